This design comes from an exercise in tuning for small area on the open sky130 flow, not from production work. At most, simulation tests tie the RTL to the original design; equivalence was not proved. Runs are listed by start time; runs that overlapped did not see each other's results, and the first one shown may already differ from the original design. Not every run is shown, and edits may drop behaviour that the tests do not exercise. For runs 2 to 6, only the layout was checked, not whether the RTL still works. Power and IR drop assume default switching activity.

[flow/run.sh]
#!/bin/bash
# synth_recipe.tcl (not shown) runs the flow's synth.tcl, then flattens the netlist and writes it again
# the make line also repeats each setting of config.mk as NAME=value (left out here)
make -C /OpenROAD-flow-scripts/flow DESIGN_CONFIG=/design/flow/config.mk WORK_HOME=/design/flow/orfs CLKGATE_MAP_FILE= SYNTH_SCRIPT=/design/flow/synth_recipe.tcl finish
[flow/config.mk]
export PLATFORM = sky130hd
export DESIGN_NAME = lininterp
export DESIGN_NICKNAME = lininterp
export VERILOG_FILES = /design/flow/design.v
export SDC_FILE = /design/flow/constraint.sdc
export NUM_CORES = 4
export LEC_CHECK = 0
export CAP_MARGIN = 20
export CORE_MARGIN = 2
export CORE_UTILIZATION = 40
export SLEW_MARGIN = 20
[flow/constraint.sdc]
create_clock -name core_clock -period 10.0 [get_ports {i_clk}]
set_input_delay 2.0000 -clock core_clock [delete_from_list [all_inputs] [get_ports {i_clk}]]
set_output_delay 2.0000 -clock core_clock [all_outputs]
set_load 0.01 [all_outputs]
[flow/design.v]
`default_nettype none
module	lininterp #(
		parameter	INW   = 28,	 
				OWID  = 28,	 
				MPREC = 28,	 
				CTRBITS = 32	 
	) (
		input	wire			i_clk,
		input	wire			i_reset,
		input	wire			i_ce,
		input	wire	[(CTRBITS-1):0]	i_step,
		input	wire	[(INW-1):0]	i_data,
		output	wire			o_ce,
		output	wire	[(OWID-1):0]	o_data
	);
	localparam	FWID = MPREC+INW;
	reg				pre_ce;
	reg				r_ce, r_ovfl;
	reg	signed	[(INW-1):0]	r_next, r_last;
	reg	signed	[(INW):0]	r_slope;
	reg		[(CTRBITS-1):0]	r_counter;
	reg	signed	[(MPREC):0]	r_offset;
	wire	signed [(MPREC):0]	pre_offset;
	reg				x_ce;
	reg	[(INW-1):0]		x_base;
	reg	signed [(MPREC+INW+1):0] x_offset;
	reg	[(MPREC+INW-1):0]		pre_rounding;
	reg	[(FWID-1):0]	rounded_result;
	always @(posedge i_clk)
	if (i_reset)
	begin
		pre_ce <= 1'b0;
	end else
		pre_ce <= i_ce;
	always @(posedge i_clk)
	if (i_reset)
	begin
		r_next <= 0;
		r_last <= 0;
		r_slope <= 0;
	end else
	if (i_ce)
	begin
		r_next <= i_data;
		r_last <= r_next;
		r_slope <= { i_data[(INW-1)], i_data }
			- { r_next[(INW-1)], r_next };
	end
	always @(posedge i_clk)
	if (i_reset)
	begin
		r_ovfl <= 1'b1;
		r_counter <= 0;
	end else
	if (i_ce)
		{ r_ovfl, r_counter } <= r_counter + i_step;
	else if (!r_ovfl)
		{ r_ovfl, r_counter } <= r_counter + i_step;
	always @(posedge i_clk)
	if (i_reset)
	begin
		r_ce <= 1'b0;
	end else
		r_ce <= ((pre_ce)||(!r_ovfl));
	assign	pre_offset = { 1'b0, r_counter[(CTRBITS-1):(CTRBITS-MPREC)] };
	always @(posedge i_clk)
	if (i_reset)
	begin
		r_offset <= 0;
	end else
	if (r_ce)
		r_offset <= pre_offset;
	always @(posedge i_clk)
	if (i_reset)
	begin
		x_base <= 0;
		x_offset <= 0;
	end else
	if (r_ce)
	begin
		x_base   <= r_last;
		x_offset <= r_slope * r_offset;
	end
	always @(posedge i_clk)
	if (i_reset)
	begin
		x_ce <= 1'b0;
	end else
		x_ce <= r_ce;
	always @(posedge i_clk)
	if (i_reset)
	begin
		pre_rounding <= 0;
	end else
	if (x_ce)
		pre_rounding <= { x_base, {(MPREC){1'b0}} }
				+ x_offset[(MPREC+INW-1):0];
	always @(posedge i_clk)
	if (i_reset)
	begin
		rounded_result <= 0;
	end else
	if (x_ce)
		rounded_result <= pre_rounding
			+ { {(OWID){1'b0}},
				pre_rounding[(FWID-OWID)],
			{(FWID-OWID-1){!pre_rounding[(FWID-OWID)]}} };
	assign	o_ce = x_ce;
	assign	o_data = rounded_result[(FWID-1):(FWID-OWID)];
	/*verilator lint_off UNUSED*/
	wire	unused;
	assign	unused = &{ 1'b0, x_offset[(MPREC+INW+1):(MPREC+INW)],
			rounded_result[(FWID-OWID-1):0] };
	/*verilator lint_on UNUSED*/
endmodule
==> results by group, run 1 <==
Run status
  – Status: finished clean

Clocking
  – H-tree depth: 2
  – TritonCTS clock tree: built
  – Hold buffers post-CTS: 0
  – CTS clk-pin slew, worst paths: 0.07 ns
  – CTS root buf: clkbuf_16
  – Worst-Skew Late Latency: 0.55 ns
  – Post-cts sizing count: 0
  – CTS Buffer Depth: 3
  – CTS Sinks: 317
  – CTS Buf Count: 34
  – Post-CTS setup buffers: 0

Floorplanning
  – IO Pins: 92
  – Core area: 0.114 mm²
  – Die X: 342 µm
  – Die area: 0.117 mm²
  – Starting Density: 0.401
  – Die Y-Extent: 342 µm
  – Standard-cell row count: 124

Run
  – Max_cap viols: 0

Min path
  – Worst min-delay path class: register to register

Yosys
  – Top cells by area, synth: fa_1, dfxtp_1, ha_1, inv_1, and2_1
  – Syn_area_per_cell: 9.15 µm²
  – Synth Flop Type: dfxtp_1
  – FF+latch count, synth: 317
  – Syn Inst Count: 4993
  – Mapped cell area: 0.0457 mm²
  – Most frequent cell after synthesis: inv_1
  – Synth async-reset ratio: 0
  – Yosys top cell area share: 0.375
  – Post-synth EDFFs: 0
  – Ys Warns: 1
  – Synth area leader: fa_1
  – Post-synthesis sequential area ratio: 0.139
  – Most instantiated cells after synthesis: inv_1, fa_1, and2_1
  – Cell variety after synth: 75

Critical path
  – Crit Path Category: register to register
  – Crit path top cell by count: fa_1
  – CP required: 10.41 ns
  – Worst Setup Start Kind: register
  – Largest delay share family, worst path: adder cells
  – Crit path arrival time: 9.47 ns
  – Crit. End Element: register
  – CP Cell Sequence: nand2_1 -> fa_1 -> fa_1 -> fa_1 -> fa_1 -> inv_1 -> fa_1 -> fa_1 -> fa_1 -> inv_1 -> fa_1 -> inv_1 -> ha_1 -> and3_1 -> a221oi_1 -> a21oi_1 -> a211oi_1 -> o211ai_1 -> a41oi_1 -> o21ai_1 -> a221oi_2 -> mux2i_1 -> a211oi_1
  – CP Buf/Inv Count: 3
  – Slowest stage cell, crit path: dfxtp_1
  – R2R Setup Slk: 0.93 ns
  – CP max stage delay: 0.94 ns
  – Max FO, Critical Path: 30

STA
  – Final max-slew violation count: 0
  – RSZ-0062 raised after global routing: false
  – Clock Skew: 0.0299 ns
  – Actual slew at the worst max-slew pin: 1.12 ns
  – Final hold vios: 0
  – Final setup viols: 0
  – Final Critical Period: 9.07 ns
  – Slew headroom: 0.250
  – Tcrit/Tclk final: 0.907
  – Max Freq: 110 MHz
  – Setup_tns: 0 ns

Power and ir drop
  – PD cells: 99.3 mW/mm²
  – Lkg Pwr: 0.0243 µW
  – Total chip power: 4900 µW
  – Max VDD drop: 0.000108 V

Detailed routing
  – Average routed wire per standard cell: 18.8 µm
  – Avg Vias per Cell: 5.08
  – DRC viols: 0
  – Initial DRC Count: 1963
  – DR pass1 iterations: 5
  – Via count of the routed design: 32907
  – Post-route ant nets: 0
  – Routed wire length: 122 mm

Layout
  – Fin nets: 6143
  – Area Overhead vs Synth: 7.93%
  – Layout cell share with drive strength beyond 1: 0.0361

Global route
  – Initial antenna violation count: 2
  – Total grt overflow: 0
  – Vias in the first global route: 34565
  – Pin count of the biggest net entering global routing: 91
  – First-pass GRT wire length: 197 mm
  – Gr usage total: 0.215

Place
  – Final RePlAce weighted congestion: 0.911
  – Port bufs: 91
  – Post-DP HPWL: 98.1 mm
==> area by class of cell <==
cell class,instances,area (µm²)
Tap cell,1512,1890
Sequential cell,317,6360
Multi-Input combinational cell,3473,34800
Clock inverter,13,209
Antenna cell,1,2.50
Inverter,942,3540
Timing Repair Buffer,173,1530
Clock buffer,46,956
Fill cell,11225,64600
==> state kept, by name (all words and copies together), names as in the netlist <==
register / flops
pre_rounding: 56
x_offset: 56
r_counter: 32
r_slope: 29
r_last: 28
r_next: 28
r_offset: 28
rounded_result: 28
x_base: 28
pre_ce: 1
r_ce: 1
r_ovfl: 1
x_ce: 1
==> layout by cell type, fill, tap and decap left out, types with 47 or more instances in the layout <==
cell type,Yosys,layout
xor2_1,49,49
nand2_1,414,414
mux2i_1,211,211
xnor2_1,107,107
buf_4,1,83
a21oi_1,135,135
dfxtp_1,317,307
o21ai_0,78,78
ha_1,283,283
and2_1,523,523
a21o_1,73,73
a211oi_1,47,47
fa_1,856,856
nor2_1,320,320
clkdlybuf4s50_1,0,89
inv_1,942,942
==> stage by stage <==
stage	setup WS (ns)	util	cells	cell area, µm²	hold slack (ns)
5_1_grt	0.399	0.433	6476	49300	0.458
4_1_cts	0.881	0.433	6476	49300	0.429
3_5_place_dp	0.927	0.423	6417	48200	0.442
2_1_floorplan	2.01	-	4993	45700	0.415
3_3_place_gp	1.13	0.423	6417	48200	0.437
6_report	0.932	0.433	6477	49300	0.445
==> power by group <==
part | switching (µW) | internal, µW
clock network | 576 | 784
logic | 1170 | 782
registers | 222 | 1370
total | 1970 | 2930
==> logic make-up after synthesis <==
kind of cell / after synthesis / synth area share
flip-flops: 317 / 0.139
AND/OR/NAND/NOR: 1462 / 0.159
multiplexers: 211 / 0.0462
XOR/XNOR: 156 / 0.0299
buffers and inverters: 1203 / 0.0989
AO/OA/AOI/OAI: 505 / 0.0745
adder cells (fa/ha/maj): 1139 / 0.452
==> path summary, 6_finish.rpt <==
check             cells past startpoint   startpoint      endpoint
setup / recovery                     23  r_offset[2]  x_offset[55]
hold / removal                        1       r_ovfl          r_ce
hold reg to reg                       1       r_ovfl          r_ce
setup reg to reg                     23  r_offset[2]  x_offset[55]
==> routing by layer <==
| metal | vias to the layer above | share of wire | GRT usage |
|---|---|---|---|
| met5 | - | 0 | 0 |
| met4 | 0 | 0.028 | 0.0503 |
| met2 | 675 | 0.49 | 0.369 |
| li1 | 15223 | - | - |
| met3 | 153 | 0.045 | 0.0268 |
| met1 | 16856 | 0.43 | 0.287 |
==> worst register-to-register path, delay by kind of cell (launching register included) <==
kind	cells	cell delay, ns
flip-flops	1	0.94
adder cells (fa/ha/maj)	9	5.03
AO/OA/AOI/OAI	8	1.76
multiplexers	1	0.21
AND/OR/NAND/NOR	2	0.54
buffers and inverters	3	0.44
==> run 2: too many edits to list; what changed since run 1 <==
flow/design.v: 115 -> 3745 lines; modules unchanged: 0
  lininterp: edited, 114 -> 3736 lines, shown in part
  lininterp_fa: new, 4 lines
  lininterp_ha: new, 4 lines
==> module lininterp, changes in run 2, first 103 of 3808 lines <==
@@ -1,8 +1,8 @@
 module	lininterp #(
-		parameter	INW   = 28,	 
-				OWID  = 28,	 
-				MPREC = 28,	 
-				CTRBITS = 32	 
+		parameter	INW   = 28,
+				OWID  = 28,
+				MPREC = 28,
+				CTRBITS = 32
 	) (
 		input	wire			i_clk,
 		input	wire			i_reset,
@@ -12,103 +12,3725 @@
 		output	wire			o_ce,
 		output	wire	[(OWID-1):0]	o_data
 	);
-	localparam	FWID = MPREC+INW;
-	reg				pre_ce;
-	reg				r_ce, r_ovfl;
-	reg	signed	[(INW-1):0]	r_next, r_last;
-	reg	signed	[(INW):0]	r_slope;
-	reg		[(CTRBITS-1):0]	r_counter;
-	reg	signed	[(MPREC):0]	r_offset;
-	wire	signed [(MPREC):0]	pre_offset;
-	reg				x_ce;
-	reg	[(INW-1):0]		x_base;
-	reg	signed [(MPREC+INW+1):0] x_offset;
-	reg	[(MPREC+INW-1):0]		pre_rounding;
-	reg	[(FWID-1):0]	rounded_result;
+	reg			pre_ce, r_ce, r_ovfl, x_ce, p_valid;
+	reg	[27:0]		r_next;
+	reg	[28:0]		r_slope;
+	reg	[31:0]		r_counter;
+	reg	[27:0]		r_offset;
+	reg	[27:0]		x_res, p_res, o_res;
+	wire	one1;
+	wire	two2;
+	wire	neg3;
+	wire	pp4;
+	wire	pp5;
+	wire	pp6;
+	wire	pp7;
+	wire	pp8;
+	wire	pp9;
+	wire	pp10;
+	wire	pp11;
+	wire	pp12;
+	wire	pp13;
+	wire	pp14;
+	wire	pp15;
+	wire	pp16;
+	wire	pp17;
+	wire	pp18;
+	wire	pp19;
+	wire	pp20;
+	wire	pp21;
+	wire	pp22;
+	wire	pp23;
+	wire	pp24;
+	wire	pp25;
+	wire	pp26;
+	wire	pp27;
+	wire	pp28;
+	wire	pp29;
+	wire	pp30;
+	wire	pp31;
+	wire	pp32;
+	wire	pp33;
+	wire	one34;
+	wire	two35;
+	wire	neg36;
+	wire	pp37;
+	wire	pp38;
+	wire	pp39;
+	wire	pp40;
+	wire	pp41;
+	wire	pp42;
+	wire	pp43;
+	wire	pp44;
+	wire	pp45;
+	wire	pp46;
+	wire	pp47;
+	wire	pp48;
+	wire	pp49;
+	wire	pp50;
+	wire	pp51;
+	wire	pp52;
+	wire	pp53;
+	wire	pp54;
+	wire	pp55;
+	wire	pp56;
+	wire	pp57;
+	wire	pp58;
+	wire	pp59;
+	wire	pp60;
+	wire	pp61;
+	wire	pp62;
+	wire	pp63;
+	wire	pp64;
+	wire	pp65;
+	wire	pp66;
+	wire	one67;
==> module lininterp_fa as of run 2 <==
module lininterp_fa(input wire a, input wire b, input wire c, output wire s, output wire co);
	assign s = a ^ b ^ c;
	assign co = (a & b) | (c & (a ^ b));
endmodule
==> module lininterp_ha as of run 2 <==
module lininterp_ha(input wire a, input wire b, output wire s, output wire co);
	assign s = a ^ b;
	assign co = a & b;
endmodule
--- a/flow/config.mk
+++ b/flow/config.mk
@@ -5,7 +5,10 @@
 export SDC_FILE = /design/flow/constraint.sdc
 export NUM_CORES = 4
 export LEC_CHECK = 0
+export ABC_AREA = 1
 export CAP_MARGIN = 20
 export CORE_MARGIN = 2
 export CORE_UTILIZATION = 40
 export SLEW_MARGIN = 20
+export SYNTH_HIERARCHICAL = 1
+export SYNTH_MINIMUM_KEEP_SIZE = 0
==> run 2 against run 1 <==
Effect of this change: still clean; register-to-register slack gained 1.0 ns; count of clock-buffer cells in the layout shrank 16; first-iteration DRC count grew 7.8%; sequential share of layout area grew 3.7 points; cell count shrank 43%; core utilization grew 0.50 points; sequential cell count shrank 111.
==> results by group, run 2 <==
Min path
  – Worst min-delay path class: register to register

Floorplanning
  – Die X: 267 µm (-22%)
  – IO Pins: 92 (unchanged)
  – Starting Density: 0.404 (+0.00314)
  – Standard-cell row count: 96 (-23%)
  – Die Y-Extent: 267 µm (-22%)
  – Die area: 0.0715 mm² (-39%)
  – Core area: 0.0686 mm² (-40%)

Yosys
  – Synth area leader: fa_1
  – Post-synthesis sequential area ratio: 0.179 (+0.0405)
  – Syn Inst Count: 2809 (-44%)
  – Yosys top cell area share: 0.325 (-0.0502)
  – Synth Flop Type: dfxtp_1
  – Top cells by area, synth: fa_1, xor2_1, edfxtp_1, o22ai_1, dfxtp_1
  – Syn_area_per_cell: 9.88 µm² (+7.9%)
  – Most instantiated cells after synthesis: fa_1, xor2_1, o22ai_1
  – Mapped cell area: 0.0277 mm² (-39%)
  – Cell variety after synth: 47 (-37%)
  – Synth async-reset ratio: 0 (unchanged)
  – FF+latch count, synth: 206 (-35%)
  – Most frequent cell after synthesis: fa_1
  – Ys Warns: 7 (+6)
  – Post-synth EDFFs: 85 (+85)

Layout
  – Commonest non-fill, non-tap cells in the layout: fa_1, xor2_1, o22ai_1, nand2_1, ha_1
  – Largest regs: r_counter: 32 flops, r_slope: 29 flops
  – Fin nets: 3424 (-44%)
  – Layout cell share with drive strength beyond 1: 0.0770 (+0.0410)
  – Most common cell after layout, fill and taps aside: fa_1
  – Area Overhead vs Synth: 8.32%
  – Max reg flops: 32
  – Sequential cell area: 0.00499 mm² (-22%)
  – Most flops, register: r_counter
  – Fill cells: 6454 (-43%)
  – Multi-input logic area: 0.0211 mm² (-40%)
  – Number of inserted diodes: 0 (-1)

Clocking
  – Worst-Skew Late Latency: 0.57 ns (+0.02 ns)
  – CTS Buffer Depth: 3 (unchanged)
  – Post-CTS setup buffers: 0 (unchanged)
  – CTS root buf: clkbuf_16
  – CTS clk-pin slew, worst paths: 0.07 ns (about the same)
  – TritonCTS clock tree: built
  – Hold buffers post-CTS: 0 (unchanged)
  – H-tree depth: 1 (-1)
  – CTS Buf Count: 25 (-26%)
  – Post-cts sizing count: 0 (unchanged)
  – CTS Sinks: 206 (-35%)

Critical path
  – Crit path arrival time: 8.34 ns (-1.13 ns)
  – Worst setup path end: x_res[27]
  – Worst r2r dst: x_res[27]
  – Crit path launch: r_offset[11]
  – Crit. End Element: register
  – CP required: 10.32 ns (-0.09 ns)
  – Worst Setup Start Kind: register
  – Reg2Reg Depth: 24 (+4.3%)
  – Max FO, Critical Path: 35 (+17%)
  – Crit Path Category: register to register
  – R2R Setup Slk: 1.98 ns (+1.04 ns)
  – Reg2reg start: r_offset[11]

Run status
  – Status: finished clean

Detailed routing
  – Via count of the routed design: 21591 (-34%)
  – Average routed wire per standard cell: 23.2 µm (+23%)
  – Avg Vias per Cell: 5.82 (+15%)
  – DRC viols: 0 (unchanged)
  – Routed wire length: 86.0 mm (-29%)
  – DR pass1 iterations: 6 (+1)
  – Initial DRC Count: 2117 (+7.8%)
  – Post-route ant nets: 0 (unchanged)

STA
  – Final Critical Period: 8.02 ns (-1.04 ns)
  – Final hold vios: 0 (unchanged)
  – Tcrit/Tclk final: 0.802 (-0.104)
  – Final setup viols: 0 (unchanged)
  – RSZ-0062 raised after global routing: false
  – Final max-slew violation count: 0 (unchanged)
  – Setup_tns: 0 ns (unchanged)
  – Slew headroom: 0.254 (+0.00361)
  – Actual slew at the worst max-slew pin: 1.12 ns (-0.00388 ns)
  – Max Freq: 125 MHz (+13%)
  – Clock Skew: 0.0332 ns (+0.00336 ns)

Global route
  – Total grt overflow: 0 (unchanged)
  – First-pass GRT wire length: 134 mm (-32%)
  – Gr usage total: 0.242 (+0.0278)
  – Initial antenna violation count: 0 (-2)
  – Pin count of the biggest net entering global routing: 82 (-9.9%)
  – Vias in the first global route: 22733 (-34%)

Run
  – Max_cap viols: 0 (unchanged)

Place
  – Post-DP HPWL: 61.1 mm (-38%)
  – Port bufs: 91 (unchanged)
  – Final RePlAce weighted congestion: 0.933 (+2.4%)
run 2: Yosys stat by module (local to each module, per instance):
module / area, µm² / cells / times used / flip-flops and latches
lininterp_fa: 20.0 / 1 / 393 / 0
lininterp_ha: 12.5 / 1 / 40 / 0
lininterp: 19400 / 2376 / 1 / 206
run 2: per-layer routing:
layer / routed length [µm] / vias up / global-route usage
met5: 0 / - / 0
met4: 2820 / 0 / 0.0802
met3: 7200 / 183 / 0.0442
met2: 39400 / 1133 / 0.385
met1: 36500 / 10890 / 0.334
li1: - / 9385 / -
run 2: kinds of logic (layout without fill, tap and decap cells):
| group | after synthesis | after routing | share of synthesized area |
|---|---|---|---|
| compound gates | 687 | 687 | 0.151 |
| fa+ha+maj | 602 | 602 | 0.393 |
| xor+xnor | 457 | 457 | 0.144 |
| simple gates | 434 | 434 | 0.0668 |
| buf+inv | 422 | 376 | 0.0648 |
| flops | 206 | 206 | 0.179 |
| other cells | 1 | 16 | 0.000135 |
run 2: worst min path at each step:
stage,start,endpoint,slack (ns),cells after the start
finish,x_res[18],p_res[18],0.42,0
global route,x_res[18],p_res[18],0.43,0
CTS,x_res[25],p_res[25],0.42,0
detailed placement,x_res[25],p_res[25],0.41,0
global placement,x_res[13],p_res[13],0.41,0
floorplan,x_res[0],p_res[0],0.40,0
run 2: critical path, cell delays in order (launching register included):
cell and delay, ns:
dfxtp_2 1.07, inv_1 0.28, o21ai_4 0.85, o22ai_1 0.17, xor2_1 0.21, fa_1 0.58, fa_1 0.45, fa_1 0.53
fa_1 0.52, fa_1 0.53, fa_1 0.54, ha_1 0.36, a21o_1 0.20, nor2_1 0.12, nand2_1 0.08, a21oi_2 0.16
nand2_4 0.12, nand2_2 0.08, nand2_2 0.11, nand2_2 0.09, nand2_2 0.07, nand2_2 0.07, nand2_2 0.05, fa_1 0.38
xnor2_1 0.13
run 2: area by class of cell:
class,instances,share of cell area
clock buffer,30,0.0218
clock inverter,16,0.00770
inverter,199,0.0249
multi-input combinational,2196,0.701
sequential,206,0.166
tap,931,0.0388
timing repair buffer,131,0.0401
run 2: stage by stage:
stage	setup WS [ns]	area (µm²)	utilization	hold slack (ns)	std cells
2_1_floorplan	3.72	27800	-	0.400	2824
3_3_place_gp	1.85	29100	0.425	0.408	3663
3_5_place_dp	2.11	29200	0.425	0.407	3663
4_1_cts	2.09	30000	0.438	0.423	3709
5_1_grt	1.71	30100	0.438	0.426	3709
6_report	1.98	30100	0.438	0.423	3709
Power of run 2 is left out: the tool's default activity adds up to more than one toggle a clock period on the data nets, which glitch-free logic cannot reach.
==> inputs of run 3 (changes only) <==
--- a/flow/design.v
+++ b/flow/design.v
@@ -3712,7 +3712,6 @@
 	else if (r_ce)
 		r_offset <= r_counter[31:4];
 	always @(posedge i_clk)
-	if (r_ce)
 		x_res <= rres;
 	always @(posedge i_clk)
 	if (i_reset)
--- a/flow/config.mk
+++ b/flow/config.mk
@@ -9,6 +9,8 @@
 export CAP_MARGIN = 20
 export CORE_MARGIN = 2
 export CORE_UTILIZATION = 40
+export CTS_BUF_LIST = sky130_fd_sc_hd__clkbuf_4
+export CTS_CLUSTER_SIZE = 20
 export SLEW_MARGIN = 20
 export SYNTH_HIERARCHICAL = 1
 export SYNTH_MINIMUM_KEEP_SIZE = 0
==> run 3 against run 2 <==
Effect of this change: wire length increased by 0.99%; count of clock-buffer cells in the layout up 56; largest cell class unchanged; critical path depth rose by 2; critical path type unchanged; critical endpoint is now x_res[27]; die area fell by 1.3%; highest routed layer unchanged; setup slack better by 0.088 ns; cell area is 1.3% lower; worst hold slack got worse by 0.032 ns; register-to-register slack better by 0.09 ns; core utilization increased by 0.19 points.
==> results by group, run 3 <==
Yosys
  – Most instantiated cells after synthesis: fa_1, xor2_1, o22ai_1
  – Post-synth EDFFs: 57 (-33%)
  – Synth area leader: fa_1
  – Syn_area_per_cell: 9.73 µm² (-1.5%)
  – FF+latch count, synth: 206 (unchanged)
  – Synth async-reset ratio: 0 (unchanged)
  – Most frequent cell after synthesis: fa_1
  – Cell variety after synth: 44 (-6.4%)
  – Yosys top cell area share: 0.329 (+0.00450)
  – Ys Warns: 7 (unchanged)
  – Post-synthesis sequential area ratio: 0.172 (-0.00776)
  – Mapped cell area: 0.0274 mm² (-1.4%)
  – Synth Flop Type: dfxtp_1
  – Syn Inst Count: 2813 (+0.14%)
  – Top cells by area, synth: fa_1, xor2_1, dfxtp_1, o22ai_1, ha_1

Global route
  – Pin count of the biggest net entering global routing: 76 (-7.3%)
  – GR Layer Usage met3: 0.0543 (+0.0101)
  – First-pass GRT wire length: 133 mm (-0.28%)
  – Vias in the first global route: 22565 (-0.74%)
  – Total grt overflow: 0 (unchanged)
  – Met2 Track Usage GR: 0.385 (about the same)
  – Gr usage total: 0.246 (+0.00375)
  – Most Used Layer, Global Route: met2
  – Met1 Use GR: 0.332 (-0.00247)
  – Initial antenna violation count: 2 (+2)

Detailed routing
  – Average routed wire per standard cell: 23.3 µm (+0.50%)
  – Routed wire length: 86.8 mm (+0.99%)
  – DRC viols: 0 (unchanged)
  – DR pass1 iterations: 5 (-1)
  – Via count of the routed design: 21875 (+1.3%)
  – Avg Vias per Cell: 5.87 (+0.83%)
  – Post-route ant nets: 0 (unchanged)
  – Initial DRC Count: 2156 (+1.8%)

Critical path
  – CP required: 10.72 ns (+0.40 ns)
  – CP max stage delay: 0.65 ns (-0.42 ns)
  – Slowest stage cell, crit path: nand2_1
  – Crit. End Element: register
  – Crit path arrival time: 8.65 ns (+0.31 ns)
  – Crit path top cell by count: fa_1
  – Crit Path Category: register to register
  – Max FO, Critical Path: 36 (+2.9%)
  – Worst Setup Start Kind: register

STA
  – Final max-slew violation count: 0 (unchanged)
  – Setup_tns: 0 ns (unchanged)
  – Final setup viols: 0 (unchanged)
  – RSZ-0062 raised after global routing: false
  – Max Freq: 126 MHz (+1.1%)
  – Final Critical Period: 7.94 ns (-0.0882 ns)
  – Final hold vios: 0 (unchanged)
  – Slew headroom: 0.220 (-0.0337)
  – Clock Skew: 0.101 ns (+0.0673 ns)
  – Actual slew at the worst max-slew pin: 1.17 ns (+0.0477 ns)
  – Tcrit/Tclk final: 0.794 (-0.00882)

Place
  – Final RePlAce weighted congestion: 0.928 (-0.54%)
  – Cell area after placement: 0.0288 mm² (-1.4%)
  – Placed insts: 3611 (-1.4%)
  – Port bufs: 91 (unchanged)
  – Post-DP HPWL: 60.8 mm (-0.54%)

Layout
  – Max reg flops: 32 (unchanged)
  – Fill cells: 6298 (-2.4%)
  – Design area: 0.0297 mm² (-1.3%)
  – Largest regs: r_counter: 32 flops, r_slope: 29 flops
  – Most flops, register: r_counter
  – Layout cell share with drive strength beyond 1: 0.0940 (+0.0169)
  – Most common cell after layout, fill and taps aside: fa_1
  – Non-Filler Instances: 3727 (+0.49%)
  – Fin nets: 3467 (+1.3%)
  – Commonest non-fill, non-tap cells in the layout: fa_1, xor2_1, o22ai_1, nand2_1
  – Multi-input logic area: 0.0210 mm² (-0.33%)
  – Finished Core Util: 0.440 (+0.00187)
  – Sequential cell area: 0.00471 mm² (-5.6%)
  – Area Overhead vs Synth: 8.38% (about the same)

Floorplanning
  – Die X: 266 µm (-0.68%)
  – Core area: 0.0674 mm² (-1.7%)
  – Die area: 0.0705 mm² (-1.3%)
  – Starting Density: 0.406 (+0.00152)
  – Standard-cell row count: 95 (-1.0%)
  – Die Y-Extent: 266 µm (-0.68%)
  – IO Pins: 92 (unchanged)

Min path
  – Worst min-delay path class: register to register

Clocking
  – Worst-Skew Late Latency: 0.84 ns (+0.27 ns)
  – CTS Buf Count: 59 (+140%)
  – CTS clk-pin slew, worst paths: 0.07 ns (about the same)
  – CTS Sinks: 206 (unchanged)
  – CTS root buf: clkbuf_4
  – CTS Buffer Depth: 3 (unchanged)
  – TritonCTS clock tree: built
  – Hold buffers post-CTS: 0 (unchanged)
  – Post-CTS setup buffers: 0 (unchanged)
  – Post-cts sizing count: 0 (unchanged)
  – H-tree depth: 2 (+1)

Run
  – Max_cap viols: 0 (unchanged)

Run status
  – Status: finished clean
==> run 3: cell types whose count changed after synthesis, sizes merged, moves of 8 or more <==
cell	before	now
dfxtp	121	149
clkbuf	60	71
buf	163	152
edfxtp	85	57
o21ai	98	108
nand2	222	230
==> run 3: path summary, 6_finish.rpt <==
| check | endpoint | slack (ns) | from | cells after the start |
|---|---|---|---|---|
| setup / recovery | x_res[27] | 2.06 | r_offset[17] | 26 |
| hold / removal | p_res[7] | 0.39 | x_res[7] | 0 |
| setup reg to reg | x_res[27] | 2.06 | r_offset[17] | 26 |
| hold reg to reg | p_res[7] | 0.39 | x_res[7] | 0 |
==> run 3: cell families (layout without fill, tap and decap cells) <==
family / Yosys count / count (layout) / share of synthesized area
DFF: 206 / 206 / 0.172
xor gates and xnor gates: 452 / 452 / 0.145
AOI/OAI and AO/OA: 695 / 695 / 0.154
buffers and inverters: 426 / 450 / 0.0650
adders and majority gates: 602 / 602 / 0.399
and+or+nand+nor: 431 / 431 / 0.0662
other: 1 / 18 / 0.000137
==> run 3: critical path: cells and delay by family (launching register included) <==
family	cells	cell delay [ns]
flops	1	0.34
buf+inv	2	0.71
compound gates	3	0.86
simple gates	11	1.67
fa+ha+maj	8	3.79
xor+xnor	2	0.36
==> run 3: routing by layer <==
metal / up-vias / share of wire
li1: 9516 / -
met1: 10950 / 0.41
met2: 1194 / 0.45
met3: 215 / 0.093
met4: 0 / 0.042
met5: - / 0
==> run 3: per-stage QoR <==
step	hold WS (ns)	setup slack, ns
2_1_floorplan	0.386	3.85
3_3_place_gp	0.390	2.15
3_5_place_dp	0.389	2.10
4_1_cts	0.395	2.04
5_1_grt	0.402	1.86
6_report	0.391	2.06
==> run 3: layout make-up <==
| class | instances | share of cell area |
|---|---|---|
| Clock buffer | 86 | 0.0218 |
| Timing Repair Buffer | 136 | 0.0435 |
| Tap cell | 873 | 0.0368 |
| Clock inverter | 25 | 0.00553 |
| Sequential cell | 206 | 0.159 |
| Inverter | 203 | 0.0257 |
| Antenna cell | 2 | 0.000169 |
| Multi-Input combinational cell | 2196 | 0.708 |
==> run 3: per-module statistics from Yosys, one instance, submodules excluded <==
module	area, µm²	flops+latches
lininterp_fa	20.0	0
lininterp	19000	206
lininterp_ha	12.5	0
Power of run 3 is left out for the same reason.
==> inputs of run 4 (changes only) <==
--- a/flow/config.mk
+++ b/flow/config.mk
@@ -9,8 +9,8 @@
 export CAP_MARGIN = 20
 export CORE_MARGIN = 2
 export CORE_UTILIZATION = 40
-export CTS_BUF_LIST = sky130_fd_sc_hd__clkbuf_4
-export CTS_CLUSTER_SIZE = 20
+export CTS_BUF_LIST = sky130_fd_sc_hd__clkbuf_8
+export CTS_CLUSTER_SIZE = 30
 export SLEW_MARGIN = 20
 export SYNTH_HIERARCHICAL = 1
 export SYNTH_MINIMUM_KEEP_SIZE = 0
==> run 4 against run 3 <==
Effect of this change: first-iteration DRC count rose by 4.6%; global-route usage fell by 0.13 points; clock skew fell by 0.053 ns; non-clock buffer count did not move; area after synthesis did not move; cell area fell by 0.17%; core utilization fell by 0.076 points; highest routed layer unchanged; synthesized cell count did not move; still clean on timing, DRC and antenna; via count fell by 1.4%.
==> results by group, run 4 <==
Clocking
  – CTS root buf: clkbuf_8
  – Post-CTS setup buffers: 0 (unchanged)
  – Post-cts sizing count: 0 (unchanged)
  – H-tree depth: 2 (unchanged)
  – Worst-Skew Late Latency: 0.61 ns (-0.23 ns)
  – TritonCTS clock tree: built
  – Hold buffers post-CTS: 0 (unchanged)
  – CTS Buffer Depth: 3 (unchanged)
  – CTS Buf Count: 38 (-36%)
  – CTS clk-pin slew, worst paths: 0.06 ns (about the same)
  – CTS Sinks: 206 (unchanged)

Layout
  – Non-Filler Instances: 3681 (-1.2%)
  – Area Overhead vs Synth: 8.19%
  – Layout cell share with drive strength beyond 1: 0.0798 (-0.0142)
  – Fin nets: 3446 (-0.61%)
  – Commonest non-fill, non-tap cells in the layout: fa_1, xor2_1, o22ai_1, nand2_1, inv_1
  – Number of inserted diodes: 0 (-2)
  – Most flops, register: r_counter
  – Max reg flops: 32 (unchanged)
  – Largest regs: r_counter: 32 flops, r_slope: 29 flops
  – Most common cell after layout, fill and taps aside: fa_1

Yosys
  – Ys Warns: 7 (unchanged)
  – FF+latch count, synth: 206 (unchanged)
  – Most frequent cell after synthesis: fa_1
  – Synth Flop Type: dfxtp_1
  – Post-synthesis sequential area ratio: 0.172 (unchanged)
  – Synth async-reset ratio: 0 (unchanged)
  – Yosys top cell area share: 0.329 (unchanged)
  – Top cells by area, synth: fa_1, xor2_1, dfxtp_1, o22ai_1, ha_1
  – Synth area leader: fa_1
  – Syn_area_per_cell: 9.73 µm² (unchanged)
  – Most instantiated cells after synthesis: fa_1, xor2_1, o22ai_1
  – Post-synth EDFFs: 57 (unchanged)
  – Syn Inst Count: 2813 (unchanged)
  – Mapped cell area: 0.0274 mm² (unchanged)
  – Cell variety after synth: 44 (unchanged)

Global route
  – Vias in the first global route: 22372 (-0.86%)
  – Total grt overflow: 0 (unchanged)
  – GR Layer Usage met3: 0.0526 (-0.00176)
  – Initial antenna violation count: 0 (-2)
  – First-pass GRT wire length: 133 mm (-0.57%)
  – Met1 Use GR: 0.332 (about the same)
  – Met2 Track Usage GR: 0.383 (-0.00241)
  – Gr usage total: 0.245 (-0.00134)
  – Pin count of the biggest net entering global routing: 76 (unchanged)
  – Most Used Layer, Global Route: met2

Critical path
  – Slowest stage cell, crit path: nand2_1
  – Reg2Reg Depth: 26 (unchanged)
  – Worst Setup Start Kind: register
  – Crit path top cell by count: fa_1
  – Max FO, Critical Path: 36 (unchanged)
  – CP required: 10.50 ns (-0.22 ns)
  – CP max stage delay: 0.65 ns (about the same)
  – Crit path arrival time: 8.35 ns (-0.30 ns)
  – R2R Setup Slk: 2.15 ns (+0.08 ns)
  – Reg2reg start: r_offset[17]
  – Crit. End Element: register
  – Worst r2r dst: x_res[27]
  – Crit Path Category: register to register

Place
  – Placed insts: 3611 (unchanged)
  – Port bufs: 91 (unchanged)
  – Final RePlAce weighted congestion: 0.928 (unchanged)
  – Post-place setup slack: 2.10 ns (unchanged)
  – Post-DP HPWL: 60.8 mm (unchanged)

Detailed routing
  – DRC viols: 0 (unchanged)
  – DR pass1 iterations: 5 (unchanged)
  – Average routed wire per standard cell: 23.5 µm (+0.89%)
  – Via count of the routed design: 21560 (-1.4%)
  – Post-route ant nets: 0 (unchanged)
  – Avg Vias per Cell: 5.86 (-0.21%)
  – Initial DRC Count: 2255 (+4.6%)
  – Routed wire length: 86.5 mm (-0.35%)

Floorplanning
  – Core area: 0.0674 mm² (unchanged)
  – Die Y-Extent: 266 µm (unchanged)
  – IO Pins: 92 (unchanged)
  – Standard-cell row count: 95 (unchanged)
  – Starting Density: 0.406 (unchanged)
  – Die area: 0.0705 mm² (unchanged)
  – Die X: 266 µm (unchanged)

STA
  – Tcrit/Tclk final: 0.785 (-0.00841)
  – Max Freq: 127 MHz (+1.1%)
  – Final worst slack: 2.15 ns (+0.0841 ns)
  – RSZ-0062 raised after global routing: false
  – Final hold vios: 0 (unchanged)
  – Actual slew at the worst max-slew pin: 1.16 ns (-0.00495 ns)
  – Slew headroom: 0.224 (+0.00331)
  – Final max-slew violation count: 0 (unchanged)
  – Clock Skew: 0.0476 ns (-0.0529 ns)
  – Final Critical Period: 7.85 ns (-0.0841 ns)
  – Final setup viols: 0 (unchanged)
  – Setup_tns: 0 ns (unchanged)

Min path
  – HP Start: x_res[10]
  – Worst-case hold path end point: p_res[10]
  – Worst min-delay path class: register to register
  – Hold Path Depth: 0 (unchanged)

Run status
  – Status: finished clean

Run
  – Max_cap viols: 0 (unchanged)
run 4: Yosys stat by module (local to each module, per instance):
module        times used  cells
lininterp_ha          40      1
lininterp_fa         393      1
lininterp              1   2380
run 4: worst max path at each step:
stage                             from         to  slack (ns)  cells after the start
final                     r_offset[17]  x_res[27]        2.15                     26
after global routing       r_offset[9]  x_res[10]        1.87                     23
after CTS                  r_offset[9]  x_res[27]        2.08                     24
after detailed placement   r_offset[9]  x_res[27]        2.10                     24
after global placement     r_offset[9]  x_res[27]        2.15                     25
after floorplan           r_offset[15]  x_res[19]        3.85                     26
run 4: critical path: cells and delay by family, from the launching register on:
kind,cells,cell delay [ns]
AOI/OAI and AO/OA,3,0.85
xor gates and xnor gates,2,0.36
adders and majority gates,8,3.78
buffers and inverters,2,0.70
DFF,1,0.33
and+or+nand+nor,11,1.65
run 4: cell families after synthesis:
logic type | synth area share
compound gates | 0.154
xor+xnor | 0.145
fa+ha+maj | 0.399
buf+inv | 0.0650
flops | 0.172
other cells | 0.000137
simple gates | 0.0662
run 4: layout make-up:
class                           count  area (µm²)
Fill cell                        6281       37800
Multi-Input combinational cell   2196       21000
Sequential cell                   206        4710
Timing Repair Buffer              136        1290
Tap cell                          873        1090
Inverter                          203         762
Clock buffer                       42         578
Clock inverter                     25         185
run 4: per-stage QoR:
stage / hold slack (ns) / area [µm²] / utilization
floorplan: 0.386 / 27400 / -
global placement: 0.390 / 28800 / 0.427
detailed placement: 0.389 / 28800 / 0.427
CTS: 0.399 / 29500 / 0.438
global route: 0.405 / 29600 / 0.439
finish: 0.401 / 29600 / 0.439
run 4: metal layers:
layer / wire, µm / up-vias
met5: 0 / -
met1: 35800 / 10775
met3: 8230 / 200
met2: 39000 / 1156
met4: 3440 / 0
li1: - / 9429
Power of run 4 is left out for the same reason.
==> inputs of run 5 (changes only) <==
--- a/flow/config.mk
+++ b/flow/config.mk
@@ -8,9 +8,8 @@
 export ABC_AREA = 1
 export CAP_MARGIN = 20
 export CORE_MARGIN = 2
-export CORE_UTILIZATION = 40
-export CTS_BUF_LIST = sky130_fd_sc_hd__clkbuf_8
-export CTS_CLUSTER_SIZE = 30
+export CORE_UTILIZATION = 70
+export PLACE_DENSITY = 0.8
 export SLEW_MARGIN = 20
 export SYNTH_HIERARCHICAL = 1
 export SYNTH_MINIMUM_KEEP_SIZE = 0
==> run 5 against run 4 <==
Effect of this change: still clean on timing, DRC and antenna; sequential cell count is the same; worst hold slack gained 0.00095 ns; cell area shrank 1.6%; count of clock-buffer cells in the layout shrank 8; global-route usage grew 19 points; non-clock buffer count grew 7; cell count shrank 10%; register-to-register slack lost 0.28 ns; via count grew 4.8%; highest routed layer is now met5.
==> results by group, run 5 <==
Yosys
  – Syn_area_per_cell: 9.73 µm² (unchanged)
  – Mapped cell area: 0.0274 mm² (unchanged)
  – Syn Inst Count: 2813 (unchanged)
  – Top cells by area, synth: fa_1, xor2_1, dfxtp_1, o22ai_1, ha_1
  – FF+latch count, synth: 206 (unchanged)
  – Yosys top cell area share: 0.329 (unchanged)
  – Ys Warns: 7 (unchanged)
  – Most frequent cell after synthesis: fa_1
  – Cell variety after synth: 44 (unchanged)
  – Most instantiated cells after synthesis: fa_1, xor2_1, o22ai_1
  – Post-synth EDFFs: 57 (unchanged)
  – Synth area leader: fa_1
  – Synth Flop Type: dfxtp_1
  – Post-synthesis sequential area ratio: 0.172 (unchanged)
  – Synth async-reset ratio: 0 (unchanged)

Critical path
  – Crit path top cell by count: fa_1
  – Crit Path Category: register to register
  – Largest delay share family, worst path: adder cells
  – Max FO, Critical Path: 28 (-22%)
  – Crit path arrival time: 8.54 ns (+0.19 ns)
  – Crit. End Element: register
  – CP max stage delay: 0.79 ns (+0.14 ns)
  – CP required: 10.41 ns (-0.09 ns)
  – Slowest stage cell, crit path: o21ai_2
  – Worst Setup Start Kind: register
  – CP Buf/Inv Count: 3 (+1)

Floorplanning
  – Starting Density: 0.708 (+0.302)
  – Core area: 0.0386 mm² (-43%)
  – Standard-cell row count: 72 (-24%)
  – Die area: 0.0407 mm² (-42%)
  – IO Pins: 92 (unchanged)
  – Die X: 202 µm (-24%)
  – Die Y-Extent: 202 µm (-24%)

Place
  – Port bufs: 91 (unchanged)
  – Post-DP HPWL: 60.5 mm (-0.43%)
  – Final RePlAce weighted congestion: 0.997 (+7.5%)

Detailed routing
  – Via count of the routed design: 22585 (+4.8%)
  – DRC viols: 0 (unchanged)
  – Initial DRC Count: 2723 (+21%)
  – Avg Vias per Cell: 6.83 (+17%)
  – Routed wire length: 85.8 mm (-0.75%)
  – Average routed wire per standard cell: 26.0 µm (+10%)
  – Post-route ant nets: 0 (unchanged)
  – DR pass1 iterations: 5 (unchanged)

Clocking
  – CTS Sinks: 206 (unchanged)
  – Worst-Skew Late Latency: 0.56 ns (-0.05 ns)
  – TritonCTS clock tree: built
  – H-tree depth: 1 (-1)
  – Hold buffers post-CTS: 0 (unchanged)
  – CTS Buffer Depth: 3 (unchanged)
  – Post-cts sizing count: 0 (unchanged)
  – CTS Buf Count: 23 (-39%)
  – CTS clk-pin slew, worst paths: 0.06 ns (about the same)
  – CTS root buf: clkbuf_16
  – Post-CTS setup buffers: 0 (unchanged)

STA
  – Worst hold slack: 0.402 ns (+0.000949 ns)
  – Final Critical Period: 8.13 ns (+0.281 ns)
  – Final setup viols: 0 (unchanged)
  – Max Freq: 123 MHz (-3.5%)
  – Setup_tns: 0 ns (unchanged)
  – Clock Skew: 0.0201 ns (-0.0275 ns)
  – Final hold vios: 0 (unchanged)
  – Final max-slew violation count: 0 (unchanged)
  – Actual slew at the worst max-slew pin: 1.14 ns (-0.0241 ns)
  – Slew headroom: 0.237 (+0.0132)
  – RSZ-0062 raised after global routing: false
  – Tcrit/Tclk final: 0.813 (+0.0281)

Run
  – Max_cap viols: 0 (unchanged)

Run status
  – Status: finished clean

Layout
  – Max reg flops: 32 (unchanged)
  – Largest regs: r_counter: 32 flops, r_slope: 29 flops
  – Most common cell after layout, fill and taps aside: fa_1
  – Commonest non-fill, non-tap cells in the layout: fa_1, xor2_1, o22ai_1, nand2_1
  – Number of inserted diodes: 0 (unchanged)
  – Most flops, register: r_counter
  – Layout cell share with drive strength beyond 1: 0.0753 (-0.00448)
  – Area Overhead vs Synth: 6.44%
  – Fin nets: 3438 (-0.23%)

Global route
  – Vias in the first global route: 23789 (+6.3%)
  – Gr usage total: 0.430 (+0.185)
  – First-pass GRT wire length: 134 mm (+0.86%)
  – Initial antenna violation count: 1 (+1)
  – Pin count of the biggest net entering global routing: 74 (-2.6%)
  – Total grt overflow: 0 (unchanged)

Min path
  – Worst min-delay path class: register to register
-- run 5: cell counts after synthesis --
No cell type changed its count.
-- run 5: worst paths after layout --
path	from	to	slack (ns)	cells past startpoint
setup / recovery	r_offset[3]	x_res[26]	1.87	26
hold / removal	x_res[16]	p_res[16]	0.40	0
setup reg to reg	r_offset[3]	x_res[26]	1.87	26
hold reg to reg	x_res[16]	p_res[16]	0.40	0
-- run 5: cell families (layout without fill, tap and decap cells) --
group | after synthesis | in the layout | share of synthesized area
compound gates | 695 | 695 | 0.154
other cells | 1 | 16 | 0.000137
fa+ha+maj | 602 | 602 | 0.399
flops | 206 | 206 | 0.172
simple gates | 431 | 431 | 0.0662
buf+inv | 426 | 387 | 0.0650
xor+xnor | 452 | 452 | 0.145
-- run 5: area by class of cell --
cell class	instances	area (µm²)
multi-input combinational	2196	21000
fill	2651	9520
sequential	206	4710
timing repair buffer	143	1300
inverter	203	762
clock buffer	34	658
tap	518	648
clock inverter	7	78.8
-- run 5: Yosys stat by module, one instance, submodules excluded --
module / flip-flops and latches / area (µm²)
lininterp: 206 / 19000
lininterp_fa: 0 / 20.0
lininterp_ha: 0 / 12.5
-- run 5: per-layer routing --
metal | global-route usage | wire length [µm]
met5 | 0 | 9
met4 | 0.204 | 5010
met3 | 0.151 | 12000
met2 | 0.653 | 37400
met1 | 0.554 | 31400
-- run 5: metrics by stage --
step / worst slack [ns] / utilization / instances / area (µm²)
6_report: 1.87 / 0.754 / 3307 / 29100
5_1_grt: 1.70 / 0.754 / 3307 / 29100
4_1_cts: 2.04 / 0.753 / 3306 / 29100
3_5_place_dp: 2.06 / 0.734 / 3265 / 28400
3_3_place_gp: 2.21 / 0.734 / 3265 / 28400
2_1_floorplan: 3.85 / - / 2828 / 27400
Power of run 5 is left out for the same reason.
## Run 6: large edit since run 5, in outline
flow/design.v: 3744 -> 3335 lines; modules unchanged: 2
  lininterp: edited, 3735 -> 3326 lines, shown in part
==> module lininterp as of run 6, first 130 of 3326 lines <==
module	lininterp #(
		parameter	INW   = 28,
				OWID  = 28,
				MPREC = 28,
				CTRBITS = 32
	) (
		input	wire			i_clk,
		input	wire			i_reset,
		input	wire			i_ce,
		input	wire	[(CTRBITS-1):0]	i_step,
		input	wire	[(INW-1):0]	i_data,
		output	wire			o_ce,
		output	wire	[(OWID-1):0]	o_data
	);
	reg			pre_ce, r_ce, r_ovfl, x_ce, p_valid;
	reg	[27:0]		r_next;
	reg	[28:0]		r_slope;
	reg	[31:0]		r_counter;
	reg	[27:0]		r_offset;
	reg	[27:0]		x_res, p_res, o_res;
	wire	one1;
	wire	two2;
	wire	neg3;
	wire	pp4;
	wire	pp5;
	wire	pp6;
	wire	pp7;
	wire	pp8;
	wire	pp9;
	wire	pp10;
	wire	pp11;
	wire	pp12;
	wire	pp13;
	wire	pp14;
	wire	pp15;
	wire	pp16;
	wire	pp17;
	wire	pp18;
	wire	pp19;
	wire	pp20;
	wire	pp21;
	wire	pp22;
	wire	pp23;
	wire	pp24;
	wire	pp25;
	wire	pp26;
	wire	pp27;
	wire	pp28;
	wire	pp29;
	wire	pp30;
	wire	pp31;
	wire	pp32;
	wire	pp33;
	wire	one34;
	wire	two35;
	wire	neg36;
	wire	pp37;
	wire	pp38;
	wire	pp39;
	wire	pp40;
	wire	pp41;
	wire	pp42;
	wire	pp43;
	wire	pp44;
	wire	pp45;
	wire	pp46;
	wire	pp47;
	wire	pp48;
	wire	pp49;
	wire	pp50;
	wire	pp51;
	wire	pp52;
	wire	pp53;
	wire	pp54;
	wire	pp55;
	wire	pp56;
	wire	pp57;
	wire	pp58;
	wire	pp59;
	wire	pp60;
	wire	pp61;
	wire	pp62;
	wire	pp63;
	wire	pp64;
	wire	pp65;
	wire	pp66;
	wire	one67;
	wire	two68;
	wire	neg69;
	wire	pp70;
	wire	pp71;
	wire	pp72;
	wire	pp73;
	wire	pp74;
	wire	pp75;
	wire	pp76;
	wire	pp77;
	wire	pp78;
	wire	pp79;
	wire	pp80;
	wire	pp81;
	wire	pp82;
	wire	pp83;
	wire	pp84;
	wire	pp85;
	wire	pp86;
	wire	pp87;
	wire	pp88;
	wire	pp89;
	wire	pp90;
	wire	pp91;
	wire	pp92;
	wire	pp93;
	wire	pp94;
	wire	pp95;
	wire	pp96;
	wire	pp97;
	wire	pp98;
	wire	pp99;
	wire	one100;
	wire	two101;
	wire	neg102;
	wire	pp103;
	wire	pp104;
	wire	pp105;
	wire	pp106;
	wire	pp107;
	wire	pp108;
	wire	pp109;
	wire	pp110;
--- a/flow/config.mk
+++ b/flow/config.mk
@@ -9,6 +9,9 @@
 export CAP_MARGIN = 20
 export CORE_MARGIN = 2
 export CORE_UTILIZATION = 70
+export CTS_BUF_LIST = sky130_fd_sc_hd__clkbuf_8
+export CTS_CLUSTER_DIAMETER = 100
+export CTS_CLUSTER_SIZE = 15
 export PLACE_DENSITY = 0.8
 export SLEW_MARGIN = 20
 export SYNTH_HIERARCHICAL = 1
==> run 6 against run 5 <==
Effect of this change: worst hold slack better by 0.0055 ns; area after synthesis shrank 3.5%; register-to-register slack lost 0.49 ns; cell count shrank 3.4%; highest routed layer unchanged.
==> results by group, run 6 <==
Run status
  – Status: finished clean

Detailed routing
  – DRC viols: 0 (unchanged)
  – Routed wire length: 78.8 mm (-8.2%)
  – Post-route ant nets: 0 (unchanged)
  – Average routed wire per standard cell: 24.7 µm (-4.9%)
  – Via count of the routed design: 21357 (-5.4%)
  – DR pass1 iterations: 10 (+5)
  – Initial DRC Count: 2666 (-2.1%)
  – Avg Vias per Cell: 6.69 (-2.1%)

Layout
  – Layout cell share with drive strength beyond 1: 0.0652 (-0.0101)
  – Largest regs: r_counter: 32 flops, r_slope: 29 flops
  – Area Overhead vs Synth: 6.43% (about the same)
  – Fin nets: 3305 (-3.9%)
  – Most flops, register: r_counter
  – Commonest non-fill, non-tap cells in the layout: fa_1, xor2_1, o22ai_1, inv_1, nand2_1
  – Most common cell after layout, fill and taps aside: fa_1
  – Number of inserted diodes: 0 (unchanged)
  – Fill cells: 2621 (-1.1%)
  – Max reg flops: 32 (unchanged)

Clocking
  – Worst-Skew Late Latency: 0.61 ns (+0.05 ns)
  – Hold buffers post-CTS: 0 (unchanged)
  – CTS Sinks: 206 (unchanged)
  – CTS clk-pin slew, worst paths: 0.10 ns (+0.04 ns)
  – TritonCTS clock tree: built
  – CTS Buffer Depth: 3 (unchanged)
  – CTS Buf Count: 18 (-22%)
  – Post-CTS setup buffers: 0 (unchanged)
  – CTS root buf: clkbuf_8
  – Post-cts sizing count: 0 (unchanged)
  – H-tree depth: 1 (unchanged)

Critical path
  – Slowest stage cell, crit path: dfxtp_2
  – Crit path top cell by count: fa_1
  – CP max stage delay: 0.99 ns (+0.20 ns)
  – R2R Setup Slk: 1.37 ns (-0.49 ns)
  – Reg2reg start: r_offset[3]
  – Crit Path Category: register to register
  – Reg2Reg Depth: 31 (+19%)
  – CP Buf/Inv Count: 3 (unchanged)
  – Worst r2r dst: x_res[23]
  – Crit. End Element: register
  – Largest delay share family, worst path: adder cells
  – Max FO, Critical Path: 35 (+25%)
  – Crit path arrival time: 9.16 ns (+0.62 ns)
  – CP required: 10.53 ns (+0.12 ns)
  – Worst Setup Start Kind: register

Yosys
  – Post-synthesis sequential area ratio: 0.178 (+0.00614)
  – FF+latch count, synth: 206 (unchanged)
  – Mapped cell area: 0.0264 mm² (-3.5%)
  – Cell variety after synth: 40 (-9.1%)
  – Syn Inst Count: 2707 (-3.8%)
  – Ys Warns: 7 (unchanged)
  – Post-synth EDFFs: 57 (unchanged)
  – Most frequent cell after synthesis: fa_1
  – Synth async-reset ratio: 0 (unchanged)
  – Top cells by area, synth: fa_1, xor2_1, dfxtp_1, o22ai_1, edfxtp_1
  – Syn_area_per_cell: 9.76 µm² (+0.32%)
  – Synth area leader: fa_1
  – Synth Flop Type: dfxtp_1
  – Most instantiated cells after synthesis: fa_1, xor2_1, o22ai_1
  – Yosys top cell area share: 0.363 (+0.0338)

Floorplanning
  – Core area: 0.0374 mm² (-3.2%)
  – IO Pins: 92 (unchanged)
  – Die area: 0.0393 mm² (-3.4%)
  – Die Y-Extent: 198 µm (-1.7%)
  – Die X: 198 µm (-1.7%)
  – Starting Density: 0.706 (-0.00168)
  – Standard-cell row count: 71 (-1.4%)

STA
  – Slew headroom: 0.198 (-0.0388)
  – Setup_tns: 0 ns (unchanged)
  – Actual slew at the worst max-slew pin: 1.20 ns (+0.0624 ns)
  – Final Critical Period: 8.63 ns (+0.494 ns)
  – Tcrit/Tclk final: 0.863 (+0.0494)
  – RSZ-0062 raised after global routing: false
  – Final max-slew violation count: 0 (unchanged)
  – Final setup viols: 0 (unchanged)
  – Max Freq: 116 MHz (-5.7%)
  – Final hold vios: 0 (unchanged)
  – Clock Skew: 0.0696 ns (+0.0495 ns)

Place
  – Final RePlAce weighted congestion: 1.03 (+3.1%)
  – Port bufs: 91 (unchanged)
  – Post-DP HPWL: 57.9 mm (-4.3%)

Min path
  – Worst min-delay path class: register to register
  – HP Start: x_res[3]
  – Worst-case hold path end point: p_res[3]
  – Hold Path Depth: 0 (unchanged)

Global route
  – Gr usage total: 0.413 (-0.0170)
  – Vias in the first global route: 21803 (-8.3%)
  – First-pass GRT wire length: 122 mm (-9.1%)
  – Pin count of the biggest net entering global routing: 88 (+19%)
  – Initial antenna violation count: 1 (unchanged)
  – Total grt overflow: 0 (unchanged)

Run
  – Max_cap viols: 0 (unchanged)
## run 6: per-layer routing
metal | wire length, µm | track usage | vias to the layer above
met1 | 27600 | 0.519 | 10329
met5 | 15 | 0 | -
met3 | 11500 | 0.154 | 422
li1 | - | - | 8928
met2 | 34300 | 0.619 | 1676
met4 | 5430 | 0.230 | 2
## run 6: logic make-up after synthesis
logic type      count (synthesis)  share of synthesized area
buf+inv                       431                     0.0623
xor+xnor                      422                      0.140
other cells                     1                   0.000142
fa+ha+maj                     569                      0.406
compound gates                651                      0.144
flops                         206                      0.178
simple gates                  427                     0.0701
## run 6: final cells by class
type                    instances  area, µm²  area share
clock buffers                  18        248     0.00881
clock inverters                12       75.1     0.00267
inverters                     205        772      0.0275
multi-input cells            2070      20100       0.716
flip-flops and latches        206       4710       0.168
well taps                     511        639      0.0227
repair buffers                172       1540      0.0547
## run 6: Yosys stat by module, one instance, submodules excluded
module | cells | times used | cell area, µm²
lininterp_fa | 1 | 479 | 20.0
lininterp | 2173 | 1 | 16100
lininterp_ha | 1 | 55 | 12.5
## run 6: worst max path at each step
stage / startpoint / to / slack, ns / cells past startpoint
2_1_floorplan: r_offset[11] / x_res[23] / 2.46 / 31
3_3_place_gp: r_offset[3] / x_res[23] / 1.64 / 31
3_5_place_dp: r_offset[3] / x_res[23] / 1.42 / 31
4_1_cts: r_offset[3] / x_res[23] / 1.45 / 31
5_1_grt: r_offset[3] / x_res[23] / 1.00 / 31
6_report: r_offset[3] / x_res[23] / 1.37 / 31
## run 6: metrics by stage
step | cells | setup WS [ns] | hold WS [ns] | instance area [µm²] | utilization
after floorplan | 2707 | 2.46 | 0.386 | 26400 | -
after CTS | 3193 | 1.45 | 0.407 | 28100 | 0.751
after global placement | 3163 | 1.64 | 0.386 | 27800 | 0.742
after detailed placement | 3163 | 1.42 | 0.389 | 27800 | 0.742
after global routing | 3194 | 1.00 | 0.422 | 28100 | 0.752
final | 3194 | 1.37 | 0.407 | 28100 | 0.752
Power of run 6 is left out for the same reason.
==> inputs of run 7 (changes only) <==
--- a/flow/design.v
+++ b/flow/design.v
@@ -13,7 +13,7 @@
 		output	wire			o_ce,
 		output	wire	[(OWID-1):0]	o_data
 	);
-	reg			pre_ce, r_ce, r_ovfl, x_ce, p_valid;
+	reg			pre_ce, r_ce, r_ovfl, x_ce, p_valid, r_first;
 	reg	[27:0]		r_next;
 	reg	[28:0]		r_slope;
 	reg	[31:0]		r_counter;
@@ -3123,35 +3123,35 @@
 	assign sum1716 = s1712 ^ e1715;
 	assign ao1717 = s1710 & s1712;
 	assign bc1718 = c1713 | (bc1709 & ao1717);
-	assign nn1719 = ~r_next[0];
-	assign nn1720 = ~r_next[1];
-	assign nn1721 = ~r_next[2];
-	assign nn1722 = ~r_next[3];
-	assign nn1723 = ~r_next[4];
-	assign nn1724 = ~r_next[5];
-	assign nn1725 = ~r_next[6];
-	assign nn1726 = ~r_next[7];
-	assign nn1727 = ~r_next[8];
-	assign nn1728 = ~r_next[9];
-	assign nn1729 = ~r_next[10];
-	assign nn1730 = ~r_next[11];
-	assign nn1731 = ~r_next[12];
-	assign nn1732 = ~r_next[13];
-	assign nn1733 = ~r_next[14];
-	assign nn1734 = ~r_next[15];
-	assign nn1735 = ~r_next[16];
-	assign nn1736 = ~r_next[17];
-	assign nn1737 = ~r_next[18];
-	assign nn1738 = ~r_next[19];
-	assign nn1739 = ~r_next[20];
-	assign nn1740 = ~r_next[21];
-	assign nn1741 = ~r_next[22];
-	assign nn1742 = ~r_next[23];
-	assign nn1743 = ~r_next[24];
-	assign nn1744 = ~r_next[25];
-	assign nn1745 = ~r_next[26];
-	assign nn1746 = ~r_next[27];
-	assign nn1747 = ~r_next[27];
+	assign nn1719 = ~(r_next[0] & !r_first);
+	assign nn1720 = ~(r_next[1] & !r_first);
+	assign nn1721 = ~(r_next[2] & !r_first);
+	assign nn1722 = ~(r_next[3] & !r_first);
+	assign nn1723 = ~(r_next[4] & !r_first);
+	assign nn1724 = ~(r_next[5] & !r_first);
+	assign nn1725 = ~(r_next[6] & !r_first);
+	assign nn1726 = ~(r_next[7] & !r_first);
+	assign nn1727 = ~(r_next[8] & !r_first);
+	assign nn1728 = ~(r_next[9] & !r_first);
+	assign nn1729 = ~(r_next[10] & !r_first);
+	assign nn1730 = ~(r_next[11] & !r_first);
+	assign nn1731 = ~(r_next[12] & !r_first);
+	assign nn1732 = ~(r_next[13] & !r_first);
+	assign nn1733 = ~(r_next[14] & !r_first);
+	assign nn1734 = ~(r_next[15] & !r_first);
+	assign nn1735 = ~(r_next[16] & !r_first);
+	assign nn1736 = ~(r_next[17] & !r_first);
+	assign nn1737 = ~(r_next[18] & !r_first);
+	assign nn1738 = ~(r_next[19] & !r_first);
+	assign nn1739 = ~(r_next[20] & !r_first);
+	assign nn1740 = ~(r_next[21] & !r_first);
+	assign nn1741 = ~(r_next[22] & !r_first);
+	assign nn1742 = ~(r_next[23] & !r_first);
+	assign nn1743 = ~(r_next[24] & !r_first);
+	assign nn1744 = ~(r_next[25] & !r_first);
+	assign nn1745 = ~(r_next[26] & !r_first);
+	assign nn1746 = ~(r_next[27] & !r_first);
+	assign nn1747 = ~(r_next[27] & !r_first);
 	lininterp_ha u_s1748 (i_data[0], nn1719, s1748, c1749);
 	lininterp_fa u_s1750 (i_data[1], nn1720, c1749, s1750, c1751);
 	lininterp_fa u_s1752 (i_data[2], nn1721, c1751, s1752, c1753);
@@ -3278,10 +3278,13 @@
 	else
 		pre_ce <= i_ce;
 	always @(posedge i_clk)
+	if (i_ce)
+		r_next <= i_data;
+	always @(posedge i_clk)
 	if (i_reset)
-		r_next <= 0;
+		r_first <= 1'b1;
 	else if (i_ce)
-		r_next <= i_data;
+		r_first <= 1'b0;
 	always @(posedge i_clk)
 	if (i_ce)
 		r_slope <= slope_d;
--- a/flow/config.mk
+++ b/flow/config.mk
@@ -8,11 +8,11 @@
 export ABC_AREA = 1
 export CAP_MARGIN = 20
 export CORE_MARGIN = 2
-export CORE_UTILIZATION = 70
+export CORE_UTILIZATION = 65
 export CTS_BUF_LIST = sky130_fd_sc_hd__clkbuf_8
 export CTS_CLUSTER_DIAMETER = 100
-export CTS_CLUSTER_SIZE = 15
-export PLACE_DENSITY = 0.8
+export CTS_CLUSTER_SIZE = 12
+export PLACE_DENSITY = 0.75
 export SLEW_MARGIN = 20
 export SYNTH_HIERARCHICAL = 1
 export SYNTH_MINIMUM_KEEP_SIZE = 0
==> run 7 against run 6 <==
Effect of this change: wire length fell by 2.1%; die area rose by 7.3%; synthesized cell count fell by 1.8%; setup slack got worse by 0.062 ns; register-to-register slack got worse by 0.06 ns; global-route usage fell by 3.5 points; area after synthesis fell by 0.23%; count of clock-buffer cells in the layout rose by 5; critical path type unchanged; critical endpoint unchanged; highest routed layer is now met4.
==> results by group, run 7 <==
Global route
  – First-pass GRT wire length: 121 mm (-0.79%)
  – Met2 Track Usage GR: 0.589 (-0.0299)
  – Vias in the first global route: 21608 (-0.89%)
  – Most Used Layer, Global Route: met2
  – Met1 Use GR: 0.491 (-0.0277)
  – Initial antenna violation count: 1 (unchanged)
  – Total grt overflow: 0 (unchanged)
  – GR Layer Usage met3: 0.108 (-0.0466)
  – Pin count of the biggest net entering global routing: 61 (-31%)
  – Gr usage total: 0.378 (-0.0345)

Detailed routing
  – Via count of the routed design: 20864 (-2.3%)
  – Post-route ant nets: 0 (unchanged)
  – DRC viols: 0 (unchanged)
  – Routed wire length: 77.2 mm (-2.1%)
  – DR pass1 iterations: 6 (-4)
  – Avg Vias per Cell: 6.57 (-1.7%)
  – Average routed wire per standard cell: 24.3 µm (-1.5%)
  – Initial DRC Count: 2633 (-1.2%)

Yosys
  – Synth Flop Type: dfxtp_1
  – Yosys top cell area share: 0.364 (+0.000827)
  – Post-synth EDFFs: 85 (+49%)
  – Syn Inst Count: 2657 (-1.8%)
  – Synth area leader: fa_1
  – Top cells by area, synth: fa_1, xor2_1, edfxtp_1, dfxtp_1, o22ai_1
  – Most frequent cell after synthesis: fa_1
  – Cell variety after synth: 42 (+5.0%)
  – Ys Warns: 7 (unchanged)
  – FF+latch count, synth: 207 (+0.49%)
  – Mapped cell area: 0.0264 mm² (-0.23%)
  – Most instantiated cells after synthesis: fa_1, xor2_1, o22ai_1
  – Post-synthesis sequential area ratio: 0.190 (+0.0118)
  – Synth async-reset ratio: 0 (unchanged)
  – Syn_area_per_cell: 9.92 µm² (+1.7%)

Critical path
  – Crit Path Category: register to register
  – Worst Setup Start Kind: register
  – R2R Setup Slk: 1.31 ns (-0.06 ns)
  – CP required: 10.51 ns (-0.02 ns)
  – Slowest stage cell, crit path: dfxtp_2
  – CP max stage delay: 1.00 ns (about the same)
  – Max FO, Critical Path: 35 (unchanged)
  – Crit path top cell by count: nand2_2
  – Crit. End Element: register
  – Crit path arrival time: 9.20 ns (+0.04 ns)

STA
  – Final setup viols: 0 (unchanged)
  – Tcrit/Tclk final: 0.869 (+0.00623)
  – RSZ-0062 raised after global routing: false
  – Final Critical Period: 8.69 ns (+0.0623 ns)
  – Final max-slew violation count: 0 (unchanged)
  – Actual slew at the worst max-slew pin: 1.11 ns (-0.0936 ns)
  – Slew headroom: 0.261 (+0.0626)
  – Max Freq: 115 MHz (-0.72%)
  – Final hold vios: 0 (unchanged)
  – Setup_tns: 0 ns (unchanged)
  – Clock Skew: 0.0317 ns (-0.0379 ns)

Layout
  – Commonest non-fill, non-tap cells in the layout: fa_1, xor2_1, o22ai_1, nand2_1, nor2_1
  – Most flops, register: r_counter
  – Largest regs: r_counter: 32 flops, r_slope: 29 flops
  – Most common cell after layout, fill and taps aside: fa_1
  – Fin nets: 3268 (-1.1%)
  – Max reg flops: 32 (unchanged)
  – Area Overhead vs Synth: 7.03%
  – Layout cell share with drive strength beyond 1: 0.0683 (+0.00310)

Floorplanning
  – IO Pins: 92 (unchanged)
  – Standard-cell row count: 73 (+2.8%)
  – Die area: 0.0422 mm² (+7.3%)
  – Starting Density: 0.660 (-0.0460)
  – Die Y-Extent: 205 µm (+3.6%)
  – Die X: 205 µm (+3.6%)
  – Core area: 0.0399 mm² (+6.7%)

Clocking
  – CTS Buffer Depth: 3 (unchanged)
  – H-tree depth: 1 (unchanged)
  – CTS clk-pin slew, worst paths: 0.09 ns (about the same)
  – Post-cts sizing count: 0 (unchanged)
  – TritonCTS clock tree: built
  – Worst-Skew Late Latency: 0.59 ns (-0.02 ns)
  – CTS Sinks: 207 (+0.49%)
  – Post-CTS setup buffers: 0 (unchanged)
  – CTS root buf: clkbuf_8
  – Hold buffers post-CTS: 0 (unchanged)
  – CTS Buf Count: 22 (+4)

Place
  – Final RePlAce weighted congestion: 1.00 (-2.3%)
  – Post-DP HPWL: 57.5 mm (-0.63%)
  – Port bufs: 91 (unchanged)

Run
  – Max_cap viols: 0 (unchanged)

Run status
  – Status: finished clean

Min path
  – Worst min-delay path class: register to register
[run 7: cell count changes after synthesis, moves of 5 or more]
| cell | change |
|---|---|
| edfxtp_1 | +28 |
| buf_2 | -18 |
| o21ai_0 | -28 |
| a21oi_1 | -26 |
| dfxtp_1 | -27 |
| inv_1 | -17 |
| clkbuf_1 | +11 |
| xnor2_1 | -5 |
| nand2_1 | +31 |
[run 7: cells by family (layout without fill, tap and decap cells)]
family | after synthesis | in the layout | synth area share
simple gates | 456 | 456 | 0.0727
flops | 207 | 207 | 0.190
buf+inv | 408 | 400 | 0.0585
fa+ha+maj | 569 | 569 | 0.407
other cells | 1 | 2 | 0.000142
compound gates | 600 | 600 | 0.134
xor+xnor | 416 | 416 | 0.138
[run 7: per-module statistics from Yosys, one instance, submodules excluded]
module        cell area (µm²)  flops+latches  cells inside  times used
lininterp               16100            207          2123           1
lininterp_fa             20.0              0             1         479
lininterp_ha             12.5              0             1          55
[run 7: path summary, 6_finish.rpt]
check	startpoint	to	depth (start not counted)
worst max-delay path	r_offset[3]	x_res[23]	33
worst min-delay path	x_res[1]	p_res[1]	0
worst max register to register	r_offset[3]	x_res[23]	33
worst min register to register	x_res[1]	p_res[1]	0
[run 7: worst max-delay path, delay by kind of cell, from the launching register on]
family          cells  cell delay (ns)
compound gates      2             0.68
xor+xnor            2             0.31
fa+ha+maj          11             4.56
buf+inv             2             0.55
flops               1             1.00
simple gates       16             1.49
[run 7: cell type report]
cell class	instances	area (µm²)
multi-input combinational	2042	19900
fill	2987	11700
antenna	1	2.50
inverter	187	702
clock buffer	23	317
clock inverter	14	77.6
sequential	207	5010
tap	525	657
timing repair buffer	176	1560
[run 7: through the flow]
step                      std cells  instance area [µm²]  worst slack (ns)  hold slack (ns)  utilization
after CTS                      3173                28200              1.43            0.402        0.706
after floorplan                2657                26400              2.38            0.386            -
after detailed placement       3136                27800              1.45            0.389        0.696
final                          3175                28200              1.31            0.403        0.707
after global placement         3136                27800              1.56            0.386        0.696
after global routing           3174                28200             0.865            0.403        0.707
[run 7: layer usage]
metal	wire (µm)	part of all wire
met3	9290	0.12
met2	34600	0.45
met5	0	0
met4	4450	0.058
met1	28800	0.37
Power of run 7 is left out for the same reason.
==> inputs of run 8 (changes only) <==
==> flow/flow/run.sh (new file) <==
#!/bin/bash
# Layout flow: the standard flow (standard.sh, unchanged synthesis and
# steps), except that the input and output port buffers are made from the
# smallest buffer cell, sky130_fd_sc_hd__buf_1, instead of the cell that
# buffer_ports picks by default. Every port still gets its own buffer.
set -euo pipefail
export BUFFER_PORTS_ARGS="-buffer_cell sky130_fd_sc_hd__buf_1"
bash standard.sh finish > standard_flow.log 2>&1
==> flow/standard.sh (new file) <==
#!/bin/bash
# synth_recipe.tcl (not shown) runs the flow's synth.tcl, then flattens the netlist and writes it again
# the make line also repeats each setting of config.mk as NAME=value (left out here)
make -C /OpenROAD-flow-scripts/flow DESIGN_CONFIG=/design/flow/config.mk WORK_HOME=/design/flow/orfs CLKGATE_MAP_FILE= SYNTH_SCRIPT=/design/flow/synth_recipe.tcl "${@:-finish}"
removed: flow/run.sh
==> run 8 against run 7 <==
Effect of this change: cell count about the same; sequential share of layout area increased by 0.34 points; worst hold slack better by 0.0032 ns; count of clock-buffer cells in the layout unchanged; area after synthesis unchanged; die area unchanged; fmax shrank 1.0%; sequential cell count is the same; register-to-register slack got worse by 0.09 ns; wire length rose by 3.2%; first-iteration DRC count rose by 1.6%.
==> results by group, run 8 <==
Run status
  – Status: finished clean

STA
  – Setup_tns: 0 ns (unchanged)
  – Worst hold slack: 0.406 ns (+0.00317 ns)
  – Final Critical Period: 8.78 ns (+0.0913 ns)
  – Final setup viols: 0 (unchanged)
  – Slew headroom: 0.221 (-0.0392)
  – RSZ-0062 raised after global routing: false
  – Final hold vios: 0 (unchanged)
  – Tcrit/Tclk final: 0.878 (+0.00913)
  – Max Freq: 114 MHz (-1.0%)
  – Clock Skew: 0.0216 ns (-0.0101 ns)
  – Actual slew at the worst max-slew pin: 1.17 ns (+0.0615 ns)
  – Final max-slew violation count: 0 (unchanged)

Floorplanning
  – Core area: 0.0399 mm² (unchanged)
  – Die area: 0.0422 mm² (unchanged)
  – Die Y-Extent: 205 µm (unchanged)
  – Die X: 205 µm (unchanged)
  – IO Pins: 92 (unchanged)
  – Starting Density: 0.660 (unchanged)
  – Standard-cell row count: 73 (unchanged)

Critical path
  – Crit path arrival time: 9.30 ns (+0.10 ns)
  – Crit path top cell by count: nand2_2
  – Slowest stage cell, crit path: dfxtp_2
  – CP required: 10.52 ns (about the same)
  – CP Buf/Inv Count: 2 (unchanged)
  – CP max stage delay: 1.00 ns (about the same)
  – Worst Setup Start Kind: register
  – Max FO, Critical Path: 35 (unchanged)
  – Largest delay share family, worst path: adder cells
  – Crit. End Element: register
  – Crit Path Category: register to register

Global route
  – Total grt overflow: 0 (unchanged)
  – Pin count of the biggest net entering global routing: 61 (unchanged)
  – First-pass GRT wire length: 123 mm (+2.0%)
  – Gr usage total: 0.388 (+0.00975)
  – Vias in the first global route: 21856 (+1.1%)
  – Initial antenna violation count: 1 (unchanged)

Yosys
  – Syn Inst Count: 2657 (unchanged)
  – Synth async-reset ratio: 0 (unchanged)
  – Xor/xnor share of the synthesized area: 0.138 (unchanged)
  – Main combinational cell family by area after synthesis: adder cells
  – Post-synthesis adder-cell area fraction: 0.407 (unchanged)
  – Synth area leader: fa_1
  – Syn_area_per_cell: 9.92 µm² (unchanged)
  – Cell variety after synth: 42 (unchanged)
  – Mapped cell area: 0.0264 mm² (unchanged)
  – Post-synth EDFFs: 85 (unchanged)
  – Compound-Gate Fraction of Synth Area: 0.134 (unchanged)
  – Most instantiated cells after synthesis: fa_1, xor2_1, o22ai_1
  – FF+latch count, synth: 207 (unchanged)
  – Post-synthesis sequential area ratio: 0.190 (unchanged)
  – Synth Area in Simple Gates: 0.0727 (unchanged)
  – Top cells by area, synth: fa_1, xor2_1, edfxtp_1, dfxtp_1, o22ai_1
  – Most frequent cell after synthesis: fa_1
  – Yosys top cell area share: 0.364 (unchanged)
  – Ys Warns: 7 (unchanged)
  – Mux cell area share after synthesis: 0 (unchanged)
  – Synth Flop Type: dfxtp_1

Clocking
  – H-tree depth: 1 (unchanged)
  – CTS Buffer Depth: 3 (unchanged)
  – CTS Buf Count: 22 (unchanged)
  – CTS root buf: clkbuf_8
  – TritonCTS clock tree: built
  – Post-CTS setup buffers: 0 (unchanged)
  – Hold buffers post-CTS: 0 (unchanged)
  – Worst-Skew Late Latency: 0.60 ns (about the same)
  – Post-cts sizing count: 0 (unchanged)
  – CTS clk-pin slew, worst paths: 0.10 ns (about the same)
  – CTS Sinks: 207 (unchanged)

Detailed routing
  – Via count of the routed design: 20954 (+0.43%)
  – Avg Vias per Cell: 6.59 (+0.34%)
  – Initial DRC Count: 2676 (+1.6%)
  – Post-route ant nets: 0 (unchanged)
  – Average routed wire per standard cell: 25.1 µm (+3.1%)
  – DR pass1 iterations: 7 (+1)
  – DRC viols: 0 (unchanged)
  – Routed wire length: 79.6 mm (+3.2%)

Layout
  – Most common cell after layout, fill and taps aside: fa_1
  – Most flops, register: r_counter
  – Max reg flops: 32 (unchanged)
  – Largest regs: r_counter: 32 flops, r_slope: 29 flops
  – Layout cell share with drive strength beyond 1: 0.0698 (+0.00143)
  – Fin nets: 3271 (+0.092%)
  – Area Overhead vs Synth: 5.01%
  – Commonest non-fill, non-tap cells in the layout: fa_1, xor2_1, o22ai_1, nand2_1, nor2_1

Min path
  – Worst min-delay path class: register to register

Place
  – Final RePlAce weighted congestion: 1.03 (+2.5%)
  – Port bufs: 91 (unchanged)
  – Post-DP HPWL: 58.0 mm (+0.74%)

Run
  – Max_cap viols: 0 (unchanged)
## run 8: cell counts after synthesis
No cell type changed its count.
## run 8: per-module statistics from Yosys (local to each module, per instance)
| module | cells inside | area (µm²) |
|---|---|---|
| lininterp | 2123 | 16100 |
| lininterp_fa | 1 | 20.0 |
| lininterp_ha | 1 | 12.5 |
## run 8: layer usage
metal | global-route usage | part of all wire | up-vias
met5 | 0.00595 | 0.00016 | -
met1 | 0.503 | 0.37 | 10374
li1 | - | - | 8825
met2 | 0.595 | 0.45 | 1463
met3 | 0.125 | 0.13 | 290
met4 | 0.185 | 0.052 | 2
## run 8: final timing paths
check	startpoint	end	slack (ns)	cells after the start
worst min register to register	x_res[17]	p_res[17]	0.41	0
worst max-delay path	r_offset[3]	x_res[23]	1.22	33
worst min-delay path	x_res[17]	p_res[17]	0.41	0
worst max register to register	r_offset[3]	x_res[23]	1.22	33
## run 8: cells by family after synthesis
group | Yosys count
compound gates | 600
xor+xnor | 416
flops | 207
other cells | 1
simple gates | 456
buf+inv | 408
fa+ha+maj | 569
## run 8: area by class of cell
type	instances	area, µm²
Antenna cell	1	2.50
Clock buffer	23	317
Clock inverter	14	78.8
Fill cell	3031	12200
Inverter	187	702
Multi-Input combinational cell	2042	19900
Sequential cell	207	5010
Tap cell	525	657
Timing Repair Buffer	179	1020
## run 8: worst reg2reg max path, delay by kind of cell, from the launching register on
family	cells	cell delay, ns
flops	1	1.00
fa+ha+maj	11	4.59
buf+inv	2	0.53
compound gates	2	0.68
xor+xnor	2	0.33
simple gates	16	1.61
## run 8: per-stage QoR
| stage | instance area (µm²) | std cells | setup WS (ns) | util |
|---|---|---|---|---|
| finish | 27700 | 3178 | 1.22 | 0.693 |
| global route | 27700 | 3177 | 0.790 | 0.693 |
| CTS | 27600 | 3176 | 1.33 | 0.692 |
| detailed placement | 27200 | 3139 | 1.34 | 0.683 |
| global placement | 27200 | 3139 | 1.57 | 0.683 |
| floorplan | 26400 | 2657 | 2.38 | - |
Power of run 8 is left out for the same reason.
==> inputs of run 9 (changes only) <==
==> flow/flow/run.sh (replaced) <==
#!/bin/bash
# Layout flow: the standard flow (standard.sh: the standard synthesis and
# ORFS steps, unchanged), run with these settings:
#  - the input and output port buffers use the smallest buffer cell,
#    sky130_fd_sc_hd__buf_1 (every port still gets its own buffer);
#  - synthesis buffers are removed at floorplan, and placement is not
#    timing driven, so no buffers are kept from virtual repair runs;
#  - clock tree: clkbuf_8 buffers, sink clusters of up to 12, and no
#    dummy loads.
set -euo pipefail
export BUFFER_PORTS_ARGS="-buffer_cell sky130_fd_sc_hd__buf_1"
export REMOVE_ABC_BUFFERS=1
export CTS_ARGS="-sink_clustering_enable -repair_clock_nets -sink_clustering_size 12 -sink_clustering_max_diameter 100 -buf_list sky130_fd_sc_hd__clkbuf_8 -dont_use_dummy_load"
bash standard.sh finish > standard_flow.log 2>&1
--- a/flow/config.mk
+++ b/flow/config.mk
@@ -9,9 +9,7 @@
 export CAP_MARGIN = 20
 export CORE_MARGIN = 2
 export CORE_UTILIZATION = 65
-export CTS_BUF_LIST = sky130_fd_sc_hd__clkbuf_8
-export CTS_CLUSTER_DIAMETER = 100
-export CTS_CLUSTER_SIZE = 12
+export GPL_TIMING_DRIVEN = 0
 export PLACE_DENSITY = 0.75
 export SLEW_MARGIN = 20
 export SYNTH_HIERARCHICAL = 1
==> run 9 against run 8 <==
Effect of this change: still clean; cell area is 0.44% higher; via count up 2.8%; worst hold slack worse by 0.038 ns.
==> results by group, run 9 <==
Global route
  – Initial antenna violation count: 1 (unchanged)
  – Met2 Track Usage GR: 0.622 (+0.0279)
  – Gr usage total: 0.395 (+0.00671)
  – Vias in the first global route: 22905 (+4.8%)
  – Total grt overflow: 0 (unchanged)
  – First-pass GRT wire length: 126 mm (+2.6%)
  – Most Used Layer, Global Route: met2
  – GR Layer Usage met3: 0.111 (-0.0138)
  – Met1 Use GR: 0.482 (-0.0209)
  – Pin count of the biggest net entering global routing: 61 (unchanged)

Layout
  – Commonest non-fill, non-tap cells in the layout: fa_1, xor2_1, o22ai_1, nand2_1, nor2_1
  – Area Overhead vs Synth: 5.47%
  – Design area: 0.0278 mm² (+0.44%)
  – Non-Filler Instances: 3107 (-2.2%)
  – Largest regs: r_counter: 32 flops, r_slope: 29 flops
  – Max reg flops: 32 (unchanged)
  – Finished Core Util: 0.696 (+0.00304)
  – Most common cell after layout, fill and taps aside: fa_1
  – Layout cell share with drive strength beyond 1: 0.0573 (-0.0124)
  – Fill cells: 2951 (-2.6%)
  – Fin nets: 3215 (-1.7%)
  – Most flops, register: r_counter

STA
  – Slew headroom: 0.234 (+0.0121)
  – Final max-slew violation count: 0 (unchanged)
  – Final setup viols: 0 (unchanged)
  – Worst hold slack: 0.368 ns (-0.0384 ns)
  – RSZ-0062 raised after global routing: false
  – Actual slew at the worst max-slew pin: 1.14 ns (-0.0253 ns)
  – Final Critical Period: 8.84 ns (+0.0587 ns)
  – Final hold vios: 0 (unchanged)
  – Clock Skew: 0.0530 ns (+0.0314 ns)
  – Tcrit/Tclk final: 0.884 (+0.00587)
  – Max Freq: 113 MHz (-0.66%)

Critical path
  – Crit Path Category: register to register
  – Slowest stage cell, crit path: dfxtp_2
  – CP required: 10.53 ns (about the same)
  – Worst Setup Start Kind: register
  – Max FO, Critical Path: 29 (-17%)
  – Crit path top cell by count: fa_1
  – Crit path arrival time: 9.37 ns (+0.07 ns)
  – Crit. End Element: register
  – CP max stage delay: 0.80 ns (-0.20 ns)

Clocking
  – TritonCTS clock tree: built
  – CTS Buf Count: 21 (-4.5%)
  – Post-cts sizing count: 0 (unchanged)
  – H-tree depth: 1 (unchanged)
  – CTS root buf: clkbuf_8
  – CTS Buffer Depth: 3 (unchanged)
  – Worst-Skew Late Latency: 0.60 ns (about the same)
  – CTS clk-pin slew, worst paths: 0.08 ns (-0.02 ns)
  – Hold buffers post-CTS: 0 (unchanged)
  – Post-CTS setup buffers: 0 (unchanged)
  – CTS Sinks: 207 (unchanged)

Detailed routing
  – Average routed wire per standard cell: 26.1 µm (+4.1%)
  – Post-route ant nets: 0 (unchanged)
  – Via count of the routed design: 21544 (+2.8%)
  – Avg Vias per Cell: 6.93 (+5.2%)
  – DRC viols: 0 (unchanged)
  – Routed wire length: 81.0 mm (+1.7%)
  – Initial DRC Count: 2765 (+3.3%)
  – DR pass1 iterations: 10 (+3)

Run status
  – Status: finished clean

Yosys
  – Syn Inst Count: 2657 (unchanged)
  – Synth async-reset ratio: 0 (unchanged)
  – Synth Flop Type: dfxtp_1
  – Top cells by area, synth: fa_1, xor2_1, edfxtp_1, dfxtp_1, o22ai_1
  – Syn_area_per_cell: 9.92 µm² (unchanged)
  – Cell variety after synth: 42 (unchanged)
  – Ys Warns: 7 (unchanged)
  – Most frequent cell after synthesis: fa_1
  – Mapped cell area: 0.0264 mm² (unchanged)
  – Most instantiated cells after synthesis: fa_1, xor2_1, o22ai_1
  – Yosys top cell area share: 0.364 (unchanged)
  – Synth area leader: fa_1
  – Post-synth EDFFs: 85 (unchanged)
  – FF+latch count, synth: 207 (unchanged)
  – Post-synthesis sequential area ratio: 0.190 (unchanged)

Floorplanning
  – Die area: 0.0422 mm² (unchanged)
  – Starting Density: 0.660 (unchanged)
  – IO Pins: 92 (unchanged)
  – Core area: 0.0399 mm² (unchanged)
  – Standard-cell row count: 73 (unchanged)
  – Die X: 205 µm (unchanged)
  – Die Y-Extent: 205 µm (unchanged)

Place
  – Post-DP HPWL: 56.0 mm (-3.5%)
  – Port bufs: 91 (unchanged)
  – Final RePlAce weighted congestion: 0.914 (-11%)
  – Placed insts: 3082 (-1.8%)
  – Cell area after placement: 0.0274 mm² (+0.66%)

Min path
  – Worst min-delay path class: register to register

Run
  – Max_cap viols: 0 (unchanged)
==> run 9: changes by cell type in the layout (fill, tap and decap cells not counted), moves of 12 or more <==
| cell | change |
|---|---|
| buf_4 | -87 |
| buf_16 | +19 |
| inv_1 | -14 |
| nand2_1 | -12 |
| nand2_2 | +12 |
==> run 9: critical path: cells and delay by family (launching register included) <==
kind | cells | cell delay, ns
adders and majority gates | 12 | 5.18
and+or+nand+nor | 12 | 1.65
DFF | 1 | 0.80
AOI/OAI and AO/OA | 1 | 0.42
buffers and inverters | 2 | 0.36
xor gates and xnor gates | 2 | 0.35
==> run 9: final timing paths <==
check / startpoint / end / slack [ns] / cells past startpoint
min reg2reg: x_res[1] / p_res[1] / 0.37 / 0
max: r_offset[9] / x_res[23] / 1.16 / 29
min: x_res[1] / p_res[1] / 0.37 / 0
max reg2reg: r_offset[9] / x_res[23] / 1.16 / 29
==> run 9: metal layers <==
| layer | share of wire | vias to the layer above |
|---|---|---|
| met2 | 0.46 | 1774 |
| li1 | - | 8707 |
| met4 | 0.072 | 0 |
| met5 | 0 | - |
| met3 | 0.13 | 527 |
| met1 | 0.34 | 10536 |
==> run 9: through the flow <==
stage | setup slack, ns | TNS (ns)
finish | 1.16 | 0
global route | 0.891 | 0
CTS | 0.923 | 0
detailed placement | 0.968 | 0
global placement | -1.60 | -31.78
floorplan | 1.09 | 0
==> run 9: kinds of logic after synthesis <==
family	synth area share
flops	0.190
xor+xnor	0.138
other cells	0.000142
buf+inv	0.0585
compound gates	0.134
fa+ha+maj	0.407
simple gates	0.0727
==> run 9: per-module statistics from Yosys, one instance, submodules excluded <==
| module | times used | flip-flops and latches | area, µm² |
|---|---|---|---|
| lininterp_fa | 479 | 0 | 20.0 |
| lininterp_ha | 55 | 0 | 12.5 |
| lininterp | 1 | 207 | 16100 |
==> run 9: area by class of cell <==
type,count,area (µm²),share of cell area
well taps,525,657,0.0236
inverters,187,702,0.0253
flip-flops and latches,207,5030,0.181
multi-input cells,2042,20000,0.719
clock buffers,21,289,0.0104
repair buffers,124,1120,0.0404
diodes,1,2.50,0.0000900
Power of run 9 is left out for the same reason.
==> inputs of run 10 (changes only) <==
--- a/flow/flow/run.sh
+++ b/flow/flow/run.sh
@@ -9,6 +9,6 @@
 #    dummy loads.
 set -euo pipefail
 export BUFFER_PORTS_ARGS="-buffer_cell sky130_fd_sc_hd__buf_1"
-export REMOVE_ABC_BUFFERS=1
+
 export CTS_ARGS="-sink_clustering_enable -repair_clock_nets -sink_clustering_size 12 -sink_clustering_max_diameter 100 -buf_list sky130_fd_sc_hd__clkbuf_8 -dont_use_dummy_load"
 bash standard.sh finish > standard_flow.log 2>&1
--- a/flow/config.mk
+++ b/flow/config.mk
@@ -9,7 +9,6 @@
 export CAP_MARGIN = 20
 export CORE_MARGIN = 2
 export CORE_UTILIZATION = 65
-export GPL_TIMING_DRIVEN = 0
 export PLACE_DENSITY = 0.75
 export SLEW_MARGIN = 20
 export SYNTH_HIERARCHICAL = 1
==> run 10 against run 9 <==
Effect of this change: critical path depth decreased by 2; cell count increased by 1.8%; area after synthesis unchanged; still clean; non-clock buffer count increased by 55; via count decreased by 3.2%; sequential share of layout area increased by 0.086 points; highest routed layer is now met5; synthesized cell count unchanged; critical path type unchanged; register-to-register slack improved by 0.08 ns; global-route usage decreased by 0.72 points; first-iteration DRC count decreased by 12%; fmax increased by 0.93%; wire length decreased by 2.0%.
==> results by group, run 10 <==
Critical path
  – Crit Path Category: register to register
  – Crit path top cell by count: fa_1
  – Slowest stage cell, crit path: dfxtp_2
  – CP max stage delay: 1.01 ns (+0.21 ns)
  – CP required: 10.52 ns (about the same)
  – Largest delay share family, worst path: adder cells
  – CP Buf/Inv Count: 0 (-2)
  – Crit path arrival time: 9.28 ns (-0.09 ns)
  – Worst Setup Start Kind: register
  – Max FO, Critical Path: 35 (+21%)
  – Crit. End Element: register

Yosys
  – Most instantiated cells after synthesis: fa_1, xor2_1, o22ai_1
  – Post-synthesis adder-cell area fraction: 0.407 (unchanged)
  – Mapped cell area: 0.0264 mm² (unchanged)
  – Synth Area in Simple Gates: 0.0727 (unchanged)
  – Post-synth EDFFs: 85 (unchanged)
  – Main combinational cell family by area after synthesis: adder cells
  – Post-synthesis sequential area ratio: 0.190 (unchanged)
  – Xor/xnor share of the synthesized area: 0.138 (unchanged)
  – Synth area leader: fa_1
  – Synth async-reset ratio: 0 (unchanged)
  – Top cells by area, synth: fa_1, xor2_1, edfxtp_1, dfxtp_1, o22ai_1
  – Cell variety after synth: 42 (unchanged)
  – Syn Inst Count: 2657 (unchanged)
  – Compound-Gate Fraction of Synth Area: 0.134 (unchanged)
  – Yosys top cell area share: 0.364 (unchanged)
  – Syn_area_per_cell: 9.92 µm² (unchanged)
  – Mux cell area share after synthesis: 0 (unchanged)
  – FF+latch count, synth: 207 (unchanged)
  – Ys Warns: 7 (unchanged)
  – Most frequent cell after synthesis: fa_1
  – Synth Flop Type: dfxtp_1

Clocking
  – CTS Sinks: 207 (unchanged)
  – Post-cts sizing count: 0 (unchanged)
  – Worst-Skew Late Latency: 0.60 ns (about the same)
  – CTS Buffer Depth: 3 (unchanged)
  – TritonCTS clock tree: built
  – CTS clk-pin slew, worst paths: 0.08 ns (about the same)
  – CTS root buf: clkbuf_8
  – H-tree depth: 1 (unchanged)
  – Post-CTS setup buffers: 0 (unchanged)
  – Hold buffers post-CTS: 0 (unchanged)
  – CTS Buf Count: 22 (+4.8%)

STA
  – Final hold vios: 0 (unchanged)
  – Final max-slew violation count: 0 (unchanged)
  – Clock Skew: 0.0660 ns (+0.0131 ns)
  – Final setup viols: 0 (unchanged)
  – Max Freq: 114 MHz (+0.93%)
  – Final Critical Period: 8.76 ns (-0.0814 ns)
  – RSZ-0062 raised after global routing: false
  – Worst hold slack: 0.387 ns (+0.0197 ns)
  – Actual slew at the worst max-slew pin: 1.15 ns (+0.00554 ns)
  – Slew headroom: 0.235 (+0.00102)
  – Setup_tns: 0 ns (unchanged)
  – Tcrit/Tclk final: 0.876 (-0.00814)

Run
  – Max_cap viols: 0 (unchanged)

Layout
  – Commonest non-fill, non-tap cells in the layout: fa_1, xor2_1, o22ai_1, nand2_1, nor2_1
  – Multi-input logic area: 0.0199 mm² (-0.56%)
  – Fin nets: 3271 (+1.7%)
  – Most flops, register: r_counter
  – Finished Core Util: 0.691 (-0.00536)
  – Non-Filler Instances: 3163 (+1.8%)
  – Largest regs: r_counter: 32 flops, r_slope: 29 flops
  – Layout cell share with drive strength beyond 1: 0.0683 (+0.0109)
  – Fill cells: 3040 (+3.0%)
  – Sequential cell area: 0.00501 mm² (-0.30%)
  – Most common cell after layout, fill and taps aside: fa_1
  – Area Overhead vs Synth: 4.66%
  – Max reg flops: 32 (unchanged)

Detailed routing
  – DR pass1 iterations: 9 (-1)
  – DRC viols: 0 (unchanged)
  – Routed wire length: 79.4 mm (-2.0%)
  – Avg Vias per Cell: 6.59 (-4.9%)
  – Post-route ant nets: 0 (unchanged)
  – Via count of the routed design: 20857 (-3.2%)
  – Average routed wire per standard cell: 25.1 µm (-3.7%)
  – Initial DRC Count: 2431 (-12%)

Global route
  – Gr usage total: 0.388 (-0.00717)
  – First-pass GRT wire length: 123 mm (-2.6%)
  – Pin count of the biggest net entering global routing: 61 (unchanged)
  – Initial antenna violation count: 1 (unchanged)
  – Vias in the first global route: 21857 (-4.6%)
  – Total grt overflow: 0 (unchanged)

Min path
  – Worst min-delay path class: register to register

Run status
  – Status: finished clean

Floorplanning
  – Die Y-Extent: 205 µm (unchanged)
  – Die area: 0.0422 mm² (unchanged)
  – Starting Density: 0.660 (unchanged)
  – Standard-cell row count: 73 (unchanged)
  – Core area: 0.0399 mm² (unchanged)
  – Die X: 205 µm (unchanged)
  – IO Pins: 92 (unchanged)

Place
  – Port bufs: 91 (unchanged)
  – Post-DP HPWL: 58.0 mm (+3.6%)
  – Final RePlAce weighted congestion: 1.03 (+13%)
  – Placed insts: 3139 (+1.8%)
## run 10: cell count changes in the layout (fill, tap and decap cells not counted), moves of 2 or more
cell,change
buf_8,-6
clkinv_1,+6
nand2_1,+12
buf_12,-7
dfxtp_1,+2
inv_1,+4
dfxtp_4,-5
buf_4,+87
dfxtp_2,+3
o21ai_2,+11
o21ai_4,-11
nand2_2,-12
inv_2,-10
buf_16,-19
## run 10: kinds of logic (layout without fill, tap and decap cells)
logic type,Yosys count,after routing
adders and majority gates,569,569
buffers and inverters,408,388
AOI/OAI and AO/OA,600,600
xor gates and xnor gates,416,416
and+or+nand+nor,456,456
DFF,207,207
other,1,2
## run 10: worst reg2reg max path: cells and delay by family (launching register included)
kind	cells	cell delay, ns
flip-flops	1	1.01
XOR/XNOR	2	0.33
adder cells (fa/ha/maj)	12	5.17
AO/OA/AOI/OAI	2	0.88
AND/OR/NAND/NOR	11	1.32
## run 10: per-stage QoR
| stage | worst slack [ns] | instance area (µm²) |
|---|---|---|
| floorplan | 2.38 | 26400 |
| global placement | 1.57 | 27200 |
| detailed placement | 1.34 | 27200 |
| CTS | 1.35 | 27500 |
| global route | 0.814 | 27600 |
| finish | 1.24 | 27600 |
## run 10: cell type report
cell class / instances / area share
repair buffers: 179 / 0.0371
multi-input cells: 2042 / 0.721
clock buffers: 22 / 0.0110
flip-flops and latches: 207 / 0.182
inverters: 187 / 0.0254
well taps: 525 / 0.0238
diodes: 1 / 0.0000907
## run 10: path summary, 6_finish.rpt
path | end | startpoint | slack, ns | depth (start not counted)
max | x_res[23] | r_offset[3] | 1.24 | 27
min | p_res[2] | x_res[2] | 0.39 | 0
max reg2reg | x_res[23] | r_offset[3] | 1.24 | 27
min reg2reg | p_res[2] | x_res[2] | 0.39 | 0
## run 10: per-module statistics from Yosys, one instance, submodules excluded
| module | area [µm²] | copies in the design |
|---|---|---|
| lininterp_fa | 20.0 | 479 |
| lininterp | 16100 | 1 |
| lininterp_ha | 12.5 | 55 |
## run 10: per-layer routing
metal | part of all wire | GRT usage | vias up | wire length, µm
met1 | 0.38 | 0.502 | 10305 | 29900
met2 | 0.44 | 0.593 | 1461 | 35300
met4 | 0.053 | 0.186 | 2 | 4190
li1 | - | - | 8801 | -
met3 | 0.13 | 0.126 | 288 | 10000
met5 | 0.00016 | 0.00595 | - | 13
Power of run 10 is left out for the same reason.
==> inputs of run 11 (changes only) <==
--- a/flow/config.mk
+++ b/flow/config.mk
@@ -6,10 +6,10 @@
 export NUM_CORES = 4
 export LEC_CHECK = 0
 export ABC_AREA = 1
-export CAP_MARGIN = 20
+export CAP_MARGIN = 5
 export CORE_MARGIN = 2
 export CORE_UTILIZATION = 65
 export PLACE_DENSITY = 0.75
-export SLEW_MARGIN = 20
+export SLEW_MARGIN = 5
 export SYNTH_HIERARCHICAL = 1
 export SYNTH_MINIMUM_KEEP_SIZE = 0
==> run 11 against run 10 <==
Effect of this change: global-route usage stayed put; sequential cell count stayed put; wire length hardly changed; register-to-register slack hardly changed; non-clock buffer count is 1 lower; worst hold slack hardly changed; first-iteration DRC count is 1.2% lower; die area stayed put; sequential share of layout area hardly changed; setup slack better by 0.0095 ns; via count hardly changed; cell count hardly changed; critical endpoint unchanged; highest routed layer unchanged.
==> results by group, run 11 <==
Yosys
  – Cell variety after synth: 42 (unchanged)
  – Ys Warns: 7 (unchanged)
  – Top cells by area, synth: fa_1, xor2_1, edfxtp_1, dfxtp_1, o22ai_1
  – Post-synthesis sequential area ratio: 0.190 (unchanged)
  – Synth Flop Type: dfxtp_1
  – Mapped cell area: 0.0264 mm² (unchanged)
  – Synth async-reset ratio: 0 (unchanged)
  – FF+latch count, synth: 207 (unchanged)
  – Syn_area_per_cell: 9.92 µm² (unchanged)
  – Most instantiated cells after synthesis: fa_1, xor2_1, o22ai_1
  – Yosys top cell area share: 0.364 (unchanged)
  – Synth area leader: fa_1
  – Syn Inst Count: 2657 (unchanged)
  – Post-synth EDFFs: 85 (unchanged)
  – Most frequent cell after synthesis: fa_1

Clocking
  – CTS Buf Count: 22 (unchanged)
  – H-tree depth: 1 (unchanged)
  – CTS Sinks: 207 (unchanged)
  – CTS Buffer Depth: 3 (unchanged)
  – TritonCTS clock tree: built
  – CTS clk-pin slew, worst paths: 0.08 ns (about the same)
  – CTS root buf: clkbuf_8
  – Post-cts sizing count: 0 (unchanged)
  – Post-CTS setup buffers: 0 (unchanged)
  – Worst-Skew Late Latency: 0.60 ns (about the same)
  – Hold buffers post-CTS: 0 (unchanged)

Min path
  – Worst min-delay path class: register to register
  – HP Start: x_res[2]

STA
  – Setup_tns: 0 ns (unchanged)
  – Final Critical Period: 8.75 ns (-0.00952 ns)
  – Clock Skew: 0.0665 ns (+0.000482 ns)
  – Tcrit/Tclk final: 0.875 (-0.000952)
  – Final max-slew violation count: 0 (unchanged)
  – Actual slew at the worst max-slew pin: 1.38 ns (+0.234 ns)
  – Slew headroom: 0.0789 (-0.156)
  – Final setup viols: 0 (unchanged)
  – Max Freq: 114 MHz (+0.11%)
  – Final hold vios: 0 (unchanged)
  – RSZ-0062 raised after global routing: false

Detailed routing
  – Via count of the routed design: 20870 (+0.062%)
  – DR pass1 iterations: 8 (-1)
  – Average routed wire per standard cell: 25.1 µm (about the same)
  – Routed wire length: 79.3 mm (about the same)
  – Avg Vias per Cell: 6.60 (about the same)
  – Initial DRC Count: 2403 (-1.2%)
  – Post-route ant nets: 0 (unchanged)
  – DRC viols: 0 (unchanged)

Critical path
  – Crit path launch: r_offset[3]
  – Crit. End Element: register
  – Crit path arrival time: 9.27 ns (about the same)
  – Max FO, Critical Path: 35 (unchanged)
  – CP max stage delay: 0.98 ns (-0.03 ns)
  – Reg2reg start: r_offset[3]
  – Worst Setup Start Kind: register
  – Crit path top cell by count: nand2_2
  – Crit Path Category: register to register
  – Slowest stage cell, crit path: dfxtp_2
  – CP required: 10.52 ns (about the same)

Global route
  – Initial antenna violation count: 1 (unchanged)
  – Gr usage total: 0.388 (unchanged)
  – Total grt overflow: 0 (unchanged)
  – First-pass GRT wire length: 123 mm (unchanged)
  – Pin count of the biggest net entering global routing: 61 (unchanged)
  – Vias in the first global route: 21857 (unchanged)

Place
  – Port bufs: 91 (unchanged)
  – Final RePlAce weighted congestion: 1.03 (unchanged)
  – Post-DP HPWL: 58.0 mm (unchanged)

Layout
  – Fin nets: 3270 (-0.031%)
  – Commonest non-fill, non-tap cells in the layout: fa_1, xor2_1, o22ai_1, nand2_1, nor2_1
  – Area Overhead vs Synth: 4.52%
  – Most flops, register: r_counter
  – Most common cell after layout, fill and taps aside: fa_1
  – Layout cell share with drive strength beyond 1: 0.0679 (-0.000353)
  – Max reg flops: 32 (unchanged)
  – Largest regs: r_counter: 32 flops, r_slope: 29 flops

Run
  – Max_cap viols: 0 (unchanged)

Floorplanning
  – Standard-cell row count: 73 (unchanged)
  – Core area: 0.0399 mm² (unchanged)
  – IO Pins: 92 (unchanged)
  – Starting Density: 0.660 (unchanged)
  – Die X: 205 µm (unchanged)
  – Die Y-Extent: 205 µm (unchanged)
  – Die area: 0.0422 mm² (unchanged)

Run status
  – Status: finished clean
-- run 11: per-module statistics from Yosys, one instance, submodules excluded --
module / flip-flops and latches / copies in the design / area (µm²)
lininterp_fa: 0 / 479 / 20.0
lininterp: 207 / 1 / 16100
lininterp_ha: 0 / 55 / 12.5
-- run 11: path summary, 6_finish.rpt --
check / depth (start not counted) / slack, ns / endpoint
setup reg to reg: 33 / 1.25 / x_res[23]
hold reg to reg: 0 / 0.39 / p_res[2]
hold / removal: 0 / 0.39 / p_res[2]
setup / recovery: 33 / 1.25 / x_res[23]
-- run 11: critical path: cells and delay by family (launching register included) --
family / cells / cell delay, ns
fa+ha+maj: 11 / 4.57
simple gates: 16 / 1.61
flops: 1 / 0.98
compound gates: 2 / 0.67
buf+inv: 2 / 0.53
xor+xnor: 2 / 0.32
-- run 11: metrics by stage --
stage / setup WS [ns] / instances / hold slack, ns / area (µm²) / utilization
after floorplan: 2.38 / 2657 / 0.386 / 26400 / -
after global placement: 1.57 / 3139 / 0.385 / 27200 / 0.683
after detailed placement: 1.34 / 3139 / 0.390 / 27200 / 0.683
after CTS: 1.35 / 3161 / 0.390 / 27500 / 0.690
after global routing: 0.814 / 3161 / 0.397 / 27500 / 0.690
final: 1.25 / 3162 / 0.387 / 27500 / 0.690
-- run 11: final cells by class --
cell class | instances | area, µm²
clock buffers | 22 | 303
diodes | 1 | 2.50
inverters | 187 | 702
flip-flops and latches | 207 | 5010
well taps | 525 | 657
repair buffers | 178 | 996
fillers | 3042 | 12400
multi-input cells | 2042 | 19900
-- run 11: metal layers --
| metal | vias up | routed length [µm] | global-route usage |
|---|---|---|---|
| met5 | - | 13 | 0.00595 |
| li1 | 8804 | - | - |
| met2 | 1425 | 35100 | 0.593 |
| met4 | 2 | 4340 | 0.186 |
| met1 | 10339 | 30100 | 0.502 |
| met3 | 300 | 9770 | 0.126 |
-- run 11: cells by family after synthesis --
| family | after synthesis | synth area share |
|---|---|---|
| other | 1 | 0.000142 |
| DFF | 207 | 0.190 |
| and+or+nand+nor | 456 | 0.0727 |
| buffers and inverters | 408 | 0.0585 |
| AOI/OAI and AO/OA | 600 | 0.134 |
| xor gates and xnor gates | 416 | 0.138 |
| adders and majority gates | 569 | 0.407 |
Power of run 11 is left out for the same reason.
==> inputs of run 12 (changes only) <==
--- a/flow/design.v
+++ b/flow/design.v
@@ -18,6 +18,7 @@
 	reg	[28:0]		r_slope;
 	reg	[31:0]		r_counter;
 	reg	[27:0]		r_offset;
+	wire			cnt_en = i_ce || !r_ovfl;
 	reg	[27:0]		x_res, p_res, o_res;
 	wire	one1;
 	wire	two2;
@@ -1161,109 +1162,109 @@
 	wire	s1140;
 	wire	c1141;
 	wire	s1142;
-	wire	c1143;
-	wire	s1144;
-	wire	c1145;
-	wire	s1146;
-	wire	c1147;
-	wire	s1148;
-	wire	c1149;
-	wire	s1150;
-	wire	c1151;
-	wire	s1152;
-	wire	c1153;
-	wire	s1154;
-	wire	c1155;
-	wire	s1156;
-	wire	c1157;
-	wire	s1158;
-	wire	c1159;
-	wire	s1160;
-	wire	c1161;
-	wire	s1162;
-	wire	c1163;
-	wire	s1164;
-	wire	c1165;
-	wire	s1166;
-	wire	c1167;
-	wire	s1168;
-	wire	c1169;
-	wire	s1170;
-	wire	c1171;
-	wire	s1172;
-	wire	c1173;
-	wire	s1174;
-	wire	c1175;
-	wire	s1176;
-	wire	c1177;
-	wire	s1178;
-	wire	c1179;
-	wire	s1180;
-	wire	c1181;
-	wire	s1182;
-	wire	c1183;
-	wire	s1184;
-	wire	c1185;
-	wire	s1186;
-	wire	c1187;
-	wire	s1188;
-	wire	c1189;
-	wire	s1190;
-	wire	c1191;
-	wire	s1192;
-	wire	c1193;
-	wire	s1194;
-	wire	c1195;
-	wire	s1196;
-	wire	c1197;
-	wire	s1198;
-	wire	c1199;
-	wire	s1200;
-	wire	c1201;
-	wire	s1202;
-	wire	c1203;
-	wire	s1204;
-	wire	c1205;
-	wire	s1206;
-	wire	c1207;
-	wire	s1208;
-	wire	c1209;
-	wire	s1210;
-	wire	c1211;
-	wire	s1212;
-	wire	c1213;
-	wire	s1214;
-	wire	c1215;
-	wire	s1216;
-	wire	c1217;
-	wire	s1218;
-	wire	c1219;
-	wire	s1220;
-	wire	c1221;
-	wire	s1222;
-	wire	c1223;
-	wire	s1224;
-	wire	c1225;
-	wire	s1226;
-	wire	c1227;
-	wire	s1228;
-	wire	c1229;
-	wire	s1230;
-	wire	c1231;
-	wire	s1232;
-	wire	c1233;
-	wire	s1234;
-	wire	c1235;
-	wire	s1236;
-	wire	c1237;
-	wire	s1238;
-	wire	c1239;
-	wire	s1240;
-	wire	c1241;
-	wire	s1242;
-	wire	c1243;
-	wire	s1244;
-	wire	c1245;
+	wire	s1143;
+	wire	c1144;
+	wire	s1145;
+	wire	c1146;
+	wire	s1147;
+	wire	c1148;
+	wire	s1149;
+	wire	c1150;
+	wire	s1151;
+	wire	c1152;
+	wire	s1153;
+	wire	c1154;
+	wire	s1155;
+	wire	c1156;
+	wire	s1157;
+	wire	c1158;
+	wire	s1159;
+	wire	c1160;
+	wire	s1161;
+	wire	c1162;
+	wire	s1163;
+	wire	c1164;
+	wire	s1165;
+	wire	c1166;
+	wire	s1167;
+	wire	c1168;
+	wire	s1169;
+	wire	c1170;
+	wire	s1171;
+	wire	c1172;
+	wire	s1173;
+	wire	c1174;
+	wire	s1175;
+	wire	c1176;
+	wire	s1177;
+	wire	c1178;
+	wire	s1179;
+	wire	c1180;
+	wire	s1181;
+	wire	c1182;
+	wire	s1183;
+	wire	c1184;
+	wire	s1185;
+	wire	c1186;
+	wire	s1187;
+	wire	c1188;
+	wire	s1189;
+	wire	c1190;
+	wire	s1191;
+	wire	c1192;
+	wire	s1193;
+	wire	c1194;
+	wire	s1195;
+	wire	c1196;
+	wire	s1197;
+	wire	c1198;
+	wire	s1199;
+	wire	c1200;
+	wire	s1201;
+	wire	c1202;
+	wire	s1203;
+	wire	c1204;
+	wire	s1205;
+	wire	c1206;
+	wire	s1207;
+	wire	c1208;
+	wire	s1209;
+	wire	c1210;
+	wire	s1211;
+	wire	c1212;
+	wire	s1213;
+	wire	c1214;
+	wire	s1215;
+	wire	c1216;
+	wire	s1217;
+	wire	c1218;
+	wire	s1219;
+	wire	c1220;
+	wire	s1221;
+	wire	c1222;
+	wire	s1223;
+	wire	c1224;
+	wire	s1225;
+	wire	c1226;
+	wire	s1227;
+	wire	c1228;
+	wire	s1229;
+	wire	c1230;
+	wire	s1231;
+	wire	c1232;
+	wire	s1233;
+	wire	c1234;
+	wire	s1235;
+	wire	c1236;
+	wire	s1237;
+	wire	c1238;
+	wire	s1239;
+	wire	c1240;
+	wire	s1241;
+	wire	c1242;
+	wire	s1243;
+	wire	c1244;
+	wire	s1245;
 	wire	s1246;
 	wire	c1247;
 	wire	s1248;
@@ -1371,31 +1372,31 @@
 	wire	s1350;
 	wire	c1351;
 	wire	s1352;
-	wire	c1353;
-	wire	s1354;
-	wire	c1355;
-	wire	s1356;
-	wire	c1357;
-	wire	s1358;
-	wire	c1359;
-	wire	s1360;
-	wire	c1361;
-	wire	s1362;
-	wire	c1363;
-	wire	s1364;
-	wire	c1365;
-	wire	s1366;
-	wire	c1367;
-	wire	s1368;
-	wire	c1369;
-	wire	s1370;
-	wire	c1371;
-	wire	s1372;
-	wire	c1373;
-	wire	s1374;
-	wire	c1375;
-	wire	s1376;
-	wire	c1377;
+	wire	s1353;
+	wire	c1354;
+	wire	s1355;
+	wire	c1356;
+	wire	s1357;
+	wire	c1358;
+	wire	s1359;
+	wire	c1360;
+	wire	s1361;
+	wire	c1362;
+	wire	s1363;
+	wire	c1364;
+	wire	s1365;
+	wire	c1366;
+	wire	s1367;
+	wire	c1368;
+	wire	s1369;
+	wire	c1370;
+	wire	s1371;
+	wire	c1372;
+	wire	s1373;
+	wire	c1374;
+	wire	s1375;
+	wire	c1376;
+	wire	or1377;
 	wire	s1378;
 	wire	c1379;
 	wire	s1380;
@@ -1408,163 +1409,163 @@
 	wire	c1387;
 	wire	s1388;
 	wire	c1389;
-	wire	s1390;
-	wire	c1391;
-	wire	sum1392;
-	wire	e1393;
-	wire	sum1394;
-	wire	ao1395;
-	wire	e1396;
-	wire	sum1397;
-	wire	ao1398;
-	wire	e1399;
-	wire	sum1400;
-	wire	ao1401;
-	wire	e1402;
-	wire	sum1403;
-	wire	ao1404;
-	wire	e1405;
-	wire	sum1406;
-	wire	ao1407;
-	wire	bc1408;
-	wire	s1409;
-	wire	c1410;
-	wire	s1411;
-	wire	c1412;
-	wire	s1413;
-	wire	c1414;
-	wire	s1415;
-	wire	c1416;
-	wire	s1417;
-	wire	c1418;
-	wire	sum1419;
-	wire	e1420;
-	wire	sum1421;
-	wire	ao1422;
-	wire	e1423;
-	wire	sum1424;
-	wire	ao1425;
-	wire	e1426;
-	wire	sum1427;
-	wire	ao1428;
-	wire	e1429;
+	wire	or1390;
+	wire	al1391;
+	wire	nzb1392;
+	wire	bc1393;
+	wire	s1394;
+	wire	c1395;
+	wire	s1396;
+	wire	c1397;
+	wire	s1398;
+	wire	c1399;
+	wire	s1400;
+	wire	c1401;
+	wire	s1402;
+	wire	c1403;
+	wire	or1404;
+	wire	al1405;
+	wire	nzb1406;
+	wire	bc1407;
+	wire	s1408;
+	wire	c1409;
+	wire	s1410;
+	wire	c1411;
+	wire	s1412;
+	wire	c1413;
+	wire	s1414;
+	wire	c1415;
+	wire	or1416;
+	wire	al1417;
+	wire	nzb1418;
+	wire	bc1419;
+	wire	s1420;
+	wire	c1421;
+	wire	s1422;
+	wire	c1423;
+	wire	s1424;
+	wire	c1425;
+	wire	s1426;
+	wire	c1427;
+	wire	s1428;
+	wire	c1429;
 	wire	sum1430;
-	wire	ao1431;
-	wire	bc1432;
-	wire	s1433;
-	wire	c1434;
-	wire	s1435;
-	wire	c1436;
-	wire	s1437;
-	wire	c1438;
-	wire	s1439;
-	wire	c1440;
-	wire	s1441;
-	wire	c1442;
-	wire	sum1443;
-	wire	e1444;
-	wire	sum1445;
-	wire	ao1446;
-	wire	e1447;
-	wire	sum1448;
-	wire	ao1449;
-	wire	e1450;
-	wire	sum1451;
-	wire	ao1452;
-	wire	e1453;
+	wire	e1431;
+	wire	sum1432;
+	wire	ao1433;
+	wire	e1434;
+	wire	sum1435;
+	wire	ao1436;
+	wire	e1437;
+	wire	sum1438;
+	wire	ao1439;
+	wire	e1440;
+	wire	sum1441;
+	wire	ao1442;
+	wire	bc1443;
+	wire	s1444;
+	wire	c1445;
+	wire	s1446;
+	wire	c1447;
+	wire	s1448;
+	wire	c1449;
+	wire	s1450;
+	wire	c1451;
+	wire	s1452;
+	wire	c1453;
 	wire	sum1454;
-	wire	ao1455;
-	wire	bc1456;
-	wire	s1457;
-	wire	c1458;
-	wire	s1459;
-	wire	c1460;
-	wire	s1461;
-	wire	c1462;
-	wire	s1463;
-	wire	c1464;
-	wire	s1465;
-	wire	c1466;
-	wire	sum1467;
-	wire	e1468;
-	wire	sum1469;
-	wire	ao1470;
-	wire	e1471;
-	wire	sum1472;
-	wire	ao1473;
-	wire	e1474;
-	wire	sum1475;
-	wire	ao1476;
-	wire	e1477;
-	wire	sum1478;
-	wire	ao1479;
-	wire	bc1480;
-	wire	s1481;
-	wire	c1482;
-	wire	s1483;
-	wire	c1484;
-	wire	s1485;
-	wire	c1486;
-	wire	s1487;
-	wire	c1488;
-	wire	s1489;
-	wire	c1490;
+	wire	e1455;
+	wire	sum1456;
+	wire	ao1457;
+	wire	e1458;
+	wire	sum1459;
+	wire	ao1460;
+	wire	e1461;
+	wire	sum1462;
+	wire	ao1463;
+	wire	e1464;
+	wire	sum1465;
+	wire	ao1466;
+	wire	bc1467;
+	wire	s1468;
+	wire	c1469;
+	wire	s1470;
+	wire	c1471;
+	wire	s1472;
+	wire	c1473;
+	wire	s1474;
+	wire	c1475;
+	wire	s1476;
+	wire	c1477;
+	wire	s1478;
+	wire	c1479;
+	wire	sum1480;
+	wire	e1481;
+	wire	sum1482;
+	wire	ao1483;
+	wire	e1484;
+	wire	sum1485;
+	wire	ao1486;
+	wire	e1487;
+	wire	sum1488;
+	wire	ao1489;
+	wire	e1490;
 	wire	sum1491;
-	wire	e1492;
-	wire	sum1493;
-	wire	ao1494;
-	wire	e1495;
-	wire	sum1496;
-	wire	ao1497;
-	wire	e1498;
-	wire	sum1499;
-	wire	ao1500;
-	wire	e1501;
-	wire	sum1502;
-	wire	ao1503;
-	wire	bc1504;
+	wire	ao1492;
+	wire	e1493;
+	wire	sum1494;
+	wire	ao1495;
+	wire	bc1496;
+	wire	s1497;
+	wire	c1498;
+	wire	s1499;
+	wire	c1500;
+	wire	s1501;
+	wire	c1502;
+	wire	s1503;
+	wire	c1504;
 	wire	s1505;
 	wire	c1506;
 	wire	s1507;
 	wire	c1508;
-	wire	s1509;
-	wire	c1510;
-	wire	s1511;
-	wire	c1512;
-	wire	s1513;
-	wire	c1514;
-	wire	s1515;
-	wire	c1516;
+	wire	sum1509;
+	wire	e1510;
+	wire	sum1511;
+	wire	ao1512;
+	wire	e1513;
+	wire	sum1514;
+	wire	ao1515;
+	wire	e1516;
 	wire	sum1517;
-	wire	e1518;
-	wire	sum1519;
-	wire	ao1520;
-	wire	e1521;
-	wire	sum1522;
-	wire	ao1523;
-	wire	e1524;
-	wire	sum1525;
-	wire	ao1526;
-	wire	e1527;
-	wire	sum1528;
-	wire	ao1529;
-	wire	e1530;
-	wire	sum1531;
-	wire	ao1532;
-	wire	bc1533;
+	wire	ao1518;
+	wire	e1519;
+	wire	sum1520;
+	wire	ao1521;
+	wire	e1522;
+	wire	sum1523;
+	wire	ao1524;
+	wire	bc1525;
+	wire	s1526;
+	wire	c1527;
+	wire	s1528;
+	wire	c1529;
+	wire	s1530;
+	wire	c1531;
+	wire	s1532;
+	wire	c1533;
 	wire	s1534;
 	wire	c1535;
 	wire	s1536;
 	wire	c1537;
 	wire	s1538;
 	wire	c1539;
-	wire	s1540;
-	wire	c1541;
-	wire	s1542;
-	wire	c1543;
-	wire	s1544;
-	wire	c1545;
-	wire	sum1546;
+	wire	sum1540;
+	wire	e1541;
+	wire	sum1542;
+	wire	ao1543;
+	wire	e1544;
+	wire	sum1545;
+	wire	ao1546;
 	wire	e1547;
 	wire	sum1548;
 	wire	ao1549;
@@ -1577,39 +1578,39 @@
 	wire	e1556;
 	wire	sum1557;
 	wire	ao1558;
-	wire	e1559;
-	wire	sum1560;
-	wire	ao1561;
-	wire	bc1562;
-	wire	s1563;
-	wire	c1564;
-	wire	s1565;
-	wire	c1566;
-	wire	s1567;
-	wire	c1568;
-	wire	s1569;
-	wire	c1570;
-	wire	s1571;
-	wire	c1572;
-	wire	s1573;
-	wire	c1574;
-	wire	sum1575;
-	wire	e1576;
-	wire	sum1577;
-	wire	ao1578;
-	wire	e1579;
-	wire	sum1580;
-	wire	ao1581;
-	wire	e1582;
-	wire	sum1583;
-	wire	ao1584;
-	wire	e1585;
-	wire	sum1586;
-	wire	ao1587;
-	wire	e1588;
-	wire	sum1589;
-	wire	ao1590;
-	wire	bc1591;
+	wire	bc1559;
+	wire	st1560;
+	wire	st1561;
+	wire	st1562;
+	wire	st1563;
+	wire	st1564;
+	wire	st1565;
+	wire	st1566;
+	wire	st1567;
+	wire	st1568;
+	wire	st1569;
+	wire	st1570;
+	wire	st1571;
+	wire	st1572;
+	wire	st1573;
+	wire	st1574;
+	wire	st1575;
+	wire	st1576;
+	wire	st1577;
+	wire	st1578;
+	wire	st1579;
+	wire	st1580;
+	wire	st1581;
+	wire	st1582;
+	wire	st1583;
+	wire	st1584;
+	wire	st1585;
+	wire	st1586;
+	wire	st1587;
+	wire	st1588;
+	wire	st1589;
+	wire	st1590;
+	wire	st1591;
 	wire	s1592;
 	wire	c1593;
 	wire	s1594;
@@ -1908,8 +1909,9 @@
 	wire	ao1887;
 	wire	bc1888;
 	wire	[55:0]	mA, mB;
-	assign mA = {s1354, s1352, s1350, s1348, s1346, s1344, s1342, s1340, s1338, s1336, s1334, s1332, s1330, s1328, s1326, s1324, s1322, s1320, s1318, s1316, s1314, s1312, s1310, s1308, s1306, s1304, s1302, s1300, s1298, s1296, s1294, s1292, s1290, s1288, s1286, s1284, s1282, s1280, s1278, s1276, s1274, s1272, s1270, s1268, s1266, s1264, s1262, s1260, s1258, s1256, s1254, s1252, s1250, s1248, pp5, pp4};
-	assign mB = {c1353, c1351, c1349, c1347, c1345, c1343, c1341, c1339, c1337, c1335, c1333, c1331, c1329, c1327, c1325, c1323, c1321, c1319, c1317, c1315, c1313, c1311, c1309, c1307, c1305, c1303, c1301, c1299, c1297, c1295, c1293, c1291, c1289, c1287, c1285, c1283, c1281, c1279, c1277, c1275, c1273, c1271, c1269, c1267, c1265, c1263, c1261, c1259, c1257, c1255, c1253, c1251, c1249, neg36, 1'b0, neg3};
+	wire	lo_nz;
+	assign mA = {s1352, s1350, s1348, s1346, s1344, s1342, s1340, s1338, s1336, s1334, s1332, s1330, s1328, s1326, s1324, s1322, s1320, s1318, s1316, s1314, s1312, s1310, s1308, s1306, s1304, s1302, s1300, s1298, s1296, s1294, s1292, s1290, s1288, s1286, s1284, s1282, s1280, s1278, s1276, s1274, s1272, s1270, s1268, s1266, s1264, s1262, s1260, s1258, s1256, s1254, s1252, s1250, s1248, s1246, pp5, pp4};
+	assign mB = {c1351, c1349, c1347, c1345, c1343, c1341, c1339, c1337, c1335, c1333, c1331, c1329, c1327, c1325, c1323, c1321, c1319, c1317, c1315, c1313, c1311, c1309, c1307, c1305, c1303, c1301, c1299, c1297, c1295, c1293, c1291, c1289, c1287, c1285, c1283, c1281, c1279, c1277, c1275, c1273, c1271, c1269, c1267, c1265, c1263, c1261, c1259, c1257, c1255, c1253, c1251, c1249, c1247, neg36, 1'b0, neg3};
 	assign one1 = r_offset[0] ^ 1'b0;
 	assign two2 = (r_offset[1] & ~r_offset[0] & ~1'b0) | (~r_offset[1] & r_offset[0] & 1'b0);
 	assign neg3 = r_offset[1];
@@ -2739,315 +2741,318 @@
 	assign s1137 = ~r_next[24];
 	lininterp_fa u_s1138 (pp429, pp460, pp488, s1138, c1139);
 	lininterp_ha u_s1140 (pp461, pp489, s1140, c1141);
-	lininterp_ha u_s1142 (pp462, pp490, s1142, c1143);
-	lininterp_ha u_s1144 (pp8, pp39, s1144, c1145);
-	lininterp_ha u_s1146 (pp9, pp40, s1146, c1147);
-	lininterp_fa u_s1148 (s955, pp72, pp103, s1148, c1149);
-	lininterp_fa u_s1150 (s957, pp73, pp104, s1150, c1151);
-	lininterp_fa u_s1152 (s959, s961, neg135, s1152, c1153);
-	lininterp_fa u_s1154 (s963, s965, c960, s1154, c1155);
-	lininterp_fa u_s1156 (s967, s969, c964, s1156, c1157);
-	lininterp_fa u_s1158 (s971, s973, c968, s1158, c1159);
-	lininterp_fa u_s1160 (s975, s977, c972, s1160, c1161);
-	lininterp_fa u_s1162 (s979, s981, c976, s1162, c1163);
-	lininterp_fa u_s1164 (s983, s985, c980, s1164, c1165);
-	lininterp_fa u_s1166 (s987, s989, c984, s1166, c1167);
-	lininterp_fa u_s1168 (s991, s993, c988, s1168, c1169);
-	lininterp_fa u_s1170 (s995, s997, c992, s1170, c1171);
-	lininterp_fa u_s1172 (s999, s1001, c996, s1172, c1173);
-	lininterp_fa u_s1174 (s1003, s1005, c1000, s1174, c1175);
-	lininterp_fa u_s1176 (s1007, s1009, c1004, s1176, c1177);
-	lininterp_fa u_s1178 (s1011, s1013, c1008, s1178, c1179);
-	lininterp_fa u_s1180 (s1015, s1017, c1012, s1180, c1181);
-	lininterp_fa u_s1182 (s1019, s1021, c1016, s1182, c1183);
-	lininterp_fa u_s1184 (s1023, s1025, c1020, s1184, c1185);
-	lininterp_fa u_s1186 (s1027, s1029, c1024, s1186, c1187);
-	lininterp_fa u_s1188 (s1031, s1033, c1028, s1188, c1189);
-	lininterp_fa u_s1190 (s1035, s1037, c1032, s1190, c1191);
-	lininterp_fa u_s1192 (s1039, s1041, c1036, s1192, c1193);
-	lininterp_fa u_s1194 (s1043, s1045, c1040, s1194, c1195);
-	lininterp_fa u_s1196 (s1047, s1049, c1044, s1196, c1197);
-	lininterp_fa u_s1198 (s1051, s1053, c1048, s1198, c1199);
-	lininterp_fa u_s1200 (s1055, s1057, c1052, s1200, c1201);
-	lininterp_fa u_s1202 (s1059, s1061, c1056, s1202, c1203);
-	lininterp_fa u_s1204 (s1063, s1065, c1060, s1204, c1205);
-	lininterp_fa u_s1206 (s1067, s1069, c1064, s1206, c1207);
-	lininterp_fa u_s1208 (s1071, s1073, c1068, s1208, c1209);
-	lininterp_fa u_s1210 (s1075, s1077, c1072, s1210, c1211);
-	lininterp_fa u_s1212 (s1079, s1081, c1076, s1212, c1213);
-	lininterp_fa u_s1214 (s1083, s1085, c1080, s1214, c1215);
-	lininterp_fa u_s1216 (s1087, s1089, c1084, s1216, c1217);
-	lininterp_fa u_s1218 (s1091, s1093, c1088, s1218, c1219);
-	lininterp_fa u_s1220 (s1095, s1097, c1092, s1220, c1221);
-	lininterp_fa u_s1222 (s1099, s1101, c1096, s1222, c1223);
-	lininterp_fa u_s1224 (s1103, s1105, c1100, s1224, c1225);
-	lininterp_fa u_s1226 (s1107, s1109, c1104, s1226, c1227);
-	lininterp_fa u_s1228 (s1111, s1113, c1108, s1228, c1229);
-	lininterp_fa u_s1230 (s1115, s1117, c1112, s1230, c1231);
-	lininterp_fa u_s1232 (s1119, s1121, c1116, s1232, c1233);
-	lininterp_fa u_s1234 (s1123, s1125, c1120, s1234, c1235);
-	lininterp_fa u_s1236 (s1127, s1129, c1124, s1236, c1237);
-	lininterp_fa u_s1238 (s1131, s1133, c1128, s1238, c1239);
-	lininterp_fa u_s1240 (s1135, s1137, c1132, s1240, c1241);
-	lininterp_fa u_s1242 (s1138, r_next[25], c1136, s1242, c1243);
-	assign s1244 = ~(s1140 ^ r_next[26]);
-	assign c1245 = s1140 | r_next[26];
-	assign s1246 = ~(s1142 ^ r_next[27]);
-	assign c1247 = s1142 | r_next[27];
-	lininterp_ha u_s1248 (pp6, pp37, s1248, c1249);
-	lininterp_ha u_s1250 (pp7, pp38, s1250, c1251);
-	lininterp_fa u_s1252 (s1144, pp70, neg69, s1252, c1253);
-	lininterp_fa u_s1254 (s1146, pp71, c1145, s1254, c1255);
-	lininterp_fa u_s1256 (s1148, neg102, c1147, s1256, c1257);
-	lininterp_fa u_s1258 (s1150, c956, c1149, s1258, c1259);
-	lininterp_fa u_s1260 (s1152, c958, c1151, s1260, c1261);
-	lininterp_fa u_s1262 (s1154, c962, c1153, s1262, c1263);
-	lininterp_fa u_s1264 (s1156, c966, c1155, s1264, c1265);
-	lininterp_fa u_s1266 (s1158, c970, c1157, s1266, c1267);
-	lininterp_fa u_s1268 (s1160, c974, c1159, s1268, c1269);
-	lininterp_fa u_s1270 (s1162, c978, c1161, s1270, c1271);
-	lininterp_fa u_s1272 (s1164, c982, c1163, s1272, c1273);
-	lininterp_fa u_s1274 (s1166, c986, c1165, s1274, c1275);
-	lininterp_fa u_s1276 (s1168, c990, c1167, s1276, c1277);
-	lininterp_fa u_s1278 (s1170, c994, c1169, s1278, c1279);
-	lininterp_fa u_s1280 (s1172, c998, c1171, s1280, c1281);
-	lininterp_fa u_s1282 (s1174, c1002, c1173, s1282, c1283);
-	lininterp_fa u_s1284 (s1176, c1006, c1175, s1284, c1285);
-	lininterp_fa u_s1286 (s1178, c1010, c1177, s1286, c1287);
-	lininterp_fa u_s1288 (s1180, c1014, c1179, s1288, c1289);
-	lininterp_fa u_s1290 (s1182, c1018, c1181, s1290, c1291);
-	lininterp_fa u_s1292 (s1184, c1022, c1183, s1292, c1293);
-	lininterp_fa u_s1294 (s1186, c1026, c1185, s1294, c1295);
-	lininterp_fa u_s1296 (s1188, c1030, c1187, s1296, c1297);
-	lininterp_fa u_s1298 (s1190, c1034, c1189, s1298, c1299);
-	lininterp_fa u_s1300 (s1192, c1038, c1191, s1300, c1301);
-	lininterp_fa u_s1302 (s1194, c1042, c1193, s1302, c1303);
-	lininterp_fa u_s1304 (s1196, c1046, c1195, s1304, c1305);
-	lininterp_fa u_s1306 (s1198, c1050, c1197, s1306, c1307);
-	lininterp_fa u_s1308 (s1200, c1054, c1199, s1308, c1309);
-	lininterp_fa u_s1310 (s1202, c1058, c1201, s1310, c1311);
-	lininterp_fa u_s1312 (s1204, c1062, c1203, s1312, c1313);
-	lininterp_fa u_s1314 (s1206, c1066, c1205, s1314, c1315);
-	lininterp_fa u_s1316 (s1208, c1070, c1207, s1316, c1317);
-	lininterp_fa u_s1318 (s1210, c1074, c1209, s1318, c1319);
-	lininterp_fa u_s1320 (s1212, c1078, c1211, s1320, c1321);
-	lininterp_fa u_s1322 (s1214, c1082, c1213, s1322, c1323);
-	lininterp_fa u_s1324 (s1216, c1086, c1215, s1324, c1325);
-	lininterp_fa u_s1326 (s1218, c1090, c1217, s1326, c1327);
-	lininterp_fa u_s1328 (s1220, c1094, c1219, s1328, c1329);
-	lininterp_fa u_s1330 (s1222, c1098, c1221, s1330, c1331);
-	lininterp_fa u_s1332 (s1224, c1102, c1223, s1332, c1333);
-	lininterp_fa u_s1334 (s1226, c1106, c1225, s1334, c1335);
-	lininterp_fa u_s1336 (s1228, c1110, c1227, s1336, c1337);
-	lininterp_fa u_s1338 (s1230, c1114, c1229, s1338, c1339);
-	lininterp_fa u_s1340 (s1232, c1118, c1231, s1340, c1341);
-	lininterp_fa u_s1342 (s1234, c1122, c1233, s1342, c1343);
-	lininterp_fa u_s1344 (s1236, c1126, c1235, s1344, c1345);
-	lininterp_fa u_s1346 (s1238, c1130, c1237, s1346, c1347);
-	lininterp_fa u_s1348 (s1240, c1134, c1239, s1348, c1349);
-	lininterp_fa u_s1350 (s1242, r_next[24], c1241, s1350, c1351);
-	lininterp_fa u_s1352 (s1244, c1139, c1243, s1352, c1353);
-	lininterp_fa u_s1354 (s1246, c1141, c1245, s1354, c1355);
-	lininterp_ha u_s1356 (pp4, neg3, s1356, c1357);
-	lininterp_fa u_s1358 (pp5, 1'b0, c1357, s1358, c1359);
-	lininterp_fa u_s1360 (s1248, neg36, c1359, s1360, c1361);
-	lininterp_fa u_s1362 (s1250, c1249, c1361, s1362, c1363);
-	lininterp_fa u_s1364 (s1252, c1251, c1363, s1364, c1365);
-	lininterp_fa u_s1366 (s1254, c1253, c1365, s1366, c1367);
-	lininterp_fa u_s1368 (s1256, c1255, c1367, s1368, c1369);
-	lininterp_fa u_s1370 (s1258, c1257, c1369, s1370, c1371);
-	lininterp_fa u_s1372 (s1260, c1259, c1371, s1372, c1373);
-	lininterp_fa u_s1374 (s1262, c1261, c1373, s1374, c1375);
-	lininterp_fa u_s1376 (s1264, c1263, c1375, s1376, c1377);
-	lininterp_fa u_s1378 (s1266, c1265, c1377, s1378, c1379);
-	lininterp_ha u_s1380 (s1268, c1267, s1380, c1381);
+	assign s1142 = pp462 ^ pp490;
+	lininterp_ha u_s1143 (pp8, pp39, s1143, c1144);
+	lininterp_ha u_s1145 (pp9, pp40, s1145, c1146);
+	lininterp_fa u_s1147 (s955, pp72, pp103, s1147, c1148);
+	lininterp_fa u_s1149 (s957, pp73, pp104, s1149, c1150);
+	lininterp_fa u_s1151 (s959, s961, neg135, s1151, c1152);
+	lininterp_fa u_s1153 (s963, s965, c960, s1153, c1154);
+	lininterp_fa u_s1155 (s967, s969, c964, s1155, c1156);
+	lininterp_fa u_s1157 (s971, s973, c968, s1157, c1158);
+	lininterp_fa u_s1159 (s975, s977, c972, s1159, c1160);
+	lininterp_fa u_s1161 (s979, s981, c976, s1161, c1162);
+	lininterp_fa u_s1163 (s983, s985, c980, s1163, c1164);
+	lininterp_fa u_s1165 (s987, s989, c984, s1165, c1166);
+	lininterp_fa u_s1167 (s991, s993, c988, s1167, c1168);
+	lininterp_fa u_s1169 (s995, s997, c992, s1169, c1170);
+	lininterp_fa u_s1171 (s999, s1001, c996, s1171, c1172);
+	lininterp_fa u_s1173 (s1003, s1005, c1000, s1173, c1174);
+	lininterp_fa u_s1175 (s1007, s1009, c1004, s1175, c1176);
+	lininterp_fa u_s1177 (s1011, s1013, c1008, s1177, c1178);
+	lininterp_fa u_s1179 (s1015, s1017, c1012, s1179, c1180);
+	lininterp_fa u_s1181 (s1019, s1021, c1016, s1181, c1182);
+	lininterp_fa u_s1183 (s1023, s1025, c1020, s1183, c1184);
+	lininterp_fa u_s1185 (s1027, s1029, c1024, s1185, c1186);
+	lininterp_fa u_s1187 (s1031, s1033, c1028, s1187, c1188);
+	lininterp_fa u_s1189 (s1035, s1037, c1032, s1189, c1190);
+	lininterp_fa u_s1191 (s1039, s1041, c1036, s1191, c1192);
+	lininterp_fa u_s1193 (s1043, s1045, c1040, s1193, c1194);
+	lininterp_fa u_s1195 (s1047, s1049, c1044, s1195, c1196);
+	lininterp_fa u_s1197 (s1051, s1053, c1048, s1197, c1198);
+	lininterp_fa u_s1199 (s1055, s1057, c1052, s1199, c1200);
+	lininterp_fa u_s1201 (s1059, s1061, c1056, s1201, c1202);
+	lininterp_fa u_s1203 (s1063, s1065, c1060, s1203, c1204);
+	lininterp_fa u_s1205 (s1067, s1069, c1064, s1205, c1206);
+	lininterp_fa u_s1207 (s1071, s1073, c1068, s1207, c1208);
+	lininterp_fa u_s1209 (s1075, s1077, c1072, s1209, c1210);
+	lininterp_fa u_s1211 (s1079, s1081, c1076, s1211, c1212);
+	lininterp_fa u_s1213 (s1083, s1085, c1080, s1213, c1214);
+	lininterp_fa u_s1215 (s1087, s1089, c1084, s1215, c1216);
+	lininterp_fa u_s1217 (s1091, s1093, c1088, s1217, c1218);
+	lininterp_fa u_s1219 (s1095, s1097, c1092, s1219, c1220);
+	lininterp_fa u_s1221 (s1099, s1101, c1096, s1221, c1222);
+	lininterp_fa u_s1223 (s1103, s1105, c1100, s1223, c1224);
+	lininterp_fa u_s1225 (s1107, s1109, c1104, s1225, c1226);
+	lininterp_fa u_s1227 (s1111, s1113, c1108, s1227, c1228);
+	lininterp_fa u_s1229 (s1115, s1117, c1112, s1229, c1230);
+	lininterp_fa u_s1231 (s1119, s1121, c1116, s1231, c1232);
+	lininterp_fa u_s1233 (s1123, s1125, c1120, s1233, c1234);
+	lininterp_fa u_s1235 (s1127, s1129, c1124, s1235, c1236);
+	lininterp_fa u_s1237 (s1131, s1133, c1128, s1237, c1238);
+	lininterp_fa u_s1239 (s1135, s1137, c1132, s1239, c1240);
+	lininterp_fa u_s1241 (s1138, r_next[25], c1136, s1241, c1242);
+	assign s1243 = ~(s1140 ^ r_next[26]);
+	assign c1244 = s1140 | r_next[26];
+	assign s1245 = s1142 ^ r_next[27] ^ 1'b1;
+	lininterp_ha u_s1246 (pp6, pp37, s1246, c1247);
+	lininterp_ha u_s1248 (pp7, pp38, s1248, c1249);
+	lininterp_fa u_s1250 (s1143, pp70, neg69, s1250, c1251);
+	lininterp_fa u_s1252 (s1145, pp71, c1144, s1252, c1253);
+	lininterp_fa u_s1254 (s1147, neg102, c1146, s1254, c1255);
+	lininterp_fa u_s1256 (s1149, c956, c1148, s1256, c1257);
+	lininterp_fa u_s1258 (s1151, c958, c1150, s1258, c1259);
+	lininterp_fa u_s1260 (s1153, c962, c1152, s1260, c1261);
+	lininterp_fa u_s1262 (s1155, c966, c1154, s1262, c1263);
+	lininterp_fa u_s1264 (s1157, c970, c1156, s1264, c1265);
+	lininterp_fa u_s1266 (s1159, c974, c1158, s1266, c1267);
+	lininterp_fa u_s1268 (s1161, c978, c1160, s1268, c1269);
+	lininterp_fa u_s1270 (s1163, c982, c1162, s1270, c1271);
+	lininterp_fa u_s1272 (s1165, c986, c1164, s1272, c1273);
+	lininterp_fa u_s1274 (s1167, c990, c1166, s1274, c1275);
+	lininterp_fa u_s1276 (s1169, c994, c1168, s1276, c1277);
+	lininterp_fa u_s1278 (s1171, c998, c1170, s1278, c1279);
+	lininterp_fa u_s1280 (s1173, c1002, c1172, s1280, c1281);
+	lininterp_fa u_s1282 (s1175, c1006, c1174, s1282, c1283);
+	lininterp_fa u_s1284 (s1177, c1010, c1176, s1284, c1285);
+	lininterp_fa u_s1286 (s1179, c1014, c1178, s1286, c1287);
+	lininterp_fa u_s1288 (s1181, c1018, c1180, s1288, c1289);
+	lininterp_fa u_s1290 (s1183, c1022, c1182, s1290, c1291);
+	lininterp_fa u_s1292 (s1185, c1026, c1184, s1292, c1293);
+	lininterp_fa u_s1294 (s1187, c1030, c1186, s1294, c1295);
+	lininterp_fa u_s1296 (s1189, c1034, c1188, s1296, c1297);
+	lininterp_fa u_s1298 (s1191, c1038, c1190, s1298, c1299);
+	lininterp_fa u_s1300 (s1193, c1042, c1192, s1300, c1301);
+	lininterp_fa u_s1302 (s1195, c1046, c1194, s1302, c1303);
+	lininterp_fa u_s1304 (s1197, c1050, c1196, s1304, c1305);
+	lininterp_fa u_s1306 (s1199, c1054, c1198, s1306, c1307);
+	lininterp_fa u_s1308 (s1201, c1058, c1200, s1308, c1309);
+	lininterp_fa u_s1310 (s1203, c1062, c1202, s1310, c1311);
+	lininterp_fa u_s1312 (s1205, c1066, c1204, s1312, c1313);
+	lininterp_fa u_s1314 (s1207, c1070, c1206, s1314, c1315);
+	lininterp_fa u_s1316 (s1209, c1074, c1208, s1316, c1317);
+	lininterp_fa u_s1318 (s1211, c1078, c1210, s1318, c1319);
+	lininterp_fa u_s1320 (s1213, c1082, c1212, s1320, c1321);
+	lininterp_fa u_s1322 (s1215, c1086, c1214, s1322, c1323);
+	lininterp_fa u_s1324 (s1217, c1090, c1216, s1324, c1325);
+	lininterp_fa u_s1326 (s1219, c1094, c1218, s1326, c1327);
+	lininterp_fa u_s1328 (s1221, c1098, c1220, s1328, c1329);
+	lininterp_fa u_s1330 (s1223, c1102, c1222, s1330, c1331);
+	lininterp_fa u_s1332 (s1225, c1106, c1224, s1332, c1333);
+	lininterp_fa u_s1334 (s1227, c1110, c1226, s1334, c1335);
+	lininterp_fa u_s1336 (s1229, c1114, c1228, s1336, c1337);
+	lininterp_fa u_s1338 (s1231, c1118, c1230, s1338, c1339);
+	lininterp_fa u_s1340 (s1233, c1122, c1232, s1340, c1341);
+	lininterp_fa u_s1342 (s1235, c1126, c1234, s1342, c1343);
+	lininterp_fa u_s1344 (s1237, c1130, c1236, s1344, c1345);
+	lininterp_fa u_s1346 (s1239, c1134, c1238, s1346, c1347);
+	lininterp_fa u_s1348 (s1241, r_next[24], c1240, s1348, c1349);
+	lininterp_fa u_s1350 (s1243, c1139, c1242, s1350, c1351);
+	assign s1352 = s1245 ^ c1141 ^ c1244;
+	lininterp_ha u_s1353 (pp4, neg3, s1353, c1354);
+	lininterp_fa u_s1355 (pp5, 1'b0, c1354, s1355, c1356);
+	lininterp_fa u_s1357 (s1246, neg36, c1356, s1357, c1358);
+	lininterp_fa u_s1359 (s1248, c1247, c1358, s1359, c1360);
+	lininterp_fa u_s1361 (s1250, c1249, c1360, s1361, c1362);
+	lininterp_fa u_s1363 (s1252, c1251, c1362, s1363, c1364);
+	lininterp_fa u_s1365 (s1254, c1253, c1364, s1365, c1366);
+	lininterp_fa u_s1367 (s1256, c1255, c1366, s1367, c1368);
+	lininterp_fa u_s1369 (s1258, c1257, c1368, s1369, c1370);
+	lininterp_fa u_s1371 (s1260, c1259, c1370, s1371, c1372);
+	lininterp_fa u_s1373 (s1262, c1261, c1372, s1373, c1374);
+	lininterp_fa u_s1375 (s1264, c1263, c1374, s1375, c1376);
+	assign or1377 = s1353 | s1355 | s1357 | s1359 | s1361 | s1363 | s1365 | s1367 | s1369 | s1371 | s1373 | s1375;
+	lininterp_ha u_s1378 (s1266, c1265, s1378, c1379);
+	lininterp_fa u_s1380 (s1268, c1267, c1379, s1380, c1381);
 	lininterp_fa u_s1382 (s1270, c1269, c1381, s1382, c1383);
 	lininterp_fa u_s1384 (s1272, c1271, c1383, s1384, c1385);
 	lininterp_fa u_s1386 (s1274, c1273, c1385, s1386, c1387);
 	lininterp_fa u_s1388 (s1276, c1275, c1387, s1388, c1389);
-	lininterp_fa u_s1390 (s1278, c1277, c1389, s1390, c1391);
-	assign sum1392 = s1380 ^ c1379;
-	assign e1393 = c1379 & s1380;
-	assign sum1394 = s1382 ^ e1393;
-	assign ao1395 = s1380 & s1382;
-	assign e1396 = c1379 & ao1395;
-	assign sum1397 = s1384 ^ e1396;
-	assign ao1398 = ao1395 & s1384;
-	assign e1399 = c1379 & ao1398;
-	assign sum1400 = s1386 ^ e1399;
-	assign ao1401 = ao1398 & s1386;
-	assign e1402 = c1379 & ao1401;
-	assign sum1403 = s1388 ^ e1402;
-	assign ao1404 = ao1401 & s1388;
-	assign e1405 = c1379 & ao1404;
-	assign sum1406 = s1390 ^ e1405;
-	assign ao1407 = ao1404 & s1390;
-	assign bc1408 = c1391 | (c1379 & ao1407);
-	lininterp_ha u_s1409 (s1280, c1279, s1409, c1410);
-	lininterp_fa u_s1411 (s1282, c1281, c1410, s1411, c1412);
-	lininterp_fa u_s1413 (s1284, c1283, c1412, s1413, c1414);
-	lininterp_fa u_s1415 (s1286, c1285, c1414, s1415, c1416);
-	lininterp_fa u_s1417 (s1288, c1287, c1416, s1417, c1418);
-	assign sum1419 = s1409 ^ bc1408;
-	assign e1420 = bc1408 & s1409;
-	assign sum1421 = s1411 ^ e1420;
-	assign ao1422 = s1409 & s1411;
-	assign e1423 = bc1408 & ao1422;
-	assign sum1424 = s1413 ^ e1423;
-	assign ao1425 = ao1422 & s1413;
-	assign e1426 = bc1408 & ao1425;
-	assign sum1427 = s1415 ^ e1426;
-	assign ao1428 = ao1425 & s1415;
-	assign e1429 = bc1408 & ao1428;
-	assign sum1430 = s1417 ^ e1429;
-	assign ao1431 = ao1428 & s1417;
-	assign bc1432 = c1418 | (bc1408 & ao1431);
-	lininterp_ha u_s1433 (s1290, c1289, s1433, c1434);
-	lininterp_fa u_s1435 (s1292, c1291, c1434, s1435, c1436);
-	lininterp_fa u_s1437 (s1294, c1293, c1436, s1437, c1438);
-	lininterp_fa u_s1439 (s1296, c1295, c1438, s1439, c1440);
-	lininterp_fa u_s1441 (s1298, c1297, c1440, s1441, c1442);
-	assign sum1443 = s1433 ^ bc1432;
-	assign e1444 = bc1432 & s1433;
-	assign sum1445 = s1435 ^ e1444;
-	assign ao1446 = s1433 & s1435;
-	assign e1447 = bc1432 & ao1446;
-	assign sum1448 = s1437 ^ e1447;
-	assign ao1449 = ao1446 & s1437;
-	assign e1450 = bc1432 & ao1449;
-	assign sum1451 = s1439 ^ e1450;
-	assign ao1452 = ao1449 & s1439;
-	assign e1453 = bc1432 & ao1452;
-	assign sum1454 = s1441 ^ e1453;
-	assign ao1455 = ao1452 & s1441;
-	assign bc1456 = c1442 | (bc1432 & ao1455);
-	lininterp_ha u_s1457 (s1300, c1299, s1457, c1458);
-	lininterp_fa u_s1459 (s1302, c1301, c1458, s1459, c1460);
-	lininterp_fa u_s1461 (s1304, c1303, c1460, s1461, c1462);
-	lininterp_fa u_s1463 (s1306, c1305, c1462, s1463, c1464);
-	lininterp_fa u_s1465 (s1308, c1307, c1464, s1465, c1466);
-	assign sum1467 = s1457 ^ bc1456;
-	assign e1468 = bc1456 & s1457;
-	assign sum1469 = s1459 ^ e1468;
-	assign ao1470 = s1457 & s1459;
-	assign e1471 = bc1456 & ao1470;
-	assign sum1472 = s1461 ^ e1471;
-	assign ao1473 = ao1470 & s1461;
-	assign e1474 = bc1456 & ao1473;
-	assign sum1475 = s1463 ^ e1474;
-	assign ao1476 = ao1473 & s1463;
-	assign e1477 = bc1456 & ao1476;
-	assign sum1478 = s1465 ^ e1477;
-	assign ao1479 = ao1476 & s1465;
-	assign bc1480 = c1466 | (bc1456 & ao1479);
-	lininterp_ha u_s1481 (s1310, c1309, s1481, c1482);
-	lininterp_fa u_s1483 (s1312, c1311, c1482, s1483, c1484);
-	lininterp_fa u_s1485 (s1314, c1313, c1484, s1485, c1486);
-	lininterp_fa u_s1487 (s1316, c1315, c1486, s1487, c1488);
-	lininterp_fa u_s1489 (s1318, c1317, c1488, s1489, c1490);
-	assign sum1491 = s1481 ^ bc1480;
-	assign e1492 = bc1480 & s1481;
-	assign sum1493 = s1483 ^ e1492;
-	assign ao1494 = s1481 & s1483;
-	assign e1495 = bc1480 & ao1494;
-	assign sum1496 = s1485 ^ e1495;
-	assign ao1497 = ao1494 & s1485;
-	assign e1498 = bc1480 & ao1497;
-	assign sum1499 = s1487 ^ e1498;
-	assign ao1500 = ao1497 & s1487;
-	assign e1501 = bc1480 & ao1500;
-	assign sum1502 = s1489 ^ e1501;
-	assign ao1503 = ao1500 & s1489;
-	assign bc1504 = c1490 | (bc1480 & ao1503);
-	lininterp_ha u_s1505 (s1320, c1319, s1505, c1506);
-	lininterp_fa u_s1507 (s1322, c1321, c1506, s1507, c1508);
-	lininterp_fa u_s1509 (s1324, c1323, c1508, s1509, c1510);
-	lininterp_fa u_s1511 (s1326, c1325, c1510, s1511, c1512);
-	lininterp_fa u_s1513 (s1328, c1327, c1512, s1513, c1514);
-	lininterp_fa u_s1515 (s1330, c1329, c1514, s1515, c1516);
-	assign sum1517 = s1505 ^ bc1504;
-	assign e1518 = bc1504 & s1505;
-	assign sum1519 = s1507 ^ e1518;
-	assign ao1520 = s1505 & s1507;
-	assign e1521 = bc1504 & ao1520;
-	assign sum1522 = s1509 ^ e1521;
-	assign ao1523 = ao1520 & s1509;
-	assign e1524 = bc1504 & ao1523;
-	assign sum1525 = s1511 ^ e1524;
-	assign ao1526 = ao1523 & s1511;
-	assign e1527 = bc1504 & ao1526;
-	assign sum1528 = s1513 ^ e1527;
-	assign ao1529 = ao1526 & s1513;
-	assign e1530 = bc1504 & ao1529;
-	assign sum1531 = s1515 ^ e1530;
-	assign ao1532 = ao1529 & s1515;
-	assign bc1533 = c1516 | (bc1504 & ao1532);
-	lininterp_ha u_s1534 (s1332, c1331, s1534, c1535);
-	lininterp_fa u_s1536 (s1334, c1333, c1535, s1536, c1537);
-	lininterp_fa u_s1538 (s1336, c1335, c1537, s1538, c1539);
-	lininterp_fa u_s1540 (s1338, c1337, c1539, s1540, c1541);
-	lininterp_fa u_s1542 (s1340, c1339, c1541, s1542, c1543);
-	lininterp_fa u_s1544 (s1342, c1341, c1543, s1544, c1545);
-	assign sum1546 = s1534 ^ bc1533;
-	assign e1547 = bc1533 & s1534;
-	assign sum1548 = s1536 ^ e1547;
-	assign ao1549 = s1534 & s1536;
-	assign e1550 = bc1533 & ao1549;
-	assign sum1551 = s1538 ^ e1550;
-	assign ao1552 = ao1549 & s1538;
-	assign e1553 = bc1533 & ao1552;
-	assign sum1554 = s1540 ^ e1553;
-	assign ao1555 = ao1552 & s1540;
-	assign e1556 = bc1533 & ao1555;
-	assign sum1557 = s1542 ^ e1556;
-	assign ao1558 = ao1555 & s1542;
-	assign e1559 = bc1533 & ao1558;
-	assign sum1560 = s1544 ^ e1559;
-	assign ao1561 = ao1558 & s1544;
-	assign bc1562 = c1545 | (bc1533 & ao1561);
-	lininterp_ha u_s1563 (s1344, c1343, s1563, c1564);
-	lininterp_fa u_s1565 (s1346, c1345, c1564, s1565, c1566);
-	lininterp_fa u_s1567 (s1348, c1347, c1566, s1567, c1568);
-	lininterp_fa u_s1569 (s1350, c1349, c1568, s1569, c1570);
-	lininterp_fa u_s1571 (s1352, c1351, c1570, s1571, c1572);
-	lininterp_fa u_s1573 (s1354, c1353, c1572, s1573, c1574);
-	assign sum1575 = s1563 ^ bc1562;
-	assign e1576 = bc1562 & s1563;
-	assign sum1577 = s1565 ^ e1576;
-	assign ao1578 = s1563 & s1565;
-	assign e1579 = bc1562 & ao1578;
-	assign sum1580 = s1567 ^ e1579;
-	assign ao1581 = ao1578 & s1567;
-	assign e1582 = bc1562 & ao1581;
-	assign sum1583 = s1569 ^ e1582;
-	assign ao1584 = ao1581 & s1569;
-	assign e1585 = bc1562 & ao1584;
-	assign sum1586 = s1571 ^ e1585;
-	assign ao1587 = ao1584 & s1571;
-	assign e1588 = bc1562 & ao1587;
-	assign sum1589 = s1573 ^ e1588;
-	assign ao1590 = ao1587 & s1573;
-	assign bc1591 = c1574 | (bc1562 & ao1590);
-	lininterp_ha u_s1592 (r_counter[0], i_step[0], s1592, c1593);
-	lininterp_fa u_s1594 (r_counter[1], i_step[1], c1593, s1594, c1595);
-	lininterp_fa u_s1596 (r_counter[2], i_step[2], c1595, s1596, c1597);
-	lininterp_fa u_s1598 (r_counter[3], i_step[3], c1597, s1598, c1599);
-	lininterp_fa u_s1600 (r_counter[4], i_step[4], c1599, s1600, c1601);
-	lininterp_fa u_s1602 (r_counter[5], i_step[5], c1601, s1602, c1603);
-	lininterp_fa u_s1604 (r_counter[6], i_step[6], c1603, s1604, c1605);
-	lininterp_fa u_s1606 (r_counter[7], i_step[7], c1605, s1606, c1607);
-	lininterp_fa u_s1608 (r_counter[8], i_step[8], c1607, s1608, c1609);
-	lininterp_fa u_s1610 (r_counter[9], i_step[9], c1609, s1610, c1611);
-	lininterp_ha u_s1612 (r_counter[10], i_step[10], s1612, c1613);
-	lininterp_fa u_s1614 (r_counter[11], i_step[11], c1613, s1614, c1615);
-	lininterp_fa u_s1616 (r_counter[12], i_step[12], c1615, s1616, c1617);
-	lininterp_fa u_s1618 (r_counter[13], i_step[13], c1617, s1618, c1619);
-	lininterp_fa u_s1620 (r_counter[14], i_step[14], c1619, s1620, c1621);
-	lininterp_fa u_s1622 (r_counter[15], i_step[15], c1621, s1622, c1623);
-	lininterp_fa u_s1624 (r_counter[16], i_step[16], c1623, s1624, c1625);
-	lininterp_fa u_s1626 (r_counter[17], i_step[17], c1625, s1626, c1627);
-	lininterp_fa u_s1628 (r_counter[18], i_step[18], c1627, s1628, c1629);
-	lininterp_fa u_s1630 (r_counter[19], i_step[19], c1629, s1630, c1631);
+	assign or1390 = s1378 | s1380 | s1382 | s1384 | s1386 | s1388;
+	assign al1391 = s1378 & s1380 & s1382 & s1384 & s1386 & s1388;
+	assign nzb1392 = c1376 ? ~al1391 : or1390;
+	assign bc1393 = c1389 | (c1376 & al1391);
+	lininterp_ha u_s1394 (s1278, c1277, s1394, c1395);
+	lininterp_fa u_s1396 (s1280, c1279, c1395, s1396, c1397);
+	lininterp_fa u_s1398 (s1282, c1281, c1397, s1398, c1399);
+	lininterp_fa u_s1400 (s1284, c1283, c1399, s1400, c1401);
+	lininterp_fa u_s1402 (s1286, c1285, c1401, s1402, c1403);
+	assign or1404 = s1394 | s1396 | s1398 | s1400 | s1402;
+	assign al1405 = s1394 & s1396 & s1398 & s1400 & s1402;
+	assign nzb1406 = bc1393 ? ~al1405 : or1404;
+	assign bc1407 = c1403 | (bc1393 & al1405);
+	lininterp_ha u_s1408 (s1288, c1287, s1408, c1409);
+	lininterp_fa u_s1410 (s1290, c1289, c1409, s1410, c1411);
+	lininterp_fa u_s1412 (s1292, c1291, c1411, s1412, c1413);
+	lininterp_fa u_s1414 (s1294, c1293, c1413, s1414, c1415);
+	assign or1416 = s1408 | s1410 | s1412 | s1414;
+	assign al1417 = s1408 & s1410 & s1412 & s1414;
+	assign nzb1418 = bc1407 ? ~al1417 : or1416;
+	assign bc1419 = c1415 | (bc1407 & al1417);
+	assign lo_nz = or1377 | nzb1392 | nzb1406 | nzb1418;
+	lininterp_ha u_s1420 (s1296, c1295, s1420, c1421);
+	lininterp_fa u_s1422 (s1298, c1297, c1421, s1422, c1423);
+	lininterp_fa u_s1424 (s1300, c1299, c1423, s1424, c1425);
+	lininterp_fa u_s1426 (s1302, c1301, c1425, s1426, c1427);
+	lininterp_fa u_s1428 (s1304, c1303, c1427, s1428, c1429);
+	assign sum1430 = s1420 ^ bc1419;
+	assign e1431 = bc1419 & s1420;
+	assign sum1432 = s1422 ^ e1431;
+	assign ao1433 = s1420 & s1422;
+	assign e1434 = bc1419 & ao1433;
+	assign sum1435 = s1424 ^ e1434;
+	assign ao1436 = ao1433 & s1424;
+	assign e1437 = bc1419 & ao1436;
+	assign sum1438 = s1426 ^ e1437;
+	assign ao1439 = ao1436 & s1426;
+	assign e1440 = bc1419 & ao1439;
+	assign sum1441 = s1428 ^ e1440;
+	assign ao1442 = ao1439 & s1428;
+	assign bc1443 = c1429 | (bc1419 & ao1442);
+	lininterp_ha u_s1444 (s1306, c1305, s1444, c1445);
+	lininterp_fa u_s1446 (s1308, c1307, c1445, s1446, c1447);
+	lininterp_fa u_s1448 (s1310, c1309, c1447, s1448, c1449);
+	lininterp_fa u_s1450 (s1312, c1311, c1449, s1450, c1451);
+	lininterp_fa u_s1452 (s1314, c1313, c1451, s1452, c1453);
+	assign sum1454 = s1444 ^ bc1443;
+	assign e1455 = bc1443 & s1444;
+	assign sum1456 = s1446 ^ e1455;
+	assign ao1457 = s1444 & s1446;
+	assign e1458 = bc1443 & ao1457;
+	assign sum1459 = s1448 ^ e1458;
+	assign ao1460 = ao1457 & s1448;
+	assign e1461 = bc1443 & ao1460;
+	assign sum1462 = s1450 ^ e1461;
+	assign ao1463 = ao1460 & s1450;
+	assign e1464 = bc1443 & ao1463;
+	assign sum1465 = s1452 ^ e1464;
+	assign ao1466 = ao1463 & s1452;
+	assign bc1467 = c1453 | (bc1443 & ao1466);
+	lininterp_ha u_s1468 (s1316, c1315, s1468, c1469);
+	lininterp_fa u_s1470 (s1318, c1317, c1469, s1470, c1471);
+	lininterp_fa u_s1472 (s1320, c1319, c1471, s1472, c1473);
+	lininterp_fa u_s1474 (s1322, c1321, c1473, s1474, c1475);
+	lininterp_fa u_s1476 (s1324, c1323, c1475, s1476, c1477);
+	lininterp_fa u_s1478 (s1326, c1325, c1477, s1478, c1479);
+	assign sum1480 = s1468 ^ bc1467;
+	assign e1481 = bc1467 & s1468;
+	assign sum1482 = s1470 ^ e1481;
+	assign ao1483 = s1468 & s1470;
+	assign e1484 = bc1467 & ao1483;
+	assign sum1485 = s1472 ^ e1484;
+	assign ao1486 = ao1483 & s1472;
+	assign e1487 = bc1467 & ao1486;
+	assign sum1488 = s1474 ^ e1487;
+	assign ao1489 = ao1486 & s1474;
+	assign e1490 = bc1467 & ao1489;
+	assign sum1491 = s1476 ^ e1490;
+	assign ao1492 = ao1489 & s1476;
+	assign e1493 = bc1467 & ao1492;
+	assign sum1494 = s1478 ^ e1493;
+	assign ao1495 = ao1492 & s1478;
+	assign bc1496 = c1479 | (bc1467 & ao1495);
+	lininterp_ha u_s1497 (s1328, c1327, s1497, c1498);
+	lininterp_fa u_s1499 (s1330, c1329, c1498, s1499, c1500);
+	lininterp_fa u_s1501 (s1332, c1331, c1500, s1501, c1502);
+	lininterp_fa u_s1503 (s1334, c1333, c1502, s1503, c1504);
+	lininterp_fa u_s1505 (s1336, c1335, c1504, s1505, c1506);
+	lininterp_fa u_s1507 (s1338, c1337, c1506, s1507, c1508);
+	assign sum1509 = s1497 ^ bc1496;
+	assign e1510 = bc1496 & s1497;
+	assign sum1511 = s1499 ^ e1510;
+	assign ao1512 = s1497 & s1499;
+	assign e1513 = bc1496 & ao1512;
+	assign sum1514 = s1501 ^ e1513;
+	assign ao1515 = ao1512 & s1501;
+	assign e1516 = bc1496 & ao1515;
+	assign sum1517 = s1503 ^ e1516;
+	assign ao1518 = ao1515 & s1503;
+	assign e1519 = bc1496 & ao1518;
+	assign sum1520 = s1505 ^ e1519;
+	assign ao1521 = ao1518 & s1505;
+	assign e1522 = bc1496 & ao1521;
+	assign sum1523 = s1507 ^ e1522;
+	assign ao1524 = ao1521 & s1507;
+	assign bc1525 = c1508 | (bc1496 & ao1524);
+	lininterp_ha u_s1526 (s1340, c1339, s1526, c1527);
+	lininterp_fa u_s1528 (s1342, c1341, c1527, s1528, c1529);
+	lininterp_fa u_s1530 (s1344, c1343, c1529, s1530, c1531);
+	lininterp_fa u_s1532 (s1346, c1345, c1531, s1532, c1533);
+	lininterp_fa u_s1534 (s1348, c1347, c1533, s1534, c1535);
+	lininterp_fa u_s1536 (s1350, c1349, c1535, s1536, c1537);
+	lininterp_fa u_s1538 (s1352, c1351, c1537, s1538, c1539);
+	assign sum1540 = s1526 ^ bc1525;
+	assign e1541 = bc1525 & s1526;
+	assign sum1542 = s1528 ^ e1541;
+	assign ao1543 = s1526 & s1528;
+	assign e1544 = bc1525 & ao1543;
+	assign sum1545 = s1530 ^ e1544;
+	assign ao1546 = ao1543 & s1530;
+	assign e1547 = bc1525 & ao1546;
+	assign sum1548 = s1532 ^ e1547;
+	assign ao1549 = ao1546 & s1532;
+	assign e1550 = bc1525 & ao1549;
+	assign sum1551 = s1534 ^ e1550;
+	assign ao1552 = ao1549 & s1534;
+	assign e1553 = bc1525 & ao1552;
+	assign sum1554 = s1536 ^ e1553;
+	assign ao1555 = ao1552 & s1536;
+	assign e1556 = bc1525 & ao1555;
+	assign sum1557 = s1538 ^ e1556;
+	assign ao1558 = ao1555 & s1538;
+	assign bc1559 = c1539 | (bc1525 & ao1558);
+	assign st1560 = i_step[0] & cnt_en;
+	assign st1561 = i_step[1] & cnt_en;
+	assign st1562 = i_step[2] & cnt_en;
+	assign st1563 = i_step[3] & cnt_en;
+	assign st1564 = i_step[4] & cnt_en;
+	assign st1565 = i_step[5] & cnt_en;
+	assign st1566 = i_step[6] & cnt_en;
+	assign st1567 = i_step[7] & cnt_en;
+	assign st1568 = i_step[8] & cnt_en;
+	assign st1569 = i_step[9] & cnt_en;
+	assign st1570 = i_step[10] & cnt_en;
+	assign st1571 = i_step[11] & cnt_en;
+	assign st1572 = i_step[12] & cnt_en;
+	assign st1573 = i_step[13] & cnt_en;
+	assign st1574 = i_step[14] & cnt_en;
+	assign st1575 = i_step[15] & cnt_en;
+	assign st1576 = i_step[16] & cnt_en;
+	assign st1577 = i_step[17] & cnt_en;
+	assign st1578 = i_step[18] & cnt_en;
+	assign st1579 = i_step[19] & cnt_en;
+	assign st1580 = i_step[20] & cnt_en;
+	assign st1581 = i_step[21] & cnt_en;
+	assign st1582 = i_step[22] & cnt_en;
+	assign st1583 = i_step[23] & cnt_en;
+	assign st1584 = i_step[24] & cnt_en;
+	assign st1585 = i_step[25] & cnt_en;
+	assign st1586 = i_step[26] & cnt_en;
+	assign st1587 = i_step[27] & cnt_en;
+	assign st1588 = i_step[28] & cnt_en;
+	assign st1589 = i_step[29] & cnt_en;
+	assign st1590 = i_step[30] & cnt_en;
+	assign st1591 = i_step[31] & cnt_en;
+	lininterp_ha u_s1592 (r_counter[0], st1560, s1592, c1593);
+	lininterp_fa u_s1594 (r_counter[1], st1561, c1593, s1594, c1595);
+	lininterp_fa u_s1596 (r_counter[2], st1562, c1595, s1596, c1597);
+	lininterp_fa u_s1598 (r_counter[3], st1563, c1597, s1598, c1599);
+	lininterp_fa u_s1600 (r_counter[4], st1564, c1599, s1600, c1601);
+	lininterp_fa u_s1602 (r_counter[5], st1565, c1601, s1602, c1603);
+	lininterp_fa u_s1604 (r_counter[6], st1566, c1603, s1604, c1605);
+	lininterp_fa u_s1606 (r_counter[7], st1567, c1605, s1606, c1607);
+	lininterp_fa u_s1608 (r_counter[8], st1568, c1607, s1608, c1609);
+	lininterp_fa u_s1610 (r_counter[9], st1569, c1609, s1610, c1611);
+	lininterp_ha u_s1612 (r_counter[10], st1570, s1612, c1613);
+	lininterp_fa u_s1614 (r_counter[11], st1571, c1613, s1614, c1615);
+	lininterp_fa u_s1616 (r_counter[12], st1572, c1615, s1616, c1617);
+	lininterp_fa u_s1618 (r_counter[13], st1573, c1617, s1618, c1619);
+	lininterp_fa u_s1620 (r_counter[14], st1574, c1619, s1620, c1621);
+	lininterp_fa u_s1622 (r_counter[15], st1575, c1621, s1622, c1623);
+	lininterp_fa u_s1624 (r_counter[16], st1576, c1623, s1624, c1625);
+	lininterp_fa u_s1626 (r_counter[17], st1577, c1625, s1626, c1627);
+	lininterp_fa u_s1628 (r_counter[18], st1578, c1627, s1628, c1629);
+	lininterp_fa u_s1630 (r_counter[19], st1579, c1629, s1630, c1631);
 	assign sum1632 = s1612 ^ c1611;
 	assign e1633 = c1611 & s1612;
 	assign sum1634 = s1614 ^ e1633;
@@ -3077,16 +3082,16 @@
 	assign sum1658 = s1630 ^ e1657;
 	assign ao1659 = ao1656 & s1630;
 	assign bc1660 = c1631 | (c1611 & ao1659);
-	lininterp_ha u_s1661 (r_counter[20], i_step[20], s1661, c1662);
-	lininterp_fa u_s1663 (r_counter[21], i_step[21], c1662, s1663, c1664);
-	lininterp_fa u_s1665 (r_counter[22], i_step[22], c1664, s1665, c1666);
-	lininterp_fa u_s1667 (r_counter[23], i_step[23], c1666, s1667, c1668);
-	lininterp_fa u_s1669 (r_counter[24], i_step[24], c1668, s1669, c1670);
-	lininterp_fa u_s1671 (r_counter[25], i_step[25], c1670, s1671, c1672);
-	lininterp_fa u_s1673 (r_counter[26], i_step[26], c1672, s1673, c1674);
-	lininterp_fa u_s1675 (r_counter[27], i_step[27], c1674, s1675, c1676);
-	lininterp_fa u_s1677 (r_counter[28], i_step[28], c1676, s1677, c1678);
-	lininterp_fa u_s1679 (r_counter[29], i_step[29], c1678, s1679, c1680);
+	lininterp_ha u_s1661 (r_counter[20], st1580, s1661, c1662);
+	lininterp_fa u_s1663 (r_counter[21], st1581, c1662, s1663, c1664);
+	lininterp_fa u_s1665 (r_counter[22], st1582, c1664, s1665, c1666);
+	lininterp_fa u_s1667 (r_counter[23], st1583, c1666, s1667, c1668);
+	lininterp_fa u_s1669 (r_counter[24], st1584, c1668, s1669, c1670);
+	lininterp_fa u_s1671 (r_counter[25], st1585, c1670, s1671, c1672);
+	lininterp_fa u_s1673 (r_counter[26], st1586, c1672, s1673, c1674);
+	lininterp_fa u_s1675 (r_counter[27], st1587, c1674, s1675, c1676);
+	lininterp_fa u_s1677 (r_counter[28], st1588, c1676, s1677, c1678);
+	lininterp_fa u_s1679 (r_counter[29], st1589, c1678, s1679, c1680);
 	assign sum1681 = s1661 ^ bc1660;
 	assign e1682 = bc1660 & s1661;
 	assign sum1683 = s1663 ^ e1682;
@@ -3116,8 +3121,8 @@
 	assign sum1707 = s1679 ^ e1706;
 	assign ao1708 = ao1705 & s1679;
 	assign bc1709 = c1680 | (bc1660 & ao1708);
-	lininterp_ha u_s1710 (r_counter[30], i_step[30], s1710, c1711);
-	lininterp_fa u_s1712 (r_counter[31], i_step[31], c1711, s1712, c1713);
+	lininterp_ha u_s1710 (r_counter[30], st1590, s1710, c1711);
+	lininterp_fa u_s1712 (r_counter[31], st1591, c1711, s1712, c1713);
 	assign sum1714 = s1710 ^ bc1709;
 	assign e1715 = bc1709 & s1710;
 	assign sum1716 = s1712 ^ e1715;
@@ -3265,12 +3270,14 @@
 	assign ao1887 = s1880 & s1882;
 	assign bc1888 = c1883 | (bc1879 & ao1887);
 	wire	[55:0]	sum;
-	assign sum = {sum1589, sum1586, sum1583, sum1580, sum1577, sum1575, sum1560, sum1557, sum1554, sum1551, sum1548, sum1546, sum1531, sum1528, sum1525, sum1522, sum1519, sum1517, sum1502, sum1499, sum1496, sum1493, sum1491, sum1478, sum1475, sum1472, sum1469, sum1467, sum1454, sum1451, sum1448, sum1445, sum1443, sum1430, sum1427, sum1424, sum1421, sum1419, sum1406, sum1403, sum1400, sum1397, sum1394, sum1392, s1378, s1376, s1374, s1372, s1370, s1368, s1366, s1364, s1362, s1360, s1358, s1356};
+	assign sum = {sum1557, sum1554, sum1551, sum1548, sum1545, sum1542, sum1540, sum1523, sum1520, sum1517, sum1514, sum1511, sum1509, sum1494, sum1491, sum1488, sum1485, sum1482, sum1480, sum1465, sum1462, sum1459, sum1456, sum1454, sum1441, sum1438, sum1435, sum1432, sum1430, 1'b0, 1'b0, 1'b0, 1'b0, 1'b0, 1'b0, 1'b0, 1'b0, 1'b0, 1'b0, 1'b0, 1'b0, 1'b0, 1'b0, 1'b0, 1'b0, 1'b0, 1'b0, 1'b0, 1'b0, 1'b0, 1'b0, 1'b0, 1'b0, 1'b0, 1'b0, 1'b0};
 	wire	[28:0]	slope_d;
 	assign slope_d = {sum1886, sum1884, sum1877, sum1874, sum1871, sum1868, sum1865, sum1862, sum1859, sum1856, sum1854, sum1833, sum1830, sum1827, sum1824, sum1821, sum1818, sum1815, sum1812, sum1810, sum1789, sum1786, sum1783, sum1780, sum1777, sum1774, sum1771, sum1768, sum1766};
-	wire	[32:0]	cnt_d;
-	assign cnt_d = {bc1718, sum1716, sum1714, sum1707, sum1704, sum1701, sum1698, sum1695, sum1692, sum1689, sum1686, sum1683, sum1681, sum1658, sum1655, sum1652, sum1649, sum1646, sum1643, sum1640, sum1637, sum1634, sum1632, s1610, s1608, s1606, s1604, s1602, s1600, s1598, s1596, s1594, s1592};
-	wire		sticky = |sum[26:0];
+	wire	[31:0]	cnt_sum;
+	wire		cnt_co;
+	assign cnt_sum = {sum1716, sum1714, sum1707, sum1704, sum1701, sum1698, sum1695, sum1692, sum1689, sum1686, sum1683, sum1681, sum1658, sum1655, sum1652, sum1649, sum1646, sum1643, sum1640, sum1637, sum1634, sum1632, s1610, s1608, s1606, s1604, s1602, s1600, s1598, s1596, s1594, s1592};
+	assign cnt_co = bc1718;
+	wire		sticky = lo_nz;
 	wire	[27:0]	rres = { sum[55:29], sum[28] & (sum[27] | sticky) };
 	always @(posedge i_clk)
 	if (i_reset)
@@ -3290,11 +3297,14 @@
 		r_slope <= slope_d;
 	always @(posedge i_clk)
 	if (i_reset)
-	begin
-		r_ovfl <= 1'b1;
 		r_counter <= 0;
-	end else if (i_ce || !r_ovfl)
-		{ r_ovfl, r_counter } <= cnt_d;
+	else
+		r_counter <= cnt_sum;
+	always @(posedge i_clk)
+	if (i_reset)
+		r_ovfl <= 1'b1;
+	else if (cnt_en)
+		r_ovfl <= cnt_co;
 	always @(posedge i_clk)
 	if (i_reset)
 		r_ce <= 1'b0;
@@ -3332,6 +3342,9 @@
 	assign s = a ^ b ^ c;
 	assign co = (a & b) | (c & (a ^ b));
 endmodule
+module lininterp_bsel(input wire one, input wire two, input wire neg, input wire s1, input wire s0, output wire pp);
+	assign pp = ((one & s1) | (two & s0)) ^ neg;
+endmodule
 module lininterp_ha(input wire a, input wire b, output wire s, output wire co);
 	assign s = a ^ b;
 	assign co = a & b;
==> flow/flow/run.sh (replaced) <==
#!/bin/bash
set -euo pipefail
export BUFFER_PORTS_ARGS="-buffer_cell sky130_fd_sc_hd__buf_1"
export CTS_ARGS="-sink_clustering_enable -repair_clock_nets -sink_clustering_size 12 -sink_clustering_max_diameter 100 -buf_list sky130_fd_sc_hd__clkbuf_8 -dont_use_dummy_load"
bash standard.sh finish > standard_flow.log 2>&1
==> run 12 against run 11 <==
Effect of this change: first-iteration DRC count down 1.7%; sequential cell count stayed put; still clean on timing, DRC and antenna; setup slack improved by 0.010 ns; critical endpoint is now x_res[22]; highest routed layer is now met4.
==> results by group, run 12 <==
Run status
  – Status: finished clean

Yosys
  – Most frequent cell after synthesis: fa_1
  – Yosys top cell area share: 0.366 (+0.00211)
  – Xor/xnor share of the synthesized area: 0.147 (+0.00879)
  – Post-synthesis sequential area ratio: 0.191 (+0.00150)
  – Cell variety after synth: 39 (-7.1%)
  – Post-synthesis adder-cell area fraction: 0.407 (+0.000530)
  – Top cells by area, synth: fa_1, xor2_1, edfxtp_1, o22ai_1, dfxtp_1
  – FF+latch count, synth: 207 (unchanged)
  – Post-synth EDFFs: 85 (unchanged)
  – Main combinational cell family by area after synthesis: adder cells
  – Synth async-reset ratio: 0 (unchanged)
  – Mapped cell area: 0.0262 mm² (-0.78%)
  – Syn_area_per_cell: 10.1 µm² (+1.6%)
  – Mux cell area share after synthesis: 0 (unchanged)
  – Synth area leader: fa_1
  – Ys Warns: 7 (unchanged)
  – Syn Inst Count: 2594 (-2.4%)
  – Synth Flop Type: dfxtp_1
  – Synth Area in Simple Gates: 0.0662 (-0.00651)
  – Compound-Gate Fraction of Synth Area: 0.125 (-0.00937)
  – Most instantiated cells after synthesis: fa_1, xor2_1, o22ai_1

Critical path
  – Crit path arrival time: 9.23 ns (-0.04 ns)
  – Crit. End Element: register
  – CP Buf/Inv Count: 1 (-1)
  – Instance count on the critical path: 25 (-24%)
  – Largest delay share family, worst path: adder cells
  – Max FO, Critical Path: 26 (-26%)
  – Worst Setup Start Kind: register
  – Reg2Reg Depth: 25 (-24%)
  – CP required: 10.50 ns (-0.02 ns)
  – CP max stage delay: 0.69 ns (-0.29 ns)
  – Crit Path Category: register to register
  – Crit path top cell by count: fa_1
  – Slowest stage cell, crit path: nand2_1

Global route
  – Vias in the first global route: 20940 (-4.2%)
  – Total grt overflow: 0 (unchanged)
  – Pin count of the biggest net entering global routing: 59 (-3.3%)
  – Initial antenna violation count: 0 (-1)
  – Gr usage total: 0.370 (-0.0182)
  – First-pass GRT wire length: 117 mm (-4.4%)

Clocking
  – CTS root buf: clkbuf_8
  – CTS Sinks: 207 (unchanged)
  – Post-CTS setup buffers: 0 (unchanged)
  – Post-cts sizing count: 0 (unchanged)
  – H-tree depth: 1 (unchanged)
  – CTS Buffer Depth: 3 (unchanged)
  – TritonCTS clock tree: built
  – Worst-Skew Late Latency: 0.57 ns (-0.03 ns)
  – Hold buffers post-CTS: 0 (unchanged)
  – CTS Buf Count: 21 (-4.5%)
  – CTS clk-pin slew, worst paths: 0.09 ns (about the same)

Layout
  – Most common cell after layout, fill and taps aside: fa_1
  – Design area: 0.0271 mm² (-1.5%)
  – Most flops, register: r_counter
  – Layout cell share with drive strength beyond 1: 0.0686 (+0.000695)
  – Fin nets: 3180 (-2.8%)
  – Area Overhead vs Synth: 3.75%
  – Number of inserted diodes: 0 (-1)
  – Commonest non-fill, non-tap cells in the layout: fa_1, xor2_1, o22ai_1, inv_1, nand2_1
  – Max reg flops: 32 (unchanged)
  – Largest regs: r_counter: 32 flops, r_slope: 29 flops
  – Non-Filler Instances: 3076 (-2.7%)

Detailed routing
  – Average routed wire per standard cell: 24.3 µm (-3.2%)
  – Via count of the routed design: 20118 (-3.6%)
  – Initial DRC Count: 2361 (-1.7%)
  – Post-route ant nets: 0 (unchanged)
  – Avg Vias per Cell: 6.54 (-0.91%)
  – DR pass1 iterations: 6 (-2)
  – DRC viols: 0 (unchanged)
  – Routed wire length: 74.7 mm (-5.8%)

Place
  – Final RePlAce weighted congestion: 1.03 (+0.47%)
  – Post-place setup slack: 1.48 ns (+0.136 ns)
  – Placed insts: 3055 (-2.7%)
  – Port bufs: 91 (unchanged)
  – Post-DP HPWL: 54.1 mm (-6.6%)
  – Cell area after placement: 0.0268 mm² (-1.5%)

Run
  – Max_cap viols: 0 (unchanged)

STA
  – RSZ-0062 raised after global routing: false
  – Max Freq: 114 MHz (+0.11%)
  – Final worst slack: 1.26 ns (+0.00996 ns)
  – Slew headroom: 0.0855 (+0.00665)
  – Setup_tns: 0 ns (unchanged)
  – Clock Skew: 0.0600 ns (-0.00655 ns)
  – Final hold vios: 0 (unchanged)
  – Actual slew at the worst max-slew pin: 1.37 ns (-0.0133 ns)
  – Final max-slew violation count: 0 (unchanged)
  – Tcrit/Tclk final: 0.874 (-0.000996)
  – Final setup viols: 0 (unchanged)
  – Final Critical Period: 8.74 ns (-0.00996 ns)

Floorplanning
  – Die X: 205 µm (-0.38%)
  – IO Pins: 92 (unchanged)
  – Die area: 0.0419 mm² (-0.77%)
  – Starting Density: 0.658 (-0.00216)
  – Die Y-Extent: 205 µm (-0.38%)
  – Standard-cell row count: 73 (unchanged)
  – Core area: 0.0397 mm² (-0.46%)

Min path
  – Worst min-delay path class: register to register
  – Hold Path Depth: 0 (unchanged)
[run 12: changes by cell type in the layout (fill, tap and decap cells not counted), moves of 7 or more]
cell      previous run  this run
inv_1              156       185
clkinv_1            25         5
nand3_1             28        21
nor2_1             167       160
buf_4               87        64
a21oi_1            100        75
o22ai_1            365       391
xor2_1             410       431
inv_2                6        26
o21ai_0             87        45
nand2_1            208       176
o21bai_1             9         1
[run 12: final timing paths]
path	endpoint	slack, ns	start
hold reg to reg	p_res[1]	0.38	x_res[1]
hold / removal	p_res[1]	0.38	x_res[1]
setup / recovery	x_res[22]	1.26	r_offset[7]
setup reg to reg	x_res[22]	1.26	r_offset[7]
[run 12: stage by stage]
step                hold WS, ns  utilization
floorplan                 0.386            -
global placement          0.387        0.676
detailed placement        0.389        0.676
CTS                       0.378        0.683
global route              0.375        0.683
finish                    0.380        0.683
[run 12: per-module statistics from Yosys (local to each module, per instance)]
module / flip-flops and latches / copies in the design / area (µm²) / cells
lininterp_fa: 0 / 478 / 20.0 / 1
lininterp_ha: 0 / 54 / 12.5 / 1
lininterp: 207 / 1 / 15900 / 2062
[run 12: area by class of cell]
cell class,instances,area [µm²]
clock buffers,21,289
repair buffers,155,823
well taps,525,657
fillers,3064,12600
inverters,216,811
flip-flops and latches,207,5010
multi-input cells,1952,19500
[run 12: layer usage]
metal  part of all wire  up-vias  global-route usage
met5                  0        -                   0
met4              0.046        0               0.151
met3               0.13      276               0.108
met2               0.45     1401               0.565
met1               0.38     9943               0.498
li1                   -     8498                   -
[run 12: logic make-up (layout without fill, tap and decap cells)]
group	count (synthesis)	count (layout)
fa+ha+maj	564	564
flops	207	207
compound gates	543	543
simple gates	405	405
other cells	1	1
xor+xnor	439	439
buf+inv	435	392
Power of run 12 is left out for the same reason.
==> inputs of run 13 (changes only) <==
==> flow/flow/run.sh (replaced) <==
#!/bin/bash
set -euo pipefail
export BUFFER_PORTS_ARGS="-buffer_cell sky130_fd_sc_hd__buf_1"
export CTS_ARGS="-sink_clustering_enable -repair_clock_nets -sink_clustering_size 16 -sink_clustering_max_diameter 100 -buf_list sky130_fd_sc_hd__clkbuf_8 -dont_use_dummy_load"
bash standard.sh finish > standard_flow.log 2>&1
--- a/flow/config.mk
+++ b/flow/config.mk
@@ -8,8 +8,8 @@
 export ABC_AREA = 1
 export CAP_MARGIN = 5
 export CORE_MARGIN = 2
-export CORE_UTILIZATION = 65
-export PLACE_DENSITY = 0.75
+export CORE_UTILIZATION = 70
+export PLACE_DENSITY = 0.78
 export SLEW_MARGIN = 5
 export SYNTH_HIERARCHICAL = 1
 export SYNTH_MINIMUM_KEEP_SIZE = 0
==> run 13 against run 12 <==
Effect of this change: still clean on timing, DRC and antenna; worst hold slack worse by 0.026 ns; global-route usage up 2.8 points; register-to-register slack worse by 0.32 ns; fmax fell by 3.5%; die area is 7.0% lower; sequential share of layout area increased by 0.10 points; sequential cell count did not move; wire length fell by 0.46%; cell count is 2.2% lower; synthesized cell count is the same; critical path type unchanged; highest routed layer is now met5.
==> results by group, run 13 <==
Floorplanning
  – Die Y-Extent: 197 µm (-3.6%)
  – IO Pins: 92 (unchanged)
  – Die area: 0.0389 mm² (-7.0%)
  – Starting Density: 0.713 (+0.0544)
  – Core area: 0.0367 mm² (-7.6%)
  – Die X: 197 µm (-3.6%)
  – Standard-cell row count: 70 (-4.1%)

Clocking
  – Worst-Skew Late Latency: 0.56 ns (about the same)
  – CTS Sinks: 207 (unchanged)
  – H-tree depth: 1 (unchanged)
  – Post-CTS setup buffers: 0 (unchanged)
  – Hold buffers post-CTS: 0 (unchanged)
  – CTS clk-pin slew, worst paths: 0.11 ns (+0.02 ns)
  – CTS root buf: clkbuf_8
  – CTS Buffer Depth: 3 (unchanged)
  – CTS Buf Count: 17 (-19%)
  – Post-cts sizing count: 0 (unchanged)
  – TritonCTS clock tree: built

Layout
  – Most flops, register: r_counter
  – Fill cells: 2648 (-14%)
  – Largest regs: r_counter: 32 flops, r_slope: 29 flops
  – Fin nets: 3170 (-0.31%)
  – Most common cell after layout, fill and taps aside: fa_1
  – Layout cell share with drive strength beyond 1: 0.0653 (-0.00327)
  – Area Overhead vs Synth: 3.19%
  – Number of inserted diodes: 0 (unchanged)
  – Commonest non-fill, non-tap cells in the layout: fa_1, xor2_1, o22ai_1, inv_1, nand2_1
  – Max reg flops: 32 (unchanged)

STA
  – Worst hold slack: 0.354 ns (-0.0258 ns)
  – Final setup viols: 0 (unchanged)
  – Final max-slew violation count: 0 (unchanged)
  – Slew headroom: 0.163 (+0.0770)
  – Max Freq: 110 MHz (-3.5%)
  – Setup_tns: 0 ns (unchanged)
  – Final Critical Period: 9.06 ns (+0.319 ns)
  – Clock Skew: 0.0768 ns (+0.0168 ns)
  – Actual slew at the worst max-slew pin: 1.26 ns (-0.112 ns)
  – Final hold vios: 0 (unchanged)
  – RSZ-0062 raised after global routing: false
  – Tcrit/Tclk final: 0.906 (+0.0319)

Yosys
  – Synth Flop Type: dfxtp_1
  – Ys Warns: 7 (unchanged)
  – Syn_area_per_cell: 10.1 µm² (unchanged)
  – FF+latch count, synth: 207 (unchanged)
  – Syn Inst Count: 2594 (unchanged)
  – Post-synth EDFFs: 85 (unchanged)
  – Cell variety after synth: 39 (unchanged)
  – Yosys top cell area share: 0.366 (unchanged)
  – Most instantiated cells after synthesis: fa_1, xor2_1, o22ai_1
  – Synth area leader: fa_1
  – Top cells by area, synth: fa_1, xor2_1, edfxtp_1, o22ai_1, dfxtp_1
  – Mapped cell area: 0.0262 mm² (unchanged)
  – Synth async-reset ratio: 0 (unchanged)
  – Post-synthesis sequential area ratio: 0.191 (unchanged)
  – Most frequent cell after synthesis: fa_1

Place
  – Post-DP HPWL: 53.8 mm (-0.67%)
  – Final RePlAce weighted congestion: 1.09 (+5.2%)
  – Port bufs: 91 (unchanged)

Global route
  – Gr usage total: 0.398 (+0.0283)
  – First-pass GRT wire length: 118 mm (+0.49%)
  – Total grt overflow: 0 (unchanged)
  – Vias in the first global route: 21684 (+3.6%)
  – Initial antenna violation count: 1 (+1)
  – Pin count of the biggest net entering global routing: 59 (unchanged)

Critical path
  – CP Buf/Inv Count: 1 (unchanged)
  – R2R Setup Slk: 0.94 ns (-0.32 ns)
  – Max FO, Critical Path: 35 (+35%)
  – Reg2reg start: r_offset[3]
  – Crit path arrival time: 9.54 ns (+0.31 ns)
  – Instance count on the critical path: 26 (+4.0%)
  – Worst Setup Start Kind: register
  – Crit Path Category: register to register
  – Crit. End Element: register
  – Crit path top cell by count: fa_1
  – CP max stage delay: 1.00 ns (+0.31 ns)
  – Worst r2r dst: x_res[22]
  – Slowest stage cell, crit path: dfxtp_2
  – Largest delay share family, worst path: adder cells
  – Reg2Reg Depth: 26 (+4.0%)
  – CP required: 10.48 ns (-0.02 ns)

Min path
  – Worst min-delay path class: register to register
  – HP Start: x_res[2]
  – Worst-case hold path end point: p_res[2]
  – Hold Path Depth: 0 (unchanged)

Detailed routing
  – DR pass1 iterations: 10 (+4)
  – Avg Vias per Cell: 6.84 (+4.5%)
  – Routed wire length: 74.4 mm (-0.46%)
  – Average routed wire per standard cell: 24.7 µm (+1.8%)
  – Via count of the routed design: 20567 (+2.2%)
  – DRC viols: 0 (unchanged)
  – Post-route ant nets: 0 (unchanged)
  – Initial DRC Count: 2483 (+5.2%)

Run status
  – Status: finished clean

Run
  – Max_cap viols: 0 (unchanged)
[run 13: cell counts after synthesis]
Identical to the previous run, type by type.
[run 13: layer usage]
| metal | vias to the layer above | wire length [µm] | track usage |
|---|---|---|---|
| met5 | - | 64 | 0.0102 |
| met4 | 4 | 4530 | 0.202 |
| met3 | 406 | 10100 | 0.127 |
| met2 | 1626 | 32700 | 0.605 |
| met1 | 10060 | 27000 | 0.517 |
| li1 | 8471 | - | - |
[run 13: per-module statistics from Yosys (local to each module, per instance)]
module        flops+latches  area, µm²
lininterp_fa              0       20.0
lininterp               207      15900
lininterp_ha              0       12.5
[run 13: kinds of logic (layout without fill, tap and decap cells)]
group | count (synthesis) | in the layout | share of synthesized area
adders and majority gates | 564 | 564 | 0.407
and+or+nand+nor | 405 | 405 | 0.0662
other | 1 | 1 | 0.000143
buffers and inverters | 435 | 382 | 0.0635
xor gates and xnor gates | 439 | 439 | 0.147
DFF | 207 | 207 | 0.191
AOI/OAI and AO/OA | 543 | 543 | 0.125
[run 13: worst max path at each step]
stage / slack, ns / start / end
after detailed placement: 1.12 / r_offset[3] / x_res[22]
after global routing: 0.54 / r_offset[3] / x_res[22]
after CTS: 1.09 / r_offset[3] / x_res[22]
after global placement: 1.38 / r_offset[11] / x_res[22]
after floorplan: 2.40 / r_offset[7] / x_res[22]
final: 0.94 / r_offset[3] / x_res[22]
[run 13: stage by stage]
step	setup WS (ns)	instances	util	area, µm²
final	0.942	3009	0.735	27000
after global routing	0.537	3009	0.735	27000
after CTS	1.09	3009	0.735	27000
after detailed placement	1.12	2992	0.729	26700
after global placement	1.38	2992	0.729	26700
after floorplan	2.40	2594	-	26200
[run 13: layout make-up]
class | count | area (µm²) | area share
multi-input cells | 1952 | 19600 | 0.725
flip-flops and latches | 207 | 5010 | 0.186
inverters | 216 | 811 | 0.0300
repair buffers | 149 | 778 | 0.0288
well taps | 468 | 586 | 0.0217
clock buffers | 17 | 234 | 0.00867
Power of run 13 is left out for the same reason.
==> inputs of run 14 (changes only) <==
--- a/flow/design.v
+++ b/flow/design.v
@@ -1449,102 +1449,102 @@
 	wire	c1427;
 	wire	s1428;
 	wire	c1429;
-	wire	sum1430;
-	wire	e1431;
-	wire	sum1432;
-	wire	ao1433;
-	wire	e1434;
-	wire	sum1435;
-	wire	ao1436;
-	wire	e1437;
-	wire	sum1438;
-	wire	ao1439;
-	wire	e1440;
-	wire	sum1441;
-	wire	ao1442;
-	wire	bc1443;
-	wire	s1444;
-	wire	c1445;
-	wire	s1446;
-	wire	c1447;
-	wire	s1448;
-	wire	c1449;
-	wire	s1450;
-	wire	c1451;
-	wire	s1452;
-	wire	c1453;
-	wire	sum1454;
-	wire	e1455;
-	wire	sum1456;
-	wire	ao1457;
-	wire	e1458;
-	wire	sum1459;
-	wire	ao1460;
-	wire	e1461;
-	wire	sum1462;
-	wire	ao1463;
-	wire	e1464;
-	wire	sum1465;
-	wire	ao1466;
-	wire	bc1467;
-	wire	s1468;
-	wire	c1469;
-	wire	s1470;
-	wire	c1471;
-	wire	s1472;
-	wire	c1473;
-	wire	s1474;
-	wire	c1475;
-	wire	s1476;
-	wire	c1477;
-	wire	s1478;
-	wire	c1479;
-	wire	sum1480;
-	wire	e1481;
-	wire	sum1482;
-	wire	ao1483;
-	wire	e1484;
+	wire	s1430;
+	wire	c1431;
+	wire	s1432;
+	wire	c1433;
+	wire	sum1434;
+	wire	al1435;
+	wire	bc1436;
+	wire	s1437;
+	wire	c1438;
+	wire	s1439;
+	wire	c1440;
+	wire	s1441;
+	wire	c1442;
+	wire	s1443;
+	wire	c1444;
+	wire	s1445;
+	wire	c1446;
+	wire	s1447;
+	wire	c1448;
+	wire	s1449;
+	wire	c1450;
+	wire	sum1451;
+	wire	al1452;
+	wire	bc1453;
+	wire	s1454;
+	wire	c1455;
+	wire	s1456;
+	wire	c1457;
+	wire	s1458;
+	wire	c1459;
+	wire	s1460;
+	wire	c1461;
+	wire	s1462;
+	wire	c1463;
+	wire	s1464;
+	wire	c1465;
+	wire	s1466;
+	wire	c1467;
+	wire	sum1468;
+	wire	al1469;
+	wire	bc1470;
+	wire	s1471;
+	wire	c1472;
+	wire	s1473;
+	wire	c1474;
+	wire	s1475;
+	wire	c1476;
+	wire	s1477;
+	wire	c1478;
+	wire	s1479;
+	wire	c1480;
+	wire	s1481;
+	wire	c1482;
+	wire	s1483;
+	wire	c1484;
 	wire	sum1485;
-	wire	ao1486;
-	wire	e1487;
-	wire	sum1488;
-	wire	ao1489;
-	wire	e1490;
-	wire	sum1491;
-	wire	ao1492;
-	wire	e1493;
-	wire	sum1494;
-	wire	ao1495;
-	wire	bc1496;
-	wire	s1497;
-	wire	c1498;
-	wire	s1499;
-	wire	c1500;
-	wire	s1501;
-	wire	c1502;
-	wire	s1503;
-	wire	c1504;
+	wire	al1486;
+	wire	bc1487;
+	wire	s1488;
+	wire	c1489;
+	wire	s1490;
+	wire	c1491;
+	wire	s1492;
+	wire	c1493;
+	wire	s1494;
+	wire	c1495;
+	wire	s1496;
+	wire	c1497;
+	wire	s1498;
+	wire	c1499;
+	wire	s1500;
+	wire	c1501;
+	wire	sum1502;
+	wire	al1503;
+	wire	bc1504;
 	wire	s1505;
 	wire	c1506;
 	wire	s1507;
 	wire	c1508;
-	wire	sum1509;
-	wire	e1510;
-	wire	sum1511;
-	wire	ao1512;
-	wire	e1513;
-	wire	sum1514;
-	wire	ao1515;
-	wire	e1516;
-	wire	sum1517;
-	wire	ao1518;
-	wire	e1519;
-	wire	sum1520;
-	wire	ao1521;
-	wire	e1522;
-	wire	sum1523;
-	wire	ao1524;
-	wire	bc1525;
+	wire	s1509;
+	wire	c1510;
+	wire	s1511;
+	wire	c1512;
+	wire	s1513;
+	wire	c1514;
+	wire	s1515;
+	wire	c1516;
+	wire	s1517;
+	wire	c1518;
+	wire	sum1519;
+	wire	al1520;
+	wire	bc1521;
+	wire	s1522;
+	wire	c1523;
+	wire	s1524;
+	wire	c1525;
 	wire	s1526;
 	wire	c1527;
 	wire	s1528;
@@ -1560,25 +1560,25 @@
 	wire	s1538;
 	wire	c1539;
 	wire	sum1540;
-	wire	e1541;
-	wire	sum1542;
-	wire	ao1543;
-	wire	e1544;
-	wire	sum1545;
-	wire	ao1546;
-	wire	e1547;
-	wire	sum1548;
-	wire	ao1549;
-	wire	e1550;
-	wire	sum1551;
-	wire	ao1552;
-	wire	e1553;
-	wire	sum1554;
-	wire	ao1555;
-	wire	e1556;
-	wire	sum1557;
-	wire	ao1558;
-	wire	bc1559;
+	wire	al1541;
+	wire	bc1542;
+	wire	st1543;
+	wire	st1544;
+	wire	st1545;
+	wire	st1546;
+	wire	st1547;
+	wire	st1548;
+	wire	st1549;
+	wire	st1550;
+	wire	st1551;
+	wire	st1552;
+	wire	st1553;
+	wire	st1554;
+	wire	st1555;
+	wire	st1556;
+	wire	st1557;
+	wire	st1558;
+	wire	st1559;
 	wire	st1560;
 	wire	st1561;
 	wire	st1562;
@@ -1594,92 +1594,92 @@
 	wire	st1572;
 	wire	st1573;
 	wire	st1574;
-	wire	st1575;
-	wire	st1576;
-	wire	st1577;
-	wire	st1578;
-	wire	st1579;
-	wire	st1580;
-	wire	st1581;
-	wire	st1582;
-	wire	st1583;
-	wire	st1584;
-	wire	st1585;
-	wire	st1586;
-	wire	st1587;
-	wire	st1588;
-	wire	st1589;
-	wire	st1590;
-	wire	st1591;
-	wire	s1592;
-	wire	c1593;
-	wire	s1594;
-	wire	c1595;
-	wire	s1596;
-	wire	c1597;
-	wire	s1598;
-	wire	c1599;
-	wire	s1600;
-	wire	c1601;
-	wire	s1602;
-	wire	c1603;
-	wire	s1604;
-	wire	c1605;
-	wire	s1606;
-	wire	c1607;
-	wire	s1608;
-	wire	c1609;
-	wire	s1610;
-	wire	c1611;
-	wire	s1612;
-	wire	c1613;
-	wire	s1614;
-	wire	c1615;
-	wire	s1616;
-	wire	c1617;
-	wire	s1618;
-	wire	c1619;
-	wire	s1620;
-	wire	c1621;
-	wire	s1622;
-	wire	c1623;
-	wire	s1624;
-	wire	c1625;
-	wire	s1626;
-	wire	c1627;
+	wire	s1575;
+	wire	c1576;
+	wire	s1577;
+	wire	c1578;
+	wire	s1579;
+	wire	c1580;
+	wire	s1581;
+	wire	c1582;
+	wire	s1583;
+	wire	c1584;
+	wire	s1585;
+	wire	c1586;
+	wire	s1587;
+	wire	c1588;
+	wire	s1589;
+	wire	c1590;
+	wire	s1591;
+	wire	c1592;
+	wire	s1593;
+	wire	c1594;
+	wire	s1595;
+	wire	c1596;
+	wire	s1597;
+	wire	c1598;
+	wire	s1599;
+	wire	c1600;
+	wire	s1601;
+	wire	c1602;
+	wire	s1603;
+	wire	c1604;
+	wire	s1605;
+	wire	c1606;
+	wire	s1607;
+	wire	c1608;
+	wire	s1609;
+	wire	c1610;
+	wire	s1611;
+	wire	c1612;
+	wire	s1613;
+	wire	c1614;
+	wire	s1615;
+	wire	c1616;
+	wire	s1617;
+	wire	c1618;
+	wire	s1619;
+	wire	c1620;
+	wire	s1621;
+	wire	c1622;
+	wire	s1623;
+	wire	c1624;
+	wire	sum1625;
+	wire	al1626;
+	wire	bc1627;
 	wire	s1628;
 	wire	c1629;
 	wire	s1630;
 	wire	c1631;
-	wire	sum1632;
-	wire	e1633;
-	wire	sum1634;
-	wire	ao1635;
-	wire	e1636;
-	wire	sum1637;
-	wire	ao1638;
-	wire	e1639;
-	wire	sum1640;
-	wire	ao1641;
-	wire	e1642;
-	wire	sum1643;
-	wire	ao1644;
-	wire	e1645;
-	wire	sum1646;
-	wire	ao1647;
-	wire	e1648;
-	wire	sum1649;
-	wire	ao1650;
-	wire	e1651;
-	wire	sum1652;
-	wire	ao1653;
-	wire	e1654;
-	wire	sum1655;
-	wire	ao1656;
-	wire	e1657;
-	wire	sum1658;
-	wire	ao1659;
-	wire	bc1660;
+	wire	s1632;
+	wire	c1633;
+	wire	s1634;
+	wire	c1635;
+	wire	s1636;
+	wire	c1637;
+	wire	s1638;
+	wire	c1639;
+	wire	s1640;
+	wire	c1641;
+	wire	s1642;
+	wire	c1643;
+	wire	s1644;
+	wire	c1645;
+	wire	s1646;
+	wire	c1647;
+	wire	s1648;
+	wire	c1649;
+	wire	s1650;
+	wire	c1651;
+	wire	s1652;
+	wire	c1653;
+	wire	sum1654;
+	wire	al1655;
+	wire	bc1656;
+	wire	s1657;
+	wire	c1658;
+	wire	s1659;
+	wire	c1660;
 	wire	s1661;
 	wire	c1662;
 	wire	s1663;
@@ -1700,117 +1700,117 @@
 	wire	c1678;
 	wire	s1679;
 	wire	c1680;
-	wire	sum1681;
-	wire	e1682;
+	wire	s1681;
+	wire	c1682;
 	wire	sum1683;
-	wire	ao1684;
-	wire	e1685;
-	wire	sum1686;
-	wire	ao1687;
-	wire	e1688;
-	wire	sum1689;
-	wire	ao1690;
-	wire	e1691;
-	wire	sum1692;
-	wire	ao1693;
-	wire	e1694;
-	wire	sum1695;
-	wire	ao1696;
-	wire	e1697;
-	wire	sum1698;
-	wire	ao1699;
-	wire	e1700;
-	wire	sum1701;
-	wire	ao1702;
-	wire	e1703;
-	wire	sum1704;
-	wire	ao1705;
-	wire	e1706;
-	wire	sum1707;
-	wire	ao1708;
-	wire	bc1709;
-	wire	s1710;
-	wire	c1711;
-	wire	s1712;
-	wire	c1713;
-	wire	sum1714;
-	wire	e1715;
-	wire	sum1716;
-	wire	ao1717;
-	wire	bc1718;
-	wire	nn1719;
-	wire	nn1720;
-	wire	nn1721;
-	wire	nn1722;
-	wire	nn1723;
-	wire	nn1724;
-	wire	nn1725;
-	wire	nn1726;
-	wire	nn1727;
-	wire	nn1728;
-	wire	nn1729;
-	wire	nn1730;
-	wire	nn1731;
-	wire	nn1732;
-	wire	nn1733;
-	wire	nn1734;
-	wire	nn1735;
-	wire	nn1736;
-	wire	nn1737;
-	wire	nn1738;
-	wire	nn1739;
-	wire	nn1740;
-	wire	nn1741;
-	wire	nn1742;
-	wire	nn1743;
-	wire	nn1744;
-	wire	nn1745;
-	wire	nn1746;
-	wire	nn1747;
-	wire	s1748;
-	wire	c1749;
-	wire	s1750;
-	wire	c1751;
-	wire	s1752;
-	wire	c1753;
-	wire	s1754;
-	wire	c1755;
-	wire	s1756;
-	wire	c1757;
-	wire	s1758;
-	wire	c1759;
-	wire	s1760;
-	wire	c1761;
-	wire	s1762;
-	wire	c1763;
-	wire	s1764;
-	wire	c1765;
-	wire	sum1766;
-	wire	e1767;
-	wire	sum1768;
-	wire	ao1769;
-	wire	e1770;
-	wire	sum1771;
-	wire	ao1772;
-	wire	e1773;
-	wire	sum1774;
-	wire	ao1775;
-	wire	e1776;
+	wire	al1684;
+	wire	bc1685;
+	wire	nn1686;
+	wire	nn1687;
+	wire	nn1688;
+	wire	nn1689;
+	wire	nn1690;
+	wire	nn1691;
+	wire	nn1692;
+	wire	nn1693;
+	wire	nn1694;
+	wire	nn1695;
+	wire	nn1696;
+	wire	nn1697;
+	wire	nn1698;
+	wire	nn1699;
+	wire	nn1700;
+	wire	nn1701;
+	wire	nn1702;
+	wire	nn1703;
+	wire	nn1704;
+	wire	nn1705;
+	wire	nn1706;
+	wire	nn1707;
+	wire	nn1708;
+	wire	nn1709;
+	wire	nn1710;
+	wire	nn1711;
+	wire	nn1712;
+	wire	nn1713;
+	wire	nn1714;
+	wire	s1715;
+	wire	c1716;
+	wire	s1717;
+	wire	c1718;
+	wire	s1719;
+	wire	c1720;
+	wire	s1721;
+	wire	c1722;
+	wire	s1723;
+	wire	c1724;
+	wire	s1725;
+	wire	c1726;
+	wire	s1727;
+	wire	c1728;
+	wire	s1729;
+	wire	c1730;
+	wire	s1731;
+	wire	c1732;
+	wire	s1733;
+	wire	s1734;
+	wire	c1735;
+	wire	s1736;
+	wire	c1737;
+	wire	s1738;
+	wire	c1739;
+	wire	s1740;
+	wire	c1741;
+	wire	s1742;
+	wire	c1743;
+	wire	s1744;
+	wire	c1745;
+	wire	s1746;
+	wire	c1747;
+	wire	sum1748;
+	wire	al1749;
+	wire	bc1750;
+	wire	s1751;
+	wire	c1752;
+	wire	s1753;
+	wire	c1754;
+	wire	s1755;
+	wire	c1756;
+	wire	s1757;
+	wire	c1758;
+	wire	s1759;
+	wire	c1760;
+	wire	s1761;
+	wire	c1762;
+	wire	s1763;
+	wire	c1764;
+	wire	s1765;
+	wire	c1766;
+	wire	s1767;
+	wire	c1768;
+	wire	s1769;
+	wire	c1770;
+	wire	s1771;
+	wire	c1772;
+	wire	s1773;
+	wire	c1774;
+	wire	s1775;
+	wire	c1776;
 	wire	sum1777;
-	wire	ao1778;
-	wire	e1779;
-	wire	sum1780;
-	wire	ao1781;
-	wire	e1782;
-	wire	sum1783;
-	wire	ao1784;
-	wire	e1785;
-	wire	sum1786;
-	wire	ao1787;
-	wire	e1788;
-	wire	sum1789;
-	wire	ao1790;
-	wire	bc1791;
+	wire	al1778;
+	wire	bc1779;
+	wire	s1780;
+	wire	c1781;
+	wire	s1782;
+	wire	c1783;
+	wire	s1784;
+	wire	c1785;
+	wire	s1786;
+	wire	c1787;
+	wire	s1788;
+	wire	c1789;
+	wire	s1790;
+	wire	c1791;
 	wire	s1792;
 	wire	c1793;
 	wire	s1794;
@@ -1825,89 +1825,34 @@
 	wire	c1803;
 	wire	s1804;
 	wire	c1805;
-	wire	s1806;
-	wire	c1807;
-	wire	s1808;
-	wire	c1809;
-	wire	sum1810;
-	wire	e1811;
-	wire	sum1812;
-	wire	ao1813;
-	wire	e1814;
-	wire	sum1815;
-	wire	ao1816;
-	wire	e1817;
-	wire	sum1818;
-	wire	ao1819;
-	wire	e1820;
-	wire	sum1821;
-	wire	ao1822;
-	wire	e1823;
-	wire	sum1824;
-	wire	ao1825;
-	wire	e1826;
-	wire	sum1827;
-	wire	ao1828;
-	wire	e1829;
-	wire	sum1830;
-	wire	ao1831;
-	wire	e1832;
-	wire	sum1833;
-	wire	ao1834;
-	wire	bc1835;
-	wire	s1836;
-	wire	c1837;
-	wire	s1838;
-	wire	c1839;
-	wire	s1840;
-	wire	c1841;
-	wire	s1842;
-	wire	c1843;
-	wire	s1844;
-	wire	c1845;
-	wire	s1846;
-	wire	c1847;
-	wire	s1848;
-	wire	c1849;
-	wire	s1850;
-	wire	c1851;
-	wire	s1852;
-	wire	c1853;
-	wire	sum1854;
-	wire	e1855;
-	wire	sum1856;
-	wire	ao1857;
-	wire	e1858;
-	wire	sum1859;
-	wire	ao1860;
-	wire	e1861;
-	wire	sum1862;
-	wire	ao1863;
-	wire	e1864;
-	wire	sum1865;
-	wire	ao1866;
-	wire	e1867;
-	wire	sum1868;
-	wire	ao1869;
-	wire	e1870;
-	wire	sum1871;
-	wire	ao1872;
-	wire	e1873;
-	wire	sum1874;
-	wire	ao1875;
-	wire	e1876;
-	wire	sum1877;
-	wire	ao1878;
-	wire	bc1879;
-	wire	s1880;
-	wire	c1881;
-	wire	s1882;
-	wire	c1883;
-	wire	sum1884;
-	wire	e1885;
-	wire	sum1886;
-	wire	ao1887;
-	wire	bc1888;
+	wire	sum1806;
+	wire	al1807;
+	wire	bc1808;
+	wire	s1809;
+	wire	c1810;
+	wire	s1811;
+	wire	c1812;
+	wire	s1813;
+	wire	c1814;
+	wire	s1815;
+	wire	c1816;
+	wire	s1817;
+	wire	c1818;
+	wire	s1819;
+	wire	c1820;
+	wire	s1821;
+	wire	c1822;
+	wire	s1823;
+	wire	c1824;
+	wire	s1825;
+	wire	c1826;
+	wire	s1827;
+	wire	c1828;
+	wire	s1829;
+	wire	c1830;
+	wire	sum1831;
+	wire	al1832;
+	wire	bc1833;
 	wire	[55:0]	mA, mB;
 	wire	lo_nz;
 	assign mA = {s1352, s1350, s1348, s1346, s1344, s1342, s1340, s1338, s1336, s1334, s1332, s1330, s1328, s1326, s1324, s1322, s1320, s1318, s1316, s1314, s1312, s1310, s1308, s1306, s1304, s1302, s1300, s1298, s1296, s1294, s1292, s1290, s1288, s1286, s1284, s1282, s1280, s1278, s1276, s1274, s1272, s1270, s1268, s1266, s1264, s1262, s1260, s1258, s1256, s1254, s1252, s1250, s1248, s1246, pp5, pp4};
@@ -2894,389 +2839,269 @@
 	lininterp_fa u_s1422 (s1298, c1297, c1421, s1422, c1423);
 	lininterp_fa u_s1424 (s1300, c1299, c1423, s1424, c1425);
 	lininterp_fa u_s1426 (s1302, c1301, c1425, s1426, c1427);
-	lininterp_fa u_s1428 (s1304, c1303, c1427, s1428, c1429);
-	assign sum1430 = s1420 ^ bc1419;
-	assign e1431 = bc1419 & s1420;
-	assign sum1432 = s1422 ^ e1431;
-	assign ao1433 = s1420 & s1422;
-	assign e1434 = bc1419 & ao1433;
-	assign sum1435 = s1424 ^ e1434;
-	assign ao1436 = ao1433 & s1424;
-	assign e1437 = bc1419 & ao1436;
-	assign sum1438 = s1426 ^ e1437;
-	assign ao1439 = ao1436 & s1426;
-	assign e1440 = bc1419 & ao1439;
-	assign sum1441 = s1428 ^ e1440;
-	assign ao1442 = ao1439 & s1428;
-	assign bc1443 = c1429 | (bc1419 & ao1442);
-	lininterp_ha u_s1444 (s1306, c1305, s1444, c1445);
-	lininterp_fa u_s1446 (s1308, c1307, c1445, s1446, c1447);
-	lininterp_fa u_s1448 (s1310, c1309, c1447, s1448, c1449);
-	lininterp_fa u_s1450 (s1312, c1311, c1449, s1450, c1451);
-	lininterp_fa u_s1452 (s1314, c1313, c1451, s1452, c1453);
-	assign sum1454 = s1444 ^ bc1443;
-	assign e1455 = bc1443 & s1444;
-	assign sum1456 = s1446 ^ e1455;
-	assign ao1457 = s1444 & s1446;
-	assign e1458 = bc1443 & ao1457;
-	assign sum1459 = s1448 ^ e1458;
-	assign ao1460 = ao1457 & s1448;
-	assign e1461 = bc1443 & ao1460;
-	assign sum1462 = s1450 ^ e1461;
-	assign ao1463 = ao1460 & s1450;
-	assign e1464 = bc1443 & ao1463;
-	assign sum1465 = s1452 ^ e1464;
-	assign ao1466 = ao1463 & s1452;
-	assign bc1467 = c1453 | (bc1443 & ao1466);
-	lininterp_ha u_s1468 (s1316, c1315, s1468, c1469);
-	lininterp_fa u_s1470 (s1318, c1317, c1469, s1470, c1471);
-	lininterp_fa u_s1472 (s1320, c1319, c1471, s1472, c1473);
-	lininterp_fa u_s1474 (s1322, c1321, c1473, s1474, c1475);
-	lininterp_fa u_s1476 (s1324, c1323, c1475, s1476, c1477);
-	lininterp_fa u_s1478 (s1326, c1325, c1477, s1478, c1479);
-	assign sum1480 = s1468 ^ bc1467;
-	assign e1481 = bc1467 & s1468;
-	assign sum1482 = s1470 ^ e1481;
-	assign ao1483 = s1468 & s1470;
-	assign e1484 = bc1467 & ao1483;
-	assign sum1485 = s1472 ^ e1484;
-	assign ao1486 = ao1483 & s1472;
-	assign e1487 = bc1467 & ao1486;
-	assign sum1488 = s1474 ^ e1487;
-	assign ao1489 = ao1486 & s1474;
-	assign e1490 = bc1467 & ao1489;
-	assign sum1491 = s1476 ^ e1490;
-	assign ao1492 = ao1489 & s1476;
-	assign e1493 = bc1467 & ao1492;
-	assign sum1494 = s1478 ^ e1493;
-	assign ao1495 = ao1492 & s1478;
-	assign bc1496 = c1479 | (bc1467 & ao1495);
-	lininterp_ha u_s1497 (s1328, c1327, s1497, c1498);
-	lininterp_fa u_s1499 (s1330, c1329, c1498, s1499, c1500);
-	lininterp_fa u_s1501 (s1332, c1331, c1500, s1501, c1502);
-	lininterp_fa u_s1503 (s1334, c1333, c1502, s1503, c1504);
-	lininterp_fa u_s1505 (s1336, c1335, c1504, s1505, c1506);
+	lininterp_ha u_s1428 (s1420, bc1419, s1428, c1429);
+	lininterp_ha u_s1430 (s1422, c1429, s1430, c1431);
+	lininterp_ha u_s1432 (s1424, c1431, s1432, c1433);
+	assign sum1434 = s1426 ^ c1433;
+	assign al1435 = s1420 & s1422 & s1424 & s1426;
+	assign bc1436 = c1427 | (bc1419 & al1435);
+	lininterp_ha u_s1437 (s1304, c1303, s1437, c1438);
+	lininterp_fa u_s1439 (s1306, c1305, c1438, s1439, c1440);
+	lininterp_fa u_s1441 (s1308, c1307, c1440, s1441, c1442);
+	lininterp_fa u_s1443 (s1310, c1309, c1442, s1443, c1444);
+	lininterp_ha u_s1445 (s1437, bc1436, s1445, c1446);
+	lininterp_ha u_s1447 (s1439, c1446, s1447, c1448);
+	lininterp_ha u_s1449 (s1441, c1448, s1449, c1450);
+	assign sum1451 = s1443 ^ c1450;
+	assign al1452 = s1437 & s1439 & s1441 & s1443;
+	assign bc1453 = c1444 | (bc1436 & al1452);
+	lininterp_ha u_s1454 (s1312, c1311, s1454, c1455);
+	lininterp_fa u_s1456 (s1314, c1313, c1455, s1456, c1457);
+	lininterp_fa u_s1458 (s1316, c1315, c1457, s1458, c1459);
+	lininterp_fa u_s1460 (s1318, c1317, c1459, s1460, c1461);
+	lininterp_ha u_s1462 (s1454, bc1453, s1462, c1463);
+	lininterp_ha u_s1464 (s1456, c1463, s1464, c1465);
+	lininterp_ha u_s1466 (s1458, c1465, s1466, c1467);
+	assign sum1468 = s1460 ^ c1467;
+	assign al1469 = s1454 & s1456 & s1458 & s1460;
+	assign bc1470 = c1461 | (bc1453 & al1469);
+	lininterp_ha u_s1471 (s1320, c1319, s1471, c1472);
+	lininterp_fa u_s1473 (s1322, c1321, c1472, s1473, c1474);
+	lininterp_fa u_s1475 (s1324, c1323, c1474, s1475, c1476);
+	lininterp_fa u_s1477 (s1326, c1325, c1476, s1477, c1478);
+	lininterp_ha u_s1479 (s1471, bc1470, s1479, c1480);
+	lininterp_ha u_s1481 (s1473, c1480, s1481, c1482);
+	lininterp_ha u_s1483 (s1475, c1482, s1483, c1484);
+	assign sum1485 = s1477 ^ c1484;
+	assign al1486 = s1471 & s1473 & s1475 & s1477;
+	assign bc1487 = c1478 | (bc1470 & al1486);
+	lininterp_ha u_s1488 (s1328, c1327, s1488, c1489);
+	lininterp_fa u_s1490 (s1330, c1329, c1489, s1490, c1491);
+	lininterp_fa u_s1492 (s1332, c1331, c1491, s1492, c1493);
+	lininterp_fa u_s1494 (s1334, c1333, c1493, s1494, c1495);
+	lininterp_ha u_s1496 (s1488, bc1487, s1496, c1497);
+	lininterp_ha u_s1498 (s1490, c1497, s1498, c1499);
+	lininterp_ha u_s1500 (s1492, c1499, s1500, c1501);
+	assign sum1502 = s1494 ^ c1501;
+	assign al1503 = s1488 & s1490 & s1492 & s1494;
+	assign bc1504 = c1495 | (bc1487 & al1503);
+	lininterp_ha u_s1505 (s1336, c1335, s1505, c1506);
 	lininterp_fa u_s1507 (s1338, c1337, c1506, s1507, c1508);
-	assign sum1509 = s1497 ^ bc1496;
-	assign e1510 = bc1496 & s1497;
-	assign sum1511 = s1499 ^ e1510;
-	assign ao1512 = s1497 & s1499;
-	assign e1513 = bc1496 & ao1512;
-	assign sum1514 = s1501 ^ e1513;
-	assign ao1515 = ao1512 & s1501;
-	assign e1516 = bc1496 & ao1515;
-	assign sum1517 = s1503 ^ e1516;
-	assign ao1518 = ao1515 & s1503;
-	assign e1519 = bc1496 & ao1518;
-	assign sum1520 = s1505 ^ e1519;
-	assign ao1521 = ao1518 & s1505;
-	assign e1522 = bc1496 & ao1521;
-	assign sum1523 = s1507 ^ e1522;
-	assign ao1524 = ao1521 & s1507;
-	assign bc1525 = c1508 | (bc1496 & ao1524);
-	lininterp_ha u_s1526 (s1340, c1339, s1526, c1527);
-	lininterp_fa u_s1528 (s1342, c1341, c1527, s1528, c1529);
-	lininterp_fa u_s1530 (s1344, c1343, c1529, s1530, c1531);
-	lininterp_fa u_s1532 (s1346, c1345, c1531, s1532, c1533);
-	lininterp_fa u_s1534 (s1348, c1347, c1533, s1534, c1535);
-	lininterp_fa u_s1536 (s1350, c1349, c1535, s1536, c1537);
-	lininterp_fa u_s1538 (s1352, c1351, c1537, s1538, c1539);
-	assign sum1540 = s1526 ^ bc1525;
-	assign e1541 = bc1525 & s1526;
-	assign sum1542 = s1528 ^ e1541;
-	assign ao1543 = s1526 & s1528;
-	assign e1544 = bc1525 & ao1543;
-	assign sum1545 = s1530 ^ e1544;
-	assign ao1546 = ao1543 & s1530;
-	assign e1547 = bc1525 & ao1546;
-	assign sum1548 = s1532 ^ e1547;
-	assign ao1549 = ao1546 & s1532;
-	assign e1550 = bc1525 & ao1549;
-	assign sum1551 = s1534 ^ e1550;
-	assign ao1552 = ao1549 & s1534;
-	assign e1553 = bc1525 & ao1552;
-	assign sum1554 = s1536 ^ e1553;
-	assign ao1555 = ao1552 & s1536;
-	assign e1556 = bc1525 & ao1555;
-	assign sum1557 = s1538 ^ e1556;
-	assign ao1558 = ao1555 & s1538;
-	assign bc1559 = c1539 | (bc1525 & ao1558);
-	assign st1560 = i_step[0] & cnt_en;
-	assign st1561 = i_step[1] & cnt_en;
-	assign st1562 = i_step[2] & cnt_en;
-	assign st1563 = i_step[3] & cnt_en;
-	assign st1564 = i_step[4] & cnt_en;
-	assign st1565 = i_step[5] & cnt_en;
-	assign st1566 = i_step[6] & cnt_en;
-	assign st1567 = i_step[7] & cnt_en;
-	assign st1568 = i_step[8] & cnt_en;
-	assign st1569 = i_step[9] & cnt_en;
-	assign st1570 = i_step[10] & cnt_en;
-	assign st1571 = i_step[11] & cnt_en;
-	assign st1572 = i_step[12] & cnt_en;
-	assign st1573 = i_step[13] & cnt_en;
-	assign st1574 = i_step[14] & cnt_en;
-	assign st1575 = i_step[15] & cnt_en;
-	assign st1576 = i_step[16] & cnt_en;
-	assign st1577 = i_step[17] & cnt_en;
-	assign st1578 = i_step[18] & cnt_en;
-	assign st1579 = i_step[19] & cnt_en;
-	assign st1580 = i_step[20] & cnt_en;
-	assign st1581 = i_step[21] & cnt_en;
-	assign st1582 = i_step[22] & cnt_en;
-	assign st1583 = i_step[23] & cnt_en;
-	assign st1584 = i_step[24] & cnt_en;
-	assign st1585 = i_step[25] & cnt_en;
-	assign st1586 = i_step[26] & cnt_en;
-	assign st1587 = i_step[27] & cnt_en;
-	assign st1588 = i_step[28] & cnt_en;
-	assign st1589 = i_step[29] & cnt_en;
-	assign st1590 = i_step[30] & cnt_en;
-	assign st1591 = i_step[31] & cnt_en;
-	lininterp_ha u_s1592 (r_counter[0], st1560, s1592, c1593);
-	lininterp_fa u_s1594 (r_counter[1], st1561, c1593, s1594, c1595);
-	lininterp_fa u_s1596 (r_counter[2], st1562, c1595, s1596, c1597);
-	lininterp_fa u_s1598 (r_counter[3], st1563, c1597, s1598, c1599);
-	lininterp_fa u_s1600 (r_counter[4], st1564, c1599, s1600, c1601);
-	lininterp_fa u_s1602 (r_counter[5], st1565, c1601, s1602, c1603);
-	lininterp_fa u_s1604 (r_counter[6], st1566, c1603, s1604, c1605);
-	lininterp_fa u_s1606 (r_counter[7], st1567, c1605, s1606, c1607);
-	lininterp_fa u_s1608 (r_counter[8], st1568, c1607, s1608, c1609);
-	lininterp_fa u_s1610 (r_counter[9], st1569, c1609, s1610, c1611);
-	lininterp_ha u_s1612 (r_counter[10], st1570, s1612, c1613);
-	lininterp_fa u_s1614 (r_counter[11], st1571, c1613, s1614, c1615);
-	lininterp_fa u_s1616 (r_counter[12], st1572, c1615, s1616, c1617);
-	lininterp_fa u_s1618 (r_counter[13], st1573, c1617, s1618, c1619);
-	lininterp_fa u_s1620 (r_counter[14], st1574, c1619, s1620, c1621);
-	lininterp_fa u_s1622 (r_counter[15], st1575, c1621, s1622, c1623);
-	lininterp_fa u_s1624 (r_counter[16], st1576, c1623, s1624, c1625);
-	lininterp_fa u_s1626 (r_counter[17], st1577, c1625, s1626, c1627);
-	lininterp_fa u_s1628 (r_counter[18], st1578, c1627, s1628, c1629);
-	lininterp_fa u_s1630 (r_counter[19], st1579, c1629, s1630, c1631);
-	assign sum1632 = s1612 ^ c1611;
-	assign e1633 = c1611 & s1612;
-	assign sum1634 = s1614 ^ e1633;
-	assign ao1635 = s1612 & s1614;
-	assign e1636 = c1611 & ao1635;
-	assign sum1637 = s1616 ^ e1636;
-	assign ao1638 = ao1635 & s1616;
-	assign e1639 = c1611 & ao1638;
-	assign sum1640 = s1618 ^ e1639;
-	assign ao1641 = ao1638 & s1618;
-	assign e1642 = c1611 & ao1641;
-	assign sum1643 = s1620 ^ e1642;
-	assign ao1644 = ao1641 & s1620;
-	assign e1645 = c1611 & ao1644;
-	assign sum1646 = s1622 ^ e1645;
-	assign ao1647 = ao1644 & s1622;
-	assign e1648 = c1611 & ao1647;
-	assign sum1649 = s1624 ^ e1648;
-	assign ao1650 = ao1647 & s1624;
-	assign e1651 = c1611 & ao1650;
-	assign sum1652 = s1626 ^ e1651;
-	assign ao1653 = ao1650 & s1626;
-	assign e1654 = c1611 & ao1653;
-	assign sum1655 = s1628 ^ e1654;
-	assign ao1656 = ao1653 & s1628;
-	assign e1657 = c1611 & ao1656;
-	assign sum1658 = s1630 ^ e1657;
-	assign ao1659 = ao1656 & s1630;
-	assign bc1660 = c1631 | (c1611 & ao1659);
-	lininterp_ha u_s1661 (r_counter[20], st1580, s1661, c1662);
-	lininterp_fa u_s1663 (r_counter[21], st1581, c1662, s1663, c1664);
-	lininterp_fa u_s1665 (r_counter[22], st1582, c1664, s1665, c1666);
-	lininterp_fa u_s1667 (r_counter[23], st1583, c1666, s1667, c1668);
-	lininterp_fa u_s1669 (r_counter[24], st1584, c1668, s1669, c1670);
-	lininterp_fa u_s1671 (r_counter[25], st1585, c1670, s1671, c1672);
-	lininterp_fa u_s1673 (r_counter[26], st1586, c1672, s1673, c1674);
-	lininterp_fa u_s1675 (r_counter[27], st1587, c1674, s1675, c1676);
-	lininterp_fa u_s1677 (r_counter[28], st1588, c1676, s1677, c1678);
-	lininterp_fa u_s1679 (r_counter[29], st1589, c1678, s1679, c1680);
-	assign sum1681 = s1661 ^ bc1660;
-	assign e1682 = bc1660 & s1661;
-	assign sum1683 = s1663 ^ e1682;
-	assign ao1684 = s1661 & s1663;
-	assign e1685 = bc1660 & ao1684;
-	assign sum1686 = s1665 ^ e1685;
-	assign ao1687 = ao1684 & s1665;
-	assign e1688 = bc1660 & ao1687;
-	assign sum1689 = s1667 ^ e1688;
-	assign ao1690 = ao1687 & s1667;
-	assign e1691 = bc1660 & ao1690;
-	assign sum1692 = s1669 ^ e1691;
-	assign ao1693 = ao1690 & s1669;
-	assign e1694 = bc1660 & ao1693;
-	assign sum1695 = s1671 ^ e1694;
-	assign ao1696 = ao1693 & s1671;
-	assign e1697 = bc1660 & ao1696;
-	assign sum1698 = s1673 ^ e1697;
-	assign ao1699 = ao1696 & s1673;
-	assign e1700 = bc1660 & ao1699;
-	assign sum1701 = s1675 ^ e1700;
-	assign ao1702 = ao1699 & s1675;
-	assign e1703 = bc1660 & ao1702;
-	assign sum1704 = s1677 ^ e1703;
-	assign ao1705 = ao1702 & s1677;
-	assign e1706 = bc1660 & ao1705;
-	assign sum1707 = s1679 ^ e1706;
-	assign ao1708 = ao1705 & s1679;
-	assign bc1709 = c1680 | (bc1660 & ao1708);
-	lininterp_ha u_s1710 (r_counter[30], st1590, s1710, c1711);
-	lininterp_fa u_s1712 (r_counter[31], st1591, c1711, s1712, c1713);
-	assign sum1714 = s1710 ^ bc1709;
-	assign e1715 = bc1709 & s1710;
-	assign sum1716 = s1712 ^ e1715;
-	assign ao1717 = s1710 & s1712;
-	assign bc1718 = c1713 | (bc1709 & ao1717);
-	assign nn1719 = ~(r_next[0] & !r_first);
-	assign nn1720 = ~(r_next[1] & !r_first);
-	assign nn1721 = ~(r_next[2] & !r_first);
-	assign nn1722 = ~(r_next[3] & !r_first);
-	assign nn1723 = ~(r_next[4] & !r_first);
-	assign nn1724 = ~(r_next[5] & !r_first);
-	assign nn1725 = ~(r_next[6] & !r_first);
-	assign nn1726 = ~(r_next[7] & !r_first);
-	assign nn1727 = ~(r_next[8] & !r_first);
-	assign nn1728 = ~(r_next[9] & !r_first);
-	assign nn1729 = ~(r_next[10] & !r_first);
-	assign nn1730 = ~(r_next[11] & !r_first);
-	assign nn1731 = ~(r_next[12] & !r_first);
-	assign nn1732 = ~(r_next[13] & !r_first);
-	assign nn1733 = ~(r_next[14] & !r_first);
-	assign nn1734 = ~(r_next[15] & !r_first);
-	assign nn1735 = ~(r_next[16] & !r_first);
-	assign nn1736 = ~(r_next[17] & !r_first);
-	assign nn1737 = ~(r_next[18] & !r_first);
-	assign nn1738 = ~(r_next[19] & !r_first);
-	assign nn1739 = ~(r_next[20] & !r_first);
-	assign nn1740 = ~(r_next[21] & !r_first);
-	assign nn1741 = ~(r_next[22] & !r_first);
-	assign nn1742 = ~(r_next[23] & !r_first);
-	assign nn1743 = ~(r_next[24] & !r_first);
-	assign nn1744 = ~(r_next[25] & !r_first);
-	assign nn1745 = ~(r_next[26] & !r_first);
-	assign nn1746 = ~(r_next[27] & !r_first);
-	assign nn1747 = ~(r_next[27] & !r_first);
-	lininterp_ha u_s1748 (i_data[0], nn1719, s1748, c1749);
-	lininterp_fa u_s1750 (i_data[1], nn1720, c1749, s1750, c1751);
-	lininterp_fa u_s1752 (i_data[2], nn1721, c1751, s1752, c1753);
-	lininterp_fa u_s1754 (i_data[3], nn1722, c1753, s1754, c1755);
-	lininterp_fa u_s1756 (i_data[4], nn1723, c1755, s1756, c1757);
-	lininterp_fa u_s1758 (i_data[5], nn1724, c1757, s1758, c1759);
-	lininterp_fa u_s1760 (i_data[6], nn1725, c1759, s1760, c1761);
-	lininterp_fa u_s1762 (i_data[7], nn1726, c1761, s1762, c1763);
-	lininterp_fa u_s1764 (i_data[8], nn1727, c1763, s1764, c1765);
-	assign sum1766 = s1748 ^ 1'b1;
-	assign e1767 = 1'b1 & s1748;
-	assign sum1768 = s1750 ^ e1767;
-	assign ao1769 = s1748 & s1750;
-	assign e1770 = 1'b1 & ao1769;
-	assign sum1771 = s1752 ^ e1770;
-	assign ao1772 = ao1769 & s1752;
-	assign e1773 = 1'b1 & ao1772;
-	assign sum1774 = s1754 ^ e1773;
-	assign ao1775 = ao1772 & s1754;
-	assign e1776 = 1'b1 & ao1775;
-	assign sum1777 = s1756 ^ e1776;
-	assign ao1778 = ao1775 & s1756;
-	assign e1779 = 1'b1 & ao1778;
-	assign sum1780 = s1758 ^ e1779;
-	assign ao1781 = ao1778 & s1758;
-	assign e1782 = 1'b1 & ao1781;
-	assign sum1783 = s1760 ^ e1782;
-	assign ao1784 = ao1781 & s1760;
-	assign e1785 = 1'b1 & ao1784;
-	assign sum1786 = s1762 ^ e1785;
-	assign ao1787 = ao1784 & s1762;
-	assign e1788 = 1'b1 & ao1787;
-	assign sum1789 = s1764 ^ e1788;
-	assign ao1790 = ao1787 & s1764;
-	assign bc1791 = c1765 | (1'b1 & ao1790);
-	lininterp_ha u_s1792 (i_data[9], nn1728, s1792, c1793);
-	lininterp_fa u_s1794 (i_data[10], nn1729, c1793, s1794, c1795);
-	lininterp_fa u_s1796 (i_data[11], nn1730, c1795, s1796, c1797);
-	lininterp_fa u_s1798 (i_data[12], nn1731, c1797, s1798, c1799);
-	lininterp_fa u_s1800 (i_data[13], nn1732, c1799, s1800, c1801);
-	lininterp_fa u_s1802 (i_data[14], nn1733, c1801, s1802, c1803);
-	lininterp_fa u_s1804 (i_data[15], nn1734, c1803, s1804, c1805);
-	lininterp_fa u_s1806 (i_data[16], nn1735, c1805, s1806, c1807);
-	lininterp_fa u_s1808 (i_data[17], nn1736, c1807, s1808, c1809);
-	assign sum1810 = s1792 ^ bc1791;
-	assign e1811 = bc1791 & s1792;
-	assign sum1812 = s1794 ^ e1811;
-	assign ao1813 = s1792 & s1794;
-	assign e1814 = bc1791 & ao1813;
-	assign sum1815 = s1796 ^ e1814;
-	assign ao1816 = ao1813 & s1796;
-	assign e1817 = bc1791 & ao1816;
-	assign sum1818 = s1798 ^ e1817;
-	assign ao1819 = ao1816 & s1798;
-	assign e1820 = bc1791 & ao1819;
-	assign sum1821 = s1800 ^ e1820;
-	assign ao1822 = ao1819 & s1800;
-	assign e1823 = bc1791 & ao1822;
-	assign sum1824 = s1802 ^ e1823;
-	assign ao1825 = ao1822 & s1802;
-	assign e1826 = bc1791 & ao1825;
-	assign sum1827 = s1804 ^ e1826;
-	assign ao1828 = ao1825 & s1804;
-	assign e1829 = bc1791 & ao1828;
-	assign sum1830 = s1806 ^ e1829;
-	assign ao1831 = ao1828 & s1806;
-	assign e1832 = bc1791 & ao1831;
-	assign sum1833 = s1808 ^ e1832;
-	assign ao1834 = ao1831 & s1808;
-	assign bc1835 = c1809 | (bc1791 & ao1834);
-	lininterp_ha u_s1836 (i_data[18], nn1737, s1836, c1837);
-	lininterp_fa u_s1838 (i_data[19], nn1738, c1837, s1838, c1839);
-	lininterp_fa u_s1840 (i_data[20], nn1739, c1839, s1840, c1841);
-	lininterp_fa u_s1842 (i_data[21], nn1740, c1841, s1842, c1843);
-	lininterp_fa u_s1844 (i_data[22], nn1741, c1843, s1844, c1845);
-	lininterp_fa u_s1846 (i_data[23], nn1742, c1845, s1846, c1847);
-	lininterp_fa u_s1848 (i_data[24], nn1743, c1847, s1848, c1849);
-	lininterp_fa u_s1850 (i_data[25], nn1744, c1849, s1850, c1851);
-	lininterp_fa u_s1852 (i_data[26], nn1745, c1851, s1852, c1853);
-	assign sum1854 = s1836 ^ bc1835;
-	assign e1855 = bc1835 & s1836;
-	assign sum1856 = s1838 ^ e1855;
-	assign ao1857 = s1836 & s1838;
-	assign e1858 = bc1835 & ao1857;
-	assign sum1859 = s1840 ^ e1858;
-	assign ao1860 = ao1857 & s1840;
-	assign e1861 = bc1835 & ao1860;
-	assign sum1862 = s1842 ^ e1861;
-	assign ao1863 = ao1860 & s1842;
-	assign e1864 = bc1835 & ao1863;
-	assign sum1865 = s1844 ^ e1864;
-	assign ao1866 = ao1863 & s1844;
-	assign e1867 = bc1835 & ao1866;
-	assign sum1868 = s1846 ^ e1867;
-	assign ao1869 = ao1866 & s1846;
-	assign e1870 = bc1835 & ao1869;
-	assign sum1871 = s1848 ^ e1870;
-	assign ao1872 = ao1869 & s1848;
-	assign e1873 = bc1835 & ao1872;
-	assign sum1874 = s1850 ^ e1873;
-	assign ao1875 = ao1872 & s1850;
-	assign e1876 = bc1835 & ao1875;
-	assign sum1877 = s1852 ^ e1876;
-	assign ao1878 = ao1875 & s1852;
-	assign bc1879 = c1853 | (bc1835 & ao1878);
-	lininterp_ha u_s1880 (i_data[27], nn1746, s1880, c1881);
-	lininterp_fa u_s1882 (i_data[27], nn1747, c1881, s1882, c1883);
-	assign sum1884 = s1880 ^ bc1879;
-	assign e1885 = bc1879 & s1880;
-	assign sum1886 = s1882 ^ e1885;
-	assign ao1887 = s1880 & s1882;
-	assign bc1888 = c1883 | (bc1879 & ao1887);
+	lininterp_fa u_s1509 (s1340, c1339, c1508, s1509, c1510);
+	lininterp_fa u_s1511 (s1342, c1341, c1510, s1511, c1512);
+	lininterp_ha u_s1513 (s1505, bc1504, s1513, c1514);
+	lininterp_ha u_s1515 (s1507, c1514, s1515, c1516);
+	lininterp_ha u_s1517 (s1509, c1516, s1517, c1518);
+	assign sum1519 = s1511 ^ c1518;
+	assign al1520 = s1505 & s1507 & s1509 & s1511;
+	assign bc1521 = c1512 | (bc1504 & al1520);
+	lininterp_ha u_s1522 (s1344, c1343, s1522, c1523);
+	lininterp_fa u_s1524 (s1346, c1345, c1523, s1524, c1525);
+	lininterp_fa u_s1526 (s1348, c1347, c1525, s1526, c1527);
+	lininterp_fa u_s1528 (s1350, c1349, c1527, s1528, c1529);
+	lininterp_fa u_s1530 (s1352, c1351, c1529, s1530, c1531);
+	lininterp_ha u_s1532 (s1522, bc1521, s1532, c1533);
+	lininterp_ha u_s1534 (s1524, c1533, s1534, c1535);
+	lininterp_ha u_s1536 (s1526, c1535, s1536, c1537);
+	lininterp_ha u_s1538 (s1528, c1537, s1538, c1539);
+	assign sum1540 = s1530 ^ c1539;
+	assign al1541 = s1522 & s1524 & s1526 & s1528 & s1530;
+	assign bc1542 = c1531 | (bc1521 & al1541);
+	assign st1543 = i_step[0] & cnt_en;
+	assign st1544 = i_step[1] & cnt_en;
+	assign st1545 = i_step[2] & cnt_en;
+	assign st1546 = i_step[3] & cnt_en;
+	assign st1547 = i_step[4] & cnt_en;
+	assign st1548 = i_step[5] & cnt_en;
+	assign st1549 = i_step[6] & cnt_en;
+	assign st1550 = i_step[7] & cnt_en;
+	assign st1551 = i_step[8] & cnt_en;
+	assign st1552 = i_step[9] & cnt_en;
+	assign st1553 = i_step[10] & cnt_en;
+	assign st1554 = i_step[11] & cnt_en;
+	assign st1555 = i_step[12] & cnt_en;
+	assign st1556 = i_step[13] & cnt_en;
+	assign st1557 = i_step[14] & cnt_en;
+	assign st1558 = i_step[15] & cnt_en;
+	assign st1559 = i_step[16] & cnt_en;
+	assign st1560 = i_step[17] & cnt_en;
+	assign st1561 = i_step[18] & cnt_en;
+	assign st1562 = i_step[19] & cnt_en;
+	assign st1563 = i_step[20] & cnt_en;
+	assign st1564 = i_step[21] & cnt_en;
+	assign st1565 = i_step[22] & cnt_en;
+	assign st1566 = i_step[23] & cnt_en;
+	assign st1567 = i_step[24] & cnt_en;
+	assign st1568 = i_step[25] & cnt_en;
+	assign st1569 = i_step[26] & cnt_en;
+	assign st1570 = i_step[27] & cnt_en;
+	assign st1571 = i_step[28] & cnt_en;
+	assign st1572 = i_step[29] & cnt_en;
+	assign st1573 = i_step[30] & cnt_en;
+	assign st1574 = i_step[31] & cnt_en;
+	lininterp_ha u_s1575 (r_counter[0], st1543, s1575, c1576);
+	lininterp_fa u_s1577 (r_counter[1], st1544, c1576, s1577, c1578);
+	lininterp_fa u_s1579 (r_counter[2], st1545, c1578, s1579, c1580);
+	lininterp_fa u_s1581 (r_counter[3], st1546, c1580, s1581, c1582);
+	lininterp_fa u_s1583 (r_counter[4], st1547, c1582, s1583, c1584);
+	lininterp_fa u_s1585 (r_counter[5], st1548, c1584, s1585, c1586);
+	lininterp_fa u_s1587 (r_counter[6], st1549, c1586, s1587, c1588);
+	lininterp_fa u_s1589 (r_counter[7], st1550, c1588, s1589, c1590);
+	lininterp_fa u_s1591 (r_counter[8], st1551, c1590, s1591, c1592);
+	lininterp_fa u_s1593 (r_counter[9], st1552, c1592, s1593, c1594);
+	lininterp_ha u_s1595 (r_counter[10], st1553, s1595, c1596);
+	lininterp_fa u_s1597 (r_counter[11], st1554, c1596, s1597, c1598);
+	lininterp_fa u_s1599 (r_counter[12], st1555, c1598, s1599, c1600);
+	lininterp_fa u_s1601 (r_counter[13], st1556, c1600, s1601, c1602);
+	lininterp_fa u_s1603 (r_counter[14], st1557, c1602, s1603, c1604);
+	lininterp_fa u_s1605 (r_counter[15], st1558, c1604, s1605, c1606);
+	lininterp_fa u_s1607 (r_counter[16], st1559, c1606, s1607, c1608);
+	lininterp_fa u_s1609 (r_counter[17], st1560, c1608, s1609, c1610);
+	lininterp_ha u_s1611 (s1595, c1594, s1611, c1612);
+	lininterp_ha u_s1613 (s1597, c1612, s1613, c1614);
+	lininterp_ha u_s1615 (s1599, c1614, s1615, c1616);
+	lininterp_ha u_s1617 (s1601, c1616, s1617, c1618);
+	lininterp_ha u_s1619 (s1603, c1618, s1619, c1620);
+	lininterp_ha u_s1621 (s1605, c1620, s1621, c1622);
+	lininterp_ha u_s1623 (s1607, c1622, s1623, c1624);
+	assign sum1625 = s1609 ^ c1624;
+	assign al1626 = s1595 & s1597 & s1599 & s1601 & s1603 & s1605 & s1607 & s1609;
+	assign bc1627 = c1610 | (c1594 & al1626);
+	lininterp_ha u_s1628 (r_counter[18], st1561, s1628, c1629);
+	lininterp_fa u_s1630 (r_counter[19], st1562, c1629, s1630, c1631);
+	lininterp_fa u_s1632 (r_counter[20], st1563, c1631, s1632, c1633);
+	lininterp_fa u_s1634 (r_counter[21], st1564, c1633, s1634, c1635);
+	lininterp_fa u_s1636 (r_counter[22], st1565, c1635, s1636, c1637);
+	lininterp_fa u_s1638 (r_counter[23], st1566, c1637, s1638, c1639);
+	lininterp_fa u_s1640 (r_counter[24], st1567, c1639, s1640, c1641);
+	lininterp_ha u_s1642 (s1628, bc1627, s1642, c1643);
+	lininterp_ha u_s1644 (s1630, c1643, s1644, c1645);
+	lininterp_ha u_s1646 (s1632, c1645, s1646, c1647);
+	lininterp_ha u_s1648 (s1634, c1647, s1648, c1649);
+	lininterp_ha u_s1650 (s1636, c1649, s1650, c1651);
+	lininterp_ha u_s1652 (s1638, c1651, s1652, c1653);
+	assign sum1654 = s1640 ^ c1653;
+	assign al1655 = s1628 & s1630 & s1632 & s1634 & s1636 & s1638 & s1640;
+	assign bc1656 = c1641 | (bc1627 & al1655);
+	lininterp_ha u_s1657 (r_counter[25], st1568, s1657, c1658);
+	lininterp_fa u_s1659 (r_counter[26], st1569, c1658, s1659, c1660);
+	lininterp_fa u_s1661 (r_counter[27], st1570, c1660, s1661, c1662);
+	lininterp_fa u_s1663 (r_counter[28], st1571, c1662, s1663, c1664);
+	lininterp_fa u_s1665 (r_counter[29], st1572, c1664, s1665, c1666);
+	lininterp_fa u_s1667 (r_counter[30], st1573, c1666, s1667, c1668);
+	lininterp_fa u_s1669 (r_counter[31], st1574, c1668, s1669, c1670);
+	lininterp_ha u_s1671 (s1657, bc1656, s1671, c1672);
+	lininterp_ha u_s1673 (s1659, c1672, s1673, c1674);
+	lininterp_ha u_s1675 (s1661, c1674, s1675, c1676);
+	lininterp_ha u_s1677 (s1663, c1676, s1677, c1678);
+	lininterp_ha u_s1679 (s1665, c1678, s1679, c1680);
+	lininterp_ha u_s1681 (s1667, c1680, s1681, c1682);
+	assign sum1683 = s1669 ^ c1682;
+	assign al1684 = s1657 & s1659 & s1661 & s1663 & s1665 & s1667 & s1669;
+	assign bc1685 = c1670 | (bc1656 & al1684);
+	assign nn1686 = ~(r_next[0] & !r_first);
+	assign nn1687 = ~(r_next[1] & !r_first);
+	assign nn1688 = ~(r_next[2] & !r_first);
+	assign nn1689 = ~(r_next[3] & !r_first);
+	assign nn1690 = ~(r_next[4] & !r_first);
+	assign nn1691 = ~(r_next[5] & !r_first);
+	assign nn1692 = ~(r_next[6] & !r_first);
+	assign nn1693 = ~(r_next[7] & !r_first);
+	assign nn1694 = ~(r_next[8] & !r_first);
+	assign nn1695 = ~(r_next[9] & !r_first);
+	assign nn1696 = ~(r_next[10] & !r_first);
+	assign nn1697 = ~(r_next[11] & !r_first);
+	assign nn1698 = ~(r_next[12] & !r_first);
+	assign nn1699 = ~(r_next[13] & !r_first);
+	assign nn1700 = ~(r_next[14] & !r_first);
+	assign nn1701 = ~(r_next[15] & !r_first);
+	assign nn1702 = ~(r_next[16] & !r_first);
+	assign nn1703 = ~(r_next[17] & !r_first);
+	assign nn1704 = ~(r_next[18] & !r_first);
+	assign nn1705 = ~(r_next[19] & !r_first);
+	assign nn1706 = ~(r_next[20] & !r_first);
+	assign nn1707 = ~(r_next[21] & !r_first);
+	assign nn1708 = ~(r_next[22] & !r_first);
+	assign nn1709 = ~(r_next[23] & !r_first);
+	assign nn1710 = ~(r_next[24] & !r_first);
+	assign nn1711 = ~(r_next[25] & !r_first);
+	assign nn1712 = ~(r_next[26] & !r_first);
+	assign nn1713 = ~(r_next[27] & !r_first);
+	assign nn1714 = ~(r_next[27] & !r_first);
+	lininterp_ha u_s1715 (i_data[0], nn1686, s1715, c1716);
+	lininterp_fa u_s1717 (i_data[1], nn1687, c1716, s1717, c1718);
+	lininterp_fa u_s1719 (i_data[2], nn1688, c1718, s1719, c1720);
+	lininterp_fa u_s1721 (i_data[3], nn1689, c1720, s1721, c1722);
+	lininterp_fa u_s1723 (i_data[4], nn1690, c1722, s1723, c1724);
+	lininterp_fa u_s1725 (i_data[5], nn1691, c1724, s1725, c1726);
+	lininterp_fa u_s1727 (i_data[6], nn1692, c1726, s1727, c1728);
+	lininterp_fa u_s1729 (i_data[7], nn1693, c1728, s1729, c1730);
+	lininterp_fa u_s1731 (i_data[8], nn1694, c1730, s1731, c1732);
+	assign s1733 = ~s1715;
+	lininterp_ha u_s1734 (s1717, s1715, s1734, c1735);
+	lininterp_ha u_s1736 (s1719, c1735, s1736, c1737);
+	lininterp_ha u_s1738 (s1721, c1737, s1738, c1739);
+	lininterp_ha u_s1740 (s1723, c1739, s1740, c1741);
+	lininterp_ha u_s1742 (s1725, c1741, s1742, c1743);
+	lininterp_ha u_s1744 (s1727, c1743, s1744, c1745);
+	lininterp_ha u_s1746 (s1729, c1745, s1746, c1747);
+	assign sum1748 = s1731 ^ c1747;
+	assign al1749 = s1715 & s1717 & s1719 & s1721 & s1723 & s1725 & s1727 & s1729 & s1731;
+	assign bc1750 = c1732 | (1'b1 & al1749);
+	lininterp_ha u_s1751 (i_data[9], nn1695, s1751, c1752);
+	lininterp_fa u_s1753 (i_data[10], nn1696, c1752, s1753, c1754);
+	lininterp_fa u_s1755 (i_data[11], nn1697, c1754, s1755, c1756);
+	lininterp_fa u_s1757 (i_data[12], nn1698, c1756, s1757, c1758);
+	lininterp_fa u_s1759 (i_data[13], nn1699, c1758, s1759, c1760);
+	lininterp_fa u_s1761 (i_data[14], nn1700, c1760, s1761, c1762);
+	lininterp_fa u_s1763 (i_data[15], nn1701, c1762, s1763, c1764);
+	lininterp_ha u_s1765 (s1751, bc1750, s1765, c1766);
+	lininterp_ha u_s1767 (s1753, c1766, s1767, c1768);
+	lininterp_ha u_s1769 (s1755, c1768, s1769, c1770);
+	lininterp_ha u_s1771 (s1757, c1770, s1771, c1772);
+	lininterp_ha u_s1773 (s1759, c1772, s1773, c1774);
+	lininterp_ha u_s1775 (s1761, c1774, s1775, c1776);
+	assign sum1777 = s1763 ^ c1776;
+	assign al1778 = s1751 & s1753 & s1755 & s1757 & s1759 & s1761 & s1763;
+	assign bc1779 = c1764 | (bc1750 & al1778);
+	lininterp_ha u_s1780 (i_data[16], nn1702, s1780, c1781);
+	lininterp_fa u_s1782 (i_data[17], nn1703, c1781, s1782, c1783);
+	lininterp_fa u_s1784 (i_data[18], nn1704, c1783, s1784, c1785);
+	lininterp_fa u_s1786 (i_data[19], nn1705, c1785, s1786, c1787);
+	lininterp_fa u_s1788 (i_data[20], nn1706, c1787, s1788, c1789);
+	lininterp_fa u_s1790 (i_data[21], nn1707, c1789, s1790, c1791);
+	lininterp_fa u_s1792 (i_data[22], nn1708, c1791, s1792, c1793);
+	lininterp_ha u_s1794 (s1780, bc1779, s1794, c1795);
+	lininterp_ha u_s1796 (s1782, c1795, s1796, c1797);
+	lininterp_ha u_s1798 (s1784, c1797, s1798, c1799);
+	lininterp_ha u_s1800 (s1786, c1799, s1800, c1801);
+	lininterp_ha u_s1802 (s1788, c1801, s1802, c1803);
+	lininterp_ha u_s1804 (s1790, c1803, s1804, c1805);
+	assign sum1806 = s1792 ^ c1805;
+	assign al1807 = s1780 & s1782 & s1784 & s1786 & s1788 & s1790 & s1792;
+	assign bc1808 = c1793 | (bc1779 & al1807);
+	lininterp_ha u_s1809 (i_data[23], nn1709, s1809, c1810);
+	lininterp_fa u_s1811 (i_data[24], nn1710, c1810, s1811, c1812);
+	lininterp_fa u_s1813 (i_data[25], nn1711, c1812, s1813, c1814);
+	lininterp_fa u_s1815 (i_data[26], nn1712, c1814, s1815, c1816);
+	lininterp_fa u_s1817 (i_data[27], nn1713, c1816, s1817, c1818);
+	lininterp_fa u_s1819 (i_data[27], nn1714, c1818, s1819, c1820);
+	lininterp_ha u_s1821 (s1809, bc1808, s1821, c1822);
+	lininterp_ha u_s1823 (s1811, c1822, s1823, c1824);
+	lininterp_ha u_s1825 (s1813, c1824, s1825, c1826);
+	lininterp_ha u_s1827 (s1815, c1826, s1827, c1828);
+	lininterp_ha u_s1829 (s1817, c1828, s1829, c1830);
+	assign sum1831 = s1819 ^ c1830;
+	assign al1832 = s1809 & s1811 & s1813 & s1815 & s1817 & s1819;
+	assign bc1833 = c1820 | (bc1808 & al1832);
 	wire	[55:0]	sum;
-	assign sum = {sum1557, sum1554, sum1551, sum1548, sum1545, sum1542, sum1540, sum1523, sum1520, sum1517, sum1514, sum1511, sum1509, sum1494, sum1491, sum1488, sum1485, sum1482, sum1480, sum1465, sum1462, sum1459, sum1456, sum1454, sum1441, sum1438, sum1435, sum1432, sum1430, 1'b0, 1'b0, 1'b0, 1'b0, 1'b0, 1'b0, 1'b0, 1'b0, 1'b0, 1'b0, 1'b0, 1'b0, 1'b0, 1'b0, 1'b0, 1'b0, 1'b0, 1'b0, 1'b0, 1'b0, 1'b0, 1'b0, 1'b0, 1'b0, 1'b0, 1'b0, 1'b0};
+	assign sum = {sum1540, s1538, s1536, s1534, s1532, sum1519, s1517, s1515, s1513, sum1502, s1500, s1498, s1496, sum1485, s1483, s1481, s1479, sum1468, s1466, s1464, s1462, sum1451, s1449, s1447, s1445, sum1434, s1432, s1430, s1428, 1'b0, 1'b0, 1'b0, 1'b0, 1'b0, 1'b0, 1'b0, 1'b0, 1'b0, 1'b0, 1'b0, 1'b0, 1'b0, 1'b0, 1'b0, 1'b0, 1'b0, 1'b0, 1'b0, 1'b0, 1'b0, 1'b0, 1'b0, 1'b0, 1'b0, 1'b0, 1'b0};
 	wire	[28:0]	slope_d;
-	assign slope_d = {sum1886, sum1884, sum1877, sum1874, sum1871, sum1868, sum1865, sum1862, sum1859, sum1856, sum1854, sum1833, sum1830, sum1827, sum1824, sum1821, sum1818, sum1815, sum1812, sum1810, sum1789, sum1786, sum1783, sum1780, sum1777, sum1774, sum1771, sum1768, sum1766};
+	assign slope_d = {sum1831, s1829, s1827, s1825, s1823, s1821, sum1806, s1804, s1802, s1800, s1798, s1796, s1794, sum1777, s1775, s1773, s1771, s1769, s1767, s1765, sum1748, s1746, s1744, s1742, s1740, s1738, s1736, s1734, s1733};
 	wire	[31:0]	cnt_sum;
 	wire		cnt_co;
-	assign cnt_sum = {sum1716, sum1714, sum1707, sum1704, sum1701, sum1698, sum1695, sum1692, sum1689, sum1686, sum1683, sum1681, sum1658, sum1655, sum1652, sum1649, sum1646, sum1643, sum1640, sum1637, sum1634, sum1632, s1610, s1608, s1606, s1604, s1602, s1600, s1598, s1596, s1594, s1592};
-	assign cnt_co = bc1718;
+	assign cnt_sum = {sum1683, s1681, s1679, s1677, s1675, s1673, s1671, sum1654, s1652, s1650, s1648, s1646, s1644, s1642, sum1625, s1623, s1621, s1619, s1617, s1615, s1613, s1611, s1593, s1591, s1589, s1587, s1585, s1583, s1581, s1579, s1577, s1575};
+	assign cnt_co = bc1685;
 	wire		sticky = lo_nz;
 	wire	[27:0]	rres = { sum[55:29], sum[28] & (sum[27] | sticky) };
 	always @(posedge i_clk)
==> flow/flow/run.sh (replaced) <==
#!/bin/bash
set -euo pipefail
export BUFFER_PORTS_ARGS="-buffer_cell sky130_fd_sc_hd__buf_1"
export CTS_ARGS="-sink_clustering_enable -repair_clock_nets -sink_clustering_size 12 -sink_clustering_max_diameter 100 -buf_list sky130_fd_sc_hd__clkbuf_8 -dont_use_dummy_load"
bash standard.sh finish > standard_flow.log 2>&1
--- a/flow/config.mk
+++ b/flow/config.mk
@@ -8,8 +8,8 @@
 export ABC_AREA = 1
 export CAP_MARGIN = 5
 export CORE_MARGIN = 2
-export CORE_UTILIZATION = 70
-export PLACE_DENSITY = 0.78
+export CORE_UTILIZATION = 65
+export PLACE_DENSITY = 0.75
 export SLEW_MARGIN = 5
 export SYNTH_HIERARCHICAL = 1
 export SYNTH_MINIMUM_KEEP_SIZE = 0
==> run 14 against run 13 <==
Effect of this change: die area rose by 7.2%; worst hold slack improved by 0.047 ns; setup slack improved by 0.41 ns; core utilization fell by 5.1 points; critical path depth rose by 14; register-to-register slack improved by 0.41 ns; synthesized cell count fell by 3.0%; first-iteration DRC count rose by 5.9%; non-clock buffer count rose by 16; area after synthesis fell by 0.30%; critical path type unchanged; critical endpoint is now x_res[27]; largest cell class unchanged.
==> results by group, run 14 <==
Clocking
  – Hold buffers post-CTS: 0 (unchanged)
  – CTS Buffer Depth: 3 (unchanged)
  – Post-CTS setup buffers: 0 (unchanged)
  – CTS root buf: clkbuf_8
  – Worst-Skew Late Latency: 0.58 ns (+0.02 ns)
  – H-tree depth: 1 (unchanged)
  – CTS clk-pin slew, worst paths: 0.08 ns (-0.03 ns)
  – CTS Buf Count: 22 (+5)
  – Post-cts sizing count: 0 (unchanged)
  – TritonCTS clock tree: built
  – CTS Sinks: 207 (unchanged)

Layout
  – Commonest non-fill, non-tap cells in the layout: fa_1, xor2_1, o22ai_1, inv_1, nor2_1
  – Most flops, register: r_counter
  – Design area: 0.0271 mm² (+0.52%)
  – Largest regs: r_counter: 32 flops, r_slope: 29 flops
  – Area Overhead vs Synth: 4.04%
  – Fin nets: 3160 (-0.32%)
  – Most common cell after layout, fill and taps aside: fa_1
  – Max reg flops: 32 (unchanged)
  – Fill cells: 3098 (+17%)
  – Layout cell share with drive strength beyond 1: 0.0700 (+0.00469)
  – Number of inserted diodes: 0 (unchanged)

Detailed routing
  – Average routed wire per standard cell: 25.3 µm (+2.3%)
  – Post-route ant nets: 0 (unchanged)
  – DRC viols: 0 (unchanged)
  – Via count of the routed design: 20145 (-2.1%)
  – Initial DRC Count: 2629 (+5.9%)
  – Avg Vias per Cell: 6.69 (-2.1%)
  – Routed wire length: 76.1 mm (+2.4%)
  – DR pass1 iterations: 8 (-2)

Critical path
  – Crit. End Element: register
  – Crit path top cell by count: nand2_2
  – Crit Path Category: register to register
  – Max FO, Critical Path: 21 (-40%)
  – Slowest stage cell, crit path: dfxtp_2
  – CP required: 10.46 ns (-0.02 ns)
  – Crit path arrival time: 9.12 ns (-0.42 ns)
  – CP max stage delay: 0.65 ns (-0.35 ns)
  – Worst Setup Start Kind: register

Yosys
  – Synth Flop Type: dfxtp_1
  – Most instantiated cells after synthesis: fa_1, xor2_1, o22ai_1
  – Top cells by area, synth: fa_1, xor2_1, edfxtp_1, o22ai_1, dfxtp_1
  – Syn Inst Count: 2516 (-3.0%)
  – Mapped cell area: 0.0261 mm² (-0.30%)
  – Most frequent cell after synthesis: fa_1
  – Post-synthesis sequential area ratio: 0.192 (+0.000577)
  – Synth area leader: fa_1
  – Post-synth EDFFs: 85 (unchanged)
  – Ys Warns: 7 (unchanged)
  – Yosys top cell area share: 0.366 (-0.000429)
  – FF+latch count, synth: 207 (unchanged)
  – Synth async-reset ratio: 0 (unchanged)
  – Cell variety after synth: 34 (-13%)
  – Syn_area_per_cell: 10.4 µm² (+2.8%)

Place
  – Post-DP HPWL: 55.1 mm (+2.4%)
  – Final RePlAce weighted congestion: 1.04 (-4.1%)
  – Cell area after placement: 0.0268 mm² (+0.28%)
  – Port bufs: 91 (unchanged)

Floorplanning
  – Die Y-Extent: 204 µm (+3.5%)
  – Starting Density: 0.658 (-0.0549)
  – Die area: 0.0417 mm² (+7.2%)
  – Die X: 204 µm (+3.5%)
  – Core area: 0.0396 mm² (+8.0%)
  – IO Pins: 92 (unchanged)
  – Standard-cell row count: 73 (+4.3%)

Global route
  – Initial antenna violation count: 1 (unchanged)
  – Vias in the first global route: 21306 (-1.7%)
  – Pin count of the biggest net entering global routing: 59 (unchanged)
  – Total grt overflow: 0 (unchanged)
  – Gr usage total: 0.375 (-0.0227)
  – First-pass GRT wire length: 119 mm (+0.53%)

Run status
  – Status: finished clean

STA
  – Tcrit/Tclk final: 0.865 (-0.0405)
  – Final setup viols: 0 (unchanged)
  – Actual slew at the worst max-slew pin: 1.14 ns (-0.112 ns)
  – Max Freq: 116 MHz (+4.7%)
  – Worst hold slack: 0.401 ns (+0.0468 ns)
  – Final max-slew violation count: 0 (unchanged)
  – RSZ-0062 raised after global routing: false
  – Slew headroom: 0.235 (+0.0728)
  – Setup_tns: 0 ns (unchanged)
  – Final hold vios: 0 (unchanged)
  – Final Critical Period: 8.65 ns (-0.405 ns)
  – Clock Skew: 0.0462 ns (-0.0306 ns)

Run
  – Max_cap viols: 0 (unchanged)

Min path
  – Worst min-delay path class: register to register
-- run 14: changes by cell type after synthesis, sizes merged, moves of 6 or more --
| cell | previous run | this run |
|---|---|---|
| nor3 | 9 | 2 |
| ha | 86 | 134 |
| nand2 | 196 | 170 |
| clkbuf | 139 | 100 |
| o21ai | 58 | 46 |
| a21oi | 75 | 59 |
| nand4 | 1 | 7 |
| inv | 211 | 192 |
| nand3 | 22 | 5 |
| buf | 80 | 118 |
| xor2 | 431 | 418 |
| nor2 | 171 | 158 |
-- run 14: routing by layer --
metal  vias to the layer above  GRT usage  wire length [µm]
met5                         -          0                13
met3                       408      0.117             10000
met1                      9804      0.487             27900
li1                       8304          -                 -
met2                      1627      0.570             33600
met4                         2      0.192              4640
-- run 14: path summary, 6_finish.rpt --
| path | startpoint | endpoint | slack, ns | depth (start not counted) |
|---|---|---|---|---|
| hold / removal | x_res[2] | p_res[2] | 0.40 | 0 |
| setup reg to reg | r_offset[3] | x_res[27] | 1.35 | 40 |
| setup / recovery | r_offset[3] | x_res[27] | 1.35 | 40 |
| hold reg to reg | x_res[2] | p_res[2] | 0.40 | 0 |
-- run 14: cell type report --
cell class | instances | area [µm²] | share of cell area
flip-flops and latches | 207 | 5010 | 0.185
repair buffers | 165 | 898 | 0.0331
inverters | 194 | 728 | 0.0268
multi-input cells | 1897 | 19500 | 0.720
well taps | 525 | 657 | 0.0242
clock buffers | 22 | 303 | 0.0112
-- run 14: cells by family after synthesis --
family	synth area share
simple gates	0.0543
fa+ha+maj	0.430
other cells	0.000144
xor+xnor	0.142
flops	0.192
compound gates	0.120
buf+inv	0.0619
-- run 14: Yosys stat by module (local to each module, per instance) --
module | area, µm² | flops+latches | cells | times used
lininterp | 15000 | 207 | 1919 | 1
lininterp_ha | 12.5 | 0 | 1 | 121
lininterp_fa | 20.0 | 0 | 1 | 476
-- run 14: per-stage QoR --
step	utilization	cells	setup WS, ns
4_1_cts	0.684	3010	1.46
3_3_place_gp	0.677	2988	1.69
2_1_floorplan	-	2516	2.06
5_1_grt	0.684	3010	1.02
3_5_place_dp	0.677	2988	1.47
6_report	0.684	3010	1.35
-- run 14: critical path, delay by kind of cell, from the launching register on --
family	cells	cell delay, ns
and+or+nand+nor	21	1.56
xor gates and xnor gates	2	0.36
adders and majority gates	14	5.05
DFF	1	0.65
buffers and inverters	1	0.37
AOI/OAI and AO/OA	2	0.53
Power of run 14 is left out for the same reason.
==> inputs of run 15 (changes only) <==
==> flow/run.sh (new file) <==
#!/bin/bash
# synth_recipe.tcl (not shown) runs the flow's synth.tcl, then flattens the netlist and writes it again
# the make line also repeats each setting of config.mk as NAME=value (left out here)
make -C /OpenROAD-flow-scripts/flow DESIGN_CONFIG=/design/flow/config.mk WORK_HOME=/design/flow/orfs CLKGATE_MAP_FILE= SYNTH_SCRIPT=/design/flow/synth_recipe.tcl finish
--- a/flow/config.mk
+++ b/flow/config.mk
@@ -9,6 +9,9 @@
 export CAP_MARGIN = 5
 export CORE_MARGIN = 2
 export CORE_UTILIZATION = 65
+export CTS_BUF_LIST = sky130_fd_sc_hd__clkbuf_8
+export CTS_CLUSTER_DIAMETER = 100
+export CTS_CLUSTER_SIZE = 12
 export PLACE_DENSITY = 0.75
 export SLEW_MARGIN = 5
 export SYNTH_HIERARCHICAL = 1
removed: flow/flow/run.sh
removed: flow/standard.sh
==> run 15 against run 14 <==
Effect of this change: synthesized cell count is the same; count of clock-buffer cells in the layout is the same; still clean on timing, DRC and antenna; setup slack lost 0.065 ns; core utilization grew 1.7 points.
==> results by group, run 15 <==
Floorplanning
  – Core area: 0.0396 mm² (unchanged)
  – Starting Density: 0.658 (unchanged)
  – Die Y-Extent: 204 µm (unchanged)
  – IO Pins: 92 (unchanged)
  – Die area: 0.0417 mm² (unchanged)
  – Die X: 204 µm (unchanged)
  – Standard-cell row count: 73 (unchanged)

Layout
  – Fin nets: 3158 (-0.063%)
  – Area Overhead vs Synth: 6.57%
  – Max reg flops: 32 (unchanged)
  – Layout cell share with drive strength beyond 1: 0.0705 (+0.000464)
  – Most flops, register: r_counter
  – Commonest non-fill, non-tap cells in the layout: fa_1, xor2_1, o22ai_1, inv_1, nor2_1
  – Largest regs: r_counter: 32 flops, r_slope: 29 flops
  – Most common cell after layout, fill and taps aside: fa_1
  – Finished Core Util: 0.701 (+0.0166)

STA
  – Slew headroom: 0.204 (-0.0311)
  – Final max-slew violation count: 0 (unchanged)
  – Actual slew at the worst max-slew pin: 1.19 ns (+0.0495 ns)
  – Clock Skew: 0.0268 ns (-0.0194 ns)
  – Final hold vios: 0 (unchanged)
  – Final setup viols: 0 (unchanged)
  – Final worst slack: 1.28 ns (-0.0652 ns)
  – Setup_tns: 0 ns (unchanged)
  – Tcrit/Tclk final: 0.872 (+0.00652)
  – Max Freq: 115 MHz (-0.75%)
  – RSZ-0062 raised after global routing: false
  – Final Critical Period: 8.72 ns (+0.0652 ns)

Yosys
  – Most instantiated cells after synthesis: fa_1, xor2_1, o22ai_1
  – Synth async-reset ratio: 0 (unchanged)
  – Most frequent cell after synthesis: fa_1
  – Top cells by area, synth: fa_1, xor2_1, edfxtp_1, o22ai_1, dfxtp_1
  – Syn_area_per_cell: 10.4 µm² (unchanged)
  – Mapped cell area: 0.0261 mm² (unchanged)
  – Synth Flop Type: dfxtp_1
  – Ys Warns: 7 (unchanged)
  – FF+latch count, synth: 207 (unchanged)
  – Cell variety after synth: 34 (unchanged)
  – Synth area leader: fa_1
  – Post-synth EDFFs: 85 (unchanged)
  – Syn Inst Count: 2516 (unchanged)
  – Post-synthesis sequential area ratio: 0.192 (unchanged)
  – Yosys top cell area share: 0.366 (unchanged)

Clocking
  – H-tree depth: 1 (unchanged)
  – CTS clk-pin slew, worst paths: 0.09 ns (about the same)
  – Hold buffers post-CTS: 0 (unchanged)
  – Worst-Skew Late Latency: 0.60 ns (+0.02 ns)
  – CTS Sinks: 207 (unchanged)
  – TritonCTS clock tree: built
  – CTS Buffer Depth: 3 (unchanged)
  – Post-CTS setup buffers: 0 (unchanged)
  – Post-cts sizing count: 0 (unchanged)
  – CTS Buf Count: 22 (unchanged)
  – CTS root buf: clkbuf_8

Critical path
  – Crit path top cell by count: fa_1
  – Max FO, Critical Path: 22 (+4.8%)
  – Worst r2r dst: x_res[27]
  – CP Buf/Inv Count: 2 (+1)
  – Crit. End Element: register
  – CP required: 10.48 ns (+0.02 ns)
  – R2R Setup Slk: 1.28 ns (-0.07 ns)
  – Crit path arrival time: 9.20 ns (+0.08 ns)
  – Worst Setup Start Kind: register
  – Crit Path Category: register to register
  – Reg2reg start: r_offset[7]
  – Reg2Reg Depth: 32 (-20%)
  – Largest delay share family, worst path: adder cells
  – Slowest stage cell, crit path: o21ai_2
  – CP max stage delay: 0.79 ns (+0.14 ns)

Global route
  – Vias in the first global route: 21045 (-1.2%)
  – Total grt overflow: 0 (unchanged)
  – Pin count of the biggest net entering global routing: 59 (unchanged)
  – Gr usage total: 0.382 (+0.00660)
  – First-pass GRT wire length: 120 mm (+1.1%)
  – Initial antenna violation count: 0 (-1)

Detailed routing
  – Post-route ant nets: 0 (unchanged)
  – Via count of the routed design: 20243 (+0.49%)
  – Initial DRC Count: 2629 (unchanged)
  – Avg Vias per Cell: 6.70 (about the same)
  – Routed wire length: 77.5 mm (+1.8%)
  – DR pass1 iterations: 8 (unchanged)
  – Average routed wire per standard cell: 25.6 µm (+1.3%)
  – DRC viols: 0 (unchanged)

Min path
  – Worst min-delay path class: register to register
  – HP Start: x_res[2]
  – Worst-case hold path end point: p_res[2]
  – Hold Path Depth: 0 (unchanged)

Place
  – Port bufs: 91 (unchanged)
  – Post-place setup slack: 1.45 ns (-0.0266 ns)
  – Final RePlAce weighted congestion: 1.00 (-4.1%)
  – Post-DP HPWL: 55.1 mm (about the same)

Run status
  – Status: finished clean

Run
  – Max_cap viols: 0 (unchanged)
-- run 15: cell counts after synthesis --
No cell type changed its count.
-- run 15: per-module statistics from Yosys, one instance, submodules excluded --
| module | times used | flops+latches | cell area (µm²) | cells inside |
|---|---|---|---|---|
| lininterp | 1 | 207 | 15000 | 1919 |
| lininterp_fa | 476 | 0 | 20.0 | 1 |
| lininterp_ha | 121 | 0 | 12.5 | 1 |
-- run 15: metrics by stage --
step | hold WS [ns] | cell area (µm²) | instances
2_1_floorplan | 0.386 | 26100 | 2516
3_3_place_gp | 0.387 | 27400 | 2986
3_5_place_dp | 0.389 | 27400 | 2986
4_1_cts | 0.405 | 27800 | 3022
5_1_grt | 0.410 | 27800 | 3022
6_report | 0.405 | 27800 | 3023
-- run 15: worst max path at each step --
stage / from / to / slack (ns) / depth (start not counted)
floorplan: i_ce / r_counter[31] / 2.06 / 25
global placement: r_offset[3] / x_res[27] / 1.56 / 40
detailed placement: r_offset[3] / x_res[27] / 1.45 / 35
CTS: r_offset[3] / x_res[27] / 1.42 / 35
global route: r_offset[3] / x_res[27] / 0.98 / 40
finish: r_offset[7] / x_res[27] / 1.28 / 32
-- run 15: cell families (layout without fill, tap and decap cells) --
group	after synthesis	count (layout)	share of synthesized area
adder cells (fa/ha/maj)	610	610	0.430
AO/OA/AOI/OAI	516	516	0.120
XOR/XNOR	423	423	0.142
buffers and inverters	412	393	0.0619
AND/OR/NAND/NOR	347	347	0.0543
flip-flops	207	207	0.192
other	1	2	0.000144
-- run 15: worst reg2reg max path, delay by kind of cell, from the launching register on --
| kind | cells | cell delay (ns) |
|---|---|---|
| AOI/OAI and AO/OA | 2 | 0.87 |
| xor gates and xnor gates | 2 | 0.37 |
| adders and majority gates | 14 | 5.31 |
| buffers and inverters | 2 | 0.47 |
| DFF | 1 | 0.76 |
| and+or+nand+nor | 12 | 0.85 |
-- run 15: routing by layer --
metal,global-route usage,part of all wire
met1,0.510,0.37
met2,0.575,0.44
met3,0.111,0.13
met4,0.185,0.058
met5,0,0
-- run 15: area by class of cell --
class | instances | area (µm²)
clock buffers | 22 | 303
fillers | 3004 | 11900
repair buffers | 163 | 1450
multi-input cells | 1897 | 19500
well taps | 525 | 657
diodes | 1 | 2.50
flip-flops and latches | 207 | 5010
clock inverters | 14 | 109
inverters | 194 | 728
Power of run 15 is left out for the same reason.
==> inputs of run 16 (changes only) <==
==> flow/flow/run.sh (new file) <==
#!/bin/bash
set -euo pipefail
export BUFFER_PORTS_ARGS="-buffer_cell sky130_fd_sc_hd__buf_1"
export CTS_ARGS="-sink_clustering_enable -repair_clock_nets -sink_clustering_size 8 -sink_clustering_max_diameter 60 -buf_list sky130_fd_sc_hd__clkbuf_4 -dont_use_dummy_load"
bash standard.sh finish > standard_flow.log 2>&1
==> flow/standard.sh (new file) <==
#!/bin/bash
# synth_recipe.tcl (not shown) runs the flow's synth.tcl, then flattens the netlist and writes it again
# the make line also repeats each setting of config.mk as NAME=value (left out here)
make -C /OpenROAD-flow-scripts/flow DESIGN_CONFIG=/design/flow/config.mk WORK_HOME=/design/flow/orfs CLKGATE_MAP_FILE= SYNTH_SCRIPT=/design/flow/synth_recipe.tcl "${@:-finish}"
--- a/flow/config.mk
+++ b/flow/config.mk
@@ -9,9 +9,6 @@
 export CAP_MARGIN = 5
 export CORE_MARGIN = 2
 export CORE_UTILIZATION = 65
-export CTS_BUF_LIST = sky130_fd_sc_hd__clkbuf_8
-export CTS_CLUSTER_DIAMETER = 100
-export CTS_CLUSTER_SIZE = 12
 export PLACE_DENSITY = 0.75
 export SLEW_MARGIN = 5
 export SYNTH_HIERARCHICAL = 1
removed: flow/run.sh
==> run 16 against run 15 <==
Effect of this change: largest cell class unchanged; fmax is 0.51% higher; non-clock buffer count is 2 higher; worst hold slack got worse by 0.0011 ns; sequential cell count stayed put; critical endpoint unchanged.
==> results by group, run 16 <==
Global route
  – First-pass GRT wire length: 119 mm (-0.97%)
  – Initial antenna violation count: 3 (+3)
  – Vias in the first global route: 21441 (+1.9%)
  – Gr usage total: 0.376 (-0.00613)
  – Total grt overflow: 0 (unchanged)
  – Pin count of the biggest net entering global routing: 59 (unchanged)

Yosys
  – Most frequent cell after synthesis: fa_1
  – Syn Inst Count: 2516 (unchanged)
  – Ys Warns: 7 (unchanged)
  – Post-synthesis sequential area ratio: 0.192 (unchanged)
  – Cell variety after synth: 34 (unchanged)
  – FF+latch count, synth: 207 (unchanged)
  – Syn_area_per_cell: 10.4 µm² (unchanged)
  – Top cells by area, synth: fa_1, xor2_1, edfxtp_1, o22ai_1, dfxtp_1
  – Synth area leader: fa_1
  – Synth Flop Type: dfxtp_1
  – Most instantiated cells after synthesis: fa_1, xor2_1, o22ai_1
  – Post-synth EDFFs: 85 (unchanged)
  – Synth async-reset ratio: 0 (unchanged)
  – Mapped cell area: 0.0261 mm² (unchanged)
  – Yosys top cell area share: 0.366 (unchanged)

Floorplanning
  – Core area: 0.0396 mm² (unchanged)
  – IO Pins: 92 (unchanged)
  – Die area: 0.0417 mm² (unchanged)
  – Starting Density: 0.658 (unchanged)
  – Die X: 204 µm (unchanged)
  – Die Y-Extent: 204 µm (unchanged)
  – Standard-cell row count: 73 (unchanged)

Clocking
  – CTS Sinks: 207 (unchanged)
  – CTS Buf Count: 31 (+41%)
  – Hold buffers post-CTS: 0 (unchanged)
  – Worst-Skew Late Latency: 0.78 ns (+0.18 ns)
  – TritonCTS clock tree: built
  – CTS clk-pin slew, worst paths: 0.09 ns (about the same)
  – Post-CTS setup buffers: 0 (unchanged)
  – CTS Buffer Depth: 3 (unchanged)
  – CTS root buf: clkbuf_4
  – Post-cts sizing count: 0 (unchanged)
  – H-tree depth: 1 (unchanged)

STA
  – Actual slew at the worst max-slew pin: 1.18 ns (-0.0176 ns)
  – Setup_tns: 0 ns (unchanged)
  – Clock Skew: 0.0869 ns (+0.0601 ns)
  – Max Freq: 115 MHz (+0.51%)
  – Final worst slack: 1.33 ns (+0.0441 ns)
  – Slew headroom: 0.214 (+0.00981)
  – Final Critical Period: 8.67 ns (-0.0441 ns)
  – Final hold vios: 0 (unchanged)
  – RSZ-0062 raised after global routing: false
  – Final max-slew violation count: 0 (unchanged)
  – Worst hold slack: 0.404 ns (-0.00105 ns)
  – Final setup viols: 0 (unchanged)
  – Tcrit/Tclk final: 0.867 (-0.00441)

Critical path
  – Worst r2r dst: x_res[27]
  – R2R Setup Slk: 1.33 ns (+0.04 ns)
  – Max FO, Critical Path: 21 (-4.5%)
  – Crit Path Category: register to register
  – Crit. End Element: register
  – CP required: 10.62 ns (+0.14 ns)
  – CP max stage delay: 0.66 ns (-0.13 ns)
  – Slowest stage cell, crit path: dfxtp_2
  – Crit path top cell by count: nand2_2
  – Worst Setup Start Kind: register
  – Reg2reg start: r_offset[3]
  – Crit path arrival time: 9.30 ns (+0.10 ns)
  – Reg2Reg Depth: 40 (+25%)

Place
  – Post-place setup slack: 1.47 ns (+0.0266 ns)
  – Post-DP HPWL: 55.1 mm (about the same)
  – Final RePlAce weighted congestion: 1.04 (+4.3%)
  – Port bufs: 91 (unchanged)
  – Cell area after placement: 0.0268 mm² (-2.0%)

Detailed routing
  – Avg Vias per Cell: 6.70 (about the same)
  – Via count of the routed design: 20231 (-0.059%)
  – Routed wire length: 76.3 mm (-1.5%)
  – WL met2: 34.2 mm (+1.1%)
  – WL met1: 28.0 mm (-3.5%)
  – DRC viols: 0 (unchanged)
  – DR pass1 iterations: 8 (unchanged)
  – Initial DRC Count: 2398 (-8.8%)
  – Post-route ant nets: 0 (unchanged)
  – Top sig layer: met5
  – Average routed wire per standard cell: 25.3 µm (-1.5%)
  – Met3 routed WL: 9.67 mm (-5.1%)

Layout
  – Fill cells: 3121 (+3.9%)
  – Most flops, register: r_counter
  – Largest regs: r_counter: 32 flops, r_slope: 29 flops
  – Design area: 0.0271 mm² (-2.6%)
  – Layout cell share with drive strength beyond 1: 0.0734 (+0.00289)
  – Commonest non-fill, non-tap cells in the layout: fa_1, xor2_1, o22ai_1, inv_1, nor2_1
  – Fin nets: 3169 (+0.35%)
  – Area Overhead vs Synth: 3.79%
  – Most common cell after layout, fill and taps aside: fa_1
  – Max reg flops: 32 (unchanged)

Min path
  – HP Start: x_res[11]
  – Hold Path Depth: 0 (unchanged)
  – Worst min-delay path class: register to register
  – Worst-case hold path end point: p_res[11]

Run status
  – Status: finished clean

Run
  – Max_cap viols: 0 (unchanged)
## run 16: logic make-up (layout without fill, tap and decap cells)
family,Yosys count,in the layout,share of synthesized area
adder cells (fa/ha/maj),610,610,0.430
other,1,3,0.000144
XOR/XNOR,423,423,0.142
flip-flops,207,207,0.192
AND/OR/NAND/NOR,347,347,0.0543
buffers and inverters,412,390,0.0619
AO/OA/AOI/OAI,516,516,0.120
## run 16: final cells by class
class | count | area (µm²) | share of cell area
diodes | 2 | 5.00 | 0.000185
inverters | 194 | 728 | 0.0269
multi-input cells | 1897 | 19500 | 0.722
well taps | 525 | 657 | 0.0243
flip-flops and latches | 207 | 5010 | 0.185
clock buffers | 31 | 233 | 0.00860
repair buffers | 165 | 898 | 0.0332
## run 16: routing by layer
layer | vias up | track usage
met5 | - | 0
met4 | 2 | 0.195
met3 | 397 | 0.118
met2 | 1574 | 0.576
met1 | 9902 | 0.481
li1 | 8356 | -
## run 16: stage by stage
step / instances / utilization
final: 3021 / 0.683
after global routing: 3020 / 0.683
after CTS: 3019 / 0.683
after detailed placement: 2988 / 0.677
after global placement: 2988 / 0.677
after floorplan: 2516 / -
## run 16: worst max path at each step
stage                      startpoint  cells past startpoint  slack, ns             to
after CTS                 r_offset[3]                     38       1.49      x_res[27]
after detailed placement  r_offset[3]                     38       1.47      x_res[27]
after global routing      r_offset[3]                     40       0.98      x_res[27]
final                     r_offset[3]                     40       1.33      x_res[27]
after global placement    r_offset[3]                     38       1.69      x_res[27]
after floorplan                  i_ce                     25       2.06  r_counter[31]
## run 16: critical path, delay by kind of cell, from the launching register on
family / cells / cell delay, ns
AO/OA/AOI/OAI: 2 / 0.52
buffers and inverters: 1 / 0.37
adder cells (fa/ha/maj): 14 / 5.07
flip-flops: 1 / 0.66
XOR/XNOR: 2 / 0.36
AND/OR/NAND/NOR: 21 / 1.55
## run 16: per-module statistics from Yosys (local to each module, per instance)
module / copies in the design / area (µm²) / cells inside / flip-flops and latches
lininterp: 1 / 15000 / 1919 / 207
lininterp_fa: 476 / 20.0 / 1 / 0
lininterp_ha: 121 / 12.5 / 1 / 0
Power of run 16 is left out for the same reason.
==> inputs of run 17 (changes only) <==
==> flow/flow/run.sh (replaced) <==
#!/bin/bash
set -euo pipefail
export BUFFER_PORTS_ARGS="-buffer_cell sky130_fd_sc_hd__buf_1"
export CTS_ARGS="-sink_clustering_enable -repair_clock_nets -sink_clustering_size 14 -sink_clustering_max_diameter 100 -buf_list {sky130_fd_sc_hd__clkbuf_4 sky130_fd_sc_hd__clkbuf_8} -dont_use_dummy_load"
bash standard.sh finish > standard_flow.log 2>&1
==> run 17 against run 16 <==
Effect of this change: setup slack improved by 0.0061 ns; synthesized cell count unchanged; non-clock buffer count unchanged; global-route usage about the same; fmax is essentially flat; sequential share of layout area hardly changed; count of clock-buffer cells in the layout is 12 lower; worst hold slack is essentially flat; die area is the same.
==> results by group, run 17 <==
Floorplanning
  – IO Pins: 92 (unchanged)
  – Die X: 204 µm (unchanged)
  – Die Y-Extent: 204 µm (unchanged)
  – Die area: 0.0417 mm² (unchanged)
  – Starting Density: 0.658 (unchanged)
  – Standard-cell row count: 73 (unchanged)
  – Core area: 0.0396 mm² (unchanged)

Yosys
  – Post-synthesis sequential area ratio: 0.192 (unchanged)
  – FF+latch count, synth: 207 (unchanged)
  – Compound-Gate Fraction of Synth Area: 0.120 (unchanged)
  – Ys Warns: 7 (unchanged)
  – Post-synth EDFFs: 85 (unchanged)
  – Yosys top cell area share: 0.366 (unchanged)
  – Synth Area in Simple Gates: 0.0543 (unchanged)
  – Most frequent cell after synthesis: fa_1
  – Synth async-reset ratio: 0 (unchanged)
  – Most instantiated cells after synthesis: fa_1, xor2_1, o22ai_1
  – Main combinational cell family by area after synthesis: adder cells
  – Mux cell area share after synthesis: 0 (unchanged)
  – Top cells by area, synth: fa_1, xor2_1, edfxtp_1, o22ai_1, dfxtp_1
  – Mapped cell area: 0.0261 mm² (unchanged)
  – Synth Flop Type: dfxtp_1
  – Cell variety after synth: 34 (unchanged)
  – Post-synthesis adder-cell area fraction: 0.430 (unchanged)
  – Syn Inst Count: 2516 (unchanged)
  – Xor/xnor share of the synthesized area: 0.142 (unchanged)
  – Syn_area_per_cell: 10.4 µm² (unchanged)
  – Synth area leader: fa_1

Run
  – Max_cap viols: 0 (unchanged)

Critical path
  – Crit path top cell by count: nand2_2
  – Crit. End Element: register
  – Reg2reg start: r_offset[3]
  – Slowest stage cell, crit path: dfxtp_2
  – Max FO, Critical Path: 21 (unchanged)
  – CP max stage delay: 0.65 ns (about the same)
  – CP required: 10.46 ns (-0.16 ns)
  – Crit path arrival time: 9.13 ns (-0.17 ns)
  – Worst Setup Start Kind: register
  – Crit Path Category: register to register
  – Crit path launch: r_offset[3]

Place
  – Final RePlAce weighted congestion: 1.04 (unchanged)
  – Post-DP HPWL: 55.1 mm (unchanged)
  – Port bufs: 91 (unchanged)

Min path
  – HP Start: x_res[13]
  – Worst min-delay path class: register to register

Global route
  – Total grt overflow: 0 (unchanged)
  – Pin count of the biggest net entering global routing: 59 (unchanged)
  – Initial antenna violation count: 2 (-1)
  – Gr usage total: 0.376 (about the same)
  – First-pass GRT wire length: 119 mm (-0.19%)
  – Vias in the first global route: 21285 (-0.73%)

Layout
  – Commonest non-fill, non-tap cells in the layout: fa_1, xor2_1, o22ai_1, inv_1, nor2_1
  – Area Overhead vs Synth: 3.88% (about the same)
  – Max reg flops: 32 (unchanged)
  – Layout cell share with drive strength beyond 1: 0.0689 (-0.00448)
  – Number of inserted diodes: 0 (-2)
  – Largest regs: r_counter: 32 flops, r_slope: 29 flops
  – Fin nets: 3157 (-0.38%)
  – Most flops, register: r_counter
  – Most common cell after layout, fill and taps aside: fa_1

STA
  – Actual slew at the worst max-slew pin: 1.17 ns (-0.00458 ns)
  – Max Freq: 115 MHz (about the same)
  – Final max-slew violation count: 0 (unchanged)
  – Clock Skew: 0.0434 ns (-0.0435 ns)
  – Final setup viols: 0 (unchanged)
  – Slew headroom: 0.217 (+0.00306)
  – RSZ-0062 raised after global routing: false
  – Setup_tns: 0 ns (unchanged)
  – Final Critical Period: 8.67 ns (-0.00611 ns)
  – Tcrit/Tclk final: 0.867 (about the same)
  – Final hold vios: 0 (unchanged)

Clocking
  – CTS clk-pin slew, worst paths: 0.09 ns (about the same)
  – TritonCTS clock tree: built
  – H-tree depth: 1 (unchanged)
  – CTS Sinks: 207 (unchanged)
  – Worst-Skew Late Latency: 0.59 ns (-0.19 ns)
  – CTS Buffer Depth: 3 (unchanged)
  – Post-cts sizing count: 0 (unchanged)
  – Post-CTS setup buffers: 0 (unchanged)
  – CTS Buf Count: 19 (-39%)
  – Hold buffers post-CTS: 0 (unchanged)
  – CTS root buf: clkbuf_8

Detailed routing
  – Post-route ant nets: 0 (unchanged)
  – Avg Vias per Cell: 6.67 (-0.35%)
  – Via count of the routed design: 20067 (-0.81%)
  – DR pass1 iterations: 7 (-1)
  – Average routed wire per standard cell: 25.3 µm (+0.25%)
  – DRC viols: 0 (unchanged)
  – Initial DRC Count: 2698 (+13%)
  – Routed wire length: 76.2 mm (-0.21%)

Run status
  – Status: finished clean
run 17: logic make-up after synthesis:
| group | Yosys count |
|---|---|
| adder cells (fa/ha/maj) | 610 |
| AO/OA/AOI/OAI | 516 |
| XOR/XNOR | 423 |
| buffers and inverters | 412 |
| AND/OR/NAND/NOR | 347 |
| flip-flops | 207 |
| other | 1 |
run 17: cell type report:
type / count / area [µm²]
tap: 525 / 657
multi-input combinational: 1897 / 19500
timing repair buffer: 165 / 898
fill: 3106 / 12600
inverter: 194 / 728
clock buffer: 19 / 262
sequential: 207 / 5010
run 17: per-module statistics from Yosys, one instance, submodules excluded:
module        cell area (µm²)  flip-flops and latches  copies in the design  cells inside
lininterp_ha             12.5                       0                   121             1
lininterp_fa             20.0                       0                   476             1
lininterp               15000                     207                     1          1919
run 17: path summary, 6_finish.rpt:
check	to	slack (ns)	depth (start not counted)
setup / recovery	x_res[27]	1.33	40
hold / removal	p_res[13]	0.40	0
setup reg to reg	x_res[27]	1.33	40
hold reg to reg	p_res[13]	0.40	0
run 17: worst max-delay path: cells and delay by family (launching register included):
family	cells	cell delay, ns
AO/OA/AOI/OAI	2	0.53
XOR/XNOR	2	0.38
AND/OR/NAND/NOR	21	1.54
adder cells (fa/ha/maj)	14	5.05
flip-flops	1	0.65
buffers and inverters	1	0.37
run 17: per-stage QoR:
stage               area (µm²)  std cells  hold WS (ns)  setup slack, ns  utilization
global route             27100       3007         0.415            0.992        0.683
global placement         26800       2988         0.389             1.69        0.677
detailed placement       26800       2988         0.389             1.47        0.677
CTS                      27100       3007         0.403             1.48        0.683
finish                   27100       3007         0.404             1.33        0.683
floorplan                26100       2516         0.386             2.06            -
run 17: per-layer routing:
metal | vias up | GRT usage | wire length, µm
li1 | 8303 | - | -
met1 | 9827 | 0.486 | 27900
met2 | 1556 | 0.573 | 34000
met3 | 377 | 0.115 | 9620
met4 | 4 | 0.195 | 4570
met5 | - | 0 | 31
Power of run 17 is left out for the same reason.
## Run 18: large edit since run 17, in outline
flow/design.v: 3176 -> 3175 lines; modules unchanged: 3
  lininterp: edited, 3164 -> 3153 lines, shown in part
  lininterp_fag: new, 5 lines
  lininterp_hag: new, 5 lines
==> module lininterp, changes in run 18, first 126 of 3612 lines <==
@@ -23,7 +23,7 @@
 	wire	two2;
 	wire	neg3;
 	wire	pp4;
-	wire	pp5;
+	wire	pn5;
 	wire	pp6;
 	wire	pp7;
 	wire	pp8;
@@ -52,12 +52,12 @@
 	wire	pp31;
 	wire	pp32;
 	wire	pp33;
-	wire	one34;
-	wire	two35;
-	wire	neg36;
-	wire	pp37;
+	wire	pp34;
+	wire	one35;
+	wire	two36;
+	wire	neg37;
 	wire	pp38;
-	wire	pp39;
+	wire	pn39;
 	wire	pp40;
 	wire	pp41;
 	wire	pp42;
@@ -85,13 +85,13 @@
 	wire	pp64;
 	wire	pp65;
 	wire	pp66;
-	wire	one67;
-	wire	two68;
-	wire	neg69;
-	wire	pp70;
-	wire	pp71;
+	wire	pp67;
+	wire	pp68;
+	wire	one69;
+	wire	two70;
+	wire	neg71;
 	wire	pp72;
-	wire	pp73;
+	wire	pn73;
 	wire	pp74;
 	wire	pp75;
 	wire	pp76;
@@ -118,14 +118,14 @@
 	wire	pp97;
 	wire	pp98;
 	wire	pp99;
-	wire	one100;
-	wire	two101;
-	wire	neg102;
-	wire	pp103;
-	wire	pp104;
-	wire	pp105;
+	wire	pp100;
+	wire	pp101;
+	wire	pp102;
+	wire	one103;
+	wire	two104;
+	wire	neg105;
 	wire	pp106;
-	wire	pp107;
+	wire	pn107;
 	wire	pp108;
 	wire	pp109;
 	wire	pp110;
@@ -151,15 +151,15 @@
 	wire	pp130;
 	wire	pp131;
 	wire	pp132;
-	wire	one133;
-	wire	two134;
-	wire	neg135;
+	wire	pp133;
+	wire	pp134;
+	wire	pp135;
 	wire	pp136;
-	wire	pp137;
-	wire	pp138;
-	wire	pp139;
+	wire	one137;
+	wire	two138;
+	wire	neg139;
 	wire	pp140;
-	wire	pp141;
+	wire	pn141;
 	wire	pp142;
 	wire	pp143;
 	wire	pp144;
@@ -184,16 +184,16 @@
 	wire	pp163;
 	wire	pp164;
 	wire	pp165;
-	wire	one166;
-	wire	two167;
-	wire	neg168;
+	wire	pp166;
+	wire	pp167;
+	wire	pp168;
 	wire	pp169;
 	wire	pp170;
-	wire	pp171;
-	wire	pp172;
-	wire	pp173;
+	wire	one171;
+	wire	two172;
+	wire	neg173;
 	wire	pp174;
-	wire	pp175;
+	wire	pn175;
 	wire	pp176;
 	wire	pp177;
 	wire	pp178;
@@ -217,17 +217,17 @@
 	wire	pp196;
 	wire	pp197;
 	wire	pp198;
-	wire	one199;
-	wire	two200;
-	wire	neg201;
+	wire	pp199;
+	wire	pp200;
+	wire	pp201;
==> module lininterp_fag as of run 18 <==
module lininterp_fag(input wire a, input wire b, input wire en, input wire c, output wire s, output wire co);
	wire	bg = b & en;
	assign s = a ^ bg ^ c;
	assign co = (a & bg) | (c & (a ^ bg));
endmodule
==> module lininterp_hag as of run 18 <==
module lininterp_hag(input wire a, input wire b, input wire en, output wire s, output wire co);
	wire	bg = b & en;
	assign s = a ^ bg;
	assign co = a & bg;
endmodule
==> run 18 against run 17 <==
Effect of this change: still clean on timing, DRC and antenna; fmax shrank 1.1%; clock skew increased by 0.024 ns; critical endpoint unchanged; first-iteration DRC count is 26% lower; core utilization is 0.57 points lower; critical path type unchanged; worst hold slack gained 0.0049 ns; highest routed layer unchanged; count of clock-buffer cells in the layout unchanged; cell count about the same; area after synthesis is 0.59% lower; via count decreased by 2.7%; synthesized cell count grew 0.56%; global-route usage decreased by 2.2 points; wire length shrank 8.0%.
==> results by group, run 18 <==
Clocking
  – CTS Buffer Depth: 3 (unchanged)
  – TritonCTS clock tree: built
  – CTS root buf: clkbuf_8
  – CTS Sinks: 207 (unchanged)
  – Post-cts sizing count: 0 (unchanged)
  – CTS clk-pin slew, worst paths: 0.09 ns (about the same)
  – Post-CTS setup buffers: 0 (unchanged)
  – H-tree depth: 1 (unchanged)
  – Hold buffers post-CTS: 0 (unchanged)
  – Worst-Skew Late Latency: 0.58 ns (about the same)
  – CTS Buf Count: 19 (unchanged)

Yosys
  – Syn_area_per_cell: 10.2 µm² (-1.1%)
  – Mapped cell area: 0.0259 mm² (-0.59%)
  – Synth Area in Simple Gates: 0.0630 (+0.00877)
  – Ys Warns: 7 (unchanged)
  – Post-synthesis adder-cell area fraction: 0.426 (-0.00374)
  – Main combinational cell family by area after synthesis: adder cells
  – Syn Inst Count: 2530 (+0.56%)
  – Post-synthesis sequential area ratio: 0.193 (+0.00113)
  – Synth Flop Type: dfxtp_1
  – Synth area leader: fa_1
  – Xor/xnor share of the synthesized area: 0.138 (-0.00389)
  – Cell variety after synth: 33 (-2.9%)
  – FF+latch count, synth: 207 (unchanged)
  – Post-synth EDFFs: 85 (unchanged)
  – Top cells by area, synth: fa_1, xor2_1, edfxtp_1, o22ai_1, dfxtp_1
  – Yosys top cell area share: 0.368 (+0.00215)
  – Mux cell area share after synthesis: 0 (unchanged)
  – Most frequent cell after synthesis: fa_1
  – Compound-Gate Fraction of Synth Area: 0.119 (-0.000885)
  – Synth async-reset ratio: 0 (unchanged)
  – Most instantiated cells after synthesis: fa_1, xor2_1, o22ai_1

STA
  – Slew headroom: 0.209 (-0.00776)
  – Final setup viols: 0 (unchanged)
  – Tcrit/Tclk final: 0.876 (+0.00923)
  – Final max-slew violation count: 0 (unchanged)
  – Max Freq: 114 MHz (-1.1%)
  – Final hold vios: 0 (unchanged)
  – Actual slew at the worst max-slew pin: 1.18 ns (+0.0132 ns)
  – Final Critical Period: 8.76 ns (+0.0923 ns)
  – RSZ-0062 raised after global routing: false
  – Setup_tns: 0 ns (unchanged)
  – Clock Skew: 0.0675 ns (+0.0242 ns)

Critical path
  – Crit. End Element: register
  – Reg2reg start: r_offset[2]
  – CP max stage delay: 0.55 ns (-0.10 ns)
  – Crit path launch: r_offset[2]
  – Crit Path Category: register to register
  – Max FO, Critical Path: 28 (+33%)
  – Worst Setup Start Kind: register
  – Crit path arrival time: 9.27 ns (+0.14 ns)
  – Reg2Reg Depth: 38 (-5.0%)
  – Crit path top cell by count: nand2_2
  – CP required: 10.51 ns (+0.05 ns)
  – Slowest stage cell, crit path: nand2_1

Run status
  – Status: finished clean

Layout
  – Largest regs: r_counter: 32 flops, r_slope: 29 flops
  – Most common cell after layout, fill and taps aside: fa_1
  – Most flops, register: r_counter
  – Max reg flops: 32 (unchanged)
  – Layout cell share with drive strength beyond 1: 0.0649 (-0.00398)
  – Commonest non-fill, non-tap cells in the layout: fa_1, xor2_1, o22ai_1, nand2_1, inv_1
  – Fin nets: 3142 (-0.48%)
  – Area Overhead vs Synth: 3.38%

Detailed routing
  – Avg Vias per Cell: 6.49 (-2.7%)
  – DR pass1 iterations: 8 (+1)
  – Via count of the routed design: 19516 (-2.7%)
  – Initial DRC Count: 2000 (-26%)
  – Average routed wire per standard cell: 23.3 µm (-8.0%)
  – Post-route ant nets: 0 (unchanged)
  – DRC viols: 0 (unchanged)
  – Routed wire length: 70.0 mm (-8.0%)

Floorplanning
  – Die area: 0.0415 mm² (-0.58%)
  – Starting Density: 0.655 (-0.00234)
  – Die X: 204 µm (-0.29%)
  – IO Pins: 92 (unchanged)
  – Core area: 0.0395 mm² (-0.23%)
  – Die Y-Extent: 204 µm (-0.29%)
  – Standard-cell row count: 73 (unchanged)

Global route
  – Total grt overflow: 0 (unchanged)
  – Initial antenna violation count: 2 (unchanged)
  – First-pass GRT wire length: 113 mm (-4.5%)
  – Gr usage total: 0.354 (-0.0218)
  – Vias in the first global route: 20724 (-2.6%)
  – Pin count of the biggest net entering global routing: 59 (unchanged)

Place
  – Port bufs: 91 (unchanged)
  – Post-DP HPWL: 52.2 mm (-5.2%)
  – Final RePlAce weighted congestion: 1.01 (-3.0%)

Run
  – Max_cap viols: 0 (unchanged)

Min path
  – Hold Path Depth: 0 (unchanged)
  – HP Start: x_res[6]
  – Worst min-delay path class: register to register
==> run 18: critical path: cells and delay by family (launching register included) <==
kind            cells  cell delay [ns]
compound gates      1             0.39
xor+xnor            2             0.36
fa+ha+maj          14             5.05
buf+inv             1             0.07
flops               1             0.35
simple gates       20             2.47
==> run 18: layout make-up <==
cell class / instances / area [µm²]
well taps: 525 / 657
flip-flops and latches: 207 / 5010
multi-input cells: 1911 / 19400
diodes: 1 / 2.50
inverters: 194 / 728
clock buffers: 19 / 262
fillers: 3067 / 12800
repair buffers: 149 / 778
==> run 18: modules after synthesis, one instance, submodules excluded <==
| module | flip-flops and latches | cells | copies in the design | cell area (µm²) |
|---|---|---|---|---|
| lininterp | 207 | 1946 | 1 | 15000 |
| lininterp_fa | 0 | 1 | 476 | 20.0 |
| lininterp_ha | 0 | 1 | 108 | 12.5 |
==> run 18: per-layer routing <==
layer / up-vias / track usage / wire [µm]
met5: - / 0.00595 / 8
met4: 2 / 0.166 / 3720
met3: 257 / 0.0714 / 6700
met2: 1183 / 0.578 / 33500
met1: 9791 / 0.456 / 26100
li1: 8283 / - / -
==> run 18: worst paths after layout <==
| path | endpoint | slack [ns] |
|---|---|---|
| max | x_res[27] | 1.24 |
| min | p_res[6] | 0.41 |
| max reg2reg | x_res[27] | 1.24 |
| min reg2reg | p_res[6] | 0.41 |
==> run 18: kinds of logic (layout without fill, tap and decap cells) <==
| logic type | after synthesis | after routing |
|---|---|---|
| fa+ha+maj | 597 | 597 |
| compound gates | 515 | 515 |
| buf+inv | 412 | 362 |
| xor+xnor | 409 | 409 |
| simple gates | 389 | 389 |
| flops | 207 | 207 |
| other cells | 1 | 2 |
==> run 18: metrics by stage <==
step	area [µm²]	worst slack, ns	hold slack [ns]	std cells	util
finish	26800	1.24	0.408	3006	0.677
global route	26800	0.837	0.416	3005	0.677
CTS	26800	1.34	0.409	3005	0.677
detailed placement	26500	1.38	0.389	2986	0.671
global placement	26500	1.61	0.387	2986	0.671
floorplan	25900	2.06	0.386	2530	-
Power of run 18 is left out for the same reason.

[what the ideal ports hide]
The flow's constraints put no driver on any port. The routed layouts listed below were extracted and timed again, unchanged, in two steps.
Step 1 assumes that a clkbuf_16 drives the clock port and a buf_2 every other input.
Step 2, shift: input delay + t, output delay - t, t = (earliest + latest rising clock arrival at the registers) / 2. This alone moves slack from input paths to output paths.
Three values: ideal ports, drivers, drivers and shift; two values: the first two.
run | t (ns) | slack for setup (ns) | worst hold slack (ns) | latest minus earliest clock arrival (ns)
run 1 | 0.592 | 0.932 / 0.932 / 0.932 | 0.445 / 0.445 / 0.445 | 0.031 / 0.032
run 2 | 0.613 | 1.976 / 1.976 / 1.976 | 0.423 / 0.423 / 0.423 | 0.033 / 0.033
run 3 | 0.849 | 2.064 / 2.064 / 2.064 | 0.391 / 0.391 / 0.391 | 0.103 / 0.103
run 4 | 0.638 | 2.148 / 2.148 / 2.148 | 0.401 / 0.401 / 0.401 | 0.048 / 0.048
run 5 | 0.609 | 1.867 / 1.867 / 1.867 | 0.402 / 0.402 / 0.402 | 0.021 / 0.021
run 6 | 0.631 | 1.373 / 1.373 / 1.373 | 0.407 / 0.407 / 0.407 | 0.070 / 0.070
run 7 | 0.631 | 1.311 / 1.311 / 1.311 | 0.403 / 0.403 / 0.403 | 0.032 / 0.032
run 8 | 0.646 | 1.219 / 1.219 / 1.219 | 0.406 / 0.406 / 0.406 | 0.022 / 0.022
run 9 | 0.627 | 1.161 / 1.161 / 1.161 | 0.368 / 0.368 / 0.368 | 0.053 / 0.053
run 10 | 0.620 | 1.242 / 1.242 / 1.242 | 0.387 / 0.387 / 0.387 | 0.066 / 0.066
run 11 | 0.622 | 1.252 / 1.252 / 1.252 | 0.387 / 0.387 / 0.387 | 0.066 / 0.066
run 12 | 0.598 | 1.262 / 1.262 / 1.262 | 0.380 / 0.380 / 0.380 | 0.060 / 0.060
run 13 | 0.579 | 0.942 / 0.942 / 0.942 | 0.354 / 0.354 / 0.354 | 0.077 / 0.076
run 14 | 0.609 | 1.347 / 1.347 / 1.347 | 0.401 / 0.401 / 0.401 | 0.046 / 0.046
run 15 | 0.641 | 1.282 / 1.282 / 1.282 | 0.405 / 0.405 / 0.405 | 0.027 / 0.027
run 16 | 0.793 | 1.326 / 1.326 / 1.326 | 0.404 / 0.404 / 0.404 | 0.087 / 0.087
run 17 | 0.625 | 1.332 / 1.332 / 1.332 | 0.404 / 0.404 / 0.404 | 0.043 / 0.043
run 18 | 0.608 | 1.240 / 1.240 / 1.240 | 0.408 / 0.408 / 0.408 | 0.068 / 0.068
After both steps setup and hold are still met in every run listed.
